Background: an optimization exercise with open tools, aiming at small area. Do not read the settings as production practice.
At most, simulation tests tie the RTL to the original design; equivalence was not proved.
Runs are listed by start time; runs that overlapped did not see each other's results, and the first one shown may already differ from the original design.
Some runs may be left out. An edit can pass the tests and still lose a function that they never use.
The RTL of runs 2 to 5 was laid out without a check of its function.
No activity file was given, so power comes from the tool's default toggle rates.

[flow/config.mk]
export PLATFORM = sky130hd
export DESIGN_NAME = crossbar
export DESIGN_NICKNAME = crossbar
export VERILOG_FILES = /design/flow/design.v
export SDC_FILE = /design/flow/constraint.sdc
export NUM_CORES = 4
export LEC_CHECK = 0
export CAP_MARGIN = 20
export CORE_AREA = 5 5 295 295
export DIE_AREA = 0 0 300 300
export SLEW_MARGIN = 20
[flow/constraint.sdc]
create_clock -name core_clock -period 6.0 [get_ports {clk}]
set_input_delay 1.2000 -clock core_clock [delete_from_list [all_inputs] [get_ports {clk}]]
set_output_delay 1.2000 -clock core_clock [all_outputs]
set_load 0.01 [all_outputs]
[flow/design.v]
module arbiter (
	  clk,    
	  rst,    
	  req3,
	  req2,
	  req1,
	  req0,   
	  gnt3,   
	  gnt2,   
	  gnt1,   
	  gnt0
	);
	input           clk;    
	input           rst;    
	input           req3;   
	input           req2;   
	input           req1;   
	input           req0;   
	output          gnt3;   
	output          gnt2;   
	output          gnt1;   
	output          gnt0;
	wire    [1:0]   gnt       ;   
	wire            comreq    ; 
	wire            beg       ;
	wire   [1:0]    lgnt      ;
	wire            lcomreq   ;
	reg             lgnt0     ;
	reg             lgnt1     ;
	reg             lgnt2     ;
	reg             lgnt3     ;
	reg             lasmask   ;
	reg             lmask0    ;
	reg             lmask1    ;
	reg             ledge     ;
	always @ (posedge clk)
	if (rst) begin
	  lgnt0 <= 0;
	  lgnt1 <= 0;
	  lgnt2 <= 0;
	  lgnt3 <= 0;
	end else begin                                     
	  lgnt0 <=(~lcomreq & ~lmask1 & ~lmask0 & ~req3 & ~req2 & ~req1 & req0)
			  | (~lcomreq & ~lmask1 &  lmask0 & ~req3 & ~req2 &  req0)
			  | (~lcomreq &  lmask1 & ~lmask0 & ~req3 &  req0)
			  | (~lcomreq &  lmask1 &  lmask0 & req0  )
			  | ( lcomreq & lgnt0 );
	  lgnt1 <=(~lcomreq & ~lmask1 & ~lmask0 &  req1)
			  | (~lcomreq & ~lmask1 &  lmask0 & ~req3 & ~req2 &  req1 & ~req0)
			  | (~lcomreq &  lmask1 & ~lmask0 & ~req3 &  req1 & ~req0)
			  | (~lcomreq &  lmask1 &  lmask0 &  req1 & ~req0)
			  | ( lcomreq &  lgnt1);
	  lgnt2 <=(~lcomreq & ~lmask1 & ~lmask0 &  req2  & ~req1)
			  | (~lcomreq & ~lmask1 &  lmask0 &  req2)
			  | (~lcomreq &  lmask1 & ~lmask0 & ~req3 &  req2  & ~req1 & ~req0)
			  | (~lcomreq &  lmask1 &  lmask0 &  req2 & ~req1 & ~req0)
			  | ( lcomreq &  lgnt2);
	  lgnt3 <=(~lcomreq & ~lmask1 & ~lmask0 & req3  & ~req2 & ~req1)
			  | (~lcomreq & ~lmask1 &  lmask0 & req3  & ~req2)
			  | (~lcomreq &  lmask1 & ~lmask0 & req3)
			  | (~lcomreq &  lmask1 &  lmask0 & req3  & ~req2 & ~req1 & ~req0)
			  | ( lcomreq & lgnt3);
	end 
	assign beg = (req3 | req2 | req1 | req0) & ~lcomreq;
	always @ (posedge clk)
	begin                                     
	  lasmask <= (beg & ~ledge & ~lasmask);
	  ledge   <= (beg & ~ledge &  lasmask) 
				 |  (beg &  ledge & ~lasmask);
	end 
	assign lcomreq = ( req3 & lgnt3 )
						 | ( req2 & lgnt2 )
						 | ( req1 & lgnt1 )
						 | ( req0 & lgnt0 );
	assign  lgnt =  {(lgnt3 | lgnt2),(lgnt3 | lgnt1)};
	always @ (posedge clk )
	if( rst ) begin
	  lmask1 <= 0;
	  lmask0 <= 0;
	end else if(lasmask) begin
	  lmask1 <= lgnt[1];
	  lmask0 <= lgnt[0];
	end else begin
	  lmask1 <= lmask1;
	  lmask0 <= lmask0;
	end 
	assign comreq = lcomreq;
	assign gnt    = lgnt;
	assign gnt3   = lgnt3;
	assign gnt2   = lgnt2;
	assign gnt1   = lgnt1;
	assign gnt0   = lgnt0;
endmodule
module crossbar (
	input clk,
	input reset,
	input master_0_req,				 
	output master_0_ack,
	input master_0_cmd,				 
	output master_0_resp,
	input [31:0] master_0_addr,
	input [31:0] master_0_wdata,
	output [31:0] master_0_rdata,
	input master_1_req,				 
	output master_1_ack,
	input master_1_cmd,				 
	output master_1_resp,
	input [31:0] master_1_addr,
	input [31:0] master_1_wdata,
	output [31:0] master_1_rdata,
	input master_2_req,
	output master_2_ack,
	input master_2_cmd,
	output master_2_resp,
	input [31:0] master_2_addr,
	input [31:0] master_2_wdata,
	output [31:0] master_2_rdata,
	input master_3_req,
	output master_3_ack,
	input master_3_cmd,
	output master_3_resp,
	input [31:0] master_3_addr,
	input [31:0] master_3_wdata,
	output [31:0] master_3_rdata,
	output slave_0_req,
	input slave_0_ack,
	output slave_0_cmd,
	input slave_0_resp,
	input [31:0] slave_0_rdata,
	output [31:0] slave_0_wdata,
	output [31:0] slave_0_addr,
	output slave_1_req,
	input slave_1_ack,
	output slave_1_cmd,
	input slave_1_resp,
	input [31:0] slave_1_rdata,
	output [31:0] slave_1_wdata,
	output [31:0] slave_1_addr,
	output slave_2_req,
	input slave_2_ack,
	output slave_2_cmd,
	input slave_2_resp,
	input [31:0] slave_2_rdata,
	output [31:0] slave_2_wdata,
	output [31:0] slave_2_addr,
	output slave_3_req,
	input slave_3_ack,
	output slave_3_cmd,
	input slave_3_resp,
	input [31:0] slave_3_rdata,
	output [31:0] slave_3_wdata,
	output [31:0] slave_3_addr
	);
	wire [3:0] slave_resp = {slave_3_resp, slave_2_resp, slave_1_resp, slave_0_resp};
	wire [3:0] slave_ack = {slave_3_ack, slave_2_ack, slave_1_ack, slave_0_ack};
	reg [3:0] master_read;	 
	wire [3:0] master;
	arbiter arb(
		.clk(clk),
		.rst(reset),
		.req0(master_0_req),
		.req1(master_1_req),
		.req2(master_2_req),
		.req3(master_3_req),
		.gnt0(master[0]),
		.gnt1(master[1]),
		.gnt2(master[2]),
		.gnt3(master[3])
	);
	assign master_0_resp = (master_read == 4'b0001 && slave_resp)?1'b1:1'b0;
	assign master_1_resp = (master_read == 4'b0010 && slave_resp)?1'b1:1'b0;
	assign master_2_resp = (master_read == 4'b0100 && slave_resp)?1'b1:1'b0;
	assign master_3_resp = (master_read == 4'b1000 && slave_resp)?1'b1:1'b0;
	assign master_0_rdata = (master_0_resp)?
									slave_0_resp?slave_0_rdata:
									slave_1_resp?slave_1_rdata:
									slave_2_resp?slave_2_rdata:
									slave_3_resp?slave_3_rdata:0:0;
	assign master_1_rdata = (master_1_resp)?
									slave_0_resp?slave_0_rdata:
									slave_1_resp?slave_1_rdata:
									slave_2_resp?slave_2_rdata:
									slave_3_resp?slave_3_rdata:0:0;
	assign master_2_rdata = (master_2_resp)?
									slave_0_resp?slave_0_rdata:
									slave_1_resp?slave_1_rdata:
									slave_2_resp?slave_2_rdata:
									slave_3_resp?slave_3_rdata:0:0;
	assign master_3_rdata = (master_3_resp)?
									slave_0_resp?slave_0_rdata:
									slave_1_resp?slave_1_rdata:
									slave_2_resp?slave_2_rdata:
									slave_3_resp?slave_3_rdata:0:0;
	assign master_0_ack = (master == 4'b0001 && slave_ack)?1'b1:1'b0;
	assign master_1_ack = (master == 4'b0010 && slave_ack)?1'b1:1'b0;
	assign master_2_ack = (master == 4'b0100 && slave_ack)?1'b1:1'b0;
	assign master_3_ack = (master == 4'b1000 && slave_ack)?1'b1:1'b0;
	assign slave_0_addr = (slave_0_ack)?
								 (master == 4'b0001)?master_0_addr:
								 (master == 4'b0010)?master_1_addr:
								 (master == 4'b0100)?master_2_addr:
								 (master == 4'b1000)?master_3_addr:0:0;
	assign slave_1_addr = (slave_1_ack)?
								 (master == 4'b0001)?master_0_addr:
								 (master == 4'b0010)?master_1_addr:
								 (master == 4'b0100)?master_2_addr:
								 (master == 4'b1000)?master_3_addr:0:0;
	assign slave_2_addr = (slave_2_ack)?
								 (master == 4'b0001)?master_0_addr:
								 (master == 4'b0010)?master_1_addr:
								 (master == 4'b0100)?master_2_addr:
								 (master == 4'b1000)?master_3_addr:0:0;
	assign slave_3_addr = (slave_3_ack)?
								 (master == 4'b0001)?master_0_addr:
								 (master == 4'b0010)?master_1_addr:
								 (master == 4'b0100)?master_2_addr:
								 (master == 4'b1000)?master_3_addr:0:0;
	assign slave_0_wdata = (slave_0_ack)?
								  (master == 4'b0001)?master_0_wdata:
								  (master == 4'b0010)?master_1_wdata:
								  (master == 4'b0100)?master_2_wdata:
								  (master == 4'b1000)?master_3_wdata:0:0;
	assign slave_1_wdata = (slave_1_ack)?
								  (master == 4'b0001)?master_0_wdata:
								  (master == 4'b0010)?master_1_wdata:
								  (master == 4'b0100)?master_2_wdata:
								  (master == 4'b1000)?master_3_wdata:0:0;
	assign slave_2_wdata = (slave_2_ack)?
								  (master == 4'b0001)?master_0_wdata:
								  (master == 4'b0010)?master_1_wdata:
								  (master == 4'b0100)?master_2_wdata:
								  (master == 4'b1000)?master_3_wdata:0:0;
	assign slave_3_wdata = (slave_3_ack)?
								  (master == 4'b0001)?master_0_wdata:
								  (master == 4'b0010)?master_1_wdata:
								  (master == 4'b0100)?master_2_wdata:
								  (master == 4'b1000)?master_3_wdata:0:0;
	assign slave_0_cmd = (slave_0_ack)?
								(master == 4'b0001)?master_0_cmd:
								(master == 4'b0010)?master_1_cmd:
								(master == 4'b0100)?master_2_cmd:
								(master == 4'b1000)?master_3_cmd:1'b0:1'b0;
	assign slave_1_cmd = (slave_1_ack)?
								(master == 4'b0001)?master_0_cmd:
								(master == 4'b0010)?master_1_cmd:
								(master == 4'b0100)?master_2_cmd:
								(master == 4'b1000)?master_3_cmd:1'b0:1'b0;
	assign slave_2_cmd = (slave_2_ack)?
								(master == 4'b0001)?master_0_cmd:
								(master == 4'b0010)?master_1_cmd:
								(master == 4'b0100)?master_2_cmd:
								(master == 4'b1000)?master_3_cmd:1'b0:1'b0;
	assign slave_3_cmd = (slave_3_ack)?
								(master == 4'b0001)?master_0_cmd:
								(master == 4'b0010)?master_1_cmd:
								(master == 4'b0100)?master_2_cmd:
								(master == 4'b1000)?master_3_cmd:1'b0:1'b0;
	assign slave_0_req = ((master == 4'b0001 && master_0_addr[31:30] == 2'b00) ||
								 (master == 4'b0010 && master_1_addr[31:30] == 2'b00) ||
								 (master == 4'b0100 && master_2_addr[31:30] == 2'b00) ||
								 (master == 4'b1000 && master_3_addr[31:30] == 2'b00))?1'b1:1'b0;
	assign slave_1_req = ((master == 4'b0001 && master_0_addr[31:30] == 2'b01) ||
								 (master == 4'b0010 && master_1_addr[31:30] == 2'b01) ||
								 (master == 4'b0100 && master_2_addr[31:30] == 2'b01) ||
								 (master == 4'b1000 && master_3_addr[31:30] == 2'b01))?1'b1:1'b0;
	assign slave_2_req = ((master == 4'b0001 && master_0_addr[31:30] == 2'b10) ||
								 (master == 4'b0010 && master_1_addr[31:30] == 2'b10) ||
								 (master == 4'b0100 && master_2_addr[31:30] == 2'b10) ||
								 (master == 4'b1000 && master_3_addr[31:30] == 2'b10))?1'b1:1'b0;
	assign slave_3_req = ((master == 4'b0001 && master_0_addr[31:30] == 2'b11) ||
								 (master == 4'b0010 && master_1_addr[31:30] == 2'b11) ||
								 (master == 4'b0100 && master_2_addr[31:30] == 2'b11) ||
								 (master == 4'b1000 && master_3_addr[31:30] == 2'b11))?1'b1:1'b0;
	always @(posedge clk)
	begin
		if (reset)
			master_read <= 0;
		else if (slave_resp)
			master_read <= 0;
		else if (master)
			master_read <= (master[0] && !master_0_cmd)?4'b0001:
								(master[1] && !master_1_cmd)?4'b0010:
								(master[2] && !master_2_cmd)?4'b0100:
								(master[3] && !master_3_cmd)?4'b1000:4'b0000;
	end
endmodule
[flow/run.sh]
#!/bin/bash
# synth_recipe.tcl (not shown) runs the flow's synth.tcl, then flattens the netlist and writes it again
# the make line also repeats each setting of config.mk as NAME=value (left out here)
make -C /OpenROAD-flow-scripts/flow DESIGN_CONFIG=/design/flow/config.mk WORK_HOME=/design/flow/orfs CLKGATE_MAP_FILE= SYNTH_SCRIPT=/design/flow/synth_recipe.tcl finish
==> impl_results.rst, run 1 <==
.. list-table::
   :header-rows: 1

   * - Metric
     - Value
   * - Dominant combinational cell family by area after synthesis
     - simple AND/OR/NAND/NOR gates
   * - Wire length per cell
     - 23.3 um
   * - Site row count
     - 106
   * - Highest clock frequency the design can meet
     - 206 MHz
   * - Compound-gate portion of the synthesized area
     - 42.3%
   * - Total number of yosys warnings
     - 2
   * - Arrival time of the worst setup path
     - 3.66 ns
   * - Leftover overflow at the end of global routing
     - 0
   * - Die width
     - 300 um
   * - Simple-gate area share of the yosys netlist
     - 42.4%
   * - Distinct cell type count after synthesis
     - 34
   * - Actual slew at the worst max-slew pin
     - 0.874 ns
   * - Via count
     - 10,400
   * - Buffer type at the clock tree root
     - sky130_fd_sc_hd__clkbuf_16
   * - Worst min path class
     - register to register
   * - Die Span Y
     - 300 um
   * - Fin. max-slew vios
     - 0
   * - Fraction of the mapped netlist area in adder cells
     - 0%
   * - Cell area after placement
     - 0.0150 mm2
   * - Crit path max fanout
     - 33
   * - Post-synthesis net count
     - 1,360
   * - # DRC
     - 0
   * - Area Growth Syn to Fin
     - 159%
   * - Post-CTS setup buffer count
     - 0
   * - Maximum number of pins on one net before global-route repair
     - 65
   * - Top post-synthesis cells by area
     - sky130_fd_sc_hd__nor2b_1 (27%), sky130_fd_sc_hd__a22oi_1 (21%), sky130_fd_sc_hd__nor2_1 (11%)
   * - Final standard cell utilization of the core
     - 18.1%
   * - Antenna violations before repair
     - 17
   * - Inserted Clock Buffers
     - 3
   * - Top flip-flop cell by instance count after synthesis
     - sky130_fd_sc_hd__dfxtp_1
   * - Fin Setup TNS
     - 0 ns
   * - Floorplan die area
     - 0.0900 mm2
   * - Max clock buf depth
     - 2
   * - Wire length of the first global-routing pass
     - 83,800 um
   * - Flop pwr share
     - 5.2%
   * - Number of H-tree levels
     - 1
   * - Number of iterations in the first detailed-routing pass
     - 5
   * - Summed area of non-filler cells in the final layout
     - 0.0151 mm2
   * - Relative slew margins
     - 41.7%
   * - Mapped cell area
     - 0.00584 mm2
   * - Worst EP required
     - 4.80 ns
   * - Fraction of final layout cells sized beyond drive strength 1
     - 3.38%
   * - Max-cap violations
     - 0
   * - Placed wire-length estimate
     - 55,900 um
   * - Top-level I/O count
     - 802
   * - Post-CTS Resized
     - 0
   * - Highest ir drop seen on vdd
     - 0.0830 mV
   * - Post-route minimum period
     - 4.86 ns
   * - Initial cell density of the core
     - 6.99%
   * - EDFF count, synth
     - 0
   * - Ordered list of cells on the worst path
     - clkdlybuf4s50_1, nor4_2, buf_4, nor2_1, nand3_2, nor2_1, clkdlybuf4s50_1
   * - Combinational group share of total power
     - 89.9%
   * - Cells after synthesis
     - 958
   * - Fraction of power consumed by the clock network
     - 4.9%
   * - Core Box Area
     - 0.0836 mm2
   * - Share of synthesized registers carrying an async set or reset
     - 0%
   * - Post-layout total power
     - 0.00241 W
   * - Routability-driven placement congestion ratio
     - 0.870
   * - Final critical-path share of the clock period
     - 81.1%
   * - Cell type with the largest total area after synthesis
     - sky130_fd_sc_hd__nor2b_1
   * - Final setup vio count
     - 0
   * - Delay of the slowest cell on the worst path
     - 0.66 ns
   * - Clock latency at the later pin of the worst-skew pair
     - 0.24 ns
   * - Via count normalized by instance count
     - 3.77
   * - Mean cell area of the mapped netlist
     - 6.10 um2
   * - Slowest stage cell, crit path
     - sky130_fd_sc_hd__nand3_2
   * - Post-layout nets
     - 2,088
   * - Type of element launching the critical path
     - input port
   * - Area share of the leading cell type in the synthesized netlist
     - 26.6%
   * - Category of cells accounting for the largest share of critical-path delay
     - buffers and inverters
   * - Clock transition time at the flip-flop clock pins of the worst setup and hold paths
     - 0.04 ns
   * - Sinks on Clock Net
     - 12
   * - Switching power share of the total
     - 50.0%
   * - Setup crit end kind
     - primary output
   * - # hold bufs at CTS
     - 0
   * - Parity-gate share of the synthesized area counting xor and xnor cells
     - 0.150%
   * - Setup repair after global routing missed its margin
     - false
   * - Cell internal pwr
     - 0.00121 W
   * - Net Sw Power
     - 0.00121 W
   * - Post-detailed-route count of antenna-violating nets
     - 0
   * - Port bufs
     - 801
   * - Number of hold violations in the final report
     - 0
   * - Share of cell area taken by muxes after synthesis
     - 0%
   * - First-iteration detailed-routing DRC count
     - 802
   * - Worst Skew
     - 0.00110 ns
   * - Yosys reg bits
     - 12
   * - Leading cell types by count after synthesis
     - sky130_fd_sc_hd__nor2b_1 (248), sky130_fd_sc_hd__nor2_1 (165), sky130_fd_sc_hd__a22oi_1 (160)
   * - Leading cell type by number of instances after synthesis
     - sky130_fd_sc_hd__nor2b_1
   * - FILL cells
     - 9,554
   * - Setup Crit Path Kind
     - input port to primary output
   * - CTS tree
     - built
   * - Total routing usage reported by global routing
     - 13.1%
   * - Outcome
     - complete, no violations
   * - Via count of the first global-routing pass
     - 10,200
   * - Power per Cell Area
     - 160 mW/mm2
   * - Leakage
     - 4.87 nW
   * - Sum of buffers and inverters on the critical path
     - 3
   * - Part of the Yosys area used for sequential elements
     - 4.11%
   * - Worst hold slack
     - 0.446 ns
   * - Post-Route WL
     - 64,700 um
-- state kept, by name (all words and copies together) (netlist names) --
register	flops
arb.lmask0	1
arb.lgnt3	1
arb.lgnt0	1
arb.ledge	1
arb.lgnt1	1
arb.lmask1	1
arb.lgnt2	1
arb.lasmask	1
master_read	4
-- per-stage QoR --
| step | std cells | setup slack, ns |
|---|---|---|
| after CTS | 2764 | 1.12 |
| final | 2770 | 1.14 |
| after floorplan | 958 | 2.45 |
| after global placement | 2761 | 1.15 |
| after global routing | 2769 | 0.946 |
| after detailed placement | 2761 | 1.12 |
-- metal layers --
| layer | up-vias | GRT usage, % | share of wire, % |
|---|---|---|---|
| li1 | 4872 | - | - |
| met1 | 4881 | 15.4 | 39 |
| met2 | 601 | 23.9 | 50 |
| met3 | 75 | 3.02 | 7.8 |
| met4 | 8 | 2.96 | 2.4 |
| met5 | - | 0 | 0.080 |
-- cells in the final DEF (no fill, tap or decap), drive strengths merged, types with 3 or more instances in the layout --
master / netlist / routed
o22a: 67 / 67
a21oi: 43 / 43
nand3: 10 / 10
nor2: 165 / 165
nor3b: 3 / 3
nor3: 5 / 5
a22oi: 160 / 160
nor2b: 248 / 248
clkbuf: 67 / 3
inv: 43 / 43
a221o: 33 / 33
diode: 0 / 6
or3: 4 / 4
nor4: 4 / 4
nand2: 20 / 20
buf: 45 / 41
nand2b: 3 / 3
clkdlybuf4s50: 0 / 794
o221ai: 4 / 4
dfxtp: 12 / 12
-- path summary, 6_finish.rpt --
path	from	to	slack [ns]	depth (start not counted)
min	arb.ledge	arb.lasmask	0.45	1
max reg2reg	arb.lgnt1	master_read[2]	4.58	3
max	slave_3_resp	master_1_rdata[21]	1.14	7
min reg2reg	arb.ledge	arb.lasmask	0.45	1
-- area by class of cell --
class	count	area [um2]	area share, %
Antenna cell	6	15.0	0.0994
Tap cell	1080	1350	8.94
Clock buffer	3	75.1	0.497
Inverter	43	161	1.07
Timing Repair Buffer	835	8250	54.6
Multi-Input combinational cell	791	5020	33.2
Sequential cell	12	240	1.59
-- power by group through the flow --
| stage | clock network [W] | registers, W | logic (W) |
|---|---|---|---|
| global placement | 0 | 0.000126 | 0.00221 |
| global route | 0.000122 | 0.000129 | 0.00231 |
| floorplan | 0 | 0.000111 | 0.000890 |
| detailed placement | 0 | 0.000127 | 0.00221 |
| finish | 0.000119 | 0.000126 | 0.00217 |
| CTS | 0.000120 | 0.000125 | 0.00221 |
-- worst reg2reg max path: cells and delay by family, from the launching register on --
| kind | cells | cell delay, ns |
|---|---|---|
| AOI/OAI and AO/OA | 1 | 0.16 |
| DFF | 1 | 0.44 |
| and+or+nand+nor | 2 | 0.75 |
-- kinds of logic (layout without fill, tap and decap cells) --
family,count (synthesis),in the layout
buffers and inverters,155,881
DFF,12,12
other,0,6
AOI/OAI and AO/OA,320,320
and+or+nand+nor,470,470
xor gates and xnor gates,1,1
==> run 2, diff against run 1 <==
==> flow/design.v (replaced) <==
module arbiter (
	input            clk,
	input            rst,
	input      [3:0] req,
	output reg [3:0] gnt
);
	reg [1:0] mask;
	reg       lasmask;
	reg       ledge;
	wire comreq = |(req & gnt);
	wire beg    = (|req) & ~comreq;
	reg [3:0] nxt;
	always @* begin
		case (mask)
			2'd0: nxt = req[1] ? 4'b0010 : req[2] ? 4'b0100 : req[3] ? 4'b1000 : req[0] ? 4'b0001 : 4'b0000;
			2'd1: nxt = req[2] ? 4'b0100 : req[3] ? 4'b1000 : req[0] ? 4'b0001 : req[1] ? 4'b0010 : 4'b0000;
			2'd2: nxt = req[3] ? 4'b1000 : req[0] ? 4'b0001 : req[1] ? 4'b0010 : req[2] ? 4'b0100 : 4'b0000;
			default: nxt = req[0] ? 4'b0001 : req[1] ? 4'b0010 : req[2] ? 4'b0100 : req[3] ? 4'b1000 : 4'b0000;
		endcase
	end
	always @(posedge clk)
		if (rst)
			gnt <= 4'b0000;
		else if (!comreq)
			gnt <= nxt;
	always @(posedge clk) begin
		lasmask <= beg & ~ledge & ~lasmask;
		ledge   <= beg & (ledge ^ lasmask);
	end
	always @(posedge clk)
		if (rst)
			mask <= 2'b00;
		else if (lasmask)
			mask <= {gnt[3] | gnt[2], gnt[3] | gnt[1]};
endmodule
module crossbar (
	input clk,
	input reset,
	input master_0_req,				 
	output master_0_ack,
	input master_0_cmd,				 
	output master_0_resp,
	input [31:0] master_0_addr,
	input [31:0] master_0_wdata,
	output [31:0] master_0_rdata,
	input master_1_req,				 
	output master_1_ack,
	input master_1_cmd,				 
	output master_1_resp,
	input [31:0] master_1_addr,
	input [31:0] master_1_wdata,
	output [31:0] master_1_rdata,
	input master_2_req,
	output master_2_ack,
	input master_2_cmd,
	output master_2_resp,
	input [31:0] master_2_addr,
	input [31:0] master_2_wdata,
	output [31:0] master_2_rdata,
	input master_3_req,
	output master_3_ack,
	input master_3_cmd,
	output master_3_resp,
	input [31:0] master_3_addr,
	input [31:0] master_3_wdata,
	output [31:0] master_3_rdata,
	output slave_0_req,
	input slave_0_ack,
	output slave_0_cmd,
	input slave_0_resp,
	input [31:0] slave_0_rdata,
	output [31:0] slave_0_wdata,
	output [31:0] slave_0_addr,
	output slave_1_req,
	input slave_1_ack,
	output slave_1_cmd,
	input slave_1_resp,
	input [31:0] slave_1_rdata,
	output [31:0] slave_1_wdata,
	output [31:0] slave_1_addr,
	output slave_2_req,
	input slave_2_ack,
	output slave_2_cmd,
	input slave_2_resp,
	input [31:0] slave_2_rdata,
	output [31:0] slave_2_wdata,
	output [31:0] slave_2_addr,
	output slave_3_req,
	input slave_3_ack,
	output slave_3_cmd,
	input slave_3_resp,
	input [31:0] slave_3_rdata,
	output [31:0] slave_3_wdata,
	output [31:0] slave_3_addr
	);
	wire [3:0] req  = {master_3_req, master_2_req, master_1_req, master_0_req};
	wire [3:0] cmd  = {master_3_cmd, master_2_cmd, master_1_cmd, master_0_cmd};
	wire [3:0] sack = {slave_3_ack, slave_2_ack, slave_1_ack, slave_0_ack};
	wire [3:0] sresp = {slave_3_resp, slave_2_resp, slave_1_resp, slave_0_resp};
	wire any_ack  = |sack;
	wire any_resp = |sresp;
	wire [3:0] gnt;
	arbiter arb (.clk(clk), .rst(reset), .req(req), .gnt(gnt));
	wire [64:0] mx = ({65{gnt[0]}} & {master_0_cmd, master_0_addr, master_0_wdata})
	               | ({65{gnt[1]}} & {master_1_cmd, master_1_addr, master_1_wdata})
	               | ({65{gnt[2]}} & {master_2_cmd, master_2_addr, master_2_wdata})
	               | ({65{gnt[3]}} & {master_3_cmd, master_3_addr, master_3_wdata});
	assign {slave_0_cmd, slave_0_addr, slave_0_wdata} = {65{slave_0_ack}} & mx;
	assign {slave_1_cmd, slave_1_addr, slave_1_wdata} = {65{slave_1_ack}} & mx;
	assign {slave_2_cmd, slave_2_addr, slave_2_wdata} = {65{slave_2_ack}} & mx;
	assign {slave_3_cmd, slave_3_addr, slave_3_wdata} = {65{slave_3_ack}} & mx;
	wire [1:0] sa = mx[63:62];
	assign slave_0_req = (|gnt) & ~sa[1] & ~sa[0];
	assign slave_1_req = ~sa[1] &  sa[0];
	assign slave_2_req =  sa[1] & ~sa[0];
	assign slave_3_req =  sa[1] &  sa[0];
	assign master_0_ack = gnt[0] & any_ack;
	assign master_1_ack = gnt[1] & any_ack;
	assign master_2_ack = gnt[2] & any_ack;
	assign master_3_ack = gnt[3] & any_ack;
	reg [3:0] rd_own;
	always @(posedge clk)
		if (reset | any_resp)
			rd_own <= 4'b0000;
		else if (|gnt)
			rd_own <= gnt & ~cmd;
	wire [3:0] mresp = rd_own & {4{any_resp}};
	assign {master_3_resp, master_2_resp, master_1_resp, master_0_resp} = mresp;
	wire [3:0] psel = {~(sresp[0] | sresp[1] | sresp[2]),
	                   ~sresp[0] & ~sresp[1] & sresp[2],
	                   ~sresp[0] & sresp[1],
	                   sresp[0]};
	wire [31:0] rsel = ({32{psel[0]}} & slave_0_rdata)
	                 | ({32{psel[1]}} & slave_1_rdata)
	                 | ({32{psel[2]}} & slave_2_rdata)
	                 | ({32{psel[3]}} & slave_3_rdata);
	assign master_0_rdata = {32{mresp[0]}} & rsel;
	assign master_1_rdata = {32{mresp[1]}} & rsel;
	assign master_2_rdata = {32{mresp[2]}} & rsel;
	assign master_3_rdata = {32{mresp[3]}} & rsel;
endmodule
==> flow/flow/run.sh (new file) <==
#!/bin/bash
# Standard ORFS layout, but the port buffers that buffer_ports inserts are the
# smallest plain buffer instead of the cell it picks by default.
set -euo pipefail
bash standard.sh "BUFFER_PORTS_ARGS=-buffer_cell sky130_fd_sc_hd__buf_1" finish > standard.log 2>&1
==> flow/standard.sh (new file) <==
#!/bin/bash
# synth_recipe.tcl (not shown) runs the flow's synth.tcl, then flattens the netlist and writes it again
# the make line also repeats each setting of config.mk as NAME=value (left out here)
make -C /OpenROAD-flow-scripts/flow DESIGN_CONFIG=/design/flow/config.mk WORK_HOME=/design/flow/orfs CLKGATE_MAP_FILE= SYNTH_SCRIPT=/design/flow/synth_recipe.tcl "${@:-finish}"
removed: flow/run.sh
==> run 2 against run 1 <==
Setup slack better by 0.026 ns. Die area unchanged. Largest power group unchanged. Sequential share of layout area grew 1.1 points. Synthesized area shrank 11%. Combinational power shrank 31%. Utilization decreased by 6.7 points. Maximum frequency rose by 0.55%. Global-route usage fell by 1.6 points.
==> impl_results.rst, run 2 <==
.. list-table::
   :header-rows: 1

   * - Metric
     - Value
   * - Outcome
     - complete, no violations
   * - Area Growth Syn to Fin
     - 82.4%
   * - Mean cell area of the mapped netlist
     - 6.00 um2 (-1.6%)
   * - Wire length per cell
     - 21.3 um (-8.6%)
   * - Wire length of the first global-routing pass
     - 72,400 um (-14%)
   * - Leftover overflow at the end of global routing
     - 0 (unchanged)
   * - Routability-driven placement congestion ratio
     - 0.894 (+2.7%)
   * - Via count of the first global-routing pass
     - 8,909 (-13%)
   * - Post-CTS setup buffer count
     - 0 (unchanged)
   * - Setup Crit Path Kind
     - input port to primary output
   * - Total number of yosys warnings
     - 2 (unchanged)
   * - Worst min path class
     - register to register
   * - Delay of the slowest cell on the worst path
     - 0.88 ns (+0.22 ns)
   * - Post-Route WL
     - 57,600 um (-11%)
   * - Clock latency at the later pin of the worst-skew pair
     - 0.25 ns (about the same)
   * - Floorplan die area
     - 0.0900 mm2 (unchanged)
   * - Type of element launching the critical path
     - input port
   * - Buffer type at the clock tree root
     - sky130_fd_sc_hd__clkbuf_16
   * - Leakage
     - 3.23 nW (-34%)
   * - Area share of the leading cell type in the synthesized netlist
     - 31.4% (+4.9 points)
   * - # DRC
     - 0 (unchanged)
   * - Antenna violations before repair
     - 19 (+2)
   * - Site row count
     - 106 (unchanged)
   * - Startpoint of the worst hold path
     - arb.ledge
   * - Most common cell after layout, fill and taps aside
     - sky130_fd_sc_hd__buf_1
   * - Most frequent cells in the layout
     - sky130_fd_sc_hd__buf_1 (794), sky130_fd_sc_hd__and2_1 (261), sky130_fd_sc_hd__a22oi_1 (168)
   * - Final setup vio count
     - 0 (unchanged)
   * - Post-layout total power
     - 0.00180 W (-26%)
   * - Post-CTS Resized
     - 0 (unchanged)
   * - Origin of the worst setup path
     - slave_2_resp
   * - Number of H-tree levels
     - 1 (unchanged)
   * - Placed wire-length estimate
     - 50,900 um (-8.9%)
   * - Highest ir drop seen on vdd
     - 0.0965 mV (+16%)
   * - Post-synthesis net count
     - 1,268 (-6.8%)
   * - Summed area of non-filler cells in the final layout
     - 0.00947 mm2 (-37%)
   * - Initial cell density of the core
     - 6.22% (-0.77 points)
   * - Inserted Clock Buffers
     - 3 (unchanged)
   * - First-iteration detailed-routing DRC count
     - 896 (+12%)
   * - Placed cell count
     - 2,681 (-2.9%)
   * - Max clock buf depth
     - 2 (unchanged)
   * - Post-layout worst setup margin
     - 1.16 ns (+0.0264 ns)
   * - # hold bufs at CTS
     - 0 (unchanged)
   * - Sinks on Clock Net
     - 12 (unchanged)
   * - Die Span Y
     - 300 um (unchanged)
   * - Top post-synthesis cells by area
     - sky130_fd_sc_hd__and2_1 (31%), sky130_fd_sc_hd__a22oi_1 (24%), sky130_fd_sc_hd__nor2_1 (10%)
   * - Cells after synthesis
     - 866 (-9.6%)
   * - Distinct cell type count after synthesis
     - 36 (+5.9%)
   * - Part of the Yosys area used for sequential elements
     - 4.63% (+0.51 points)
   * - Leading cell type by number of instances after synthesis
     - sky130_fd_sc_hd__and2_1
   * - Yosys reg bits
     - 12 (unchanged)
   * - Port bufs
     - 801 (unchanged)
   * - Arrival time of the worst setup path
     - 3.64 ns (-0.02 ns)
   * - Max-cap violations
     - 0 (unchanged)
   * - Crit path max fanout
     - 11 (-67%)
   * - Final Instance Count excl. Fillers
     - 2,701 (-2.5%)
   * - Worst EP required
     - 4.80 ns (about the same)
   * - Top flip-flop cell by instance count after synthesis
     - sky130_fd_sc_hd__dfxtp_1
   * - Worst Skew
     - 0.00222 ns (+0.00112 ns)
   * - Power per Cell Area
     - 190 mW/mm2 (+19%)
   * - Setup crit end kind
     - primary output
   * - Cell type with the largest total area after synthesis
     - sky130_fd_sc_hd__and2_1
   * - Via count normalized by instance count
     - 3.61 (-4.1%)
   * - Clock transition time at the flip-flop clock pins of the worst setup and hold paths
     - 0.05 ns (about the same)
   * - Core Box Area
     - 0.0836 mm2 (unchanged)
   * - Final critical-path share of the clock period
     - 80.6% (-0.44 points)
   * - FILL cells
     - 9,853 (+3.1%)
   * - Relative slew margins
     - 26.7% (-15 points)
   * - Mapped cell area
     - 0.00519 mm2 (-11%)
   * - Ordered list of cells on the worst path
     - clkbuf_2, buf_4, mux2i_1, o21ai_0, mux2i_1, nor2_1, buf_1
   * - Slowest stage cell, crit path
     - sky130_fd_sc_hd__mux2i_1
   * - Actual slew at the worst max-slew pin
     - 1.07 ns (+0.195 ns)
   * - Via count
     - 9,761 (-6.5%)
   * - Top cell by count, worst path
     - sky130_fd_sc_hd__mux2i_1
   * - RR Startpoint
     - arb.gnt[0]
   * - Total routing usage reported by global routing
     - 11.4% (-1.6 points)
   * - Share of synthesized registers carrying an async set or reset
     - 0% (unchanged)
   * - Post-detailed-route count of antenna-violating nets
     - 0 (unchanged)
   * - CTS tree
     - built
   * - Number of iterations in the first detailed-routing pass
     - 6 (+1)
   * - EDFF count, synth
     - 0 (unchanged)
   * - Post-route minimum period
     - 4.84 ns (-0.0264 ns)
   * - Fin Setup TNS
     - 0 ns (unchanged)
   * - Setup repair after global routing missed its margin
     - false
   * - Largest registers
     - arb.gnt (4), rd_own (4), arb.mask (2)
   * - Fraction of final layout cells sized beyond drive strength 1
     - 2.74% (-0.64 points)
   * - Worst-case setup slack after placement
     - 1.14 ns (+0.0202 ns)
   * - Post-layout nets
     - 2,008 (-3.8%)
   * - Highest clock frequency the design can meet
     - 207 MHz (+0.55%)
   * - Top-level I/O count
     - 802 (unchanged)
   * - Leading cell types by count after synthesis
     - sky130_fd_sc_hd__and2_1 (261), sky130_fd_sc_hd__a22oi_1 (168), sky130_fd_sc_hd__nor2_1 (143)
   * - Number of hold violations in the final report
     - 0 (unchanged)
   * - Die width
     - 300 um (unchanged)
   * - Fin. max-slew vios
     - 0 (unchanged)
   * - Maximum number of pins on one net before global-route repair
     - 67 (+3.1%)
   * - Cell area after placement
     - 0.00936 mm2 (-38%)
==> run 2: cell type report <==
class | count | area, um2 | share of cell area (%)
multi-input combinational | 759 | 4540 | 47.9
sequential | 12 | 255 | 2.69
antenna | 16 | 40.0 | 0.423
timing repair buffer | 824 | 3190 | 33.7
clock buffer | 3 | 75.1 | 0.792
tap | 1080 | 1350 | 14.3
inverter | 6 | 22.5 | 0.238
clock inverter | 1 | 3.75 | 0.0396
==> run 2: power breakdown <==
part | total (W) | switching (W) | internal [W]
sequential | 0.000162 | 0.0000640 | 0.0000983
combinational | 0.00150 | 0.00103 | 0.000475
clock | 0.000131 | 0.0000429 | 0.0000885
==> run 2: cell families after synthesis <==
logic type / count (synthesis) / synth area share, %
multiplexers: 27 / 5.20
AND/OR/NAND/NOR: 508 / 50.6
AO/OA/AOI/OAI: 223 / 31.3
XOR/XNOR: 1 / 0.169
flip-flops: 12 / 4.63
buffers and inverters: 95 / 8.12
==> run 2: final timing paths <==
check        depth (start not counted)  slack [ns]            endpoint
max reg2reg                          5        3.92          arb.gnt[2]
max                                  7        1.16  master_1_rdata[19]
min                                  1        0.46         arb.lasmask
min reg2reg                          1        0.46         arb.lasmask
==> run 2: worst max-delay path: cells and delay by family <==
kind                   cells  cell delay (ns)
buffers and inverters      3             0.86
and+or+nand+nor            1             0.12
AOI/OAI and AO/OA          1             0.26
muxes                      2             1.17
==> run 2: routing by layer <==
metal  share of wire, %  track usage (%)  up-vias
li1                   -                -     4458
met1                 39             13.5     4496
met2                 49             20.4      719
met3                8.4             2.46       82
met4                3.6             4.02        6
met5              0.066                0        -
==> run 2: through the flow <==
stage | hold slack (ns) | util (%)
floorplan | 0.429 | -
global placement | 0.437 | 11.2
detailed placement | 0.450 | 11.2
CTS | 0.455 | 11.3
global route | 0.484 | 11.3
finish | 0.455 | 11.3
==> run 3, diff against run 2 <==
==> flow/design.v (replaced) <==
module cb_aoi222 (input a0, input b0, input a1, input b1, input a2, input b2, output y);
	assign y = ~((a0 & b0) | (a1 & b1) | (a2 & b2));
endmodule
module cb_nand2 (input a, input b, output y);
	assign y = ~(a & b);
endmodule
module cb_aoi21 (input a0, input a1, input b, output y);
	assign y = ~((a0 & a1) | b);
endmodule
module cb_slice (
	input  [3:0] s,
	input  [3:0] d,
	input  [3:0] nen,
	output [3:0] o,
	output       y1,
	output       y2
);
	cb_aoi222 u_a (.a0(s[0]), .b0(d[0]), .a1(s[1]), .b1(d[1]), .a2(s[2]), .b2(d[2]), .y(y1));
	cb_nand2  u_n (.a(s[3]), .b(d[3]), .y(y2));
	cb_aoi21  u_o0 (.a0(y1), .a1(y2), .b(nen[0]), .y(o[0]));
	cb_aoi21  u_o1 (.a0(y1), .a1(y2), .b(nen[1]), .y(o[1]));
	cb_aoi21  u_o2 (.a0(y1), .a1(y2), .b(nen[2]), .y(o[2]));
	cb_aoi21  u_o3 (.a0(y1), .a1(y2), .b(nen[3]), .y(o[3]));
endmodule
module crossbar (
	input clk,
	input reset,
	input master_0_req,				 
	output master_0_ack,
	input master_0_cmd,				 
	output master_0_resp,
	input [31:0] master_0_addr,
	input [31:0] master_0_wdata,
	output [31:0] master_0_rdata,
	input master_1_req,				 
	output master_1_ack,
	input master_1_cmd,				 
	output master_1_resp,
	input [31:0] master_1_addr,
	input [31:0] master_1_wdata,
	output [31:0] master_1_rdata,
	input master_2_req,
	output master_2_ack,
	input master_2_cmd,
	output master_2_resp,
	input [31:0] master_2_addr,
	input [31:0] master_2_wdata,
	output [31:0] master_2_rdata,
	input master_3_req,
	output master_3_ack,
	input master_3_cmd,
	output master_3_resp,
	input [31:0] master_3_addr,
	input [31:0] master_3_wdata,
	output [31:0] master_3_rdata,
	output slave_0_req,
	input slave_0_ack,
	output slave_0_cmd,
	input slave_0_resp,
	input [31:0] slave_0_rdata,
	output [31:0] slave_0_wdata,
	output [31:0] slave_0_addr,
	output slave_1_req,
	input slave_1_ack,
	output slave_1_cmd,
	input slave_1_resp,
	input [31:0] slave_1_rdata,
	output [31:0] slave_1_wdata,
	output [31:0] slave_1_addr,
	output slave_2_req,
	input slave_2_ack,
	output slave_2_cmd,
	input slave_2_resp,
	input [31:0] slave_2_rdata,
	output [31:0] slave_2_wdata,
	output [31:0] slave_2_addr,
	output slave_3_req,
	input slave_3_ack,
	output slave_3_cmd,
	input slave_3_resp,
	input [31:0] slave_3_rdata,
	output [31:0] slave_3_wdata,
	output [31:0] slave_3_addr
	);
	wire [3:0] req   = {master_3_req, master_2_req, master_1_req, master_0_req};
	wire [3:0] cmd   = {master_3_cmd, master_2_cmd, master_1_cmd, master_0_cmd};
	wire [3:0] sack  = {slave_3_ack, slave_2_ack, slave_1_ack, slave_0_ack};
	wire [3:0] sresp = {slave_3_resp, slave_2_resp, slave_1_resp, slave_0_resp};
	wire any_ack  = |sack;
	wire any_resp = |sresp;
	reg [3:0] gnt;
	reg [1:0] mask;
	reg       lasmask;
	reg       ledge;
	wire comreq = |(req & gnt);
	wire beg    = (|req) & ~comreq;
	reg [3:0] nxt;
	always @* begin
		case (mask)
			2'd0: nxt = req[1] ? 4'b0010 : req[2] ? 4'b0100 : req[3] ? 4'b1000 : req[0] ? 4'b0001 : 4'b0000;
			2'd1: nxt = req[2] ? 4'b0100 : req[3] ? 4'b1000 : req[0] ? 4'b0001 : req[1] ? 4'b0010 : 4'b0000;
			2'd2: nxt = req[3] ? 4'b1000 : req[0] ? 4'b0001 : req[1] ? 4'b0010 : req[2] ? 4'b0100 : 4'b0000;
			default: nxt = req[0] ? 4'b0001 : req[1] ? 4'b0010 : req[2] ? 4'b0100 : req[3] ? 4'b1000 : 4'b0000;
		endcase
	end
	always @(posedge clk)
		if (reset)
			gnt <= 4'b0000;
		else if (!comreq)
			gnt <= nxt;
	always @(posedge clk) begin
		lasmask <= beg & ~ledge & ~lasmask;
		ledge   <= beg & (ledge ^ lasmask);
	end
	always @(posedge clk)
		if (reset)
			mask <= 2'b00;
		else if (lasmask)
			mask <= {gnt[3] | gnt[2], gnt[3] | gnt[1]};
	reg [3:0] rd_own;
	always @(posedge clk)
		if (reset | any_resp)
			rd_own <= 4'b0000;
		else if (|gnt)
			rd_own <= gnt & ~cmd;
	wire [3:0] mresp = rd_own & {4{any_resp}};
	assign {master_3_resp, master_2_resp, master_1_resp, master_0_resp} = mresp;
	assign master_0_ack = gnt[0] & any_ack;
	assign master_1_ack = gnt[1] & any_ack;
	assign master_2_ack = gnt[2] & any_ack;
	assign master_3_ack = gnt[3] & any_ack;
	wire [64:0] m0 = {master_0_cmd, master_0_addr, master_0_wdata};
	wire [64:0] m1 = {master_1_cmd, master_1_addr, master_1_wdata};
	wire [64:0] m2 = {master_2_cmd, master_2_addr, master_2_wdata};
	wire [64:0] m3 = {master_3_cmd, master_3_addr, master_3_wdata};
	wire [64:0] s0, s1, s2, s3, my1, my2;
	wire [3:0] nack = ~sack;
	genvar b;
	generate
		for (b = 0; b < 65; b = b + 1) begin : wsl
			cb_slice u (.s(gnt), .d({m3[b], m2[b], m1[b], m0[b]}), .nen(nack),
			            .o({s3[b], s2[b], s1[b], s0[b]}), .y1(my1[b]), .y2(my2[b]));
		end
	endgenerate
	assign {slave_0_cmd, slave_0_addr, slave_0_wdata} = s0;
	assign {slave_1_cmd, slave_1_addr, slave_1_wdata} = s1;
	assign {slave_2_cmd, slave_2_addr, slave_2_wdata} = s2;
	assign {slave_3_cmd, slave_3_addr, slave_3_wdata} = s3;
	wire a31 = ~(my1[63] & my2[63]);
	wire a30 = ~(my1[62] & my2[62]);
	assign slave_0_req = (|gnt) & ~a31 & ~a30;
	assign slave_1_req = ~a31 &  a30;
	assign slave_2_req =  a31 & ~a30;
	assign slave_3_req =  a31 &  a30;
	wire [3:0] psel = {~(sresp[0] | sresp[1] | sresp[2]),
	                   ~sresp[0] & ~sresp[1] & sresp[2],
	                   ~sresp[0] & sresp[1],
	                   sresp[0]};
	wire [3:0] nresp = ~mresp;
	wire [31:0] r0, r1, r2, r3;
	generate
		for (b = 0; b < 32; b = b + 1) begin : rsl
			cb_slice u (.s(psel), .d({slave_3_rdata[b], slave_2_rdata[b], slave_1_rdata[b], slave_0_rdata[b]}),
			            .nen(nresp), .o({r3[b], r2[b], r1[b], r0[b]}), .y1(), .y2());
		end
	endgenerate
	assign master_0_rdata = r0;
	assign master_1_rdata = r1;
	assign master_2_rdata = r2;
	assign master_3_rdata = r3;
endmodule
==> flow/flow/run.sh (replaced) <==
#!/bin/bash
# Standard ORFS synthesis, then every combinational cell swapped to its lowest
# drive strength (the repair steps size up what needs it), then the standard
# ORFS layout with the smallest plain buffer on every port.
set -euo pipefail
RES=orfs/results/$FLOW_PLATFORM/crossbar/base
bash standard.sh synth > synth.log 2>&1
SYNTH_ODB=$RES/1_synth.odb openroad -no_init -exit flow/shrink.tcl > shrink.log 2>&1
bash standard.sh "BUFFER_PORTS_ARGS=-buffer_cell sky130_fd_sc_hd__buf_1" finish > standard.log 2>&1
==> flow/flow/shrink.tcl (new file) <==
# Swap every combinational cell of the synthesized netlist to the lowest drive
# strength of the same cell; the later repair steps size up what needs it.
# Flip-flops keep the cell type synthesis gave them.
read_db $::env(SYNTH_ODB)
set db [ord::get_db]
set block [ord::get_db_block]
set n 0
foreach inst [$block getInsts] {
  set m [[$inst getMaster] getName]
  if {![regexp {^(sky130_fd_sc_hd__[a-z0-9]+)_([0-9]+)$} $m -> base drive]} { continue }
  if {[regexp {__(df|ed|sd|dl|conb|tap|fill|decap|diode)} $base]} { continue }
  foreach d {1 0} {
    if {$d eq $drive} { break }
    set nm [$db findMaster ${base}_$d]
    if {$nm ne "NULL"} {
      $inst swapMaster $nm
      incr n
      break
    }
  }
}
puts "shrink: swapped $n cells"
write_db $::env(SYNTH_ODB)
--- a/flow/config.mk
+++ b/flow/config.mk
@@ -11 +11,2 @@
 export SLEW_MARGIN = 20
+export SYNTH_HIERARCHICAL = 1
==> run 3 against run 2 <==
Still clean. Clock skew decreased by 0.0011 ns. Combinational power shrank 11%. First-iteration DRC count up 92%. Sequential power is 18% higher. Clock-buffer cell count is the same. Global-route usage grew 2.8 points. Design area shrank 6.3%. Synthesized cell count down 22%. Maximum frequency is 1.5% lower. Register-to-register slack improved by 0.17 ns. Largest power group unchanged. Highest routed layer unchanged.
==> impl_results.rst, run 3 <==
.. list-table::
   :header-rows: 1

   * - Metric
     - Value
   * - Via count of the first global-routing pass
     - 9,749 (+9.4%)
   * - Largest registers
     - gnt (4), rd_own (4), mask (2)
   * - Crit path max fanout
     - 36 (+25)
   * - Floorplan die area
     - 0.0900 mm2 (unchanged)
   * - Post-Route WL
     - 71,300 um (+24%)
   * - Setup repair after global routing missed its margin
     - false
   * - Fraction of final layout cells sized beyond drive strength 1
     - 4.44% (+1.7 points)
   * - Post-CTS Resized
     - 0 (unchanged)
   * - Total number of yosys warnings
     - 7 (+5)
   * - Port bufs
     - 801 (unchanged)
   * - Most common cell after layout, fill and taps aside
     - sky130_fd_sc_hd__buf_1
   * - Leakage
     - 2.32 nW (-28%)
   * - Most frequent cells in the layout
     - sky130_fd_sc_hd__buf_1 (800), sky130_fd_sc_hd__a21oi_1 (398), sky130_fd_sc_hd__nand2_1 (104)
   * - Fin. max-slew vios
     - 0 (unchanged)
   * - Type of element launching the critical path
     - input port
   * - Antenna violations before repair
     - 76 (+57)
   * - Clock transition time at the flip-flop clock pins of the worst setup and hold paths
     - 0.05 ns (about the same)
   * - Buffer type at the clock tree root
     - sky130_fd_sc_hd__clkbuf_16
   * - Sinks on Clock Net
     - 12 (unchanged)
   * - Worst-case setup slack after placement
     - 1.14 ns (-0.00198 ns)
   * - Via count normalized by instance count
     - 4.19 (+16%)
   * - Highest ir drop seen on vdd
     - 0.111 mV (+15%)
   * - Maximum number of pins on one net before global-route repair
     - 57 (-15%)
   * - Arrival time of the worst setup path
     - 3.71 ns (+0.07 ns)
   * - Number of iterations in the first detailed-routing pass
     - 8 (+2)
   * - Placed cell count
     - 2,595 (-3.2%)
   * - Setup Crit Path Kind
     - input port to primary output
   * - Die Span Y
     - 300 um (unchanged)
   * - Final setup vio count
     - 0 (unchanged)
   * - Initial cell density of the core
     - 4.72% (-1.5 points)
   * - Clock latency at the later pin of the worst-skew pair
     - 0.24 ns (about the same)
   * - Total routing usage reported by global routing
     - 14.2% (+2.8 points)
   * - Leftover overflow at the end of global routing
     - 0 (unchanged)
   * - Placed wire-length estimate
     - 62,600 um (+23%)
   * - Mapped cell area
     - 0.00394 mm2 (-24%)
   * - Post-route minimum period
     - 4.91 ns (+0.0759 ns)
   * - Wire length per cell
     - 27.0 um (+27%)
   * - # hold bufs at CTS
     - 0 (unchanged)
   * - Core Box Area
     - 0.0836 mm2 (unchanged)
   * - First-iteration detailed-routing DRC count
     - 1,721 (+92%)
   * - Post-synthesis net count
     - 1,074 (-15%)
   * - Cells after synthesis
     - 672 (-22%)
   * - Routability-driven placement congestion ratio
     - 1.02 (+14%)
   * - Power per Cell Area
     - 186 mW/mm2 (-2.0%)
   * - Final Instance Count excl. Fillers
     - 2,639 (-2.3%)
   * - Die width
     - 300 um (unchanged)
   * - Final critical-path share of the clock period
     - 81.9% (+1.3 points)
   * - Setup crit end kind
     - primary output
   * - Worst min path class
     - register to register
   * - Post-layout worst setup margin
     - 1.09 ns (-0.0759 ns)
   * - Via count
     - 11,100 (+13%)
   * - Worst Skew
     - 0.00113 ns (-0.00109 ns)
   * - Worst EP required
     - 4.80 ns (about the same)
   * - Mean cell area of the mapped netlist
     - 5.86 um2 (-2.2%)
   * - Max-cap violations
     - 0 (unchanged)
   * - Wire length of the first global-routing pass
     - 88,300 um (+22%)
   * - Relative slew margins
     - 16.6% (-10 points)
   * - Highest clock frequency the design can meet
     - 204 MHz (-1.5%)
   * - Top-level I/O count
     - 802 (unchanged)
   * - Site row count
     - 106 (unchanged)
   * - Area Growth Syn to Fin
     - 125%
   * - # DRC
     - 0 (unchanged)
   * - Post-detailed-route count of antenna-violating nets
     - 0 (unchanged)
   * - Max clock buf depth
     - 2 (unchanged)
   * - Inserted Clock Buffers
     - 3 (unchanged)
   * - Number of H-tree levels
     - 1 (unchanged)
   * - Actual slew at the worst max-slew pin
     - 1.25 ns (+0.182 ns)
   * - Number of hold violations in the final report
     - 0 (unchanged)
   * - Post-layout nets
     - 1,933 (-3.7%)
   * - CTS tree
     - built
   * - Fin Setup TNS
     - 0 ns (unchanged)
   * - Post-CTS setup buffer count
     - 0 (unchanged)
   * - FILL cells
     - 9,969 (+1.2%)
   * - Outcome
     - complete, no violations
==> run 3: final timing paths <==
path / from / to / cells after the start / slack, ns
hold / removal: ledge / lasmask / 1 / 0.45
hold reg to reg: ledge / lasmask / 1 / 0.45
setup reg to reg: gnt[1] / gnt[3] / 5 / 4.09
setup / recovery: slave_0_resp / master_2_rdata[31] / 7 / 1.09
==> run 3: per-stage QoR <==
stage	cell area, um2	total power [W]	util [%]	hold slack [ns]
2_1_floorplan	3940	0.000754	-	0.422
3_3_place_gp	8630	0.00149	10.3	0.427
3_5_place_dp	8650	0.00150	10.4	0.452
4_1_cts	8730	0.00164	10.5	0.451
5_1_grt	8850	0.00176	10.6	0.488
6_report	8880	0.00165	10.6	0.450
==> run 3: metal layers <==
layer	share of wire, %	track usage (%)	up-vias
li1	-	-	4620
met1	36	16.0	5161
met2	46	23.9	1027
met3	13	6.06	222
met4	4.6	5.28	32
met5	0.27	0	-
==> run 3: power breakdown <==
part / internal, W / switching, W / total (W)
sequential: 0.0000979 / 0.0000932 / 0.000191
clock: 0.0000879 / 0.0000358 / 0.000124
combinational: 0.000432 / 0.000903 / 0.00134
total: 0.000618 / 0.00103 / 0.00165
==> run 3: final cells by class <==
class	instances	area [um2]	share of cell area, %
antenna	29	72.6	0.817
inverter	10	42.5	0.479
timing repair buffer	854	3400	38.3
clock inverter	1	3.75	0.0423
sequential	12	255	2.87
multi-input combinational	650	3680	41.4
clock buffer	3	75.1	0.845
tap	1080	1350	15.2
==> run 3: worst max-delay path, cell delays in order <==
cell	delay [ns]
sky130_fd_sc_hd__clkbuf_2	0.08
sky130_fd_sc_hd__buf_4	0.26
sky130_fd_sc_hd__or4_1	0.71
sky130_fd_sc_hd__nand2_1	0.83
sky130_fd_sc_hd__buf_4	0.34
sky130_fd_sc_hd__a21oi_1	0.08
sky130_fd_sc_hd__buf_1	0.18
==> run 4, diff against run 3 <==
--- a/flow/config.mk
+++ b/flow/config.mk
@@ -8,4 +8,5 @@
 export CAP_MARGIN = 20
-export CORE_AREA = 5 5 295 295
-export DIE_AREA = 0 0 300 300
+export CORE_AREA = 5 5 195 195
+export CTS_BUF_LIST = sky130_fd_sc_hd__clkbuf_2
+export DIE_AREA = 0 0 200 200
 export SLEW_MARGIN = 20
==> run 4 against run 3 <==
The run now fails in I/O pin placement (3_2_place_iop). Synthesized cell count unchanged. Synthesized area unchanged.
==> impl_results.rst, run 4 <==
.. list-table::
   :header-rows: 1

   * - Metric
     - Value
   * - Outcome
     - did not finish
   * - Mapped cell area
     - 0.00394 mm2 (unchanged)
   * - Site row count
     - 69 (-35%)
   * - Post-synthesis net count
     - 1,074 (unchanged)
   * - Die Span Y
     - 200 um (-33%)
   * - Die width
     - 200 um (-33%)
   * - Total number of yosys warnings
     - 7 (unchanged)
   * - Error Message
     - [ERROR PPL-0024] Number of IO pins (802) exceeds maximum number of available positions (718). Increase the die perimeter from 800.00um to 1090.72um.
   * - Cells after synthesis
     - 672 (unchanged)
   * - Mean cell area of the mapped netlist
     - 5.86 um2 (unchanged)
   * - Terminating stage of the flow
     - I/O pin placement (3_2_place_iop)
   * - Initial cell density of the core
     - 11.1% (+6.4 points)
==> run 5, diff against run 4 <==
--- a/flow/config.mk
+++ b/flow/config.mk
@@ -8,5 +8,5 @@
 export CAP_MARGIN = 20
-export CORE_AREA = 5 5 195 195
+export CORE_AREA = 5 5 155 155
 export CTS_BUF_LIST = sky130_fd_sc_hd__clkbuf_2
-export DIE_AREA = 0 0 200 200
+export DIE_AREA = 0 0 160 160
 export SLEW_MARGIN = 20
==> run 5 against run 4 <==
The run again fails in I/O pin placement (3_2_place_iop). Synthesized area stayed put. Synthesized cell count stayed put.
==> impl_results.rst, run 5 <==
.. list-table::
   :header-rows: 1

   * - Metric
     - Value
   * - Outcome
     - did not finish
   * - Terminating stage of the flow
     - I/O pin placement (3_2_place_iop)
   * - Error Message
     - [ERROR PPL-0024] Number of IO pins (802) exceeds maximum number of available positions (572). Increase the die perimeter from 640.00um to 1090.72um.
   * - Site row count
     - 54 (-22%)
   * - Die width
     - 160 um (-20%)
   * - Cells after synthesis
     - 672 (unchanged)
   * - Mapped cell area
     - 0.00394 mm2 (unchanged)
   * - Initial cell density of the core
     - 17.9% (+6.9 points)
   * - Total number of yosys warnings
     - 7 (unchanged)
   * - Mean cell area of the mapped netlist
     - 5.86 um2 (unchanged)
   * - Post-synthesis net count
     - 1,074 (unchanged)
   * - Die Span Y
     - 160 um (-20%)
==> run 6, diff against run 5 <==
--- a/flow/design.v
+++ b/flow/design.v
@@ -3,7 +3,7 @@
 endmodule
-module cb_nand2 (input a, input b, output y);
-	assign y = ~(a & b);
+module cb_nor2 (input a, input b, output y);
+	assign y = ~(a | b);
 endmodule
-module cb_aoi21 (input a0, input a1, input b, output y);
-	assign y = ~((a0 & a1) | b);
+module cb_a21boi (input a0, input a1, input bn, output y);
+	assign y = ~((a0 & a1) | ~bn);
 endmodule
@@ -14,11 +14,11 @@
 	output [3:0] o,
-	output       y1,
-	output       y2
+	output       m_n
 );
+	wire y1;
 	cb_aoi222 u_a (.a0(s[0]), .b0(d[0]), .a1(s[1]), .b1(d[1]), .a2(s[2]), .b2(d[2]), .y(y1));
-	cb_nand2  u_n (.a(s[3]), .b(d[3]), .y(y2));
-	cb_aoi21  u_o0 (.a0(y1), .a1(y2), .b(nen[0]), .y(o[0]));
-	cb_aoi21  u_o1 (.a0(y1), .a1(y2), .b(nen[1]), .y(o[1]));
-	cb_aoi21  u_o2 (.a0(y1), .a1(y2), .b(nen[2]), .y(o[2]));
-	cb_aoi21  u_o3 (.a0(y1), .a1(y2), .b(nen[3]), .y(o[3]));
+	cb_a21boi u_b (.a0(s[3]), .a1(d[3]), .bn(y1), .y(m_n));
+	cb_nor2   u_o0 (.a(m_n), .b(nen[0]), .y(o[0]));
+	cb_nor2   u_o1 (.a(m_n), .b(nen[1]), .y(o[1]));
+	cb_nor2   u_o2 (.a(m_n), .b(nen[2]), .y(o[2]));
+	cb_nor2   u_o3 (.a(m_n), .b(nen[3]), .y(o[3]));
 endmodule
@@ -135,3 +135,3 @@
 	wire [64:0] m3 = {master_3_cmd, master_3_addr, master_3_wdata};
-	wire [64:0] s0, s1, s2, s3, my1, my2;
+	wire [64:0] s0, s1, s2, s3, mxn;
 	wire [3:0] nack = ~sack;
@@ -141,3 +141,3 @@
 			cb_slice u (.s(gnt), .d({m3[b], m2[b], m1[b], m0[b]}), .nen(nack),
-			            .o({s3[b], s2[b], s1[b], s0[b]}), .y1(my1[b]), .y2(my2[b]));
+			            .o({s3[b], s2[b], s1[b], s0[b]}), .m_n(mxn[b]));
 		end
@@ -148,4 +148,4 @@
 	assign {slave_3_cmd, slave_3_addr, slave_3_wdata} = s3;
-	wire a31 = ~(my1[63] & my2[63]);
-	wire a30 = ~(my1[62] & my2[62]);
+	wire a31 = ~mxn[63];
+	wire a30 = ~mxn[62];
 	assign slave_0_req = (|gnt) & ~a31 & ~a30;
@@ -163,3 +163,3 @@
 			cb_slice u (.s(psel), .d({slave_3_rdata[b], slave_2_rdata[b], slave_1_rdata[b], slave_0_rdata[b]}),
-			            .nen(nresp), .o({r3[b], r2[b], r1[b], r0[b]}), .y1(), .y2());
+			            .nen(nresp), .o({r3[b], r2[b], r1[b], r0[b]}), .m_n());
 		end
--- a/flow/config.mk
+++ b/flow/config.mk
@@ -8,5 +8,5 @@
 export CAP_MARGIN = 20
-export CORE_AREA = 5 5 155 155
-export CTS_BUF_LIST = sky130_fd_sc_hd__clkbuf_2
-export DIE_AREA = 0 0 160 160
+export CORE_AREA = 5 5 295 295
+export CTS_BUF_LIST = sky130_fd_sc_hd__clkbuf_2 sky130_fd_sc_hd__clkbuf_4 sky130_fd_sc_hd__clkbuf_8
+export DIE_AREA = 0 0 300 300
 export SLEW_MARGIN = 20
==> run 6 against run 5 <==
Synthesized area down 3.2%. Now clean on timing, DRC and antenna. Synthesized cell count down 0.15%.
==> impl_results.rst, run 6 <==
.. list-table::
   :header-rows: 1

   * - Metric
     - Value
   * - Outcome
     - complete, no violations
   * - Routability-driven placement congestion ratio
     - 0.870
   * - Max-cap violations
     - 0
   * - Max clock buf depth
     - 2
   * - Highest ir drop seen on vdd
     - 0.0897 mV
   * - Most frequent cells in the layout
     - sky130_fd_sc_hd__buf_1 (800), sky130_fd_sc_hd__nor2_1 (403), sky130_fd_sc_hd__a222oi_1 (97)
   * - Post-layout total power
     - 0.00161 W
   * - Post-CTS Resized
     - 0
   * - Met2 layer wire length in the routed design
     - 28,400 um
   * - Area Growth Syn to Fin
     - 121%
   * - Port bufs
     - 801
   * - Fraction of final layout cells sized beyond drive strength 1
     - 2.47%
   * - Die width
     - 300 um (+88%)
   * - Site row count
     - 106 (+96%)
   * - Routed met3 length
     - 5190 um
   * - RR Startpoint
     - gnt[2]
   * - Die Span Y
     - 300 um (+88%)
   * - Crit path max fanout
     - 30
   * - Sinks on Clock Net
     - 12
   * - Worst min path class
     - register to register
   * - Top routing layer in use
     - met5
   * - Worst reg-to-reg path cell count
     - 5
   * - Flop-to-flop setup slack
     - 4.02 ns
   * - Top-level I/O count
     - 802
   * - Leftover overflow at the end of global routing
     - 0
   * - Number of H-tree levels
     - 1
   * - Antenna violations before repair
     - 21
   * - Number of hold violations in the final report
     - 0
   * - Placed wire-length estimate
     - 49,100 um
   * - Via count of the first global-routing pass
     - 8,555
   * - Total number of cells along the worst setup path
     - 7
   * - Actual slew at the worst max-slew pin
     - 1.03 ns
   * - Type of element launching the critical path
     - input port
   * - Maximum number of pins on one net before global-route repair
     - 66
   * - Worst reg2reg path endpoint
     - gnt[1]
   * - Buffer type at the clock tree root
     - sky130_fd_sc_hd__clkbuf_8
   * - Worst EP required
     - 4.80 ns
   * - Via count normalized by instance count
     - 3.63
   * - Post-detailed-route count of antenna-violating nets
     - 0
   * - # DRC
     - 0
   * - Post-CTS setup buffer count
     - 0
   * - Ordered list of cells on the worst path
     - clkbuf_2, nor3b_2, buf_4, a222oi_1, a21boi_1, nor2_1, buf_1
   * - Worst Skew
     - 0.00918 ns
   * - Clock latency at the later pin of the worst-skew pair
     - 0.26 ns
   * - Final standard cell utilization of the core
     - 10.1%
   * - Arrival time of the worst setup path
     - 3.15 ns
   * - Final critical-path share of the clock period
     - 72.6%
   * - Delay of the slowest cell on the worst path
     - 0.71 ns
   * - Post-synthesis net count
     - 1,073 (-0.093%)
   * - Setup repair after global routing missed its margin
     - false
   * - Number of cells on the worst hold path
     - 1
   * - Most common cell after layout, fill and taps aside
     - sky130_fd_sc_hd__buf_1
   * - Mapped cell area
     - 0.00381 mm2 (-3.2%)
   * - Wire length per cell
     - 21.4 um
   * - Power per Cell Area
     - 191 mW/mm2
   * - Floorplan die area
     - 0.0900 mm2
   * - Worst hold slack
     - 0.465 ns
   * - Sum of buffers and inverters on the critical path
     - 3
   * - Final setup vio count
     - 0
   * - Post-layout nets
     - 1,900
   * - Clock transition time at the flip-flop clock pins of the worst setup and hold paths
     - 0.07 ns
   * - FILL cells
     - 9,915
   * - Largest registers
     - gnt (4), rd_own (4), mask (2)
   * - Cells after synthesis
     - 671 (-0.15%)
   * - Setup Crit Path Kind
     - input port to primary output
   * - Relative slew margins
     - 31.2%
   * - Total number of yosys warnings
     - 7 (unchanged)
   * - Leakage
     - 2.55 nW
   * - Fin Setup TNS
     - 0 ns
   * - Category of cells accounting for the largest share of critical-path delay
     - compound AO/OA/AOI/OAI gates
   * - Inserted Clock Buffers
     - 3
   * - Number of iterations in the first detailed-routing pass
     - 9
   * - Slowest stage cell, crit path
     - sky130_fd_sc_hd__a21boi_1
   * - Wire length of the first global-routing pass
     - 70,100 um
   * - Highest clock frequency the design can meet
     - 230 MHz
   * - Post-route minimum period
     - 4.35 ns
   * - Via count
     - 9,395
   * - # hold bufs at CTS
     - 0
   * - First-iteration detailed-routing DRC count
     - 1,495
   * - Routed met1 length
     - 20,700 um
   * - Startpoint of the worst hold path
     - ledge
   * - Core Box Area
     - 0.0836 mm2
   * - Setup crit end kind
     - primary output
   * - Mean cell area of the mapped netlist
     - 5.68 um2 (-3.1%)
   * - Initial cell density of the core
     - 4.56% (-13 points)
   * - Total routing usage reported by global routing
     - 11.0%
   * - Post-Route WL
     - 55,300 um
   * - CTS tree
     - built
   * - Min-Delay Endpoint
     - lasmask
   * - Fin. max-slew vios
     - 0
[run 6: report_power, final]
part / leakage (nW) / internal (W) / switching [W]
clock: 0.0232 / 0.0000456 / 0.0000411
sequential: 0.101 / 0.0000976 / 0.0000843
combinational: 2.43 / 0.000415 / 0.000931
total: 2.55 / 0.000558 / 0.00106
[run 6: worst reg2reg max path: cells and delay by family (launching register included)]
family | cells | cell delay, ns
DFF | 1 | 0.71
buffers and inverters | 1 | 0.42
and+or+nand+nor | 2 | 0.38
AOI/OAI and AO/OA | 2 | 0.36
[run 6: final cells by class]
class | instances | area (um2) | share of cell area [%]
multi-input combinational | 649 | 3550 | 42.1
timing repair buffer | 822 | 3170 | 37.5
tap | 1080 | 1350 | 16.0
sequential | 12 | 255 | 3.03
clock buffer | 3 | 41.3 | 0.490
inverter | 10 | 40.0 | 0.475
antenna | 10 | 25.0 | 0.297
clock inverter | 1 | 3.75 | 0.0445
[run 6: worst max path at each step]
stage / start / endpoint / slack, ns
6_report: slave_0_resp / master_2_rdata[14] / 1.65
5_1_grt: slave_0_resp / master_3_rdata[22] / 1.51
4_1_cts: slave_0_resp / master_0_rdata[16] / 1.60
3_5_place_dp: slave_0_resp / master_0_rdata[16] / 1.61
3_3_place_gp: slave_0_resp / master_3_rdata[14] / 1.64
2_1_floorplan: slave_1_resp / master_0_rdata[0] / 1.06
[run 6: per-stage QoR]
stage / worst slack, ns / instance area [um2] / instances
final: 1.65 / 8430 / 2587
after global routing: 1.51 / 8410 / 2578
after CTS: 1.60 / 8410 / 2577
after detailed placement: 1.61 / 8360 / 2573
after global placement: 1.64 / 8360 / 2573
after floorplan: 1.06 / 3810 / 671
[run 6: layer usage]
metal / vias up / track usage [%]
li1: 4214 / -
met1: 4398 / 12.8
met2: 699 / 20.7
met3: 64 / 2.79
met4: 20 / 1.80
met5: - / 0
==> run 7, diff against run 6 <==
==> flow/design.v (replaced) <==
module cb_inv    (input a, output y);                      assign y = ~a;                                  endmodule
module cb_and2   (input a, input b, output y);             assign y = a & b;                               endmodule
module cb_or2    (input a, input b, output y);             assign y = a | b;                               endmodule
module cb_nand2  (input a, input b, output y);             assign y = ~(a & b);                            endmodule
module cb_nor2   (input a, input b, output y);             assign y = ~(a | b);                            endmodule
module cb_xnor2  (input a, input b, output y);             assign y = ~(a ^ b);                            endmodule
module cb_nor2b  (input a, input bn, output y);            assign y = ~(a | ~bn);                          endmodule
module cb_nand2b (input an, input b, output y);            assign y = ~(~an & b);                          endmodule
module cb_nand3  (input a, input b, input c, output y);    assign y = ~(a & b & c);                        endmodule
module cb_nor3   (input a, input b, input c, output y);    assign y = ~(a | b | c);                        endmodule
module cb_nor3b  (input a, input b, input cn, output y);   assign y = ~(a | b | ~cn);                      endmodule
module cb_and3b  (input an, input b, input c, output y);   assign y = ~an & b & c;                         endmodule
module cb_and4b  (input an, input b, input c, input d, output y); assign y = ~an & b & c & d;              endmodule
module cb_nand4  (input a, input b, input c, input d, output y);  assign y = ~(a & b & c & d);             endmodule
module cb_nor4   (input a, input b, input c, input d, output y);  assign y = ~(a | b | c | d);             endmodule
module cb_a21oi  (input a0, input a1, input b, output y);  assign y = ~((a0 & a1) | b);                    endmodule
module cb_a21o   (input a0, input a1, input b, output y);  assign y = (a0 & a1) | b;                       endmodule
module cb_a211o  (input a0, input a1, input b, input c, output y); assign y = (a0 & a1) | b | c;           endmodule
module cb_a21boi (input a0, input a1, input bn, output y); assign y = ~((a0 & a1) | ~bn);                  endmodule
module cb_aoi22  (input a0, input b0, input a1, input b1, output y); assign y = ~((a0 & b0) | (a1 & b1));  endmodule
module cb_aoi222 (input a0, input b0, input a1, input b1, input a2, input b2, output y);
	assign y = ~((a0 & b0) | (a1 & b1) | (a2 & b2));
endmodule
module cb_mux2i  (input a0, input a1, input s, output y);  assign y = ~(s ? a1 : a0);                      endmodule
module cb_slice (
	input  [3:0] s,
	input  [3:0] d,
	input  [3:0] nen,
	output [3:0] o,
	output       m_n
);
	wire y1;
	cb_aoi222 u_a (.a0(s[0]), .b0(d[0]), .a1(s[1]), .b1(d[1]), .a2(s[2]), .b2(d[2]), .y(y1));
	cb_a21boi u_b (.a0(s[3]), .a1(d[3]), .bn(y1), .y(m_n));
	cb_nor2   u_o0 (.a(m_n), .b(nen[0]), .y(o[0]));
	cb_nor2   u_o1 (.a(m_n), .b(nen[1]), .y(o[1]));
	cb_nor2   u_o2 (.a(m_n), .b(nen[2]), .y(o[2]));
	cb_nor2   u_o3 (.a(m_n), .b(nen[3]), .y(o[3]));
endmodule
module crossbar (
	input clk,
	input reset,
	input master_0_req,				 
	output master_0_ack,
	input master_0_cmd,				 
	output master_0_resp,
	input [31:0] master_0_addr,
	input [31:0] master_0_wdata,
	output [31:0] master_0_rdata,
	input master_1_req,				 
	output master_1_ack,
	input master_1_cmd,				 
	output master_1_resp,
	input [31:0] master_1_addr,
	input [31:0] master_1_wdata,
	output [31:0] master_1_rdata,
	input master_2_req,
	output master_2_ack,
	input master_2_cmd,
	output master_2_resp,
	input [31:0] master_2_addr,
	input [31:0] master_2_wdata,
	output [31:0] master_2_rdata,
	input master_3_req,
	output master_3_ack,
	input master_3_cmd,
	output master_3_resp,
	input [31:0] master_3_addr,
	input [31:0] master_3_wdata,
	output [31:0] master_3_rdata,
	output slave_0_req,
	input slave_0_ack,
	output slave_0_cmd,
	input slave_0_resp,
	input [31:0] slave_0_rdata,
	output [31:0] slave_0_wdata,
	output [31:0] slave_0_addr,
	output slave_1_req,
	input slave_1_ack,
	output slave_1_cmd,
	input slave_1_resp,
	input [31:0] slave_1_rdata,
	output [31:0] slave_1_wdata,
	output [31:0] slave_1_addr,
	output slave_2_req,
	input slave_2_ack,
	output slave_2_cmd,
	input slave_2_resp,
	input [31:0] slave_2_rdata,
	output [31:0] slave_2_wdata,
	output [31:0] slave_2_addr,
	output slave_3_req,
	input slave_3_ack,
	output slave_3_cmd,
	input slave_3_resp,
	input [31:0] slave_3_rdata,
	output [31:0] slave_3_wdata,
	output [31:0] slave_3_addr
	);
	wire [3:0] r  = {master_3_req, master_2_req, master_1_req, master_0_req};
	wire [3:0] c  = {master_3_cmd, master_2_cmd, master_1_cmd, master_0_cmd};
	wire [3:0] k  = {slave_3_ack, slave_2_ack, slave_1_ack, slave_0_ack};
	wire [3:0] s  = {slave_3_resp, slave_2_resp, slave_1_resp, slave_0_resp};
	reg  [3:0] g;
	reg        m1, mx, la, le;
	reg  [1:0] ri;
	reg        rv;
	wire [3:0] g_d;
	wire       m1_d, mx_d, la_d, le_d, rv_d;
	wire [1:0] ri_d;
	always @(posedge clk) begin
		g  <= g_d;
		m1 <= m1_d;
		mx <= mx_d;
		la <= la_d;
		le <= le_d;
		ri <= ri_d;
		rv <= rv_d;
	end
	wire cu, cw, ncr, nar, beg;
	cb_aoi22 u_cu  (.a0(g[0]), .b0(r[0]), .a1(g[1]), .b1(r[1]), .y(cu));
	cb_aoi22 u_cw  (.a0(g[2]), .b0(r[2]), .a1(g[3]), .b1(r[3]), .y(cw));
	cb_and2  u_ncr (.a(cu), .b(cw), .y(ncr));
	cb_nor4  u_nar (.a(r[0]), .b(r[1]), .c(r[2]), .d(r[3]), .y(nar));
	cb_nor2b u_beg (.a(nar), .bn(ncr), .y(beg));
	wire lx;
	cb_nor3b  u_la (.a(la), .b(le), .cn(beg), .y(la_d));
	cb_xnor2  u_lx (.a(la), .b(le), .y(lx));
	cb_nor2b  u_le (.a(lx), .bn(beg), .y(le_d));
	wire nm1, nmx;
	wire [3:0] nX, nY, nZ;    
	cb_inv   u_nm1 (.a(m1), .y(nm1));
	cb_inv   u_nmx (.a(mx), .y(nmx));
	cb_nand2b u_x0 (.an(mx), .b(m1), .y(nX[0]));
	cb_or2    u_x1 (.a(m1), .b(mx), .y(nX[1]));
	cb_nand2b u_x2 (.an(m1), .b(mx), .y(nX[2]));
	cb_nand2  u_x3 (.a(m1), .b(mx), .y(nX[3]));
	assign nY = {nmx, m1, mx, nm1};
	cb_nor2   u_z0 (.a(m1), .b(mx), .y(nZ[0]));
	cb_nor2b  u_z1 (.a(m1), .bn(mx), .y(nZ[1]));
	cb_and2   u_z2 (.a(m1), .b(mx), .y(nZ[2]));
	cb_nor2b  u_z3 (.a(mx), .bn(m1), .y(nZ[3]));
	wire [3:0] h, t;
	genvar i;
	generate
		for (i = 0; i < 4; i = i + 1) begin : gn
			cb_aoi222 u_h (.a0(r[(i+3)%4]), .b0(nX[i]), .a1(r[(i+2)%4]), .b1(nY[i]),
			               .a2(r[(i+1)%4]), .b2(nZ[i]), .y(h[i]));
			cb_a21oi  u_t (.a0(h[i]), .a1(ncr), .b(g[i]), .y(t[i]));
			cb_nor3b  u_g (.a(t[i]), .b(reset), .cn(r[i]), .y(g_d[i]));
		end
	endgenerate
	wire e1, ex, q1, qx;
	cb_or2   u_e1 (.a(g[2]), .b(g[3]), .y(e1));      
	cb_or2   u_ex (.a(g[1]), .b(g[2]), .y(ex));      
	cb_mux2i u_q1 (.a0(m1), .a1(e1), .s(la), .y(q1));
	cb_mux2i u_qx (.a0(mx), .a1(ex), .s(la), .y(qx));
	cb_nor2  u_m1 (.a(q1), .b(reset), .y(m1_d));
	cb_nor2  u_mx (.a(qx), .b(reset), .y(mx_d));
	wire [64:0] m0 = {master_0_cmd, master_0_addr, master_0_wdata};
	wire [64:0] m1v = {master_1_cmd, master_1_addr, master_1_wdata};
	wire [64:0] m2v = {master_2_cmd, master_2_addr, master_2_wdata};
	wire [64:0] m3v = {master_3_cmd, master_3_addr, master_3_wdata};
	wire [64:0] s0, s1, s2, s3, mxn;
	wire [3:0] nk;
	generate
		for (i = 0; i < 4; i = i + 1) begin : nkg
			cb_inv u (.a(k[i]), .y(nk[i]));
		end
	endgenerate
	genvar b;
	generate
		for (b = 0; b < 65; b = b + 1) begin : wsl
			cb_slice u (.s(g), .d({m3v[b], m2v[b], m1v[b], m0[b]}), .nen(nk),
			            .o({s3[b], s2[b], s1[b], s0[b]}), .m_n(mxn[b]));
		end
	endgenerate
	assign {slave_0_cmd, slave_0_addr, slave_0_wdata} = s0;
	assign {slave_1_cmd, slave_1_addr, slave_1_wdata} = s1;
	assign {slave_2_cmd, slave_2_addr, slave_2_wdata} = s2;
	assign {slave_3_cmd, slave_3_addr, slave_3_wdata} = s3;
	wire nag;
	cb_nor4  u_nag (.a(g[0]), .b(g[1]), .c(g[2]), .d(g[3]), .y(nag));
	cb_and3b u_sr0 (.an(nag), .b(mxn[63]), .c(mxn[62]), .y(slave_0_req));
	cb_nor2b u_sr1 (.a(mxn[62]), .bn(mxn[63]), .y(slave_1_req));
	cb_nor2b u_sr2 (.a(mxn[63]), .bn(mxn[62]), .y(slave_2_req));
	cb_nor2  u_sr3 (.a(mxn[63]), .b(mxn[62]), .y(slave_3_req));
	wire aack;
	cb_nand4 u_aack (.a(nk[0]), .b(nk[1]), .c(nk[2]), .d(nk[3]), .y(aack));
	cb_and2  u_ma0 (.a(g[0]), .b(aack), .y(master_0_ack));
	cb_and2  u_ma1 (.a(g[1]), .b(aack), .y(master_1_ack));
	cb_and2  u_ma2 (.a(g[2]), .b(aack), .y(master_2_ack));
	cb_and2  u_ma3 (.a(g[3]), .b(aack), .y(master_3_ack));
	wire nrs, ogv;
	cb_nor4   u_nrs (.a(s[0]), .b(s[1]), .c(s[2]), .d(s[3]), .y(nrs));   
	cb_a21o   u_ri1 (.a0(nag), .a1(ri[1]), .b(e1), .y(ri_d[1]));
	cb_a211o  u_ri0 (.a0(nag), .a1(ri[0]), .b(g[1]), .c(g[3]), .y(ri_d[0]));
	cb_nand2b u_ogv (.an(rv), .b(nag), .y(ogv));                           
	cb_and4b  u_rv  (.an(reset), .b(nrs), .c(mxn[64]), .d(ogv), .y(rv_d));
	wire w, ni1, ni0;
	wire [3:0] nresp;
	cb_nor2b u_w   (.a(nrs), .bn(rv), .y(w));
	cb_inv   u_ni1 (.a(ri[1]), .y(ni1));
	cb_inv   u_ni0 (.a(ri[0]), .y(ni0));
	cb_nand3 u_nr0 (.a(w), .b(ni1),   .c(ni0),   .y(nresp[0]));
	cb_nand3 u_nr1 (.a(w), .b(ni1),   .c(ri[0]), .y(nresp[1]));
	cb_nand3 u_nr2 (.a(w), .b(ri[1]), .c(ni0),   .y(nresp[2]));
	cb_nand3 u_nr3 (.a(w), .b(ri[1]), .c(ri[0]), .y(nresp[3]));
	cb_inv   u_mr0 (.a(nresp[0]), .y(master_0_resp));
	cb_inv   u_mr1 (.a(nresp[1]), .y(master_1_resp));
	cb_inv   u_mr2 (.a(nresp[2]), .y(master_2_resp));
	cb_inv   u_mr3 (.a(nresp[3]), .y(master_3_resp));
	wire [3:0] psel;
	assign psel[0] = s[0];
	cb_nor2b u_p1 (.a(s[0]), .bn(s[1]), .y(psel[1]));
	cb_nor3b u_p2 (.a(s[0]), .b(s[1]), .cn(s[2]), .y(psel[2]));
	cb_nor3  u_p3 (.a(s[0]), .b(s[1]), .c(s[2]), .y(psel[3]));
	wire [31:0] r0, r1, r2, r3;
	generate
		for (b = 0; b < 32; b = b + 1) begin : rsl
			cb_slice u (.s(psel), .d({slave_3_rdata[b], slave_2_rdata[b], slave_1_rdata[b], slave_0_rdata[b]}),
			            .nen(nresp), .o({r3[b], r2[b], r1[b], r0[b]}), .m_n());
		end
	endgenerate
	assign master_0_rdata = r0;
	assign master_1_rdata = r1;
	assign master_2_rdata = r2;
	assign master_3_rdata = r3;
endmodule
==> run 7 against run 6 <==
Via count rose by 2.6%. Still clean. Register-to-register slack got worse by 0.48 ns. Sequential power fell by 26%. Non-clock buffer count fell by 1. Worst hold slack got worse by 0.013 ns. Synthesized cell count fell by 1.3%. Cell count fell by 0.46%. Largest cell class unchanged. Maximum frequency fell by 3.5%. Clock skew fell by 0.0041 ns.
==> impl_results.rst, run 7 <==
.. list-table::
   :header-rows: 1

   * - Metric
     - Value
   * - Sinks on Clock Net
     - 11 (-1)
   * - # DRC
     - 0 (unchanged)
   * - Setup crit end kind
     - primary output
   * - Via count normalized by instance count
     - 3.74 (+3.1%)
   * - Setup repair after global routing missed its margin
     - false
   * - Worst Skew
     - 0.00512 ns (-0.00406 ns)
   * - Core Box Area
     - 0.0836 mm2 (unchanged)
   * - Fin. max-slew vios
     - 0 (unchanged)
   * - Post-detailed-route count of antenna-violating nets
     - 0 (unchanged)
   * - Most flop-heavy register
     - g
   * - Port bufs
     - 801 (unchanged)
   * - Clock transition time at the flip-flop clock pins of the worst setup and hold paths
     - 0.06 ns (about the same)
   * - Most common cell after layout, fill and taps aside
     - sky130_fd_sc_hd__buf_1
   * - Number of iterations in the first detailed-routing pass
     - 8 (-1)
   * - Via count of the first global-routing pass
     - 8,631 (+0.89%)
   * - Worst min path class
     - register to register
   * - Fin Setup TNS
     - 0 ns (unchanged)
   * - Final critical-path share of the clock period
     - 75.2% (+2.7 points)
   * - Outcome
     - complete, no violations
   * - Total routing usage reported by global routing
     - 10.7% (-0.28 points)
   * - Die width
     - 300 um (unchanged)
   * - Arrival time of the worst setup path
     - 3.31 ns (+0.16 ns)
   * - Clock latency at the later pin of the worst-skew pair
     - 0.26 ns (about the same)
   * - Die Span Y
     - 300 um (unchanged)
   * - Worst EP required
     - 4.80 ns (about the same)
   * - Wire length of the first global-routing pass
     - 69,000 um (-1.5%)
   * - Final Instance Count excl. Fillers
     - 2,575 (-0.46%)
   * - Mean cell area of the mapped netlist
     - 5.74 um2 (+0.96%)
   * - Post-route minimum period
     - 4.51 ns (+0.159 ns)
   * - Placed cell count
     - 2,563 (-0.39%)
   * - Fraction of final layout cells sized beyond drive strength 1
     - 2.89% (+0.42 points)
   * - Most frequent cells in the layout
     - sky130_fd_sc_hd__buf_1 (800), sky130_fd_sc_hd__nor2_1 (392), sky130_fd_sc_hd__a222oi_1 (101)
   * - Post-CTS Resized
     - 0 (unchanged)
   * - Number of H-tree levels
     - 1 (unchanged)
   * - Post-layout worst setup margin
     - 1.49 ns (-0.159 ns)
   * - FILL cells
     - 9,914 (-0.010%)
   * - Wire length per cell
     - 21.2 um (-0.64%)
   * - Top-level I/O count
     - 802 (unchanged)
   * - Floorplan die area
     - 0.0900 mm2 (unchanged)
   * - Cell area after placement
     - 0.00836 mm2 (about the same)
   * - Post-CTS setup buffer count
     - 0 (unchanged)
   * - Largest registers
     - g (4), ri (2)
   * - Max clock buf depth
     - 2 (unchanged)
   * - Type of element launching the critical path
     - input port
   * - Highest ir drop seen on vdd
     - 0.0651 mV (-27%)
   * - Post-layout nets
     - 1,890 (-0.53%)
   * - Site row count
     - 106 (unchanged)
   * - Antenna violations before repair
     - 32 (+52%)
   * - First-iteration detailed-routing DRC count
     - 1,525 (+2.0%)
   * - Highest-utilization routing layer at the global route stage
     - met2
   * - Met1 track utilization from global routing
     - 13.4% (+0.61 points)
   * - Via count
     - 9,642 (+2.6%)
   * - Inserted Clock Buffers
     - 3 (unchanged)
   * - Highest clock frequency the design can meet
     - 222 MHz (-3.5%)
   * - Buffer type at the clock tree root
     - sky130_fd_sc_hd__clkbuf_8
   * - Met3 global-route usage
     - 2.08% (-0.71 points)
   * - Routability-driven placement congestion ratio
     - 0.968 (+11%)
   * - Post-Route WL
     - 54,700 um (-1.1%)
   * - # hold bufs at CTS
     - 0 (unchanged)
   * - Leftover overflow at the end of global routing
     - 0 (unchanged)
   * - Summed area of non-filler cells in the final layout
     - 0.00843 mm2 (about the same)
   * - Actual slew at the worst max-slew pin
     - 1.02 ns (-0.0153 ns)
   * - Post-synthesis net count
     - 1,064 (-0.84%)
   * - Placed wire-length estimate
     - 47,600 um (-3.0%)
   * - Cells after synthesis
     - 662 (-1.3%)
   * - Flip-flop count of the largest register, all copies and words added
     - 4
   * - Total number of yosys warnings
     - 7 (unchanged)
   * - Post-layout total power
     - 0.00107 W (-34%)
   * - Area Growth Syn to Fin
     - 122%
   * - CTS tree
     - built
   * - Worst-case setup slack after placement
     - 1.55 ns (-0.0641 ns)
   * - Final setup vio count
     - 0 (unchanged)
   * - Power per Cell Area
     - 127 mW/mm2 (-34%)
   * - Leakage
     - 2.57 nW (+0.81%)
   * - Met2 capacity usage during global routing
     - 18.9% (-1.8 points)
   * - Mapped cell area
     - 0.00380 mm2 (-0.39%)
   * - Relative slew margins
     - 32.0% (+0.88 points)
   * - Number of hold violations in the final report
     - 0 (unchanged)
   * - Initial cell density of the core
     - 4.55% (-0.018 points)
   * - Setup Crit Path Kind
     - input port to primary output
   * - Maximum number of pins on one net before global-route repair
     - 70 (+6.1%)
   * - Crit path max fanout
     - 33 (+10%)
   * - Max-cap violations
     - 0 (unchanged)
==> run 7: final cells by class <==
cell class	count	area (um2)	area share (%)
inverters	12	45.0	0.534
clock buffers	3	41.3	0.490
multi-input cells	639	3580	42.4
clock inverters	1	5.00	0.0593
repair buffers	821	3160	37.4
flip-flops and latches	11	235	2.79
well taps	1080	1350	16.0
diodes	8	20.0	0.237
==> run 7: report_power, final <==
| group | switching (W) | leakage, nW | internal [W] |
|---|---|---|---|
| sequential | 0.0000453 | 0.0936 | 0.0000887 |
| clock | 0.0000377 | 0.0255 | 0.0000461 |
| combinational | 0.000569 | 2.45 | 0.000284 |
| total | 0.000652 | 2.57 | 0.000419 |
==> run 7: worst max-delay path: stages <==
cell and delay, ns:
sky130_fd_sc_hd__clkbuf_2 0.19, sky130_fd_sc_hd__nor4_1 0.10, sky130_fd_sc_hd__nor2b_1 0.35, sky130_fd_sc_hd__nand3_2 0.78, sky130_fd_sc_hd__nor2_1 0.45, sky130_fd_sc_hd__buf_1 0.19
==> run 7: per-layer routing <==
metal,share of wire (%),up-vias
met2,47,906
li1,-,4179
met5,0,-
met1,40,4450
met4,3.4,0
met3,9.6,107
==> run 7: stage by stage <==
step / util (%) / hold WS [ns]
2_1_floorplan: - / 0.420
3_3_place_gp: 10.0 / 0.434
3_5_place_dp: 10.0 / 0.431
4_1_cts: 10.1 / 0.451
5_1_grt: 10.1 / 0.464
6_report: 10.1 / 0.452
==> run 7: worst paths after layout <==
kind         cells past startpoint                 end          from  slack, ns
max                              6  master_1_rdata[29]  slave_0_resp       1.49
min                              1                  la            le       0.45
max reg2reg                      4                  rv          g[2]       3.54
min reg2reg                      1                  la            le       0.45
==> run 8, diff against run 7 <==
--- a/flow/flow/run.sh
+++ b/flow/flow/run.sh
@@ -8,2 +8,2 @@
 SYNTH_ODB=$RES/1_synth.odb openroad -no_init -exit flow/shrink.tcl > shrink.log 2>&1
-bash standard.sh "BUFFER_PORTS_ARGS=-buffer_cell sky130_fd_sc_hd__buf_1" finish > standard.log 2>&1
+bash standard.sh "BUFFER_PORTS_ARGS=-buffer_cell sky130_fd_sc_hd__buf_1" RECOVER_POWER=100 finish > standard.log 2>&1
--- a/flow/config.mk
+++ b/flow/config.mk
@@ -11,2 +11,3 @@
 export DIE_AREA = 0 0 300 300
+export GPL_TIMING_DRIVEN = 0
 export SLEW_MARGIN = 20
==> run 8 against run 7 <==
Now fails the layout checks on capacitance limit, slew limit. Combinational power barely moved. Cell count grew 0.43%. Critical path depth increased by 2. Largest cell class unchanged. Sequential power down 12%. Largest power group unchanged. Highest routed layer is now met5.
==> impl_results.rst, run 8 <==
.. list-table::
   :header-rows: 1

   * - Metric
     - Value
   * - Type of element launching the critical path
     - input port
   * - Floorplan die area
     - 0.0900 mm2 (unchanged)
   * - Wire length of the first global-routing pass
     - 66,600 um (-3.4%)
   * - Port bufs
     - 801 (unchanged)
   * - Via count
     - 9,573 (-0.72%)
   * - Fin Setup TNS
     - 0 ns (unchanged)
   * - Worst hold slack
     - 0.446 ns (-0.00579 ns)
   * - Flip-flop count of the largest register, all copies and words added
     - 4 (unchanged)
   * - Fin. max-slew vios
     - 95 (+95)
   * - Set of violated layout checks
     - capacitance limit, slew limit
   * - Antenna violations before repair
     - 39 (+22%)
   * - Leftover overflow at the end of global routing
     - 0 (unchanged)
   * - Number of hold violations in the final report
     - 0 (unchanged)
   * - Highest-utilization routing layer at the global route stage
     - met2
   * - Highest ir drop seen on vdd
     - 0.128 mV (+97%)
   * - # hold bufs at CTS
     - 0 (unchanged)
   * - Flop pwr share
     - 11.3% (-1.2 points)
   * - Leakage
     - 2.61 nW (+1.5%)
   * - Most frequent cells in the layout
     - sky130_fd_sc_hd__buf_1 (792), sky130_fd_sc_hd__nor2_1 (392), sky130_fd_sc_hd__a222oi_1 (101)
   * - Via count normalized by instance count
     - 3.70 (-1.1%)
   * - Cell area after placement
     - 0.00865 mm2 (+3.4%)
   * - Switching power share of the total
     - 60.4% (-0.49 points)
   * - Post-CTS setup buffer count
     - 0 (unchanged)
   * - Fraction of final layout cells sized beyond drive strength 1
     - 2.08% (-0.81 points)
   * - Core Box Area
     - 0.0836 mm2 (unchanged)
   * - Wire length per cell
     - 20.3 um (-4.5%)
   * - Arrival time of the worst setup path
     - 4.15 ns (+0.84 ns)
   * - Power per Cell Area
     - 122 mW/mm2 (-4.2%)
   * - Mean cell area of the mapped netlist
     - 5.74 um2 (unchanged)
   * - Met1 track utilization from global routing
     - 12.2% (-1.2 points)
   * - Relative slew margins
     - -51.2% (-83 points)
   * - # DRC
     - 0 (unchanged)
   * - Die Span Y
     - 300 um (unchanged)
   * - Outcome
     - failed layout checks
   * - Placed wire-length estimate
     - 46,000 um (-3.4%)
   * - Cell internal pwr
     - 0.000415 W (-0.99%)
   * - Site row count
     - 106 (unchanged)
   * - Initial cell density of the core
     - 4.55% (unchanged)
   * - Maximum number of pins on one net before global-route repair
     - 65 (-7.1%)
   * - Most flop-heavy register
     - g
   * - Setup Crit Path Kind
     - input port to primary output
   * - Worst EP required
     - 4.80 ns (about the same)
   * - Summed area of non-filler cells in the final layout
     - 0.00860 mm2 (+2.0%)
   * - Sinks on Clock Net
     - 11 (unchanged)
   * - Final setup vio count
     - 0 (unchanged)
   * - Setup repair after global routing missed its margin
     - false
   * - Post-layout nets
     - 1,891 (+0.053%)
   * - Crit path max fanout
     - 36 (+9.1%)
   * - Area Growth Syn to Fin
     - 126%
   * - CTS tree
     - built
   * - Mapped cell area
     - 0.00380 mm2 (unchanged)
   * - Buffer type at the clock tree root
     - sky130_fd_sc_hd__clkbuf_8
   * - First-iteration detailed-routing DRC count
     - 1,516 (-0.59%)
   * - Clock latency at the later pin of the worst-skew pair
     - 0.24 ns (-0.02 ns)
   * - Met3 global-route usage
     - 2.83% (+0.75 points)
   * - Clock transition time at the flip-flop clock pins of the worst setup and hold paths
     - 0.06 ns (about the same)
   * - Fraction of power consumed by the clock network
     - 7.5% (-0.3 points)
   * - Largest registers
     - g (4), ri (2)
   * - Combinational group share of total power
     - 81.2% (+1.5 points)
   * - Total routing usage reported by global routing
     - 10.3% (-0.44 points)
   * - Actual slew at the worst max-slew pin
     - 2.25 ns (+1.23 ns)
   * - Post-detailed-route count of antenna-violating nets
     - 0 (unchanged)
   * - Post-CTS Resized
     - 0 (unchanged)
   * - Worst min path class
     - register to register
   * - Setup crit end kind
     - primary output
   * - Post-route minimum period
     - 5.35 ns (+0.841 ns)
   * - Net Sw Power
     - 0.000633 W (-3.0%)
   * - Highest clock frequency the design can meet
     - 187 MHz (-16%)
   * - Routability-driven placement congestion ratio
     - 0.954 (-1.4%)
   * - Inserted Clock Buffers
     - 3 (unchanged)
   * - Total number of yosys warnings
     - 7 (unchanged)
   * - Max-cap violations
     - 8 (+8)
   * - Final standard cell utilization of the core
     - 10.3% (+0.20 points)
   * - Final critical-path share of the clock period
     - 89.2% (+14 points)
   * - Post-Route WL
     - 52,400 um (-4.1%)
   * - Die width
     - 300 um (unchanged)
   * - Top-level I/O count
     - 802 (unchanged)
   * - Met2 capacity usage during global routing
     - 17.5% (-1.4 points)
   * - Via count of the first global-routing pass
     - 8,529 (-1.2%)
   * - Cells after synthesis
     - 662 (unchanged)
   * - Worst Skew
     - 0.00171 ns (-0.00341 ns)
   * - Number of H-tree levels
     - 1 (unchanged)
   * - Most common cell after layout, fill and taps aside
     - sky130_fd_sc_hd__buf_1
   * - Post-synthesis net count
     - 1,064 (unchanged)
   * - Max clock buf depth
     - 2 (unchanged)
   * - Number of iterations in the first detailed-routing pass
     - 9 (+1)
run 8: cell types whose count changed in the layout (fill, tap and decap cells not counted), sizes merged:
cell,change
buf,-12
clkbuf,+13
clkinvlp,+1
diode,+10
inv,-1
run 8: path summary, 6_finish.rpt:
path                                           end  slack (ns)          from  depth (start not counted)
worst max register to register                  rv        3.71          g[0]                          3
worst max-delay path            master_3_rdata[21]        0.65  slave_0_resp                          8
worst min register to register                  la        0.45            le                          1
worst min-delay path                            la        0.45            le                          1
run 8: metrics by stage:
stage	setup slack, ns	instances	total power [W]
3_5_place_dp	1.16	2564	0.000997
4_1_cts	1.17	2568	0.00108
3_3_place_gp	-1.73	2543	0.000950
2_1_floorplan	1.06	662	0.000514
5_1_grt	0.516	2581	0.00113
6_report	0.646	2586	0.00105
run 8: cell type report:
type,instances,area [um2]
fillers,9856,75000
multi-input cells,639,3550
diodes,18,45.0
repair buffers,822,3320
clock inverters,1,5.00
clock buffers,3,41.3
well taps,1080,1350
flip-flops and latches,11,231
inverters,12,53.8
run 8: power by group through the flow:
stage / Clock, W / Sequential (W) / Combinational [W]
CTS: 0.0000843 / 0.000121 / 0.000880
global route: 0.0000898 / 0.000123 / 0.000922
finish: 0.0000791 / 0.000118 / 0.000850
floorplan: 0 / 0.000129 / 0.000384
global placement: 0 / 0.000157 / 0.000793
detailed placement: 0 / 0.000122 / 0.000875
run 8: per-layer routing:
| metal | wire (um) | up-vias |
|---|---|---|
| met5 | 64 | - |
| met4 | 2430 | 10 |
| met3 | 6130 | 123 |
| met2 | 24300 | 878 |
| met1 | 19500 | 4369 |
| li1 | - | 4193 |
run 8: worst max-delay path: stages:
cell                       delay (ns)
sky130_fd_sc_hd__buf_2           0.61
sky130_fd_sc_hd__nor3b_2         0.31
sky130_fd_sc_hd__clkbuf_1        0.37
sky130_fd_sc_hd__buf_4           0.29
sky130_fd_sc_hd__a222oi_1        0.29
sky130_fd_sc_hd__a21boi_0        0.78
sky130_fd_sc_hd__nor2_1          0.10
sky130_fd_sc_hd__buf_1           0.16
==> run 9, diff against run 8 <==
--- a/flow/flow/run.sh
+++ b/flow/flow/run.sh
@@ -8,2 +8,2 @@
 SYNTH_ODB=$RES/1_synth.odb openroad -no_init -exit flow/shrink.tcl > shrink.log 2>&1
-bash standard.sh "BUFFER_PORTS_ARGS=-buffer_cell sky130_fd_sc_hd__buf_1" RECOVER_POWER=100 finish > standard.log 2>&1
+bash standard.sh "BUFFER_PORTS_ARGS=-buffer_cell sky130_fd_sc_hd__buf_1" finish > standard.log 2>&1
==> run 9 against run 8 <==
The run now finishes clean. Global-route usage stayed put. Via count is 0.23% lower. Register-to-register slack better by 0.38 ns. Synthesized cell count stayed put. Combinational power is 3.1% higher.
==> impl_results.rst, run 9 <==
.. list-table::
   :header-rows: 1

   * - Metric
     - Value
   * - Area Growth Syn to Fin
     - 130%
   * - Fin Setup TNS
     - 0 ns (unchanged)
   * - Final setup vio count
     - 0 (unchanged)
   * - Flip-flop count of the largest register, all copies and words added
     - 4 (unchanged)
   * - # DRC
     - 0 (unchanged)
   * - Sum of buffers and inverters on the critical path
     - 4 (unchanged)
   * - Highest clock frequency the design can meet
     - 202 MHz (+8.2%)
   * - Fraction of final layout cells sized beyond drive strength 1
     - 3.56% (+1.5 points)
   * - Crit path max fanout
     - 36 (unchanged)
   * - Delay of the slowest cell on the worst path
     - 0.82 ns (+0.04 ns)
   * - Final critical-path share of the clock period
     - 82.5% (-6.7 points)
   * - Leftover overflow at the end of global routing
     - 0 (unchanged)
   * - Via count
     - 9,551 (-0.23%)
   * - Buffer type at the clock tree root
     - sky130_fd_sc_hd__clkbuf_8
   * - Power per Cell Area
     - 123 mW/mm2 (+1.3%)
   * - Wire length per cell
     - 20.3 um (+0.16%)
   * - Inserted Clock Buffers
     - 3 (unchanged)
   * - Fraction of power consumed by the clock network
     - 7.5% (about the same)
   * - Cell internal pwr
     - 0.000435 W (+4.9%)
   * - Most common cell after layout, fill and taps aside
     - sky130_fd_sc_hd__buf_1
   * - Worst reg-to-reg path cell count
     - 3 (unchanged)
   * - Arrival time of the worst setup path
     - 3.75 ns (-0.40 ns)
   * - Clock latency at the later pin of the worst-skew pair
     - 0.24 ns (about the same)
   * - Die Span Y
     - 300 um (unchanged)
   * - Floorplan die area
     - 0.0900 mm2 (unchanged)
   * - Type of element launching the critical path
     - input port
   * - Worst min path class
     - register to register
   * - Setup crit end kind
     - primary output
   * - Origin of the worst setup path
     - slave_0_resp
   * - Site row count
     - 106 (unchanged)
   * - Setup Crit Path Kind
     - input port to primary output
   * - Fin. max-slew vios
     - 0 (-100%)
   * - Post-CTS setup buffer count
     - 0 (unchanged)
   * - Net Sw Power
     - 0.000642 W (+1.5%)
   * - Largest registers
     - g (4), ri (2)
   * - Highest ir drop seen on vdd
     - 0.129 mV (+0.86%)
   * - Max clock buf depth
     - 2 (unchanged)
   * - Antenna violations before repair
     - 39 (unchanged)
   * - Die width
     - 300 um (unchanged)
   * - Most frequent cells in the layout
     - sky130_fd_sc_hd__buf_1 (800), sky130_fd_sc_hd__nor2_1 (392), sky130_fd_sc_hd__a222oi_1 (101)
   * - Number of H-tree levels
     - 1 (unchanged)
   * - Top-level I/O count
     - 802 (unchanged)
   * - Via count normalized by instance count
     - 3.69 (-0.23%)
   * - Wire length of the first global-routing pass
     - 66,600 um (unchanged)
   * - Relative slew margins
     - 21.3% (+72 points)
   * - Max-cap violations
     - 0 (-8)
   * - Worst Skew
     - 0.000414 ns (-0.00129 ns)
   * - Combinational group share of total power
     - 81.3% (about the same)
   * - Worst EP required
     - 4.80 ns (about the same)
   * - Number of iterations in the first detailed-routing pass
     - 9 (unchanged)
   * - Post-synthesis net count
     - 1,064 (unchanged)
   * - Routability-driven placement congestion ratio
     - 0.954 (unchanged)
   * - Slowest stage cell, crit path
     - sky130_fd_sc_hd__nor3b_2
   * - Total number of cells along the worst setup path
     - 8 (unchanged)
   * - Cells after synthesis
     - 662 (unchanged)
   * - Total routing usage reported by global routing
     - 10.3% (unchanged)
   * - Core Box Area
     - 0.0836 mm2 (unchanged)
   * - Switching power share of the total
     - 59.6% (-0.78 points)
   * - First-iteration detailed-routing DRC count
     - 1,574 (+3.8%)
   * - Placed wire-length estimate
     - 46,000 um (unchanged)
   * - Sinks on Clock Net
     - 11 (unchanged)
   * - Number of cells on the worst hold path
     - 1 (unchanged)
   * - Category of cells accounting for the largest share of critical-path delay
     - buffers and inverters
   * - Via count of the first global-routing pass
     - 8,529 (unchanged)
   * - Post-Route WL
     - 52,500 um (+0.16%)
   * - Total number of yosys warnings
     - 7 (unchanged)
   * - Flop pwr share
     - 11.2% (about the same)
   * - Actual slew at the worst max-slew pin
     - 1.18 ns (-1.07 ns)
   * - RR Startpoint
     - g[0]
   * - Outcome
     - complete, no violations
   * - Startpoint of the worst hold path
     - le
   * - Number of hold violations in the final report
     - 0 (unchanged)
   * - CTS tree
     - built
   * - Clock transition time at the flip-flop clock pins of the worst setup and hold paths
     - 0.06 ns (about the same)
   * - # hold bufs at CTS
     - 0 (unchanged)
   * - Port bufs
     - 801 (unchanged)
   * - Post-detailed-route count of antenna-violating nets
     - 0 (unchanged)
   * - Top cell by count, worst path
     - sky130_fd_sc_hd__buf_4
   * - Leakage
     - 2.68 nW (+2.5%)
   * - Final standard cell utilization of the core
     - 10.5% (+0.16 points)
   * - Post-CTS Resized
     - 0 (unchanged)
   * - Mean cell area of the mapped netlist
     - 5.74 um2 (unchanged)
   * - Most flop-heavy register
     - g
   * - Ordered list of cells on the worst path
     - buf_2, nor3b_2, buf_4, buf_4, a222oi_1, a21boi_1, nor2_1, buf_1
   * - Mapped cell area
     - 0.00380 mm2 (unchanged)
   * - Post-layout nets
     - 1,891 (unchanged)
   * - Post-route minimum period
     - 4.95 ns (-0.404 ns)
   * - Maximum number of pins on one net before global-route repair
     - 65 (unchanged)
   * - Initial cell density of the core
     - 4.55% (unchanged)
   * - Setup repair after global routing missed its margin
     - false
[run 9: path summary, 6_finish.rpt]
kind	slack, ns	to
max	1.05	master_3_rdata[17]
min	0.45	la
max reg2reg	4.09	rv
min reg2reg	0.45	la
[run 9: area by class of cell]
cell class | instances | area, um2
antenna | 18 | 45.0
clock buffer | 3 | 41.3
clock inverter | 1 | 5.00
fill | 9833 | 74800
inverter | 12 | 55.1
multi-input combinational | 639 | 3620
sequential | 11 | 235
tap | 1080 | 1350
timing repair buffer | 822 | 3390
[run 9: metal layers]
metal	track usage (%)	vias up	routed length, um
li1	-	4190	-
met1	12.2	4347	19800
met2	17.5	886	24500
met3	2.83	118	5850
met4	4.37	10	2220
met5	0	-	64
[run 9: worst reg2reg max path, stage by stage (launching register included)]
cell                       delay, ns
sky130_fd_sc_hd__dfxtp_4        0.41
sky130_fd_sc_hd__a222oi_1       0.34
sky130_fd_sc_hd__a21boi_1       0.81
sky130_fd_sc_hd__and4b_1        0.30
[run 9: power groups by stage]
stage / sequential (W) / clock, W / combinational [W]
after global routing: 0.000124 / 0.0000898 / 0.000947
after CTS: 0.000121 / 0.0000843 / 0.000880
final: 0.000120 / 0.0000806 / 0.000876
after global placement: 0.000157 / 0 / 0.000793
after floorplan: 0.000129 / 0 / 0.000384
after detailed placement: 0.000122 / 0 / 0.000875
[run 9: metrics by stage]
stage / area [um2] / worst slack (ns) / instances / total power [W] / hold WS (ns)
floorplan: 3800 / 1.06 / 662 / 0.000514 / 0.420
global placement: 8160 / -1.73 / 2543 / 0.000950 / 0.426
detailed placement: 8650 / 1.16 / 2564 / 0.000997 / 0.443
CTS: 8690 / 1.17 / 2568 / 0.00108 / 0.452
global route: 8720 / 0.952 / 2581 / 0.00116 / 0.489
finish: 8740 / 1.05 / 2586 / 0.00108 / 0.446
==> run 10, diff against run 9 <==
--- a/flow/config.mk
+++ b/flow/config.mk
@@ -11,3 +11,3 @@
 export DIE_AREA = 0 0 300 300
-export GPL_TIMING_DRIVEN = 0
+export PLACE_DENSITY = 0.85
 export SLEW_MARGIN = 20
==> run 10 against run 9 <==
Largest cell class unchanged. Power rose by 0.56%. Synthesized area did not move. Non-clock buffer count rose by 6. Via count rose by 3.8%. Highest routed layer unchanged. Die area did not move. Register-to-register slack got worse by 0.54 ns. First-iteration DRC count rose by 18%. Critical path type unchanged. Routed wire length rose by 9.9%.
==> impl_results.rst, run 10 <==
.. list-table::
   :header-rows: 1

   * - Metric
     - Value
   * - Post-Route WL
     - 57,700 um (+9.9%)
   * - Die width
     - 300 um (unchanged)
   * - Floorplan die area
     - 0.0900 mm2 (unchanged)
   * - Number of iterations in the first detailed-routing pass
     - 11 (+2)
   * - Leftover overflow at the end of global routing
     - 0 (unchanged)
   * - Inserted Clock Buffers
     - 3 (unchanged)
   * - Leakage
     - 2.63 nW (-1.9%)
   * - Arrival time of the worst setup path
     - 3.43 ns (-0.32 ns)
   * - Setup crit end kind
     - primary output
   * - Via count of the first global-routing pass
     - 8,617 (+1.0%)
   * - Most common cell after layout, fill and taps aside
     - sky130_fd_sc_hd__buf_1
   * - First-iteration detailed-routing DRC count
     - 1,853 (+18%)
   * - Final critical-path share of the clock period
     - 77.2% (-5.4 points)
   * - Worst EP required
     - 4.80 ns (about the same)
   * - Final setup vio count
     - 0 (unchanged)
   * - Post-detailed-route count of antenna-violating nets
     - 0 (unchanged)
   * - Die Span Y
     - 300 um (unchanged)
   * - Max-cap violations
     - 0 (unchanged)
   * - Site row count
     - 106 (unchanged)
   * - Setup repair after global routing missed its margin
     - false
   * - Post-CTS setup buffer count
     - 0 (unchanged)
   * - Highest ir drop seen on vdd
     - 0.0726 mV (-44%)
   * - Core Box Area
     - 0.0836 mm2 (unchanged)
   * - Flip-flop count of the largest register, all copies and words added
     - 4 (unchanged)
   * - Via count
     - 9,917 (+3.8%)
   * - Mean cell area of the mapped netlist
     - 5.74 um2 (unchanged)
   * - Fin. max-slew vios
     - 0 (unchanged)
   * - Initial cell density of the core
     - 4.55% (unchanged)
   * - Max clock buf depth
     - 2 (unchanged)
   * - Wire length per cell
     - 22.2 um (+9.6%)
   * - Worst min path class
     - register to register
   * - Via count normalized by instance count
     - 3.82 (+3.5%)
   * - Most frequent cells in the layout
     - sky130_fd_sc_hd__buf_1 (800), sky130_fd_sc_hd__nor2_1 (392), sky130_fd_sc_hd__a222oi_1 (101)
   * - Post-layout total power
     - 0.00108 W (+0.56%)
   * - Post-layout nets
     - 1,897 (+0.32%)
   * - Fraction of final layout cells sized beyond drive strength 1
     - 3.68% (+0.12 points)
   * - Post-CTS Resized
     - 0 (unchanged)
   * - Type of element launching the critical path
     - input port
   * - Most flop-heavy register
     - g
   * - Clock latency at the later pin of the worst-skew pair
     - 0.24 ns (about the same)
   * - # DRC
     - 0 (unchanged)
   * - Outcome
     - complete, no violations
   * - Clock transition time at the flip-flop clock pins of the worst setup and hold paths
     - 0.05 ns (about the same)
   * - Area Growth Syn to Fin
     - 125%
   * - Fin Setup TNS
     - 0 ns (unchanged)
   * - Total routing usage reported by global routing
     - 11.3% (+1.0 points)
   * - Actual slew at the worst max-slew pin
     - 1.09 ns (-0.0905 ns)
   * - Routability-driven placement congestion ratio
     - 0.914 (-4.2%)
   * - Worst Skew
     - 0.00606 ns (+0.00565 ns)
   * - Cells after synthesis
     - 662 (unchanged)
   * - Maximum number of pins on one net before global-route repair
     - 52 (-20%)
   * - Antenna violations before repair
     - 47 (+21%)
   * - # hold bufs at CTS
     - 0 (unchanged)
   * - Number of hold violations in the final report
     - 0 (unchanged)
   * - Sinks on Clock Net
     - 11 (unchanged)
   * - Placed wire-length estimate
     - 50,800 um (+11%)
   * - Highest clock frequency the design can meet
     - 216 MHz (+6.9%)
   * - Largest registers
     - g (4), ri (2)
   * - CTS tree
     - built
   * - Buffer type at the clock tree root
     - sky130_fd_sc_hd__clkbuf_8
   * - Post-synthesis net count
     - 1,064 (unchanged)
   * - Power per Cell Area
     - 127 mW/mm2 (+2.8%)
   * - Top-level I/O count
     - 802 (unchanged)
   * - Setup Crit Path Kind
     - input port to primary output
   * - Mapped cell area
     - 0.00380 mm2 (unchanged)
   * - Relative slew margins
     - 27.3% (+6.0 points)
   * - Number of H-tree levels
     - 1 (unchanged)
   * - Wire length of the first global-routing pass
     - 70,900 um (+6.3%)
   * - Crit path max fanout
     - 8 (-78%)
   * - Port bufs
     - 801 (unchanged)
   * - Total number of yosys warnings
     - 7 (unchanged)
   * - Post-route minimum period
     - 4.63 ns (-0.321 ns)
==> run 10: cell type report <==
type,count,area (um2)
multi-input combinational,639,3610
antenna,20,50.0
clock inverter,1,5.00
clock buffer,3,41.3
sequential,11,235
timing repair buffer,828,3210
inverter,12,45.0
fill,9780,75000
tap,1080,1350
==> run 10: routing by layer <==
layer / track usage, % / share of wire, % / vias up
li1: - / - / 4211
met1: 12.8 / 37 / 4513
met2: 18.9 / 45 / 991
met3: 5.15 / 13 / 168
met4: 4.24 / 4.6 / 34
met5: 0 / 0.38 / -
==> run 10: worst max-delay path, stage by stage <==
cell and delay [ns]:
sky130_fd_sc_hd__buf_1 0.07, sky130_fd_sc_hd__a222oi_1 0.77, sky130_fd_sc_hd__a21boi_2 0.94, sky130_fd_sc_hd__and3b_1 0.29, sky130_fd_sc_hd__buf_1 0.16
==> run 10: final timing paths <==
path                     start  slack, ns  depth (start not counted)     endpoint
max          master_0_addr[30]       1.37                          5  slave_0_req
min                         le       0.45                          1           la
max reg2reg               g[0]       3.55                          4           rv
min reg2reg                 le       0.45                          1           la
==> run 10: metrics by stage <==
stage | utilization [%] | area [um2] | hold WS, ns | cells | worst slack, ns
6_report | 10.2 | 8550 | 0.452 | 2594 | 1.37
5_1_grt | 10.2 | 8520 | 0.470 | 2582 | 1.36
4_1_cts | 10.2 | 8490 | 0.448 | 2574 | 1.27
3_5_place_dp | 10.1 | 8440 | 0.442 | 2570 | 1.28
3_3_place_gp | 10.1 | 8410 | 0.428 | 2569 | 1.32
2_1_floorplan | - | 3800 | 0.420 | 662 | 1.06
==> run 10: report_power, final <==
group          leakage [nW]  total [W]  internal (W)  switching, W
clock                0.0256  0.0000745     0.0000457     0.0000288
combinational          2.51   0.000883      0.000284      0.000598
sequential           0.0936   0.000126     0.0000889     0.0000375
==> run 11, diff against run 10 <==
==> flow/config.mk (replaced) <==
export PLATFORM = sky130hd
export DESIGN_NAME = crossbar
export DESIGN_NICKNAME = crossbar
export VERILOG_FILES = /design/flow/design.v
export SDC_FILE = /design/flow/constraint.sdc
export NUM_CORES = 4
export LEC_CHECK = 0
export CAP_MARGIN = 5
export CORE_AREA = 5 5 295 295
export CTS_BUF_LIST = sky130_fd_sc_hd__clkbuf_4
export DIE_AREA = 0 0 300 300
export SLEW_MARGIN = 5
export SYNTH_HIERARCHICAL = 1
==> run 11 against run 10 <==
Clock-buffer cell count is the same. Clock skew barely moved. Synthesized cell count did not move. Sequential cell count unchanged. Largest cell class unchanged. Still clean.
==> impl_results.rst, run 11 <==
.. list-table::
   :header-rows: 1

   * - Metric
     - Value
   * - Number of hold violations in the final report
     - 0 (unchanged)
   * - Via count normalized by instance count
     - 3.72 (-2.8%)
   * - Slowest stage cell, crit path
     - sky130_fd_sc_hd__nand3_2
   * - Cells after synthesis
     - 662 (unchanged)
   * - Clock transition time at the flip-flop clock pins of the worst setup and hold paths
     - 0.09 ns (+0.04 ns)
   * - Fin. max-slew vios
     - 0 (unchanged)
   * - Post-route minimum period
     - 4.51 ns (-0.116 ns)
   * - Outcome
     - complete, no violations
   * - Antenna violations before repair
     - 31 (-34%)
   * - Top-level I/O count
     - 802 (unchanged)
   * - Crit path max fanout
     - 33 (+25)
   * - Wire length of the first global-routing pass
     - 69,000 um (-2.6%)
   * - Largest registers
     - g (4), ri (2)
   * - Fraction of final layout cells sized beyond drive strength 1
     - 2.76% (-0.92 points)
   * - Relative slew margins
     - 19.9% (-7.4 points)
   * - Highest ir drop seen on vdd
     - 0.0658 mV (-9.4%)
   * - Worst min path class
     - register to register
   * - Flop-to-flop setup slack
     - 3.54 ns (about the same)
   * - Worst EP required
     - 4.80 ns (about the same)
   * - Core Box Area
     - 0.0836 mm2 (unchanged)
   * - Number of H-tree levels
     - 1 (unchanged)
   * - Site row count
     - 106 (unchanged)
   * - Number of iterations in the first detailed-routing pass
     - 9 (-2)
   * - Initial cell density of the core
     - 4.55% (unchanged)
   * - Mean cell area of the mapped netlist
     - 5.74 um2 (unchanged)
   * - Die Span Y
     - 300 um (unchanged)
   * - Most frequent cells in the layout
     - sky130_fd_sc_hd__buf_1 (800), sky130_fd_sc_hd__nor2_1 (392), sky130_fd_sc_hd__a222oi_1 (101)
   * - Maximum number of pins on one net before global-route repair
     - 70 (+35%)
   * - Post-synthesis net count
     - 1,064 (unchanged)
   * - Highest clock frequency the design can meet
     - 222 MHz (+2.6%)
   * - Via count of the first global-routing pass
     - 8,631 (+0.16%)
   * - Buffer type at the clock tree root
     - sky130_fd_sc_hd__clkbuf_4
   * - Post-detailed-route count of antenna-violating nets
     - 0 (unchanged)
   * - Post-CTS setup buffer count
     - 0 (unchanged)
   * - Power per Cell Area
     - 125 mW/mm2 (-1.4%)
   * - CTS tree
     - built
   * - First-iteration detailed-routing DRC count
     - 1,585 (-14%)
   * - Most common cell after layout, fill and taps aside
     - sky130_fd_sc_hd__buf_1
   * - Placed wire-length estimate
     - 47,600 um (-6.4%)
   * - Post-layout nets
     - 1,890 (-0.37%)
   * - Mapped cell area
     - 0.00380 mm2 (unchanged)
   * - Final setup vio count
     - 0 (unchanged)
   * - Delay of the slowest cell on the worst path
     - 0.78 ns (-0.16 ns)
   * - Final critical-path share of the clock period
     - 75.2% (-1.9 points)
   * - Routability-driven placement congestion ratio
     - 0.968 (+5.8%)
   * - Leftover overflow at the end of global routing
     - 0 (unchanged)
   * - Area Growth Syn to Fin
     - 121%
   * - Max clock buf depth
     - 2 (unchanged)
   * - FILL cells
     - 9,915 (+1.4%)
   * - Clock latency at the later pin of the worst-skew pair
     - 0.30 ns (+0.06 ns)
   * - Inserted Clock Buffers
     - 3 (unchanged)
   * - # hold bufs at CTS
     - 0 (unchanged)
   * - Arrival time of the worst setup path
     - 3.31 ns (-0.12 ns)
   * - Setup crit end kind
     - primary output
   * - Wire length per cell
     - 21.2 um (-4.5%)
   * - Most flop-heavy register
     - g
   * - Total number of yosys warnings
     - 7 (unchanged)
   * - Flip-flop count of the largest register, all copies and words added
     - 4 (unchanged)
   * - Post-CTS Resized
     - 0 (unchanged)
   * - Setup repair after global routing missed its margin
     - false
   * - Port bufs
     - 801 (unchanged)
   * - Sinks on Clock Net
     - 11 (unchanged)
   * - Ordered list of cells on the worst path
     - clkbuf_2, nor4_1, nor2b_1, nand3_2, nor2_1, buf_1
   * - Worst Skew
     - 0.00622 ns (+0.000162 ns)
   * - Fin Setup TNS
     - 0 ns (unchanged)
   * - Max-cap violations
     - 0 (unchanged)
   * - Leakage
     - 2.56 nW (-2.3%)
   * - # DRC
     - 0 (unchanged)
   * - Post-Route WL
     - 54,700 um (-5.2%)
   * - Setup Crit Path Kind
     - input port to primary output
   * - Via count
     - 9,575 (-3.4%)
   * - Total routing usage reported by global routing
     - 10.7% (-0.60 points)
   * - Actual slew at the worst max-slew pin
     - 1.20 ns (+0.111 ns)
   * - Final standard cell utilization of the core
     - 10.1% (-0.17 points)
   * - Die width
     - 300 um (unchanged)
   * - Type of element launching the critical path
     - input port
   * - Floorplan die area
     - 0.0900 mm2 (unchanged)
==> run 11: stage by stage <==
step           hold WS [ns]  total power (W)  cells  area [um2]  setup WS, ns
3_5_place_dp          0.431         0.000991   2563        8360          1.55
2_1_floorplan         0.420         0.000514    662        3800          1.06
6_report              0.457          0.00105   2576        8410          1.49
3_3_place_gp          0.434         0.000987   2563        8360          1.58
5_1_grt               0.469          0.00114   2574        8400          1.45
4_1_cts               0.456          0.00106   2567        8390          1.55
==> run 11: metal layers <==
metal / routed length, um / up-vias / global-route usage [%]
li1: - / 4178 / -
met1: 21800 / 4450 / 13.4
met2: 25900 / 844 / 18.9
met3: 5060 / 103 / 2.08
met4: 1910 / 0 / 2.95
met5: 0 / - / 0
==> run 11: worst max-delay path: cells and delay by family <==
family                 cells  cell delay (ns)
buffers and inverters      2             0.38
AND/OR/NAND/NOR            4             1.68
==> run 11: worst paths after layout <==
path,startpoint,endpoint,depth (start not counted)
max reg2reg,g[2],rv,4
max,slave_0_resp,master_1_rdata[29],6
min,le,la,1
min reg2reg,le,la,1
==> run 11: area by class of cell <==
| type | instances | area, um2 | area share (%) |
|---|---|---|---|
| inverters | 12 | 45.0 | 0.536 |
| multi-input cells | 639 | 3570 | 42.4 |
| flip-flops and latches | 11 | 235 | 2.80 |
| clock inverters | 1 | 5.00 | 0.0595 |
| clock buffers | 3 | 22.5 | 0.268 |
| diodes | 9 | 22.5 | 0.268 |
| well taps | 1080 | 1350 | 16.1 |
| repair buffers | 821 | 3160 | 37.6 |
==> run 11: report_power, final <==
group	switching (W)	leakage, nW	internal (W)	total, W
sequential	0.0000457	0.0936	0.0000886	0.000134
combinational	0.000570	2.45	0.000284	0.000853
clock	0.0000377	0.0178	0.0000249	0.0000627
total	0.000653	2.56	0.000397	0.00105
==> run 12, diff against run 11 <==
--- a/flow/config.mk
+++ b/flow/config.mk
@@ -7,7 +7,8 @@
 export LEC_CHECK = 0
-export CAP_MARGIN = 5
+export CAP_MARGIN = 20
 export CORE_AREA = 5 5 295 295
 export CTS_BUF_LIST = sky130_fd_sc_hd__clkbuf_4
+export CTS_CLUSTER_SIZE = 20
 export DIE_AREA = 0 0 300 300
-export SLEW_MARGIN = 5
+export SLEW_MARGIN = 20
 export SYNTH_HIERARCHICAL = 1
==> run 12 against run 11 <==
Critical endpoint unchanged. Critical path type unchanged. Still clean on timing, DRC and antenna. Critical path depth did not move. Largest cell class unchanged. Combinational power is essentially flat. Worst hold slack about the same.
==> impl_results.rst, run 12 <==
.. list-table::
   :header-rows: 1

   * - Metric
     - Value
   * - Setup Crit Path Kind
     - input port to primary output
   * - Relative slew margins
     - 31.6% (+12 points)
   * - Floorplan die area
     - 0.0900 mm2 (unchanged)
   * - Worst reg-to-reg path cell count
     - 4 (unchanged)
   * - Fin. max-slew vios
     - 0 (unchanged)
   * - Reg area
     - 235 um2 (unchanged)
   * - Largest registers
     - g (4), ri (2)
   * - Flop-to-flop setup slack
     - 3.53 ns (about the same)
   * - Post-CTS setup buffer count
     - 0 (unchanged)
   * - FILL cells
     - 9,916 (+0.010%)
   * - Most frequent cells in the layout
     - sky130_fd_sc_hd__buf_1 (800), sky130_fd_sc_hd__nor2_1 (392), sky130_fd_sc_hd__a222oi_1 (101)
   * - Top-level I/O count
     - 802 (unchanged)
   * - Via count normalized by instance count
     - 3.75 (+0.76%)
   * - Wire length per cell
     - 21.2 um (about the same)
   * - Worst reg2reg path endpoint
     - rv
   * - Highest clock frequency the design can meet
     - 222 MHz (about the same)
   * - Area Growth Syn to Fin
     - 122% (about the same)
   * - Die Span Y
     - 300 um (unchanged)
   * - Clock latency at the later pin of the worst-skew pair
     - 0.30 ns (about the same)
   * - Site row count
     - 106 (unchanged)
   * - Fin Setup TNS
     - 0 ns (unchanged)
   * - Post-detailed-route count of antenna-violating nets
     - 0 (unchanged)
   * - Worst EP required
     - 4.80 ns (about the same)
   * - Wire length of the first global-routing pass
     - 69,000 um (unchanged)
   * - Most common cell after layout, fill and taps aside
     - sky130_fd_sc_hd__buf_1
   * - Post-Route WL
     - 54,600 um (about the same)
   * - Cells after synthesis
     - 662 (unchanged)
   * - Inserted Clock Buffers
     - 3 (unchanged)
   * - RR Startpoint
     - g[2]
   * - Sinks on Clock Net
     - 11 (unchanged)
   * - Total routing usage reported by global routing
     - 10.7% (unchanged)
   * - Number of H-tree levels
     - 1 (unchanged)
   * - Actual slew at the worst max-slew pin
     - 1.02 ns (-0.175 ns)
   * - First-iteration detailed-routing DRC count
     - 1,524 (-3.8%)
   * - Number of cells on the worst hold path
     - 1 (unchanged)
   * - Origin of the worst setup path
     - slave_0_resp
   * - Number of iterations in the first detailed-routing pass
     - 10 (+1)
   * - End point of the critical path
     - master_1_rdata[29]
   * - Antenna violations before repair
     - 32 (+3.2%)
   * - Post-route minimum period
     - 4.51 ns (-0.00317 ns)
   * - # hold bufs at CTS
     - 0 (unchanged)
   * - Total number of yosys warnings
     - 7 (unchanged)
   * - Core Box Area
     - 0.0836 mm2 (unchanged)
   * - Worst min path class
     - register to register
   * - Placed wire-length estimate
     - 47,600 um (unchanged)
   * - Type of element launching the critical path
     - input port
   * - Mapped cell area
     - 0.00380 mm2 (unchanged)
   * - Buffer type at the clock tree root
     - sky130_fd_sc_hd__clkbuf_4
   * - Post-layout nets
     - 1,890 (unchanged)
   * - Clock transition time at the flip-flop clock pins of the worst setup and hold paths
     - 0.09 ns (about the same)
   * - Leakage
     - 2.57 nW (about the same)
   * - Via count
     - 9,648 (+0.76%)
   * - Flip-flop count of the largest register, all copies and words added
     - 4 (unchanged)
   * - Setup crit end kind
     - primary output
   * - Routability-driven placement congestion ratio
     - 0.968 (unchanged)
   * - CTS tree
     - built
   * - Max-cap violations
     - 0 (unchanged)
   * - Post-layout total power
     - 0.00105 W (unchanged)
   * - Outcome
     - complete, no violations
   * - Maximum number of pins on one net before global-route repair
     - 70 (unchanged)
   * - Die width
     - 300 um (unchanged)
   * - Final critical-path share of the clock period
     - 75.2% (about the same)
   * - Port bufs
     - 801 (unchanged)
   * - Most flop-heavy register
     - g
   * - Highest ir drop seen on vdd
     - 0.0655 mV (-0.47%)
   * - Crit path max fanout
     - 33 (unchanged)
   * - Fraction of final layout cells sized beyond drive strength 1
     - 2.89% (+0.13 points)
   * - Number of hold violations in the final report
     - 0 (unchanged)
   * - Multi-input logic area
     - 0.00358 mm2 (+0.21%)
   * - Leftover overflow at the end of global routing
     - 0 (unchanged)
   * - Post-synthesis net count
     - 1,064 (unchanged)
   * - Worst Skew
     - 0.00599 ns (-0.000234 ns)
   * - Arrival time of the worst setup path
     - 3.31 ns (about the same)
   * - Max clock buf depth
     - 2 (unchanged)
   * - # DRC
     - 0 (unchanged)
   * - Post-CTS Resized
     - 0 (unchanged)
   * - Final setup vio count
     - 0 (unchanged)
   * - Setup repair after global routing missed its margin
     - false
   * - Via count of the first global-routing pass
     - 8,631 (unchanged)
   * - Initial cell density of the core
     - 4.55% (unchanged)
   * - Power per Cell Area
     - 125 mW/mm2 (about the same)
   * - Mean cell area of the mapped netlist
     - 5.74 um2 (unchanged)
-- run 12: worst min path at each step --
| stage | slack, ns | from | to |
|---|---|---|---|
| after floorplan | 0.42 | le | la |
| after global placement | 0.43 | le | la |
| after detailed placement | 0.43 | le | la |
| after CTS | 0.46 | le | la |
| after global routing | 0.47 | le | la |
| final | 0.46 | le | la |
-- run 12: cell type report --
| class | count | share of cell area, % |
|---|---|---|
| well taps | 1080 | 16.1 |
| clock inverters | 1 | 0.0595 |
| clock buffers | 3 | 0.268 |
| flip-flops and latches | 11 | 2.79 |
| repair buffers | 821 | 37.5 |
| inverters | 12 | 0.535 |
| multi-input cells | 639 | 42.5 |
| diodes | 9 | 0.268 |
-- run 12: per-layer routing --
layer / global-route usage (%) / vias up / share of wire (%)
met1: 13.4 / 4454 / 40
li1: - / 4179 / -
met5: 0 / - / 0
met2: 18.9 / 908 / 47
met3: 2.08 / 107 / 9.7
met4: 2.95 / 0 / 3.4
-- run 12: critical path, stage by stage --
cell,delay (ns)
sky130_fd_sc_hd__clkbuf_2,0.19
sky130_fd_sc_hd__nor4_1,0.10
sky130_fd_sc_hd__nor2b_1,0.35
sky130_fd_sc_hd__nand3_2,0.78
sky130_fd_sc_hd__nor2_1,0.44
sky130_fd_sc_hd__buf_1,0.19
-- run 12: per-stage QoR --
| step | hold slack [ns] | std cells | utilization, % | setup WS (ns) | area (um2) |
|---|---|---|---|---|---|
| global route | 0.469 | 2574 | 10.1 | 1.45 | 8410 |
| CTS | 0.456 | 2567 | 10.0 | 1.55 | 8390 |
| detailed placement | 0.431 | 2563 | 10.0 | 1.55 | 8360 |
| finish | 0.457 | 2576 | 10.1 | 1.49 | 8420 |
| global placement | 0.434 | 2563 | 10.0 | 1.58 | 8360 |
| floorplan | 0.420 | 662 | - | 1.06 | 3800 |
-- run 12: report_power, final --
group,switching (W),internal [W]
clock,0.0000378,0.0000249
sequential,0.0000456,0.0000886
combinational,0.000569,0.000284
total,0.000653,0.000398
==> run 13, diff against run 12 <==
--- a/flow/flow/run.sh
+++ b/flow/flow/run.sh
@@ -8,2 +8,2 @@
 SYNTH_ODB=$RES/1_synth.odb openroad -no_init -exit flow/shrink.tcl > shrink.log 2>&1
-bash standard.sh "BUFFER_PORTS_ARGS=-buffer_cell sky130_fd_sc_hd__buf_1" finish > standard.log 2>&1
+bash standard.sh "BUFFER_PORTS_ARGS=-buffer_cell sky130_fd_sc_hd__buf_1" "PLACE_PINS_ARGS=-min_distance 1 -min_distance_in_tracks" finish > standard.log 2>&1
--- a/flow/config.mk
+++ b/flow/config.mk
@@ -8,6 +8,5 @@
 export CAP_MARGIN = 20
-export CORE_AREA = 5 5 295 295
+export CORE_AREA = 5 5 245 245
 export CTS_BUF_LIST = sky130_fd_sc_hd__clkbuf_4
-export CTS_CLUSTER_SIZE = 20
-export DIE_AREA = 0 0 300 300
+export DIE_AREA = 0 0 250 250
 export SLEW_MARGIN = 20
==> run 13 against run 12 <==
Sequential share of layout area barely moved. Global-route usage is 2.6 points higher. Design area decreased by 5.2%. First-iteration DRC count decreased by 13%. Non-clock buffer count is 4 lower. Critical endpoint is now master_2_rdata[12].
==> impl_results.rst, run 13 <==
.. list-table::
   :header-rows: 1

   * - Metric
     - Value
   * - Max-cap violations
     - 0 (unchanged)
   * - FILL cells
     - 6,783 (-32%)
   * - Post-Route WL
     - 46,600 um (-15%)
   * - # hold bufs at CTS
     - 0 (unchanged)
   * - Leakage
     - 2.56 nW (-0.41%)
   * - Number of H-tree levels
     - 1 (unchanged)
   * - Ordered list of cells on the worst path
     - clkbuf_2, nor4_1, nor2b_1, nand3_2, nor2_1, buf_1
   * - Multi-input logic area
     - 0.00357 mm2 (-0.17%)
   * - Delay of the slowest cell on the worst path
     - 0.82 ns (+0.04 ns)
   * - Post-layout nets
     - 1,886 (-0.21%)
   * - Highest clock frequency the design can meet
     - 224 MHz (+0.90%)
   * - Mean cell area of the mapped netlist
     - 5.74 um2 (unchanged)
   * - Slowest stage cell, crit path
     - sky130_fd_sc_hd__nand3_2
   * - Buffer type at the clock tree root
     - sky130_fd_sc_hd__clkbuf_4
   * - Sinks on Clock Net
     - 11 (unchanged)
   * - Inserted Clock Buffers
     - 3 (unchanged)
   * - Post-CTS Resized
     - 0 (unchanged)
   * - Wire length per cell
     - 20.7 um (-2.5%)
   * - Via count
     - 9,754 (+1.1%)
   * - Fin. max-slew vios
     - 0 (unchanged)
   * - Core Box Area
     - 0.0574 mm2 (-31%)
   * - Worst min path class
     - register to register
   * - Highest ir drop seen on vdd
     - 0.0608 mV (-7.2%)
   * - Post-CTS setup buffer count
     - 0 (unchanged)
   * - Post-detailed-route count of antenna-violating nets
     - 0 (unchanged)
   * - Routability-driven placement congestion ratio
     - 1.00 (+3.4%)
   * - Cell area after placement
     - 0.00794 mm2 (-5.0%)
   * - Mapped cell area
     - 0.00380 mm2 (unchanged)
   * - Die Span Y
     - 250 um (-17%)
   * - Actual slew at the worst max-slew pin
     - 1.05 ns (+0.0229 ns)
   * - Setup repair after global routing missed its margin
     - false
   * - Final setup vio count
     - 0 (unchanged)
   * - CTS tree
     - built
   * - Power per Cell Area
     - 121 mW/mm2 (-2.8%)
   * - Outcome
     - complete, no violations
   * - # DRC
     - 0 (unchanged)
   * - Die width
     - 250 um (-17%)
   * - Worst hold slack
     - 0.449 ns (-0.00825 ns)
   * - Final standard cell utilization of the core
     - 13.9% (+3.8 points)
   * - Flip-flop count of the largest register, all copies and words added
     - 4 (unchanged)
   * - First-iteration detailed-routing DRC count
     - 1,324 (-13%)
   * - Most common cell after layout, fill and taps aside
     - sky130_fd_sc_hd__buf_1
   * - Area Growth Syn to Fin
     - 110%
   * - Port bufs
     - 801 (unchanged)
   * - Site row count
     - 88 (-17%)
   * - Post-synthesis net count
     - 1,064 (unchanged)
   * - Setup crit end kind
     - primary output
   * - Top-level I/O count
     - 802 (unchanged)
   * - Worst EP required
     - 4.80 ns (about the same)
   * - Leftover overflow at the end of global routing
     - 0 (unchanged)
   * - RR Startpoint
     - g[3]
   * - Reg area
     - 225 um2 (-4.3%)
   * - Relative slew margins
     - 30.2% (-1.4 points)
   * - Antenna violations before repair
     - 5 (-84%)
   * - Origin of the worst setup path
     - slave_0_resp
   * - Setup Crit Path Kind
     - input port to primary output
   * - End point of the critical path
     - master_2_rdata[12]
   * - Crit path max fanout
     - 33 (unchanged)
   * - Initial cell density of the core
     - 6.62% (+2.1 points)
   * - Worst Skew
     - 0.00387 ns (-0.00212 ns)
   * - Clock transition time at the flip-flop clock pins of the worst setup and hold paths
     - 0.08 ns (about the same)
   * - Largest registers
     - g (4), ri (2)
   * - Max clock buf depth
     - 2 (unchanged)
   * - Worst reg2reg path endpoint
     - la
   * - Fin Setup TNS
     - 0 ns (unchanged)
   * - Worst reg-to-reg path cell count
     - 6 (+2)
   * - Arrival time of the worst setup path
     - 3.27 ns (-0.04 ns)
   * - Placed wire-length estimate
     - 38,000 um (-20%)
   * - Floorplan die area
     - 0.0625 mm2 (-31%)
   * - Placed cell count
     - 2,244 (-12%)
   * - Post-route minimum period
     - 4.47 ns (-0.0403 ns)
   * - Via count normalized by instance count
     - 4.33 (+16%)
   * - Final Instance Count excl. Fillers
     - 2,252 (-13%)
   * - Summed area of non-filler cells in the final layout
     - 0.00798 mm2 (-5.2%)
   * - Cells after synthesis
     - 662 (unchanged)
   * - Fraction of final layout cells sized beyond drive strength 1
     - 2.43% (-0.46 points)
   * - Most frequent cells in the layout
     - sky130_fd_sc_hd__buf_1 (800), sky130_fd_sc_hd__nor2_1 (392), sky130_fd_sc_hd__a222oi_1 (101)
   * - Wire length of the first global-routing pass
     - 63,900 um (-7.4%)
   * - Total number of yosys warnings
     - 7 (unchanged)
   * - Total routing usage reported by global routing
     - 13.3% (+2.6 points)
   * - Final critical-path share of the clock period
     - 74.5% (-0.67 points)
   * - Number of iterations in the first detailed-routing pass
     - 24 (+14)
   * - Clock latency at the later pin of the worst-skew pair
     - 0.27 ns (-0.03 ns)
   * - Type of element launching the critical path
     - input port
   * - Most flop-heavy register
     - g
   * - Maximum number of pins on one net before global-route repair
     - 65 (-7.1%)
   * - Via count of the first global-routing pass
     - 9,312 (+7.9%)
   * - Flop-to-flop setup slack
     - 3.71 ns (+0.18 ns)
   * - Number of hold violations in the final report
     - 0 (unchanged)
[run 13: worst min path at each step]
stage | from | endpoint | slack (ns) | depth (start not counted)
after floorplan | le | la | 0.42 | 1
after global placement | le | la | 0.44 | 1
after detailed placement | le | la | 0.44 | 1
after CTS | le | la | 0.45 | 1
after global routing | le | la | 0.45 | 1
final | le | la | 0.45 | 1
[run 13: stage by stage]
stage / total power [W] / setup slack (ns)
floorplan: 0.000514 / 1.06
global placement: 0.000921 / 1.43
detailed placement: 0.000913 / 1.43
CTS: 0.000972 / 1.44
global route: 0.00104 / 1.30
finish: 0.000967 / 1.53
[run 13: cell type report]
cell class / count / share of cell area (%)
antenna: 4 / 0.125
sequential: 11 / 2.82
clock buffer: 3 / 0.282
inverter: 12 / 0.565
clock inverter: 1 / 0.0627
timing repair buffer: 817 / 39.4
multi-input combinational: 639 / 44.8
tap: 765 / 12.0
[run 13: worst max-delay path, delay by kind of cell]
kind | cells | cell delay (ns)
simple gates | 4 | 1.58
buf+inv | 2 | 0.44
[run 13: routing by layer]
| layer | track usage (%) | vias up | share of wire (%) |
|---|---|---|---|
| met1 | 14.9 | 4440 | 36 |
| met4 | 4.82 | 8 | 4.1 |
| met3 | 3.92 | 188 | 11 |
| met5 | 0 | - | 0.12 |
| li1 | - | 4170 | - |
| met2 | 24.0 | 948 | 49 |
[run 13: report_power, final]
part	switching, W	internal [W]
sequential	0.0000344	0.0000892
combinational	0.000515	0.000276
clock	0.0000279	0.0000247
==> run 14, diff against run 13 <==
==> flow/flow/run.sh (replaced) <==
#!/bin/bash
# Standard ORFS synthesis, then every combinational cell swapped to its lowest
# drive strength (the repair steps size up what needs it), then the standard
# ORFS layout with the smallest plain buffer on every port, and the pins of each
# data bit (the four masters' and four slaves' copies) placed side by side.
set -euo pipefail
RES=orfs/results/$FLOW_PLATFORM/crossbar/base
bash standard.sh synth > synth.log 2>&1
SYNTH_ODB=$RES/1_synth.odb openroad -no_init -exit flow/shrink.tcl > shrink.log 2>&1
bash standard.sh "BUFFER_PORTS_ARGS=-buffer_cell sky130_fd_sc_hd__buf_1" "PLACE_PINS_ARGS=$(cat flow/pin_groups.txt)" finish > standard.log 2>&1
==> flow/flow/pin_groups.txt (new file) <==
-group_pins {master_0_addr[0] master_1_addr[0] master_2_addr[0] master_3_addr[0] slave_0_addr[0] slave_1_addr[0] slave_2_addr[0] slave_3_addr[0]} -group_pins {master_0_addr[1] master_1_addr[1] master_2_addr[1] master_3_addr[1] slave_0_addr[1] slave_1_addr[1] slave_2_addr[1] slave_3_addr[1]} -group_pins {master_0_addr[2] master_1_addr[2] master_2_addr[2] master_3_addr[2] slave_0_addr[2] slave_1_addr[2] slave_2_addr[2] slave_3_addr[2]} -group_pins {master_0_addr[3] master_1_addr[3] master_2_addr[3] master_3_addr[3] slave_0_addr[3] slave_1_addr[3] slave_2_addr[3] slave_3_addr[3]} -group_pins {master_0_addr[4] master_1_addr[4] master_2_addr[4] master_3_addr[4] slave_0_addr[4] slave_1_addr[4] slave_2_addr[4] slave_3_addr[4]} -group_pins {master_0_addr[5] master_1_addr[5] master_2_addr[5] master_3_addr[5] slave_0_addr[5] slave_1_addr[5] slave_2_addr[5] slave_3_addr[5]} -group_pins {master_0_addr[6] master_1_addr[6] master_2_addr[6] master_3_addr[6] slave_0_addr[6] slave_1_addr[6] slave_2_addr[6] slave_3_addr[6]} -group_pins {master_0_addr[7] master_1_addr[7] master_2_addr[7] master_3_addr[7] slave_0_addr[7] slave_1_addr[7] slave_2_addr[7] slave_3_addr[7]} -group_pins {master_0_addr[8] master_1_addr[8] master_2_addr[8] master_3_addr[8] slave_0_addr[8] slave_1_addr[8] slave_2_addr[8] slave_3_addr[8]} -group_pins {master_0_addr[9] master_1_addr[9] master_2_addr[9] master_3_addr[9] slave_0_addr[9] slave_1_addr[9] slave_2_addr[9] slave_3_addr[9]} -group_pins {master_0_addr[10] master_1_addr[10] master_2_addr[10] master_3_addr[10] slave_0_addr[10] slave_1_addr[10] slave_2_addr[10] slave_3_addr[10]} -group_pins {master_0_addr[11] master_1_addr[11] master_2_addr[11] master_3_addr[11] slave_0_addr[11] slave_1_addr[11] slave_2_addr[11] slave_3_addr[11]} -group_pins {master_0_addr[12] master_1_addr[12] master_2_addr[12] master_3_addr[12] slave_0_addr[12] slave_1_addr[12] slave_2_addr[12] slave_3_addr[12]} -group_pins {master_0_addr[13] master_1_addr[13] master_2_addr[13] master_3_addr[13] slave_0_addr[13] slave_1_addr[13] slave_2_addr[13] slave_3_addr[13]} -group_pins {master_0_addr[14] master_1_addr[14] master_2_addr[14] master_3_addr[14] slave_0_addr[14] slave_1_addr[14] slave_2_addr[14] slave_3_addr[14]} -group_pins {master_0_addr[15] master_1_addr[15] master_2_addr[15] master_3_addr[15] slave_0_addr[15] slave_1_addr[15] slave_2_addr[15] slave_3_addr[15]} -group_pins {master_0_addr[16] master_1_addr[16] master_2_addr[16] master_3_addr[16] slave_0_addr[16] slave_1_addr[16] slave_2_addr[16] slave_3_addr[16]} -group_pins {master_0_addr[17] master_1_addr[17] master_2_addr[17] master_3_addr[17] slave_0_addr[17] slave_1_addr[17] slave_2_addr[17] slave_3_addr[17]} -group_pins {master_0_addr[18] master_1_addr[18] master_2_addr[18] master_3_addr[18] slave_0_addr[18] slave_1_addr[18] slave_2_addr[18] slave_3_addr[18]} -group_pins {master_0_addr[19] master_1_addr[19] master_2_addr[19] master_3_addr[19] slave_0_addr[19] slave_1_addr[19] slave_2_addr[19] slave_3_addr[19]} -group_pins {master_0_addr[20] master_1_addr[20] master_2_addr[20] master_3_addr[20] slave_0_addr[20] slave_1_addr[20] slave_2_addr[20] slave_3_addr[20]} -group_pins {master_0_addr[21] master_1_addr[21] master_2_addr[21] master_3_addr[21] slave_0_addr[21] slave_1_addr[21] slave_2_addr[21] slave_3_addr[21]} -group_pins {master_0_addr[22] master_1_addr[22] master_2_addr[22] master_3_addr[22] slave_0_addr[22] slave_1_addr[22] slave_2_addr[22] slave_3_addr[22]} -group_pins {master_0_addr[23] master_1_addr[23] master_2_addr[23] master_3_addr[23] slave_0_addr[23] slave_1_addr[23] slave_2_addr[23] slave_3_addr[23]} -group_pins {master_0_addr[24] master_1_addr[24] master_2_addr[24] master_3_addr[24] slave_0_addr[24] slave_1_addr[24] slave_2_addr[24] slave_3_addr[24]} -group_pins {master_0_addr[25] master_1_addr[25] master_2_addr[25] master_3_addr[25] slave_0_addr[25] slave_1_addr[25] slave_2_addr[25] slave_3_addr[25]} -group_pins {master_0_addr[26] master_1_addr[26] master_2_addr[26] master_3_addr[26] slave_0_addr[26] slave_1_addr[26] slave_2_addr[26] slave_3_addr[26]} -group_pins {master_0_addr[27] master_1_addr[27] master_2_addr[27] master_3_addr[27] slave_0_addr[27] slave_1_addr[27] slave_2_addr[27] slave_3_addr[27]} -group_pins {master_0_addr[28] master_1_addr[28] master_2_addr[28] master_3_addr[28] slave_0_addr[28] slave_1_addr[28] slave_2_addr[28] slave_3_addr[28]} -group_pins {master_0_addr[29] master_1_addr[29] master_2_addr[29] master_3_addr[29] slave_0_addr[29] slave_1_addr[29] slave_2_addr[29] slave_3_addr[29]} -group_pins {master_0_addr[30] master_1_addr[30] master_2_addr[30] master_3_addr[30] slave_0_addr[30] slave_1_addr[30] slave_2_addr[30] slave_3_addr[30]} -group_pins {master_0_addr[31] master_1_addr[31] master_2_addr[31] master_3_addr[31] slave_0_addr[31] slave_1_addr[31] slave_2_addr[31] slave_3_addr[31]} -group_pins {master_0_wdata[0] master_1_wdata[0] master_2_wdata[0] master_3_wdata[0] slave_0_wdata[0] slave_1_wdata[0] slave_2_wdata[0] slave_3_wdata[0]} -group_pins {master_0_wdata[1] master_1_wdata[1] master_2_wdata[1] master_3_wdata[1] slave_0_wdata[1] slave_1_wdata[1] slave_2_wdata[1] slave_3_wdata[1]} -group_pins {master_0_wdata[2] master_1_wdata[2] master_2_wdata[2] master_3_wdata[2] slave_0_wdata[2] slave_1_wdata[2] slave_2_wdata[2] slave_3_wdata[2]} -group_pins {master_0_wdata[3] master_1_wdata[3] master_2_wdata[3] master_3_wdata[3] slave_0_wdata[3] slave_1_wdata[3] slave_2_wdata[3] slave_3_wdata[3]} -group_pins {master_0_wdata[4] master_1_wdata[4] master_2_wdata[4] master_3_wdata[4] slave_0_wdata[4] slave_1_wdata[4] slave_2_wdata[4] slave_3_wdata[4]} -group_pins {master_0_wdata[5] master_1_wdata[5] master_2_wdata[5] master_3_wdata[5] slave_0_wdata[5] slave_1_wdata[5] slave_2_wdata[5] slave_3_wdata[5]} -group_pins {master_0_wdata[6] master_1_wdata[6] master_2_wdata[6] master_3_wdata[6] slave_0_wdata[6] slave_1_wdata[6] slave_2_wdata[6] slave_3_wdata[6]} -group_pins {master_0_wdata[7] master_1_wdata[7] master_2_wdata[7] master_3_wdata[7] slave_0_wdata[7] slave_1_wdata[7] slave_2_wdata[7] slave_3_wdata[7]} -group_pins {master_0_wdata[8] master_1_wdata[8] master_2_wdata[8] master_3_wdata[8] slave_0_wdata[8] slave_1_wdata[8] slave_2_wdata[8] slave_3_wdata[8]} -group_pins {master_0_wdata[9] master_1_wdata[9] master_2_wdata[9] master_3_wdata[9] slave_0_wdata[9] slave_1_wdata[9] slave_2_wdata[9] slave_3_wdata[9]} -group_pins {master_0_wdata[10] master_1_wdata[10] master_2_wdata[10] master_3_wdata[10] slave_0_wdata[10] slave_1_wdata[10] slave_2_wdata[10] slave_3_wdata[10]} -group_pins {master_0_wdata[11] master_1_wdata[11] master_2_wdata[11] master_3_wdata[11] slave_0_wdata[11] slave_1_wdata[11] slave_2_wdata[11] slave_3_wdata[11]} -group_pins {master_0_wdata[12] master_1_wdata[12] master_2_wdata[12] master_3_wdata[12] slave_0_wdata[12] slave_1_wdata[12] slave_2_wdata[12] slave_3_wdata[12]} -group_pins {master_0_wdata[13] master_1_wdata[13] master_2_wdata[13] master_3_wdata[13] slave_0_wdata[13] slave_1_wdata[13] slave_2_wdata[13] slave_3_wdata[13]} -group_pins {master_0_wdata[14] master_1_wdata[14] master_2_wdata[14] master_3_wdata[14] slave_0_wdata[14] slave_1_wdata[14] slave_2_wdata[14] slave_3_wdata[14]} -group_pins {master_0_wdata[15] master_1_wdata[15] master_2_wdata[15] master_3_wdata[15] slave_0_wdata[15] slave_1_wdata[15] slave_2_wdata[15] slave_3_wdata[15]} -group_pins {master_0_wdata[16] master_1_wdata[16] master_2_wdata[16] master_3_wdata[16] slave_0_wdata[16] slave_1_wdata[16] slave_2_wdata[16] slave_3_wdata[16]} -group_pins {master_0_wdata[17] master_1_wdata[17] master_2_wdata[17] master_3_wdata[17] slave_0_wdata[17] slave_1_wdata[17] slave_2_wdata[17] slave_3_wdata[17]} -group_pins {master_0_wdata[18] master_1_wdata[18] master_2_wdata[18] master_3_wdata[18] slave_0_wdata[18] slave_1_wdata[18] slave_2_wdata[18] slave_3_wdata[18]} -group_pins {master_0_wdata[19] master_1_wdata[19] master_2_wdata[19] master_3_wdata[19] slave_0_wdata[19] slave_1_wdata[19] slave_2_wdata[19] slave_3_wdata[19]} -group_pins {master_0_wdata[20] master_1_wdata[20] master_2_wdata[20] master_3_wdata[20] slave_0_wdata[20] slave_1_wdata[20] slave_2_wdata[20] slave_3_wdata[20]} -group_pins {master_0_wdata[21] master_1_wdata[21] master_2_wdata[21] master_3_wdata[21] slave_0_wdata[21] slave_1_wdata[21] slave_2_wdata[21] slave_3_wdata[21]} -group_pins {master_0_wdata[22] master_1_wdata[22] master_2_wdata[22] master_3_wdata[22] slave_0_wdata[22] slave_1_wdata[22] slave_2_wdata[22] slave_3_wdata[22]} -group_pins {master_0_wdata[23] master_1_wdata[23] master_2_wdata[23] master_3_wdata[23] slave_0_wdata[23] slave_1_wdata[23] slave_2_wdata[23] slave_3_wdata[23]} -group_pins {master_0_wdata[24] master_1_wdata[24] master_2_wdata[24] master_3_wdata[24] slave_0_wdata[24] slave_1_wdata[24] slave_2_wdata[24] slave_3_wdata[24]} -group_pins {master_0_wdata[25] master_1_wdata[25] master_2_wdata[25] master_3_wdata[25] slave_0_wdata[25] slave_1_wdata[25] slave_2_wdata[25] slave_3_wdata[25]} -group_pins {master_0_wdata[26] master_1_wdata[26] master_2_wdata[26] master_3_wdata[26] slave_0_wdata[26] slave_1_wdata[26] slave_2_wdata[26] slave_3_wdata[26]} -group_pins {master_0_wdata[27] master_1_wdata[27] master_2_wdata[27] master_3_wdata[27] slave_0_wdata[27] slave_1_wdata[27] slave_2_wdata[27] slave_3_wdata[27]} -group_pins {master_0_wdata[28] master_1_wdata[28] master_2_wdata[28] master_3_wdata[28] slave_0_wdata[28] slave_1_wdata[28] slave_2_wdata[28] slave_3_wdata[28]} -group_pins {master_0_wdata[29] master_1_wdata[29] master_2_wdata[29] master_3_wdata[29] slave_0_wdata[29] slave_1_wdata[29] slave_2_wdata[29] slave_3_wdata[29]} -group_pins {master_0_wdata[30] master_1_wdata[30] master_2_wdata[30] master_3_wdata[30] slave_0_wdata[30] slave_1_wdata[30] slave_2_wdata[30] slave_3_wdata[30]} -group_pins {master_0_wdata[31] master_1_wdata[31] master_2_wdata[31] master_3_wdata[31] slave_0_wdata[31] slave_1_wdata[31] slave_2_wdata[31] slave_3_wdata[31]} -group_pins {master_0_cmd master_1_cmd master_2_cmd master_3_cmd slave_0_cmd slave_1_cmd slave_2_cmd slave_3_cmd} -group_pins {slave_0_rdata[0] slave_1_rdata[0] slave_2_rdata[0] slave_3_rdata[0] master_0_rdata[0] master_1_rdata[0] master_2_rdata[0] master_3_rdata[0]} -group_pins {slave_0_rdata[1] slave_1_rdata[1] slave_2_rdata[1] slave_3_rdata[1] master_0_rdata[1] master_1_rdata[1] master_2_rdata[1] master_3_rdata[1]} -group_pins {slave_0_rdata[2] slave_1_rdata[2] slave_2_rdata[2] slave_3_rdata[2] master_0_rdata[2] master_1_rdata[2] master_2_rdata[2] master_3_rdata[2]} -group_pins {slave_0_rdata[3] slave_1_rdata[3] slave_2_rdata[3] slave_3_rdata[3] master_0_rdata[3] master_1_rdata[3] master_2_rdata[3] master_3_rdata[3]} -group_pins {slave_0_rdata[4] slave_1_rdata[4] slave_2_rdata[4] slave_3_rdata[4] master_0_rdata[4] master_1_rdata[4] master_2_rdata[4] master_3_rdata[4]} -group_pins {slave_0_rdata[5] slave_1_rdata[5] slave_2_rdata[5] slave_3_rdata[5] master_0_rdata[5] master_1_rdata[5] master_2_rdata[5] master_3_rdata[5]} -group_pins {slave_0_rdata[6] slave_1_rdata[6] slave_2_rdata[6] slave_3_rdata[6] master_0_rdata[6] master_1_rdata[6] master_2_rdata[6] master_3_rdata[6]} -group_pins {slave_0_rdata[7] slave_1_rdata[7] slave_2_rdata[7] slave_3_rdata[7] master_0_rdata[7] master_1_rdata[7] master_2_rdata[7] master_3_rdata[7]} -group_pins {slave_0_rdata[8] slave_1_rdata[8] slave_2_rdata[8] slave_3_rdata[8] master_0_rdata[8] master_1_rdata[8] master_2_rdata[8] master_3_rdata[8]} -group_pins {slave_0_rdata[9] slave_1_rdata[9] slave_2_rdata[9] slave_3_rdata[9] master_0_rdata[9] master_1_rdata[9] master_2_rdata[9] master_3_rdata[9]} -group_pins {slave_0_rdata[10] slave_1_rdata[10] slave_2_rdata[10] slave_3_rdata[10] master_0_rdata[10] master_1_rdata[10] master_2_rdata[10] master_3_rdata[10]} -group_pins {slave_0_rdata[11] slave_1_rdata[11] slave_2_rdata[11] slave_3_rdata[11] master_0_rdata[11] master_1_rdata[11] master_2_rdata[11] master_3_rdata[11]} -group_pins {slave_0_rdata[12] slave_1_rdata[12] slave_2_rdata[12] slave_3_rdata[12] master_0_rdata[12] master_1_rdata[12] master_2_rdata[12] master_3_rdata[12]} -group_pins {slave_0_rdata[13] slave_1_rdata[13] slave_2_rdata[13] slave_3_rdata[13] master_0_rdata[13] master_1_rdata[13] master_2_rdata[13] master_3_rdata[13]} -group_pins {slave_0_rdata[14] slave_1_rdata[14] slave_2_rdata[14] slave_3_rdata[14] master_0_rdata[14] master_1_rdata[14] master_2_rdata[14] master_3_rdata[14]} -group_pins {slave_0_rdata[15] slave_1_rdata[15] slave_2_rdata[15] slave_3_rdata[15] master_0_rdata[15] master_1_rdata[15] master_2_rdata[15] master_3_rdata[15]} -group_pins {slave_0_rdata[16] slave_1_rdata[16] slave_2_rdata[16] slave_3_rdata[16] master_0_rdata[16] master_1_rdata[16] master_2_rdata[16] master_3_rdata[16]} -group_pins {slave_0_rdata[17] slave_1_rdata[17] slave_2_rdata[17] slave_3_rdata[17] master_0_rdata[17] master_1_rdata[17] master_2_rdata[17] master_3_rdata[17]} -group_pins {slave_0_rdata[18] slave_1_rdata[18] slave_2_rdata[18] slave_3_rdata[18] master_0_rdata[18] master_1_rdata[18] master_2_rdata[18] master_3_rdata[18]} -group_pins {slave_0_rdata[19] slave_1_rdata[19] slave_2_rdata[19] slave_3_rdata[19] master_0_rdata[19] master_1_rdata[19] master_2_rdata[19] master_3_rdata[19]} -group_pins {slave_0_rdata[20] slave_1_rdata[20] slave_2_rdata[20] slave_3_rdata[20] master_0_rdata[20] master_1_rdata[20] master_2_rdata[20] master_3_rdata[20]} -group_pins {slave_0_rdata[21] slave_1_rdata[21] slave_2_rdata[21] slave_3_rdata[21] master_0_rdata[21] master_1_rdata[21] master_2_rdata[21] master_3_rdata[21]} -group_pins {slave_0_rdata[22] slave_1_rdata[22] slave_2_rdata[22] slave_3_rdata[22] master_0_rdata[22] master_1_rdata[22] master_2_rdata[22] master_3_rdata[22]} -group_pins {slave_0_rdata[23] slave_1_rdata[23] slave_2_rdata[23] slave_3_rdata[23] master_0_rdata[23] master_1_rdata[23] master_2_rdata[23] master_3_rdata[23]} -group_pins {slave_0_rdata[24] slave_1_rdata[24] slave_2_rdata[24] slave_3_rdata[24] master_0_rdata[24] master_1_rdata[24] master_2_rdata[24] master_3_rdata[24]} -group_pins {slave_0_rdata[25] slave_1_rdata[25] slave_2_rdata[25] slave_3_rdata[25] master_0_rdata[25] master_1_rdata[25] master_2_rdata[25] master_3_rdata[25]} -group_pins {slave_0_rdata[26] slave_1_rdata[26] slave_2_rdata[26] slave_3_rdata[26] master_0_rdata[26] master_1_rdata[26] master_2_rdata[26] master_3_rdata[26]} -group_pins {slave_0_rdata[27] slave_1_rdata[27] slave_2_rdata[27] slave_3_rdata[27] master_0_rdata[27] master_1_rdata[27] master_2_rdata[27] master_3_rdata[27]} -group_pins {slave_0_rdata[28] slave_1_rdata[28] slave_2_rdata[28] slave_3_rdata[28] master_0_rdata[28] master_1_rdata[28] master_2_rdata[28] master_3_rdata[28]} -group_pins {slave_0_rdata[29] slave_1_rdata[29] slave_2_rdata[29] slave_3_rdata[29] master_0_rdata[29] master_1_rdata[29] master_2_rdata[29] master_3_rdata[29]} -group_pins {slave_0_rdata[30] slave_1_rdata[30] slave_2_rdata[30] slave_3_rdata[30] master_0_rdata[30] master_1_rdata[30] master_2_rdata[30] master_3_rdata[30]} -group_pins {slave_0_rdata[31] slave_1_rdata[31] slave_2_rdata[31] slave_3_rdata[31] master_0_rdata[31] master_1_rdata[31] master_2_rdata[31] master_3_rdata[31]}
--- a/flow/config.mk
+++ b/flow/config.mk
@@ -8,5 +8,5 @@
 export CAP_MARGIN = 20
-export CORE_AREA = 5 5 245 245
+export CORE_AREA = 5 5 295 295
 export CTS_BUF_LIST = sky130_fd_sc_hd__clkbuf_4
-export DIE_AREA = 0 0 250 250
+export DIE_AREA = 0 0 300 300
 export SLEW_MARGIN = 20
==> run 14 against run 13 <==
Design area up 5.0%. Critical path depth up 2. Sequential cell count stayed put. Die area rose by 44%. First-iteration DRC count is 6.8% lower. Clock power grew 18%. Synthesized area unchanged. Routed wire length down 32%. Largest power group unchanged. Utilization decreased by 3.9 points. Worst hold slack better by 0.0086 ns. Highest routed layer is now met4.
==> impl_results.rst, run 14 <==
.. list-table::
   :header-rows: 1

   * - Metric
     - Value
   * - Die Span Y
     - 300 um (+20%)
   * - Cells after synthesis
     - 662 (unchanged)
   * - Core Box Area
     - 0.0836 mm2 (+46%)
   * - Flop pwr share
     - 16.9% (+4.1 points)
   * - Combinational group share of total power
     - 76.2% (-5.6 points)
   * - Placed cell count
     - 2,559 (+14%)
   * - Floorplan die area
     - 0.0900 mm2 (+44%)
   * - Sinks on Clock Net
     - 11 (unchanged)
   * - Final critical-path share of the clock period
     - 72.7% (-1.8 points)
   * - Post-detailed-route count of antenna-violating nets
     - 0 (unchanged)
   * - Leftover overflow at the end of global routing
     - 0 (unchanged)
   * - Total number of yosys warnings
     - 7 (unchanged)
   * - Number of H-tree levels
     - 1 (unchanged)
   * - Final setup vio count
     - 0 (unchanged)
   * - Setup crit end kind
     - primary output
   * - Fin Setup TNS
     - 0 ns (unchanged)
   * - Post-Route WL
     - 31,700 um (-32%)
   * - Routability-driven placement congestion ratio
     - 0.699 (-30%)
   * - First-iteration detailed-routing DRC count
     - 1,234 (-6.8%)
   * - Actual slew at the worst max-slew pin
     - 1.03 ns (-0.0121 ns)
   * - Number of hold violations in the final report
     - 0 (unchanged)
   * - Post-CTS setup buffer count
     - 0 (unchanged)
   * - Worst Skew
     - 0.0117 ns (+0.00783 ns)
   * - Switching power share of the total
     - 56.5% (-3.2 points)
   * - Post-synthesis net count
     - 1,064 (unchanged)
   * - Area Growth Syn to Fin
     - 120%
   * - Port bufs
     - 801 (unchanged)
   * - Initial cell density of the core
     - 4.55% (-2.1 points)
   * - # hold bufs at CTS
     - 0 (unchanged)
   * - Fraction of final layout cells sized beyond drive strength 1
     - 2.49% (+0.067 points)
   * - Most common cell after layout, fill and taps aside
     - sky130_fd_sc_hd__buf_1
   * - Highest ir drop seen on vdd
     - 0.0570 mV (-6.2%)
   * - Mapped cell area
     - 0.00380 mm2 (unchanged)
   * - Leakage
     - 2.55 nW (-0.23%)
   * - Clock transition time at the flip-flop clock pins of the worst setup and hold paths
     - 0.08 ns (about the same)
   * - Summed area of non-filler cells in the final layout
     - 0.00837 mm2 (+5.0%)
   * - Via count
     - 8,558 (-12%)
   * - Worst reg2reg path endpoint
     - rv
   * - Worst min path class
     - register to register
   * - Type of element launching the critical path
     - input port
   * - Power per Cell Area
     - 108 mW/mm2 (-11%)
   * - Total routing usage reported by global routing
     - 5.92% (-7.4 points)
   * - # DRC
     - 0 (unchanged)
   * - CTS tree
     - built
   * - Mean cell area of the mapped netlist
     - 5.74 um2 (unchanged)
   * - Origin of the worst setup path
     - slave_0_resp
   * - Worst-case setup slack after placement
     - 1.63 ns (+0.205 ns)
   * - Net Sw Power
     - 0.000509 W (-12%)
   * - Number of iterations in the first detailed-routing pass
     - 10 (-58%)
   * - Arrival time of the worst setup path
     - 3.16 ns (-0.11 ns)
   * - Outcome
     - complete, no violations
   * - Via count of the first global-routing pass
     - 7,618 (-18%)
   * - Setup Crit Path Kind
     - input port to primary output
   * - Cell internal pwr
     - 0.000392 W (+0.59%)
   * - Inserted Clock Buffers
     - 3 (unchanged)
   * - Fraction of power consumed by the clock network
     - 6.9% (+1.5 points)
   * - Post-route minimum period
     - 4.36 ns (-0.110 ns)
   * - Highest clock frequency the design can meet
     - 229 MHz (+2.5%)
   * - Most frequent cells in the layout
     - sky130_fd_sc_hd__buf_1 (800), sky130_fd_sc_hd__nor2_1 (392), sky130_fd_sc_hd__a222oi_1 (101)
   * - Relative slew margins
     - 31.0% (+0.81 points)
   * - Max-cap violations
     - 0 (unchanged)
   * - Antenna violations before repair
     - 2 (-3)
   * - Final Instance Count excl. Fillers
     - 2,565 (+14%)
   * - Flip-flop count of the largest register, all copies and words added
     - 4 (unchanged)
   * - Setup repair after global routing missed its margin
     - false
   * - Cell area after placement
     - 0.00834 mm2 (+5.0%)
   * - End point of the critical path
     - master_1_rdata[12]
   * - Post-layout worst setup margin
     - 1.64 ns (+0.110 ns)
   * - Die width
     - 300 um (+20%)
   * - Max clock buf depth
     - 2 (unchanged)
   * - Fin. max-slew vios
     - 0 (unchanged)
   * - Buffer type at the clock tree root
     - sky130_fd_sc_hd__clkbuf_4
   * - Wire length per cell
     - 12.4 um (-40%)
   * - Top-level I/O count
     - 802 (unchanged)
   * - Largest registers
     - g (4), ri (2)
   * - Site row count
     - 106 (+20%)
   * - RR Startpoint
     - g[2]
   * - Crit path max fanout
     - 33 (unchanged)
   * - Post-layout total power
     - 0.000902 W (-6.8%)
   * - Most flop-heavy register
     - g
   * - Wire length of the first global-routing pass
     - 42,900 um (-33%)
   * - Worst EP required
     - 4.80 ns (about the same)
   * - Flop-to-flop setup slack
     - 3.90 ns (+0.19 ns)
   * - Via count normalized by instance count
     - 3.34 (-23%)
   * - Placed wire-length estimate
     - 25,600 um (-33%)
   * - Post-layout nets
     - 1,886 (unchanged)
   * - Maximum number of pins on one net before global-route repair
     - 72 (+11%)
   * - Post-CTS Resized
     - 0 (unchanged)
   * - Worst reg-to-reg path cell count
     - 4 (-2)
   * - Clock latency at the later pin of the worst-skew pair
     - 0.29 ns (+0.02 ns)
run 14: cell count changes in the layout (fill, tap and decap cells not counted), sizes merged:
| cell | change |
|---|---|
| clkinv | -1 |
| diode | -2 |
| clkbuf | +1 |
run 14: power by group through the flow:
| stage | Combinational (W) | Sequential [W] | Clock, W |
|---|---|---|---|
| finish | 0.000687 | 0.000153 | 0.0000621 |
| global route | 0.000763 | 0.000160 | 0.0000706 |
| CTS | 0.000693 | 0.000156 | 0.0000694 |
| detailed placement | 0.000689 | 0.000158 | 0 |
| global placement | 0.000673 | 0.000155 | 0 |
| floorplan | 0.000384 | 0.000129 | 0 |
run 14: critical path, cell delays in order:
cell                       delay, ns
sky130_fd_sc_hd__clkbuf_2       0.15
sky130_fd_sc_hd__buf_4          0.40
sky130_fd_sc_hd__nor3b_2        0.13
sky130_fd_sc_hd__buf_4          0.26
sky130_fd_sc_hd__a222oi_1       0.37
sky130_fd_sc_hd__a21boi_1       0.35
sky130_fd_sc_hd__nor2_1         0.07
sky130_fd_sc_hd__buf_1          0.15
run 14: cell type report:
type / instances / area, um2
diodes: 2 / 5.00
well taps: 1080 / 1350
fillers: 9843 / 75200
flip-flops and latches: 11 / 235
clock buffers: 4 / 30.0
repair buffers: 817 / 3130
inverters: 12 / 45.0
multi-input cells: 639 / 3580
run 14: layer usage:
metal | global-route usage, % | wire length (um) | vias up | part of all wire, %
met3 | 0.888 | 2950 | 25 | 9.3
met1 | 6.28 | 11300 | 3775 | 36
met5 | 0 | 0 | - | 0
met4 | 1.34 | 551 | 0 | 1.7
met2 | 12.1 | 16900 | 590 | 53
li1 | - | - | 4168 | -
run 14: per-stage QoR:
step           utilization (%)  hold WS [ns]
5_1_grt                   10.0         0.493
2_1_floorplan                -         0.420
6_report                  10.0         0.457
3_5_place_dp              9.98         0.442
4_1_cts                   10.0         0.456
3_3_place_gp              9.98         0.431
run 14: worst min-delay path by stage:
| stage | start | end | slack, ns | depth (start not counted) |
|---|---|---|---|---|
| global placement | le | la | 0.43 | 1 |
| CTS | le | la | 0.46 | 1 |
| global route | le | la | 0.49 | 1 |
| floorplan | le | la | 0.42 | 1 |
| finish | le | la | 0.46 | 1 |
| detailed placement | le | la | 0.44 | 1 |
==> run 15, diff against run 14 <==
--- a/flow/flow/run.sh
+++ b/flow/flow/run.sh
@@ -9,2 +9,2 @@
 SYNTH_ODB=$RES/1_synth.odb openroad -no_init -exit flow/shrink.tcl > shrink.log 2>&1
-bash standard.sh "BUFFER_PORTS_ARGS=-buffer_cell sky130_fd_sc_hd__buf_1" "PLACE_PINS_ARGS=$(cat flow/pin_groups.txt)" finish > standard.log 2>&1
+bash standard.sh "BUFFER_PORTS_ARGS=-buffer_cell sky130_fd_sc_hd__buf_1" "PLACE_PINS_ARGS=$(cat flow/pin_groups.txt)" "CTS_ARGS=-sink_clustering_enable -repair_clock_nets -buf_list sky130_fd_sc_hd__clkbuf_4 -dont_use_dummy_load" finish > standard.log 2>&1
--- a/flow/config.mk
+++ b/flow/config.mk
@@ -8,5 +8,5 @@
 export CAP_MARGIN = 20
-export CORE_AREA = 5 5 295 295
+export CORE_AREA = 5 5 275 275
 export CTS_BUF_LIST = sky130_fd_sc_hd__clkbuf_4
-export DIE_AREA = 0 0 300 300
+export DIE_AREA = 0 0 280 280
 export SLEW_MARGIN = 20
==> run 15 against run 14 <==
Global-route usage increased by 0.27 points. Cell count decreased by 4.6%. Still clean on timing, DRC and antenna. Routed wire length decreased by 7.3%. Worst hold slack got worse by 0.00093 ns. Critical path type unchanged. Highest routed layer is now met5. Sequential share of layout area about the same.
==> impl_results.rst, run 15 <==
.. list-table::
   :header-rows: 1

   * - Metric
     - Value
   * - Top-level I/O count
     - 802 (unchanged)
   * - Slowest stage cell, crit path
     - sky130_fd_sc_hd__nor3b_2
   * - Cells after synthesis
     - 662 (unchanged)
   * - Mean cell area of the mapped netlist
     - 5.74 um2 (unchanged)
   * - Wire length per cell
     - 12.0 um (-2.9%)
   * - Category of cells accounting for the largest share of critical-path delay
     - simple AND/OR/NAND/NOR gates
   * - Worst Skew
     - 0.00970 ns (-0.00200 ns)
   * - Ordered list of cells on the worst path
     - clkbuf_2, buf_4, nor3b_2, buf_4, a222oi_1, a21boi_1, nor2_1, buf_1
   * - Post-detailed-route count of antenna-violating nets
     - 0 (unchanged)
   * - Core Box Area
     - 0.0726 mm2 (-13%)
   * - Placed cell count
     - 2,443 (-4.5%)
   * - Post-Route WL
     - 29,400 um (-7.3%)
   * - Switching power share of the total
     - 55.6% (-0.85 points)
   * - Die width
     - 280 um (-6.7%)
   * - Number of hold violations in the final report
     - 0 (unchanged)
   * - Delay of the slowest cell on the worst path
     - 0.79 ns (+0.39 ns)
   * - FILL cells
     - 8,568 (-13%)
   * - Final setup vio count
     - 0 (unchanged)
   * - Setup crit end kind
     - primary output
   * - Highest clock frequency the design can meet
     - 217 MHz (-5.4%)
   * - Initial cell density of the core
     - 5.23% (+0.69 points)
   * - Post-route minimum period
     - 4.61 ns (+0.250 ns)
   * - Site row count
     - 99 (-6.6%)
   * - Floorplan die area
     - 0.0784 mm2 (-13%)
   * - Most frequent cells in the layout
     - sky130_fd_sc_hd__buf_1 (800), sky130_fd_sc_hd__nor2_1 (392), sky130_fd_sc_hd__a222oi_1 (101)
   * - Maximum number of pins on one net before global-route repair
     - 72 (unchanged)
   * - Inserted Clock Buffers
     - 3 (unchanged)
   * - Wire length of the first global-routing pass
     - 40,900 um (-4.6%)
   * - Actual slew at the worst max-slew pin
     - 1.09 ns (+0.0505 ns)
   * - Total number of yosys warnings
     - 7 (unchanged)
   * - Total routing usage reported by global routing
     - 6.19% (+0.27 points)
   * - Flip-flop count of the largest register, all copies and words added
     - 4 (unchanged)
   * - Most common cell after layout, fill and taps aside
     - sky130_fd_sc_hd__buf_1
   * - Max-cap violations
     - 0 (unchanged)
   * - Type of element launching the critical path
     - input port
   * - Largest registers
     - g (4), ri (2)
   * - Leftover overflow at the end of global routing
     - 0 (unchanged)
   * - Fin Setup TNS
     - 0 ns (unchanged)
   * - Number of iterations in the first detailed-routing pass
     - 6 (-4)
   * - Post-synthesis net count
     - 1,064 (unchanged)
   * - Post-layout nets
     - 1,891 (+0.27%)
   * - Flop pwr share
     - 17.8% (+0.9 points)
   * - Max clock buf depth
     - 2 (unchanged)
   * - # DRC
     - 0 (unchanged)
   * - Cell area after placement
     - 0.00819 mm2 (-1.7%)
   * - Most flop-heavy register
     - g
   * - Cell internal pwr
     - 0.000385 W (-1.7%)
   * - Final standard cell utilization of the core
     - 11.3% (+1.3 points)
   * - Min-Delay Endpoint
     - la
   * - Post-CTS setup buffer count
     - 0 (unchanged)
   * - Flop-to-flop setup slack
     - 4.12 ns (+0.22 ns)
   * - First-iteration detailed-routing DRC count
     - 873 (-29%)
   * - Buffer type at the clock tree root
     - sky130_fd_sc_hd__clkbuf_4
   * - Area Growth Syn to Fin
     - 116%
   * - Worst EP required
     - 4.80 ns (about the same)
   * - Top cell by count, worst path
     - sky130_fd_sc_hd__buf_4
   * - Via count of the first global-routing pass
     - 7,674 (+0.74%)
   * - Fraction of power consumed by the clock network
     - 5.3% (-1.6 points)
   * - Highest ir drop seen on vdd
     - 0.0916 mV (+61%)
   * - Routability-driven placement congestion ratio
     - 0.777 (+11%)
   * - Power per Cell Area
     - 106 mW/mm2 (-1.8%)
   * - Sum of buffers and inverters on the critical path
     - 4 (unchanged)
   * - # hold bufs at CTS
     - 0 (unchanged)
   * - Setup repair after global routing missed its margin
     - false
   * - Total number of cells along the worst setup path
     - 8 (unchanged)
   * - Crit path max fanout
     - 36 (+9.1%)
   * - Multi-input logic area
     - 0.00355 mm2 (-0.73%)
   * - Sinks on Clock Net
     - 11 (unchanged)
   * - Final Instance Count excl. Fillers
     - 2,447 (-4.6%)
   * - Leakage
     - 2.57 nW (+0.73%)
   * - Origin of the worst setup path
     - slave_0_resp
   * - Antenna violations before repair
     - 2 (unchanged)
   * - Via count
     - 8,644 (+1.0%)
   * - Placed wire-length estimate
     - 23,600 um (-7.7%)
   * - Net Sw Power
     - 0.000483 W (-5.1%)
   * - Fraction of final layout cells sized beyond drive strength 1
     - 2.42% (-0.074 points)
   * - Fin. max-slew vios
     - 0 (unchanged)
   * - Clock transition time at the flip-flop clock pins of the worst setup and hold paths
     - 0.07 ns (about the same)
   * - Worst reg-to-reg path cell count
     - 4 (unchanged)
   * - Reg area
     - 233 um2 (-1.1%)
   * - Clock latency at the later pin of the worst-skew pair
     - 0.27 ns (-0.02 ns)
   * - Worst min path class
     - register to register
   * - Port bufs
     - 801 (unchanged)
   * - Setup Crit Path Kind
     - input port to primary output
   * - Startpoint of the worst hold path
     - le
   * - Outcome
     - complete, no violations
   * - CTS tree
     - built
   * - Arrival time of the worst setup path
     - 3.41 ns (+0.25 ns)
   * - Combinational group share of total power
     - 76.9% (+0.7 points)
   * - RR Startpoint
     - g[2]
   * - Die Span Y
     - 280 um (-6.7%)
   * - Via count normalized by instance count
     - 3.53 (+5.9%)
   * - Final critical-path share of the clock period
     - 76.8% (+4.2 points)
   * - Number of cells on the worst hold path
     - 1 (unchanged)
   * - Worst reg2reg path endpoint
     - la
   * - Relative slew margins
     - 27.7% (-3.4 points)
   * - Post-CTS Resized
     - 0 (unchanged)
   * - Number of H-tree levels
     - 1 (unchanged)
   * - Summed area of non-filler cells in the final layout
     - 0.00822 mm2 (-1.8%)
   * - Mapped cell area
     - 0.00380 mm2 (unchanged)
run 15: power groups by stage:
stage	clock (W)	combinational, W	sequential, W
final	0.0000458	0.000669	0.000155
after global routing	0.0000520	0.000744	0.000160
after CTS	0.0000492	0.000670	0.000154
after detailed placement	0	0.000666	0.000156
after global placement	0	0.000655	0.000154
after floorplan	0	0.000384	0.000129
run 15: area by class of cell:
cell class                      instances  share of cell area [%]
Antenna cell                            1                  0.0304
Inverter                               12                   0.548
Sequential cell                        11                    2.83
Timing Repair Buffer                  822                    38.5
Tap cell                              959                    14.6
Multi-Input combinational cell        639                    43.2
Clock buffer                            3                   0.274
run 15: how the worst max path moves through the flow:
stage and endpoint:
2_1_floorplan master_0_rdata[0], 3_3_place_gp master_3_rdata[24], 3_5_place_dp master_3_rdata[5], 4_1_cts master_3_rdata[5], 5_1_grt master_1_rdata[2], 6_report master_3_rdata[5]
run 15: worst register-to-register path, cell delays in order (launching register included):
cell                      delay [ns]
sky130_fd_sc_hd__dfxtp_4        1.00
sky130_fd_sc_hd__a22oi_1        0.21
sky130_fd_sc_hd__and2_1         0.24
sky130_fd_sc_hd__nor2b_1        0.16
sky130_fd_sc_hd__nor3b_1        0.14
run 15: per-stage QoR:
step	worst slack [ns]	power, W	hold WS (ns)
finish	1.39	0.000869	0.456
global route	1.32	0.000956	0.482
CTS	1.44	0.000873	0.462
detailed placement	1.45	0.000822	0.429
global placement	1.49	0.000809	0.425
floorplan	1.06	0.000514	0.420
run 15: metal layers:
| metal | vias up | part of all wire (%) | GRT usage [%] |
|---|---|---|---|
| met4 | 4 | 1.6 | 1.34 |
| met3 | 34 | 10 | 0.899 |
| met2 | 611 | 52 | 12.2 |
| met1 | 3823 | 36 | 7.00 |
| met5 | - | 0.12 | 0 |
| li1 | 4172 | - | - |
==> run 16, diff against run 15 <==
--- a/flow/config.mk
+++ b/flow/config.mk
@@ -8,5 +8,5 @@
 export CAP_MARGIN = 20
-export CORE_AREA = 5 5 275 275
+export CORE_AREA = 5 5 295 295
 export CTS_BUF_LIST = sky130_fd_sc_hd__clkbuf_4
-export DIE_AREA = 0 0 280 280
+export DIE_AREA = 0 0 300 300
 export SLEW_MARGIN = 20
==> run 16 against run 15 <==
Non-clock buffer count down 5. Worst hold slack better by 0.0027 ns. Synthesized cell count unchanged. Design area up 1.8%. Via count down 1.5%. Largest cell class unchanged. Critical path depth unchanged. Critical path type unchanged. Combinational power up 3%. Still clean on timing, DRC and antenna. Clock power up about 20%. Global-route usage down 0.27 points. Power up 2.9%.
==> impl_results.rst, run 16 <==
.. list-table::
   :header-rows: 1

   * - Metric
     - Value
   * - Arrival time of the worst setup path
     - 3.17 ns (-0.24 ns)
   * - Flop pwr share
     - 17.1% (-0.7 points)
   * - Placed wire-length estimate
     - 25,600 um (+8.3%)
   * - Post-CTS setup buffer count
     - 0 (unchanged)
   * - Top cell by count, worst path
     - sky130_fd_sc_hd__buf_4
   * - Total number of cells along the worst setup path
     - 8 (unchanged)
   * - Post-Route WL
     - 31,800 um (+8.0%)
   * - First-iteration detailed-routing DRC count
     - 1,225 (+40%)
   * - Ordered list of cells on the worst path
     - clkbuf_2, buf_4, nor3b_2, buf_4, a222oi_1, a21boi_1, nor2_1, buf_1
   * - Category of cells accounting for the largest share of critical-path delay
     - buffers and inverters
   * - # DRC
     - 0 (unchanged)
   * - Cell internal pwr
     - 0.000385 W (about the same)
   * - Actual slew at the worst max-slew pin
     - 1.02 ns (-0.0620 ns)
   * - Flop-to-flop setup slack
     - 3.90 ns (-0.22 ns)
   * - Cells after synthesis
     - 662 (unchanged)
   * - Fraction of power consumed by the clock network
     - 6.1% (+0.8 points)
   * - Highest clock frequency the design can meet
     - 229 MHz (+5.4%)
   * - Combinational group share of total power
     - 76.8% (about the same)
   * - # hold bufs at CTS
     - 0 (unchanged)
   * - Total routing usage reported by global routing
     - 5.92% (-0.27 points)
   * - Setup Crit Path Kind
     - input port to primary output
   * - Final setup vio count
     - 0 (unchanged)
   * - Antenna violations before repair
     - 2 (unchanged)
   * - Routability-driven placement congestion ratio
     - 0.699 (-10%)
   * - Die Span Y
     - 300 um (+7.1%)
   * - Mapped cell area
     - 0.00380 mm2 (unchanged)
   * - Port bufs
     - 801 (unchanged)
   * - Inserted Clock Buffers
     - 3 (unchanged)
   * - Site row count
     - 106 (+7.1%)
   * - Flip-flop count of the largest register, all copies and words added
     - 4 (unchanged)
   * - Outcome
     - complete, no violations
   * - Delay of the slowest cell on the worst path
     - 0.40 ns (-0.39 ns)
   * - Top-level I/O count
     - 802 (unchanged)
   * - Post-synthesis net count
     - 1,064 (unchanged)
   * - Mean cell area of the mapped netlist
     - 5.74 um2 (unchanged)
   * - Type of element launching the critical path
     - input port
   * - Leftover overflow at the end of global routing
     - 0 (unchanged)
   * - Initial cell density of the core
     - 4.55% (-0.69 points)
   * - Max-cap violations
     - 0 (unchanged)
   * - Multi-input logic area
     - 0.00358 mm2 (+0.74%)
   * - Switching power share of the total
     - 56.9% (+1.3 points)
   * - Number of cells on the worst hold path
     - 1 (unchanged)
   * - Worst EP required
     - 4.80 ns (about the same)
   * - Startpoint of the worst hold path
     - le
   * - Worst Skew
     - 0.0106 ns (+0.000898 ns)
   * - Post-route minimum period
     - 4.37 ns (-0.235 ns)
   * - CTS tree
     - built
   * - Sinks on Clock Net
     - 11 (unchanged)
   * - Most common cell after layout, fill and taps aside
     - sky130_fd_sc_hd__buf_1
   * - Largest registers
     - g (4), ri (2)
   * - Sum of buffers and inverters on the critical path
     - 4 (unchanged)
   * - Relative slew margins
     - 31.8% (+4.1 points)
   * - Fraction of final layout cells sized beyond drive strength 1
     - 2.43% (+0.0082 points)
   * - FILL cells
     - 9,844 (+15%)
   * - Leakage
     - 2.54 nW (-0.91%)
   * - Slowest stage cell, crit path
     - sky130_fd_sc_hd__buf_4
   * - Final standard cell utilization of the core
     - 10.0% (-1.3 points)
   * - Placed cell count
     - 2,559 (+4.7%)
   * - Worst reg-to-reg path cell count
     - 4 (unchanged)
   * - Final critical-path share of the clock period
     - 72.9% (-3.9 points)
   * - RR Startpoint
     - g[2]
   * - Buffer type at the clock tree root
     - sky130_fd_sc_hd__clkbuf_4
   * - Via count of the first global-routing pass
     - 7,614 (-0.78%)
   * - Final Instance Count excl. Fillers
     - 2,564 (+4.8%)
   * - Post-layout nets
     - 1,886 (-0.26%)
   * - Core Box Area
     - 0.0836 mm2 (+15%)
   * - Post-CTS Resized
     - 0 (unchanged)
   * - Reg area
     - 235 um2 (+1.1%)
   * - Area Growth Syn to Fin
     - 120%
   * - Number of H-tree levels
     - 1 (unchanged)
   * - Most flop-heavy register
     - g
   * - Number of hold violations in the final report
     - 0 (unchanged)
   * - Total number of yosys warnings
     - 7 (unchanged)
   * - Wire length of the first global-routing pass
     - 42,900 um (+4.9%)
   * - Wire length per cell
     - 12.4 um (+3.1%)
   * - Floorplan die area
     - 0.0900 mm2 (+15%)
   * - Clock latency at the later pin of the worst-skew pair
     - 0.29 ns (+0.02 ns)
   * - Via count normalized by instance count
     - 3.32 (-6.0%)
   * - Setup crit end kind
     - primary output
   * - Fin Setup TNS
     - 0 ns (unchanged)
   * - Number of iterations in the first detailed-routing pass
     - 6 (unchanged)
   * - Via count
     - 8,516 (-1.5%)
   * - Clock transition time at the flip-flop clock pins of the worst setup and hold paths
     - 0.08 ns (about the same)
   * - Post-detailed-route count of antenna-violating nets
     - 0 (unchanged)
   * - Min-Delay Endpoint
     - la
   * - Highest ir drop seen on vdd
     - 0.0567 mV (-38%)
   * - Power per Cell Area
     - 107 mW/mm2 (+1.1%)
   * - Worst reg2reg path endpoint
     - rv
   * - Die width
     - 300 um (+7.1%)
   * - Max clock buf depth
     - 2 (unchanged)
   * - Net Sw Power
     - 0.000509 W (+5.3%)
   * - Maximum number of pins on one net before global-route repair
     - 72 (unchanged)
   * - Worst min path class
     - register to register
   * - Fin. max-slew vios
     - 0 (unchanged)
   * - Setup repair after global routing missed its margin
     - false
   * - Crit path max fanout
     - 33 (-8.3%)
   * - Most frequent cells in the layout
     - sky130_fd_sc_hd__buf_1 (800), sky130_fd_sc_hd__nor2_1 (392), sky130_fd_sc_hd__a222oi_1 (101)
## run 16: area by class of cell
| class | count | share of cell area [%] |
|---|---|---|
| Clock buffer | 3 | 0.269 |
| Timing Repair Buffer | 817 | 37.4 |
| Antenna cell | 2 | 0.0598 |
| Inverter | 12 | 0.539 |
| Tap cell | 1080 | 16.2 |
| Multi-Input combinational cell | 639 | 42.8 |
| Sequential cell | 11 | 2.81 |
## run 16: per-stage QoR
step	setup slack, ns	power [W]	instance area [um2]	hold slack [ns]
floorplan	1.06	0.000514	3800	0.420
detailed placement	1.63	0.000847	8340	0.442
finish	1.63	0.000894	8360	0.459
global placement	1.69	0.000828	8340	0.431
CTS	1.64	0.000910	8360	0.456
global route	1.47	0.000985	8360	0.493
## run 16: worst max path at each step
stage | to | from | slack [ns]
6_report | master_1_rdata[12] | slave_0_resp | 1.63
5_1_grt | master_0_rdata[25] | slave_0_resp | 1.47
4_1_cts | master_1_rdata[23] | slave_0_resp | 1.64
3_5_place_dp | master_1_rdata[23] | slave_0_resp | 1.63
3_3_place_gp | master_2_rdata[17] | slave_0_resp | 1.69
2_1_floorplan | master_0_rdata[0] | slave_1_resp | 1.06
## run 16: metal layers
layer | global-route usage, % | wire, um | part of all wire (%)
met1 | 6.28 | 11400 | 36
met2 | 12.1 | 16900 | 53
met5 | 0 | 0 | 0
met3 | 0.888 | 2960 | 9.3
met4 | 1.37 | 522 | 1.6
## run 16: power by group through the flow
stage | Sequential (W) | Combinational [W] | Clock [W]
after floorplan | 0.000129 | 0.000384 | 0
after global placement | 0.000155 | 0.000673 | 0
after detailed placement | 0.000158 | 0.000689 | 0
after CTS | 0.000156 | 0.000693 | 0.0000613
after global routing | 0.000160 | 0.000763 | 0.0000628
final | 0.000153 | 0.000687 | 0.0000548
==> run 17, diff against run 16 <==
--- a/flow/config.mk
+++ b/flow/config.mk
@@ -11,2 +11,3 @@
 export DIE_AREA = 0 0 300 300
+export GPL_ROUTABILITY_DRIVEN = 0
 export SLEW_MARGIN = 20
==> run 17 against run 16 <==
Still clean. Sequential cell count stayed put. Clock power about the same. Sequential power hardly changed. Worst hold slack unchanged. Non-clock buffer count is the same. Routed wire length stayed put. Clock-buffer cell count did not move. Critical path type unchanged. Critical endpoint unchanged. Largest cell class unchanged. Largest power group unchanged. Highest routed layer unchanged.
==> impl_results.rst, run 17 <==
.. list-table::
   :header-rows: 1

   * - Metric
     - Value
   * - Outcome
     - complete, no violations
   * - Number of iterations in the first detailed-routing pass
     - 6 (unchanged)
   * - Wire length of the first global-routing pass
     - 42,900 um (unchanged)
   * - Setup repair after global routing missed its margin
     - false
   * - Maximum number of pins on one net before global-route repair
     - 72 (unchanged)
   * - Via count normalized by instance count
     - 3.32 (unchanged)
   * - Leakage
     - 2.54 nW (unchanged)
   * - Actual slew at the worst max-slew pin
     - 1.02 ns (unchanged)
   * - Post-layout worst setup margin
     - 1.63 ns (unchanged)
   * - Max-cap violations
     - 0 (unchanged)
   * - Highest ir drop seen on vdd
     - 0.0567 mV (unchanged)
   * - Floorplan die area
     - 0.0900 mm2 (unchanged)
   * - Largest registers
     - g (4), ri (2)
   * - Max clock buf depth
     - 2 (unchanged)
   * - Post-route minimum period
     - 4.37 ns (unchanged)
   * - Placed wire-length estimate
     - 25,600 um (unchanged)
   * - Fin Setup TNS
     - 0 ns (unchanged)
   * - Most common cell after layout, fill and taps aside
     - sky130_fd_sc_hd__buf_1
   * - Relative slew margins
     - 31.8% (unchanged)
   * - # DRC
     - 0 (unchanged)
   * - Via count of the first global-routing pass
     - 7,614 (unchanged)
   * - Worst Skew
     - 0.0106 ns (unchanged)
   * - Post-CTS Resized
     - 0 (unchanged)
   * - Flip-flop count of the largest register, all copies and words added
     - 4 (unchanged)
   * - Power per Cell Area
     - 107 mW/mm2 (unchanged)
   * - Die Span Y
     - 300 um (unchanged)
   * - Clock latency at the later pin of the worst-skew pair
     - 0.29 ns (about the same)
   * - Mapped cell area
     - 0.00380 mm2 (unchanged)
   * - Area Growth Syn to Fin
     - 120% (unchanged)
   * - Post-detailed-route count of antenna-violating nets
     - 0 (unchanged)
   * - CTS tree
     - built
   * - Startpoint of the worst hold path
     - le
   * - Crit path max fanout
     - 33 (unchanged)
   * - Arrival time of the worst setup path
     - 3.17 ns (about the same)
   * - Site row count
     - 106 (unchanged)
   * - Post-Route WL
     - 31,800 um (unchanged)
   * - Worst-case setup slack after placement
     - 1.63 ns (unchanged)
   * - Wire length per cell
     - 12.4 um (unchanged)
   * - Worst reg-to-reg path cell count
     - 4 (unchanged)
   * - Leftover overflow at the end of global routing
     - 0 (unchanged)
   * - First-iteration detailed-routing DRC count
     - 1,225 (unchanged)
   * - Fin. max-slew vios
     - 0 (unchanged)
   * - RR Startpoint
     - g[2]
   * - Via count
     - 8,516 (unchanged)
   * - Die width
     - 300 um (unchanged)
   * - Inserted Clock Buffers
     - 3 (unchanged)
   * - Clock transition time at the flip-flop clock pins of the worst setup and hold paths
     - 0.08 ns (about the same)
   * - Most flop-heavy register
     - g
   * - Placed cell count
     - 2,559 (unchanged)
   * - Fraction of final layout cells sized beyond drive strength 1
     - 2.43% (unchanged)
   * - Post-CTS setup buffer count
     - 0 (unchanged)
   * - Highest clock frequency the design can meet
     - 229 MHz (unchanged)
   * - Final critical-path share of the clock period
     - 72.9% (unchanged)
   * - Worst hold slack
     - 0.459 ns (unchanged)
   * - Number of cells on the worst hold path
     - 1 (unchanged)
   * - Sinks on Clock Net
     - 11 (unchanged)
   * - Core Box Area
     - 0.0836 mm2 (unchanged)
   * - Final Instance Count excl. Fillers
     - 2,564 (unchanged)
   * - Post-synthesis net count
     - 1,064 (unchanged)
   * - Summed area of non-filler cells in the final layout
     - 0.00836 mm2 (unchanged)
   * - Mean cell area of the mapped netlist
     - 5.74 um2 (unchanged)
   * - Type of element launching the critical path
     - input port
   * - Final setup vio count
     - 0 (unchanged)
   * - Cell area after placement
     - 0.00834 mm2 (unchanged)
   * - Total number of yosys warnings
     - 7 (unchanged)
   * - Most frequent cells in the layout
     - sky130_fd_sc_hd__buf_1 (800), sky130_fd_sc_hd__nor2_1 (392), sky130_fd_sc_hd__a222oi_1 (101)
   * - Number of hold violations in the final report
     - 0 (unchanged)
   * - # hold bufs at CTS
     - 0 (unchanged)
   * - Cells after synthesis
     - 662 (unchanged)
   * - Post-layout nets
     - 1,886 (unchanged)
   * - Number of H-tree levels
     - 1 (unchanged)
   * - Origin of the worst setup path
     - slave_0_resp
   * - Setup Crit Path Kind
     - input port to primary output
   * - Port bufs
     - 801 (unchanged)
   * - Worst EP required
     - 4.80 ns (about the same)
   * - Worst min path class
     - register to register
   * - Antenna violations before repair
     - 2 (unchanged)
   * - Top-level I/O count
     - 802 (unchanged)
   * - Initial cell density of the core
     - 4.55% (unchanged)
   * - Total routing usage reported by global routing
     - 5.92% (unchanged)
   * - Buffer type at the clock tree root
     - sky130_fd_sc_hd__clkbuf_4
   * - Setup crit end kind
     - primary output
==> run 17: final timing paths <==
| check | end | slack [ns] |
|---|---|---|
| hold reg to reg | la | 0.46 |
| setup / recovery | master_1_rdata[12] | 1.63 |
| hold / removal | la | 0.46 |
| setup reg to reg | rv | 3.90 |
==> run 17: power breakdown <==
part	total [W]	internal, W	switching (W)
Sequential	0.000153	0.0000885	0.0000643
Combinational	0.000687	0.000273	0.000413
Clock	0.0000548	0.0000233	0.0000315
==> run 17: critical path, cell delays in order <==
cell	delay, ns
sky130_fd_sc_hd__clkbuf_2	0.15
sky130_fd_sc_hd__buf_4	0.40
sky130_fd_sc_hd__nor3b_2	0.14
sky130_fd_sc_hd__buf_4	0.26
sky130_fd_sc_hd__a222oi_1	0.40
sky130_fd_sc_hd__a21boi_1	0.34
sky130_fd_sc_hd__nor2_1	0.07
sky130_fd_sc_hd__buf_1	0.15
==> run 17: stage by stage <==
| step | power [W] | utilization (%) |
|---|---|---|
| after global routing | 0.000985 | 10.0 |
| after CTS | 0.000910 | 10.0 |
| after detailed placement | 0.000847 | 9.98 |
| after floorplan | 0.000514 | - |
| final | 0.000894 | 10.0 |
| after global placement | 0.000828 | 9.98 |
==> run 17: layout make-up <==
class	instances	area (um2)
inverter	12	45.0
sequential	11	235
antenna	2	5.00
tap	1080	1350
multi-input combinational	639	3580
timing repair buffer	817	3130
clock buffer	3	22.5
fill	9844	75200
==> run 17: routing by layer <==
metal	share of wire, %	GRT usage, %
met4	1.6	1.37
met2	53	12.1
met1	36	6.28
met3	9.3	0.888
met5	0	0
==> run 18, diff against run 17 <==
==> flow/flow/run.sh (replaced) <==
#!/bin/bash
# Standard ORFS synthesis, then every combinational cell swapped to its lowest
# drive strength (the repair steps size up what needs it), then the standard
# ORFS layout with: the smallest plain buffer on every port; the pins of each
# data bit (the four masters' and four slaves' copies) side by side; clkbuf_4
# clock buffers and no dummy clock loads; and repair buffers no larger than
# the ones left out of the don't-use list below.
set -euo pipefail
RES=orfs/results/$FLOW_PLATFORM/crossbar/base
# the platform's don't-use cells, and the larger plain buffers
DONT_USE="sky130_fd_sc_hd__probe_p_8 sky130_fd_sc_hd__probec_p_8 sky130_fd_sc_hd__lpflow_bleeder_1 sky130_fd_sc_hd__lpflow_clkbufkapwr_1 sky130_fd_sc_hd__lpflow_clkbufkapwr_16 sky130_fd_sc_hd__lpflow_clkbufkapwr_2 sky130_fd_sc_hd__lpflow_clkbufkapwr_4 sky130_fd_sc_hd__lpflow_clkbufkapwr_8 sky130_fd_sc_hd__lpflow_clkinvkapwr_1 sky130_fd_sc_hd__lpflow_clkinvkapwr_16 sky130_fd_sc_hd__lpflow_clkinvkapwr_2 sky130_fd_sc_hd__lpflow_clkinvkapwr_4 sky130_fd_sc_hd__lpflow_clkinvkapwr_8 sky130_fd_sc_hd__lpflow_decapkapwr_12 sky130_fd_sc_hd__lpflow_decapkapwr_3 sky130_fd_sc_hd__lpflow_decapkapwr_4 sky130_fd_sc_hd__lpflow_decapkapwr_6 sky130_fd_sc_hd__lpflow_decapkapwr_8 sky130_fd_sc_hd__lpflow_inputiso0n_1 sky130_fd_sc_hd__lpflow_inputiso0p_1 sky130_fd_sc_hd__lpflow_inputiso1n_1 sky130_fd_sc_hd__lpflow_inputiso1p_1 sky130_fd_sc_hd__lpflow_inputisolatch_1 sky130_fd_sc_hd__lpflow_isobufsrc_1 sky130_fd_sc_hd__lpflow_isobufsrc_16 sky130_fd_sc_hd__lpflow_isobufsrc_2 sky130_fd_sc_hd__lpflow_isobufsrc_4 sky130_fd_sc_hd__lpflow_isobufsrc_8 sky130_fd_sc_hd__lpflow_isobufsrckapwr_16 sky130_fd_sc_hd__lpflow_lsbuf_lh_hl_isowell_tap_1 sky130_fd_sc_hd__lpflow_lsbuf_lh_hl_isowell_tap_2 sky130_fd_sc_hd__lpflow_lsbuf_lh_hl_isowell_tap_4 sky130_fd_sc_hd__lpflow_lsbuf_lh_isowell_4 sky130_fd_sc_hd__lpflow_lsbuf_lh_isowell_tap_1 sky130_fd_sc_hd__lpflow_lsbuf_lh_isowell_tap_2 sky130_fd_sc_hd__lpflow_lsbuf_lh_isowell_tap_4 sky130_fd_sc_hd__buf_4 sky130_fd_sc_hd__buf_6 sky130_fd_sc_hd__buf_8 sky130_fd_sc_hd__buf_12 sky130_fd_sc_hd__buf_16 sky130_fd_sc_hd__bufbuf_8 sky130_fd_sc_hd__bufbuf_16"
bash standard.sh synth > synth.log 2>&1
SYNTH_ODB=$RES/1_synth.odb openroad -no_init -exit flow/shrink.tcl > shrink.log 2>&1
bash standard.sh "BUFFER_PORTS_ARGS=-buffer_cell sky130_fd_sc_hd__buf_1" \
  "PLACE_PINS_ARGS=$(cat flow/pin_groups.txt)" \
  "CTS_ARGS=-sink_clustering_enable -repair_clock_nets -buf_list sky130_fd_sc_hd__clkbuf_4 -dont_use_dummy_load" \
  "DONT_USE_CELLS=$DONT_USE" finish > standard.log 2>&1
--- a/flow/config.mk
+++ b/flow/config.mk
@@ -11,3 +11,2 @@
 export DIE_AREA = 0 0 300 300
-export GPL_ROUTABILITY_DRIVEN = 0
 export SLEW_MARGIN = 20
==> run 18 against run 17 <==
Die area is the same. Utilization is essentially flat. Non-clock buffer count grew 10. Synthesized area is the same. Critical path type unchanged.
==> impl_results.rst, run 18 <==
.. list-table::
   :header-rows: 1

   * - Metric
     - Value
   * - Outcome
     - complete, no violations
   * - Total number of yosys warnings
     - 7 (unchanged)
   * - Top-level I/O count
     - 802 (unchanged)
   * - Antenna violations before repair
     - 5 (+3)
   * - Largest registers
     - g (4), ri (2)
   * - Fin. max-slew vios
     - 0 (unchanged)
   * - Post-CTS Resized
     - 0 (unchanged)
   * - Most frequent cells in the layout
     - sky130_fd_sc_hd__buf_1 (807), sky130_fd_sc_hd__nor2_1 (392), sky130_fd_sc_hd__a222oi_1 (101)
   * - Leftover overflow at the end of global routing
     - 0 (unchanged)
   * - Site row count
     - 106 (unchanged)
   * - Fin Setup TNS
     - 0 ns (unchanged)
   * - Die width
     - 300 um (unchanged)
   * - Highest ir drop seen on vdd
     - 0.0326 mV (-43%)
   * - Area Growth Syn to Fin
     - 121%
   * - Maximum number of pins on one net before global-route repair
     - 38 (-47%)
   * - Mapped cell area
     - 0.00380 mm2 (unchanged)
   * - Leakage
     - 2.57 nW (+0.91%)
   * - Worst EP required
     - 4.80 ns (about the same)
   * - Fraction of final layout cells sized beyond drive strength 1
     - 2.75% (+0.32 points)
   * - Clock transition time at the flip-flop clock pins of the worst setup and hold paths
     - 0.08 ns (about the same)
   * - Delay of the slowest cell on the worst path
     - 0.86 ns (+0.46 ns)
   * - Via count of the first global-routing pass
     - 7,695 (+1.1%)
   * - Reg area
     - 235 um2 (unchanged)
   * - Final critical-path share of the clock period
     - 75.5% (+2.6 points)
   * - Number of iterations in the first detailed-routing pass
     - 8 (+2)
   * - Type of element launching the critical path
     - input port
   * - Mean cell area of the mapped netlist
     - 5.74 um2 (unchanged)
   * - Post-CTS setup buffer count
     - 0 (unchanged)
   * - Number of H-tree levels
     - 1 (unchanged)
   * - Routability-driven placement congestion ratio
     - 0.695
   * - Final setup vio count
     - 0 (unchanged)
   * - Cells after synthesis
     - 662 (unchanged)
   * - FILL cells
     - 9,861 (+0.17%)
   * - Post-route minimum period
     - 4.53 ns (+0.158 ns)
   * - Wire length per cell
     - 12.3 um (-0.47%)
   * - Actual slew at the worst max-slew pin
     - 1.00 ns (-0.0205 ns)
   * - Arrival time of the worst setup path
     - 3.33 ns (+0.16 ns)
   * - Final Instance Count excl. Fillers
     - 2,573 (+0.35%)
   * - # DRC
     - 0 (unchanged)
   * - Wire length of the first global-routing pass
     - 43,000 um (+0.40%)
   * - Max clock buf depth
     - 2 (unchanged)
   * - Setup Crit Path Kind
     - input port to primary output
   * - Power per Cell Area
     - 106 mW/mm2 (-0.63%)
   * - Initial cell density of the core
     - 4.55% (unchanged)
   * - Setup crit end kind
     - primary output
   * - Core Box Area
     - 0.0836 mm2 (unchanged)
   * - Post-Route WL
     - 31,700 um (-0.12%)
   * - Relative slew margins
     - 33.1% (+1.3 points)
   * - Post-synthesis net count
     - 1,064 (unchanged)
   * - Clock latency at the later pin of the worst-skew pair
     - 0.27 ns (-0.02 ns)
   * - Worst Skew
     - 0.00282 ns (-0.00778 ns)
   * - Sinks on Clock Net
     - 11 (unchanged)
   * - First-iteration detailed-routing DRC count
     - 1,205 (-1.6%)
   * - Floorplan die area
     - 0.0900 mm2 (unchanged)
   * - Crit path max fanout
     - 33 (unchanged)
   * - Number of hold violations in the final report
     - 0 (unchanged)
   * - CTS tree
     - built
   * - Port bufs
     - 801 (unchanged)
   * - Placed wire-length estimate
     - 26,200 um (+2.4%)
   * - Setup repair after global routing missed its margin
     - false
   * - # hold bufs at CTS
     - 0 (unchanged)
   * - Most flop-heavy register
     - g
   * - Multi-input logic area
     - 0.00358 mm2 (+0.21%)
   * - Post-detailed-route count of antenna-violating nets
     - 0 (unchanged)
   * - Die Span Y
     - 300 um (unchanged)
   * - Highest clock frequency the design can meet
     - 221 MHz (-3.5%)
   * - Worst min path class
     - register to register
   * - Max-cap violations
     - 0 (unchanged)
   * - Buffer type at the clock tree root
     - sky130_fd_sc_hd__clkbuf_4
   * - Slowest stage cell, crit path
     - sky130_fd_sc_hd__nand3_2
   * - Flip-flop count of the largest register, all copies and words added
     - 4 (unchanged)
   * - Placed cell count
     - 2,567 (+0.31%)
   * - Ordered list of cells on the worst path
     - clkbuf_2, nor4_2, nor2b_1, nand3_2, nor2_1, buf_1
   * - Post-layout nets
     - 1,896 (+0.53%)
   * - Most common cell after layout, fill and taps aside
     - sky130_fd_sc_hd__buf_1
   * - Via count normalized by instance count
     - 3.36 (+1.1%)
   * - Inserted Clock Buffers
     - 3 (unchanged)
   * - Via count
     - 8,637 (+1.4%)
   * - Total routing usage reported by global routing
     - 5.91% (-0.012 points)
## run 18: metal layers
| metal | track usage [%] | vias up | wire (um) |
|---|---|---|---|
| li1 | - | 4191 | - |
| met1 | 6.49 | 3845 | 11600 |
| met2 | 12.0 | 576 | 16800 |
| met3 | 0.700 | 21 | 2720 |
| met4 | 1.32 | 4 | 580 |
| met5 | 0 | - | 27 |
## run 18: worst paths after layout
path / start / cells past startpoint / slack (ns) / end
worst max register to register: g[0] / 4 / 4.07 / rv
worst min-delay path: le / 1 / 0.45 / la
worst min register to register: le / 1 / 0.45 / la
worst max-delay path: slave_0_resp / 6 / 1.47 / master_2_rdata[29]
## run 18: through the flow
step | hold slack (ns) | power, W | util (%) | setup WS [ns] | instance area (um2)
finish | 0.447 | 0.000891 | 10.0 | 1.47 | 8380
global route | 0.474 | 0.000984 | 10.0 | 1.22 | 8380
CTS | 0.454 | 0.000907 | 10.0 | 1.36 | 8360
detailed placement | 0.441 | 0.000845 | 9.98 | 1.37 | 8340
global placement | 0.426 | 0.000831 | 9.98 | 1.47 | 8340
floorplan | 0.420 | 0.000514 | - | 1.06 | 3800
## run 18: layout make-up
| class | instances | share of cell area [%] |
|---|---|---|
| sequential | 11 | 2.81 |
| inverter | 12 | 0.537 |
| multi-input combinational | 639 | 42.8 |
| antenna | 1 | 0.0299 |
| timing repair buffer | 827 | 37.5 |
| clock buffer | 3 | 0.269 |
| tap | 1080 | 16.1 |
## run 18: worst max-delay path, delay by kind of cell
kind | cells | cell delay (ns)
and+or+nand+nor | 4 | 1.70
buffers and inverters | 2 | 0.40
## run 18: where the power goes
| part | internal [W] | switching (W) |
|---|---|---|
| combinational | 0.000273 | 0.000434 |
| sequential | 0.0000886 | 0.0000437 |
| clock | 0.0000232 | 0.0000278 |
| total | 0.000385 | 0.000505 |
==> run 19, diff against run 18 <==
==> flow/flow/run.sh (replaced) <==
#!/bin/bash
# Standard ORFS synthesis, then every combinational cell swapped to its lowest
# drive strength (the repair steps size up what needs it), then the standard
# ORFS layout with: the smallest plain buffer on every port; the pins of each
# data bit (the four masters' and four slaves' copies) side by side; clkbuf_4
# clock buffers and no dummy clock loads; and repair buffers no larger than
# the ones left out of the don't-use list below.
set -euo pipefail
RES=orfs/results/$FLOW_PLATFORM/crossbar/base
# the platform's don't-use cells, and the larger plain buffers
DONT_USE="sky130_fd_sc_hd__probe_p_8 sky130_fd_sc_hd__probec_p_8 sky130_fd_sc_hd__lpflow_bleeder_1 sky130_fd_sc_hd__lpflow_clkbufkapwr_1 sky130_fd_sc_hd__lpflow_clkbufkapwr_16 sky130_fd_sc_hd__lpflow_clkbufkapwr_2 sky130_fd_sc_hd__lpflow_clkbufkapwr_4 sky130_fd_sc_hd__lpflow_clkbufkapwr_8 sky130_fd_sc_hd__lpflow_clkinvkapwr_1 sky130_fd_sc_hd__lpflow_clkinvkapwr_16 sky130_fd_sc_hd__lpflow_clkinvkapwr_2 sky130_fd_sc_hd__lpflow_clkinvkapwr_4 sky130_fd_sc_hd__lpflow_clkinvkapwr_8 sky130_fd_sc_hd__lpflow_decapkapwr_12 sky130_fd_sc_hd__lpflow_decapkapwr_3 sky130_fd_sc_hd__lpflow_decapkapwr_4 sky130_fd_sc_hd__lpflow_decapkapwr_6 sky130_fd_sc_hd__lpflow_decapkapwr_8 sky130_fd_sc_hd__lpflow_inputiso0n_1 sky130_fd_sc_hd__lpflow_inputiso0p_1 sky130_fd_sc_hd__lpflow_inputiso1n_1 sky130_fd_sc_hd__lpflow_inputiso1p_1 sky130_fd_sc_hd__lpflow_inputisolatch_1 sky130_fd_sc_hd__lpflow_isobufsrc_1 sky130_fd_sc_hd__lpflow_isobufsrc_16 sky130_fd_sc_hd__lpflow_isobufsrc_2 sky130_fd_sc_hd__lpflow_isobufsrc_4 sky130_fd_sc_hd__lpflow_isobufsrc_8 sky130_fd_sc_hd__lpflow_isobufsrckapwr_16 sky130_fd_sc_hd__lpflow_lsbuf_lh_hl_isowell_tap_1 sky130_fd_sc_hd__lpflow_lsbuf_lh_hl_isowell_tap_2 sky130_fd_sc_hd__lpflow_lsbuf_lh_hl_isowell_tap_4 sky130_fd_sc_hd__lpflow_lsbuf_lh_isowell_4 sky130_fd_sc_hd__lpflow_lsbuf_lh_isowell_tap_1 sky130_fd_sc_hd__lpflow_lsbuf_lh_isowell_tap_2 sky130_fd_sc_hd__lpflow_lsbuf_lh_isowell_tap_4 sky130_fd_sc_hd__buf_4 sky130_fd_sc_hd__buf_6 sky130_fd_sc_hd__buf_8 sky130_fd_sc_hd__buf_12 sky130_fd_sc_hd__buf_16 sky130_fd_sc_hd__bufbuf_8 sky130_fd_sc_hd__bufbuf_16 sky130_fd_sc_hd__buf_2"
bash standard.sh synth > synth.log 2>&1
SYNTH_ODB=$RES/1_synth.odb openroad -no_init -exit flow/shrink.tcl > shrink.log 2>&1
bash standard.sh "BUFFER_PORTS_ARGS=-buffer_cell sky130_fd_sc_hd__buf_1" \
  "PLACE_PINS_ARGS=$(cat flow/pin_groups.txt)" \
  "CTS_ARGS=-sink_clustering_enable -repair_clock_nets -buf_list sky130_fd_sc_hd__clkbuf_4 -dont_use_dummy_load" \
  "DONT_USE_CELLS=$DONT_USE" finish > standard.log 2>&1
==> run 19 against run 18 <==
Sequential cell count unchanged. Setup slack worse by 0.50 ns. Clock power is 2% lower. Synthesized cell count unchanged. Critical path depth grew 1. Worst hold slack lost 0.013 ns. Maximum frequency down 10%.
==> impl_results.rst, run 19 <==
.. list-table::
   :header-rows: 1

   * - Metric
     - Value
   * - Top cell by count, worst path
     - sky130_fd_sc_hd__buf_1
   * - Sum of buffers and inverters on the critical path
     - 3 (+1)
   * - Total number of yosys warnings
     - 7 (unchanged)
   * - Post-layout total power
     - 0.000890 W (-0.10%)
   * - Fraction of final layout cells sized beyond drive strength 1
     - 1.73% (-1.0 points)
   * - Most frequent cells in the layout
     - sky130_fd_sc_hd__buf_1 (829), sky130_fd_sc_hd__nor2_1 (392), sky130_fd_sc_hd__a222oi_1 (101)
   * - Port bufs
     - 801 (unchanged)
   * - FILL cells
     - 9,845 (-0.16%)
   * - Worst Skew
     - 0.0157 ns (+0.0129 ns)
   * - Post-layout worst setup margin
     - 0.966 ns (-0.502 ns)
   * - Worst min path class
     - register to register
   * - Inserted Clock Buffers
     - 3 (unchanged)
   * - Final Instance Count excl. Fillers
     - 2,580 (+0.27%)
   * - Type of element launching the critical path
     - input port
   * - Via count
     - 8,683 (+0.53%)
   * - Summed area of non-filler cells in the final layout
     - 0.00840 mm2 (+0.19%)
   * - Top-level I/O count
     - 802 (unchanged)
   * - Routability-driven placement congestion ratio
     - 0.721 (+3.7%)
   * - Core Box Area
     - 0.0836 mm2 (unchanged)
   * - Setup crit end kind
     - primary output
   * - Setup Crit Path Kind
     - input port to primary output
   * - Max-cap violations
     - 0 (unchanged)
   * - CTS tree
     - built
   * - Worst EP required
     - 4.80 ns (about the same)
   * - # hold bufs at CTS
     - 0 (unchanged)
   * - Flip-flop count of the largest register, all copies and words added
     - 4 (unchanged)
   * - Category of cells accounting for the largest share of critical-path delay
     - simple AND/OR/NAND/NOR gates
   * - Maximum number of pins on one net before global-route repair
     - 53 (+39%)
   * - Post-detailed-route count of antenna-violating nets
     - 0 (unchanged)
   * - Highest ir drop seen on vdd
     - 0.0406 mV (+24%)
   * - Die Span Y
     - 300 um (unchanged)
   * - Post-CTS setup buffer count
     - 0 (unchanged)
   * - Worst-case setup slack after placement
     - 0.690 ns (-0.676 ns)
   * - Placed cell count
     - 2,576 (+0.35%)
   * - Multi-input logic area
     - 0.00358 mm2 (unchanged)
   * - Clock transition time at the flip-flop clock pins of the worst setup and hold paths
     - 0.09 ns (about the same)
   * - Arrival time of the worst setup path
     - 3.83 ns (+0.50 ns)
   * - Post-Route WL
     - 32,100 um (+1.2%)
   * - Number of hold violations in the final report
     - 0 (unchanged)
   * - Cells after synthesis
     - 662 (unchanged)
   * - Largest registers
     - g (4), ri (2)
   * - Slowest stage cell, crit path
     - sky130_fd_sc_hd__nor4_2
   * - Buffer type at the clock tree root
     - sky130_fd_sc_hd__clkbuf_4
   * - Site row count
     - 106 (unchanged)
   * - Mapped cell area
     - 0.00380 mm2 (unchanged)
   * - Final critical-path share of the clock period
     - 83.9% (+8.4 points)
   * - Number of H-tree levels
     - 1 (unchanged)
   * - Placed wire-length estimate
     - 26,200 um (about the same)
   * - Actual slew at the worst max-slew pin
     - 1.15 ns (+0.152 ns)
   * - Antenna violations before repair
     - 5 (unchanged)
   * - Initial cell density of the core
     - 4.55% (unchanged)
   * - Sinks on Clock Net
     - 11 (unchanged)
   * - Setup repair after global routing missed its margin
     - false
   * - Ordered list of cells on the worst path
     - clkbuf_2, nor4_2, nor2b_1, nand3_2, buf_1, nor2_1, buf_1
   * - Post-route minimum period
     - 5.03 ns (+0.502 ns)
   * - Via count of the first global-routing pass
     - 7,537 (-2.1%)
   * - Max clock buf depth
     - 2 (unchanged)
   * - Wire length of the first global-routing pass
     - 42,900 um (-0.35%)
   * - Outcome
     - complete, no violations
   * - Relative slew margins
     - 23.0% (-10 points)
   * - Die width
     - 300 um (unchanged)
   * - Final setup vio count
     - 0 (unchanged)
   * - Fin. max-slew vios
     - 0 (unchanged)
   * - # DRC
     - 0 (unchanged)
   * - Most flop-heavy register
     - g
   * - Delay of the slowest cell on the worst path
     - 0.68 ns (-0.18 ns)
   * - First-iteration detailed-routing DRC count
     - 1,292 (+7.2%)
   * - Number of iterations in the first detailed-routing pass
     - 8 (unchanged)
   * - Most common cell after layout, fill and taps aside
     - sky130_fd_sc_hd__buf_1
   * - Cell area after placement
     - 0.00837 mm2 (+0.45%)
   * - Post-layout nets
     - 1,903 (+0.37%)
   * - Floorplan die area
     - 0.0900 mm2 (unchanged)
   * - Reg area
     - 235 um2 (unchanged)
   * - Leftover overflow at the end of global routing
     - 0 (unchanged)
   * - Wire length per cell
     - 12.4 um (+0.91%)
   * - Power per Cell Area
     - 106 mW/mm2 (-0.30%)
   * - Leakage
     - 2.52 nW (-1.8%)
   * - Total routing usage reported by global routing
     - 5.94% (+0.029 points)
   * - Via count normalized by instance count
     - 3.37 (+0.26%)
   * - Mean cell area of the mapped netlist
     - 5.74 um2 (unchanged)
   * - Area Growth Syn to Fin
     - 121%
   * - Clock latency at the later pin of the worst-skew pair
     - 0.27 ns (about the same)
   * - Highest clock frequency the design can meet
     - 199 MHz (-10%)
   * - Post-synthesis net count
     - 1,064 (unchanged)
   * - Crit path max fanout
     - 24 (-27%)
   * - Post-CTS Resized
     - 0 (unchanged)
   * - Fin Setup TNS
     - 0 ns (unchanged)
run 19: cell type report:
type                    count  area share, %
multi-input cells         639           42.7
repair buffers            834           37.6
inverters                  12          0.536
diodes                      1         0.0298
clock buffers               3          0.268
flip-flops and latches     11           2.80
well taps                1080           16.1
run 19: layer usage:
| metal | GRT usage [%] | up-vias | share of wire (%) |
|---|---|---|---|
| li1 | - | 4195 | - |
| met1 | 6.75 | 3866 | 37 |
| met2 | 11.6 | 590 | 52 |
| met3 | 0.845 | 30 | 8.8 |
| met4 | 1.45 | 2 | 1.9 |
| met5 | 0 | - | 0.041 |
run 19: worst register-to-register path: stages, from the launching register on:
cell	delay [ns]
sky130_fd_sc_hd__dfxtp_4	0.57
sky130_fd_sc_hd__a222oi_1	0.45
sky130_fd_sc_hd__a21boi_1	0.61
sky130_fd_sc_hd__and4b_1	0.29
run 19: metrics by stage:
| stage | hold WS, ns | util [%] |
|---|---|---|
| after detailed placement | 0.435 | 10.0 |
| after floorplan | 0.420 | - |
| after global routing | 0.459 | 10.0 |
| final | 0.434 | 10.1 |
| after CTS | 0.437 | 10.0 |
| after global placement | 0.437 | 10.0 |
run 19: path summary, 6_finish.rpt:
check	to	depth (start not counted)	startpoint	slack (ns)
hold / removal	la	1	le	0.43
setup reg to reg	rv	3	g[0]	4.02
setup / recovery	master_2_rdata[29]	7	slave_0_resp	0.97
hold reg to reg	la	1	le	0.43
run 19: power breakdown:
part | leakage [nW] | switching, W | internal (W)
combinational | 2.42 | 0.000424 | 0.000273
sequential | 0.0936 | 0.0000534 | 0.0000886
clock | 0.0138 | 0.0000269 | 0.0000232
==> run 20, diff against run 19 <==
==> flow/flow/run.sh (replaced) <==
#!/bin/bash
# Standard ORFS synthesis, then every combinational cell swapped to its lowest
# drive strength (the repair steps size up what needs it), then the standard
# ORFS layout with the smallest plain buffer on every port, and the pins of each
# data bit (the four masters' and four slaves' copies) placed side by side.
set -euo pipefail
RES=orfs/results/$FLOW_PLATFORM/crossbar/base
bash standard.sh synth > synth.log 2>&1
SYNTH_ODB=$RES/1_synth.odb openroad -no_init -exit flow/shrink.tcl > shrink.log 2>&1
bash standard.sh "BUFFER_PORTS_ARGS=-buffer_cell sky130_fd_sc_hd__buf_1" "PLACE_PINS_ARGS=$(cat flow/pin_groups.txt)" GPL_KEEP_OVERFLOW=0.3 "CTS_ARGS=-sink_clustering_enable -repair_clock_nets -buf_list sky130_fd_sc_hd__clkbuf_4 -dont_use_dummy_load" finish > standard.log 2>&1
==> run 20 against run 19 <==
Design area is 0.16% lower. Non-clock buffer count is 16 lower. Global-route usage is 0.26 points lower. Worst hold slack better by 0.014 ns. Combinational power is 0.6% lower. Critical path depth is 1 higher. Routed wire length is 3.3% lower. Cell count is 0.50% lower. Clock-buffer cell count stayed put. Setup slack better by 0.91 ns. Highest routed layer is now met4.
==> impl_results.rst, run 20 <==
.. list-table::
   :header-rows: 1

   * - Metric
     - Value
   * - Startpoint of the worst hold path
     - le
   * - Largest registers
     - g (4), ri (2)
   * - Sum of buffers and inverters on the critical path
     - 4 (+1)
   * - Total routing usage reported by global routing
     - 5.68% (-0.26 points)
   * - Port bufs
     - 801 (unchanged)
   * - Arrival time of the worst setup path
     - 2.93 ns (-0.90 ns)
   * - Fin. max-slew vios
     - 0 (unchanged)
   * - Wire length per cell
     - 12.1 um (-2.9%)
   * - Post-CTS Resized
     - 0 (unchanged)
   * - Post-layout nets
     - 1,887 (-0.84%)
   * - Leakage
     - 2.55 nW (+1.1%)
   * - Relative slew margins
     - 30.8% (+7.8 points)
   * - Fraction of final layout cells sized beyond drive strength 1
     - 2.63% (+0.90 points)
   * - Number of iterations in the first detailed-routing pass
     - 8 (unchanged)
   * - Worst-case setup slack after placement
     - 1.76 ns (+1.07 ns)
   * - Outcome
     - complete, no violations
   * - Mapped cell area
     - 0.00380 mm2 (unchanged)
   * - Cells after synthesis
     - 662 (unchanged)
   * - Maximum number of pins on one net before global-route repair
     - 72 (+36%)
   * - Post-route minimum period
     - 4.13 ns (-0.909 ns)
   * - Clock transition time at the flip-flop clock pins of the worst setup and hold paths
     - 0.07 ns (-0.02 ns)
   * - Top-level I/O count
     - 802 (unchanged)
   * - Flip-flop count of the largest register, all copies and words added
     - 4 (unchanged)
   * - Clock latency at the later pin of the worst-skew pair
     - 0.26 ns (about the same)
   * - Met3 global-route usage
     - 0.556% (-0.29 points)
   * - Die width
     - 300 um (unchanged)
   * - Mean cell area of the mapped netlist
     - 5.74 um2 (unchanged)
   * - Actual slew at the worst max-slew pin
     - 1.04 ns (-0.116 ns)
   * - Crit path max fanout
     - 33 (+38%)
   * - Top cell by count, worst path
     - sky130_fd_sc_hd__buf_4
   * - Most frequent cells in the layout
     - sky130_fd_sc_hd__buf_1 (800), sky130_fd_sc_hd__nor2_1 (392), sky130_fd_sc_hd__a222oi_1 (101)
   * - FILL cells
     - 9,866 (+0.21%)
   * - Max clock buf depth
     - 2 (unchanged)
   * - CTS tree
     - built
   * - Met2 capacity usage during global routing
     - 11.8% (+0.22 points)
   * - Routability-driven placement congestion ratio
     - 0.696 (-3.4%)
   * - Setup Crit Path Kind
     - input port to primary output
   * - Antenna violations before repair
     - 3 (-2)
   * - Via count of the first global-routing pass
     - 7,734 (+2.6%)
   * - Post-Route WL
     - 31,000 um (-3.3%)
   * - Number of hold violations in the final report
     - 0 (unchanged)
   * - Delay of the slowest cell on the worst path
     - 0.42 ns (-0.26 ns)
   * - Number of H-tree levels
     - 1 (unchanged)
   * - Ordered list of cells on the worst path
     - clkbuf_2, nor4_2, buf_4, nor2b_1, nand3_2, buf_4, nor2_1, buf_1
   * - Worst EP required
     - 4.80 ns (about the same)
   * - Slowest stage cell, crit path
     - sky130_fd_sc_hd__buf_4
   * - Site row count
     - 106 (unchanged)
   * - Origin of the worst setup path
     - slave_0_resp
   * - Most common cell after layout, fill and taps aside
     - sky130_fd_sc_hd__buf_1
   * - Flop-to-flop setup slack
     - 3.83 ns (-0.19 ns)
   * - Category of cells accounting for the largest share of critical-path delay
     - buffers and inverters
   * - Most flop-heavy register
     - g
   * - Post-CTS setup buffer count
     - 0 (unchanged)
   * - Total number of yosys warnings
     - 7 (unchanged)
   * - Setup repair after global routing missed its margin
     - false
   * - Type of element launching the critical path
     - input port
   * - Placed wire-length estimate
     - 25,100 um (-4.4%)
   * - Final critical-path share of the clock period
     - 68.8% (-15 points)
   * - Highest clock frequency the design can meet
     - 242 MHz (+22%)
   * - Via count normalized by instance count
     - 3.35 (-0.33%)
   * - Via count
     - 8,611 (-0.83%)
   * - Worst min path class
     - register to register
   * - Highest ir drop seen on vdd
     - 0.0414 mV (+2.1%)
   * - Sinks on Clock Net
     - 11 (unchanged)
   * - Max-cap violations
     - 0 (unchanged)
   * - Initial cell density of the core
     - 4.55% (unchanged)
   * - Worst Skew
     - 0.0151 ns (-0.000636 ns)
   * - First-iteration detailed-routing DRC count
     - 1,056 (-18%)
   * - Final setup vio count
     - 0 (unchanged)
   * - Buffer type at the clock tree root
     - sky130_fd_sc_hd__clkbuf_4
   * - Fin Setup TNS
     - 0 ns (unchanged)
   * - Leftover overflow at the end of global routing
     - 0 (unchanged)
   * - Core Box Area
     - 0.0836 mm2 (unchanged)
   * - Inserted Clock Buffers
     - 3 (unchanged)
   * - RR Startpoint
     - g[2]
   * - Post-synthesis net count
     - 1,064 (unchanged)
   * - Power per Cell Area
     - 105 mW/mm2 (-1.0%)
   * - Met1 track utilization from global routing
     - 6.18% (-0.57 points)
   * - Highest-utilization routing layer at the global route stage
     - met2
   * - # DRC
     - 0 (unchanged)
   * - Die Span Y
     - 300 um (unchanged)
   * - Floorplan die area
     - 0.0900 mm2 (unchanged)
   * - Area Growth Syn to Fin
     - 121%
   * - Wire length of the first global-routing pass
     - 42,300 um (-1.5%)
   * - # hold bufs at CTS
     - 0 (unchanged)
   * - Post-layout worst setup margin
     - 1.87 ns (+0.909 ns)
   * - Post-detailed-route count of antenna-violating nets
     - 0 (unchanged)
   * - Setup crit end kind
     - primary output
## run 20: per-stage QoR
step                      utilization [%]  cells  power (W)  instance area [um2]  hold WS (ns)
after floorplan                         -    662   0.000514                 3800         0.420
after global placement               9.98   2559   0.000822                 8340         0.439
after detailed placement             10.0   2560   0.000840                 8350         0.433
after CTS                            10.0   2563   0.000890                 8370         0.450
after global routing                 10.0   2564   0.000969                 8380         0.472
final                                10.0   2567   0.000879                 8380         0.449
## run 20: final cells by class
| class | instances | area, um2 | share of cell area [%] |
|---|---|---|---|
| Clock buffer | 3 | 22.5 | 0.269 |
| Inverter | 12 | 45.0 | 0.537 |
| Antenna cell | 4 | 10.0 | 0.119 |
| Tap cell | 1080 | 1350 | 16.1 |
| Sequential cell | 11 | 235 | 2.81 |
| Multi-Input combinational cell | 639 | 3580 | 42.8 |
| Timing Repair Buffer | 818 | 3140 | 37.4 |
## run 20: metal layers
metal	vias up	share of wire [%]
li1	4168	-
met1	3847	37
met2	578	53
met3	18	8.3
met4	0	1.3
met5	-	0
## run 20: final timing paths
path,depth (start not counted),endpoint
max reg2reg,3,rv
min,1,la
max,8,master_1_rdata[27]
min reg2reg,1,la
## run 20: report_power, final
part	leakage (nW)	switching, W	internal, W	total (W)
Combinational	2.44	0.000420	0.000274	0.000694
Clock	0.0138	0.0000213	0.0000230	0.0000443
Sequential	0.0936	0.0000522	0.0000887	0.000141
Total	2.55	0.000493	0.000386	0.000879
==> run 21, diff against run 20 <==
--- a/flow/flow/run.sh
+++ b/flow/flow/run.sh
@@ -9,2 +9,2 @@
 SYNTH_ODB=$RES/1_synth.odb openroad -no_init -exit flow/shrink.tcl > shrink.log 2>&1
-bash standard.sh "BUFFER_PORTS_ARGS=-buffer_cell sky130_fd_sc_hd__buf_1" "PLACE_PINS_ARGS=$(cat flow/pin_groups.txt)" GPL_KEEP_OVERFLOW=0.3 "CTS_ARGS=-sink_clustering_enable -repair_clock_nets -buf_list sky130_fd_sc_hd__clkbuf_4 -dont_use_dummy_load" finish > standard.log 2>&1
+bash standard.sh "BUFFER_PORTS_ARGS=-buffer_cell sky130_fd_sc_hd__buf_1" "PLACE_PINS_ARGS=$(cat flow/pin_groups.txt)" GPL_KEEP_OVERFLOW=0.22 "CTS_ARGS=-sink_clustering_enable -repair_clock_nets -buf_list sky130_fd_sc_hd__clkbuf_4 -dont_use_dummy_load" finish > standard.log 2>&1
==> run 21 against run 20 <==
Power did not move. Worst hold slack unchanged. Die area unchanged. Non-clock buffer count stayed put. Highest routed layer unchanged.
==> impl_results.rst, run 21 <==
.. list-table::
   :header-rows: 1

   * - Metric
     - Value
   * - Outcome
     - complete, no violations
   * - Sum of buffers and inverters on the critical path
     - 4 (unchanged)
   * - Top-level I/O count
     - 802 (unchanged)
   * - Via count normalized by instance count
     - 3.35 (unchanged)
   * - Delay of the slowest cell on the worst path
     - 0.42 ns (about the same)
   * - Placed wire-length estimate
     - 25,100 um (unchanged)
   * - Flop-to-flop setup slack
     - 3.83 ns (about the same)
   * - Routability-driven placement congestion ratio
     - 0.696 (unchanged)
   * - Leakage
     - 2.55 nW (unchanged)
   * - # DRC
     - 0 (unchanged)
   * - Cells after synthesis
     - 662 (unchanged)
   * - Arrival time of the worst setup path
     - 2.93 ns (about the same)
   * - Worst min path class
     - register to register
   * - Die Span Y
     - 300 um (unchanged)
   * - Worst reg-to-reg path cell count
     - 3 (unchanged)
   * - Post-route minimum period
     - 4.13 ns (unchanged)
   * - Final critical-path share of the clock period
     - 68.8% (unchanged)
   * - Mapped cell area
     - 0.00380 mm2 (unchanged)
   * - CTS tree
     - built
   * - Most flop-heavy register
     - g
   * - Largest registers
     - g (4), ri (2)
   * - Worst reg2reg path endpoint
     - rv
   * - Cell area after placement
     - 0.00835 mm2 (unchanged)
   * - Category of cells accounting for the largest share of critical-path delay
     - buffers and inverters
   * - Relative slew margins
     - 30.8% (unchanged)
   * - Highest ir drop seen on vdd
     - 0.0414 mV (unchanged)
   * - Final Instance Count excl. Fillers
     - 2,567 (unchanged)
   * - Final setup vio count
     - 0 (unchanged)
   * - Slowest stage cell, crit path
     - sky130_fd_sc_hd__buf_4
   * - FILL cells
     - 9,866 (unchanged)
   * - Post-CTS Resized
     - 0 (unchanged)
   * - Worst Skew
     - 0.0151 ns (unchanged)
   * - Fin Setup TNS
     - 0 ns (unchanged)
   * - Via count of the first global-routing pass
     - 7,734 (unchanged)
   * - Number of hold violations in the final report
     - 0 (unchanged)
   * - Post-layout nets
     - 1,887 (unchanged)
   * - Placed cell count
     - 2,560 (unchanged)
   * - Site row count
     - 106 (unchanged)
   * - Crit path max fanout
     - 33 (unchanged)
   * - Leftover overflow at the end of global routing
     - 0 (unchanged)
   * - Actual slew at the worst max-slew pin
     - 1.04 ns (unchanged)
   * - Flip-flop count of the largest register, all copies and words added
     - 4 (unchanged)
   * - Die width
     - 300 um (unchanged)
   * - Setup crit end kind
     - primary output
   * - Summed area of non-filler cells in the final layout
     - 0.00838 mm2 (unchanged)
   * - Type of element launching the critical path
     - input port
   * - Sinks on Clock Net
     - 11 (unchanged)
   * - Clock latency at the later pin of the worst-skew pair
     - 0.26 ns (about the same)
   * - Ordered list of cells on the worst path
     - clkbuf_2, nor4_2, buf_4, nor2b_1, nand3_2, buf_4, nor2_1, buf_1
   * - First-iteration detailed-routing DRC count
     - 1,056 (unchanged)
   * - Buffer type at the clock tree root
     - sky130_fd_sc_hd__clkbuf_4
   * - Number of H-tree levels
     - 1 (unchanged)
   * - Most frequent cells in the layout
     - sky130_fd_sc_hd__buf_1 (800), sky130_fd_sc_hd__nor2_1 (392), sky130_fd_sc_hd__a222oi_1 (101)
   * - Max clock buf depth
     - 2 (unchanged)
   * - Highest clock frequency the design can meet
     - 242 MHz (unchanged)
   * - Worst EP required
     - 4.80 ns (about the same)
   * - Antenna violations before repair
     - 3 (unchanged)
   * - Mean cell area of the mapped netlist
     - 5.74 um2 (unchanged)
   * - Reg area
     - 235 um2 (unchanged)
   * - Min-Delay Endpoint
     - la
   * - Clock transition time at the flip-flop clock pins of the worst setup and hold paths
     - 0.07 ns (about the same)
   * - Core Box Area
     - 0.0836 mm2 (unchanged)
   * - Via count
     - 8,611 (unchanged)
   * - Total routing usage reported by global routing
     - 5.68% (unchanged)
   * - Post-synthesis net count
     - 1,064 (unchanged)
   * - Area Growth Syn to Fin
     - 121% (unchanged)
   * - Floorplan die area
     - 0.0900 mm2 (unchanged)
   * - Setup Crit Path Kind
     - input port to primary output
   * - Wire length of the first global-routing pass
     - 42,300 um (unchanged)
   * - Inserted Clock Buffers
     - 3 (unchanged)
   * - Initial cell density of the core
     - 4.55% (unchanged)
   * - Post-CTS setup buffer count
     - 0 (unchanged)
   * - Total number of yosys warnings
     - 7 (unchanged)
   * - Maximum number of pins on one net before global-route repair
     - 72 (unchanged)
   * - Fin. max-slew vios
     - 0 (unchanged)
   * - Number of cells on the worst hold path
     - 1 (unchanged)
   * - Max-cap violations
     - 0 (unchanged)
   * - Post-detailed-route count of antenna-violating nets
     - 0 (unchanged)
   * - Top cell by count, worst path
     - sky130_fd_sc_hd__buf_4
   * - Port bufs
     - 801 (unchanged)
   * - Most common cell after layout, fill and taps aside
     - sky130_fd_sc_hd__buf_1
   * - Setup repair after global routing missed its margin
     - false
   * - Multi-input logic area
     - 0.00358 mm2 (unchanged)
   * - Startpoint of the worst hold path
     - le
   * - # hold bufs at CTS
     - 0 (unchanged)
   * - Post-Route WL
     - 31,000 um (unchanged)
   * - Total number of cells along the worst setup path
     - 8 (unchanged)
   * - Wire length per cell
     - 12.1 um (unchanged)
   * - Number of iterations in the first detailed-routing pass
     - 8 (unchanged)
   * - Power per Cell Area
     - 105 mW/mm2 (unchanged)
   * - Fraction of final layout cells sized beyond drive strength 1
     - 2.63% (unchanged)
   * - RR Startpoint
     - g[2]
## run 21: cell counts in the layout (fill, tap and decap cells not counted)
No cell type changed its count.
## run 21: final cells by class
| class | instances | area share (%) |
|---|---|---|
| multi-input combinational | 639 | 42.8 |
| timing repair buffer | 818 | 37.4 |
| tap | 1080 | 16.1 |
| sequential | 11 | 2.81 |
| inverter | 12 | 0.537 |
| clock buffer | 3 | 0.269 |
| antenna | 4 | 0.119 |
## run 21: stage by stage
stage	total power (W)	hold WS, ns	util, %	setup slack [ns]
6_report	0.000879	0.449	10.0	1.87
5_1_grt	0.000969	0.472	10.0	1.70
4_1_cts	0.000890	0.450	10.0	1.75
3_5_place_dp	0.000840	0.433	10.0	1.76
3_3_place_gp	0.000822	0.439	9.98	0.198
2_1_floorplan	0.000514	0.420	-	1.06
## run 21: worst max-delay path by stage
stage,to,from
after floorplan,master_0_rdata[0],slave_1_resp
after detailed placement,master_3_rdata[22],slave_0_resp
after global placement,master_2_rdata[30],slave_0_resp
final,master_1_rdata[27],slave_0_resp
after CTS,master_3_rdata[22],slave_0_resp
after global routing,master_3_rdata[7],slave_0_resp
## run 21: per-layer routing
layer	up-vias	global-route usage, %	share of wire (%)
li1	4168	-	-
met1	3847	6.18	37
met2	578	11.8	53
met3	18	0.556	8.3
met4	0	0.995	1.3
met5	-	0	0
## run 21: where the power goes
group	switching (W)	internal (W)
clock	0.0000213	0.0000230
sequential	0.0000522	0.0000887
combinational	0.000420	0.000274
## run 21: worst reg2reg max path, delay by kind of cell (launching register included)
kind | cells | cell delay (ns)
AOI/OAI and AO/OA | 2 | 1.22
DFF | 1 | 0.61
and+or+nand+nor | 1 | 0.30
==> run 22, diff against run 21 <==
--- a/flow/design.v
+++ b/flow/design.v
@@ -133,11 +133,11 @@
 	cb_inv   u_nmx (.a(mx), .y(nmx));
-	cb_nand2b u_x0 (.an(mx), .b(m1), .y(nX[0]));
-	cb_or2    u_x1 (.a(m1), .b(mx), .y(nX[1]));
-	cb_nand2b u_x2 (.an(m1), .b(mx), .y(nX[2]));
-	cb_nand2  u_x3 (.a(m1), .b(mx), .y(nX[3]));
+	cb_nand2  u_x0 (.a(nmx), .b(m1),  .y(nX[0]));
+	cb_nand2  u_x1 (.a(nm1), .b(nmx), .y(nX[1]));
+	cb_nand2  u_x2 (.a(nm1), .b(mx),  .y(nX[2]));
+	cb_nand2  u_x3 (.a(m1),  .b(mx),  .y(nX[3]));
 	assign nY = {nmx, m1, mx, nm1};
-	cb_nor2   u_z0 (.a(m1), .b(mx), .y(nZ[0]));
-	cb_nor2b  u_z1 (.a(m1), .bn(mx), .y(nZ[1]));
-	cb_and2   u_z2 (.a(m1), .b(mx), .y(nZ[2]));
-	cb_nor2b  u_z3 (.a(mx), .bn(m1), .y(nZ[3]));
+	cb_nor2   u_z0 (.a(m1),  .b(mx),  .y(nZ[0]));
+	cb_nor2   u_z1 (.a(m1),  .b(nmx), .y(nZ[1]));
+	cb_nor2   u_z2 (.a(nm1), .b(nmx), .y(nZ[2]));
+	cb_nor2   u_z3 (.a(nm1), .b(mx),  .y(nZ[3]));
 	wire [3:0] h, t;
--- a/flow/flow/run.sh
+++ b/flow/flow/run.sh
@@ -9,2 +9,2 @@
 SYNTH_ODB=$RES/1_synth.odb openroad -no_init -exit flow/shrink.tcl > shrink.log 2>&1
-bash standard.sh "BUFFER_PORTS_ARGS=-buffer_cell sky130_fd_sc_hd__buf_1" "PLACE_PINS_ARGS=$(cat flow/pin_groups.txt)" GPL_KEEP_OVERFLOW=0.22 "CTS_ARGS=-sink_clustering_enable -repair_clock_nets -buf_list sky130_fd_sc_hd__clkbuf_4 -dont_use_dummy_load" finish > standard.log 2>&1
+bash standard.sh "BUFFER_PORTS_ARGS=-buffer_cell sky130_fd_sc_hd__buf_1" "PLACE_PINS_ARGS=$(cat flow/pin_groups.txt)" "CTS_ARGS=-sink_clustering_enable -repair_clock_nets -buf_list sky130_fd_sc_hd__clkbuf_4 -dont_use_dummy_load" finish > standard.log 2>&1
==> run 22 against run 21 <==
Clock skew decreased by 0.0080 ns. Non-clock buffer count decreased by 3. Die area unchanged. Critical endpoint is now master_2_rdata[14].
==> impl_results.rst, run 22 <==
.. list-table::
   :header-rows: 1

   * - Metric
     - Value
   * - Fin. max-slew vios
     - 0 (unchanged)
   * - Buffer type at the clock tree root
     - sky130_fd_sc_hd__clkbuf_4
   * - Post-CTS setup buffer count
     - 0 (unchanged)
   * - Post-CTS Resized
     - 0 (unchanged)
   * - Final setup vio count
     - 0 (unchanged)
   * - Via count of the first global-routing pass
     - 7,590 (-1.9%)
   * - Largest registers
     - g (4), ri (2)
   * - Final standard cell utilization of the core
     - 9.97% (-0.067 points)
   * - Setup Crit Path Kind
     - input port to primary output
   * - Clock transition time at the flip-flop clock pins of the worst setup and hold paths
     - 0.07 ns (about the same)
   * - Initial cell density of the core
     - 4.53% (-0.018 points)
   * - Clock latency at the later pin of the worst-skew pair
     - 0.27 ns (about the same)
   * - Post-layout nets
     - 1,884 (-0.16%)
   * - Maximum number of pins on one net before global-route repair
     - 72 (unchanged)
   * - Mean cell area of the mapped netlist
     - 5.72 um2 (-0.40%)
   * - First-iteration detailed-routing DRC count
     - 1,214 (+15%)
   * - CTS tree
     - built
   * - Flip-flop count of the largest register, all copies and words added
     - 4 (unchanged)
   * - Die Span Y
     - 300 um (unchanged)
   * - Leftover overflow at the end of global routing
     - 0 (unchanged)
   * - Slowest stage cell, crit path
     - sky130_fd_sc_hd__nand3_2
   * - Delay of the slowest cell on the worst path
     - 0.89 ns (+0.47 ns)
   * - Total routing usage reported by global routing
     - 5.57% (-0.11 points)
   * - Max-cap violations
     - 0 (unchanged)
   * - Final critical-path share of the clock period
     - 78.4% (+9.6 points)
   * - Sinks on Clock Net
     - 11 (unchanged)
   * - Highest ir drop seen on vdd
     - 0.0718 mV (+73%)
   * - Fraction of power consumed by the clock network
     - 5.3% (+0.3 points)
   * - Post-detailed-route count of antenna-violating nets
     - 0 (unchanged)
   * - Fin Setup TNS
     - 0 ns (unchanged)
   * - Post-route minimum period
     - 4.70 ns (+0.579 ns)
   * - Antenna violations before repair
     - 4 (+1)
   * - Worst Skew
     - 0.00712 ns (-0.00799 ns)
   * - Mapped cell area
     - 0.00378 mm2 (-0.40%)
   * - Highest clock frequency the design can meet
     - 213 MHz (-12%)
   * - Type of element launching the critical path
     - input port
   * - # hold bufs at CTS
     - 0 (unchanged)
   * - Sum of buffers and inverters on the critical path
     - 2 (-2)
   * - Most common cell after layout, fill and taps aside
     - sky130_fd_sc_hd__buf_1
   * - Outcome
     - complete, no violations
   * - Number of iterations in the first detailed-routing pass
     - 9 (+1)
   * - Category of cells accounting for the largest share of critical-path delay
     - simple AND/OR/NAND/NOR gates
   * - Combinational group share of total power
     - 76.5% (-2.4 points)
   * - Leakage
     - 2.53 nW (-0.71%)
   * - Post-Route WL
     - 30,300 um (-2.2%)
   * - Cells after synthesis
     - 662 (unchanged)
   * - Floorplan die area
     - 0.0900 mm2 (unchanged)
   * - Crit path max fanout
     - 33 (unchanged)
   * - Worst min path class
     - register to register
   * - Setup repair after global routing missed its margin
     - false
   * - Most flop-heavy register
     - g
   * - Worst EP required
     - 4.80 ns (about the same)
   * - Ordered list of cells on the worst path
     - clkbuf_2, nor4_1, nor2b_1, nand3_2, nor2_1, buf_1
   * - Port bufs
     - 801 (unchanged)
   * - Power per Cell Area
     - 105 mW/mm2 (+0.25%)
   * - Total number of yosys warnings
     - 7 (unchanged)
   * - Inserted Clock Buffers
     - 3 (unchanged)
   * - Number of H-tree levels
     - 1 (unchanged)
   * - Die width
     - 300 um (unchanged)
   * - Site row count
     - 106 (unchanged)
   * - Routability-driven placement congestion ratio
     - 0.676 (-2.9%)
   * - Area Growth Syn to Fin
     - 120%
   * - Wire length of the first global-routing pass
     - 41,200 um (-2.5%)
   * - Most frequent cells in the layout
     - sky130_fd_sc_hd__buf_1 (800), sky130_fd_sc_hd__nor2_1 (395), sky130_fd_sc_hd__a222oi_1 (101)
   * - Relative slew margins
     - 29.1% (-1.7 points)
   * - Switching power share of the total
     - 56.0% (-0.059 points)
   * - Max clock buf depth
     - 2 (unchanged)
   * - Net Sw Power
     - 0.000491 W (-0.53%)
   * - Via count normalized by instance count
     - 3.31 (-1.4%)
   * - Flop pwr share
     - 18.2% (+2.2 points)
   * - Number of hold violations in the final report
     - 0 (unchanged)
   * - Wire length per cell
     - 11.8 um (-2.0%)
   * - Fraction of final layout cells sized beyond drive strength 1
     - 2.23% (-0.40 points)
   * - Via count
     - 8,476 (-1.6%)
   * - Cell internal pwr
     - 0.000385 W (-0.29%)
   * - Setup crit end kind
     - primary output
   * - Actual slew at the worst max-slew pin
     - 1.06 ns (+0.0250 ns)
   * - # DRC
     - 0 (unchanged)
   * - Core Box Area
     - 0.0836 mm2 (unchanged)
   * - Placed wire-length estimate
     - 24,100 um (-3.6%)
   * - Top-level I/O count
     - 802 (unchanged)
   * - Arrival time of the worst setup path
     - 3.50 ns (+0.57 ns)
   * - FILL cells
     - 9,816 (-0.51%)
   * - Post-synthesis net count
     - 1,064 (unchanged)
[run 22: area by class of cell]
cell class	count	area (um2)	area share, %
clock buffer	3	22.5	0.270
antenna	2	5.00	0.0601
multi-input combinational	639	3560	42.7
timing repair buffer	815	3110	37.4
inverter	12	45.0	0.541
tap	1080	1350	16.2
sequential	11	235	2.82
[run 22: stage by stage]
step | worst slack [ns] | area, um2 | hold WS, ns | total power (W) | std cells
finish | 1.30 | 8330 | 0.444 | 0.000875 | 2562
global route | 1.02 | 8320 | 0.468 | 0.000965 | 2560
CTS | 1.22 | 8320 | 0.445 | 0.000886 | 2560
detailed placement | 1.22 | 8300 | 0.431 | 0.000835 | 2557
global placement | 1.31 | 8300 | 0.428 | 0.000820 | 2557
floorplan | 1.06 | 3780 | 0.420 | 0.000513 | 662
[run 22: path summary, 6_finish.rpt]
check	slack, ns	from	to	depth (start not counted)
max	1.30	slave_0_resp	master_2_rdata[14]	6
min	0.44	le	la	1
max reg2reg	3.77	g[2]	rv	3
min reg2reg	0.44	le	la	1
[run 22: power by group through the flow]
stage	registers, W	clock network (W)	logic, W
after detailed placement	0.000162	0	0.000673
after floorplan	0.000129	0	0.000384
after CTS	0.000160	0.0000488	0.000677
after global routing	0.000165	0.0000521	0.000747
after global placement	0.000160	0	0.000659
final	0.000159	0.0000464	0.000670
[run 22: routing by layer]
metal | track usage [%] | share of wire (%)
met4 | 0.376 | 0.38
met2 | 12.3 | 56
met1 | 5.72 | 34
met3 | 0.592 | 9.5
met5 | 0 | 0
==> run 23, diff against run 22 <==
==> flow/flow/pin_groups.txt (replaced) <==
-min_distance 1 -min_distance_in_tracks -group_pins {master_0_addr[0] master_1_addr[0] master_2_addr[0] master_3_addr[0] slave_0_addr[0] slave_1_addr[0] slave_2_addr[0] slave_3_addr[0]} -group_pins {master_0_addr[1] master_1_addr[1] master_2_addr[1] master_3_addr[1] slave_0_addr[1] slave_1_addr[1] slave_2_addr[1] slave_3_addr[1]} -group_pins {master_0_addr[2] master_1_addr[2] master_2_addr[2] master_3_addr[2] slave_0_addr[2] slave_1_addr[2] slave_2_addr[2] slave_3_addr[2]} -group_pins {master_0_addr[3] master_1_addr[3] master_2_addr[3] master_3_addr[3] slave_0_addr[3] slave_1_addr[3] slave_2_addr[3] slave_3_addr[3]} -group_pins {master_0_addr[4] master_1_addr[4] master_2_addr[4] master_3_addr[4] slave_0_addr[4] slave_1_addr[4] slave_2_addr[4] slave_3_addr[4]} -group_pins {master_0_addr[5] master_1_addr[5] master_2_addr[5] master_3_addr[5] slave_0_addr[5] slave_1_addr[5] slave_2_addr[5] slave_3_addr[5]} -group_pins {master_0_addr[6] master_1_addr[6] master_2_addr[6] master_3_addr[6] slave_0_addr[6] slave_1_addr[6] slave_2_addr[6] slave_3_addr[6]} -group_pins {master_0_addr[7] master_1_addr[7] master_2_addr[7] master_3_addr[7] slave_0_addr[7] slave_1_addr[7] slave_2_addr[7] slave_3_addr[7]} -group_pins {master_0_addr[8] master_1_addr[8] master_2_addr[8] master_3_addr[8] slave_0_addr[8] slave_1_addr[8] slave_2_addr[8] slave_3_addr[8]} -group_pins {master_0_addr[9] master_1_addr[9] master_2_addr[9] master_3_addr[9] slave_0_addr[9] slave_1_addr[9] slave_2_addr[9] slave_3_addr[9]} -group_pins {master_0_addr[10] master_1_addr[10] master_2_addr[10] master_3_addr[10] slave_0_addr[10] slave_1_addr[10] slave_2_addr[10] slave_3_addr[10]} -group_pins {master_0_addr[11] master_1_addr[11] master_2_addr[11] master_3_addr[11] slave_0_addr[11] slave_1_addr[11] slave_2_addr[11] slave_3_addr[11]} -group_pins {master_0_addr[12] master_1_addr[12] master_2_addr[12] master_3_addr[12] slave_0_addr[12] slave_1_addr[12] slave_2_addr[12] slave_3_addr[12]} -group_pins {master_0_addr[13] master_1_addr[13] master_2_addr[13] master_3_addr[13] slave_0_addr[13] slave_1_addr[13] slave_2_addr[13] slave_3_addr[13]} -group_pins {master_0_addr[14] master_1_addr[14] master_2_addr[14] master_3_addr[14] slave_0_addr[14] slave_1_addr[14] slave_2_addr[14] slave_3_addr[14]} -group_pins {master_0_addr[15] master_1_addr[15] master_2_addr[15] master_3_addr[15] slave_0_addr[15] slave_1_addr[15] slave_2_addr[15] slave_3_addr[15]} -group_pins {master_0_addr[16] master_1_addr[16] master_2_addr[16] master_3_addr[16] slave_0_addr[16] slave_1_addr[16] slave_2_addr[16] slave_3_addr[16]} -group_pins {master_0_addr[17] master_1_addr[17] master_2_addr[17] master_3_addr[17] slave_0_addr[17] slave_1_addr[17] slave_2_addr[17] slave_3_addr[17]} -group_pins {master_0_addr[18] master_1_addr[18] master_2_addr[18] master_3_addr[18] slave_0_addr[18] slave_1_addr[18] slave_2_addr[18] slave_3_addr[18]} -group_pins {master_0_addr[19] master_1_addr[19] master_2_addr[19] master_3_addr[19] slave_0_addr[19] slave_1_addr[19] slave_2_addr[19] slave_3_addr[19]} -group_pins {master_0_addr[20] master_1_addr[20] master_2_addr[20] master_3_addr[20] slave_0_addr[20] slave_1_addr[20] slave_2_addr[20] slave_3_addr[20]} -group_pins {master_0_addr[21] master_1_addr[21] master_2_addr[21] master_3_addr[21] slave_0_addr[21] slave_1_addr[21] slave_2_addr[21] slave_3_addr[21]} -group_pins {master_0_addr[22] master_1_addr[22] master_2_addr[22] master_3_addr[22] slave_0_addr[22] slave_1_addr[22] slave_2_addr[22] slave_3_addr[22]} -group_pins {master_0_addr[23] master_1_addr[23] master_2_addr[23] master_3_addr[23] slave_0_addr[23] slave_1_addr[23] slave_2_addr[23] slave_3_addr[23]} -group_pins {master_0_addr[24] master_1_addr[24] master_2_addr[24] master_3_addr[24] slave_0_addr[24] slave_1_addr[24] slave_2_addr[24] slave_3_addr[24]} -group_pins {master_0_addr[25] master_1_addr[25] master_2_addr[25] master_3_addr[25] slave_0_addr[25] slave_1_addr[25] slave_2_addr[25] slave_3_addr[25]} -group_pins {master_0_addr[26] master_1_addr[26] master_2_addr[26] master_3_addr[26] slave_0_addr[26] slave_1_addr[26] slave_2_addr[26] slave_3_addr[26]} -group_pins {master_0_addr[27] master_1_addr[27] master_2_addr[27] master_3_addr[27] slave_0_addr[27] slave_1_addr[27] slave_2_addr[27] slave_3_addr[27]} -group_pins {master_0_addr[28] master_1_addr[28] master_2_addr[28] master_3_addr[28] slave_0_addr[28] slave_1_addr[28] slave_2_addr[28] slave_3_addr[28]} -group_pins {master_0_addr[29] master_1_addr[29] master_2_addr[29] master_3_addr[29] slave_0_addr[29] slave_1_addr[29] slave_2_addr[29] slave_3_addr[29]} -group_pins {master_0_addr[30] master_1_addr[30] master_2_addr[30] master_3_addr[30] slave_0_addr[30] slave_1_addr[30] slave_2_addr[30] slave_3_addr[30]} -group_pins {master_0_addr[31] master_1_addr[31] master_2_addr[31] master_3_addr[31] slave_0_addr[31] slave_1_addr[31] slave_2_addr[31] slave_3_addr[31]} -group_pins {master_0_wdata[0] master_1_wdata[0] master_2_wdata[0] master_3_wdata[0] slave_0_wdata[0] slave_1_wdata[0] slave_2_wdata[0] slave_3_wdata[0]} -group_pins {master_0_wdata[1] master_1_wdata[1] master_2_wdata[1] master_3_wdata[1] slave_0_wdata[1] slave_1_wdata[1] slave_2_wdata[1] slave_3_wdata[1]} -group_pins {master_0_wdata[2] master_1_wdata[2] master_2_wdata[2] master_3_wdata[2] slave_0_wdata[2] slave_1_wdata[2] slave_2_wdata[2] slave_3_wdata[2]} -group_pins {master_0_wdata[3] master_1_wdata[3] master_2_wdata[3] master_3_wdata[3] slave_0_wdata[3] slave_1_wdata[3] slave_2_wdata[3] slave_3_wdata[3]} -group_pins {master_0_wdata[4] master_1_wdata[4] master_2_wdata[4] master_3_wdata[4] slave_0_wdata[4] slave_1_wdata[4] slave_2_wdata[4] slave_3_wdata[4]} -group_pins {master_0_wdata[5] master_1_wdata[5] master_2_wdata[5] master_3_wdata[5] slave_0_wdata[5] slave_1_wdata[5] slave_2_wdata[5] slave_3_wdata[5]} -group_pins {master_0_wdata[6] master_1_wdata[6] master_2_wdata[6] master_3_wdata[6] slave_0_wdata[6] slave_1_wdata[6] slave_2_wdata[6] slave_3_wdata[6]} -group_pins {master_0_wdata[7] master_1_wdata[7] master_2_wdata[7] master_3_wdata[7] slave_0_wdata[7] slave_1_wdata[7] slave_2_wdata[7] slave_3_wdata[7]} -group_pins {master_0_wdata[8] master_1_wdata[8] master_2_wdata[8] master_3_wdata[8] slave_0_wdata[8] slave_1_wdata[8] slave_2_wdata[8] slave_3_wdata[8]} -group_pins {master_0_wdata[9] master_1_wdata[9] master_2_wdata[9] master_3_wdata[9] slave_0_wdata[9] slave_1_wdata[9] slave_2_wdata[9] slave_3_wdata[9]} -group_pins {master_0_wdata[10] master_1_wdata[10] master_2_wdata[10] master_3_wdata[10] slave_0_wdata[10] slave_1_wdata[10] slave_2_wdata[10] slave_3_wdata[10]} -group_pins {master_0_wdata[11] master_1_wdata[11] master_2_wdata[11] master_3_wdata[11] slave_0_wdata[11] slave_1_wdata[11] slave_2_wdata[11] slave_3_wdata[11]} -group_pins {master_0_wdata[12] master_1_wdata[12] master_2_wdata[12] master_3_wdata[12] slave_0_wdata[12] slave_1_wdata[12] slave_2_wdata[12] slave_3_wdata[12]} -group_pins {master_0_wdata[13] master_1_wdata[13] master_2_wdata[13] master_3_wdata[13] slave_0_wdata[13] slave_1_wdata[13] slave_2_wdata[13] slave_3_wdata[13]} -group_pins {master_0_wdata[14] master_1_wdata[14] master_2_wdata[14] master_3_wdata[14] slave_0_wdata[14] slave_1_wdata[14] slave_2_wdata[14] slave_3_wdata[14]} -group_pins {master_0_wdata[15] master_1_wdata[15] master_2_wdata[15] master_3_wdata[15] slave_0_wdata[15] slave_1_wdata[15] slave_2_wdata[15] slave_3_wdata[15]} -group_pins {master_0_wdata[16] master_1_wdata[16] master_2_wdata[16] master_3_wdata[16] slave_0_wdata[16] slave_1_wdata[16] slave_2_wdata[16] slave_3_wdata[16]} -group_pins {master_0_wdata[17] master_1_wdata[17] master_2_wdata[17] master_3_wdata[17] slave_0_wdata[17] slave_1_wdata[17] slave_2_wdata[17] slave_3_wdata[17]} -group_pins {master_0_wdata[18] master_1_wdata[18] master_2_wdata[18] master_3_wdata[18] slave_0_wdata[18] slave_1_wdata[18] slave_2_wdata[18] slave_3_wdata[18]} -group_pins {master_0_wdata[19] master_1_wdata[19] master_2_wdata[19] master_3_wdata[19] slave_0_wdata[19] slave_1_wdata[19] slave_2_wdata[19] slave_3_wdata[19]} -group_pins {master_0_wdata[20] master_1_wdata[20] master_2_wdata[20] master_3_wdata[20] slave_0_wdata[20] slave_1_wdata[20] slave_2_wdata[20] slave_3_wdata[20]} -group_pins {master_0_wdata[21] master_1_wdata[21] master_2_wdata[21] master_3_wdata[21] slave_0_wdata[21] slave_1_wdata[21] slave_2_wdata[21] slave_3_wdata[21]} -group_pins {master_0_wdata[22] master_1_wdata[22] master_2_wdata[22] master_3_wdata[22] slave_0_wdata[22] slave_1_wdata[22] slave_2_wdata[22] slave_3_wdata[22]} -group_pins {master_0_wdata[23] master_1_wdata[23] master_2_wdata[23] master_3_wdata[23] slave_0_wdata[23] slave_1_wdata[23] slave_2_wdata[23] slave_3_wdata[23]} -group_pins {master_0_wdata[24] master_1_wdata[24] master_2_wdata[24] master_3_wdata[24] slave_0_wdata[24] slave_1_wdata[24] slave_2_wdata[24] slave_3_wdata[24]} -group_pins {master_0_wdata[25] master_1_wdata[25] master_2_wdata[25] master_3_wdata[25] slave_0_wdata[25] slave_1_wdata[25] slave_2_wdata[25] slave_3_wdata[25]} -group_pins {master_0_wdata[26] master_1_wdata[26] master_2_wdata[26] master_3_wdata[26] slave_0_wdata[26] slave_1_wdata[26] slave_2_wdata[26] slave_3_wdata[26]} -group_pins {master_0_wdata[27] master_1_wdata[27] master_2_wdata[27] master_3_wdata[27] slave_0_wdata[27] slave_1_wdata[27] slave_2_wdata[27] slave_3_wdata[27]} -group_pins {master_0_wdata[28] master_1_wdata[28] master_2_wdata[28] master_3_wdata[28] slave_0_wdata[28] slave_1_wdata[28] slave_2_wdata[28] slave_3_wdata[28]} -group_pins {master_0_wdata[29] master_1_wdata[29] master_2_wdata[29] master_3_wdata[29] slave_0_wdata[29] slave_1_wdata[29] slave_2_wdata[29] slave_3_wdata[29]} -group_pins {master_0_wdata[30] master_1_wdata[30] master_2_wdata[30] master_3_wdata[30] slave_0_wdata[30] slave_1_wdata[30] slave_2_wdata[30] slave_3_wdata[30]} -group_pins {master_0_wdata[31] master_1_wdata[31] master_2_wdata[31] master_3_wdata[31] slave_0_wdata[31] slave_1_wdata[31] slave_2_wdata[31] slave_3_wdata[31]} -group_pins {master_0_cmd master_1_cmd master_2_cmd master_3_cmd slave_0_cmd slave_1_cmd slave_2_cmd slave_3_cmd} -group_pins {slave_0_rdata[0] slave_1_rdata[0] slave_2_rdata[0] slave_3_rdata[0] master_0_rdata[0] master_1_rdata[0] master_2_rdata[0] master_3_rdata[0]} -group_pins {slave_0_rdata[1] slave_1_rdata[1] slave_2_rdata[1] slave_3_rdata[1] master_0_rdata[1] master_1_rdata[1] master_2_rdata[1] master_3_rdata[1]} -group_pins {slave_0_rdata[2] slave_1_rdata[2] slave_2_rdata[2] slave_3_rdata[2] master_0_rdata[2] master_1_rdata[2] master_2_rdata[2] master_3_rdata[2]} -group_pins {slave_0_rdata[3] slave_1_rdata[3] slave_2_rdata[3] slave_3_rdata[3] master_0_rdata[3] master_1_rdata[3] master_2_rdata[3] master_3_rdata[3]} -group_pins {slave_0_rdata[4] slave_1_rdata[4] slave_2_rdata[4] slave_3_rdata[4] master_0_rdata[4] master_1_rdata[4] master_2_rdata[4] master_3_rdata[4]} -group_pins {slave_0_rdata[5] slave_1_rdata[5] slave_2_rdata[5] slave_3_rdata[5] master_0_rdata[5] master_1_rdata[5] master_2_rdata[5] master_3_rdata[5]} -group_pins {slave_0_rdata[6] slave_1_rdata[6] slave_2_rdata[6] slave_3_rdata[6] master_0_rdata[6] master_1_rdata[6] master_2_rdata[6] master_3_rdata[6]} -group_pins {slave_0_rdata[7] slave_1_rdata[7] slave_2_rdata[7] slave_3_rdata[7] master_0_rdata[7] master_1_rdata[7] master_2_rdata[7] master_3_rdata[7]} -group_pins {slave_0_rdata[8] slave_1_rdata[8] slave_2_rdata[8] slave_3_rdata[8] master_0_rdata[8] master_1_rdata[8] master_2_rdata[8] master_3_rdata[8]} -group_pins {slave_0_rdata[9] slave_1_rdata[9] slave_2_rdata[9] slave_3_rdata[9] master_0_rdata[9] master_1_rdata[9] master_2_rdata[9] master_3_rdata[9]} -group_pins {slave_0_rdata[10] slave_1_rdata[10] slave_2_rdata[10] slave_3_rdata[10] master_0_rdata[10] master_1_rdata[10] master_2_rdata[10] master_3_rdata[10]} -group_pins {slave_0_rdata[11] slave_1_rdata[11] slave_2_rdata[11] slave_3_rdata[11] master_0_rdata[11] master_1_rdata[11] master_2_rdata[11] master_3_rdata[11]} -group_pins {slave_0_rdata[12] slave_1_rdata[12] slave_2_rdata[12] slave_3_rdata[12] master_0_rdata[12] master_1_rdata[12] master_2_rdata[12] master_3_rdata[12]} -group_pins {slave_0_rdata[13] slave_1_rdata[13] slave_2_rdata[13] slave_3_rdata[13] master_0_rdata[13] master_1_rdata[13] master_2_rdata[13] master_3_rdata[13]} -group_pins {slave_0_rdata[14] slave_1_rdata[14] slave_2_rdata[14] slave_3_rdata[14] master_0_rdata[14] master_1_rdata[14] master_2_rdata[14] master_3_rdata[14]} -group_pins {slave_0_rdata[15] slave_1_rdata[15] slave_2_rdata[15] slave_3_rdata[15] master_0_rdata[15] master_1_rdata[15] master_2_rdata[15] master_3_rdata[15]} -group_pins {slave_0_rdata[16] slave_1_rdata[16] slave_2_rdata[16] slave_3_rdata[16] master_0_rdata[16] master_1_rdata[16] master_2_rdata[16] master_3_rdata[16]} -group_pins {slave_0_rdata[17] slave_1_rdata[17] slave_2_rdata[17] slave_3_rdata[17] master_0_rdata[17] master_1_rdata[17] master_2_rdata[17] master_3_rdata[17]} -group_pins {slave_0_rdata[18] slave_1_rdata[18] slave_2_rdata[18] slave_3_rdata[18] master_0_rdata[18] master_1_rdata[18] master_2_rdata[18] master_3_rdata[18]} -group_pins {slave_0_rdata[19] slave_1_rdata[19] slave_2_rdata[19] slave_3_rdata[19] master_0_rdata[19] master_1_rdata[19] master_2_rdata[19] master_3_rdata[19]} -group_pins {slave_0_rdata[20] slave_1_rdata[20] slave_2_rdata[20] slave_3_rdata[20] master_0_rdata[20] master_1_rdata[20] master_2_rdata[20] master_3_rdata[20]} -group_pins {slave_0_rdata[21] slave_1_rdata[21] slave_2_rdata[21] slave_3_rdata[21] master_0_rdata[21] master_1_rdata[21] master_2_rdata[21] master_3_rdata[21]} -group_pins {slave_0_rdata[22] slave_1_rdata[22] slave_2_rdata[22] slave_3_rdata[22] master_0_rdata[22] master_1_rdata[22] master_2_rdata[22] master_3_rdata[22]} -group_pins {slave_0_rdata[23] slave_1_rdata[23] slave_2_rdata[23] slave_3_rdata[23] master_0_rdata[23] master_1_rdata[23] master_2_rdata[23] master_3_rdata[23]} -group_pins {slave_0_rdata[24] slave_1_rdata[24] slave_2_rdata[24] slave_3_rdata[24] master_0_rdata[24] master_1_rdata[24] master_2_rdata[24] master_3_rdata[24]} -group_pins {slave_0_rdata[25] slave_1_rdata[25] slave_2_rdata[25] slave_3_rdata[25] master_0_rdata[25] master_1_rdata[25] master_2_rdata[25] master_3_rdata[25]} -group_pins {slave_0_rdata[26] slave_1_rdata[26] slave_2_rdata[26] slave_3_rdata[26] master_0_rdata[26] master_1_rdata[26] master_2_rdata[26] master_3_rdata[26]} -group_pins {slave_0_rdata[27] slave_1_rdata[27] slave_2_rdata[27] slave_3_rdata[27] master_0_rdata[27] master_1_rdata[27] master_2_rdata[27] master_3_rdata[27]} -group_pins {slave_0_rdata[28] slave_1_rdata[28] slave_2_rdata[28] slave_3_rdata[28] master_0_rdata[28] master_1_rdata[28] master_2_rdata[28] master_3_rdata[28]} -group_pins {slave_0_rdata[29] slave_1_rdata[29] slave_2_rdata[29] slave_3_rdata[29] master_0_rdata[29] master_1_rdata[29] master_2_rdata[29] master_3_rdata[29]} -group_pins {slave_0_rdata[30] slave_1_rdata[30] slave_2_rdata[30] slave_3_rdata[30] master_0_rdata[30] master_1_rdata[30] master_2_rdata[30] master_3_rdata[30]} -group_pins {slave_0_rdata[31] slave_1_rdata[31] slave_2_rdata[31] slave_3_rdata[31] master_0_rdata[31] master_1_rdata[31] master_2_rdata[31] master_3_rdata[31]}
--- a/flow/config.mk
+++ b/flow/config.mk
@@ -8,5 +8,5 @@
 export CAP_MARGIN = 20
-export CORE_AREA = 5 5 295 295
+export CORE_AREA = 5 5 255 255
 export CTS_BUF_LIST = sky130_fd_sc_hd__clkbuf_4
-export DIE_AREA = 0 0 300 300
+export DIE_AREA = 0 0 260 260
 export SLEW_MARGIN = 20
==> run 23 against run 22 <==
Still clean. First-iteration DRC count decreased by 24%. Critical path depth increased by 1. Sequential power decreased by about 20%. Worst hold slack got worse by 0.0037 ns. Largest power group unchanged.
==> impl_results.rst, run 23 <==
.. list-table::
   :header-rows: 1

   * - Metric
     - Value
   * - Outcome
     - complete, no violations
   * - Clock latency at the later pin of the worst-skew pair
     - 0.29 ns (+0.02 ns)
   * - Wire length per cell
     - 13.9 um (+17%)
   * - Placed wire-length estimate
     - 25,700 um (+6.3%)
   * - Max clock buf depth
     - 2 (unchanged)
   * - RR Startpoint
     - g[2]
   * - Routability-driven placement congestion ratio
     - 0.857 (+27%)
   * - Port bufs
     - 801 (unchanged)
   * - Worst-case setup slack after placement
     - 1.37 ns (+0.143 ns)
   * - Post-layout worst setup margin
     - 1.36 ns (+0.0653 ns)
   * - Post-Route WL
     - 32,200 um (+6.2%)
   * - Most frequent cells in the layout
     - sky130_fd_sc_hd__buf_1 (800), sky130_fd_sc_hd__nor2_1 (395), sky130_fd_sc_hd__a222oi_1 (101)
   * - Total routing usage reported by global routing
     - 7.95% (+2.4 points)
   * - Worst reg-to-reg path cell count
     - 5 (+2)
   * - Total number of yosys warnings
     - 7 (unchanged)
   * - # hold bufs at CTS
     - 0 (unchanged)
   * - Die width
     - 260 um (-13%)
   * - CTS tree
     - built
   * - Min-Delay Endpoint
     - la
   * - Relative slew margins
     - 32.4% (+3.3 points)
   * - Cells after synthesis
     - 662 (unchanged)
   * - Arrival time of the worst setup path
     - 3.44 ns (-0.06 ns)
   * - Mapped cell area
     - 0.00378 mm2 (unchanged)
   * - Origin of the worst setup path
     - slave_0_resp
   * - Post-route minimum period
     - 4.64 ns (-0.0653 ns)
   * - Site row count
     - 91 (-14%)
   * - Wire length of the first global-routing pass
     - 44,100 um (+7.1%)
   * - Post-CTS Resized
     - 0 (unchanged)
   * - Final critical-path share of the clock period
     - 77.3% (-1.1 points)
   * - Most flop-heavy register
     - g
   * - Flip-flop count of the largest register, all copies and words added
     - 4 (unchanged)
   * - Max-cap violations
     - 0 (unchanged)
   * - Actual slew at the worst max-slew pin
     - 1.01 ns (-0.0513 ns)
   * - Setup Crit Path Kind
     - input port to primary output
   * - Via count
     - 9,199 (+8.5%)
   * - Number of iterations in the first detailed-routing pass
     - 9 (unchanged)
   * - Worst Skew
     - 0.00634 ns (-0.000788 ns)
   * - Flop-to-flop setup slack
     - 4.04 ns (+0.27 ns)
   * - Inserted Clock Buffers
     - 3 (unchanged)
   * - Worst reg2reg path endpoint
     - la
   * - Type of element launching the critical path
     - input port
   * - Floorplan die area
     - 0.0676 mm2 (-25%)
   * - Leftover overflow at the end of global routing
     - 0 (unchanged)
   * - First-iteration detailed-routing DRC count
     - 928 (-24%)
   * - Crit path max fanout
     - 36 (+9.1%)
   * - Via count of the first global-routing pass
     - 8,422 (+11%)
   * - Sinks on Clock Net
     - 11 (unchanged)
   * - Die Span Y
     - 260 um (-13%)
   * - Top-level I/O count
     - 802 (unchanged)
   * - FILL cells
     - 7,225 (-26%)
   * - Most common cell after layout, fill and taps aside
     - sky130_fd_sc_hd__buf_1
   * - Post-layout nets
     - 1,889 (+0.27%)
   * - Highest ir drop seen on vdd
     - 0.141 mV (+96%)
   * - Fin Setup TNS
     - 0 ns (unchanged)
   * - Worst min path class
     - register to register
   * - Mean cell area of the mapped netlist
     - 5.72 um2 (unchanged)
   * - Post-detailed-route count of antenna-violating nets
     - 0 (unchanged)
   * - Buffer type at the clock tree root
     - sky130_fd_sc_hd__clkbuf_4
   * - # DRC
     - 0 (unchanged)
   * - Leakage
     - 2.56 nW (+0.86%)
   * - Worst EP required
     - 4.80 ns (about the same)
   * - Core Box Area
     - 0.0618 mm2 (-26%)
   * - Setup repair after global routing missed its margin
     - false
   * - Fraction of final layout cells sized beyond drive strength 1
     - 2.29% (+0.060 points)
   * - Antenna violations before repair
     - 2 (-2)
   * - Via count normalized by instance count
     - 3.96 (+20%)
   * - Highest clock frequency the design can meet
     - 216 MHz (+1.4%)
   * - Power per Cell Area
     - 112 mW/mm2 (+6.7%)
   * - Post-synthesis net count
     - 1,064 (unchanged)
   * - Initial cell density of the core
     - 6.12% (+1.6 points)
   * - Largest registers
     - g (4), ri (2)
   * - Number of cells on the worst hold path
     - 1 (unchanged)
   * - Final setup vio count
     - 0 (unchanged)
   * - Number of hold violations in the final report
     - 0 (unchanged)
   * - Area Growth Syn to Fin
     - 112%
   * - Number of H-tree levels
     - 1 (unchanged)
   * - Maximum number of pins on one net before global-route repair
     - 51 (-29%)
   * - Multi-input logic area
     - 0.00353 mm2 (-0.70%)
   * - Reg area
     - 230 um2 (-2.1%)
   * - Startpoint of the worst hold path
     - le
   * - Post-CTS setup buffer count
     - 0 (unchanged)
   * - Setup crit end kind
     - primary output
   * - Clock transition time at the flip-flop clock pins of the worst setup and hold paths
     - 0.09 ns (+0.02 ns)
   * - Fin. max-slew vios
     - 0 (unchanged)
## run 23: layout make-up
| type | instances | share of cell area (%) |
|---|---|---|
| Multi-Input combinational cell | 639 | 44.0 |
| Timing Repair Buffer | 820 | 39.2 |
| Tap cell | 837 | 13.0 |
| Sequential cell | 11 | 2.87 |
| Inverter | 12 | 0.561 |
| Clock buffer | 3 | 0.280 |
| Antenna cell | 2 | 0.0623 |
## run 23: routing by layer
layer	GRT usage (%)	up-vias	part of all wire, %
met3	2.57	215	13
li1	-	4169	-
met4	4.34	0	6.2
met5	0	-	0
met1	9.17	3949	37
met2	13.1	866	44
## run 23: how the worst max path moves through the flow
stage	end	slack [ns]
floorplan	master_0_rdata[0]	1.06
global placement	master_1_rdata[7]	1.45
detailed placement	master_0_rdata[12]	1.37
CTS	master_0_rdata[12]	1.37
global route	master_2_rdata[17]	1.18
finish	master_2_rdata[5]	1.36
## run 23: stage by stage
| step | power, W | hold WS [ns] | area, um2 | utilization, % | cells |
|---|---|---|---|---|---|
| after floorplan | 0.000513 | 0.420 | 3780 | - | 662 |
| after global placement | 0.000832 | 0.438 | 8000 | 12.9 | 2319 |
| after detailed placement | 0.000840 | 0.430 | 8000 | 12.9 | 2319 |
| after CTS | 0.000906 | 0.467 | 8030 | 13.0 | 2322 |
| after global routing | 0.000988 | 0.473 | 8030 | 13.0 | 2322 |
| final | 0.000901 | 0.440 | 8030 | 13.0 | 2324 |
## run 23: power by group
group	leakage [nW]	switching, W	internal, W	total, W
sequential	0.0930	0.0000380	0.0000888	0.000127
clock	0.0138	0.0000313	0.0000233	0.0000547
combinational	2.45	0.000447	0.000272	0.000719
total	2.56	0.000516	0.000384	0.000901
## run 23: critical path, stage by stage
cell and delay, ns:
sky130_fd_sc_hd__clkbuf_2 0.44, sky130_fd_sc_hd__nor3b_2 0.75, sky130_fd_sc_hd__buf_4 0.39, sky130_fd_sc_hd__a222oi_1 0.13, sky130_fd_sc_hd__a21boi_1 0.20, sky130_fd_sc_hd__nor2_1 0.13, sky130_fd_sc_hd__buf_1 0.18
==> run 24, diff against run 23 <==
--- a/flow/flow/run.sh
+++ b/flow/flow/run.sh
@@ -9,2 +9,2 @@
 SYNTH_ODB=$RES/1_synth.odb openroad -no_init -exit flow/shrink.tcl > shrink.log 2>&1
-bash standard.sh "BUFFER_PORTS_ARGS=-buffer_cell sky130_fd_sc_hd__buf_1" "PLACE_PINS_ARGS=$(cat flow/pin_groups.txt)" "CTS_ARGS=-sink_clustering_enable -repair_clock_nets -buf_list sky130_fd_sc_hd__clkbuf_4 -dont_use_dummy_load" finish > standard.log 2>&1
+bash standard.sh "BUFFER_PORTS_ARGS=-buffer_cell sky130_fd_sc_hd__buf_1" "PLACE_PINS_ARGS=$(cat flow/pin_groups.txt)" "IO_CONSTRAINTS=$PWD/flow/io.tcl" "CTS_ARGS=-sink_clustering_enable -repair_clock_nets -buf_list sky130_fd_sc_hd__clkbuf_4 -dont_use_dummy_load" finish > standard.log 2>&1
==> flow/flow/io.tcl (new file) <==
set_io_pin_constraint -region bottom:* -pin_names {master_0_addr[0] master_1_addr[0] master_2_addr[0] master_3_addr[0] slave_0_addr[0] slave_1_addr[0] slave_2_addr[0] slave_3_addr[0] master_0_addr[1] master_1_addr[1] master_2_addr[1] master_3_addr[1] slave_0_addr[1] slave_1_addr[1] slave_2_addr[1] slave_3_addr[1] master_0_addr[2] master_1_addr[2] master_2_addr[2] master_3_addr[2] slave_0_addr[2] slave_1_addr[2] slave_2_addr[2] slave_3_addr[2] master_0_addr[3] master_1_addr[3] master_2_addr[3] master_3_addr[3] slave_0_addr[3] slave_1_addr[3] slave_2_addr[3] slave_3_addr[3] master_0_addr[4] master_1_addr[4] master_2_addr[4] master_3_addr[4] slave_0_addr[4] slave_1_addr[4] slave_2_addr[4] slave_3_addr[4] master_0_addr[5] master_1_addr[5] master_2_addr[5] master_3_addr[5] slave_0_addr[5] slave_1_addr[5] slave_2_addr[5] slave_3_addr[5] master_0_addr[6] master_1_addr[6] master_2_addr[6] master_3_addr[6] slave_0_addr[6] slave_1_addr[6] slave_2_addr[6] slave_3_addr[6] master_0_addr[7] master_1_addr[7] master_2_addr[7] master_3_addr[7] slave_0_addr[7] slave_1_addr[7] slave_2_addr[7] slave_3_addr[7] master_0_addr[8] master_1_addr[8] master_2_addr[8] master_3_addr[8] slave_0_addr[8] slave_1_addr[8] slave_2_addr[8] slave_3_addr[8] master_0_addr[9] master_1_addr[9] master_2_addr[9] master_3_addr[9] slave_0_addr[9] slave_1_addr[9] slave_2_addr[9] slave_3_addr[9] master_0_addr[10] master_1_addr[10] master_2_addr[10] master_3_addr[10] slave_0_addr[10] slave_1_addr[10] slave_2_addr[10] slave_3_addr[10] master_0_addr[11] master_1_addr[11] master_2_addr[11] master_3_addr[11] slave_0_addr[11] slave_1_addr[11] slave_2_addr[11] slave_3_addr[11] master_0_addr[12] master_1_addr[12] master_2_addr[12] master_3_addr[12] slave_0_addr[12] slave_1_addr[12] slave_2_addr[12] slave_3_addr[12] master_0_addr[13] master_1_addr[13] master_2_addr[13] master_3_addr[13] slave_0_addr[13] slave_1_addr[13] slave_2_addr[13] slave_3_addr[13] master_0_addr[14] master_1_addr[14] master_2_addr[14] master_3_addr[14] slave_0_addr[14] slave_1_addr[14] slave_2_addr[14] slave_3_addr[14] master_0_addr[15] master_1_addr[15] master_2_addr[15] master_3_addr[15] slave_0_addr[15] slave_1_addr[15] slave_2_addr[15] slave_3_addr[15] master_0_addr[16] master_1_addr[16] master_2_addr[16] master_3_addr[16] slave_0_addr[16] slave_1_addr[16] slave_2_addr[16] slave_3_addr[16] master_0_addr[17] master_1_addr[17] master_2_addr[17] master_3_addr[17] slave_0_addr[17] slave_1_addr[17] slave_2_addr[17] slave_3_addr[17] master_0_addr[18] master_1_addr[18] master_2_addr[18] master_3_addr[18] slave_0_addr[18] slave_1_addr[18] slave_2_addr[18] slave_3_addr[18] master_0_addr[19] master_1_addr[19] master_2_addr[19] master_3_addr[19] slave_0_addr[19] slave_1_addr[19] slave_2_addr[19] slave_3_addr[19] master_0_addr[20] master_1_addr[20] master_2_addr[20] master_3_addr[20] slave_0_addr[20] slave_1_addr[20] slave_2_addr[20] slave_3_addr[20] master_0_addr[21] master_1_addr[21] master_2_addr[21] master_3_addr[21] slave_0_addr[21] slave_1_addr[21] slave_2_addr[21] slave_3_addr[21] master_0_addr[22] master_1_addr[22] master_2_addr[22] master_3_addr[22] slave_0_addr[22] slave_1_addr[22] slave_2_addr[22] slave_3_addr[22] master_0_addr[23] master_1_addr[23] master_2_addr[23] master_3_addr[23] slave_0_addr[23] slave_1_addr[23] slave_2_addr[23] slave_3_addr[23] master_0_addr[24] master_1_addr[24] master_2_addr[24] master_3_addr[24] slave_0_addr[24] slave_1_addr[24] slave_2_addr[24] slave_3_addr[24] master_0_addr[25] master_1_addr[25] master_2_addr[25] master_3_addr[25] slave_0_addr[25] slave_1_addr[25] slave_2_addr[25] slave_3_addr[25] master_0_addr[26] master_1_addr[26] master_2_addr[26] master_3_addr[26] slave_0_addr[26] slave_1_addr[26] slave_2_addr[26] slave_3_addr[26] master_0_addr[27] master_1_addr[27] master_2_addr[27] master_3_addr[27] slave_0_addr[27] slave_1_addr[27] slave_2_addr[27] slave_3_addr[27] master_0_addr[28] master_1_addr[28] master_2_addr[28] master_3_addr[28] slave_0_addr[28] slave_1_addr[28] slave_2_addr[28] slave_3_addr[28] master_0_addr[29] master_1_addr[29] master_2_addr[29] master_3_addr[29] slave_0_addr[29] slave_1_addr[29] slave_2_addr[29] slave_3_addr[29] master_0_addr[30] master_1_addr[30] master_2_addr[30] master_3_addr[30] slave_0_addr[30] slave_1_addr[30] slave_2_addr[30] slave_3_addr[30] master_0_addr[31] master_1_addr[31] master_2_addr[31] master_3_addr[31] slave_0_addr[31] slave_1_addr[31] slave_2_addr[31] slave_3_addr[31] master_0_wdata[0] master_1_wdata[0] master_2_wdata[0] master_3_wdata[0] slave_0_wdata[0] slave_1_wdata[0] slave_2_wdata[0] slave_3_wdata[0] master_0_wdata[1] master_1_wdata[1] master_2_wdata[1] master_3_wdata[1] slave_0_wdata[1] slave_1_wdata[1] slave_2_wdata[1] slave_3_wdata[1] master_0_wdata[2] master_1_wdata[2] master_2_wdata[2] master_3_wdata[2] slave_0_wdata[2] slave_1_wdata[2] slave_2_wdata[2] slave_3_wdata[2] master_0_wdata[3] master_1_wdata[3] master_2_wdata[3] master_3_wdata[3] slave_0_wdata[3] slave_1_wdata[3] slave_2_wdata[3] slave_3_wdata[3] master_0_wdata[4] master_1_wdata[4] master_2_wdata[4] master_3_wdata[4] slave_0_wdata[4] slave_1_wdata[4] slave_2_wdata[4] slave_3_wdata[4] master_0_wdata[5] master_1_wdata[5] master_2_wdata[5] master_3_wdata[5] slave_0_wdata[5] slave_1_wdata[5] slave_2_wdata[5] slave_3_wdata[5]}
set_io_pin_constraint -region left:* -pin_names {master_0_wdata[6] master_1_wdata[6] master_2_wdata[6] master_3_wdata[6] slave_0_wdata[6] slave_1_wdata[6] slave_2_wdata[6] slave_3_wdata[6] master_0_wdata[7] master_1_wdata[7] master_2_wdata[7] master_3_wdata[7] slave_0_wdata[7] slave_1_wdata[7] slave_2_wdata[7] slave_3_wdata[7] master_0_wdata[8] master_1_wdata[8] master_2_wdata[8] master_3_wdata[8] slave_0_wdata[8] slave_1_wdata[8] slave_2_wdata[8] slave_3_wdata[8] master_0_wdata[9] master_1_wdata[9] master_2_wdata[9] master_3_wdata[9] slave_0_wdata[9] slave_1_wdata[9] slave_2_wdata[9] slave_3_wdata[9] master_0_wdata[10] master_1_wdata[10] master_2_wdata[10] master_3_wdata[10] slave_0_wdata[10] slave_1_wdata[10] slave_2_wdata[10] slave_3_wdata[10] master_0_wdata[11] master_1_wdata[11] master_2_wdata[11] master_3_wdata[11] slave_0_wdata[11] slave_1_wdata[11] slave_2_wdata[11] slave_3_wdata[11] master_0_wdata[12] master_1_wdata[12] master_2_wdata[12] master_3_wdata[12] slave_0_wdata[12] slave_1_wdata[12] slave_2_wdata[12] slave_3_wdata[12] master_0_wdata[13] master_1_wdata[13] master_2_wdata[13] master_3_wdata[13] slave_0_wdata[13] slave_1_wdata[13] slave_2_wdata[13] slave_3_wdata[13] master_0_wdata[14] master_1_wdata[14] master_2_wdata[14] master_3_wdata[14] slave_0_wdata[14] slave_1_wdata[14] slave_2_wdata[14] slave_3_wdata[14] master_0_wdata[15] master_1_wdata[15] master_2_wdata[15] master_3_wdata[15] slave_0_wdata[15] slave_1_wdata[15] slave_2_wdata[15] slave_3_wdata[15] master_0_wdata[16] master_1_wdata[16] master_2_wdata[16] master_3_wdata[16] slave_0_wdata[16] slave_1_wdata[16] slave_2_wdata[16] slave_3_wdata[16] master_0_wdata[17] master_1_wdata[17] master_2_wdata[17] master_3_wdata[17] slave_0_wdata[17] slave_1_wdata[17] slave_2_wdata[17] slave_3_wdata[17] master_0_wdata[18] master_1_wdata[18] master_2_wdata[18] master_3_wdata[18] slave_0_wdata[18] slave_1_wdata[18] slave_2_wdata[18] slave_3_wdata[18] master_0_wdata[19] master_1_wdata[19] master_2_wdata[19] master_3_wdata[19] slave_0_wdata[19] slave_1_wdata[19] slave_2_wdata[19] slave_3_wdata[19] master_0_wdata[20] master_1_wdata[20] master_2_wdata[20] master_3_wdata[20] slave_0_wdata[20] slave_1_wdata[20] slave_2_wdata[20] slave_3_wdata[20] master_0_wdata[21] master_1_wdata[21] master_2_wdata[21] master_3_wdata[21] slave_0_wdata[21] slave_1_wdata[21] slave_2_wdata[21] slave_3_wdata[21] master_0_wdata[22] master_1_wdata[22] master_2_wdata[22] master_3_wdata[22] slave_0_wdata[22] slave_1_wdata[22] slave_2_wdata[22] slave_3_wdata[22] master_0_wdata[23] master_1_wdata[23] master_2_wdata[23] master_3_wdata[23] slave_0_wdata[23] slave_1_wdata[23] slave_2_wdata[23] slave_3_wdata[23] master_0_wdata[24] master_1_wdata[24] master_2_wdata[24] master_3_wdata[24] slave_0_wdata[24] slave_1_wdata[24] slave_2_wdata[24] slave_3_wdata[24] master_0_wdata[25] master_1_wdata[25] master_2_wdata[25] master_3_wdata[25] slave_0_wdata[25] slave_1_wdata[25] slave_2_wdata[25] slave_3_wdata[25] master_0_wdata[26] master_1_wdata[26] master_2_wdata[26] master_3_wdata[26] slave_0_wdata[26] slave_1_wdata[26] slave_2_wdata[26] slave_3_wdata[26] master_0_wdata[27] master_1_wdata[27] master_2_wdata[27] master_3_wdata[27] slave_0_wdata[27] slave_1_wdata[27] slave_2_wdata[27] slave_3_wdata[27] master_0_wdata[28] master_1_wdata[28] master_2_wdata[28] master_3_wdata[28] slave_0_wdata[28] slave_1_wdata[28] slave_2_wdata[28] slave_3_wdata[28] master_0_wdata[29] master_1_wdata[29] master_2_wdata[29] master_3_wdata[29] slave_0_wdata[29] slave_1_wdata[29] slave_2_wdata[29] slave_3_wdata[29] master_0_wdata[30] master_1_wdata[30] master_2_wdata[30] master_3_wdata[30] slave_0_wdata[30] slave_1_wdata[30] slave_2_wdata[30] slave_3_wdata[30] master_0_wdata[31] master_1_wdata[31] master_2_wdata[31] master_3_wdata[31] slave_0_wdata[31] slave_1_wdata[31] slave_2_wdata[31] slave_3_wdata[31] master_0_cmd master_1_cmd master_2_cmd master_3_cmd slave_0_cmd slave_1_cmd slave_2_cmd slave_3_cmd}
set_io_pin_constraint -region top:0-110 -pin_names {master_0_req master_1_req master_2_req master_3_req master_0_ack master_1_ack master_2_ack master_3_ack slave_0_ack slave_1_ack slave_2_ack slave_3_ack slave_0_req slave_1_req slave_2_req slave_3_req}
set_io_pin_constraint -region right:* -pin_names {slave_0_rdata[0] slave_1_rdata[0] slave_2_rdata[0] slave_3_rdata[0] master_0_rdata[0] master_1_rdata[0] master_2_rdata[0] master_3_rdata[0] slave_0_rdata[1] slave_1_rdata[1] slave_2_rdata[1] slave_3_rdata[1] master_0_rdata[1] master_1_rdata[1] master_2_rdata[1] master_3_rdata[1] slave_0_rdata[2] slave_1_rdata[2] slave_2_rdata[2] slave_3_rdata[2] master_0_rdata[2] master_1_rdata[2] master_2_rdata[2] master_3_rdata[2] slave_0_rdata[3] slave_1_rdata[3] slave_2_rdata[3] slave_3_rdata[3] master_0_rdata[3] master_1_rdata[3] master_2_rdata[3] master_3_rdata[3] slave_0_rdata[4] slave_1_rdata[4] slave_2_rdata[4] slave_3_rdata[4] master_0_rdata[4] master_1_rdata[4] master_2_rdata[4] master_3_rdata[4] slave_0_rdata[5] slave_1_rdata[5] slave_2_rdata[5] slave_3_rdata[5] master_0_rdata[5] master_1_rdata[5] master_2_rdata[5] master_3_rdata[5] slave_0_rdata[6] slave_1_rdata[6] slave_2_rdata[6] slave_3_rdata[6] master_0_rdata[6] master_1_rdata[6] master_2_rdata[6] master_3_rdata[6] slave_0_rdata[7] slave_1_rdata[7] slave_2_rdata[7] slave_3_rdata[7] master_0_rdata[7] master_1_rdata[7] master_2_rdata[7] master_3_rdata[7] slave_0_rdata[8] slave_1_rdata[8] slave_2_rdata[8] slave_3_rdata[8] master_0_rdata[8] master_1_rdata[8] master_2_rdata[8] master_3_rdata[8] slave_0_rdata[9] slave_1_rdata[9] slave_2_rdata[9] slave_3_rdata[9] master_0_rdata[9] master_1_rdata[9] master_2_rdata[9] master_3_rdata[9] slave_0_rdata[10] slave_1_rdata[10] slave_2_rdata[10] slave_3_rdata[10] master_0_rdata[10] master_1_rdata[10] master_2_rdata[10] master_3_rdata[10] slave_0_rdata[11] slave_1_rdata[11] slave_2_rdata[11] slave_3_rdata[11] master_0_rdata[11] master_1_rdata[11] master_2_rdata[11] master_3_rdata[11] slave_0_rdata[12] slave_1_rdata[12] slave_2_rdata[12] slave_3_rdata[12] master_0_rdata[12] master_1_rdata[12] master_2_rdata[12] master_3_rdata[12] slave_0_rdata[13] slave_1_rdata[13] slave_2_rdata[13] slave_3_rdata[13] master_0_rdata[13] master_1_rdata[13] master_2_rdata[13] master_3_rdata[13] slave_0_rdata[14] slave_1_rdata[14] slave_2_rdata[14] slave_3_rdata[14] master_0_rdata[14] master_1_rdata[14] master_2_rdata[14] master_3_rdata[14] slave_0_rdata[15] slave_1_rdata[15] slave_2_rdata[15] slave_3_rdata[15] master_0_rdata[15] master_1_rdata[15] master_2_rdata[15] master_3_rdata[15] slave_0_rdata[16] slave_1_rdata[16] slave_2_rdata[16] slave_3_rdata[16] master_0_rdata[16] master_1_rdata[16] master_2_rdata[16] master_3_rdata[16] slave_0_rdata[17] slave_1_rdata[17] slave_2_rdata[17] slave_3_rdata[17] master_0_rdata[17] master_1_rdata[17] master_2_rdata[17] master_3_rdata[17] slave_0_rdata[18] slave_1_rdata[18] slave_2_rdata[18] slave_3_rdata[18] master_0_rdata[18] master_1_rdata[18] master_2_rdata[18] master_3_rdata[18] slave_0_rdata[19] slave_1_rdata[19] slave_2_rdata[19] slave_3_rdata[19] master_0_rdata[19] master_1_rdata[19] master_2_rdata[19] master_3_rdata[19] slave_0_rdata[20] slave_1_rdata[20] slave_2_rdata[20] slave_3_rdata[20] master_0_rdata[20] master_1_rdata[20] master_2_rdata[20] master_3_rdata[20] slave_0_rdata[21] slave_1_rdata[21] slave_2_rdata[21] slave_3_rdata[21] master_0_rdata[21] master_1_rdata[21] master_2_rdata[21] master_3_rdata[21] slave_0_rdata[22] slave_1_rdata[22] slave_2_rdata[22] slave_3_rdata[22] master_0_rdata[22] master_1_rdata[22] master_2_rdata[22] master_3_rdata[22] slave_0_rdata[23] slave_1_rdata[23] slave_2_rdata[23] slave_3_rdata[23] master_0_rdata[23] master_1_rdata[23] master_2_rdata[23] master_3_rdata[23] slave_0_rdata[24] slave_1_rdata[24] slave_2_rdata[24] slave_3_rdata[24] master_0_rdata[24] master_1_rdata[24] master_2_rdata[24] master_3_rdata[24] slave_0_rdata[25] slave_1_rdata[25] slave_2_rdata[25] slave_3_rdata[25] master_0_rdata[25] master_1_rdata[25] master_2_rdata[25] master_3_rdata[25]}
set_io_pin_constraint -region top:110-300 -pin_names {slave_0_rdata[26] slave_1_rdata[26] slave_2_rdata[26] slave_3_rdata[26] master_0_rdata[26] master_1_rdata[26] master_2_rdata[26] master_3_rdata[26] slave_0_rdata[27] slave_1_rdata[27] slave_2_rdata[27] slave_3_rdata[27] master_0_rdata[27] master_1_rdata[27] master_2_rdata[27] master_3_rdata[27] slave_0_rdata[28] slave_1_rdata[28] slave_2_rdata[28] slave_3_rdata[28] master_0_rdata[28] master_1_rdata[28] master_2_rdata[28] master_3_rdata[28] slave_0_rdata[29] slave_1_rdata[29] slave_2_rdata[29] slave_3_rdata[29] master_0_rdata[29] master_1_rdata[29] master_2_rdata[29] master_3_rdata[29] slave_0_rdata[30] slave_1_rdata[30] slave_2_rdata[30] slave_3_rdata[30] master_0_rdata[30] master_1_rdata[30] master_2_rdata[30] master_3_rdata[30] slave_0_rdata[31] slave_1_rdata[31] slave_2_rdata[31] slave_3_rdata[31] master_0_rdata[31] master_1_rdata[31] master_2_rdata[31] master_3_rdata[31] slave_0_resp slave_1_resp slave_2_resp slave_3_resp master_0_resp master_1_resp master_2_resp master_3_resp}
==> flow/flow/pin_groups.txt: back to that of run 14 <==
--- a/flow/config.mk
+++ b/flow/config.mk
@@ -8,5 +8,5 @@
 export CAP_MARGIN = 20
-export CORE_AREA = 5 5 255 255
+export CORE_AREA = 5 5 295 295
 export CTS_BUF_LIST = sky130_fd_sc_hd__clkbuf_4
-export DIE_AREA = 0 0 260 260
+export DIE_AREA = 0 0 300 300
 export SLEW_MARGIN = 20
==> run 24 against run 23 <==
Still clean on timing, DRC and antenna. Design area increased by 3.9%. Setup slack improved by 0.25 ns. Die area increased by 33%. Critical path depth decreased by 1. Sequential cell count unchanged. Routed wire length decreased by 16%. Global-route usage decreased by 3.1 points. Largest power group unchanged. Highest routed layer unchanged.
==> impl_results.rst, run 24 <==
.. list-table::
   :header-rows: 1

   * - Metric
     - Value
   * - Highest clock frequency the design can meet
     - 228 MHz (+5.6%)
   * - Max-cap violations
     - 0 (unchanged)
   * - Routability-driven placement congestion ratio
     - 0.722 (-16%)
   * - Post-detailed-route count of antenna-violating nets
     - 0 (unchanged)
   * - Site row count
     - 106 (+16%)
   * - Final standard cell utilization of the core
     - 9.98% (-3.0 points)
   * - Delay of the slowest cell on the worst path
     - 0.75 ns (about the same)
   * - Worst EP required
     - 4.80 ns (about the same)
   * - Area Growth Syn to Fin
     - 120%
   * - Setup repair after global routing missed its margin
     - false
   * - Wire length per cell
     - 10.6 um (-24%)
   * - Maximum number of pins on one net before global-route repair
     - 72 (+41%)
   * - Power per Cell Area
     - 105 mW/mm2 (-6.1%)
   * - CTS tree
     - built
   * - Setup crit end kind
     - primary output
   * - Flip-flop count of the largest register, all copies and words added
     - 4 (unchanged)
   * - Relative slew margins
     - 27.4% (-5.0 points)
   * - Cells after synthesis
     - 662 (unchanged)
   * - # DRC
     - 0 (unchanged)
   * - Crit path max fanout
     - 33 (-8.3%)
   * - Die Span Y
     - 300 um (+15%)
   * - Fraction of final layout cells sized beyond drive strength 1
     - 2.30% (+0.011 points)
   * - Most flop-heavy register
     - g
   * - # hold bufs at CTS
     - 0 (unchanged)
   * - First-iteration detailed-routing DRC count
     - 917 (-1.2%)
   * - Initial cell density of the core
     - 4.53% (-1.6 points)
   * - Leakage
     - 2.54 nW (-0.74%)
   * - Number of hold violations in the final report
     - 0 (unchanged)
   * - Via count of the first global-routing pass
     - 7,497 (-11%)
   * - Actual slew at the worst max-slew pin
     - 1.08 ns (+0.0700 ns)
   * - Reg area
     - 228 um2 (-1.1%)
   * - Floorplan die area
     - 0.0900 mm2 (+33%)
   * - Setup Crit Path Kind
     - input port to primary output
   * - Wire length of the first global-routing pass
     - 38,200 um (-13%)
   * - Sinks on Clock Net
     - 11 (unchanged)
   * - Fin. max-slew vios
     - 0 (unchanged)
   * - Final critical-path share of the clock period
     - 73.2% (-4.1 points)
   * - Via count
     - 8,477 (-7.8%)
   * - Clock latency at the later pin of the worst-skew pair
     - 0.26 ns (-0.03 ns)
   * - Leftover overflow at the end of global routing
     - 0 (unchanged)
   * - Mapped cell area
     - 0.00378 mm2 (unchanged)
   * - Largest registers
     - g (4), ri (2)
   * - Max clock buf depth
     - 2 (unchanged)
   * - Final setup vio count
     - 0 (unchanged)
   * - Slowest stage cell, crit path
     - sky130_fd_sc_hd__nand3_2
   * - Worst min path class
     - register to register
   * - Post-CTS Resized
     - 0 (unchanged)
   * - Number of H-tree levels
     - 1 (unchanged)
   * - Number of cells on the worst hold path
     - 1 (unchanged)
   * - Post-Route WL
     - 27,000 um (-16%)
   * - Port bufs
     - 801 (unchanged)
   * - Clock transition time at the flip-flop clock pins of the worst setup and hold paths
     - 0.07 ns (-0.02 ns)
   * - Cell area after placement
     - 0.00831 mm2 (+3.9%)
   * - Post-synthesis net count
     - 1,064 (unchanged)
   * - Ordered list of cells on the worst path
     - clkbuf_2, nor4_1, nor2b_1, nand3_2, nor2_1, buf_1
   * - Fin Setup TNS
     - 0 ns (unchanged)
   * - Antenna violations before repair
     - 2 (unchanged)
   * - Most frequent cells in the layout
     - sky130_fd_sc_hd__buf_1 (800), sky130_fd_sc_hd__nor2_1 (395), sky130_fd_sc_hd__a222oi_1 (101)
   * - Post-layout nets
     - 1,882 (-0.37%)
   * - Core Box Area
     - 0.0836 mm2 (+35%)
   * - Placed wire-length estimate
     - 22,500 um (-13%)
   * - Post-route minimum period
     - 4.39 ns (-0.247 ns)
   * - Die width
     - 300 um (+15%)
   * - Worst Skew
     - 0.00320 ns (-0.00313 ns)
   * - Buffer type at the clock tree root
     - sky130_fd_sc_hd__clkbuf_4
   * - Post-layout total power
     - 0.000878 W (-2.5%)
   * - Via count normalized by instance count
     - 3.31 (-16%)
   * - FILL cells
     - 9,798 (+36%)
   * - Total routing usage reported by global routing
     - 4.89% (-3.1 points)
   * - Arrival time of the worst setup path
     - 3.19 ns (-0.25 ns)
   * - Type of element launching the critical path
     - input port
   * - Most common cell after layout, fill and taps aside
     - sky130_fd_sc_hd__buf_1
   * - Summed area of non-filler cells in the final layout
     - 0.00834 mm2 (+3.9%)
   * - Inserted Clock Buffers
     - 3 (unchanged)
   * - Total number of yosys warnings
     - 7 (unchanged)
   * - Mean cell area of the mapped netlist
     - 5.72 um2 (unchanged)
   * - Worst reg-to-reg path cell count
     - 3 (-2)
   * - Multi-input logic area
     - 0.00357 mm2 (+1.0%)
   * - Highest ir drop seen on vdd
     - 0.0751 mV (-47%)
   * - Post-CTS setup buffer count
     - 0 (unchanged)
   * - Outcome
     - complete, no violations
   * - Number of iterations in the first detailed-routing pass
     - 9 (unchanged)
   * - Top-level I/O count
     - 802 (unchanged)
[run 24: worst paths after layout]
kind | start | end | slack [ns]
worst max-delay path | slave_0_resp | master_2_rdata[4] | 1.61
worst min register to register | le | la | 0.45
worst max register to register | g[0] | rv | 4.03
worst min-delay path | le | la | 0.45
[run 24: area by class of cell]
type / instances / share of cell area [%]
diodes: 2 / 0.0600
clock buffers: 3 / 0.270
inverters: 12 / 0.540
multi-input cells: 639 / 42.8
flip-flops and latches: 11 / 2.73
well taps: 1080 / 16.2
repair buffers: 813 / 37.4
[run 24: per-stage QoR]
step / cells / hold WS (ns) / setup slack [ns]
after global routing: 2558 / 0.464 / 1.42
after CTS: 2558 / 0.450 / 1.64
after detailed placement: 2555 / 0.432 / 1.64
after floorplan: 662 / 0.420 / 1.06
after global placement: 2555 / 0.425 / 1.70
final: 2560 / 0.448 / 1.61
[run 24: critical path: cells and delay by family]
| family | cells | cell delay [ns] |
|---|---|---|
| buffers and inverters | 2 | 0.41 |
| and+or+nand+nor | 4 | 1.51 |
[run 24: report_power, final]
| group | internal (W) | total [W] | switching (W) |
|---|---|---|---|
| combinational | 0.000275 | 0.000717 | 0.000442 |
| clock | 0.0000232 | 0.0000457 | 0.0000225 |
| sequential | 0.0000890 | 0.000116 | 0.0000266 |
| total | 0.000387 | 0.000878 | 0.000491 |
[run 24: metal layers]
metal / GRT usage, % / vias up / share of wire, %
met1: 5.70 / 3752 / 39
met3: 0.614 / 10 / 10
met4: 0.398 / 0 / 0.33
met5: 0 / - / 0
li1: - / 4159 / -
met2: 9.82 / 556 / 50

[port drivers added, routing unchanged]
In the flow no input, the clock included, has a driving cell. The finished layouts below were timed again as built, in two steps. Step 1 sets driving cells, clkbuf_16 on the clock port and buf_2 on the other inputs (assumed; they add their load-dependent delay and slew). Step 2, shift: input delay + t, output delay - t, t = (earliest + latest rising clock arrival at the registers) / 2. This alone moves slack from input paths to output paths. a / b / c = ideal ports / drivers / drivers and shift; a / b = the first two.
run	shift t [ns]	setup slack, ns	worst setup path at the end	latest minus earliest clock arrival (ns)
run 1	0.274	1.137 / 1.106 / 1.106	input to output	0.001 / 0.001
run 2	0.289	1.163 / 1.138 / 1.138	input to output	0.002 / 0.002
run 3	0.282	1.087 / 1.058 / 1.058	input to output	0.001 / 0.001
run 6	0.300	1.646 / 1.614 / 1.614	input to output	0.009 / 0.009
run 7	0.285	1.487 / 1.402 / 1.402	input to output	0.006 / 0.005
run 8	0.273	0.646 / 0.618 / 0.618	input to output	0.001 / 0.002
run 9	0.275	1.050 / 1.027 / 1.027	input to output	0.000 / 0.000
run 10	0.286	1.371 / 1.347 / 1.347	input to output	0.006 / 0.006
run 11	0.332	1.487 / 1.402 / 1.402	input to output	0.006 / 0.006
run 12	0.332	1.490 / 1.406 / 1.406	input to output	0.006 / 0.006
run 13	0.297	1.530 / 1.433 / 1.433	input to output	0.004 / 0.004
run 14	0.317	1.641 / 1.612 / 1.612	input to output	0.011 / 0.012
run 15	0.288	1.390 / 1.363 / 1.363	input to output	0.009 / 0.010
run 16	0.317	1.625 / 1.596 / 1.596	input to output	0.011 / 0.010
run 17	0.317	1.625 / 1.596 / 1.596	input to output	0.011 / 0.010
run 18	0.296	1.468 / 1.417 / 1.417	input to output	0.003 / 0.002
run 19	0.296	0.966 / 0.939 / 0.939	input to output	0.016 / 0.015
run 20	0.274	1.875 / 1.854 / 1.854	input to output	0.015 / 0.015
run 21	0.274	1.875 / 1.854 / 1.854	input to output	0.015 / 0.015
run 22	0.278	1.296 / 1.273 / 1.273	input to output	0.007 / 0.007
run 23	0.314	1.361 / 1.330 / 1.330	input to output	0.006 / 0.007
run 24	0.279	1.608 / 1.580 / 1.580	input to output	0.003 / 0.003
For run 13, which loses most, drivers alone change the setup slack by -0.097 ns; drivers and shift together by -0.097 ns.
